From an optimization exercise on the open Yosys and OpenROAD flow, aimed at small area, a short achievable clock period and few clock cycles per item; shortcuts taken in it are not production practice. Where RTL was checked, it was by simulation tests only, not by an equivalence proof against the original. Runs are listed by start time; runs that overlapped did not see each other's results, and the first one shown may already differ from the original design. Some runs may be left out. An edit can pass the tests and still lose a function that they never use. The RTL of runs 1 to 14, 20, 21, 24, 25, 27 to 30, 32 to 34, 37, 41 to 44 and 50 to 62 was laid out without a check of its function.

<file path="flow/design.v">
module unpipelined_divider #
(
    parameter N = 32
)
(
    input wire [N-1:0] dividend,
    input wire [N-1:0] divisor,
    input wire start,
    input wire rst,
    input wire clk,
    output reg [N-1:0] quotient,
    output reg [N-1:0] remainder,
    output reg done
);
    reg [N-1:0] quot_reg;         
    reg [N:0] rem_reg;            
    reg [N-1:0] div_reg;          
    reg [N-1:0] dividend_reg;     
    reg [5:0] bit_counter;        
    localparam IDLE = 2'b00;
    localparam INIT = 2'b01;
    localparam CALC = 2'b10;
    localparam FINISH = 2'b11;
    reg [1:0] state;
    always @(posedge clk or posedge rst) begin
        if (rst) begin
            quot_reg <= 0;
            rem_reg <= 0;
            div_reg <= 0;
            dividend_reg <= 0;
            bit_counter <= 0;
            done <= 0;
            quotient <= 0;
            remainder <= 0;
            state <= IDLE;
        end
        else begin
            case (state)
                IDLE: begin
                    done <= 0;
                    if (start) begin
                        state <= INIT;
                    end
                end
                INIT: begin
                    quot_reg <= 0;
                    rem_reg <= 0;
                    div_reg <= divisor;
                    dividend_reg <= dividend;
                    bit_counter <= N;   
                    state <= CALC;
                end
                CALC: begin
                    if (bit_counter > 0) begin
                        rem_reg <= {rem_reg[N-1:0], dividend_reg[N-1]};
                        dividend_reg <= {dividend_reg[N-2:0], 1'b0};   
                        if ({rem_reg[N-1:0], dividend_reg[N-1]} >= {1'b0, div_reg}) begin
                            rem_reg <= {rem_reg[N-1:0], dividend_reg[N-1]} - {1'b0, div_reg};
                            quot_reg <= {quot_reg[N-2:0], 1'b1};   
                        end else begin
                            quot_reg <= {quot_reg[N-2:0], 1'b0};   
                        end
                        bit_counter <= bit_counter - 1;
                    end else begin
                        state <= FINISH;
                    end
                end
                FINISH: begin
                    quotient <= quot_reg;
                    remainder <= rem_reg[N-1:0];
                    done <= 1;
                    state <= IDLE;
                end
            endcase
        end
    end
endmodule
</file>
<file path="flow/run.sh">
#!/bin/bash
# synth_recipe.tcl (not shown) runs the flow's synth.tcl, then flattens the netlist and writes it again
# the make line also repeats each setting of config.mk as NAME=value (left out here)
make -C /OpenROAD-flow-scripts/flow DESIGN_CONFIG=/design/flow/config.mk WORK_HOME=/design/flow/orfs CLKGATE_MAP_FILE= SYNTH_SCRIPT=/design/flow/synth_recipe.tcl finish
</file>
<file path="flow/config.mk">
export PLATFORM = sky130hd
export DESIGN_NAME = unpipelined_divider
export DESIGN_NICKNAME = unpipelined_divider
export VERILOG_FILES = /design/flow/design.v
export SDC_FILE = /design/flow/constraint.sdc
export NUM_CORES = 4
export LEC_CHECK = 0
export CAP_MARGIN = 20
export CORE_MARGIN = 2
export CORE_UTILIZATION = 40
export SLEW_MARGIN = 20
</file>
<file path="flow/constraint.sdc">
create_clock -name core_clock -period 4.0 [get_ports {clk}]
set_input_delay 0.8000 -clock core_clock [delete_from_list [all_inputs] [get_ports {clk}]]
set_output_delay 0.8000 -clock core_clock [all_outputs]
set_load 0.01 [all_outputs]
</file>
==> results.txt, run 1 <==
- The flow ran to the end and the layout has no timing, DRC or antenna violations.
- The max-slew violation count is 0.
- By area the synthesized netlist is led by sky130_fd_sc_hd__dfrtp_1 50%, sky130_fd_sc_hd__mux2_2 7.4%, sky130_fd_sc_hd__nand2_1 6.6%.
- The global routing usage summed across all routing layers is 17.6%.
- Summed over all failing endpoints, the final setup total negative slack is 0 ns.
- The slowest cell on the critical path is sky130_fd_sc_hd__a211oi_2.
- The floorplan step defined a die boundary enclosing 26300 um2.
- Once layout is complete, the utilization of the core stands at 51.3%.
- The required arrival time at the worst endpoint is 4.39 ns.
- Post-CTS timing repair inserted 0 buffers for setup.
- The number of cells on the worst hold path is 2.
- After detailed routing, the total wire length is 22.9 mm.
- The reg-to-reg setup timing slack is ~0.74 ns.
- The endpoint of the worst hold path is dividend_reg[9].
- The number of clock buffers added by TritonCTS is 24.
- The level count of the clock H-tree is 1.
- The clock reaches the later pin of the worst-skew pair after between 0.5 and 0.6 ns.
- The post-synthesis instance area is about 10000 um2.
- TritonCTS built the clock tree.
- The worst pin sits at a relative slew slack of 40.7%.
- The share of the synthesized area in the top cell type is about half.
- Walking the worst path, the cells encountered are ha_1 -> a21o_1 -> a211oi_1 -> o21ai_1 -> a211oi_2 -> o41ai_2 -> a211oi_4 -> buf_4 -> mux2i_1 -> o21ai_0.
- The fraction of layout cells with a size suffix above 1 is 12.6%.
- The number of enable-type register cells in the synthesized netlist is 0.
- Counting distinct cell types in the post-synthesis netlist gives a little under 60.
- Entering global routing, the biggest net connects 67 pins.
- 0 antenna diodes ended up in the layout.
- The final number of hold-violating endpoints is 0.
- The final period utilization is 81.5%.
- Summing over every cut layer, the via total after detailed routing is 7565.
- The post-route clock skew is 0.0130 ns.
- The number of vias per cell is ~5.2.
- Counting instances in the post-synthesis netlist gives the leading cell types as 201 x sky130_fd_sc_hd__dfrtp_1, 175 x sky130_fd_sc_hd__nand2_1, 77 x sky130_fd_sc_hd__nand3_1, 75 x sky130_fd_sc_hd__o21ai_0, 66 x sky130_fd_sc_hd__mux2_2.
- The maximum single-stage delay on the critical path is 0.48 ns.
- Setup violations remaining at the end of the flow were counted as 0.
- The area of the multi-input gates is 4600 um2.
- Summing the sequential cell areas from Yosys gives 50.4% of the chip area.
- The die outline width is around 160 um.
- Setup repair after global routing left no endpoint under its margin.
- Counting flops and latches in the post-synthesis netlist gives ~200.
- After filler insertion, the fill cell instance count of the layout stands at between 2000 and 2500.
- The data arrival time of the critical path is around 3.7 ns.
- The worst hold path begins at dividend_reg[9].
- The antenna violation net count after detailed routing is 0.
- The biggest fanout along the worst timing path is 52.
- The count of maximum capacitance violations is 0.
- The floorplan has 57 rows.
- The detailed router finished its first iteration with 343 violations.
- In this run the vertical extent of the chip is 162 um.
- The biggest area contributor in the post-synthesis netlist is sky130_fd_sc_hd__dfrtp_1.
- The total global routing overflow is 0.
- The worst min-delay path category is register to register.
- The first global-routing pass estimated roughly 38 mm of wire.
- The leading cell type by number of instances after synthesis is sky130_fd_sc_hd__dfrtp_1.
- The gate count of the mapped netlist is 991.
- For this configuration, the core starts out at a cell density of 41.0%.
- The routability congestion estimate from global placement is approximately 0.87.
- The synthesis warning total is 1.
- A synthesized cell averages a little over 10 um2.
- The number of global-route vias before repair is roughly 7300.
- The source of the worst register-to-register timing path is rem_reg[13].
- The slew of the pin with the lowest slew margin is 0.888 ns.
- STA classifies the critical path startpoint as a register.
- The initial antenna violation count is 1.
- The net count of the finished layout is 1212.
- The dominant synthesized flop cell is sky130_fd_sc_hd__dfrtp_1.
- The worst reg-to-reg path cell count is 10.
- Clock-pin slew was measured on the worst setup and hold paths at 0.06 ns.
- From synthesis to final layout, the design area changed by 25.4%.
- The clock drives 201 sinks.
- The deepest clock path buffer count is 3.
- After legalization and detailed placement, the total HPWL measured 15.5 mm.
- The number of hold-repair buffers added at the cts stage is 0.
- The mean routed wirelength per cell is approximately 16 um.
- In this run, post-CTS repair resized a total of 0 instances.
- The post-synthesis async set-or-reset flop share is 100%.
- The highest clock rate is a little over 0.3 GHz.
- The worst register-to-register path ends at rem_reg[28].
- The root buffer cell is sky130_fd_sc_hd__clkbuf_16.
- The total iterations of the first detailed-routing run is 4.
- The setup path with the least slack is of type register to register.
- Pin placement for this block handled 132 I/O pins.
- The number of port buffers is ~130.
- After floorplanning, the core was sized to cover roughly 24000 um2.
- Registers take 5030 um2.
- The clock period could shrink to 3.26 ns.
- STA classifies the critical path endpoint as a register.
- The residual DRC count is 0.
==> cell type report <==
class                      instances  share of cell area [%]
tap                              324                    3.24
clock buffer                      30                    5.38
clock inverter                    14                    1.38
timing repair buffer             148                    11.8
inverter                          42                    1.29
multi-input combinational        689                    36.8
sequential                       201                    40.2
==> worst max-delay path, delay by kind of cell, from the launching register on <==
| kind | cells | cell delay, ns |
|---|---|---|
| compound gates | 7 | 1.60 |
| buf+inv | 1 | 0.48 |
| flops | 1 | 0.41 |
| fa+ha+maj | 1 | 0.40 |
| mux | 1 | 0.25 |
==> layer usage <==
metal	part of all wire (%)	track usage (%)	up-vias
li1	-	-	3713
met1	48	24.8	3679
met2	46	28.4	141
met3	4.8	3.70	30
met4	1.6	3.66	2
met5	0.057	0	-
==> stage by stage <==
stage,hold slack (ns),worst slack (ns),instance area [um2],instances
2_1_floorplan,0.446,0.598,9990,991
3_3_place_gp,0.461,0.876,11700,1404
3_5_place_dp,0.468,0.750,11700,1404
4_1_cts,0.484,0.745,12500,1448
5_1_grt,0.500,0.495,12500,1448
6_report,0.478,0.739,12500,1448
==> placed cells by master, fill, tap and decap left out, types with 5 or more instances in the layout <==
cell,netlist,routed
sky130_fd_sc_hd__o21ai_1,8,8
sky130_fd_sc_hd__a22oi_1,10,10
sky130_fd_sc_hd__and2_1,5,5
sky130_fd_sc_hd__mux2i_1,25,25
sky130_fd_sc_hd__ha_1,38,36
sky130_fd_sc_hd__xnor2_1,11,11
sky130_fd_sc_hd__clkbuf_16,0,24
sky130_fd_sc_hd__o21ai_0,75,74
sky130_fd_sc_hd__nand3_1,77,77
sky130_fd_sc_hd__nor2b_1,6,6
sky130_fd_sc_hd__inv_1,42,41
sky130_fd_sc_hd__clkinv_2,0,5
sky130_fd_sc_hd__a21oi_1,23,23
sky130_fd_sc_hd__o311ai_0,18,18
sky130_fd_sc_hd__clkbuf_8,0,5
sky130_fd_sc_hd__xor2_1,19,19
sky130_fd_sc_hd__clkdlybuf4s50_1,0,131
sky130_fd_sc_hd__dfrtp_1,201,201
sky130_fd_sc_hd__nand2b_1,8,7
sky130_fd_sc_hd__mux2_2,66,66
sky130_fd_sc_hd__buf_4,1,14
sky130_fd_sc_hd__nand2_1,175,175
sky130_fd_sc_hd__a21o_1,16,16
sky130_fd_sc_hd__nor2_1,18,17
sky130_fd_sc_hd__a211oi_1,6,6
sky130_fd_sc_hd__a32oi_1,5,5
sky130_fd_sc_hd__and3_1,9,9
sky130_fd_sc_hd__a31oi_1,6,6
sky130_fd_sc_hd__o211ai_1,10,10
==> worst max path at each step <==
stage	cells past startpoint	startpoint	endpoint	slack, ns
floorplan	1	rst	bit_counter[0]	0.60
global placement	10	rem_reg[13]	rem_reg[28]	0.88
detailed placement	10	rem_reg[13]	rem_reg[28]	0.75
CTS	10	rem_reg[13]	rem_reg[28]	0.75
global route	10	rem_reg[9]	rem_reg[4]	0.50
finish	10	rem_reg[13]	rem_reg[28]	0.74
==> logic make-up (layout without fill, tap and decap cells) <==
logic type	count (synthesis)	after routing	share of synthesized area, %
AOI/OAI and AO/OA	210	210	13.9
and+or+nand+nor	319	319	14.3
DFF	201	201	50.4
muxes	91	91	9.94
buffers and inverters	101	234	3.93
adders and majority gates	39	39	4.96
xor gates and xnor gates	30	30	2.63
Power of run 1 is not shown: the default activity estimate is doubtful for this run.
==> run 2: changes to the inputs <==
==> flow/design.v (replaced) <==
module unpipelined_divider #
(
    parameter N = 32
)
(
    input wire [N-1:0] dividend,
    input wire [N-1:0] divisor,
    input wire start,
    input wire rst,
    input wire clk,
    output wire [N-1:0] quotient,
    output wire [N-1:0] remainder,
    output reg done
);
    reg [N-1:0] rem_reg;    
    reg [N-1:0] dq_reg;     
    reg [4:0]   cnt;        
    reg         busy;
    wire [N-1:0] r_in = start ? {N{1'b0}} : rem_reg;
    wire [N-1:0] q_in = start ? dividend : dq_reg;
    wire [N:0]   shifted = {r_in, q_in[N-1]};
    wire [N+1:0] diff    = {1'b0, shifted} - {2'b0, divisor};
    wire         ge      = ~diff[N+1];
    always @(posedge clk) begin
        rem_reg <= ge ? diff[N-1:0] : shifted[N-1:0];
        dq_reg  <= {q_in[N-2:0], ge};
    end
    always @(posedge clk or posedge rst) begin
        if (rst) begin
            busy <= 1'b0;
            done <= 1'b0;
            cnt  <= 5'd0;
        end else begin
            done <= busy && (cnt == 5'd31);
            if (start) begin
                busy <= 1'b1;
                cnt  <= 5'd1;
            end else if (busy) begin
                cnt <= cnt + 5'd1;
                if (cnt == 5'd31) busy <= 1'b0;
            end
        end
    end
    assign quotient  = dq_reg;
    assign remainder = rem_reg;
endmodule
==> results.txt, run 2 <==
- The clock drives 71 sinks.
- The synthesis warning total is 1.
- In this run, CTS created clock tree buffers numbering 9.
- Setup violations remaining at the end of the flow were counted as 0.
- Leaving out fill and tap cells, the most frequent cell in the layout is sky130_fd_sc_hd__clkdlybuf4s50_1.
- In this run the count of I/O pins placed on the die edge is about 130.
- The worst pin sits at a relative slew slack of 50.0%.
- The final number of hold-violating endpoints came to 0.
- The initial antenna violation count is 0.
- The routed layout has 3733 vias.
- Before antenna repair, the detailed router went through 4 iterations.
- CTS placed an instance of sky130_fd_sc_hd__clkbuf_8 at the clock tree root.
- In this run the critical register-to-register path is launched from rem_reg[0].
- The diode insertion count for antenna repair is 0.
- The run finished with no timing, DRC or antenna violations.
- The slowest cell on the critical path is sky130_fd_sc_hd__nor2_8.
- The total half-perimeter wirelength after legalization and detailed placement is 8.58 mm.
- The floorplan step defined a die boundary enclosing 12100 um2.
- The reg-to-reg setup timing slack is 1.01 ns.
- The post-synthesis async set-or-reset flop share is 9.86%.
- Summing the sequential cell areas from Yosys gives 32.4% of the chip area.
- At the worst endpoint, the arrival time is 3.78 ns.
- Counting flops and latches in the post-synthesis netlist gives between 70 and 80.
- The filler cell count in the final layout is between 1000 and 1500.
- The pre-CTS setup slack is between 0.07 and 0.08 ns.
- Measured in cells, the most critical reg-to-reg path has a length of 10.
- The die is 110 um tall.
- Once the clock tree was built, the resizer swapped 0 gates to a different size.
- The initial utilization of the core area, before any placement, comes to 41.3%.
- The layout contains a multi-input combinational cell count of between 300 and 400.
- The tap cell count is 140.
- The flip-flop and latch count is 71.
- For this run, the slowest stage of the critical path takes 0.62 ns.
- The clock edge transition at the registers on the reported setup and hold paths is 0.08 ns.
- Non-clock buffering takes up between 20% and 30% of total cell area after layout.
- The biggest fanout along the worst timing path is 35.
- The most critical setup path has its endpoint at rem_reg[6].
- The maximum number of pins on one net before global-route repair is 36.
- From left edge to right edge, the die measures between 100 and 150 um.
- The clock period minus worst slack is 3.53 ns.
- The antenna violation net count after detailed routing is 0.
- The met3 track demand over resource in global routing is 2.94%.
- The dominant synthesized flop cell is sky130_fd_sc_hd__dfxtp_1.
- Wires add up to 11.0 mm.
- The critical path launch point is divisor[1].
- The number of core rows is 38.
- Timing would allow up to 0.283 GHz.
- The register fraction of the total cell area is 23.3%.
- The number of buffers outside the clock class in the layout is 147.
- The number of clock buffer instances in the layout is 11.
- The number of setup buffers added after CTS is 0.
- The area overhead of the layout relative to synthesis is 38.9%.
- The required arrival time at the worst endpoint is 4.25 ns.
- The final-layout setup total negative slack is 0 ns.
- The critical path in this run is classified as input port to register.
- The net count of the finished layout is 708.
- The biggest area consumer among synthesized cells is sky130_fd_sc_hd__dfxtp_1.
- The number of stages on the worst setup path is 11.
- The register area is 1460 um2.
- The leading cell type by number of instances after synthesis is sky130_fd_sc_hd__dfxtp_1.
- Among all cell classes, the greatest summed area belongs to multi-input combinational cells.
- The count of cell types in the netlist is 50.
- In the final layout, the multi-input gates occupy 2800 um2.
- Of the total standard cell area in the layout, the multi-input combinational portion is 44.9%.
- The fraction of layout cells with a size suffix above 1 is 17.0%.
- Setup repair after global routing left no endpoint under its margin.
- Ranked by instance count, the synthesized netlist is headed by 64 x sky130_fd_sc_hd__dfxtp_1, 38 x sky130_fd_sc_hd__nor2b_1, 36 x sky130_fd_sc_hd__inv_1, 36 x sky130_fd_sc_hd__mux2_2, 34 x sky130_fd_sc_hd__ha_1.
- Traced cell by cell, the critical path runs through clkdlybuf4s50_1 -> inv_1 -> ha_1 -> nor2b_1 -> o2111ai_1 -> a21oi_2 -> a311oi_2 -> o21ai_4 -> a31oi_4 -> nor2_8 -> mux2_2.
- After layout, the inverter instance count without clock inverters stands at 36.
- The post-route clock skew is 0.00507 ns.
- In this run the tool buffered the top-level ports with 131 buffer cells.
[run 2: cell families after synthesis]
kind of cell               count (synthesis)  synth area share, %
xor gates and xnor gates                  32                 6.23
DFF                                       71                 32.4
AOI/OAI and AO/OA                        102                 15.9
muxes                                     63                 17.5
and+or+nand+nor                          109                 12.9
adders and majority gates                 35                 9.91
buffers and inverters                     52                 5.23
[run 2: layer usage]
layer  up-vias  part of all wire, %
met5         -                    0
met1      1761                   46
met4         0                  1.0
li1       1897                    -
met2        64                   50
met3        11                  3.4
[run 2: worst min-delay path by stage]
stage,end,slack (ns),cells past startpoint
global placement,dq_reg[24],0.46,1
global route,dq_reg[21],0.51,1
floorplan,cnt[4],0.49,2
CTS,dq_reg[11],0.49,1
detailed placement,dq_reg[30],0.47,1
finish,dq_reg[2],0.49,1
[run 2: worst reg2reg max path, cell delays in order (launching register included)]
cell and delay [ns]:
sky130_fd_sc_hd__dfxtp_1 0.31, sky130_fd_sc_hd__nor2b_1 0.14, sky130_fd_sc_hd__ha_1 0.27, sky130_fd_sc_hd__nor2b_1 0.17
sky130_fd_sc_hd__o2111ai_1 0.17, sky130_fd_sc_hd__a21oi_2 0.24, sky130_fd_sc_hd__a311oi_2 0.16, sky130_fd_sc_hd__o21ai_4 0.22
sky130_fd_sc_hd__a31oi_4 0.14, sky130_fd_sc_hd__nor2_8 0.63, sky130_fd_sc_hd__mux2_2 0.43
[run 2: stage by stage]
stage | util (%) | hold slack [ns] | area, um2 | cells
floorplan | - | 0.493 | 4500 | 464
global placement | 55.3 | 0.464 | 6020 | 735
detailed placement | 55.3 | 0.472 | 6020 | 735
CTS | 57.4 | 0.492 | 6240 | 751
global route | 57.4 | 0.506 | 6240 | 751
finish | 57.4 | 0.485 | 6240 | 751
Power of run 2 is not shown: the default activity estimate is doubtful for this run.
==> run 3: changes to the inputs <==
--- a/flow/design.v
+++ b/flow/design.v
@@ -17,12 +17,21 @@
     reg [4:0]   cnt;        
     reg         busy;
-    wire [N-1:0] r_in = start ? {N{1'b0}} : rem_reg;
-    wire [N-1:0] q_in = start ? dividend : dq_reg;
-    wire [N:0]   shifted = {r_in, q_in[N-1]};
+    wire d_nz = |divisor;
+    wire sk3 = (|divisor[31:24]) | (d_nz & ~(|dividend[31:8]));
+    wire sk2 = (|divisor[31:16]) | (d_nz & ~(|dividend[31:16]));
+    wire sk1 = (|divisor[31:8])  | (d_nz & ~(|dividend[31:24]));
+    wire [1:0] sh = sk3 ? 2'd3 : sk2 ? 2'd2 : sk1 ? 2'd1 : 2'd0;
+    wire [2*N-1:0] load = {{N{1'b0}}, dividend} << {sh, 3'b000};
+    wire [N:0]   shifted = {rem_reg, dq_reg[N-1]};
     wire [N+1:0] diff    = {1'b0, shifted} - {2'b0, divisor};
     wire         ge      = ~diff[N+1];
     always @(posedge clk) begin
-        rem_reg <= ge ? diff[N-1:0] : shifted[N-1:0];
-        dq_reg  <= {q_in[N-2:0], ge};
+        if (start) begin
+            rem_reg <= load[2*N-1:N];
+            dq_reg  <= load[N-1:0];
+        end else begin
+            rem_reg <= ge ? diff[N-1:0] : shifted[N-1:0];
+            dq_reg  <= {dq_reg[N-2:0], ge};
+        end
     end
     always @(posedge clk or posedge rst) begin
@@ -35,5 +44,5 @@
             if (start) begin
                 busy <= 1'b1;
-                cnt  <= 5'd1;
+                cnt  <= {sh, 3'b000};
             end else if (busy) begin
                 cnt <= cnt + 5'd1;
==> results.txt, run 3 <==
- Entering global routing, the biggest net connects 60 pins.
- The top cell types in the final layout, fill and taps aside, are 130 x sky130_fd_sc_hd__clkdlybuf4s50_1, 64 x sky130_fd_sc_hd__dfxtp_1, 58 x sky130_fd_sc_hd__mux2i_1.
- The floorplan has 40 rows.
- The max-slew violation count was 0.
- From synthesis to final layout, the design area changed by 41.5%.
- The synthesized-area fraction occupied by xor and xnor cells is 5.63%.
- The instance count after placement with tap cells included is ~900.
- In the synthesized netlist the dominant register cell turns out to be sky130_fd_sc_hd__dfxtp_1.
- The number of clock buffers inserted by TritonCTS is 9.
- The setup violation total in the final timing report is 0.
- For this design, the sink count on the clock tree is 71.
- The biggest fanout along the worst timing path is 6.
- Wires add up to 16.3 mm.
- Dividing the final minimum period by the clock period gives between 90% and 100%.
- The root buffer cell chosen for the clock tree is sky130_fd_sc_hd__clkbuf_16.
- For this run, the slowest stage of the critical path takes 0.48 ns.
- Clock skew on the completed layout was measured at about 0.0075 ns.
- Static timing analysis puts the maximum clock frequency at 0.268 GHz.
- The number of vias per cell is 5.38.
- The critical path goes through clkdlybuf4s50_1 -> inv_1 -> ha_1 -> o21ai_0 -> a2111oi_4 -> nor4_2 -> buf_4 -> a211oi_2 -> nor2_2 -> o211a_4 -> o21ba_1 -> buf_4 -> a32oi_1 -> o31ai_1.
- The share of the synthesized area in the top cell type is roughly 26%.
- The number of global-route vias before repair is a little under 5000.
- STA classifies the critical path startpoint as an input port.
- The source of the worst register-to-register timing path is rem_reg[1].
- The total iterations of the first detailed-routing run is 5.
- The path type of the worst setup path is input port to register.
- After clock tree synthesis, the clock-pin slew on the worst setup and hold paths is 0.06 ns.
- After synthesis, the most frequently instantiated cells are 64 x sky130_fd_sc_hd__dfxtp_1, 58 x sky130_fd_sc_hd__mux2i_1, 49 x sky130_fd_sc_hd__a21oi_1, 48 x sky130_fd_sc_hd__nor2_1.
- In this run the post-CTS setup repair buffer count came out at 0.
- The residual DRC count is 0.
- The deepest clock path buffer count is 2.
- The DRC violation total after the first TritonRoute iteration is 245.
- The setup slack after layout is 0.273 ns.
- The routability congestion estimate from global placement is approximately 0.9.
- The count of cell types in the netlist is 62.
- Following the worst setup path forward leads to its endpoint at rem_reg[18].
- Once layout is done, the placed cells without fillers occupy a little over 7000 um2.
- Detailed placement finished with a half-perimeter wire length of 13.1 mm.
- The placement-stage cell area is 6700 um2.
- The floorplan step set the die height to 116 um.
- The latest clock arrival within the worst-skew pair is 0.34 ns.
- The reg-to-reg critical path endpoint is rem_reg[18].
- Of the cells placed in the final design, the portion with a size suffix greater than 1 is between 10% and 20%.
- The level count of the clock H-tree is 3.
- sky130_fd_sc_hd__dfxtp_1 takes more of the synthesized area than any other cell.
- The worst pin sits at a relative slew slack of 36.4%.
- The final number of hold-violating endpoints is 0.
- The run finished with no timing, DRC or antenna violations.
- In the final routed layout, each cell accounts on average for between 15 and 20 um.
- The final layout contains around 850 nets.
- Max-cap violations in this run came to 0.
- The pre-CTS setup slack is -0.0572 ns.
- The slowest stage of the critical path is the sky130_fd_sc_hd__clkdlybuf4s50_1 cell.
- The critical path launch point is divisor[3].
- The antenna violation net count after detailed routing is 0.
- The number of ports placed on the die boundary is 132.
- The initial antenna violation count was 0.
- The mean post-synth cell area is about 8.5 um2.
- The routed layout has approximately 5000 vias.
- The share of synthesized cell area in full adder, half adder and majority cells is 8.94%.
- The first-pass GRT wire length is 25.7 mm.
- The leading cell type by number of instances after synthesis is sky130_fd_sc_hd__dfxtp_1.
- Summing all multi-input logic gate instances after layout gives 3240 um2.
- The post-synthesis sequential area ratio is 29.2%.
- Yosys mapped a number of flops with a built-in enable equal to 0.
- The worst hold slack is around 0.47 ns.
- The area inside the core boundary is 12100 um2.
- The TritonCTS clock tree is yes.
- The diode insertion count for antenna repair is 0.
- Adding up every negative setup slack in the final design gives 0 ns.
- The slew of the pin with the lowest slew margin is ~0.95 ns.
run 3: cell types whose count changed after synthesis, sizes merged, moves of 13 or more:
cell / previous run / this run
nand2: 21 / 42
o21ai: 20 / 33
nor4: 0 / 15
mux2: 58 / 8
nor2b: 38 / 3
a21oi: 36 / 49
mux2i: 5 / 58
nor2: 24 / 50
run 3: metal layers:
| layer | GRT usage [%] | vias up | part of all wire, % |
|---|---|---|---|
| li1 | - | 2453 | - |
| met1 | 34.0 | 2310 | 47 |
| met2 | 39.8 | 148 | 46 |
| met3 | 4.13 | 23 | 5.2 |
| met4 | 8.76 | 0 | 2.0 |
| met5 | 0 | - | 0 |
run 3: cell type report:
type / instances / share of cell area (%)
multi-input combinational: 449 / 46.0
timing repair buffer: 171 / 23.2
sequential: 71 / 20.7
clock buffer: 9 / 3.20
tap: 168 / 2.98
inverter: 42 / 2.24
clock inverter: 7 / 1.71
run 3: critical path: cells and delay by family:
kind,cells,cell delay [ns]
compound gates,7,1.76
buf+inv,4,0.86
fa+ha+maj,1,0.35
simple gates,2,0.14
run 3: worst min-delay path by stage:
stage	start	depth (start not counted)	slack [ns]	to
floorplan	dq_reg[9]	1	0.49	dq_reg[10]
global placement	dq_reg[10]	1	0.45	dq_reg[11]
detailed placement	dq_reg[7]	1	0.45	dq_reg[8]
CTS	dq_reg[13]	1	0.47	dq_reg[14]
global route	dq_reg[8]	1	0.49	dq_reg[9]
finish	dq_reg[8]	1	0.47	dq_reg[9]
run 3: kinds of logic after synthesis:
logic type,count (synthesis)
AO/OA/AOI/OAI,168
AND/OR/NAND/NOR,148
flip-flops,71
buffers and inverters,69
multiplexers,66
adder cells (fa/ha/maj),35
XOR/XNOR,32
Power of run 3 is not shown: the default activity estimate is doubtful for this run.
==> run 4: changes to the inputs <==
--- a/flow/config.mk
+++ b/flow/config.mk
@@ -9,3 +9,4 @@
 export CORE_MARGIN = 2
 export CORE_UTILIZATION = 40
+export SETUP_SLACK_MARGIN = 2.0
 export SLEW_MARGIN = 20
==> results.txt, run 4 <==
- Relative to the synthesized area, the layout overhead comes to 72.2%.
- In this run the biggest area consumer among cell types represents 25.7% of the synthesized area.
- The critical path buffer and inverter count is 5.
- The routed via count is 5457.
- The count of maximum capacitance violations is 0.
- The final-layout setup total negative slack is 0 ns.
- The setup violation total in the final timing report is 0.
- The final number of hold-violating endpoints is 0.
- The critical path is of the input port to register type.
- The run finished with no timing, DRC or antenna violations.
- The number of global-route vias before repair came to 5491.
- Traced cell by cell, the critical path runs through buf_8 -> inv_8 -> ha_4 -> nand4_4 -> a2111oi_4 -> nor4_4 -> a211oi_4 -> nor2_2 -> o211a_4 -> o21bai_4 -> buf_6 -> buf_12 -> buf_16 -> mux2i_2 -> o22ai_1.
- The library cell used most frequently in the layout, excluding fill and tap cells, is sky130_fd_sc_hd__buf_4.
- CTS built an H-tree with a depth of 3.
- The root buffer cell is sky130_fd_sc_hd__clkbuf_16.
- Once detail routing completed, the nets flagged for antenna violations numbered 0.
- The total half-perimeter wirelength after legalization and detailed placement is between 10 and 15 mm.
- The category of the worst setup path launch point is an input port.
- The required arrival time at the worst endpoint is 4.19 ns.
- The worst slew margin relative to its limit is 46.3%.
- The mean routed wirelength per cell is about 20 um.
- Setup repair after global routing could not meet its margin everywhere.
- After synthesis, the most frequently instantiated cells are 64 x sky130_fd_sc_hd__dfxtp_1, 58 x sky130_fd_sc_hd__mux2i_1, 49 x sky130_fd_sc_hd__a21oi_1, 48 x sky130_fd_sc_hd__nor2_1.
- After detailed routing, the total wire length is around 19 mm.
- The post-synthesis async set-or-reset flop share is roughly a tenth.
- The initial antenna violation count came to 0.
- The final layout contains a little over 900 nets.
- Yosys mapped a number of flops with a built-in enable equal to 0.
- The slew of the pin with the lowest slew margin is 0.805 ns.
- The post-synthesis instance area is about 5000 um2.
- For this configuration, the core starts out at a cell density of about two fifths.
- The slowest cell on the critical path is sky130_fd_sc_hd__a2111oi_4.
- The final non-filler cell total is 978.
- After synthesis, the cell types taking the most area are sky130_fd_sc_hd__dfxtp_1 26%, sky130_fd_sc_hd__mux2i_1 12%, sky130_fd_sc_hd__ha_1 8.5%.
- The instance count after placement with tap cells included is 884.
- The latest clock arrival within the worst-skew pair is 0.35 ns.
- After clock tree synthesis, the clock-pin slew on the worst setup and hold paths is 0.06 ns.
- The number of clock buffers inserted by TritonCTS is 9.
- Cells with a size suffix above 1 make up between 30% and 40% of the layout.
- The final period utilization is 76.1%.
- The largest single stage delay on the critical path is 0.40 ns.
- For this run, the leading register cell type out of synthesis is sky130_fd_sc_hd__dfxtp_1.
- In this run the worst path has a maximum fanout of 5.
- The flop and latch count out of synthesis is 71.
- The number of hold-repair buffers added at the cts stage is 0.
- The global routing usage summed across all routing layers is 29.3%.
- The residual DRC count is 0.
- The number of port buffers is around 130.
- 0 antenna diodes ended up in the layout.
- In this design, the largest share of critical-path delay is due to compound AO/OA/AOI/OAI gates.
- For this run, the top clock speed supported by timing is 0.328 GHz.
- The smallest clock period supported by the final layout is computed as 3.05 ns.
- In this run the post-CTS setup repair buffer count came out at 64.
- The pre-CTS setup slack is 0.0995 ns.
- In this run, the number of DRC markers left after iteration 0 of detailed routing was 308.
- For this run, the number of Yosys warnings is 1.
- The count of cell types in the netlist is 62.
- The leading cell type by number of instances after synthesis is sky130_fd_sc_hd__dfxtp_1.
- The setup slack after layout is 0.955 ns.
- The maximum number of pins on one net before global-route repair is 64.
- The core region is around 12000 um2.
- The first global-routing pass estimated between 20 and 30 mm of wire.
- Post-CTS repair changed the size of 389 cells.
- The clock sink count is between 70 and 80.
- The total iterations of the first detailed-routing run is 4.
- The worst min-delay path category is register to register.
- The deepest clock path buffer count is 2.
- Summed over all layers, the global routing overflow is 0.
- The biggest area contributor in the post-synthesis netlist is sky130_fd_sc_hd__dfxtp_1.
- At the worst endpoint, the arrival time is 3.24 ns.
- The routability congestion estimate from global placement is slightly above 0.9.
==> run 4: cell counts after synthesis <==
Identical to the previous run, type by type.
==> run 4: path summary, 6_finish.rpt <==
path	from	end	slack [ns]	cells after the start
worst max-delay path	divisor[6]	rem_reg[8]	0.95	15
worst min-delay path	dq_reg[11]	dq_reg[12]	0.47	1
worst max register to register	rem_reg[6]	rem_reg[8]	1.15	13
worst min register to register	dq_reg[11]	dq_reg[12]	0.47	1
max in group asynchronous	rst	cnt[4]	3.11	2
min in group asynchronous	rst	cnt[2]	0.68	2
==> run 4: kinds of logic (layout without fill, tap and decap cells) <==
kind of cell,after synthesis,count (layout),synth area share [%]
xor+xnor,32,32,5.63
flops,71,71,29.2
mux,66,66,13.5
compound gates,168,169,22.9
fa+ha+maj,35,35,8.94
buf+inv,69,289,5.63
simple gates,148,148,14.2
==> run 4: area by class of cell <==
cell class | count | area [um2]
Clock buffer | 9 | 225
Clock inverter | 7 | 103
Fill cell | 942 | 3480
Inverter | 42 | 180
Multi-Input combinational cell | 450 | 4270
Sequential cell | 71 | 1480
Tap cell | 168 | 210
Timing Repair Buffer | 231 | 2110
==> run 4: metrics by stage <==
step	hold slack [ns]	cell area (um2)
after floorplan	0.490	5270
after global routing	0.484	8580
final	0.471	8580
after detailed placement	0.448	6830
after CTS	0.466	8410
after global placement	0.454	6830
==> run 4: routing by layer <==
| layer | vias up | share of wire, % | wire, um | track usage (%) |
|---|---|---|---|---|
| li1 | 2588 | - | - | - |
| met1 | 2606 | 44 | 8620 | 37.6 |
| met2 | 223 | 47 | 9090 | 48.3 |
| met3 | 40 | 6.0 | 1180 | 5.75 |
| met4 | 0 | 3.0 | 587 | 12.0 |
| met5 | - | 0 | 0 | 0 |
Power of run 4 is not shown: the default activity estimate is doubtful for this run.
==> run 5: changes to the inputs <==
--- a/flow/config.mk
+++ b/flow/config.mk
@@ -9,4 +9,4 @@
 export CORE_MARGIN = 2
 export CORE_UTILIZATION = 40
-export SETUP_SLACK_MARGIN = 2.0
+export SETUP_SLACK_MARGIN = 1.0
 export SLEW_MARGIN = 20
==> results.txt, run 5 <==
- The count of cell types in the netlist is 62.
- The met2 layer usage reported by global route is 44.8%.
- The diode insertion count for antenna repair is 0.
- The endpoint identified for the worst register-to-register timing path is rem_reg[10].
- The setup check on the worst reg-to-reg path leaves a slack of 1.10 ns.
- STA classifies the critical path startpoint as an input port.
- The clock sink count is slightly above 70.
- The mean routed wirelength per cell is 19.2 um.
- The run finished with no timing, DRC or antenna violations.
- The leading cell type by number of instances after synthesis is sky130_fd_sc_hd__dfxtp_1.
- The number of vias per cell is roughly 5.6.
- Hold timing on the final database bottoms out at a slack of between 0.4 and 0.5 ns.
- Detailed routing inserted a total of 5406 vias.
- Clock-pin slew was measured on the worst setup and hold paths at 0.06 ns.
- The number of enable-type register cells in the synthesized netlist is 0.
- After routing, the total negative slack on setup checks comes to 0 ns.
- The number of hold-repair buffers added at the cts stage is 0.
- The leading cell type in the layout, fill and taps excluded is sky130_fd_sc_hd__clkdlybuf4s50_1.
- In this run, placement finished with an instance count of roughly 890.
- The area of the multi-input gates is 3980 um2.
- The number of port buffers is 131.
- The level count of the clock H-tree is 3.
- The pre-CTS setup slack is 0.112 ns.
- The deepest clock path buffer count is 2.
- The source of the worst register-to-register timing path is rem_reg[6].
- The latest clock arrival within the worst-skew pair is 0.34 ns.
- The DRC violation total after the first TritonRoute iteration is 303.
- Summing the areas of all compound-gate instances in the mapped netlist gives ~23% of the synthesized area.
- The share of synthesized cell area in full adder, half adder and majority cells is 8.94%.
- Setup violations remaining at the end of the flow were counted as 0.
- The final number of hold-violating endpoints is 0.
- The dominant combinational cell family by area after synthesis is compound AO/OA/AOI/OAI gates.
- TritonCTS built the clock tree.
- The filler cell count in the final layout is 947.
- The met3 track demand over resource in global routing is 5.44%.
- For the worst setup path, the data arrival time is 3.27 ns.
- Summing every instance area after synthesis gives 4980 um2.
- The first global-routing pass estimated about 29 mm of wire.
- The max-slew violation count was 0.
- The synthesis warning total is 1.
- Of all nets on the critical path, the largest fanout is 5.
- The global routing usage summed across all routing layers is about 28%.
- The min-delay analysis places its worst path in the category register to register.
- Setup repair after global routing could not meet its margin everywhere.
- The placement-stage cell area is 6750 um2.
- The critical path is of the input port to register type.
- Synthesis produced 589 cells.
- The total global routing overflow is 0.
- The biggest area consumer among synthesized cells is sky130_fd_sc_hd__dfxtp_1.
[run 5: cell counts after synthesis]
No cell type changed its count.
[run 5: worst min-delay path by stage]
stage	startpoint	endpoint	slack [ns]	cells past startpoint
after detailed placement	dq_reg[10]	dq_reg[11]	0.44	1
after floorplan	dq_reg[9]	dq_reg[10]	0.49	1
after global placement	dq_reg[10]	dq_reg[11]	0.45	1
after CTS	dq_reg[10]	dq_reg[11]	0.47	1
after global routing	dq_reg[10]	dq_reg[11]	0.49	1
final	dq_reg[8]	dq_reg[9]	0.47	1
[run 5: timing repair]
item                                   4_1_cts  5_1_grt
pin swaps                                   50       29
buffers inserted                            45       11
cloned                                       4        0
setup endpoints to repair                   58       55
endpoints found under the hold margin        0        0
gates resized for setup                    160       63
[run 5: critical path: stages]
cell	delay, ns
sky130_fd_sc_hd__buf_8	0.08
sky130_fd_sc_hd__inv_6	0.03
sky130_fd_sc_hd__ha_4	0.27
sky130_fd_sc_hd__nand4_4	0.11
sky130_fd_sc_hd__a2111oi_4	0.41
sky130_fd_sc_hd__nor4_4	0.11
sky130_fd_sc_hd__a211oi_4	0.29
sky130_fd_sc_hd__nor2_2	0.10
sky130_fd_sc_hd__o211a_4	0.27
sky130_fd_sc_hd__o21bai_4	0.16
sky130_fd_sc_hd__buf_6	0.12
sky130_fd_sc_hd__buf_12	0.11
sky130_fd_sc_hd__buf_16	0.12
sky130_fd_sc_hd__mux2i_1	0.18
sky130_fd_sc_hd__o22ai_1	0.08
[run 5: cell type report]
type / count / share of cell area [%]
Timing Repair Buffer: 219 / 25.4
Sequential cell: 71 / 17.6
Tap cell: 168 / 2.54
Inverter: 42 / 2.09
Clock buffer: 11 / 2.94
Clock inverter: 5 / 1.29
Multi-Input combinational cell: 449 / 48.1
[run 5: layer usage]
metal,vias to the layer above,share of wire [%]
met5,-,0
met4,0,3.5
met3,49,6.3
met2,236,47
met1,2565,43
li1,2556,-
Power of run 5 is not shown: the default activity estimate is doubtful for this run.
==> run 6: changes to the inputs <==
==> flow/flow/run.sh (new file) <==
#!/bin/bash
# The standard layout, except that the port buffers are the library's
# smallest plain buffer instead of the delay cell buffer_ports picks.
set -euo pipefail
export BUFFER_PORTS_ARGS="-buffer_cell sky130_fd_sc_hd__buf_1"
bash standard.sh > standard.log 2>&1
==> flow/standard.sh (new file) <==
#!/bin/bash
# synth_recipe.tcl (not shown) runs the flow's synth.tcl, then flattens the netlist and writes it again
# the make line also repeats each setting of config.mk as NAME=value (left out here)
make -C /OpenROAD-flow-scripts/flow DESIGN_CONFIG=/design/flow/config.mk WORK_HOME=/design/flow/orfs CLKGATE_MAP_FILE= SYNTH_SCRIPT=/design/flow/synth_recipe.tcl "${@:-finish}"
--- a/flow/config.mk
+++ b/flow/config.mk
@@ -9,4 +9,3 @@
 export CORE_MARGIN = 2
 export CORE_UTILIZATION = 40
-export SETUP_SLACK_MARGIN = 1.0
 export SLEW_MARGIN = 20
removed: flow/run.sh
==> results.txt, run 6 <==
- The synthesized-area fraction occupied by and/or/nand/nor cells is 14.2%.
- Averaged over all synthesized cells, the footprint is 8.45 um2.
- The clock edge transition at the registers on the reported setup and hold paths is approximately 0.060 ns.
- The first-pass GRT wire length is 24.4 mm.
- The max-slew violation count is 0.
- For this run, the slowest stage of the critical path takes approximately 0.53 ns.
- After clock tree synthesis, the setup repair step added 0 buffers.
- The run finished with no timing, DRC or antenna violations.
- The path type of the worst setup path is input port to register.
- The final number of hold-violating endpoints is 0.
- The number of enable-type register cells in the synthesized netlist is 0.
- The worst register-to-register path has a setup slack of 0.72 ns.
- Using the TritonRoute via totals, the vias-per-cell ratio works out to 5.48.
- Walking the worst path, the cells encountered are buf_1 -> inv_1 -> ha_1 -> a21oi_1 -> a21boi_0 -> nor4_2 -> a211oi_2 -> nor2_2 -> o211a_4 -> o21ba_1 -> buf_4 -> a32oi_1 -> o31ai_1.
- The area fraction in compound gates after synthesis is 22.9%.
- The root buffer cell is sky130_fd_sc_hd__clkbuf_16.
- The clock net in this run drives a total of 71 sinks.
- Setup violations remaining at the end of the flow were counted as 0.
- The core region is 12100 um2.
- For this run, the number of Yosys warnings is 1.
- For this block, the routed nets add up to 15.3 mm of wire.
- At the pin with the least slew margin, the transition time is just over 0.8 ns.
- The latest clock arrival within the worst-skew pair is 0.34 ns.
- The number of clock buffers inserted by TritonCTS is 9.
- The worst slew margin relative to its limit is 45.9%.
- Relative to the synthesized area, the layout overhead comes to 22.7%.
- The final standard cell area without fillers is 6110 um2.
- The die outline width is 116 um.
- The commonest cells after synthesis are 64 x sky130_fd_sc_hd__dfxtp_1, 58 x sky130_fd_sc_hd__mux2i_1, 49 x sky130_fd_sc_hd__a21oi_1, 48 x sky130_fd_sc_hd__nor2_1.
- Once the floorplan was initialized, standard cells occupied 41.3% of the core.
- The critical path launch point is divisor[7].
- The count of cell types in the netlist is 62.
- The number of ports placed on the die boundary is approximately 130.
- The worst min-delay path category is input port to asynchronous set/reset pin.
- Input and output buffers added on the ports amount to 131.
- Setup slack on the critical path of the routed design comes to 0.459 ns.
- The library cell used most frequently in the layout, excluding fill and tap cells, is sky130_fd_sc_hd__buf_1.
- The post-route netlist has 8.67% of its cells at a drive strength greater than 1.
- In this run the critical register-to-register path is captured at rem_reg[30].
- The global routing usage summed across all routing layers is 23.3%.
- Of the total synthesized cell area, the portion taken by XOR and XNOR cells is 5.63%.
- The gate count of the mapped netlist is roughly 590.
- The total global routing overflow is 0.
- The post-synthesis instance area is 4980 um2.
- The total half-perimeter wirelength after legalization and detailed placement is 12.3 mm.
- The source of the worst register-to-register timing path is dq_reg[31].
- The placement-stage cell area is 5790 um2.
- The die is 116 um tall.
- Hold is met by 0.359 ns.
- The pre-CTS setup slack is 0.130 ns.
- The number of core rows is 40.
- The TritonCTS clock tree is yes.
- The routed via count is 4963.
- The post-synthesis async set-or-reset flop share is 9.86%.
- The routability congestion estimate from global placement is 0.974.
- For this run, the detailed router's first-pass iteration total came to 5.
- Across the run, the number of max-cap violations was 0.
- The level count of the clock H-tree is 3.
- For this block, the initial DRC count from the detailed router was approximately 400.
- The floorplan step defined a die boundary enclosing 13400 um2.
- STA classifies the critical path endpoint as a register.
- The deepest clock path buffer count is 2.
- The worst path uses around nine tenths of the clock period.
- Setup repair after global routing left no endpoint under its margin.
- After detailed routing, the number of remaining DRC violations is 0.
- The share of synthesized cell area in full adder, half adder and majority cells is 8.94%.
- The post-route clock skew is 0.0122 ns.
- Sequential cells were found to cover 29.2% of the synthesized design area.
- The dominant combinational cell family by area after synthesis is compound AO/OA/AOI/OAI gates.
- In the final timing run, aggregate negative setup slack is 0 ns.
- The data arrival time of the critical path is ~3.8 ns.
run 6: metal layers:
layer  vias up  share of wire, %  global-route usage [%]
met5         -                 0                       0
met4         0               1.0                    5.06
met3        13               7.9                    5.13
met2       195                45                    36.7
met1      2316                46                    32.7
li1       2439                 -                       -
run 6: how the worst max path moves through the flow:
stage / end / slack, ns
final: rem_reg[22] / 0.46
after global routing: rem_reg[22] / 0.23
after CTS: rem_reg[22] / 0.47
after detailed placement: rem_reg[22] / 0.13
after global placement: rem_reg[30] / 0.20
after floorplan: rem_reg[24] / 0.74
run 6: critical path: cells and delay by family:
family / cells / cell delay (ns)
AO/OA/AOI/OAI: 7 / 1.57
AND/OR/NAND/NOR: 2 / 0.62
buffers and inverters: 3 / 0.41
adder cells (fa/ha/maj): 1 / 0.38
run 6: final cells by class:
class,instances,area [um2],area share [%]
Clock inverter,4,70.1,1.15
Timing Repair Buffer,160,723,11.8
Sequential cell,71,1460,23.8
Multi-Input combinational cell,449,3250,53.1
Inverter,42,158,2.58
Tap cell,168,210,3.44
Clock buffer,12,246,4.03
run 6: cell families (layout without fill, tap and decap cells):
family	Yosys count	count (layout)
compound gates	168	168
simple gates	148	148
flops	71	71
buf+inv	69	218
mux	66	66
fa+ha+maj	35	35
xor+xnor	32	32
run 6: metrics by stage:
step	util, %	std cells
floorplan	-	589
global placement	48.0	890
detailed placement	48.0	890
CTS	50.6	906
global route	50.7	906
finish	50.7	906
Power of run 6 is not shown: the default activity estimate is doubtful for this run.
==> run 7: changes to the inputs <==
--- a/flow/design.v
+++ b/flow/design.v
@@ -23,7 +23,29 @@
     wire [1:0] sh = sk3 ? 2'd3 : sk2 ? 2'd2 : sk1 ? 2'd1 : 2'd0;
     wire [2*N-1:0] load = {{N{1'b0}}, dividend} << {sh, 3'b000};
-    wire [N:0]   shifted = {rem_reg, dq_reg[N-1]};
-    wire [N+1:0] diff    = {1'b0, shifted} - {2'b0, divisor};
-    wire         ge      = ~diff[N+1];
+    wire [N:0] t = {rem_reg, dq_reg[N-1]};
+    wire [N-1:0] p = ~(t[N-1:0] ^ divisor);
+    wire [N-1:0] g0 = t[N-1:0] & ~divisor;
+    wire [N-1:0] gi = {g0[N-1:1], g0[0] | p[0]};
+    wire [N-1:0] G [0:5];
+    wire [N-1:0] P [0:5];
+    assign G[0] = gi;
+    assign P[0] = p;
+    genvar l, i;
+    generate
+        for (l = 0; l < 5; l = l + 1) begin : lvl
+            for (i = 0; i < N; i = i + 1) begin : bitp
+                if ((i >> l) & 1) begin : comb
+                    assign G[l+1][i] = G[l][i] | (P[l][i] & G[l][((i >> l) << l) - 1]);
+                    assign P[l+1][i] = P[l][i] & P[l][((i >> l) << l) - 1];
+                end else begin : pass
+                    assign G[l+1][i] = G[l][i];
+                    assign P[l+1][i] = P[l][i];
+                end
+            end
+        end
+    endgenerate
+    wire [N-1:0] cin  = {G[5][N-2:0], 1'b1};
+    wire [N-1:0] diff = p ^ cin;
+    wire         ge   = t[N] | G[5][N-1];
     always @(posedge clk) begin
         if (start) begin
@@ -31,5 +53,5 @@
             dq_reg  <= load[N-1:0];
         end else begin
-            rem_reg <= ge ? diff[N-1:0] : shifted[N-1:0];
+            rem_reg <= ge ? diff : t[N-1:0];
             dq_reg  <= {dq_reg[N-2:0], ge};
         end
==> results.txt, run 7 <==
- The flow ran to the end and the layout has no timing, DRC or antenna violations.
- The final period utilization is 86.0%.
- 132 I/O pins were placed.
- After floorplanning, the core was divided into 39 placement rows.
- The deepest clock path buffer count is 2.
- The DRC violation total after the first TritonRoute iteration is ~220.
- By area the synthesized netlist is led by sky130_fd_sc_hd__dfxtp_1 27%, sky130_fd_sc_hd__mux2i_1 10%, sky130_fd_sc_hd__ha_1 8.7%.
- STA classifies the critical path endpoint as a register.
- Tracing the worst setup path back leads to its startpoint at divisor[20].
- After the last flow step, the layout net total stands at roughly 770.
- From left edge to right edge, the die measures between 100 and 150 um.
- A synthesized cell averages a little under 9 um2.
- The detailed router placed 4554 vias in this run.
- The number of global-route vias before repair is 4520.
- The total half-perimeter wirelength after legalization and detailed placement is 11.3 mm.
- The routability congestion estimate from global placement is 0.951.
- Across the run, the number of max-cap violations was 0.
- For the pin with the worst max-slew slack, the measured transition is 0.930 ns.
- The library cell used most frequently in the layout, excluding fill and tap cells, is sky130_fd_sc_hd__buf_1.
- Buffers added to address setup during post-CTS repair amount to 0.
- In the synthesized netlist the dominant register cell turns out to be sky130_fd_sc_hd__dfxtp_1.
- After technology mapping, the gate count stands at 532.
- The die covers 12700 um2.
- In the layout the commonest cells are 130 x sky130_fd_sc_hd__buf_1, 64 x sky130_fd_sc_hd__dfxtp_1, 56 x sky130_fd_sc_hd__nor2_1.
- The antenna violation net count after detailed routing is 0.
- The number of port buffers is roughly 130.
- 0 antenna diodes ended up in the layout.
- The root buffer cell chosen for the clock tree is sky130_fd_sc_hd__clkbuf_16.
- The worst min-delay path category is input port to asynchronous set/reset pin.
- Summing all non-filler instances in the final layout gives an area of roughly 5700 um2.
- The commonest cells after synthesis are 64 x sky130_fd_sc_hd__dfxtp_1, 57 x sky130_fd_sc_hd__nor2_1, 49 x sky130_fd_sc_hd__mux2i_1, 42 x sky130_fd_sc_hd__inv_1, 36 x sky130_fd_sc_hd__a21oi_1.
- The final-layout setup total negative slack is 0 ns.
- The filler cells instantiated in the layout total 1119.
- Clock latency on the worst-skew pair, taken at its later pin, is 0.34 ns.
- The path type of the worst setup path is input port to register.
- The number of hold-repair buffers added at the cts stage is 0.
- In this design, the stage delay of the slowest critical-path cell is 0.55 ns.
- Buffers inserted during clock tree synthesis total 9.
- The total global routing overflow is 0.
- For this run, the number of Yosys warnings is 1.
- Clock-pin slew was measured on the worst setup and hold paths at 0.06 ns.
- Dividing the detail-routed wire length by the instance count gives 17.5 um.
- The area inside the core boundary is about 11000 um2.
- The share of the synthesized area in the top cell type is 27.1%.
- In the synthesized netlist the async set-or-reset flop fraction comes to 9.86%.
- The largest total area in the synthesized netlist belongs to sky130_fd_sc_hd__dfxtp_1.
- The area overhead of the layout relative to synthesis is 19.7%.
- The biggest fanout along the worst timing path is 17.
- Summing the sequential cell areas from Yosys gives 30.8% of the chip area.
- For the final database, setup skew stands at about 0.0085 ns.
- The level count of the clock H-tree is 3.
- The worst setup path is launched from an input port.
- The number of enable-type register cells in the synthesized netlist is 0.
- Before CTS, the worst setup slack after placement is 0.241 ns.
- The placement-stage cell area is 5390 um2.
- Counting I/O delays and the setup requirement, the final critical path takes ~3.4 ns.
- The leading cell type by number of instances after synthesis is sky130_fd_sc_hd__dfxtp_1.
- Post-CTS repair changed the size of 0 cells.
- Setup repair after global routing left no endpoint under its margin.
- The fraction of layout cells with a size suffix above 1 is 8.38%.
- The setup check on the worst reg-to-reg path leaves a slack of 0.78 ns.
- The reg-to-reg critical path endpoint is rem_reg[15].
- The startpoint identified for the worst register-to-register timing path is dq_reg[31].
- The max-slew violation count came to 0.
- The fraction of the core area covered by cells at the end of the flow is 49.4%.
- The worst reg-to-reg path cell count is 12.
- Headroom to the max-slew limit came out at 37.4%.
- The first TritonRoute pass finished after 4 iterations.
- The initial antenna violation count is 0.
- The initial utilization of the core area, before any placement, comes to roughly 41%.
- The first-pass GRT wire length is approximately 22 mm.
## run 7: how the worst min path moves through the flow
stage                 endpoint  slack, ns  cells past startpoint
CTS                       done       0.35                      2
floorplan           dq_reg[10]       0.49                      1
detailed placement  dq_reg[12]       0.46                      1
global placement    dq_reg[13]       0.44                      1
global route              busy       0.37                      2
finish                  cnt[3]       0.34                      2
## run 7: area by class of cell
| cell class | count | area [um2] | share of cell area, % |
|---|---|---|---|
| clock inverters | 6 | 46.3 | 0.817 |
| well taps | 143 | 179 | 3.16 |
| multi-input cells | 397 | 3010 | 53.1 |
| repair buffers | 142 | 588 | 10.4 |
| inverters | 42 | 158 | 2.78 |
| flip-flops and latches | 71 | 1460 | 25.7 |
| clock buffers | 10 | 229 | 4.04 |
## run 7: cells by family after synthesis
logic type | Yosys count | synth area share, %
buf+inv | 64 | 5.87
mux | 67 | 14.6
xor+xnor | 21 | 3.88
fa+ha+maj | 38 | 10.8
compound gates | 138 | 20.3
flops | 71 | 30.8
simple gates | 133 | 13.7
## run 7: critical path: cells and delay by family
family                   cells  cell delay, ns
AO/OA/AOI/OAI                4            1.27
adder cells (fa/ha/maj)      1            0.37
buffers and inverters        2            0.19
multiplexers                 1            0.40
AND/OR/NAND/NOR              3            0.66
## run 7: through the flow
step                instances  hold slack, ns
floorplan                 532           0.488
CTS                       811           0.349
detailed placement        795           0.455
global route              811           0.367
global placement          795           0.442
finish                    811           0.345
## run 7: per-layer routing
layer	share of wire (%)	GRT usage, %	up-vias
li1	-	-	2209
met1	43	28.3	2164
met2	48	36.6	168
met3	7.9	6.11	13
met4	0.90	5.77	0
met5	0	0	-
Power of run 7 is not shown: the default activity estimate is doubtful for this run.
==> run 8: changes to the inputs <==
--- a/flow/config.mk
+++ b/flow/config.mk
@@ -9,3 +9,4 @@
 export CORE_MARGIN = 2
 export CORE_UTILIZATION = 40
+export SETUP_SLACK_MARGIN = 1.0
 export SLEW_MARGIN = 20
==> results.txt, run 8 <==
- The total iterations of the first detailed-routing run is 5.
- The detail route stage leaves a number of antenna-violating nets equal to 0.
- The reg-to-reg setup timing slack is 1.18 ns.
- The TritonCTS clock tree is yes.
- The category of the worst setup path launch point is an input port.
- The leading cell type by number of instances after synthesis is sky130_fd_sc_hd__dfxtp_1.
- The dominant synthesized flop cell is sky130_fd_sc_hd__dfxtp_1.
- STA classifies the critical path endpoint as a register.
- From bottom edge to top edge, the die measures 113 um.
- The congestion estimate from routability-driven global placement came to 0.868.
- The clock edge transition at the registers on the reported setup and hold paths is around 0.07 ns.
- After the first detailed-routing iteration, the DRC count stood at 262.
- The final-layout setup total negative slack is 0 ns.
- The number of enable-type register cells in the synthesized netlist is 0.
- The die covers 12700 um2.
- Port buffering added 131 buffers.
- The die outline width is 113 um.
- The tool flagged a number of max-cap violations equal to 0.
- Clock latency on the worst-skew pair, taken at its later pin, is between 0.3 and 0.4 ns.
- The required arrival time at the worst endpoint is 4.27 ns.
- The critical path launch point is divisor[0].
- The worst path in the final design needs a cycle of 2.96 ns, including I/O delays and setup.
- Summing all multi-input logic gate instances after layout gives 3290 um2.
- Of all nets on the critical path, the largest fanout is 7.
- The final standard cell area without fillers is roughly 6000 um2.
- Of the synthesized area, sequential elements account for 30.8%.
- Synthesis produced a netlist whose cell count is 532.
- The filler cell count in the final layout is between 1000 and 1500.
- Counting instances in the post-synthesis netlist gives the leading cell types as 64 x sky130_fd_sc_hd__dfxtp_1, 57 x sky130_fd_sc_hd__nor2_1, 49 x sky130_fd_sc_hd__mux2i_1, 42 x sky130_fd_sc_hd__inv_1, 36 x sky130_fd_sc_hd__a21oi_1.
- The area overhead of the layout relative to synthesis is 29.4%.
- The reg-to-reg critical path endpoint is rem_reg[26].
- The number of placed instances, taps included, is slightly below 800.
- Between clock sinks in the finished design, the worst skew comes to 0.0106 ns.
- The flow ran to the end and the layout has no timing, DRC or antenna violations.
- In the final layout, flip-flops and latches occupy 1460 um2.
- The number of vias per cell is 5.64.
- Entering global routing, the biggest net connects 42 pins.
- The data arrival time of the critical path is 3.23 ns.
- The final layout contains 783 nets.
- The mean routed wirelength per cell is between 15 and 20 um.
- For this run, the number of Yosys warnings is 1.
- The startpoint identified for the worst register-to-register timing path is dq_reg[31].
- The synthesized design devotes to its leading area cell type 27.1% of total area.
- The mean post-synth cell area is 8.90 um2.
- Leaving out fill and tap cells, the most frequent cell in the layout is sky130_fd_sc_hd__buf_1.
- The floorplan has 39 rows.
- The cell sitting at the root of the clock tree is a sky130_fd_sc_hd__clkbuf_16.
- Yosys mapped the design onto 65 distinct sky130hd cell types.
- The worst slew margin relative to its limit is 63.9%.
- The flop and latch count out of synthesis is slightly above 70.
- The slew of the pin with the lowest slew margin is 0.539 ns.
- Hold is met by 0.356 ns.
- The final number of hold-violating endpoints came to 0.
- The placement-stage cell area is 5580 um2.
- The synthesized netlist occupies a cell area of 4740 um2.
- The final critical path takes up 74.1% of the cycle.
- Of the cells placed in the final design, the portion with a size suffix greater than 1 is 18.4%.
- Summed over all instances, the cell type with the most area after synthesis is sky130_fd_sc_hd__dfxtp_1.
- Measured in cells, the most critical reg-to-reg path has a length of 12.
- CTS built an H-tree with a depth of 3.
- The total global routing overflow is 0.
- The max-slew violation count is 0.
- The worst min-delay path category is input port to asynchronous set/reset pin.
- The highest clock rate is 0.338 GHz.
- The number of ports placed on the die boundary is 132.
- The initial antenna violation count is 0.
- In the synthesized netlist the async set-or-reset flop fraction comes to 9.86%.
- The total half-perimeter wirelength after legalization and detailed placement is 11.7 mm.
- The starting density of the core is 41.3%.
- The first-pass GRT wire length is 23.5 mm.
- For this run, design rule violations remaining after detail routing come to 0.
## run 8: cell count changes in the layout (fill, tap and decap cells not counted), sizes merged
cell      previous run  this run
clkinv               3         1
clkbuf              11        17
buf                141       149
clkinvlp             2         1
inv                 43        47
## run 8: timing repair
| action | CTS | global route |
|---|---|---|
| gates resized for setup | 15 | 30 |
| hold buffers | 0 | 0 |
| pin swaps | 7 | 8 |
| buffers inserted | 5 | 9 |
| setup endpoints to repair | 59 | 35 |
## run 8: cell type report
cell class	instances	share of cell area, %
multi-input combinational	397	53.6
sequential	71	23.8
timing repair buffer	157	12.2
clock buffer	9	3.68
tap	143	2.92
inverter	42	2.68
clock inverter	7	1.12
## run 8: metal layers
metal	up-vias	GRT usage [%]	wire [um]	share of wire (%)
li1	2242	-	-	-
met1	2218	30.6	6670	44
met2	174	38.6	7080	47
met3	22	4.50	1030	6.9
met4	0	6.18	284	1.9
met5	-	0	0	0
## run 8: kinds of logic (layout without fill, tap and decap cells)
logic type,count (synthesis),count (layout),share of synthesized area [%]
AND/OR/NAND/NOR,133,133,13.7
XOR/XNOR,21,21,3.88
flip-flops,71,71,30.8
AO/OA/AOI/OAI,138,138,20.3
buffers and inverters,64,215,5.87
adder cells (fa/ha/maj),38,38,10.8
multiplexers,67,67,14.6
## run 8: worst max-delay path, cell delays in order
cell                       delay [ns]
sky130_fd_sc_hd__buf_4           0.13
sky130_fd_sc_hd__ha_4            0.15
sky130_fd_sc_hd__fa_2            0.38
sky130_fd_sc_hd__nor2b_4         0.13
sky130_fd_sc_hd__o31a_1          0.20
sky130_fd_sc_hd__o211ai_1        0.14
sky130_fd_sc_hd__a211oi_2        0.31
sky130_fd_sc_hd__o21a_4          0.20
sky130_fd_sc_hd__a31oi_4         0.10
sky130_fd_sc_hd__buf_8           0.17
sky130_fd_sc_hd__or3b_1          0.37
sky130_fd_sc_hd__a21oi_1         0.15
Power of run 8 is not shown: the default activity estimate is doubtful for this run.
==> run 9: changes to the inputs <==
--- a/flow/config.mk
+++ b/flow/config.mk
@@ -9,4 +9,4 @@
 export CORE_MARGIN = 2
 export CORE_UTILIZATION = 40
-export SETUP_SLACK_MARGIN = 1.0
+export SETUP_SLACK_MARGIN = 1.5
 export SLEW_MARGIN = 20
==> results.txt, run 9 <==
- The post-synthesis async set-or-reset flop share is 9.86%.
- The share of the synthesized area in the top cell type is 27.1%.
- The global routing usage summed across all routing layers is 25.1%.
- The slew of the pin with the lowest slew margin is approximately 0.97 ns.
- The number of clock buffers added by TritonCTS is 9.
- The run finished with no timing, DRC or antenna violations.
- The finished cells cover slightly above 7000 um2.
- Across the routed clock network, the largest skew measured is approximately 0.0094 ns.
- For this run, global-route usage on met2 was measured as 42.0%.
- The top cell types in the final layout, fill and taps aside, are 107 x sky130_fd_sc_hd__buf_1, 64 x sky130_fd_sc_hd__dfxtp_1, 49 x sky130_fd_sc_hd__nor2_1.
- The total half-perimeter wirelength after legalization and detailed placement is 11.5 mm.
- The number of global-route vias before repair is between 4000 and 5000.
- The area-dominant cell class after layout is multi-input combinational cells.
- The clock edge transition at the registers on the reported setup and hold paths is 0.07 ns.
- In the post-synthesis netlist, the cell with the most instances is sky130_fd_sc_hd__dfxtp_1.
- The placement-stage cell area is 5670 um2.
- The pre-CTS setup slack is 0.372 ns.
- In the final routed layout, each cell accounts on average for roughly 19 um.
- The final non-filler cell total is between 800 and 900.
- 397 cells are multi-input combinational gates.
- Leaving out fill and tap cells, the most frequent cell in the layout is sky130_fd_sc_hd__buf_1.
- Counting along the longest clock path gives a buffer depth of 2.
- After clock tree synthesis, the repair step resized 100 gates.
- In the synthesized netlist, the cells that appear most often are 64 x sky130_fd_sc_hd__dfxtp_1, 57 x sky130_fd_sc_hd__nor2_1, 49 x sky130_fd_sc_hd__mux2i_1, 42 x sky130_fd_sc_hd__inv_1, 36 x sky130_fd_sc_hd__a21oi_1.
- The total overflow left after global routing is 0.
- The worst hold slack is 0.352 ns.
- In this run the tool buffered the top-level ports with 131 buffer cells.
- The biggest area consumer among synthesized cells is sky130_fd_sc_hd__dfxtp_1.
- The clock sink count is 71.
- In the finished design, the share of the clock period the worst path needs comes to 75.1%.
- The critical path in this run is classified as input port to register.
- The area of the multi-input gates is around 3700 um2.
- The antenna violation net count after detailed routing is 0.
- STA classifies the critical path endpoint as a register.
- The tap cell count is around 140.
- After detailed routing, the number of vias per cell comes to 5.78.
- In this run, placement finished with an instance count of between 700 and 800.
- The buffer count from post-CTS setup fixing is 35.
- The residual DRC count is 0.
- The latest clock arrival within the worst-skew pair is 0.34 ns.
- The setup violation total in the final timing report is 0.
- The worst min-delay path category is input port to asynchronous set/reset pin.
- The die area is ~13000 um2.
- By area the synthesized netlist is led by sky130_fd_sc_hd__dfxtp_1 27%, sky130_fd_sc_hd__mux2i_1 10%, sky130_fd_sc_hd__ha_1 8.7%.
- The initial antenna violation count came to 0.
- The routed via count is 4997.
- Of all nets on the critical path, the largest fanout is 7.
- The most used flip-flop cell after synthesis is sky130_fd_sc_hd__dfxtp_1.
- The number of core rows is 39.
- Clock buffers in the final layout number 9.
- The fraction of the core area covered by cells at the end of the flow is about three fifths.
- The highest clock rate is approximately 0.33 GHz.
- Buffers inserted to repair hold after CTS numbered 0.
- The number of ports placed on the die boundary is 132.
- The worst path needs 3.00 ns of the cycle, external delays included.
- The filler cell count in the final layout is 937.
- The area overhead of the layout relative to synthesis is 49.0%.
- The maximum number of pins on one net before global-route repair is 42.
- After synthesis the cells add up to between 4000 and 5000 um2.
- The busiest metal layer after global routing is met2.
- The starting density of the core is 41.3%.
- The die outline width is 113 um.
- At the worst endpoint, the required time is 4.27 ns.
- The fraction of layout cells with a size suffix above 1 is 29.8%.
- The DRC violation total after the first TritonRoute iteration is about 270.
- The number of buffers outside the clock class in the layout is 195.
- The register fraction of the total cell area is roughly a fifth.
- Measured on the final layout, buffering overhead outside the clock network stands at 18.6%.
- The routability congestion estimate from global placement is 0.884.
- The number of enable-type register cells in the synthesized netlist is 0.
- The synthesis warning total is 1.
## run 9: cell counts after synthesis
No cell type changed its count.
## run 9: path summary, 6_finish.rpt
kind | start | end | slack (ns) | depth (start not counted)
min reg2reg | dq_reg[12] | dq_reg[13] | 0.48 | 1
max in group asynchronous | rst | busy | 3.43 | 2
min | rst | done | 0.35 | 2
max reg2reg | dq_reg[31] | rem_reg[1] | 1.12 | 12
min in group core_clock | dq_reg[12] | dq_reg[13] | 0.48 | 1
max | divisor[17] | rem_reg[1] | 1.0 | 12
## run 9: metal layers
| layer | vias up | share of wire, % | wire length, um |
|---|---|---|---|
| li1 | 2332 | - | - |
| met3 | 49 | 8.1 | 1330 |
| met5 | - | 0 | 0 |
| met1 | 2387 | 41 | 6710 |
| met2 | 229 | 48 | 7990 |
| met4 | 0 | 3.0 | 493 |
## run 9: cells by family (layout without fill, tap and decap cells)
kind of cell	Yosys count	count (layout)	share of synthesized area, %
AO/OA/AOI/OAI	138	138	20.3
XOR/XNOR	21	21	3.88
adder cells (fa/ha/maj)	38	38	10.8
buffers and inverters	64	253	5.87
flip-flops	71	71	30.8
multiplexers	67	67	14.6
AND/OR/NAND/NOR	133	133	13.7
## run 9: critical path, stage by stage
cell and delay, ns:
sky130_fd_sc_hd__buf_1 0.13, sky130_fd_sc_hd__inv_1 0.09, sky130_fd_sc_hd__ha_4 0.25, sky130_fd_sc_hd__and3_4 0.17, sky130_fd_sc_hd__and3_4 0.18, sky130_fd_sc_hd__a221o_1 0.32
sky130_fd_sc_hd__or2_4 0.24, sky130_fd_sc_hd__o21a_4 0.24, sky130_fd_sc_hd__a31oi_4 0.23, sky130_fd_sc_hd__buf_12 0.18, sky130_fd_sc_hd__mux2_4 0.30, sky130_fd_sc_hd__a21oi_2 0.12
Power of run 9 is not shown: the default activity estimate is doubtful for this run.
==> run 10: changes to the inputs <==
==> flow/flow/run.sh (replaced) <==
#!/bin/bash
# The standard layout, with the port buffers set to the library's smallest
# plain buffer (buffer_ports otherwise picks a delay cell) and the settings
# below passed to the ORFS make.
set -euo pipefail
export BUFFER_PORTS_ARGS="-buffer_cell sky130_fd_sc_hd__buf_1"
export ADDER_MAP_FILE=
bash standard.sh > standard.log 2>&1
--- a/flow/config.mk
+++ b/flow/config.mk
@@ -9,4 +9,3 @@
 export CORE_MARGIN = 2
 export CORE_UTILIZATION = 40
-export SETUP_SLACK_MARGIN = 1.5
 export SLEW_MARGIN = 20
==> results.txt, run 10 <==
- Setup repair after global routing left no endpoint under its margin.
- For flop-to-flop paths, the worst setup slack is between 0.7 and 0.8 ns.
- The count of cells in the finished layout, fillers not included, comes to 888.
- Clock skew on the completed layout was measured at 0.00675 ns.
- The biggest area consumer among synthesized cells is sky130_fd_sc_hd__dfxtp_1.
- Sequential cells were found to cover 29.6% of the synthesized design area.
- The number of stages on the worst setup path is 13.
- Global routing consumed, on the met2 layer, a little over a third of the routing resources.
- For this run, the share of the core covered by cells in the final layout is 49.5%.
- TritonCTS built the clock tree.
- In this run, the number of DRC markers left after iteration 0 of detailed routing was ~220.
- The setup slack after layout is 0.453 ns.
- The area growth from synthesis to layout is 20.9%.
- The worst setup path is of the input port to register kind.
- The die is 115 um wide.
- The mean post-synth cell area is between 8 and 9 um2.
- Following the worst setup path forward leads to its endpoint at rem_reg[14].
- The number of enable-type register cells in the synthesized netlist is 0.
- The met1 global-route usage is 28.9%.
- The net count of the finished layout is 803.
- The gate count of the mapped netlist is 603.
- The slowest cell on the critical path is sky130_fd_sc_hd__maj3_1.
- The number of ports placed on the die boundary is 132.
- The root buffer cell is sky130_fd_sc_hd__clkbuf_16.
- The starting density of the core is approximately two fifths.
- The clock net in this run drives a total of 71 sinks.
- The count of instances resized after the clock tree is built is 0.
- The number of global-route vias before repair is 4643.
- The latest clock arrival within the worst-skew pair is about 0.34 ns.
- After clock tree synthesis, the clock-pin slew on the worst setup and hold paths is roughly 0.06 ns.
- The buffer count from post-CTS setup fixing is 0.
- The cell family contributing the most delay on the critical path is compound AO/OA/AOI/OAI gates.
- Buffers inserted to repair hold after CTS numbered 0.
- Counting flops with an async set or reset pin after synthesis yields a share of 9.86%.
- The setup violation total in the final timing report is 0.
- Counting instances in the post-synthesis netlist gives the leading cell types as 64 x sky130_fd_sc_hd__dfxtp_1, 53 x sky130_fd_sc_hd__nor2_1, 50 x sky130_fd_sc_hd__xnor2_1, 47 x sky130_fd_sc_hd__mux2i_1, 44 x sky130_fd_sc_hd__a21oi_1.
- The first detailed-routing pass took 4 iterations.
- The flow ran to the end and the layout has no timing, DRC or antenna violations.
- After synthesis, the netlist uses 63 different library cells.
- Global routing used 6.01% of the available met3 tracks.
- The nature of the critical path endpoint is a register.
- The library cell used most frequently in the layout, excluding fill and tap cells, is sky130_fd_sc_hd__buf_1.
- The signal on the critical path passes through buf_1 -> nor2b_1 -> nand2b_1 -> o311ai_2 -> a21o_1 -> maj3_1 -> o2111ai_1 -> and4_1 -> o221a_2 -> buf_12 -> nor3b_1 -> xor2_1 -> o21a_1.
- The area inside the core boundary is between 10000 and 15000 um2.
- The max-slew violation count came to 0.
- The biggest fanout along the worst timing path is 28.
- After routing the design area is 5940 um2.
- The worst path in the final design needs a cycle of ~3.5 ns, including I/O delays and setup.
- The synthesis warning total is 1.
- The pre-CTS setup slack is 0.115 ns.
- The source of the worst register-to-register timing path is rem_reg[1].
- In the post-synthesis netlist, the biggest area contributors are sky130_fd_sc_hd__dfxtp_1 26%, sky130_fd_sc_hd__mux2i_1 9.6%, sky130_fd_sc_hd__xnor2_1 8.9%.
- Based on the critical path, the design can be clocked at up to 0.282 GHz.
- The die area is 13200 um2.
- The worst hold slack is 0.344 ns.
- The die is between 100 and 150 um tall.
- In this run the tightest slew margin relative to its limit is between 50% and 60%.
- Counting cells, the worst reg-to-reg path comes to 12.
- The count of maximum capacitance violations is 0.
- The routability congestion estimate from global placement is 0.905.
- In this run the remaining antenna-violating nets after routing total 0.
- The critical path launch point is divisor[11].
- For the worst setup path, the data required time is 4.23 ns.
- Using the TritonRoute via totals, the vias-per-cell ratio works out to 5.37.
- The worst register-to-register path ends at rem_reg[14].
- The data arrival time of the critical path is 3.78 ns.
- The fraction of layout cells with a size suffix above 1 is 8.37%.
- Entering global routing, the biggest net connects 42 pins.
- The total global routing overflow is 0.
- The level count of the clock H-tree is 3.
- The post-detailed-routing wire length is 14.3 mm.
[run 10: cell types whose count changed after synthesis, moves of 11 or more]
cell	delta
sky130_fd_sc_hd__ha_1	-33
sky130_fd_sc_hd__xnor2_1	+37
sky130_fd_sc_hd__nor2b_1	+21
sky130_fd_sc_hd__nand2_1	+18
sky130_fd_sc_hd__o21ai_0	+11
sky130_fd_sc_hd__nand2b_1	+13
[run 10: routing by layer]
layer / vias to the layer above / share of wire, %
met5: - / 0
met4: 0 / 1.2
met3: 15 / 6.0
met2: 120 / 47
met1: 2254 / 46
li1: 2380 / -
[run 10: kinds of logic after synthesis]
family / Yosys count / synth area share, %
AOI/OAI and AO/OA: 128 / 16.5
and+or+nand+nor: 204 / 22.3
adders and majority gates: 15 / 3.21
buffers and inverters: 64 / 5.22
xor gates and xnor gates: 66 / 11.8
muxes: 55 / 11.4
DFF: 71 / 29.6
[run 10: how the worst min path moves through the flow]
stage               from         to  slack (ns)  cells after the start
2_1_floorplan  dq_reg[0]  dq_reg[1]        0.47                      2
3_3_place_gp   dq_reg[4]  dq_reg[5]        0.44                      2
3_5_place_dp   dq_reg[5]  dq_reg[6]        0.45                      2
4_1_cts              rst       busy        0.34                      2
5_1_grt              rst     cnt[1]        0.36                      2
6_report             rst       busy        0.34                      2
[run 10: layout make-up]
cell class	instances	area [um2]
Tap cell	147	184
Multi-Input combinational cell	468	3210
Clock inverter	6	73.8
Clock buffer	10	239
Inverter	40	150
Fill cell	1226	6070
Sequential cell	71	1460
Timing Repair Buffer	146	631
Power of run 10 is not shown: the default activity estimate is doubtful for this run.
==> run 11: changes to the inputs <==
--- a/flow/config.mk
+++ b/flow/config.mk
@@ -9,3 +9,4 @@
 export CORE_MARGIN = 2
 export CORE_UTILIZATION = 40
+export SETUP_SLACK_MARGIN = 1.0
 export SLEW_MARGIN = 20
==> results.txt, run 11 <==
- Data on the critical path arrives at its endpoint at 3.54 ns.
- The routed via count is 5093.
- For this run, the total global-route usage over all layers was measured as 24.1%.
- The diode insertion count for antenna repair is 0.
- In this run the number of cells on the critical path is 13.
- Clock latency on the worst-skew pair, taken at its later pin, is ~0.34 ns.
- Timing would allow up to around 0.31 GHz.
- The number of enable-type register cells in the synthesized netlist is 0.
- The count of buffers added on input and output ports is 131.
- For this run the aggregate overflow at the end of global routing stands at 0.
- In this run, distinct cell masters in the synthesized netlist total 63.
- The floorplan step defined a die boundary enclosing 13200 um2.
- The run finished with no timing, DRC or antenna violations.
- The number of core rows is 40.
- In the layout the commonest cells are 111 x sky130_fd_sc_hd__buf_1, 63 x sky130_fd_sc_hd__dfxtp_1, 47 x sky130_fd_sc_hd__mux2i_1.
- The antenna violation net count after detailed routing is 0.
- The die is 115 um wide.
- The DRC violation total after the first TritonRoute iteration is roughly 320.
- The TritonCTS clock tree is yes.
- The total half-perimeter wirelength after legalization and detailed placement is 11.4 mm.
- The root buffer cell is sky130_fd_sc_hd__clkbuf_16.
- The worst min-delay path category is input port to asynchronous set/reset pin.
- The deepest clock path buffer count is 2.
- The slowest cell on the critical path is sky130_fd_sc_hd__or4_4.
- The final number of hold-violating endpoints is 0.
- The commonest cells after synthesis are 64 x sky130_fd_sc_hd__dfxtp_1, 53 x sky130_fd_sc_hd__nor2_1, 50 x sky130_fd_sc_hd__xnor2_1, 47 x sky130_fd_sc_hd__mux2i_1, 44 x sky130_fd_sc_hd__a21oi_1.
- After clock tree synthesis, the clock-pin slew on the worst setup and hold paths is 0.06 ns.
- The maximum number of pins on one net before global-route repair is 43.
- The final critical path takes up between 80% and 90% of the cycle.
- The gate count of the mapped netlist is 603.
- Hold timing on the final database bottoms out at a slack of approximately 0.36 ns.
- The most common cell in the synthesized netlist is sky130_fd_sc_hd__dfxtp_1.
- The post-route clock skew is 0.0123 ns.
- The max-slew violation count is 0.
- The flop and latch count out of synthesis is 71.
- After routing the design area is roughly 6900 um2.
- STA classifies the critical path startpoint as an input port.
- The nature of the critical path endpoint is a register.
- In this run the worst path has a maximum fanout of 5.
- The critical path buffer and inverter count is 2.
- Setup total negative slack on the finished layout was measured at 0 ns.
- The mean post-synth cell area is between 8 and 9 um2.
- sky130_fd_sc_hd__dfxtp_1 takes more of the synthesized area than any other cell.
- The count of maximum capacitance violations is 0.
- The number of global-route vias before repair came to 5161.
- The mean routed wirelength per cell is 17.4 um.
- In this run the count of I/O pins placed on the die edge is 132.
- The share of the Yosys chip area taken by registers is 29.6%.
- In this run the tightest slew margin relative to its limit is a little over two fifths.
- Of the cells placed in the final design, the portion with a size suffix greater than 1 is roughly 25%.
- The post-synthesis async set-or-reset flop share is 9.86%.
- The level count of the clock H-tree is 3.
- The number of hold-repair buffers added at the cts stage is 0.
- The net count of the finished layout is 836.
- Traced cell by cell, the critical path runs through buf_8 -> nand2b_4 -> maj3_2 -> o311ai_2 -> a21o_1 -> maj3_2 -> o2111ai_2 -> and4_4 -> buf_6 -> a2111o_1 -> and3_4 -> or4_4 -> a21oi_2.
- The residual DRC count is 0.
- By instance count, the cell type seen most on the critical path is sky130_fd_sc_hd__maj3_2.
- The first detailed-routing pass ran for 4 iterations.
- For this configuration, the core starts out at a cell density of 40.9%.
- For the pin with the worst max-slew slack, the measured transition is 0.848 ns.
- The clock sink count is 71.
- The post-synthesis instance area is 4920 um2.
- The critical path is of the input port to register type.
- The smallest clock period supported by the final layout is computed as 3.27 ns.
- Routability-driven placement finished with a final weighted congestion of roughly 0.9.
- The share of the synthesized area in the top cell type is 26.1%.
- The setup violation total in the final timing report is 0.
- Once layout is complete, the utilization of the core stands at 57.7%.
- Ranked by total cell area, the synthesized netlist is headed by sky130_fd_sc_hd__dfxtp_1 26%, sky130_fd_sc_hd__mux2i_1 9.6%, sky130_fd_sc_hd__xnor2_1 8.9%.
- For this run, the number of Yosys warnings is 1.
- Buffers inserted during clock tree synthesis total 9.
## run 11: worst paths after layout
path                          endpoint        from  slack (ns)
hold / removal                    done         rst        0.36
max in group asynchronous       cnt[2]         rst        3.41
setup / recovery           rem_reg[29]  divisor[8]        0.73
min in group core_clock     dq_reg[31]  dq_reg[30]        0.46
setup reg to reg           rem_reg[29]  rem_reg[3]        0.81
hold reg to reg             dq_reg[31]  dq_reg[30]        0.46
## run 11: layout make-up
type	count	area [um2]
Inverter	40	150
Fill cell	1065	5080
Tap cell	147	184
Multi-Input combinational cell	469	3780
Sequential cell	71	1460
Clock inverter	6	86.3
Clock buffer	10	229
Timing Repair Buffer	178	1040
## run 11: routing by layer
layer  share of wire [%]  up-vias  track usage, %
met3                 5.8       39            4.69
met5                   0        -               0
li1                    -     2461               -
met2                  48      166            39.1
met1                  43     2427            30.5
met4                 3.1        0            12.4
## run 11: cell families (layout without fill, tap and decap cells)
family / after synthesis / count (layout) / synth area share, %
fa+ha+maj: 15 / 15 / 3.21
compound gates: 128 / 129 / 16.5
simple gates: 204 / 204 / 22.3
mux: 55 / 55 / 11.4
buf+inv: 64 / 234 / 5.22
xor+xnor: 66 / 66 / 11.8
flops: 71 / 71 / 29.6
## run 11: metrics by stage
step                      instances  setup WS (ns)
after global routing            921          0.643
final                           921          0.732
after CTS                       915          0.733
after detailed placement        870          0.125
after global placement          870          0.279
after floorplan                 603          0.670
## run 11: timing repair
action / 4_1_cts / 5_1_grt
gates resized for setup: 106 / 46
setup buffers: 26 / 6
pin swaps: 63 / 35
setup endpoints to repair: 44 / 34
gates cloned: 3 / 0
Power of run 11 is not shown: the default activity estimate is doubtful for this run.
==> run 12: changes to the inputs <==
--- a/flow/flow/run.sh
+++ b/flow/flow/run.sh
@@ -5,4 +5,4 @@
 set -euo pipefail
 export BUFFER_PORTS_ARGS="-buffer_cell sky130_fd_sc_hd__buf_1"
-export ADDER_MAP_FILE=
+
 bash standard.sh > standard.log 2>&1
--- a/flow/config.mk
+++ b/flow/config.mk
@@ -9,4 +9,5 @@
 export CORE_MARGIN = 2
 export CORE_UTILIZATION = 40
+export CTS_BUF_LIST = sky130_fd_sc_hd__clkbuf_4 sky130_fd_sc_hd__clkbuf_8
 export SETUP_SLACK_MARGIN = 1.0
 export SLEW_MARGIN = 20
==> results.txt, run 12 <==
- The flow ran to the end and the layout has no timing, DRC or antenna violations.
- The antenna violation net count after detailed routing is 0.
- After clock tree synthesis, the setup repair step added 4 buffers.
- The number of ports placed on the die boundary is about 130.
- The floorplan has 39 rows.
- The number of vias per cell is 5.65.
- From left edge to right edge, the die measures 113 um.
- The layout has 42 inverters outside the clock class.
- The average instance in the mapped netlist occupies 8.90 um2.
- Prior to clock tree synthesis, the placed netlist has a worst setup slack of 0.148 ns.
- The number of global-route vias before repair is ~4600.
- The number of clock buffer instances in the layout is 9.
- The design received a total of 143 well taps at floorplan.
- Once layout is complete, the utilization of the core stands at 52.6%.
- The pre-antenna-repair detailed-routing pass consisted of 4 iterations.
- The final layout contains 779 nets.
- The detailed-routed wire length on met3 is 979 um.
- The slowest cell on the critical path is sky130_fd_sc_hd__fa_2.
- Across all setup checks in the final design, the least slack found is between 1 and 1.5 ns.
- The count of cell types in the netlist is 65.
- The first-pass GRT wire length is between 20 and 25 mm.
- The signal on the critical path passes through buf_1 -> inv_1 -> ha_4 -> o211a_1 -> o31a_1 -> o211ai_1 -> buf_4 -> a21oi_4 -> or2_4 -> fa_2 -> xor2_1 -> mux2i_1 -> o21ai_1.
- The count of maximum capacitance violations is 0.
- The highest clock rate is ~0.34 GHz.
- The uppermost layer routed is met4.
- The worst pin sits at a relative slew slack of 63.4%.
- The flip-flop and latch count is 71.
- The clock passes through at most 2 buffers.
- After detailed routing, the number of remaining DRC violations is 0.
- The clock edge transition at the registers on the reported setup and hold paths is 0.09 ns.
- After layout, the minimum clock period comes to 2.96 ns.
- The instance count after placement with tap cells included is 796.
- The final period utilization is 73.9%.
- The leading cell type by number of instances after synthesis is sky130_fd_sc_hd__dfxtp_1.
- STA puts the critical path data required time at 4.23 ns.
- TritonCTS built the clock tree.
- The count of buffers added on input and output ports is 131.
- The worst hold slack is 0.334 ns.
- After synthesis the cells add up to 4740 um2.
- Summed over all layers, the routed wires come to 15.1 mm.
- The number of enable-type register cells in the synthesized netlist is 0.
- The die covers 12700 um2.
- Across all layers, the routed design uses 4644 vias.
- Of all the cell area in the finished design, the clock network holds 3.20%.
- The first routing iteration left 263 violations.
- The routability congestion estimate from global placement is approximately 0.87.
- The biggest area contributor in the post-synthesis netlist is sky130_fd_sc_hd__dfxtp_1.
- The repair_antennas step left the layout with diodes totalling 0.
- The total global routing overflow is 0.
## run 12: cell types whose count changed in the layout (fill, tap and decap cells not counted), moves of 13 or more
cell / delta
sky130_fd_sc_hd__nor2_1: +25
sky130_fd_sc_hd__xnor2_1: -21
sky130_fd_sc_hd__ha_1: +20
sky130_fd_sc_hd__buf_4: -19
sky130_fd_sc_hd__nand2_1: -19
sky130_fd_sc_hd__nor2_4: -17
sky130_fd_sc_hd__xnor2_2: -16
sky130_fd_sc_hd__o21ai_1: -15
sky130_fd_sc_hd__ha_4: +13
sky130_fd_sc_hd__nor2b_1: -13
## run 12: kinds of logic after synthesis
group / Yosys count / share of synthesized area (%)
AOI/OAI and AO/OA: 138 / 20.3
and+or+nand+nor: 133 / 13.7
DFF: 71 / 30.8
muxes: 67 / 14.6
buffers and inverters: 64 / 5.87
adders and majority gates: 38 / 10.8
xor gates and xnor gates: 21 / 3.88
## run 12: worst paths after layout
check / startpoint / slack (ns) / to
worst max-delay path: divisor[3] / 1.05 / rem_reg[17]
worst min-delay path: rst / 0.33 / cnt[0]
worst max register to register: dq_reg[31] / 1.12 / rem_reg[17]
worst min register to register: dq_reg[12] / 0.46 / dq_reg[13]
max in group asynchronous: rst / 3.44 / cnt[3]
min in group core_clock: dq_reg[12] / 0.46 / dq_reg[13]
## run 12: worst max-delay path, delay by kind of cell
| family | cells | cell delay (ns) |
|---|---|---|
| buffers and inverters | 3 | 0.39 |
| adders and majority gates | 2 | 0.63 |
| AOI/OAI and AO/OA | 5 | 0.78 |
| and+or+nand+nor | 1 | 0.26 |
| xor gates and xnor gates | 1 | 0.14 |
| muxes | 1 | 0.16 |
## run 12: routing by layer
metal  global-route usage (%)  vias up
met5                        0        -
met4                     5.93        0
met3                     4.66       19
met2                     38.4      158
met1                     30.3     2228
li1                         -     2239
Power of run 12 is not shown: the default activity estimate is doubtful for this run.
==> run 13: changes to the inputs <==
--- a/flow/config.mk
+++ b/flow/config.mk
@@ -8,6 +8,5 @@
 export CAP_MARGIN = 20
 export CORE_MARGIN = 2
-export CORE_UTILIZATION = 40
-export CTS_BUF_LIST = sky130_fd_sc_hd__clkbuf_4 sky130_fd_sc_hd__clkbuf_8
+export CORE_UTILIZATION = 65
 export SETUP_SLACK_MARGIN = 1.0
 export SLEW_MARGIN = 20
==> results.txt, run 13 <==
- The share of synthesized cell area in full adder, half adder and majority cells is 10.8%.
- The gate count of the mapped netlist is ~530.
- The final number of hold-violating endpoints is 0.
- In this run the clock root is driven by a sky130_fd_sc_hd__clkbuf_8.
- The number of global-route vias before repair is ~4600.
- The total global routing overflow is 0.
- The reg-to-reg setup timing slack is 1.02 ns.
- The biggest fanout along the worst timing path is 5.
- The die area is 7980 um2.
- The post-synthesis async set-or-reset flop share is under 10%.
- After Yosys synthesis, and, or, nand and nor cells account for 13.7% of the synthesized area.
- The setup slack after layout is 0.824 ns.
- The synthesized netlist devotes 20.3% of its cell area to compound gates.
- The clock sink count is 71.
- The level count of the clock H-tree is 3.
- The number of enable-type register cells in the synthesized netlist is 0.
- Setup total negative slack on the finished layout was measured at 0 ns.
- The dominant combinational cell family by area after synthesis is compound AO/OA/AOI/OAI gates.
- The highest clock rate is 0.315 GHz.
- The detail route stage leaves a number of antenna-violating nets equal to 0.
- The count of cell types in the netlist is 65.
- The required arrival time at the worst endpoint is 4.22 ns.
- The post-route clock skew is 0.0103 ns.
- The area inside the core boundary is 7140 um2.
- The detailed-routed wire length on met3 is 1.65 mm.
- For this block, the initial DRC count from the detailed router was approximately 550.
- The portion of netlist area occupied by mux cells is 14.6%.
- The category of the worst setup path launch point is an input port.
- The data arrival time of the critical path is 3.40 ns.
- The run finished with no timing, DRC or antenna violations.
- The final period utilization is 79.4%.
- The routability congestion estimate from global placement is 0.953.
- After detailed routing, the average wire length per cell comes to 20.1 um.
- Walking the worst path, the cells encountered are buf_1 -> inv_1 -> ha_1 -> a21o_1 -> a31oi_1 -> o21a_1 -> a211oi_4 -> o21a_4 -> a31oi_4 -> buf_4 -> mux2i_1 -> o21ai_1.
- By count the netlist is led by 64 x sky130_fd_sc_hd__dfxtp_1, 57 x sky130_fd_sc_hd__nor2_1, 49 x sky130_fd_sc_hd__mux2i_1, 42 x sky130_fd_sc_hd__inv_1, 36 x sky130_fd_sc_hd__a21oi_1.
- The worst slew margin relative to its limit is 39.7%.
- In the layout the commonest cells are 127 x sky130_fd_sc_hd__buf_1, 64 x sky130_fd_sc_hd__dfxtp_1, 56 x sky130_fd_sc_hd__nor2_1.
- The number of stages on the worst setup path is 12.
- The residual DRC count is 0.
- In this run, synthesis produced a sequential element count of 71.
- A synthesized cell averages 8.90 um2.
- In the post-synthesis netlist, the biggest area contributors are sky130_fd_sc_hd__dfxtp_1 27%, sky130_fd_sc_hd__mux2i_1 10%, sky130_fd_sc_hd__ha_1 8.7%.
- Buffers placed on the I/O ports in this run total about 130.
- The synthesized design spends more area on one cell type than any other, namely sky130_fd_sc_hd__dfxtp_1.
- The worst setup path is captured at a register.
- The clock edge transition at the registers on the reported setup and hold paths is ~0.09 ns.
- For this run, the number of Yosys warnings is 1.
- Wire segments on met2 add up to 7.38 mm in the final route.
- The kind of cell adding the most delay to the critical path is compound AO/OA/AOI/OAI gates.
- Entering global routing, the biggest net connects 43 pins.
- The diode insertion count for antenna repair is 0.
- The number of ports placed on the die boundary is 132.
- The critical path buffer and inverter count is 3.
- The max-slew violation count came to 0.
- Of the post-synthesis cell area, the dominant cell type holds a little over a quarter.
- The final layout contains routed wiring with a total length of about 16 mm.
- The die outline width is 89.4 um.
- The floorplan has 31 rows.
- The filler cells instantiated in the layout total 457.
- The area overhead of the layout relative to synthesis is 26.2%.
- The total half-perimeter wirelength after legalization and detailed placement is 10.9 mm.
- Leaving out fill and tap cells, the most frequent cell in the layout is sky130_fd_sc_hd__buf_1.
- The post-synthesis instance area is 4740 um2.
- The reg-to-reg critical path endpoint is rem_reg[16].
- Counting I/O delays and the setup requirement, the final critical path takes ~3.2 ns.
- The initial antenna violation count came to 0.
- The initial utilization of the core area, before any placement, comes to 66.4%.
- The slew of the pin with the lowest slew margin is 0.903 ns.
- For this run, the register share of the synthesized area comes to 30.8%.
- The met1 layer wirelength in the final routing is slightly above 6 mm.
- The routed via count is approximately 5000.
==> run 13: changes by cell type in the layout (fill, tap and decap cells not counted), sizes merged <==
cell and change:
buf +5, bufinv +1, inv -2, clkbuf -4, a31oi +1
==> run 13: stage by stage <==
step | hold slack (ns) | util [%] | instances | cell area (um2)
final | 0.321 | 83.8 | 779 | 5980
after global routing | 0.353 | 83.8 | 779 | 5980
after CTS | 0.322 | 81.3 | 772 | 5800
after detailed placement | 0.449 | 77.0 | 749 | 5490
after global placement | 0.445 | 77.0 | 749 | 5490
after floorplan | 0.488 | - | 532 | 4910
==> run 13: final cells by class <==
cell class / count / area (um2) / area share (%)
Sequential cell: 71 / 1460 / 24.4
Tap cell: 99 / 124 / 2.07
Clock inverter: 6 / 73.8 / 1.23
Timing Repair Buffer: 153 / 726 / 12.1
Clock buffer: 10 / 138 / 2.30
Multi-Input combinational cell: 398 / 3300 / 55.2
Inverter: 42 / 161 / 2.70
==> run 13: how the worst max path moves through the flow <==
stage,to,slack (ns),startpoint
after floorplan,rem_reg[15],0.93,divisor[0]
after global placement,rem_reg[4],0.50,divisor[16]
after detailed placement,rem_reg[4],0.40,divisor[16]
after CTS,rem_reg[26],1.02,divisor[0]
after global routing,rem_reg[16],0.81,divisor[9]
final,rem_reg[16],0.82,divisor[9]
==> run 13: layer usage <==
metal / GRT usage, % / vias up
met5: 0 / -
met4: 14.5 / 0
met3: 7.94 / 89
met2: 59.1 / 373
met1: 44.3 / 2364
li1: - / 2237
==> run 13: what timing repair did <==
action,in CTS,in global routing
endpoints found under the hold margin,0,0
setup endpoints to repair,35,43
cloned,1,1
setup buffers,6,6
hold buffers,0,0
pin swaps,3,17
gates resized for setup,8,30
Power of run 13 is not shown: the default activity estimate is doubtful for this run.
==> run 14: changes to the inputs <==
--- a/flow/design.v
+++ b/flow/design.v
@@ -24,28 +24,7 @@
     wire [2*N-1:0] load = {{N{1'b0}}, dividend} << {sh, 3'b000};
     wire [N:0] t = {rem_reg, dq_reg[N-1]};
-    wire [N-1:0] p = ~(t[N-1:0] ^ divisor);
-    wire [N-1:0] g0 = t[N-1:0] & ~divisor;
-    wire [N-1:0] gi = {g0[N-1:1], g0[0] | p[0]};
-    wire [N-1:0] G [0:5];
-    wire [N-1:0] P [0:5];
-    assign G[0] = gi;
-    assign P[0] = p;
-    genvar l, i;
-    generate
-        for (l = 0; l < 5; l = l + 1) begin : lvl
-            for (i = 0; i < N; i = i + 1) begin : bitp
-                if ((i >> l) & 1) begin : comb
-                    assign G[l+1][i] = G[l][i] | (P[l][i] & G[l][((i >> l) << l) - 1]);
-                    assign P[l+1][i] = P[l][i] & P[l][((i >> l) << l) - 1];
-                end else begin : pass
-                    assign G[l+1][i] = G[l][i];
-                    assign P[l+1][i] = P[l][i];
-                end
-            end
-        end
-    endgenerate
-    wire [N-1:0] cin  = {G[5][N-2:0], 1'b1};
-    wire [N-1:0] diff = p ^ cin;
-    wire         ge   = t[N] | G[5][N-1];
+    wire [N-1:0] r_step;
+    wire ge;
+    div_step #(.N(N)) step (.t(t), .divisor(divisor), .r(r_step), .ge(ge));
     always @(posedge clk) begin
         if (start) begin
@@ -53,5 +32,5 @@
             dq_reg  <= load[N-1:0];
         end else begin
-            rem_reg <= ge ? diff : t[N-1:0];
+            rem_reg <= r_step;
             dq_reg  <= {dq_reg[N-2:0], ge};
         end
@@ -76,2 +55,12 @@
     assign remainder = rem_reg;
 endmodule
+module div_step #(parameter N = 32) (
+    input  wire [N:0]   t,
+    input  wire [N-1:0] divisor,
+    output wire [N-1:0] r,
+    output wire         ge
+);
+    wire [N+1:0] diff = {1'b0, t} - {2'b0, divisor};
+    assign ge = ~diff[N+1];
+    assign r  = ge ? diff[N-1:0] : t[N-1:0];
+endmodule
--- a/flow/config.mk
+++ b/flow/config.mk
@@ -8,5 +8,6 @@
 export CAP_MARGIN = 20
 export CORE_MARGIN = 2
-export CORE_UTILIZATION = 65
+export CORE_UTILIZATION = 40
+export CTS_BUF_LIST = sky130_fd_sc_hd__clkbuf_4 sky130_fd_sc_hd__clkbuf_8
 export SETUP_SLACK_MARGIN = 1.0
 export SLEW_MARGIN = 20
==> results.txt, run 14 <==
- The flow ran to the end and the layout has no timing, DRC or antenna violations.
- By area the synthesized netlist is led by sky130_fd_sc_hd__dfxtp_1 25%, sky130_fd_sc_hd__ha_1 8.2%, sky130_fd_sc_hd__mux2i_1 7.9%.
- After routing, the total negative slack on setup checks comes to 0 ns.
- The pre-CTS setup slack is 0.552 ns.
- The number of global-route vias before repair came to 5098.
- Summing all non-filler instances in the final layout gives an area of slightly above 6000 um2.
- The maximum number of pins on one net before global-route repair is 50.
- The total iterations of the first detailed-routing run is 5.
- The mean post-synth cell area is 8.24 um2.
- The setup slack after layout is 0.995 ns.
- The synthesized-area fraction occupied by and/or/nand/nor cells is 18.2%.
- For met3 alone, demand over resource in global routing was 5.36%.
- The category of the worst setup path launch point is an input port.
- The area overhead of the layout relative to synthesis is 17.5%.
- The die is 118 um wide.
- The post-synthesis instance area is 5220 um2.
- The area inside the core boundary is 12700 um2.
- The sum of met2 wire segment lengths after detailed routing is around 7.3 mm.
- Cells with a size suffix above 1 make up between 9 and 10% of the layout.
- STA classifies the critical path endpoint as a register.
- The met2 layer usage reported by global route is 35.3%.
- The share of the synthesized area in the top cell type is 24.6%.
- The slowest cell on the critical path is sky130_fd_sc_hd__ha_1.
- Derived from the worst setup path, the maximum achievable clock frequency is 0.333 GHz.
- The detail route stage leaves a number of antenna-violating nets equal to 0.
- The clock edge transition at the registers on the reported setup and hold paths is 0.08 ns.
- The critical path buffer and inverter count is 3.
- The setup violation total in the final timing report is 0.
- The library cell used most frequently in the layout, excluding fill and tap cells, is sky130_fd_sc_hd__buf_1.
- The path type of the worst setup path is input port to register.
- The residual DRC count is 0.
- The floorplan has 41 rows.
- Clock tree synthesis selected as its root buffer the cell sky130_fd_sc_hd__clkbuf_8.
- Leaving out fill and tap cells, the most frequent cells in the layout are 130 x sky130_fd_sc_hd__buf_1, 64 x sky130_fd_sc_hd__dfxtp_1, 61 x sky130_fd_sc_hd__nand2_1.
- The final number of hold-violating endpoints is 0.
- TritonCTS built the clock tree.
- The count of cell types in the netlist is 74.
- Sequential cells were found to cover approximately 28% of the synthesized design area.
- For this run, the number of Yosys warnings is 1.
- For this run, the leading register cell type out of synthesis is sky130_fd_sc_hd__dfxtp_1.
- The biggest area consumer among synthesized cells is sky130_fd_sc_hd__dfxtp_1.
- Along the worst path, the maximum fanout reaches 9.
- The share of synthesized cell area in full adder, half adder and majority cells is 8.54%.
- The fraction of the core area covered by cells at the end of the flow is about 48%.
- The final period utilization is 75.1%.
- Setup repair after global routing could not meet its margin everywhere.
- For this run, global-route usage on met1 was measured as 31.6%.
- The detailed router used layers up to and including met4.
- Counting I/O delays and the setup requirement, the final critical path takes about 3 ns.
- The synthesized-area fraction occupied by xor and xnor cells is 4.53%.
- The slew of the pin with the lowest slew margin is 0.999 ns.
- The required arrival time at the worst endpoint is about 4.2 ns.
- For this block, wires on met1 add up to about 7.7 mm.
- Dividing the detail-routed wire length by the instance count gives 17.7 um.
- The latest clock arrival within the worst-skew pair is approximately 0.35 ns.
- In this run, the number of DRC markers left after iteration 0 of detailed routing was ~340.
- After global routing, the most crowded layer is met2.
- In the global route stage, overall resource usage came out at 22.9%.
- The routed via count is around 5300.
- The placement-stage cell area is 5800 um2.
- The final non-filler cell total is 932.
- The repair_antennas step left the layout with diodes totalling 0.
- Measured against its own limit, the worst slew margin works out to 33.3%.
- The instance count after placement with tap cells included is 914.
- The signal on the critical path passes through buf_1 -> inv_1 -> ha_1 -> a21oi_2 -> o21ai_1 -> o2111ai_1 -> a21oi_2 -> o31a_1 -> buf_4 -> nand2_4 -> a31oi_1 -> or3_1.
- The count of maximum capacitance violations is 0.
- The post-synthesis async set-or-reset flop share is 9.86%.
- The die boundary height is 118 um.
- The portion of netlist area occupied by mux cells is a little under a tenth.
- The number of enable-type register cells in the synthesized netlist is 0.
- The number of vias per cell is 5.69.
[run 14: cell count changes after synthesis, moves of 6 or more]
cell / change
sky130_fd_sc_hd__mux2i_1: -8
sky130_fd_sc_hd__nand2_1: +41
sky130_fd_sc_hd__a21oi_1: +13
sky130_fd_sc_hd__xor2_1: +6
sky130_fd_sc_hd__mux2_2: -10
sky130_fd_sc_hd__o21ai_0: +7
sky130_fd_sc_hd__nor2_1: -10
sky130_fd_sc_hd__o21ai_1: +23
[run 14: cells by family (layout without fill, tap and decap cells)]
logic type / count (synthesis) / after routing
xor+xnor: 27 / 27
flops: 71 / 71
fa+ha+maj: 35 / 35
mux: 49 / 49
buf+inv: 73 / 199
compound gates: 195 / 195
simple gates: 183 / 184
[run 14: final cells by class]
type | instances | area [um2]
multi-input cells | 490 | 3480
fillers | 1300 | 6540
inverters | 43 | 161
flip-flops and latches | 71 | 1460
well taps | 172 | 215
clock buffers | 11 | 145
repair buffers | 140 | 564
clock inverters | 5 | 105
[run 14: worst paths after layout]
check                            start     endpoint  slack (ns)  depth (start not counted)
setup / recovery            divisor[4]  rem_reg[23]         1.0                         12
max in group asynchronous          rst       cnt[1]        3.44                          2
hold reg to reg             dq_reg[11]   dq_reg[12]        0.47                          1
hold / removal                     rst       cnt[2]        0.34                          2
setup reg to reg           rem_reg[20]  rem_reg[23]        1.20                         10
min in group core_clock     dq_reg[11]   dq_reg[12]        0.47                          1
[run 14: timing repair]
| action | 4_1_cts | 5_1_grt |
|---|---|---|
| resized for setup | 6 | 12 |
| hold buffers | 0 | 0 |
| pin swaps | 1 | 6 |
| gates cloned | 0 | 1 |
| buffers inserted | 1 | 0 |
| setup endpoints to repair | 7 | 51 |
| hold endpoints to repair | 0 | 0 |
Power of run 14 is not shown: the default activity estimate is doubtful for this run.
==> run 15: changes to the inputs <==
--- a/flow/design.v
+++ b/flow/design.v
@@ -61,6 +61,28 @@
     output wire         ge
 );
-    wire [N+1:0] diff = {1'b0, t} - {2'b0, divisor};
-    assign ge = ~diff[N+1];
-    assign r  = ge ? diff[N-1:0] : t[N-1:0];
+    wire [N-1:0] p = ~(t[N-1:0] ^ divisor);
+    wire [N-1:0] g0 = t[N-1:0] & ~divisor;
+    wire [N-1:0] gi = {g0[N-1:1], g0[0] | p[0]};
+    wire [N-1:0] G [0:5];
+    wire [N-1:0] P [0:5];
+    assign G[0] = gi;
+    assign P[0] = p;
+    genvar l, i;
+    generate
+        for (l = 0; l < 5; l = l + 1) begin : lvl
+            for (i = 0; i < N; i = i + 1) begin : bitp
+                if ((i >> l) & 1) begin : comb
+                    assign G[l+1][i] = G[l][i] | (P[l][i] & G[l][((i >> l) << l) - 1]);
+                    assign P[l+1][i] = P[l][i] & P[l][((i >> l) << l) - 1];
+                end else begin : pass
+                    assign G[l+1][i] = G[l][i];
+                    assign P[l+1][i] = P[l][i];
+                end
+            end
+        end
+    endgenerate
+    wire [N-1:0] cin  = {G[5][N-2:0], 1'b1};
+    wire [N-1:0] diff = p ^ cin;
+    assign       ge   = t[N] | G[5][N-1];
+    assign r = ge ? diff : t[N-1:0];
 endmodule
--- a/flow/config.mk
+++ b/flow/config.mk
@@ -10,4 +10,4 @@
 export CORE_UTILIZATION = 40
 export CTS_BUF_LIST = sky130_fd_sc_hd__clkbuf_4 sky130_fd_sc_hd__clkbuf_8
-export SETUP_SLACK_MARGIN = 1.0
+export SETUP_SLACK_MARGIN = 1.25
 export SLEW_MARGIN = 20
==> results.txt, run 15 <==
- The flow ran to the end and the layout has no timing, DRC or antenna violations.
- For this design, the sink count on the clock tree is 71.
- After global routing the overflow that remains totals 0.
- In this run the worst setup path begins at divisor[0].
- In this run, synthesis produced a sequential element count of 71.
- For this run, the slowest stage of the critical path takes ~0.37 ns.
- The required arrival time at the worst endpoint is 4.30 ns.
- The slowest cell on the critical path is sky130_fd_sc_hd__a211o_4.
- STA classifies the critical path endpoint as a register.
- The commonest cells after synthesis are 64 x sky130_fd_sc_hd__dfxtp_1, 52 x sky130_fd_sc_hd__inv_1, 48 x sky130_fd_sc_hd__mux2i_1, 46 x sky130_fd_sc_hd__a21oi_1, 43 x sky130_fd_sc_hd__nor2_1.
- By area the synthesized netlist is led by sky130_fd_sc_hd__dfxtp_1 27%, sky130_fd_sc_hd__mux2i_1 10%, sky130_fd_sc_hd__ha_1 8.6%.
- The number of port buffers is 131.
- A synthesized cell averages 8.68 um2.
- The root buffer cell is sky130_fd_sc_hd__clkbuf_8.
- For this run, the register share of the synthesized area comes to 30.3%.
- The share of the synthesized area in the top cell type is 26.7%.
- The die outline width is 114 um.
- The dominant synthesized flop cell is sky130_fd_sc_hd__dfxtp_1.
- The library cells used most frequently in the layout, excluding fill and tap cells, are 125 x sky130_fd_sc_hd__buf_1, 63 x sky130_fd_sc_hd__dfxtp_1, 48 x sky130_fd_sc_hd__inv_1.
- The die boundary height is 114 um.
- The highest clock rate is roughly 0.35 GHz.
- For the final routed database, the setup TNS stands at 0 ns.
- The max-slew violation count is 0.
- For this configuration, the core starts out at a cell density of 40.5%.
- Synthesis produced 553 cells.
- The final number of hold-violating endpoints is 0.
- The clock edge transition at the registers on the reported setup and hold paths is 0.08 ns.
- The reg-to-reg critical path endpoint is rem_reg[29].
- The filler cell count in the final layout is 1139.
- The antenna violation net count after detailed routing is 0.
- The number of stages on the worst setup path is 12.
- Across every metal layer, demand over resource in global routing totals between 20% and 30%.
- Cells with a size suffix above 1 make up 21.2% of the layout.
- For the worst setup path, the data arrival time is 3.16 ns.
- For this block, the via count after detailed routing is 4877.
- The number of global-route vias before repair is 4459.
- The reg-to-reg setup timing slack is 1.22 ns.
- The smallest clock period supported by the final layout is computed as 2.86 ns.
- The worst hold slack is 0.342 ns.
- Buffers inserted to repair hold after CTS numbered 0.
- The worst min-delay path category is input port to asynchronous set/reset pin.
- The critical path buffer and inverter count is 2.
- The placed instances occupy a cell area of 5570 um2.
- The routability congestion estimate from global placement is 0.892.
- The pre-CTS setup slack is about 0.42 ns.
- The slew of the pin with the lowest slew margin is 0.618 ns.
- The worst register-to-register path has a depth of 12.
- The diode insertion count for antenna repair is 0.
- The mean routed wirelength per cell is 18.6 um.
- The source of the worst register-to-register timing path is dq_reg[31].
- The area of the multi-input gates is 3450 um2.
- The final critical path takes up between 70% and 80% of the cycle.
- The clock passes through at most 2 buffers.
- Pin placement for this block handled 132 I/O pins.
- The level count of the clock H-tree is 3.
- The TritonCTS clock tree is yes.
- The kind of cell with the highest combined delay along the critical path is compound AO/OA/AOI/OAI gates.
- The endpoint of the worst setup timing path is rem_reg[29].
- The synthesis warning total is 2.
- The die area is roughly 13000 um2.
- The clock arrives with 0.00924 ns of skew.
- The final standard cell area without fillers is 6580 um2.
- After the last flow step, the layout net total stands at between 800 and 900.
- After synthesis the cells add up to slightly below 5000 um2.
- The count of maximum capacitance violations is 0.
- Along the worst path, the maximum fanout reaches 5.
- The post-synthesis async set-or-reset flop share is approximately 9.9%.
- The number of vias per cell is 5.62.
- The setup slack after layout is 1.14 ns.
- The number of enable-type register cells in the synthesized netlist is 0.
- The detailed router finished its first iteration with between 300 and 400 violations.
==> run 15: changes by cell type in the layout (fill, tap and decap cells not counted), moves of 8 or more <==
cell                      previous run  this run
sky130_fd_sc_hd__ha_4                0         9
sky130_fd_sc_hd__o21ai_1            24        10
sky130_fd_sc_hd__ha_1               30        21
sky130_fd_sc_hd__buf_4               8        28
sky130_fd_sc_hd__nand2_1            61        24
sky130_fd_sc_hd__o21ai_0            25         7
sky130_fd_sc_hd__nor2_1             47        39
==> run 15: final cells by class <==
class	count	area share (%)
flip-flops and latches	71	22.2
clock buffers	11	2.30
inverters	52	3.08
clock inverters	5	1.94
repair buffers	175	15.2
multi-input cells	407	52.5
well taps	147	2.80
==> run 15: logic make-up after synthesis <==
| kind of cell | synth area share (%) |
|---|---|
| AOI/OAI and AO/OA | 22.0 |
| xor gates and xnor gates | 3.83 |
| DFF | 30.3 |
| and+or+nand+nor | 13.8 |
| adders and majority gates | 10.7 |
| buffers and inverters | 6.83 |
| muxes | 12.6 |
==> run 15: through the flow <==
| step | utilization (%) | instances |
|---|---|---|
| floorplan | - | 553 |
| global placement | 46.9 | 818 |
| detailed placement | 46.9 | 818 |
| CTS | 50.9 | 846 |
| global route | 55.4 | 868 |
| finish | 55.4 | 868 |
==> run 15: repair_timing <==
item                                    CTS  global route
gates cloned                              2             5
setup buffers                            10            17
gates resized for setup                  29            58
endpoints found under the setup margin   61            44
pin swaps                                 9            30
==> run 15: layer usage <==
layer  vias to the layer above  wire length, um  track usage (%)
li1                       2340                -                -
met1                      2339             7180             32.1
met2                       175             7610             36.7
met3                        23             1020             3.88
met4                         0              292             5.85
met5                         -                0                0
Testbench counts for the RTL of run 15, summed over its fixed seeds: cycles 10,456, items 512.
Power of run 15 is not shown: the default activity estimate is doubtful for this run.
==> run 16: changes to the inputs <==
--- a/flow/config.mk
+++ b/flow/config.mk
@@ -10,4 +10,4 @@
 export CORE_UTILIZATION = 40
 export CTS_BUF_LIST = sky130_fd_sc_hd__clkbuf_4 sky130_fd_sc_hd__clkbuf_8
-export SETUP_SLACK_MARGIN = 1.25
+export SETUP_SLACK_MARGIN = 1.5
 export SLEW_MARGIN = 20
==> results.txt, run 16 <==
- The total half-perimeter wirelength after legalization and detailed placement is 11.6 mm.
- The total iterations of the first detailed-routing run is 5.
- The area inside the core boundary is approximately 12000 um2.
- Among all stages on the critical path, the largest delay is contributed by sky130_fd_sc_hd__a311o_1.
- Routability-driven placement finished with a final weighted congestion of roughly 0.89.
- In the layout the commonest cells are 114 x sky130_fd_sc_hd__buf_1, 63 x sky130_fd_sc_hd__dfxtp_1, 48 x sky130_fd_sc_hd__inv_1.
- The initial antenna violation count is 0.
- The met1 global-route usage is 32.7%.
- STA puts the critical path data required time at 4.25 ns.
- The fraction of layout cells with a size suffix above 1 is 25.7%.
- In the routed design, unresolved DRC markers number 0.
- The first-pass GRT wire length is between 20 and 25 mm.
- The maximum single-stage delay on the critical path is 0.41 ns.
- The leading cell type by number of instances after synthesis is sky130_fd_sc_hd__dfxtp_1.
- Global routing used between 20% and 30% of the available tracks.
- The critical path buffer and inverter count is 1.
- The post-synthesis async set-or-reset flop share is 9.86%.
- The die covers 12900 um2.
- The synthesis warning total is 2.
- Each instance of the synthesized netlist takes up on average 8.68 um2.
- Along the worst path, the maximum fanout reaches 4.
- The post-synthesis sequential area ratio is 30.3%.
- In this run the core area contains 40 standard-cell rows.
- The number of ports placed on the die boundary is 132.
- After detailed routing, the total wire length is 16.2 mm.
- The biggest area consumer among synthesized cells is sky130_fd_sc_hd__dfxtp_1.
- The maximum number of pins on one net before global-route repair is 49.
- During placement, the flow inserted port buffers numbering 131.
- The gate count of the mapped netlist is 553.
- After global routing, the most crowded layer is met2.
- The number of global-route vias before repair came to 4822.
- The worst slew margin relative to its limit is 57.5%.
- The initial utilization of the core area, before any placement, comes to about two fifths.
- The flow ran to the end and the layout has no timing, DRC or antenna violations.
- Buffers inserted to repair hold after CTS numbered 0.
- The die boundary height is 114 um.
- The worst setup path is captured at a register.
- On the critical path the largest part of the delay comes from compound AO/OA/AOI/OAI gates.
- For this run, the leading register cell type out of synthesis is sky130_fd_sc_hd__dfxtp_1.
- The worst min-delay path category is input port to asynchronous set/reset pin.
- Leaving out fill and tap cells, the most frequent cell in the layout is sky130_fd_sc_hd__buf_1.
- The reg-to-reg setup timing slack is 1.18 ns.
- The net count of the finished layout is 821.
- The deepest clock path buffer count is 2.
- Traced cell by cell, the critical path runs through buf_8 -> ha_4 -> fa_2 -> nand2b_4 -> a21o_1 -> a211o_4 -> a311o_1 -> a21oi_2 -> xnor2_1 -> a21oi_1 -> a22o_1.
- The flop and latch count out of synthesis is 71.
- The worst hold slack is 0.330 ns.
- The number of different library cells used by synthesis comes to 63.
- Setup repair after global routing could not meet its margin everywhere.
==> run 16: kinds of logic (layout without fill, tap and decap cells) <==
| family | after synthesis | after routing | synth area share [%] |
|---|---|---|---|
| AOI/OAI and AO/OA | 153 | 153 | 22.0 |
| and+or+nand+nor | 136 | 136 | 13.8 |
| buffers and inverters | 75 | 243 | 6.83 |
| DFF | 71 | 71 | 30.3 |
| muxes | 59 | 59 | 12.6 |
| adders and majority gates | 38 | 38 | 10.7 |
| xor gates and xnor gates | 21 | 21 | 3.83 |
==> run 16: per-stage QoR <==
stage	instance area (um2)	cells	setup WS (ns)
after global placement	5580	818	0.555
after detailed placement	5580	818	0.481
final	6760	868	1.10
after CTS	6370	861	1.09
after global routing	6760	868	1.05
after floorplan	4960	553	1.11
==> run 16: layer usage <==
metal / part of all wire, % / wire length [um]
met5: 0 / 0
met4: 3.0 / 490
met3: 5.4 / 871
met2: 47 / 7620
met1: 44 / 7170
==> run 16: repair_timing <==
action,CTS,global route
endpoints found under the setup margin,64,63
hold endpoints to repair,0,0
buffers inserted,24,5
gates resized for setup,70,76
pin swaps,29,41
gates cloned,3,2
==> run 16: area by class of cell <==
cell class | count | area, um2
Fill cell | 1088 | 5100
Multi-Input combinational cell | 407 | 3600
Sequential cell | 71 | 1460
Timing Repair Buffer | 175 | 1100
Inverter | 52 | 203
Tap cell | 147 | 184
Clock buffer | 11 | 151
Clock inverter | 5 | 56.3
==> run 16: worst paths after layout <==
kind,from,endpoint,cells after the start
max in group asynchronous,rst,cnt[2],2
worst min-delay path,rst,done,2
min in group core_clock,dq_reg[10],dq_reg[11],1
worst min register to register,dq_reg[10],dq_reg[11],1
worst max-delay path,divisor[0],rem_reg[23],11
worst max register to register,dq_reg[31],rem_reg[23],11
Power of run 16 is not shown: the default activity estimate is doubtful for this run.
==> run 17: changes to the inputs <==
--- a/flow/config.mk
+++ b/flow/config.mk
@@ -10,4 +10,4 @@
 export CORE_UTILIZATION = 40
 export CTS_BUF_LIST = sky130_fd_sc_hd__clkbuf_4 sky130_fd_sc_hd__clkbuf_8
-export SETUP_SLACK_MARGIN = 1.5
+export SETUP_SLACK_MARGIN = 1.0
 export SLEW_MARGIN = 20
==> results.txt, run 17 <==
- Counting every instance in the synthesized netlist gives 553.
- Detailed routing inserted a total of roughly 4600 vias.
- The met2 layer usage reported by global route is 37.1%.
- In the final timing run, aggregate negative setup slack is 0 ns.
- The die boundary height is ~110 um.
- The critical path's most frequent cell is sky130_fd_sc_hd__a21o_1.
- The deepest clock path buffer count is 2.
- The finished layout holds roughly 840 standard cells, fillers aside.
- At the worst endpoint, the arrival time is 3.18 ns.
- With fillers left out, the area of the finished cells amounts to 5730 um2.
- The level count of the clock H-tree is 3.
- The met1 layer wirelength in the final routing is 6.38 mm.
- The net count of the finished layout is between 700 and 800.
- For the pin with the worst max-slew slack, the measured transition is 0.662 ns.
- For this design the top-level I/O count stands at about 130.
- For the final database, setup skew stands at 0.0105 ns.
- The synthesized netlist devotes ~3.8% of its cell area to XOR and XNOR gates.
- By area, the combinational part of the netlist is dominated by compound AO/OA/AOI/OAI gates.
- In this run the standard cell core region covers between 10000 and 15000 um2.
- The worst register-to-register path has a depth of 11.
- The flow ran to the end and the layout has no timing, DRC or antenna violations.
- The root buffer cell is sky130_fd_sc_hd__clkbuf_8.
- During placement, the flow inserted port buffers numbering 131.
- The worst path meets setup with 1.05 ns of slack.
- The nature of the critical path endpoint is a register.
- After synthesis, the mean cell area works out to 8.68 um2.
- In this run the top signal layer used is met4.
- The leading cell type in the layout, fill and taps excluded is sky130_fd_sc_hd__buf_1.
- Global routing consumed, on the met1 layer, 28.3% of the routing resources.
- At the placement stage, the worst setup path has a slack of 0.566 ns.
- The category of the worst setup path launch point is an input port.
- The final number of hold-violating endpoints is 0.
- Once the floorplan was initialized, standard cells occupied 40.5% of the core.
- The initial antenna violation count came to 0.
- The final period utilization is 73.8%.
- The maximum number of pins on one net before global-route repair is 49.
- The kind of cell with the highest combined delay along the critical path is compound AO/OA/AOI/OAI gates.
- The first routing iteration left 286 violations.
- Setup repair after global routing could not meet its margin everywhere.
- Measured along the x axis, the die boundary spans 114 um.
- In the routed layout, each cell is associated on average with a via count of 5.52.
- The antenna violation net count after detailed routing is 0.
- The maximum single-stage delay on the critical path is between 0.3 and 0.4 ns.
- The required arrival time at the worst endpoint is 4.23 ns.
- The signal on the critical path passes through buf_1 -> ha_1 -> fa_2 -> nand2b_4 -> a21o_1 -> a211o_4 -> a31oi_4 -> a21o_1 -> buf_6 -> mux2i_2 -> o22ai_1.
- The synthesis warning total is 2.
- In the global route stage, met3 resource usage came out at 3.83%.
- Of the total synthesized cell area, the portion taken by AND, OR, NAND and NOR gates is 13.8%.
- The residual DRC count is 0.
run 17: cell counts after synthesis:
No cell type changed its count.
run 17: path summary, 6_finish.rpt:
path                            start           to  slack (ns)
setup / recovery           divisor[0]  rem_reg[10]        1.05
hold / removal                    rst         busy        0.32
setup reg to reg           dq_reg[31]  rem_reg[10]        1.15
hold reg to reg             dq_reg[9]   dq_reg[10]        0.46
max in group asynchronous         rst       cnt[3]        3.47
min in group core_clock     dq_reg[9]   dq_reg[10]        0.46
run 17: logic make-up (layout without fill, tap and decap cells):
group | after synthesis | count (layout)
buffers and inverters | 75 | 212
AO/OA/AOI/OAI | 153 | 153
AND/OR/NAND/NOR | 136 | 136
flip-flops | 71 | 71
adder cells (fa/ha/maj) | 38 | 38
multiplexers | 59 | 59
XOR/XNOR | 21 | 21
run 17: worst register-to-register path, stage by stage, from the launching register on:
cell and delay [ns]:
sky130_fd_sc_hd__dfxtp_1 0.38, sky130_fd_sc_hd__inv_1 0.06, sky130_fd_sc_hd__ha_1 0.19, sky130_fd_sc_hd__fa_2 0.35, sky130_fd_sc_hd__nand2b_4 0.16, sky130_fd_sc_hd__a21o_1 0.19, sky130_fd_sc_hd__a211o_4 0.37, sky130_fd_sc_hd__a31oi_4 0.26
sky130_fd_sc_hd__a21o_1 0.21, sky130_fd_sc_hd__buf_6 0.20, sky130_fd_sc_hd__mux2i_2 0.25, sky130_fd_sc_hd__o22ai_1 0.10
run 17: final cells by class:
class                      instances  area, um2  share of cell area, %
clock buffer                      10        131                   2.29
timing repair buffer             144        618                   10.8
sequential                        71       1460                   25.4
inverter                          52        195                   3.41
tap                              147        184                   3.21
multi-input combinational        407       3070                   53.6
clock inverter                     6       70.1                   1.22
run 17: what timing repair did:
item / in CTS / in global routing
endpoints found under the setup margin: 3 / 31
pin swaps: 0 / 4
hold buffers: 0 / 0
buffers inserted: 0 / 4
resized for setup: 2 / 11
Power of run 17 is not shown: the default activity estimate is doubtful for this run.
==> run 18: changes to the inputs <==
--- a/flow/config.mk
+++ b/flow/config.mk
@@ -10,4 +10,4 @@
 export CORE_UTILIZATION = 40
 export CTS_BUF_LIST = sky130_fd_sc_hd__clkbuf_4 sky130_fd_sc_hd__clkbuf_8
-export SETUP_SLACK_MARGIN = 1.0
+export SETUP_SLACK_MARGIN = 0.5
 export SLEW_MARGIN = 20
==> results.txt, run 18 <==
- By area, the class that comes first in the final layout consists of multi-input combinational cells.
- The source of the worst register-to-register timing path is dq_reg[31].
- For the pin with the worst max-slew slack, the measured transition is 0.781 ns.
- The path type of the worst setup path is input port to register.
- Summed over its instances, the top area cell type makes up about a quarter of the synthesized netlist area.
- The commonest cells after synthesis are 64 x sky130_fd_sc_hd__dfxtp_1, 52 x sky130_fd_sc_hd__inv_1, 48 x sky130_fd_sc_hd__mux2i_1, 46 x sky130_fd_sc_hd__a21oi_1, 43 x sky130_fd_sc_hd__nor2_1.
- The number of global-route vias before repair came to 4345.
- The initial antenna violation count was 0.
- The antenna violation net count after detailed routing is 0.
- For this design, the sink count on the clock tree is 71.
- For the worst-skew pair, the clock arrives at the later sink with an insertion delay of 0.36 ns.
- The dominant synthesized flop cell is sky130_fd_sc_hd__dfxtp_1.
- The cell count after synthesis came out at about 550.
- TritonCTS built the clock tree.
- Detailed routing inserted a total of 4659 vias.
- The first global-routing pass estimated 22.8 mm of wire.
- Cells fill 48.0% of the core in the end.
- The initial utilization of the core area, before any placement, comes to between 40% and 50%.
- The number of ports placed on the die boundary is 132.
- The setup slack after layout is slightly below 0.8 ns.
- The post-detailed-routing wire length is roughly 14 mm.
- The required arrival time at the worst endpoint is 4.23 ns.
- The max-slew violation count came to 0.
- After detailed routing, the average wire length per cell comes to 17.4 um.
- After synthesis the cells add up to 4800 um2.
- The DRC violation total after the first TritonRoute iteration is 295.
- The die boundary height is ~110 um.
- The run finished with no timing, DRC or antenna violations.
- The fraction of layout cells with a size suffix above 1 is 7.43%.
- The worst reg-to-reg path cell count is 11.
- The slowest cell on the critical path is sky130_fd_sc_hd__a21o_1.
- The area of the multi-input gates is 3020 um2.
- In the final layout, multi-input gates take up a little over half of the cell area.
- In the routed layout, each cell is associated on average with a via count of 5.59.
- The area inside the core boundary is 11900 um2.
- The number of clock buffers added by TritonCTS is 9.
- After global routing the overflow that remains totals 0.
- The die outline width is 114 um.
- Data on the critical path arrives at its endpoint at between 3 and 4 ns.
- The nature of the critical path endpoint is a register.
- The post-synthesis async set-or-reset flop share is 9.86%.
- In this run the tightest slew margin relative to its limit is between 40% and 50%.
- Traced cell by cell, the critical path runs through buf_1 -> ha_1 -> fa_1 -> nand2b_1 -> a21o_1 -> a211o_1 -> a31oi_4 -> a21o_1 -> buf_4 -> mux2i_1 -> o21ai_0.
- The critical path's most frequent cell is sky130_fd_sc_hd__a21o_1.
- Max-cap violations in this run came to 0.
- The leading cell type in the layout, fill and taps excluded is sky130_fd_sc_hd__buf_1.
- For this run, the slowest stage of the critical path takes 0.43 ns.
- In this run, synthesis inferred 0 flip-flops with an integrated enable.
- At the end of the flow, the number of nets in the layout was 786.
- In this run the cell area measured after placement is between 5000 and 6000 um2.
- The top cell types in the final layout, fill and taps aside, are 130 x sky130_fd_sc_hd__buf_1, 64 x sky130_fd_sc_hd__dfxtp_1, 52 x sky130_fd_sc_hd__inv_1.
- The fraction of area in clock buffers and inverters is approximately 4.3%.
- Ranked by total cell area, the synthesized netlist is headed by sky130_fd_sc_hd__dfxtp_1 27%, sky130_fd_sc_hd__mux2i_1 10%, sky130_fd_sc_hd__ha_1 8.6%.
- Setup repair after global routing left no endpoint under its margin.
- Along the worst path, the maximum fanout reaches 9.
- The residual DRC count is 0.
- The number of hold-repair buffers added at the cts stage is 0.
- The clock passes through at most 2 buffers.
- Global routing consumed, over all layers together, ~22% of the routing resources.
- For the final routed database, the setup TNS stands at 0 ns.
- The most common cell in the synthesized netlist is sky130_fd_sc_hd__dfxtp_1.
- The routability congestion estimate from global placement is 0.896.
- The layout has 140 buffers outside the clock class.
- The reg-to-reg setup timing slack is 0.89 ns.
- In the finished design, the share of the clock period the worst path needs comes to 80.6%.
- The root buffer cell is sky130_fd_sc_hd__clkbuf_8.
- The number of clock buffer instances in the layout is 9.
- The total half-perimeter wirelength after legalization and detailed placement is 11.5 mm.
- The number of port buffers is 131.
- The buffer count from post-CTS setup fixing is 0.
- Leaving out the clock tree, the finished layout contains an inverter count of 52.
[run 18: through the flow]
step                      hold slack (ns)  cells
final                               0.330    833
after global routing                0.346    833
after floorplan                     0.488    553
after global placement              0.440    817
after detailed placement            0.449    817
after CTS                           0.334    833
[run 18: how the worst max path moves through the flow]
stage               startpoint          end  slack, ns  cells past startpoint
floorplan           divisor[0]  rem_reg[18]       0.95                     10
global placement    divisor[0]  rem_reg[22]       0.48                     11
detailed placement  divisor[0]  rem_reg[19]       0.41                     11
CTS                 divisor[0]  rem_reg[19]       0.78                     11
global route        divisor[0]  rem_reg[19]       0.61                     11
finish              divisor[0]  rem_reg[19]       0.78                     11
[run 18: logic make-up (layout without fill, tap and decap cells)]
logic type                 count (synthesis)  count (layout)  share of synthesized area, %
and+or+nand+nor                          136             136                          13.8
muxes                                     59              59                          12.6
buffers and inverters                     75             208                          6.83
adders and majority gates                 38              38                          10.7
xor gates and xnor gates                  21              21                          3.83
AOI/OAI and AO/OA                        153             153                          22.0
DFF                                       71              71                          30.3
[run 18: metal layers]
| metal | up-vias | wire (um) | global-route usage (%) |
|---|---|---|---|
| met1 | 2192 | 6450 | 30.0 |
| met4 | 0 | 218 | 5.12 |
| li1 | 2267 | - | - |
| met3 | 20 | 1080 | 4.57 |
| met5 | - | 0 | 0 |
| met2 | 180 | 6750 | 36.9 |
[run 18: critical path, delay by kind of cell]
| family | cells | cell delay, ns |
|---|---|---|
| compound gates | 5 | 1.31 |
| fa+ha+maj | 2 | 0.58 |
| buf+inv | 2 | 0.34 |
| mux | 1 | 0.20 |
| simple gates | 1 | 0.20 |
Power of run 18 is not shown: the default activity estimate is doubtful for this run.
==> run 19: changes to the inputs <==
--- a/flow/config.mk
+++ b/flow/config.mk
@@ -10,4 +10,4 @@
 export CORE_UTILIZATION = 40
 export CTS_BUF_LIST = sky130_fd_sc_hd__clkbuf_4 sky130_fd_sc_hd__clkbuf_8
-export SETUP_SLACK_MARGIN = 0.5
+export SETUP_SLACK_MARGIN = 0.75
 export SLEW_MARGIN = 20
==> results.txt, run 19 <==
- The flow ran to the end and the layout has no timing, DRC or antenna violations.
- After clock tree synthesis, the flow added hold-fix buffers numbering 0.
- The net count of the finished layout is 786.
- The endpoint of the worst setup timing path is dq_reg[16].
- The clock sink count is 71.
- The die boundary height is 114 um.
- The number of port buffers is 131.
- The number of enable-type register cells in the synthesized netlist is 0.
- Summing the sequential cell areas from Yosys gives between 30% and 40% of the chip area.
- Ranked by instance count, the synthesized netlist is headed by 64 x sky130_fd_sc_hd__dfxtp_1, 52 x sky130_fd_sc_hd__inv_1, 48 x sky130_fd_sc_hd__mux2i_1, 46 x sky130_fd_sc_hd__a21oi_1, 43 x sky130_fd_sc_hd__nor2_1.
- The routability congestion estimate from global placement is 0.896.
- TritonCTS built the clock tree.
- For this block, the via count after detailed routing is 4637.
- The min-delay analysis places its worst path in the category input port to asynchronous set/reset pin.
- The diode insertion count for antenna repair is 0.
- In the final layout, the share of cells above drive strength 1 is 7.58%.
- Global routing consumed, over all layers together, 22.3% of the routing resources.
- After filler insertion, the fill cell instance count of the layout stands at 1201.
- Among all flip-flop cells after synthesis, the most frequent one is sky130_fd_sc_hd__dfxtp_1.
- The first global-routing pass estimated 22.8 mm of wire.
- Summing all flip-flop and latch instances after layout gives 1460 um2.
- For the final database, setup skew stands at 0.00792 ns.
- The clock edge transition at the registers on the reported setup and hold paths is around 0.080 ns.
- In the finished design, the share of the clock period the worst path needs comes to 77.5%.
- The critical path launch point is divisor[30].
- The worst path needs around 3.1 ns of the cycle, external delays included.
- For the worst setup path, the data required time is 4.28 ns.
- The final number of hold-violating endpoints is 0.
- The biggest fanout along the worst timing path is 16.
- The latest clock arrival within the worst-skew pair is about 0.36 ns.
- The post-synthesis instance area is 4800 um2.
- The count of maximum capacitance violations is 0.
- The nature of the critical path endpoint is a register.
- Leaving out fill and tap cells, the most frequent cell in the layout is sky130_fd_sc_hd__buf_1.
- Setup repair after global routing left no endpoint under its margin.
- In the layout the commonest cells are 130 x sky130_fd_sc_hd__buf_1, 64 x sky130_fd_sc_hd__dfxtp_1, 52 x sky130_fd_sc_hd__inv_1.
- The number of clock buffers inserted by TritonCTS is 9.
- STA classifies the critical path startpoint as an input port.
- The residual DRC count is 0.
- Using the TritonRoute via totals, the vias-per-cell ratio works out to about 5.6.
- The path type of the worst setup path is input port to register.
- The highest clock rate is 0.322 GHz.
- The total iterations of the first detailed-routing run is 4.
- The worst register-to-register path ends at rem_reg[15].
- The maximum number of pins on one net before global-route repair is 49.
- The max-slew violation count is 0.
- The initial antenna violation count is 0.
- The startpoint identified for the worst register-to-register timing path is dq_reg[31].
- The gate count of the mapped netlist is around 550.
[run 19: cell counts after synthesis]
No cell type changed its count.
[run 19: logic make-up after synthesis]
group	count (synthesis)	share of synthesized area, %
buffers and inverters	75	6.83
flip-flops	71	30.3
adder cells (fa/ha/maj)	38	10.7
multiplexers	59	12.6
AO/OA/AOI/OAI	153	22.0
XOR/XNOR	21	3.83
AND/OR/NAND/NOR	136	13.8
[run 19: metrics by stage]
step                      std cells  worst slack [ns]  util, %  instance area (um2)
final                           833             0.899     48.0                 5690
after global routing            833             0.751     48.0                 5690
after global placement          817             0.484     45.9                 5450
after CTS                       833             0.779     48.0                 5690
after detailed placement        817             0.406     45.9                 5450
after floorplan                 553             0.950        -                 4800
[run 19: area by class of cell]
type | count | area share [%]
inverter | 52 | 3.43
sequential | 71 | 25.6
clock buffer | 9 | 2.18
clock inverter | 7 | 2.11
timing repair buffer | 140 | 10.3
tap | 147 | 3.23
multi-input combinational | 407 | 53.2
[run 19: critical path, cell delays in order]
cell and delay (ns):
sky130_fd_sc_hd__buf_1 0.08, sky130_fd_sc_hd__nor4_1 0.41, sky130_fd_sc_hd__nand4_1 0.33, sky130_fd_sc_hd__a31oi_1 0.25
sky130_fd_sc_hd__a21oi_1 0.13, sky130_fd_sc_hd__o21ai_4 0.46, sky130_fd_sc_hd__buf_4 0.30, sky130_fd_sc_hd__and2_1 0.30
sky130_fd_sc_hd__a21oi_1 0.11, sky130_fd_sc_hd__a21oi_1 0.19
[run 19: repair_timing]
action,CTS,global route
gates resized for setup,0,1
setup endpoints to repair,0,14
buffers inserted,0,0
[run 19: layer usage]
| metal | wire (um) | GRT usage (%) | up-vias |
|---|---|---|---|
| met4 | 222 | 5.12 | 0 |
| met5 | 0 | 0 | - |
| met1 | 6520 | 30.0 | 2186 |
| li1 | - | - | 2269 |
| met2 | 6750 | 36.9 | 165 |
| met3 | 999 | 4.57 | 17 |
Power of run 19 is not shown: the default activity estimate is doubtful for this run.
==> run 20: changes to the inputs <==
--- a/flow/design.v
+++ b/flow/design.v
@@ -18,9 +18,13 @@
     reg         busy;
     wire d_nz = |divisor;
-    wire sk3 = (|divisor[31:24]) | (d_nz & ~(|dividend[31:8]));
-    wire sk2 = (|divisor[31:16]) | (d_nz & ~(|dividend[31:16]));
-    wire sk1 = (|divisor[31:8])  | (d_nz & ~(|dividend[31:24]));
-    wire [1:0] sh = sk3 ? 2'd3 : sk2 ? 2'd2 : sk1 ? 2'd1 : 2'd0;
-    wire [2*N-1:0] load = {{N{1'b0}}, dividend} << {sh, 3'b000};
+    wire sk7 = (|divisor[31:28]) | (d_nz & ~(|dividend[31:4]));
+    wire sk6 = (|divisor[31:24]) | (d_nz & ~(|dividend[31:8]));
+    wire sk5 = (|divisor[31:20]) | (d_nz & ~(|dividend[31:12]));
+    wire sk4 = (|divisor[31:16]) | (d_nz & ~(|dividend[31:16]));
+    wire sk3 = (|divisor[31:12]) | (d_nz & ~(|dividend[31:20]));
+    wire sk2 = (|divisor[31:8]) | (d_nz & ~(|dividend[31:24]));
+    wire sk1 = (|divisor[31:4]) | (d_nz & ~(|dividend[31:28]));
+    wire [2:0] sh = sk7 ? 3'd7 : sk6 ? 3'd6 : sk5 ? 3'd5 : sk4 ? 3'd4 : sk3 ? 3'd3 : sk2 ? 3'd2 : sk1 ? 3'd1 : 3'd0;
+    wire [2*N-1:0] load = {{N{1'b0}}, dividend} << {sh, 2'b00};
     wire [N:0] t = {rem_reg, dq_reg[N-1]};
     wire [N-1:0] r_step;
@@ -45,5 +49,5 @@
             if (start) begin
                 busy <= 1'b1;
-                cnt  <= {sh, 3'b000};
+                cnt  <= {sh, 2'b00};
             end else if (busy) begin
                 cnt <= cnt + 5'd1;
--- a/flow/config.mk
+++ b/flow/config.mk
@@ -10,4 +10,4 @@
 export CORE_UTILIZATION = 40
 export CTS_BUF_LIST = sky130_fd_sc_hd__clkbuf_4 sky130_fd_sc_hd__clkbuf_8
-export SETUP_SLACK_MARGIN = 0.75
+export SETUP_SLACK_MARGIN = 1.0
 export SLEW_MARGIN = 20
==> results.txt, run 20 <==
- The number of vias per cell is 5.77.
- The biggest fanout along the worst timing path is 7.
- Once layout is complete, the utilization of the core stands at 59.4%.
- The Yosys step of the flow raised 2 warnings.
- The post-route clock skew is roughly 0.0073 ns.
- The die boundary height is 118 um.
- The commonest cells after synthesis are 74 x sky130_fd_sc_hd__mux2i_1, 64 x sky130_fd_sc_hd__dfxtp_1, 44 x sky130_fd_sc_hd__inv_1, 34 x sky130_fd_sc_hd__nor2_1, 33 x sky130_fd_sc_hd__ha_1.
- The top cell type by area accounts for 24.7% of the synthesized area.
- The net count of the finished layout is 857.
- Entering global routing, the biggest net connects 44 pins.
- The clock edge transition at the registers on the reported setup and hold paths is 0.08 ns.
- At the pin with the least slew margin, the transition time is 0.713 ns.
- Derived from the worst setup path, the maximum achievable clock frequency is 0.309 GHz.
- The starting density of the core is 41.1%.
- Once detailed placement completed, the half-perimeter wirelength came to 13.2 mm.
- At the worst endpoint, the arrival time is 3.47 ns.
- The routed design uses approximately 8.5 mm of met2 wire.
- Including well taps, the total number of placed cells is between 800 and 900.
- The mean routed wirelength per cell is between 20 and 25 um.
- The library cell used most frequently in the layout, excluding fill and tap cells, is sky130_fd_sc_hd__buf_1.
- The placement-stage cell area is 5960 um2.
- The area inside the core boundary is between 10000 and 15000 um2.
- The first global-routing pass estimated 28.2 mm of wire.
- For this run, asynchronously set or reset flops after synthesis account for under 10%.
- The max-slew violation count is 0.
- STA puts the critical path data required time at around 4.2 ns.
- The gate count of the mapped netlist is 575.
- The floorplan step defined a die boundary enclosing 13900 um2.
- Setup violations remaining at the end of the flow were counted as 0.
- The die outline width is 118 um.
- The library cells used most frequently in the layout, excluding fill and tap cells, are 119 x sky130_fd_sc_hd__buf_1, 64 x sky130_fd_sc_hd__dfxtp_1, 44 x sky130_fd_sc_hd__buf_4.
- The smallest clock period supported by the final layout is computed as 3.24 ns.
- The root buffer cell is sky130_fd_sc_hd__clkbuf_8.
- For this design, the sink count on the clock tree is 71.
- The final-layout setup total negative slack is 0 ns.
- The initial antenna violation count is 0.
- The diode insertion count for antenna repair is 0.
- The reg-to-reg setup timing slack is ~0.94 ns.
- The register area is 1460 um2.
- Of the cells placed in the final design, the portion with a size suffix greater than 1 is between 20 and 30%.
- The finished cells cover 7500 um2.
- The final period utilization is between 80% and 90%.
- Counting the buffers created by CTS gives 9.
- Global routing used 25.5% of the available tracks across all layers.
- After detailed routing, no signal wire sits above met4.
- The clock passes through at most 2 buffers.
- The number of core rows is 41.
- The leading cell type by number of instances after synthesis is sky130_fd_sc_hd__mux2i_1.
- The run finished with no timing, DRC or antenna violations.
- The synthesized design contains 0 enable-type register cells.
- The detail route stage leaves a number of antenna-violating nets equal to 0.
- The nature of the critical path endpoint is a register.
- The dominant synthesized flop cell is sky130_fd_sc_hd__dfxtp_1.
- The maximum single-stage delay on the critical path is 0.60 ns.
- The category of the worst setup path launch point is an input port.
- Max-cap violations in this run came to 0.
- The worst min-delay path category is input port to asynchronous set/reset pin.
- The average instance in the mapped netlist occupies 9.02 um2.
- After synthesis, the netlist uses 68 different library cells.
- In this run the cell area of the synthesized design comes to approximately 5200 um2.
- Input and output buffers added on the ports amount to 131.
- For this run, design rule violations remaining after detail routing come to 0.
- The number of cells on the worst reg-to-reg path is 14.
- The final non-filler cell total is 929.
- The H-tree was split into 3 levels.
- The area overhead of the layout relative to synthesis is 44.6%.
- The TritonCTS clock tree is yes.
- After the first detailed-routing iteration, the DRC count stood at between 400 and 500.
- The slowest cell on the critical path is sky130_fd_sc_hd__or4_4.
- The endpoint identified for the worst register-to-register timing path is rem_reg[20].
- Setup repair after global routing could not meet its margin everywhere.
## run 20: area by class of cell
cell class	instances	share of cell area [%]
timing repair buffer	196	16.7
clock inverter	5	0.751
tap	172	2.87
inverter	45	2.25
multi-input combinational	429	56.0
clock buffer	11	2.02
sequential	71	19.4
## run 20: logic make-up (layout without fill, tap and decap cells)
family	after synthesis	after routing	synth area share [%]
buffers and inverters	75	257	6.78
multiplexers	84	84	16.6
adder cells (fa/ha/maj)	38	38	9.90
AO/OA/AOI/OAI	155	155	21.1
flip-flops	71	71	28.1
XOR/XNOR	25	25	4.22
AND/OR/NAND/NOR	127	127	13.3
## run 20: how the worst max path moves through the flow
stage                  endpoint  slack, ns  depth (start not counted)
floorplan           rem_reg[26]       0.68                         14
global placement     rem_reg[5]       0.03                         11
detailed placement   rem_reg[5]       0.08                         11
CTS                  rem_reg[6]       0.82                         12
global route        rem_reg[14]       0.67                         13
finish              rem_reg[14]       0.76                         13
## run 20: timing repair
action | in CTS | in global routing
endpoints found under the hold margin | 0 | 0
hold buffers | 0 | 0
cloned | 7 | 0
endpoints found under the setup margin | 62 | 60
gates resized for setup | 93 | 93
setup buffers | 27 | 12
pin swaps | 20 | 40
## run 20: metal layers
metal  track usage [%]  vias to the layer above
li1                  -                     2484
met1              35.6                     2604
met2              39.8                      233
met3              4.02                       42
met4              9.11                        0
met5                 0                        -
## run 20: through the flow
stage	hold slack, ns	setup slack (ns)
after global routing	0.354	0.669
after CTS	0.342	0.816
after detailed placement	0.442	0.0839
after floorplan	0.466	0.679
after global placement	0.435	0.0298
final	0.330	0.761
## run 20: worst register-to-register path: cells and delay by family, from the launching register on
family,cells,cell delay [ns]
compound gates,7,1.36
fa+ha+maj,2,0.50
buf+inv,3,0.37
flops,1,0.35
mux,1,0.18
simple gates,1,0.15
Power of run 20 is not shown: the default activity estimate is doubtful for this run.
==> run 21: changes to the inputs <==
--- a/flow/design.v
+++ b/flow/design.v
@@ -18,13 +18,9 @@
     reg         busy;
     wire d_nz = |divisor;
-    wire sk7 = (|divisor[31:28]) | (d_nz & ~(|dividend[31:4]));
-    wire sk6 = (|divisor[31:24]) | (d_nz & ~(|dividend[31:8]));
-    wire sk5 = (|divisor[31:20]) | (d_nz & ~(|dividend[31:12]));
-    wire sk4 = (|divisor[31:16]) | (d_nz & ~(|dividend[31:16]));
-    wire sk3 = (|divisor[31:12]) | (d_nz & ~(|dividend[31:20]));
-    wire sk2 = (|divisor[31:8]) | (d_nz & ~(|dividend[31:24]));
-    wire sk1 = (|divisor[31:4]) | (d_nz & ~(|dividend[31:28]));
-    wire [2:0] sh = sk7 ? 3'd7 : sk6 ? 3'd6 : sk5 ? 3'd5 : sk4 ? 3'd4 : sk3 ? 3'd3 : sk2 ? 3'd2 : sk1 ? 3'd1 : 3'd0;
-    wire [2*N-1:0] load = {{N{1'b0}}, dividend} << {sh, 2'b00};
+    wire sk3 = (|divisor[31:24]) | (d_nz & ~(|dividend[31:8]));
+    wire sk2 = (|divisor[31:16]) | (d_nz & ~(|dividend[31:16]));
+    wire sk1 = (|divisor[31:8])  | (d_nz & ~(|dividend[31:24]));
+    wire [1:0] sh = sk3 ? 2'd3 : sk2 ? 2'd2 : sk1 ? 2'd1 : 2'd0;
+    wire [2*N-1:0] load = {{N{1'b0}}, dividend} << {sh, 3'b000};
     wire [N:0] t = {rem_reg, dq_reg[N-1]};
     wire [N-1:0] r_step;
@@ -49,5 +45,5 @@
             if (start) begin
                 busy <= 1'b1;
-                cnt  <= {sh, 2'b00};
+                cnt  <= {sh, 3'b000};
             end else if (busy) begin
                 cnt <= cnt + 5'd1;
@@ -76,7 +72,7 @@
         for (l = 0; l < 5; l = l + 1) begin : lvl
             for (i = 0; i < N; i = i + 1) begin : bitp
-                if ((i >> l) & 1) begin : comb
-                    assign G[l+1][i] = G[l][i] | (P[l][i] & G[l][((i >> l) << l) - 1]);
-                    assign P[l+1][i] = P[l][i] & P[l][((i >> l) << l) - 1];
+                if (i >= (1 << l)) begin : comb
+                    assign G[l+1][i] = G[l][i] | (P[l][i] & G[l][i - (1 << l)]);
+                    assign P[l+1][i] = P[l][i] & P[l][i - (1 << l)];
                 end else begin : pass
                     assign G[l+1][i] = G[l][i];
@@ -88,5 +84,5 @@
     wire [N-1:0] cin  = {G[5][N-2:0], 1'b1};
     wire [N-1:0] diff = p ^ cin;
-    assign       ge   = t[N] | G[5][N-1];
-    assign r = ge ? diff : t[N-1:0];
+    assign ge = t[N] | G[5][N-1];
+    assign r  = ge ? diff : t[N-1:0];
 endmodule
==> results.txt, run 21 <==
- The initial antenna violation count is 0.
- The area overhead of the layout relative to synthesis is 27.8%.
- The share of the synthesized area in the top cell type is 25.5%.
- The pre-CTS setup slack is 0.328 ns.
- The die covers 13500 um2.
- For this run, design rule violations remaining after detail routing come to 0.
- The met3 track demand over resource in global routing is between 3 and 4%.
- The count of cells in the finished layout, fillers not included, comes to 903.
- The critical path contains buffers and inverters numbering 4 combined.
- The run finished with no timing, DRC or antenna violations.
- The instance count after placement with tap cells included is 872.
- The category of the worst setup path launch point is an input port.
- The post-synthesis instance area is approximately 5000 um2.
- The clock sink count is approximately 70.
- The routed layout has between 4000 and 5000 vias.
- The number of clock buffers inserted by TritonCTS is 9.
- At the pin with the least slew margin, the transition time is 0.836 ns.
- The count of maximum capacitance violations is 0.
- TritonCTS built the clock tree.
- The post-route clock skew is 0.00958 ns.
- STA puts the critical path data required time at 4.28 ns.
- The reg-to-reg critical path endpoint is rem_reg[1].
- The floorplan step set the die width to 116 um.
- Hold is met by 0.323 ns.
- The fraction of the core area covered by cells at the end of the flow is 53.0%.
- The largest individual stage delay along the critical path comes from the cell sky130_fd_sc_hd__a2111o_1.
- The congestion estimate from routability-driven global placement came to 0.927.
- The library cell used most frequently in the layout, excluding fill and tap cells, is sky130_fd_sc_hd__buf_1.
- The met1 global-route usage is 31.4%.
- The biggest area consumer among synthesized cells is sky130_fd_sc_hd__dfxtp_1.
- STA classifies the critical path endpoint as a register.
- The DRC violation total after the first TritonRoute iteration is 443.
- The diode insertion count for antenna repair is 0.
- The synthesized design contains 0 enable-type register cells.
- The filler cells instantiated in the layout total ~1200.
- The die is 116 um tall.
- The routed design uses 707 um of met3 wire.
- The post-synthesis sequential area ratio is 29.0%.
- For this run, asynchronously set or reset flops after synthesis account for 9.86%.
- After synthesis the netlist holds a flip-flop and latch count of 71.
- The met2 layer usage reported by global route is 37.2%.
- The worst path needs 2.91 ns of the cycle, external delays included.
- After the last flow step, the layout net total stands at around 830.
- Summing all placed instances gives a cell area of 5790 um2.
- met2 is the most crowded layer.
- The cell count after synthesis came out at 588.
- The mean routed wirelength per cell is 17.5 um.
- After synthesis, the mean cell area works out to 8.54 um2.
- Timing would allow up to between 0.3 and 0.4 GHz.
- Row generation in the floorplan step produced 40 rows.
- Counting stages on the worst path, the most repeated cell is sky130_fd_sc_hd__buf_12.
- The worst reg-to-reg path cell count is 14.
- The worst min-delay path category is input port to asynchronous set/reset pin.
- The worst pin sits at a relative slew slack of a little over two fifths.
- Summed over all layers, the routed wires come to 15.8 mm.
- The total iterations of the first detailed-routing run is 5.
- For this run, the total global-route usage over all layers was measured as 23.0%.
- The area inside the core boundary is 12100 um2.
- The detail route stage leaves a number of antenna-violating nets equal to 0.
- The final-layout setup total negative slack is 0 ns.
- Broken down by cell family, the worst path's largest delay share belongs to compound AO/OA/AOI/OAI gates.
- The commonest cells after synthesis are 64 x sky130_fd_sc_hd__dfxtp_1, 52 x sky130_fd_sc_hd__a21oi_1, 47 x sky130_fd_sc_hd__mux2i_1, 46 x sky130_fd_sc_hd__nor2_1, 38 x sky130_fd_sc_hd__inv_1.
- The path type of the worst setup path is input port to register.
- Setup violations remaining at the end of the flow were counted as 0.
- The clock reaches the later pin of the worst-skew pair after roughly 0.36 ns.
- sky130_fd_sc_hd__dfxtp_1 is the most common cell in the netlist.
- The most critical setup path has its startpoint at divisor[5].
- Setup repair after global routing could not meet its margin everywhere.
- Once layout is done, the placed cells without fillers occupy between 6000 and 7000 um2.
- The deepest clock path buffer count is 2.
- The final number of hold-violating endpoints is 0.
==> run 21: cell count changes after synthesis, moves of 6 or more <==
cell                      before  now
sky130_fd_sc_hd__and2_1        4   11
sky130_fd_sc_hd__mux2i_1      74   47
sky130_fd_sc_hd__inv_1        44   38
sky130_fd_sc_hd__o31ai_1       4   10
sky130_fd_sc_hd__o21ai_0      30   17
sky130_fd_sc_hd__nor2_1       34   46
sky130_fd_sc_hd__or4_1        10    1
sky130_fd_sc_hd__a22oi_1      10    0
sky130_fd_sc_hd__a21oi_1      26   52
sky130_fd_sc_hd__a221o_1       8    2
sky130_fd_sc_hd__nor4_1        5   15
sky130_fd_sc_hd__xor2_1        9   15
==> run 21: logic make-up after synthesis <==
kind of cell	share of synthesized area, %
XOR/XNOR	5.06
flip-flops	29.0
AND/OR/NAND/NOR	14.5
AO/OA/AOI/OAI	25.0
adder cells (fa/ha/maj)	8.87
multiplexers	11.6
buffers and inverters	5.93
==> run 21: how the worst max path moves through the flow <==
stage	cells past startpoint	slack, ns	to
final	12	1.09	rem_reg[1]
after global routing	12	0.95	rem_reg[17]
after CTS	12	0.99	rem_reg[1]
after detailed placement	12	0.33	rem_reg[1]
after global placement	11	0.42	rem_reg[1]
after floorplan	11	0.89	rem_reg[28]
==> run 21: timing repair <==
action / 4_1_cts / 5_1_grt
pin swaps: 13 / 17
gates resized for setup: 21 / 44
setup endpoints to repair: 37 / 34
gates cloned: 1 / 0
setup buffers: 9 / 5
==> run 21: cell type report <==
type,count,area share (%)
clock buffers,11,2.26
clock inverters,5,0.897
flip-flops and latches,71,22.7
multi-input cells,448,55.9
well taps,168,3.28
inverters,39,2.44
repair buffers,161,12.5
==> run 21: worst register-to-register path, delay by kind of cell, from the launching register on <==
kind            cells  cell delay, ns
compound gates      6            1.17
mux                 2            0.44
buf+inv             3            0.41
fa+ha+maj           2            0.39
flops               1            0.31
simple gates        1            0.05
Power of run 21 is not shown: the default activity estimate is doubtful for this run.
==> run 22: changes to the inputs <==
--- a/flow/design.v
+++ b/flow/design.v
@@ -72,7 +72,7 @@
         for (l = 0; l < 5; l = l + 1) begin : lvl
             for (i = 0; i < N; i = i + 1) begin : bitp
-                if (i >= (1 << l)) begin : comb
-                    assign G[l+1][i] = G[l][i] | (P[l][i] & G[l][i - (1 << l)]);
-                    assign P[l+1][i] = P[l][i] & P[l][i - (1 << l)];
+                if ((i >> l) & 1) begin : comb
+                    assign G[l+1][i] = G[l][i] | (P[l][i] & G[l][((i >> l) << l) - 1]);
+                    assign P[l+1][i] = P[l][i] & P[l][((i >> l) << l) - 1];
                 end else begin : pass
                     assign G[l+1][i] = G[l][i];
@@ -84,5 +84,5 @@
     wire [N-1:0] cin  = {G[5][N-2:0], 1'b1};
     wire [N-1:0] diff = p ^ cin;
-    assign ge = t[N] | G[5][N-1];
-    assign r  = ge ? diff : t[N-1:0];
+    assign       ge   = t[N] | G[5][N-1];
+    assign r = ge ? diff : t[N-1:0];
 endmodule
--- a/flow/config.mk
+++ b/flow/config.mk
@@ -6,4 +6,5 @@
 export NUM_CORES = 4
 export LEC_CHECK = 0
+export ABC_AREA = 1
 export CAP_MARGIN = 20
 export CORE_MARGIN = 2
==> results.txt, run 22 <==
- For the worst-skew pair, the clock arrives at the later sink with an insertion delay of between 0.3 and 0.4 ns.
- Summing the sequential cell areas from Yosys gives 26.4% of the chip area.
- The max-slew violation count is 0.
- The worst setup path is captured at a register.
- The met2 layer usage reported by global route is 38.4%.
- The met3 track demand over resource in global routing is 4.09%.
- At the end of routability-driven placement, the weighted congestion stood at 0.887.
- For the pin with the worst max-slew slack, the measured transition is 0.633 ns.
- The fraction of cell area in non-clock buffers is under 10%.
- The level count of the clock H-tree is 3.
- The worst hold slack is 0.316 ns.
- For this run, the number of Yosys warnings is 2.
- The number of ports placed on the die boundary is 132.
- The region available for standard cell placement spans 13300 um2.
- The die is roughly 120 um tall.
- The synthesized design devotes to its leading area cell type roughly a quarter of total area.
- The total global routing overflow is 0.
- The flow ran to the end and the layout has no timing, DRC or antenna violations.
- The filler cell count in the final layout is between 1500 and 2000.
- The TritonCTS clock tree is yes.
- The biggest fanout along the worst timing path is 34.
- The synthesized design spends more area on one cell type than any other, namely sky130_fd_sc_hd__dfxtp_1.
- Ranked by total area, the top cell class in this layout is multi-input combinational cells.
- After routing, the total negative slack on setup checks comes to 0 ns.
- After layout, the worst setup slack is 1.19 ns.
- Clock skew on the completed layout was measured at 0.0101 ns.
- The placement-stage cell area is 6100 um2.
- For met1 alone, demand over resource in global routing was 32.4%.
- The busiest metal layer after global routing is met2.
- The fraction of area in clock buffers and inverters is 3.35%.
- Averaged over all synthesized cells, the footprint is 6.25 um2.
- The final non-filler cell total is between 1000 and 1500.
- The critical path is of the input port to register type.
- In this run the core area contains 42 standard-cell rows.
- The data arrival time of the critical path is around 3.1 ns.
- The library cells used most frequently in the layout, excluding fill and tap cells, are 253 x sky130_fd_sc_hd__nand2_1, 158 x sky130_fd_sc_hd__nand3_1, 142 x sky130_fd_sc_hd__inv_1.
- The detailed-routed wire length on met3 is about 960 um.
- Of the total standard cell area in the layout, the sequential portion is 22.8%.
- The post-synthesis async set-or-reset flop share is 9.86%.
- After routing the design area is 6380 um2.
- Leaving out the clock tree, the finished layout contains a buffer count of 141.
- The die area is 14700 um2.
- The clock edge transition at the registers on the reported setup and hold paths is 0.09 ns.
- The flip-flop and latch count is 71.
- The initial antenna violation count came to 0.
- The leading cell type in the layout, fill and taps excluded is sky130_fd_sc_hd__nand2_1.
- The cell area that synthesis handed to floorplanning was 5510 um2.
- The routed design could run at a clock period as short as around 2.8 ns.
- From synthesis to final layout, the design area changed by 15.8%.
- Summed over all nets, the half-perimeter wirelength after detailed placement is between 10 and 15 mm.
- The multi-input combinational area share is between 50% and 60%.
- By area the synthesized netlist is led by sky130_fd_sc_hd__dfxtp_1 23%, sky130_fd_sc_hd__nand2_1 17%, sky130_fd_sc_hd__nand3_1 14%.
- Summing all multi-input logic gate instances after layout gives 3360 um2.
- The tree is rooted in a sky130_fd_sc_hd__clkbuf_8.
- Entering global routing, the biggest net connects 38 pins.
- Leaving out the clock tree, the finished layout contains an inverter count of around 150.
- Detailed routing placed a total of 7.63 mm of wire on met2.
- The number of global-route vias before repair is 5462.
- The clock sink count is 71.
- From left edge to right edge, the die measures roughly 120 um.
- Summed over all layers, the routed wires come to ~17 mm.
- The starting density of the core is 41.3%.
- Counting the clock-network buffers in the layout gives 10.
- In the final layout, the share of cells above drive strength 1 is roughly 5.0%.
- In the global route stage, overall resource usage came out at about a quarter.
- After detailed placement, the design holds a cell count of between 1000 and 1500.
- The mean routed wirelength per cell is 14.2 um.
- The worst min-delay path category is input port to asynchronous set/reset pin.
- TritonCTS created 9 clock buffers.
- Signal routing reaches up to met4.
- The first global-routing pass estimated ~27 mm of wire.
run 22: cell types whose count changed after synthesis, sizes merged, moves of 15 or more:
cell,previous run,this run
nand4,6,34
nand2,35,263
mux2i,47,0
inv,38,145
nor2,47,66
nand3,4,161
nor4,15,0
a21oi,53,31
run 22: repair_timing:
item | in CTS | in global routing
pin swaps | 1 | 1
cloned | 1 | 0
resized for setup | 0 | 2
buffers inserted | 0 | 5
setup endpoints to repair | 3 | 33
run 22: worst max-delay path, cell delays in order:
cell	delay, ns
sky130_fd_sc_hd__buf_1	0.12
sky130_fd_sc_hd__nor2_1	0.13
sky130_fd_sc_hd__nand2_1	0.08
sky130_fd_sc_hd__nor2_1	0.28
sky130_fd_sc_hd__nand2_1	0.21
sky130_fd_sc_hd__inv_1	0.10
sky130_fd_sc_hd__nand2_1	0.06
sky130_fd_sc_hd__nand2_2	0.31
sky130_fd_sc_hd__nand3_2	0.26
sky130_fd_sc_hd__buf_4	0.32
sky130_fd_sc_hd__nand2_1	0.12
sky130_fd_sc_hd__nand3_1	0.17
sky130_fd_sc_hd__nand2_1	0.13
run 22: worst paths after layout:
kind                                  from  cells past startpoint  slack [ns]     endpoint
worst max-delay path            divisor[8]                     13        1.19  rem_reg[10]
worst min-delay path                   rst                      2        0.32         done
worst max register to register  dq_reg[31]                     16        1.34  rem_reg[19]
worst min register to register   dq_reg[9]                      2        0.46   dq_reg[10]
max in group asynchronous              rst                      2        3.46       cnt[0]
min in group core_clock          dq_reg[9]                      2        0.46   dq_reg[10]
run 22: kinds of logic after synthesis:
kind of cell,share of synthesized area [%]
xor+xnor,1.27
buf+inv,12.9
fa+ha+maj,9.31
compound gates,6.00
flops,26.4
simple gates,44.1
Testbench counts for the RTL of run 22, summed over its fixed seeds: cycles 10,456, items 512.
Power of run 22 is not shown: the default activity estimate is doubtful for this run.
==> run 23: changes to the inputs <==
--- a/flow/config.mk
+++ b/flow/config.mk
@@ -6,8 +6,7 @@
 export NUM_CORES = 4
 export LEC_CHECK = 0
-export ABC_AREA = 1
 export CAP_MARGIN = 20
 export CORE_MARGIN = 2
-export CORE_UTILIZATION = 40
+export CORE_UTILIZATION = 55
 export CTS_BUF_LIST = sky130_fd_sc_hd__clkbuf_4 sky130_fd_sc_hd__clkbuf_8
 export SETUP_SLACK_MARGIN = 1.0
==> results.txt, run 23 <==
- Synthesis produced a netlist whose cell count is 553.
- After detailed routing, the total wire length is approximately 14 mm.
- The fraction of cell area in non-clock buffers is 10.4%.
- The area overhead of the layout relative to synthesis is 18.1%.
- The register fraction of the total cell area is around 26%.
- The net count of the finished layout is 789.
- The die area is 9490 um2.
- The run finished with no timing, DRC or antenna violations.
- The layout has 9 clock buffers.
- In this run the biggest area consumer among cell types represents 26.7% of the synthesized area.
- Synthesis inferred 71 register bits.
- The post-route clock skew is 0.0198 ns.
- The area-dominant cell class after layout is multi-input combinational cells.
- The residual DRC count is 0.
- The initial antenna violation count is 0.
- The total iterations of the first detailed-routing run is 5.
- For met3 alone, demand over resource in global routing was 4.10%.
- The root buffer cell is sky130_fd_sc_hd__clkbuf_8.
- The biggest area consumer among synthesized cells is sky130_fd_sc_hd__dfxtp_1.
- The starting density of the core is 55.9%.
- The nature of the critical path endpoint is a register.
- The number of global-route vias before repair is 4552.
- The number of ports placed on the die boundary is 132.
- The first-pass GRT wire length is 22.3 mm.
- In this run the worst hold path is classified as input port to asynchronous set/reset pin.
- The sum of met2 wire segment lengths after detailed routing is about 7 mm.
- The detailed router used layers up to and including met4.
- The library cell used most frequently in the layout, excluding fill and tap cells, is sky130_fd_sc_hd__buf_1.
- The final number of hold-violating endpoints is 0.
- The clock edge transition at the registers on the reported setup and hold paths is 0.10 ns.
- In the finished design the tool counted flip-flops and latches totalling 71.
- The maximum single-stage delay on the critical path is 0.40 ns.
- Ranked by instance count, the synthesized netlist is headed by 64 x sky130_fd_sc_hd__dfxtp_1, 52 x sky130_fd_sc_hd__inv_1, 48 x sky130_fd_sc_hd__mux2i_1, 46 x sky130_fd_sc_hd__a21oi_1, 43 x sky130_fd_sc_hd__nor2_1.
- Setup repair after global routing could not meet its margin everywhere.
- The synthesis warning total is 2.
- At the pin with the least slew margin, the transition time is approximately 0.76 ns.
- In the final layout, flip-flops and latches occupy 1460 um2.
- The total global routing overflow is 0.
- The highest clock rate is 0.345 GHz.
- about 400 cells are multi-input combinational gates.
- The busiest metal layer after global routing is met2.
- The met2 layer usage reported by global route is 49.9%.
- The tap cell count is 108.
- The final period utilization is 72.4%.
- The maximum number of pins on one net before global-route repair is 49.
- The synthesized-area fraction occupied by and/or/nand/nor cells is 13.8%.
- Of the post-synthesis cell area, the part taken by muxes is between 10% and 20%.
- STA classifies the critical path startpoint as an input port.
- Of the total synthesized cell area, the portion taken by XOR and XNOR cells is 3.83%.
==> run 23: changes by cell type in the layout (fill, tap and decap cells not counted), moves of 16 or more <==
| cell | before | now |
|---|---|---|
| sky130_fd_sc_hd__nand4_1 | 33 | 7 |
| sky130_fd_sc_hd__mux2i_1 | 0 | 48 |
| sky130_fd_sc_hd__a21oi_1 | 30 | 46 |
| sky130_fd_sc_hd__nand2_1 | 253 | 32 |
| sky130_fd_sc_hd__nor2_1 | 63 | 43 |
| sky130_fd_sc_hd__nand3_1 | 158 | 9 |
| sky130_fd_sc_hd__inv_1 | 142 | 52 |
==> run 23: worst max-delay path, delay by kind of cell <==
kind | cells | cell delay, ns
adder cells (fa/ha/maj) | 1 | 0.34
AND/OR/NAND/NOR | 1 | 0.16
AO/OA/AOI/OAI | 6 | 1.42
buffers and inverters | 3 | 0.30
multiplexers | 1 | 0.21
==> run 23: timing repair <==
action                     CTS  global route
hold buffers                 0             0
buffers inserted             2             1
pin swaps                    2             3
hold endpoints to repair     0             0
setup endpoints to repair   24            35
resized for setup            3            11
==> run 23: path summary, 6_finish.rpt <==
path,start,endpoint,slack (ns),cells after the start
setup / recovery,divisor[13],rem_reg[31],1.10,12
hold / removal,rst,cnt[2],0.31,2
setup reg to reg,dq_reg[31],rem_reg[23],1.24,12
hold reg to reg,dq_reg[13],dq_reg[14],0.46,1
max in group asynchronous,rst,busy,3.48,2
min in group core_clock,dq_reg[13],dq_reg[14],0.46,1
==> run 23: stage by stage <==
stage | hold WS (ns) | setup WS [ns] | cells | area [um2] | util, %
finish | 0.310 | 1.10 | 797 | 5670 | 66.0
global route | 0.351 | 0.996 | 797 | 5670 | 66.0
CTS | 0.322 | 1.04 | 796 | 5600 | 65.1
detailed placement | 0.446 | 0.508 | 778 | 5370 | 62.5
global placement | 0.441 | 0.584 | 778 | 5370 | 62.5
floorplan | 0.488 | 0.960 | 553 | 4800 | -
Power of run 23 is not shown: the default activity estimate is doubtful for this run.
==> run 24: changes to the inputs <==
--- a/flow/design.v
+++ b/flow/design.v
@@ -24,15 +24,12 @@
     wire [2*N-1:0] load = {{N{1'b0}}, dividend} << {sh, 3'b000};
     wire [N:0] t = {rem_reg, dq_reg[N-1]};
-    wire [N-1:0] r_step;
+    wire [N-1:0] r_diff;
     wire ge;
-    div_step #(.N(N)) step (.t(t), .divisor(divisor), .r(r_step), .ge(ge));
+    div_step #(.N(N)) step (.t(t), .divisor(divisor), .diff(r_diff), .ge(ge));
+    wire take = ge & ~start;
+    wire [N-1:0] rem_hold = start ? load[2*N-1:N] : t[N-1:0];
     always @(posedge clk) begin
-        if (start) begin
-            rem_reg <= load[2*N-1:N];
-            dq_reg  <= load[N-1:0];
-        end else begin
-            rem_reg <= r_step;
-            dq_reg  <= {dq_reg[N-2:0], ge};
-        end
+        rem_reg <= take ? r_diff : rem_hold;
+        dq_reg  <= start ? load[N-1:0] : {dq_reg[N-2:0], ge};
     end
     always @(posedge clk or posedge rst) begin
@@ -58,5 +55,5 @@
     input  wire [N:0]   t,
     input  wire [N-1:0] divisor,
-    output wire [N-1:0] r,
+    output wire [N-1:0] diff,
     output wire         ge
 );
@@ -83,6 +80,5 @@
     endgenerate
     wire [N-1:0] cin  = {G[5][N-2:0], 1'b1};
-    wire [N-1:0] diff = p ^ cin;
+    assign diff = p ^ cin;
     assign       ge   = t[N] | G[5][N-1];
-    assign r = ge ? diff : t[N-1:0];
 endmodule
==> results.txt, run 24 <==
- The met2 layer usage reported by global route is about half.
- Of the total synthesized cell area, the portion taken by AND, OR, NAND and NOR gates is 9.10%.
- After synthesis the netlist holds a flip-flop and latch count of 71.
- The busiest metal layer after global routing is met2.
- The synthesized design spends more area on one cell type than any other, namely sky130_fd_sc_hd__dfxtp_1.
- The latest clock arrival within the worst-skew pair is 0.36 ns.
- The residual DRC count is 0.
- Across all register-to-register paths, the minimum setup slack is 0.96 ns.
- The initial antenna violation count is 0.
- The number of global-route vias before repair is 4078.
- The net count of the finished layout is 724.
- The area inside the core boundary is 7810 um2.
- The routed design uses around 1.1 mm of met3 wire.
- The number of vias per cell is 6.01.
- The netlist uses 58 different library cells.
- The slew of the pin with the lowest slew margin is 1.01 ns.
- The share of synthesized cell area in full adder, half adder and majority cells is 11.4%.
- In the layout the commonest cells are 122 x sky130_fd_sc_hd__buf_1, 64 x sky130_fd_sc_hd__dfxtp_1, 38 x sky130_fd_sc_hd__inv_1.
- The run finished with no timing, DRC or antenna violations.
- By count the netlist is led by 64 x sky130_fd_sc_hd__dfxtp_1, 43 x sky130_fd_sc_hd__inv_1, 37 x sky130_fd_sc_hd__mux2i_1, 33 x sky130_fd_sc_hd__ha_1, 19 x sky130_fd_sc_hd__nor2_1.
- The Yosys step of the flow raised 2 warnings.
- Measured in cells, the most critical reg-to-reg path has a length of 13.
- Of all nets on the critical path, the largest fanout is 5.
- The first global-routing pass estimated a little over 20 mm of wire.
- In this run the core area contains 32 standard-cell rows.
- The cell count after synthesis came out at 463.
- The mean routed wirelength per cell is 19.2 um.
- Summed over all layers, the global routing overflow is 0.
- Yosys instantiated no cell more often than sky130_fd_sc_hd__dfxtp_1.
- The maximum single-stage delay on the critical path is 0.37 ns.
- The setup violation total in the final timing report is 0.
- The nature of the critical path endpoint is a register.
- Leaving out fill and tap cells, the most frequent cell in the layout is sky130_fd_sc_hd__buf_1.
- The number of clock buffers inserted by TritonCTS is 9.
- The average instance in the mapped netlist occupies 9.68 um2.
- The number of antenna diodes in the final layout is 0.
- Measured against its own limit, the worst slew margin works out to between 30% and 40%.
- The filler cell count in the final layout is between 500 and 600.
- The post-synthesis instance area is ~4500 um2.
- The clock edge transition at the registers on the reported setup and hold paths is 0.08 ns.
- Across every metal layer, demand over resource in global routing totals 30.2%.
- After synthesis, the cell types taking the most area are sky130_fd_sc_hd__dfxtp_1 29%, sky130_fd_sc_hd__ha_1 9.2%, sky130_fd_sc_hd__mux2i_1 8.3%.
- For this configuration, the core starts out at a cell density of 57.4%.
- Setup repair after global routing could not meet its margin everywhere.
- The post-detailed-routing wire length is 13.9 mm.
- The slowest cell on the critical path is sky130_fd_sc_hd__fa_2.
- Based on the critical path, the design can be clocked at up to 0.321 GHz.
- Across the routed clock network, the largest skew measured is 0.0149 ns.
- Measured against the total synthesized area, the mux share comes to roughly 12%.
run 24: cell types whose count changed after synthesis, moves of 8 or more:
cell	delta
sky130_fd_sc_hd__mux2_2	-11
sky130_fd_sc_hd__nand2_1	-18
sky130_fd_sc_hd__mux2i_1	-11
sky130_fd_sc_hd__a21oi_1	-30
sky130_fd_sc_hd__o21ai_0	-8
sky130_fd_sc_hd__nor2_1	-24
sky130_fd_sc_hd__nor4_1	-8
sky130_fd_sc_hd__inv_1	-9
run 24: area by class of cell:
cell class	instances	area (um2)	area share [%]
multi-input cells	328	3120	52.0
flip-flops and latches	71	1460	24.3
repair buffers	166	922	15.4
inverters	43	164	2.73
clock buffers	12	159	2.65
well taps	102	128	2.13
clock inverters	4	52.6	0.876
run 24: metrics by stage:
step | setup slack [ns] | hold WS [ns] | instances | util, %
finish | 0.881 | 0.343 | 726 | 76.9
global route | 0.762 | 0.371 | 726 | 76.9
CTS | 0.821 | 0.346 | 716 | 73.1
detailed placement | 0.190 | 0.445 | 685 | 65.6
global placement | 0.299 | 0.445 | 685 | 65.6
floorplan | 0.554 | 0.490 | 463 | -
run 24: timing repair:
item                                    4_1_cts  5_1_grt
pin swaps                                    19       25
gates resized for setup                      33       55
cloned                                        3        1
endpoints found under the hold margin         0        0
endpoints found under the setup margin       38       61
setup buffers                                12        9
run 24: kinds of logic (layout without fill, tap and decap cells):
group / after synthesis / in the layout
simple gates: 78 / 78
flops: 71 / 71
buf+inv: 64 / 225
compound gates: 136 / 136
mux: 50 / 50
xor+xnor: 26 / 26
fa+ha+maj: 38 / 38
run 24: worst min-delay path by stage:
stage / end / slack [ns] / cells past startpoint
detailed placement: dq_reg[8] / 0.45 / 1
floorplan: dq_reg[10] / 0.49 / 1
global route: cnt[0] / 0.37 / 2
global placement: dq_reg[12] / 0.44 / 1
finish: done / 0.34 / 2
CTS: busy / 0.35 / 2
Power of run 24 is not shown: the default activity estimate is doubtful for this run.
==> run 25: changes to the inputs <==
--- a/flow/design.v
+++ b/flow/design.v
@@ -58,27 +58,6 @@
     output wire         ge
 );
-    wire [N-1:0] p = ~(t[N-1:0] ^ divisor);
-    wire [N-1:0] g0 = t[N-1:0] & ~divisor;
-    wire [N-1:0] gi = {g0[N-1:1], g0[0] | p[0]};
-    wire [N-1:0] G [0:5];
-    wire [N-1:0] P [0:5];
-    assign G[0] = gi;
-    assign P[0] = p;
-    genvar l, i;
-    generate
-        for (l = 0; l < 5; l = l + 1) begin : lvl
-            for (i = 0; i < N; i = i + 1) begin : bitp
-                if ((i >> l) & 1) begin : comb
-                    assign G[l+1][i] = G[l][i] | (P[l][i] & G[l][((i >> l) << l) - 1]);
-                    assign P[l+1][i] = P[l][i] & P[l][((i >> l) << l) - 1];
-                end else begin : pass
-                    assign G[l+1][i] = G[l][i];
-                    assign P[l+1][i] = P[l][i];
-                end
-            end
-        end
-    endgenerate
-    wire [N-1:0] cin  = {G[5][N-2:0], 1'b1};
-    assign diff = p ^ cin;
-    assign       ge   = t[N] | G[5][N-1];
+    wire [N+1:0] d = {1'b0, t} - {2'b0, divisor};
+    assign diff = d[N-1:0];
+    assign ge   = ~d[N+1];
 endmodule
==> results.txt, run 25 <==
- The residual DRC count is 0.
- Counting the fill cells in the layout gives 785.
- The latest clock arrival within the worst-skew pair is 0.37 ns.
- By area, the class that comes first in the final layout consists of multi-input combinational cells.
- The mean routed wirelength per cell is approximately 19 um.
- The maximum single-stage delay on the critical path is roughly 0.55 ns.
- Of all cell types, the one taking the most synthesized area is sky130_fd_sc_hd__dfxtp_1.
- Counting the inverters off the clock network in the layout gives 40.
- Summed over all failing endpoints, the final setup total negative slack is 0 ns.
- Once the floorplan was initialized, standard cells occupied 57.2% of the core.
- The tightest min-delay check is of the input port to asynchronous set/reset pin type.
- The initial antenna violation count was 0.
- The area inside the core boundary is 8810 um2.
- In the final layout, flip-flops and latches occupy 1460 um2.
- The DRC violation total after the first TritonRoute iteration is 292.
- The highest clock rate is 0.334 GHz.
- On the critical path the largest part of the delay comes from simple AND/OR/NAND/NOR gates.
- Data on the critical path arrives at its endpoint at about 3.2 ns.
- The library cell used most frequently in the layout, excluding fill and tap cells, is sky130_fd_sc_hd__buf_1.
- The number of hold-repair buffers added at the cts stage is 0.
- The smallest clock period supported by the final layout is computed as 2.99 ns.
- The level count of the clock H-tree is 3.
- The detailed-routed wire length on met3 is 1.29 mm.
- The multi-input combinational gate total is approximately 450.
- Summing every instance area after synthesis gives 5030 um2.
- After layout, the buffer instance count without clock buffers stands at 152.
- The first global-routing pass estimated 24.2 mm of wire.
- The max-slew violation count came to 0.
- The critical path buffer and inverter count is 2.
- The mean post-synth cell area is 8.49 um2.
- Walking the worst path, the cells encountered are buf_1 -> or4_4 -> nor4_4 -> o21a_1 -> o22ai_2 -> nand2b_4 -> clkbuf_16 -> mux2i_2 -> a2bb2oi_1 -> a21oi_1.
- The repair_antennas step left the layout with diodes totalling 0.
- The multi-input combinational area share is 57.3%.
- In the synthesized netlist the async set-or-reset flop fraction comes to 9.86%.
- The antenna violation net count after detailed routing is 0.
- After detailed routing, the number of vias per cell comes to between 6 and 7.
- The final period utilization is 74.9%.
- The top cell type by area accounts for 25.4% of the synthesized area.
- The post-detailed-routing wire length is 15.8 mm.
- By startpoint and endpoint, the worst setup path is classified as input port to register.
- The number of port buffers is 131.
- The synthesized netlist contains 65 unique library cells.
- The die outline width is 99.7 um.
- The die area is between 9000 and 10000 um2.
- The number of gates resized after CTS was 18.
- The category of the worst setup path launch point is an input port.
- Entering global routing, the biggest net connects 38 pins.
- The area overhead of the layout relative to synthesis is 22.5%.
- The die boundary height is 99.7 um.
- The global routing usage summed across all routing layers is between 30% and 40%.
- Row generation in the floorplan step produced 34 rows.
- The fraction of area in clock buffers and inverters is about 3.1%.
- The clock passes through at most 2 buffers.
- The root buffer cell is sky130_fd_sc_hd__clkbuf_8.
- The tap cell count is 108.
- The clock drives 71 sinks.
- Setup repair after global routing could not meet its margin everywhere.
- The synthesis warning total is 1.
- The fraction of layout cells with a size suffix above 1 is 13.2%.
- The buffer count from post-CTS setup fixing is 2.
- The fraction of cell area in non-clock buffers is approximately 11%.
- The run finished with no timing, DRC or antenna violations.
- The routability congestion estimate from global placement is 0.894.
- The worst setup path is captured at a register.
- By area the synthesized netlist is led by sky130_fd_sc_hd__dfxtp_1 25%, sky130_fd_sc_hd__mux2i_1 9.3%, sky130_fd_sc_hd__ha_1 8.4%.
- The number of clock buffers inserted by TritonCTS is 9.
- The count of maximum capacitance violations is 0.
- Counting flops with a built-in enable in the synthesized netlist gives 0.
- The required arrival time at the worst endpoint is 4.24 ns.
- Along the worst path, the maximum fanout reaches 7.
- The most used flip-flop cell after synthesis is sky130_fd_sc_hd__dfxtp_1.
run 25: changes by cell type in the layout (fill, tap and decap cells not counted), moves of 8 or more:
cell / delta
sky130_fd_sc_hd__buf_4: -9
sky130_fd_sc_hd__nor2_1: +25
sky130_fd_sc_hd__o21ai_0: +13
sky130_fd_sc_hd__mux2_2: +8
sky130_fd_sc_hd__a221o_1: -8
sky130_fd_sc_hd__buf_1: +8
sky130_fd_sc_hd__ha_1: +12
sky130_fd_sc_hd__a2bb2oi_1: +12
sky130_fd_sc_hd__ha_4: -10
sky130_fd_sc_hd__nand3_1: +12
sky130_fd_sc_hd__a21oi_1: +40
sky130_fd_sc_hd__nand2_1: +32
run 25: final timing paths:
kind,cells past startpoint,endpoint,slack [ns]
max in group asynchronous,2,cnt[3],3.47
hold reg to reg,1,dq_reg[13],0.47
min in group core_clock,1,dq_reg[13],0.47
setup reg to reg,11,rem_reg[30],1.17
setup / recovery,10,dq_reg[22],1.01
hold / removal,2,busy,0.32
run 25: kinds of logic after synthesis:
logic type / after synthesis / share of synthesized area, %
compound gates: 179 / 24.3
simple gates: 158 / 16.3
fa+ha+maj: 35 / 8.85
buf+inv: 68 / 5.67
mux: 56 / 11.4
flops: 71 / 28.9
xor+xnor: 26 / 4.52
run 25: routing by layer:
layer / up-vias / GRT usage, %
met5: - / 0
met4: 0 / 8.32
met3: 34 / 6.82
met2: 254 / 50.9
met1: 2423 / 41.0
li1: 2452 / -
run 25: metrics by stage:
step / hold slack (ns) / cell area (um2) / utilization, % / worst slack (ns) / cells
global placement: 0.436 / 5610 / 63.7 / 0.472 / 812
detailed placement: 0.444 / 5610 / 63.7 / 0.356 / 812
CTS: 0.322 / 5910 / 67.1 / 0.997 / 830
floorplan: 0.490 / 5040 / - / 1.01 / 593
global route: 0.312 / 6170 / 70.0 / 0.909 / 841
finish: 0.315 / 6170 / 70.0 / 1.01 / 841
Power of run 25 is not shown: the default activity estimate is doubtful for this run.
==> run 26: changes to the inputs <==
--- a/flow/design.v
+++ b/flow/design.v
@@ -24,12 +24,15 @@
     wire [2*N-1:0] load = {{N{1'b0}}, dividend} << {sh, 3'b000};
     wire [N:0] t = {rem_reg, dq_reg[N-1]};
-    wire [N-1:0] r_diff;
+    wire [N-1:0] r_step;
     wire ge;
-    div_step #(.N(N)) step (.t(t), .divisor(divisor), .diff(r_diff), .ge(ge));
-    wire take = ge & ~start;
-    wire [N-1:0] rem_hold = start ? load[2*N-1:N] : t[N-1:0];
+    div_step #(.N(N)) step (.t(t), .divisor(divisor), .r(r_step), .ge(ge));
     always @(posedge clk) begin
-        rem_reg <= take ? r_diff : rem_hold;
-        dq_reg  <= start ? load[N-1:0] : {dq_reg[N-2:0], ge};
+        if (start) begin
+            rem_reg <= load[2*N-1:N];
+            dq_reg  <= load[N-1:0];
+        end else begin
+            rem_reg <= r_step;
+            dq_reg  <= {dq_reg[N-2:0], ge};
+        end
     end
     always @(posedge clk or posedge rst) begin
@@ -55,9 +58,31 @@
     input  wire [N:0]   t,
     input  wire [N-1:0] divisor,
-    output wire [N-1:0] diff,
+    output wire [N-1:0] r,
     output wire         ge
 );
-    wire [N+1:0] d = {1'b0, t} - {2'b0, divisor};
-    assign diff = d[N-1:0];
-    assign ge   = ~d[N+1];
+    wire [N-1:0] p = ~(t[N-1:0] ^ divisor);
+    wire [N-1:0] g0 = t[N-1:0] & ~divisor;
+    wire [N-1:0] gi = {g0[N-1:1], g0[0] | p[0]};
+    wire [N-1:0] G [0:5];
+    wire [N-1:0] P [0:5];
+    assign G[0] = gi;
+    assign P[0] = p;
+    genvar l, i;
+    generate
+        for (l = 0; l < 5; l = l + 1) begin : lvl
+            for (i = 0; i < N; i = i + 1) begin : bitp
+                if ((i >> l) & 1) begin : comb
+                    assign G[l+1][i] = G[l][i] | (P[l][i] & G[l][((i >> l) << l) - 1]);
+                    assign P[l+1][i] = P[l][i] & P[l][((i >> l) << l) - 1];
+                end else begin : pass
+                    assign G[l+1][i] = G[l][i];
+                    assign P[l+1][i] = P[l][i];
+                end
+            end
+        end
+    endgenerate
+    wire [N-1:0] cin  = {G[5][N-2:0], 1'b1};
+    wire [N-1:0] diff = p ^ cin;
+    assign       ge   = t[N] | G[5][N-1];
+    assign r = ge ? diff : t[N-1:0];
 endmodule
--- a/flow/config.mk
+++ b/flow/config.mk
@@ -10,4 +10,6 @@
 export CORE_UTILIZATION = 55
 export CTS_BUF_LIST = sky130_fd_sc_hd__clkbuf_4 sky130_fd_sc_hd__clkbuf_8
+export CTS_CLUSTER_DIAMETER = 200
+export CTS_CLUSTER_SIZE = 40
 export SETUP_SLACK_MARGIN = 1.0
 export SLEW_MARGIN = 20
==> results.txt, run 26 <==
- The flow ran to the end and the layout has no timing, DRC or antenna violations.
- The critical path buffer and inverter count is 3.
- The total global routing overflow is 0.
- The dominant synthesized flop cell is sky130_fd_sc_hd__dfxtp_1.
- The cell sitting at the root of the clock tree is a sky130_fd_sc_hd__clkbuf_8.
- The biggest fanout along the worst timing path is 5.
- The die boundary height is 97.4 um.
- On the worst path, the slowest cell contributes a delay of roughly 0.40 ns.
- The final period utilization is 72.4%.
- Leaving out fill and tap cells, the most frequent cell in the layout is sky130_fd_sc_hd__buf_1.
- The number of ports placed on the die boundary is about 130.
- In this run the tool buffered the top-level ports with 131 buffer cells.
- In the layout the commonest cells are 130 x sky130_fd_sc_hd__buf_1, 64 x sky130_fd_sc_hd__dfxtp_1, 52 x sky130_fd_sc_hd__inv_1.
- The critical path goes through buf_1 -> inv_1 -> ha_1 -> a21o_1 -> a221o_1 -> o21ai_4 -> a31oi_4 -> buf_4 -> nand2b_4 -> a211oi_2 -> mux2i_1 -> o311a_1.
- Ranked by total cell area, the synthesized netlist is headed by sky130_fd_sc_hd__dfxtp_1 27%, sky130_fd_sc_hd__mux2i_1 10%, sky130_fd_sc_hd__ha_1 8.6%.
- The final number of hold-violating endpoints is 0.
- Averaged over all synthesized cells, the footprint is 8.68 um2.
- The number of clock buffers inserted by TritonCTS is 9.
- Setup violations remaining at the end of the flow were counted as 0.
- The die is 97.4 um wide.
- The count of cell types in the netlist is 63.
- The first-pass GRT wire length is about 22 mm.
- In this run, the number of DRC markers left after iteration 0 of detailed routing was 262.
- Counting every sink on the clock net gives 71.
- Headroom to the max-slew limit came out at 49.0%.
- Adding up every negative setup slack in the final design gives 0 ns.
- The final layout contains routed wiring with a total length of 14.3 mm.
- The post-route clock skew is 0.0198 ns.
- The post-synthesis async set-or-reset flop share is 9.86%.
- After synthesis, the most frequently instantiated cells are 64 x sky130_fd_sc_hd__dfxtp_1, 52 x sky130_fd_sc_hd__inv_1, 48 x sky130_fd_sc_hd__mux2i_1, 46 x sky130_fd_sc_hd__a21oi_1, 43 x sky130_fd_sc_hd__nor2_1.
- The synthesized design contains 0 enable-type register cells.
- Setup repair after global routing could not meet its margin everywhere.
- The mean routed wirelength per cell is roughly 18 um.
- No sink is reached through more buffers than the 2 on the longest clock path.
- The region available for standard cell placement spans 8590 um2.
- The tool flagged a number of max-cap violations equal to 0.
- The worst hold slack is approximately 0.31 ns.
- The gate count of the mapped netlist is 553.
- The share of the synthesized area in the top cell type is a little over a quarter.
- The die area is 9490 um2.
- Global routing consumed, over all layers together, 29.3% of the routing resources.
- The slew of the pin with the lowest slew margin is approximately 0.76 ns.
- From synthesis to final layout, the design area changed by 18.1%.
- The most common cell in the synthesized netlist is sky130_fd_sc_hd__dfxtp_1.
- The TritonCTS clock tree is yes.
- The data arrival time of the critical path is 3.21 ns.
- The maximum number of pins on one net before global-route repair is 49.
- The net count of the finished layout is 789.
- For the worst setup path, the data required time is 4.32 ns.
[run 26: cell type report]
cell class | count | area [um2] | share of cell area (%)
inverter | 52 | 195 | 3.44
sequential | 71 | 1460 | 25.7
multi-input combinational | 407 | 3090 | 54.6
clock inverter | 7 | 73.8 | 1.30
tap | 108 | 135 | 2.38
timing repair buffer | 143 | 591 | 10.4
clock buffer | 9 | 124 | 2.19
[run 26: worst max path at each step]
stage	endpoint	cells after the start	slack, ns
after floorplan	rem_reg[18]	10	0.96
after global placement	rem_reg[29]	12	0.58
after detailed placement	rem_reg[19]	11	0.51
after CTS	rem_reg[29]	12	1.04
after global routing	rem_reg[2]	9	1.0
final	rem_reg[31]	12	1.10
[run 26: metal layers]
metal	global-route usage (%)	part of all wire, %
met5	0	0
met4	12.3	2.8
met3	4.10	5.3
met2	49.9	49
met1	37.3	43
[run 26: cell families after synthesis]
logic type               share of synthesized area, %
multiplexers                                     12.6
buffers and inverters                            6.83
AND/OR/NAND/NOR                                  13.8
flip-flops                                       30.3
adder cells (fa/ha/maj)                          10.7
XOR/XNOR                                         3.83
AO/OA/AOI/OAI                                    22.0
[run 26: through the flow]
step / cell area, um2 / cells / utilization, %
after global placement: 5370 / 778 / 62.5
final: 5670 / 797 / 66.0
after floorplan: 4800 / 553 / -
after global routing: 5670 / 797 / 66.0
after CTS: 5600 / 796 / 65.1
after detailed placement: 5370 / 778 / 62.5
[run 26: what timing repair did]
item,in CTS,in global routing
cloned,0,0
pin swaps,2,3
endpoints found under the setup margin,24,35
hold buffers,0,0
resized for setup,3,11
setup buffers,2,1
Testbench counts for the RTL of run 26, summed over its fixed seeds: cycles 10,456, items 512.
Power of run 26 is not shown: the default activity estimate is doubtful for this run.
==> run 27: changes to the inputs <==
==> flow/design.v (replaced) <==
module unpipelined_divider #
(
    parameter N = 32
)
(
    input wire [N-1:0] dividend,
    input wire [N-1:0] divisor,
    input wire start,
    input wire rst,
    input wire clk,
    output wire [N-1:0] quotient,
    output wire [N-1:0] remainder,
    output reg done
);
    reg [N-1:0] rem_reg;    
    reg [N-1:0] dq_reg;     
    reg [4:0]   cnt;        
    reg         busy;
    wire d_nz = |divisor;
    wire sk3 = (|divisor[31:24]) | (d_nz & ~(|dividend[31:8]));
    wire sk2 = (|divisor[31:16]) | (d_nz & ~(|dividend[31:16]));
    wire sk1 = (|divisor[31:8])  | (d_nz & ~(|dividend[31:24]));
    wire [1:0] sh = sk3 ? 2'd3 : sk2 ? 2'd2 : sk1 ? 2'd1 : 2'd0;
    wire [2*N-1:0] load = {{N{1'b0}}, dividend} << {sh, 3'b000};
    wire [N:0] t = {rem_reg, dq_reg[N-1]};
    wire [N-1:0] diff;
    wire ge;
    div_step step (.a(t[N-1:0]), .b(divisor), .top(t[N]), .diff(diff), .ge(ge));
    always @(posedge clk) begin
        if (start) begin
            rem_reg <= load[2*N-1:N];
            dq_reg  <= load[N-1:0];
        end else begin
            rem_reg <= ge ? diff : t[N-1:0];
            dq_reg  <= {dq_reg[N-2:0], ge};
        end
    end
    always @(posedge clk or posedge rst) begin
        if (rst) begin
            busy <= 1'b0;
            done <= 1'b0;
            cnt  <= 5'd0;
        end else begin
            done <= busy && (cnt == 5'd31);
            if (start) begin
                busy <= 1'b1;
                cnt  <= {sh, 3'b000};
            end else if (busy) begin
                cnt <= cnt + 5'd1;
                if (cnt == 5'd31) busy <= 1'b0;
            end
        end
    end
    assign quotient  = dq_reg;
    assign remainder = rem_reg;
endmodule
module div_step (
    input  wire [31:0] a,
    input  wire [31:0] b,
    input  wire        top,
    output wire [31:0] diff,
    output wire        ge
);
    wire x = top;
    wire g0_0;
    bk_gen0 l0 (.a(a[0]), .b(b[0]), .g(g0_0));
    wire g0_1, p0_1;
    bk_gen  lg1 (.a(a[1]), .b(b[1]), .g(g0_1));
    bk_prop lp1 (.a(a[1]), .b(b[1]), .p(p0_1));
    wire g0_2, p0_2;
    bk_gen  lg2 (.a(a[2]), .b(b[2]), .g(g0_2));
    bk_prop lp2 (.a(a[2]), .b(b[2]), .p(p0_2));
    wire g0_3, p0_3;
    bk_gen  lg3 (.a(a[3]), .b(b[3]), .g(g0_3));
    bk_prop lp3 (.a(a[3]), .b(b[3]), .p(p0_3));
    wire g0_4, p0_4;
    bk_gen  lg4 (.a(a[4]), .b(b[4]), .g(g0_4));
    bk_prop lp4 (.a(a[4]), .b(b[4]), .p(p0_4));
    wire g0_5, p0_5;
    bk_gen  lg5 (.a(a[5]), .b(b[5]), .g(g0_5));
    bk_prop lp5 (.a(a[5]), .b(b[5]), .p(p0_5));
    wire g0_6, p0_6;
    bk_gen  lg6 (.a(a[6]), .b(b[6]), .g(g0_6));
    bk_prop lp6 (.a(a[6]), .b(b[6]), .p(p0_6));
    wire g0_7, p0_7;
    bk_gen  lg7 (.a(a[7]), .b(b[7]), .g(g0_7));
    bk_prop lp7 (.a(a[7]), .b(b[7]), .p(p0_7));
    wire g0_8, p0_8;
    bk_gen  lg8 (.a(a[8]), .b(b[8]), .g(g0_8));
    bk_prop lp8 (.a(a[8]), .b(b[8]), .p(p0_8));
    wire g0_9, p0_9;
    bk_gen  lg9 (.a(a[9]), .b(b[9]), .g(g0_9));
    bk_prop lp9 (.a(a[9]), .b(b[9]), .p(p0_9));
    wire g0_10, p0_10;
    bk_gen  lg10 (.a(a[10]), .b(b[10]), .g(g0_10));
    bk_prop lp10 (.a(a[10]), .b(b[10]), .p(p0_10));
    wire g0_11, p0_11;
    bk_gen  lg11 (.a(a[11]), .b(b[11]), .g(g0_11));
    bk_prop lp11 (.a(a[11]), .b(b[11]), .p(p0_11));
    wire g0_12, p0_12;
    bk_gen  lg12 (.a(a[12]), .b(b[12]), .g(g0_12));
    bk_prop lp12 (.a(a[12]), .b(b[12]), .p(p0_12));
    wire g0_13, p0_13;
    bk_gen  lg13 (.a(a[13]), .b(b[13]), .g(g0_13));
    bk_prop lp13 (.a(a[13]), .b(b[13]), .p(p0_13));
    wire g0_14, p0_14;
    bk_gen  lg14 (.a(a[14]), .b(b[14]), .g(g0_14));
    bk_prop lp14 (.a(a[14]), .b(b[14]), .p(p0_14));
    wire g0_15, p0_15;
    bk_gen  lg15 (.a(a[15]), .b(b[15]), .g(g0_15));
    bk_prop lp15 (.a(a[15]), .b(b[15]), .p(p0_15));
    wire g0_16, p0_16;
    bk_gen  lg16 (.a(a[16]), .b(b[16]), .g(g0_16));
    bk_prop lp16 (.a(a[16]), .b(b[16]), .p(p0_16));
    wire g0_17, p0_17;
    bk_gen  lg17 (.a(a[17]), .b(b[17]), .g(g0_17));
    bk_prop lp17 (.a(a[17]), .b(b[17]), .p(p0_17));
    wire g0_18, p0_18;
    bk_gen  lg18 (.a(a[18]), .b(b[18]), .g(g0_18));
    bk_prop lp18 (.a(a[18]), .b(b[18]), .p(p0_18));
    wire g0_19, p0_19;
    bk_gen  lg19 (.a(a[19]), .b(b[19]), .g(g0_19));
    bk_prop lp19 (.a(a[19]), .b(b[19]), .p(p0_19));
    wire g0_20, p0_20;
    bk_gen  lg20 (.a(a[20]), .b(b[20]), .g(g0_20));
    bk_prop lp20 (.a(a[20]), .b(b[20]), .p(p0_20));
    wire g0_21, p0_21;
    bk_gen  lg21 (.a(a[21]), .b(b[21]), .g(g0_21));
    bk_prop lp21 (.a(a[21]), .b(b[21]), .p(p0_21));
    wire g0_22, p0_22;
    bk_gen  lg22 (.a(a[22]), .b(b[22]), .g(g0_22));
    bk_prop lp22 (.a(a[22]), .b(b[22]), .p(p0_22));
    wire g0_23, p0_23;
    bk_gen  lg23 (.a(a[23]), .b(b[23]), .g(g0_23));
    bk_prop lp23 (.a(a[23]), .b(b[23]), .p(p0_23));
    wire g0_24, p0_24;
    bk_gen  lg24 (.a(a[24]), .b(b[24]), .g(g0_24));
    bk_prop lp24 (.a(a[24]), .b(b[24]), .p(p0_24));
    wire g0_25, p0_25;
    bk_gen  lg25 (.a(a[25]), .b(b[25]), .g(g0_25));
    bk_prop lp25 (.a(a[25]), .b(b[25]), .p(p0_25));
    wire g0_26, p0_26;
    bk_gen  lg26 (.a(a[26]), .b(b[26]), .g(g0_26));
    bk_prop lp26 (.a(a[26]), .b(b[26]), .p(p0_26));
    wire g0_27, p0_27;
    bk_gen  lg27 (.a(a[27]), .b(b[27]), .g(g0_27));
    bk_prop lp27 (.a(a[27]), .b(b[27]), .p(p0_27));
    wire g0_28, p0_28;
    bk_gen  lg28 (.a(a[28]), .b(b[28]), .g(g0_28));
    bk_prop lp28 (.a(a[28]), .b(b[28]), .p(p0_28));
    wire g0_29, p0_29;
    bk_gen  lg29 (.a(a[29]), .b(b[29]), .g(g0_29));
    bk_prop lp29 (.a(a[29]), .b(b[29]), .p(p0_29));
    wire g0_30, p0_30;
    bk_gen  lg30 (.a(a[30]), .b(b[30]), .g(g0_30));
    bk_prop lp30 (.a(a[30]), .b(b[30]), .p(p0_30));
    wire g0_31, p0_31;
    bk_gen  lg31 (.a(a[31]), .b(b[31]), .g(g0_31));
    bk_prop lp31 (.a(a[31]), .b(b[31]), .p(p0_31));
    wire g_1_0;
    bk_dot_g n0 (.gh(g0_1), .ph(p0_1), .gl(g0_0), .g(g_1_0));
    wire g_3_2, p_3_2;
    bk_dot n1 (.gh(g0_3), .ph(p0_3), .gl(g0_2), .pl(p0_2), .g(g_3_2), .p(p_3_2));
    wire g_5_4, p_5_4;
    bk_dot n2 (.gh(g0_5), .ph(p0_5), .gl(g0_4), .pl(p0_4), .g(g_5_4), .p(p_5_4));
    wire g_7_6, p_7_6;
    bk_dot n3 (.gh(g0_7), .ph(p0_7), .gl(g0_6), .pl(p0_6), .g(g_7_6), .p(p_7_6));
    wire g_9_8, p_9_8;
    bk_dot n4 (.gh(g0_9), .ph(p0_9), .gl(g0_8), .pl(p0_8), .g(g_9_8), .p(p_9_8));
    wire g_11_10, p_11_10;
    bk_dot n5 (.gh(g0_11), .ph(p0_11), .gl(g0_10), .pl(p0_10), .g(g_11_10), .p(p_11_10));
    wire g_13_12, p_13_12;
    bk_dot n6 (.gh(g0_13), .ph(p0_13), .gl(g0_12), .pl(p0_12), .g(g_13_12), .p(p_13_12));
    wire g_15_14, p_15_14;
    bk_dot n7 (.gh(g0_15), .ph(p0_15), .gl(g0_14), .pl(p0_14), .g(g_15_14), .p(p_15_14));
    wire g_17_16, p_17_16;
    bk_dot n8 (.gh(g0_17), .ph(p0_17), .gl(g0_16), .pl(p0_16), .g(g_17_16), .p(p_17_16));
    wire g_19_18, p_19_18;
    bk_dot n9 (.gh(g0_19), .ph(p0_19), .gl(g0_18), .pl(p0_18), .g(g_19_18), .p(p_19_18));
    wire g_21_20, p_21_20;
    bk_dot n10 (.gh(g0_21), .ph(p0_21), .gl(g0_20), .pl(p0_20), .g(g_21_20), .p(p_21_20));
    wire g_23_22, p_23_22;
    bk_dot n11 (.gh(g0_23), .ph(p0_23), .gl(g0_22), .pl(p0_22), .g(g_23_22), .p(p_23_22));
    wire g_25_24, p_25_24;
    bk_dot n12 (.gh(g0_25), .ph(p0_25), .gl(g0_24), .pl(p0_24), .g(g_25_24), .p(p_25_24));
    wire g_27_26, p_27_26;
    bk_dot n13 (.gh(g0_27), .ph(p0_27), .gl(g0_26), .pl(p0_26), .g(g_27_26), .p(p_27_26));
    wire g_29_28, p_29_28;
    bk_dot n14 (.gh(g0_29), .ph(p0_29), .gl(g0_28), .pl(p0_28), .g(g_29_28), .p(p_29_28));
    wire g_31_30, p_31_30;
    bk_dot n15 (.gh(g0_31), .ph(p0_31), .gl(g0_30), .pl(p0_30), .g(g_31_30), .p(p_31_30));
    wire g_3_0;
    bk_dot_g n16 (.gh(g_3_2), .ph(p_3_2), .gl(g_1_0), .g(g_3_0));
    wire g_7_4, p_7_4;
    bk_dot n17 (.gh(g_7_6), .ph(p_7_6), .gl(g_5_4), .pl(p_5_4), .g(g_7_4), .p(p_7_4));
    wire g_11_8, p_11_8;
    bk_dot n18 (.gh(g_11_10), .ph(p_11_10), .gl(g_9_8), .pl(p_9_8), .g(g_11_8), .p(p_11_8));
    wire g_15_12, p_15_12;
    bk_dot n19 (.gh(g_15_14), .ph(p_15_14), .gl(g_13_12), .pl(p_13_12), .g(g_15_12), .p(p_15_12));
    wire g_19_16, p_19_16;
    bk_dot n20 (.gh(g_19_18), .ph(p_19_18), .gl(g_17_16), .pl(p_17_16), .g(g_19_16), .p(p_19_16));
    wire g_23_20, p_23_20;
    bk_dot n21 (.gh(g_23_22), .ph(p_23_22), .gl(g_21_20), .pl(p_21_20), .g(g_23_20), .p(p_23_20));
    wire g_27_24, p_27_24;
    bk_dot n22 (.gh(g_27_26), .ph(p_27_26), .gl(g_25_24), .pl(p_25_24), .g(g_27_24), .p(p_27_24));
    wire g_31_28, p_31_28;
    bk_dot n23 (.gh(g_31_30), .ph(p_31_30), .gl(g_29_28), .pl(p_29_28), .g(g_31_28), .p(p_31_28));
    wire g_7_0;
    bk_dot_g n24 (.gh(g_7_4), .ph(p_7_4), .gl(g_3_0), .g(g_7_0));
    wire g_15_8, p_15_8;
    bk_dot n25 (.gh(g_15_12), .ph(p_15_12), .gl(g_11_8), .pl(p_11_8), .g(g_15_8), .p(p_15_8));
    wire g_23_16, p_23_16;
    bk_dot n26 (.gh(g_23_20), .ph(p_23_20), .gl(g_19_16), .pl(p_19_16), .g(g_23_16), .p(p_23_16));
    wire g_31_24, p_31_24;
    bk_dot n27 (.gh(g_31_28), .ph(p_31_28), .gl(g_27_24), .pl(p_27_24), .g(g_31_24), .p(p_31_24));
    wire g_15_0;
    bk_dot_g n28 (.gh(g_15_8), .ph(p_15_8), .gl(g_7_0), .g(g_15_0));
    wire g_31_16, p_31_16;
    bk_dot n29 (.gh(g_31_24), .ph(p_31_24), .gl(g_23_16), .pl(p_23_16), .g(g_31_16), .p(p_31_16));
    wire g_31_0;
    bk_dot_g_or n30 (.gh(g_31_16), .ph(p_31_16), .gl(g_15_0), .x(x), .g(g_31_0));
    wire g_23_0;
    bk_dot_g n31 (.gh(g_23_16), .ph(p_23_16), .gl(g_15_0), .g(g_23_0));
    wire g_11_0;
    bk_dot_g n32 (.gh(g_11_8), .ph(p_11_8), .gl(g_7_0), .g(g_11_0));
    wire g_19_0;
    bk_dot_g n33 (.gh(g_19_16), .ph(p_19_16), .gl(g_15_0), .g(g_19_0));
    wire g_27_0;
    bk_dot_g n34 (.gh(g_27_24), .ph(p_27_24), .gl(g_23_0), .g(g_27_0));
    wire g_5_0;
    bk_dot_g n35 (.gh(g_5_4), .ph(p_5_4), .gl(g_3_0), .g(g_5_0));
    wire g_9_0;
    bk_dot_g n36 (.gh(g_9_8), .ph(p_9_8), .gl(g_7_0), .g(g_9_0));
    wire g_13_0;
    bk_dot_g n37 (.gh(g_13_12), .ph(p_13_12), .gl(g_11_0), .g(g_13_0));
    wire g_17_0;
    bk_dot_g n38 (.gh(g_17_16), .ph(p_17_16), .gl(g_15_0), .g(g_17_0));
    wire g_21_0;
    bk_dot_g n39 (.gh(g_21_20), .ph(p_21_20), .gl(g_19_0), .g(g_21_0));
    wire g_25_0;
    bk_dot_g n40 (.gh(g_25_24), .ph(p_25_24), .gl(g_23_0), .g(g_25_0));
    wire g_29_0;
    bk_dot_g n41 (.gh(g_29_28), .ph(p_29_28), .gl(g_27_0), .g(g_29_0));
    wire g_2_0;
    bk_dot_g n42 (.gh(g0_2), .ph(p0_2), .gl(g_1_0), .g(g_2_0));
    wire g_4_0;
    bk_dot_g n43 (.gh(g0_4), .ph(p0_4), .gl(g_3_0), .g(g_4_0));
    wire g_6_0;
    bk_dot_g n44 (.gh(g0_6), .ph(p0_6), .gl(g_5_0), .g(g_6_0));
    wire g_8_0;
    bk_dot_g n45 (.gh(g0_8), .ph(p0_8), .gl(g_7_0), .g(g_8_0));
    wire g_10_0;
    bk_dot_g n46 (.gh(g0_10), .ph(p0_10), .gl(g_9_0), .g(g_10_0));
    wire g_12_0;
    bk_dot_g n47 (.gh(g0_12), .ph(p0_12), .gl(g_11_0), .g(g_12_0));
    wire g_14_0;
    bk_dot_g n48 (.gh(g0_14), .ph(p0_14), .gl(g_13_0), .g(g_14_0));
    wire g_16_0;
    bk_dot_g n49 (.gh(g0_16), .ph(p0_16), .gl(g_15_0), .g(g_16_0));
    wire g_18_0;
    bk_dot_g n50 (.gh(g0_18), .ph(p0_18), .gl(g_17_0), .g(g_18_0));
    wire g_20_0;
    bk_dot_g n51 (.gh(g0_20), .ph(p0_20), .gl(g_19_0), .g(g_20_0));
    wire g_22_0;
    bk_dot_g n52 (.gh(g0_22), .ph(p0_22), .gl(g_21_0), .g(g_22_0));
    wire g_24_0;
    bk_dot_g n53 (.gh(g0_24), .ph(p0_24), .gl(g_23_0), .g(g_24_0));
    wire g_26_0;
    bk_dot_g n54 (.gh(g0_26), .ph(p0_26), .gl(g_25_0), .g(g_26_0));
    wire g_28_0;
    bk_dot_g n55 (.gh(g0_28), .ph(p0_28), .gl(g_27_0), .g(g_28_0));
    wire g_30_0;
    bk_dot_g n56 (.gh(g0_30), .ph(p0_30), .gl(g_29_0), .g(g_30_0));
    assign ge = g_31_0;
    bk_diff0 s0 (.a(a[0]), .b(b[0]), .s(diff[0]));
    bk_sum s1 (.p(p0_1), .c(g0_0), .s(diff[1]));
    bk_sum s2 (.p(p0_2), .c(g_1_0), .s(diff[2]));
    bk_sum s3 (.p(p0_3), .c(g_2_0), .s(diff[3]));
    bk_sum s4 (.p(p0_4), .c(g_3_0), .s(diff[4]));
    bk_sum s5 (.p(p0_5), .c(g_4_0), .s(diff[5]));
    bk_sum s6 (.p(p0_6), .c(g_5_0), .s(diff[6]));
    bk_sum s7 (.p(p0_7), .c(g_6_0), .s(diff[7]));
    bk_sum s8 (.p(p0_8), .c(g_7_0), .s(diff[8]));
    bk_sum s9 (.p(p0_9), .c(g_8_0), .s(diff[9]));
    bk_sum s10 (.p(p0_10), .c(g_9_0), .s(diff[10]));
    bk_sum s11 (.p(p0_11), .c(g_10_0), .s(diff[11]));
    bk_sum s12 (.p(p0_12), .c(g_11_0), .s(diff[12]));
    bk_sum s13 (.p(p0_13), .c(g_12_0), .s(diff[13]));
    bk_sum s14 (.p(p0_14), .c(g_13_0), .s(diff[14]));
    bk_sum s15 (.p(p0_15), .c(g_14_0), .s(diff[15]));
    bk_sum s16 (.p(p0_16), .c(g_15_0), .s(diff[16]));
    bk_sum s17 (.p(p0_17), .c(g_16_0), .s(diff[17]));
    bk_sum s18 (.p(p0_18), .c(g_17_0), .s(diff[18]));
    bk_sum s19 (.p(p0_19), .c(g_18_0), .s(diff[19]));
    bk_sum s20 (.p(p0_20), .c(g_19_0), .s(diff[20]));
    bk_sum s21 (.p(p0_21), .c(g_20_0), .s(diff[21]));
    bk_sum s22 (.p(p0_22), .c(g_21_0), .s(diff[22]));
    bk_sum s23 (.p(p0_23), .c(g_22_0), .s(diff[23]));
    bk_sum s24 (.p(p0_24), .c(g_23_0), .s(diff[24]));
    bk_sum s25 (.p(p0_25), .c(g_24_0), .s(diff[25]));
    bk_sum s26 (.p(p0_26), .c(g_25_0), .s(diff[26]));
    bk_sum s27 (.p(p0_27), .c(g_26_0), .s(diff[27]));
    bk_sum s28 (.p(p0_28), .c(g_27_0), .s(diff[28]));
    bk_sum s29 (.p(p0_29), .c(g_28_0), .s(diff[29]));
    bk_sum s30 (.p(p0_30), .c(g_29_0), .s(diff[30]));
    bk_sum s31 (.p(p0_31), .c(g_30_0), .s(diff[31]));
endmodule
module bk_gen0 (input wire a, input wire b, output wire g);
    assign g = a | ~b;
endmodule
module bk_gen (input wire a, input wire b, output wire g);
    assign g = a & ~b;
endmodule
module bk_prop (input wire a, input wire b, output wire p);
    assign p = ~(a ^ b);
endmodule
module bk_dot (input wire gh, input wire ph, input wire gl, input wire pl,
               output wire g, output wire p);
    assign g = gh | (ph & gl);
    assign p = ph & pl;
endmodule
module bk_dot_g (input wire gh, input wire ph, input wire gl, output wire g);
    assign g = gh | (ph & gl);
endmodule
module bk_dot_g_or (input wire gh, input wire ph, input wire gl, input wire x,
                    output wire g);
    assign g = x | gh | (ph & gl);
endmodule
module bk_sum (input wire p, input wire c, output wire s);
    assign s = p ^ c;
endmodule
module bk_diff0 (input wire a, input wire b, output wire s);
    assign s = a ^ b;
endmodule
--- a/flow/config.mk
+++ b/flow/config.mk
@@ -10,6 +10,6 @@
 export CORE_UTILIZATION = 55
 export CTS_BUF_LIST = sky130_fd_sc_hd__clkbuf_4 sky130_fd_sc_hd__clkbuf_8
-export CTS_CLUSTER_DIAMETER = 200
-export CTS_CLUSTER_SIZE = 40
 export SETUP_SLACK_MARGIN = 1.0
 export SLEW_MARGIN = 20
+export SYNTH_HIERARCHICAL = 1
+export SYNTH_MINIMUM_KEEP_SIZE = 0
==> results.txt, run 27 <==
- The die boundary height is ~100 um.
- The synthesized netlist devotes 21.8% of its cell area to compound gates.
- Clock-pin slew was measured on the worst setup and hold paths at 0.08 ns.
- The post-synthesis async set-or-reset flop share is 9.86%.
- At the pin with the least slew margin, the transition time is between 0.5 and 0.6 ns.
- The biggest area consumer among synthesized cells is sky130_fd_sc_hd__dfxtp_1.
- In the final design database the tool counted roughly 730 nets.
- Sorting the synthesized cells by area gives the leading types as sky130_fd_sc_hd__dfxtp_1 25%, sky130_fd_sc_hd__mux2i_1 13%, sky130_fd_sc_hd__a21o_1 8.5%.
- OpenSTA, run right after detailed placement, puts the worst setup slack at slightly below 0.5 ns.
- The signal on the critical path passes through buf_1 -> or4_4 -> or4_4 -> a21o_4 -> a211oi_1 -> buf_4 -> buf_12 -> mux2i_1 -> o21bai_1.
- The max-slew violation count was 0.
- The number of ports placed on the die boundary is between 100 and 150.
- During placement, the flow inserted port buffers numbering approximately 130.
- By count the netlist is led by 67 x sky130_fd_sc_hd__mux2i_1, 64 x sky130_fd_sc_hd__dfxtp_1, 57 x sky130_fd_sc_hd__a21o_1, 34 x sky130_fd_sc_hd__xor2_1, 32 x sky130_fd_sc_hd__xnor2_1.
- The placement-stage cell area is about 5600 um2.
- At the worst endpoint, the required time is 4.24 ns.
- The maximum single-stage delay on the critical path is ~0.61 ns.
- In this run, post-CTS hold repair placed 0 buffers.
- In this run the number of cells on the critical path is 9.
- The share of synthesized cell area in full adder, half adder and majority cells is 0.496%.
- The most critical setup path has its endpoint at dq_reg[29].
- The library cells used most frequently in the layout, excluding fill and tap cells, are 126 x sky130_fd_sc_hd__buf_1, 64 x sky130_fd_sc_hd__mux2i_1, 64 x sky130_fd_sc_hd__dfxtp_1.
- The post-detailed-routing wire length is 14.3 mm.
- The share of the synthesized area in the top cell type is ~25%.
- The synthesized netlist devotes 21.2% of its cell area to simple gates.
- The area of the multi-input gates is 3530 um2.
- The routability congestion estimate from global placement is 0.901.
- The mean routed wirelength per cell is 18.4 um.
- The synthesis warning total is 7.
- The area inside the core boundary is about 9000 um2.
- The portion of netlist area occupied by mux cells is 13.3%.
- The root buffer cell is sky130_fd_sc_hd__clkbuf_8.
- The final route contains about 4700 vias.
- STA classifies the critical path startpoint as an input port.
- The most critical setup path has its startpoint at divisor[5].
- Among all cell types in the netlist, the one instantiated most often is sky130_fd_sc_hd__mux2i_1.
- The final number of hold-violating endpoints is 0.
- The flow ran to the end and the layout has no timing, DRC or antenna violations.
- The filler cell count in the final layout is 764.
- The initial antenna violation count is 0.
- Counting tap cells, the placed design contains a total of about 750 instances.
- The final non-filler cell total is 776.
- TritonCTS built the clock tree.
- The final period utilization is 75.6%.
- The final standard cell area without fillers is around 6000 um2.
- The reg-to-reg setup timing slack is 1.24 ns.
- The dominant synthesized flop cell is sky130_fd_sc_hd__dfxtp_1.
- The clock sink count is 71.
- The number of core rows is 34.
run 27: cell count changes in the layout (fill, tap and decap cells not counted), moves of 24 or more:
cell	change
sky130_fd_sc_hd__a21oi_1	-37
sky130_fd_sc_hd__ha_1	-29
sky130_fd_sc_hd__inv_1	-49
sky130_fd_sc_hd__a21o_1	+45
sky130_fd_sc_hd__nor2b_4	+31
sky130_fd_sc_hd__and2_1	+24
run 27: cell type report:
| class | instances | area share, % |
|---|---|---|
| sequential | 71 | 24.3 |
| clock inverter | 7 | 1.30 |
| clock buffer | 9 | 2.07 |
| multi-input combinational | 433 | 58.9 |
| timing repair buffer | 145 | 10.9 |
| inverter | 3 | 0.188 |
| tap | 108 | 2.26 |
run 27: cell families after synthesis:
logic type      Yosys count
compound gates          147
mux                      67
fa+ha+maj                 2
xor+xnor                 66
flops                    71
buf+inv                  31
simple gates            151
run 27: layer usage:
metal | share of wire (%) | track usage (%) | vias to the layer above | wire length, um
li1 | - | - | 2223 | -
met1 | 44 | 38.7 | 2250 | 6320
met2 | 48 | 47.8 | 188 | 6810
met3 | 6.5 | 5.64 | 20 | 925
met4 | 1.8 | 8.11 | 0 | 251
met5 | 0 | 0 | - | 0
run 27: Yosys stat by module (local to each module, per instance), excerpt:
module / flip-flops and latches / copies in the design / cells
bk_diff0: 0 / 1 / 1
bk_dot: 0 / 26 / 2
bk_dot_g_or: 0 / 1 / 1
bk_gen: 0 / 31 / 1
bk_gen0: 0 / 1 / 1
bk_prop: 0 / 31 / 1
unpipelined_divider: 71 / 1 / 357
run 27: repair_timing:
item | in CTS | in global routing
pin swaps | 0 | 6
buffers inserted | 0 | 7
resized for setup | 7 | 16
hold endpoints to repair | 0 | 0
setup endpoints to repair | 24 | 32
Power of run 27 is not shown: the default activity estimate is doubtful for this run.
==> run 28: changes to the inputs <==
--- a/flow/config.mk
+++ b/flow/config.mk
@@ -10,5 +10,5 @@
 export CORE_UTILIZATION = 55
 export CTS_BUF_LIST = sky130_fd_sc_hd__clkbuf_4 sky130_fd_sc_hd__clkbuf_8
-export SETUP_SLACK_MARGIN = 1.0
+export SETUP_SLACK_MARGIN = 1.5
 export SLEW_MARGIN = 20
 export SYNTH_HIERARCHICAL = 1
==> results.txt, run 28 <==
- The routability congestion estimate from global placement is around 0.92.
- The mean post-synth cell area is 9.44 um2.
- The clock period minus worst slack is just under 3 ns.
- The die area is 9960 um2.
- The synthesized netlist contains 43 unique library cells.
- Pin placement for this block handled about 130 I/O pins.
- Of the available clock period, the critical path in the final layout requires 73.0%.
- The residual DRC count is 0.
- The die is 99.8 um wide.
- The root buffer cell is sky130_fd_sc_hd__clkbuf_8.
- The category of the worst setup path launch point is an input port.
- STA classifies the critical path endpoint as a register.
- The clock sink count is between 70 and 80.
- The number of port buffers is 131.
- During synthesis, Yosys emitted a total of 7 warnings.
- In the synthesized netlist the dominant register cell turns out to be sky130_fd_sc_hd__dfxtp_1.
- In the global route stage, met1 resource usage came out at ~41%.
- In this run the critical register-to-register path is launched from rem_reg[0].
- The TritonCTS clock tree is yes.
- The deepest clock path buffer count is 2.
- The post-route clock skew is 0.0175 ns.
- The detailed router finished its first iteration with 401 violations.
- The max-slew violation count is 0.
- The post-synthesis async set-or-reset flop share is 9.86%.
- The number of hold-repair buffers added at the cts stage is 0.
- The number of clock buffers inserted by TritonCTS is 9.
- For the pin with the worst max-slew slack, the measured transition is between 0.5 and 0.6 ns.
- The first global-routing pass estimated 24.3 mm of wire.
- Setup violations remaining at the end of the flow were counted as 0.
- The biggest fanout along the worst timing path is 8.
- The later pin in the worst-skew pair is clocked with a latency of 0.35 ns.
- The gate count of the mapped netlist is 535.
- The post-synthesis sequential area ratio is 28.8%.
- In the final layout, the share of cells above drive strength 1 is 24.2%.
- After global routing the overflow that remains totals 0.
- The global routing stage identified its most utilized layer as met2.
- The global routing usage summed across all routing layers is between 30 and 40%.
- The final number of hold-violating endpoints is 0.
- In the final routed layout, each cell accounts on average for between 20 and 25 um.
- The leading cell type by number of instances after synthesis is sky130_fd_sc_hd__mux2i_1.
- In this run the remaining antenna-violating nets after routing total 0.
- By area the synthesized netlist is led by sky130_fd_sc_hd__dfxtp_1 25%, sky130_fd_sc_hd__mux2i_1 13%, sky130_fd_sc_hd__a21o_1 8.5%.
- The biggest area consumer among synthesized cells is sky130_fd_sc_hd__dfxtp_1.
- The share of the synthesized area in the top cell type is 25.4%.
- The worst min-delay path category is input port to asynchronous set/reset pin.
- The leading cell type in the layout, fill and taps excluded is sky130_fd_sc_hd__buf_1.
- The diode insertion count for antenna repair is 0.
- The setup path with the least slack is of type input port to register.
- The area overhead of the layout relative to synthesis is 36.0%.
- The area inside the core boundary is 8810 um2.
- The critical path launch point is divisor[6].
- Prior to clock tree synthesis, the placed netlist has a worst setup slack of around 0.45 ns.
- The final-layout setup total negative slack is 0 ns.
- The die boundary height is between 90 and 100 um.
- The instance count after placement with tap cells included is ~760.
- The highest clock rate is 0.343 GHz.
- Data on the critical path is required at its endpoint by 4.23 ns.
- The flow ran to the end and the layout has no timing, DRC or antenna violations.
- The level count of the clock H-tree is 3.
- In this run the tightest slew margin relative to its limit is 61.7%.
- Global routing consumed, on the met2 layer, between 40% and 50% of the routing resources.
- The post-detailed-routing wire length is around 16 mm.
- Setup slack closes at 1.08 ns.
- The worst hold slack is 0.333 ns.
- The number of enable-type register cells in the synthesized netlist is 0.
- The final standard cell area without fillers is between 6000 and 7000 um2.
- Once placement finished, the instance area stood at approximately 5700 um2.
- After the last flow step, the layout net total stands at 775.
- The initial antenna violation count was 0.
- The number of global-route vias before repair came to approximately 4700.
- The endpoint identified for the worst register-to-register timing path is rem_reg[14].
## run 28: cell counts after synthesis
Identical to the previous run, type by type.
## run 28: per-layer routing
layer	up-vias	wire length, um
li1	2314	-
met3	38	1570
met4	0	301
met2	291	7740
met1	2353	6790
met5	-	0
## run 28: area by class of cell
cell class	instances	area [um2]
fill	644	1940
inverter	3	11.3
tap	108	135
multi-input combinational	435	3810
clock inverter	5	82.6
sequential	71	1460
clock buffer	11	145
timing repair buffer	186	1230
## run 28: how the worst max path moves through the flow
stage | end | slack, ns
floorplan | dq_reg[28] | 0.76
global placement | rem_reg[7] | 0.54
detailed placement | rem_reg[7] | 0.45
CTS | rem_reg[7] | 1.12
global route | dq_reg[29] | 1.04
finish | dq_reg[31] | 1.08
## run 28: what timing repair did
action,CTS,global route
buffers inserted,25,15
pin swaps,20,38
resized for setup,75,56
setup endpoints to repair,66,66
cloned,6,1
## run 28: cell families after synthesis
group                    after synthesis  synth area share [%]
buffers and inverters                 31                  2.92
AND/OR/NAND/NOR                      151                  21.2
AO/OA/AOI/OAI                        147                  21.8
multiplexers                          67                  13.3
XOR/XNOR                              66                  11.4
flip-flops                            71                  28.8
adder cells (fa/ha/maj)                2                 0.496
## run 28: Yosys stat by module (local to each module, per instance), excerpt
module | cell area (um2) | copies in the design
bk_diff0 | 8.76 | 1
bk_dot_g | 7.51 | 30
bk_gen0 | 6.26 | 1
bk_prop | 8.76 | 31
bk_sum | 8.76 | 31
unpipelined_divider | 3470 | 1
## run 28: worst max-delay path, stage by stage
cell and delay [ns]:
sky130_fd_sc_hd__buf_8 0.10, sky130_fd_sc_hd__or4_4 0.53, sky130_fd_sc_hd__or4_4 0.62, sky130_fd_sc_hd__a21o_4 0.27, sky130_fd_sc_hd__a211oi_4 0.32, sky130_fd_sc_hd__mux2i_1 0.34, sky130_fd_sc_hd__o221ai_1 0.15
Power of run 28 is not shown: the default activity estimate is doubtful for this run.
--- run 29: outline of the changes from run 28 ---
flow/design.v: 334 -> 419 lines; modules unchanged: 1
  div_step: edited, 251 -> 297 lines, shown in part
  sk_gen0: new, 3 lines
  sk_gen: new, 3 lines
  sk_prop: new, 3 lines
  sk_dot_p: new, 5 lines
  sk_dot_pi: new, 5 lines
  sk_dot_n: new, 5 lines
  sk_dot_ni: new, 5 lines
  sk_dotg_p: new, 3 lines
  sk_dotg_pi: new, 3 lines
  sk_dotg_n: new, 3 lines
  sk_dotg_ni: new, 3 lines
  sk_dotg_p_x: new, 4 lines
  sk_dotg_pi_x: new, 4 lines
  sk_dotg_n_x: new, 4 lines
  sk_dotg_ni_x: new, 4 lines
  sk_sum: new, 3 lines
  sk_sumn: new, 3 lines
  sk_diff0: new, 3 lines
  removed: bk_gen0, bk_gen, bk_prop, bk_dot, bk_dot_g, bk_dot_g_or, bk_sum, bk_diff0
==> module div_step, changes in run 29, first 43 of 501 lines <==
@@ -8,244 +8,290 @@
     wire x = top;
     wire g0_0;
-    bk_gen0 l0 (.a(a[0]), .b(b[0]), .g(g0_0));
+    sk_gen0 l0 (.a(a[0]), .b(b[0]), .g(g0_0));
     wire g0_1, p0_1;
-    bk_gen  lg1 (.a(a[1]), .b(b[1]), .g(g0_1));
-    bk_prop lp1 (.a(a[1]), .b(b[1]), .p(p0_1));
+    sk_gen  lg1 (.a(a[1]), .b(b[1]), .g(g0_1));
+    sk_prop lp1 (.a(a[1]), .b(b[1]), .p(p0_1));
     wire g0_2, p0_2;
-    bk_gen  lg2 (.a(a[2]), .b(b[2]), .g(g0_2));
-    bk_prop lp2 (.a(a[2]), .b(b[2]), .p(p0_2));
+    sk_gen  lg2 (.a(a[2]), .b(b[2]), .g(g0_2));
+    sk_prop lp2 (.a(a[2]), .b(b[2]), .p(p0_2));
     wire g0_3, p0_3;
-    bk_gen  lg3 (.a(a[3]), .b(b[3]), .g(g0_3));
-    bk_prop lp3 (.a(a[3]), .b(b[3]), .p(p0_3));
+    sk_gen  lg3 (.a(a[3]), .b(b[3]), .g(g0_3));
+    sk_prop lp3 (.a(a[3]), .b(b[3]), .p(p0_3));
     wire g0_4, p0_4;
-    bk_gen  lg4 (.a(a[4]), .b(b[4]), .g(g0_4));
-    bk_prop lp4 (.a(a[4]), .b(b[4]), .p(p0_4));
+    sk_gen  lg4 (.a(a[4]), .b(b[4]), .g(g0_4));
+    sk_prop lp4 (.a(a[4]), .b(b[4]), .p(p0_4));
     wire g0_5, p0_5;
-    bk_gen  lg5 (.a(a[5]), .b(b[5]), .g(g0_5));
-    bk_prop lp5 (.a(a[5]), .b(b[5]), .p(p0_5));
+    sk_gen  lg5 (.a(a[5]), .b(b[5]), .g(g0_5));
+    sk_prop lp5 (.a(a[5]), .b(b[5]), .p(p0_5));
     wire g0_6, p0_6;
-    bk_gen  lg6 (.a(a[6]), .b(b[6]), .g(g0_6));
-    bk_prop lp6 (.a(a[6]), .b(b[6]), .p(p0_6));
+    sk_gen  lg6 (.a(a[6]), .b(b[6]), .g(g0_6));
+    sk_prop lp6 (.a(a[6]), .b(b[6]), .p(p0_6));
     wire g0_7, p0_7;
-    bk_gen  lg7 (.a(a[7]), .b(b[7]), .g(g0_7));
-    bk_prop lp7 (.a(a[7]), .b(b[7]), .p(p0_7));
+    sk_gen  lg7 (.a(a[7]), .b(b[7]), .g(g0_7));
+    sk_prop lp7 (.a(a[7]), .b(b[7]), .p(p0_7));
     wire g0_8, p0_8;
-    bk_gen  lg8 (.a(a[8]), .b(b[8]), .g(g0_8));
-    bk_prop lp8 (.a(a[8]), .b(b[8]), .p(p0_8));
==> module sk_gen0 as of run 29 <==
module sk_gen0 (input wire a, input wire b, output wire g);
    assign g = a | ~b;
endmodule
==> module sk_gen as of run 29 <==
module sk_gen (input wire a, input wire b, output wire g);
    assign g = a & ~b;
endmodule
==> module sk_prop as of run 29 <==
module sk_prop (input wire a, input wire b, output wire p);
    assign p = ~(a ^ b);
endmodule
==> module sk_dot_p as of run 29 <==
module sk_dot_p (input wire gh, input wire ph, input wire gl, input wire pl,
                 output wire g, output wire p);
    assign g = ~(gh | (ph & gl));
    assign p = ~(ph & pl);
endmodule
==> module sk_dot_pi as of run 29 <==
module sk_dot_pi (input wire gh, input wire ph, input wire gl, input wire pl,
                  output wire g, output wire p);
    assign g = ~(gh | (ph & ~gl));
    assign p = ~(ph & ~pl);
endmodule
==> module sk_dot_n as of run 29 <==
module sk_dot_n (input wire gh, input wire ph, input wire gl, input wire pl,
                 output wire g, output wire p);
    assign g = ~(gh & (ph | gl));
    assign p = ~(ph | pl);
endmodule
==> module sk_dot_ni as of run 29 <==
module sk_dot_ni (input wire gh, input wire ph, input wire gl, input wire pl,
                  output wire g, output wire p);
    assign g = ~(gh & (ph | ~gl));
    assign p = ~(ph | ~pl);
endmodule
==> module sk_dotg_p as of run 29 <==
module sk_dotg_p (input wire gh, input wire ph, input wire gl, output wire g);
    assign g = ~(gh | (ph & gl));
endmodule
==> module sk_dotg_pi as of run 29 <==
module sk_dotg_pi (input wire gh, input wire ph, input wire gl, output wire g);
    assign g = ~(gh | (ph & ~gl));
endmodule
==> module sk_dotg_n as of run 29 <==
module sk_dotg_n (input wire gh, input wire ph, input wire gl, output wire g);
    assign g = ~(gh & (ph | gl));
endmodule
==> module sk_dotg_ni as of run 29 <==
module sk_dotg_ni (input wire gh, input wire ph, input wire gl, output wire g);
    assign g = ~(gh & (ph | ~gl));
endmodule
==> module sk_dotg_p_x as of run 29 <==
module sk_dotg_p_x (input wire gh, input wire ph, input wire gl, input wire x,
                    output wire g);
    assign g = ~(x | gh | (ph & gl));
endmodule
==> module sk_dotg_pi_x as of run 29 <==
module sk_dotg_pi_x (input wire gh, input wire ph, input wire gl, input wire x,
                     output wire g);
    assign g = ~(x | gh | (ph & ~gl));
endmodule
==> module sk_dotg_n_x as of run 29 <==
module sk_dotg_n_x (input wire gh, input wire ph, input wire gl, input wire x,
                    output wire g);
    assign g = x | ~(gh & (ph | gl));
endmodule
==> module sk_dotg_ni_x as of run 29 <==
module sk_dotg_ni_x (input wire gh, input wire ph, input wire gl, input wire x,
                     output wire g);
    assign g = x | ~(gh & (ph | ~gl));
endmodule
==> module sk_sum as of run 29 <==
module sk_sum (input wire p, input wire c, output wire s);
    assign s = p ^ c;
endmodule
==> module sk_sumn as of run 29 <==
module sk_sumn (input wire p, input wire c, output wire s);
    assign s = ~(p ^ c);
endmodule
==> module sk_diff0 as of run 29 <==
module sk_diff0 (input wire a, input wire b, output wire s);
    assign s = a ^ b;
endmodule
--- a/flow/config.mk
+++ b/flow/config.mk
@@ -10,5 +10,5 @@
 export CORE_UTILIZATION = 55
 export CTS_BUF_LIST = sky130_fd_sc_hd__clkbuf_4 sky130_fd_sc_hd__clkbuf_8
-export SETUP_SLACK_MARGIN = 1.5
+export SETUP_SLACK_MARGIN = 1.0
 export SLEW_MARGIN = 20
 export SYNTH_HIERARCHICAL = 1
==> results.txt, run 29 <==
- The synthesis warning total is 7.
- In this run the remaining antenna-violating nets after routing total 0.
- The final-layout setup total negative slack is 0 ns.
- Dividing the final minimum period by the clock period gives 74.7%.
- Hold repair after CTS inserted 0 buffers.
- Synthesis produced a netlist whose cell count is roughly 610.
- By count the netlist is led by 67 x sky130_fd_sc_hd__mux2i_1, 64 x sky130_fd_sc_hd__dfxtp_1, 50 x sky130_fd_sc_hd__nand2_1, 47 x sky130_fd_sc_hd__a21oi_2, 47 x sky130_fd_sc_hd__xnor2_1.
- By area the synthesized netlist is led by sky130_fd_sc_hd__dfxtp_1 23%, sky130_fd_sc_hd__mux2i_1 12%, sky130_fd_sc_hd__nor2b_4 7.8%.
- In the routed design, unresolved DRC markers number 0.
- The synthesized-area fraction occupied by and/or/nand/nor cells is 20.8%.
- On the final layout, the worst clock skew is ~0.01 ns.
- The synthesized netlist contains 47 unique library cells.
- The leading cell type in the layout, fill and taps excluded is sky130_fd_sc_hd__buf_1.
- Clock latency on the worst-skew pair, taken at its later pin, is 0.36 ns.
- At the placement stage, the worst setup path has a slack of 0.541 ns.
- At the worst endpoint, the arrival time is 3.23 ns.
- The region available for standard cell placement spans 9730 um2.
- The first-pass GRT wire length is 24.6 mm.
- The die outline width is around 100 um.
- In the final routed layout, each cell accounts on average for 17.3 um.
- Detailed placement ended at an HPWL of roughly 12 mm.
- Of all cell types, the one taking the most synthesized area is sky130_fd_sc_hd__dfxtp_1.
- For this run the aggregate overflow at the end of global routing stands at 0.
- In this run the mean area of a mapped cell was 8.91 um2.
- The critical path goes through buf_1 -> or4_4 -> or4_4 -> a21o_1 -> a211oi_2 -> buf_4 -> mux2i_2 -> o21bai_1.
- Setup violations remaining at the end of the flow were counted as 0.
- For the pin with the worst max-slew slack, the measured transition is 0.592 ns.
- The number of enable-type register cells in the synthesized netlist is 0.
- The post-synthesis sequential area ratio is 26.6%.
- Summed over its instances, the top area cell type makes up between 20% and 30% of the synthesized netlist area.
- Timing would allow up to 0.335 GHz.
- The run finished with no timing, DRC or antenna violations.
- The synthesized-area fraction occupied by xor and xnor cells is 10.6%.
- After synthesis the cells add up to 5470 um2.
- The clock period could shrink to 2.99 ns.
- The first TritonRoute pass finished after 4 iterations.
- The post-detailed-routing wire length is between 15 and 20 mm.
- Measured in cells, the most critical reg-to-reg path has a length of 12.
- By instance count, the leading cell after synthesis is sky130_fd_sc_hd__mux2i_1.
- The final non-filler cell total is 880.
- The routed via count is 5029.
- The deepest clock path buffer count is 2.
- The final number of hold-violating endpoints is 0.
- The starting density of the core is 56.2%.
- The setup slack after layout is 1.01 ns.
- The area overhead of the layout relative to synthesis is 20.0%.
- For this run, the leading register cell type out of synthesis is sky130_fd_sc_hd__dfxtp_1.
- The fraction of layout cells with a size suffix above 1 is 22.6%.
- The share of synthesized cell area in full adder, half adder and majority cells is less than 1%.
run 29: final cells by class:
| cell class | instances | area share (%) |
|---|---|---|
| flip-flops and latches | 71 | 22.2 |
| well taps | 133 | 2.54 |
| multi-input cells | 479 | 60.3 |
| clock inverters | 7 | 1.58 |
| clock buffers | 9 | 1.89 |
| inverters | 36 | 2.06 |
| repair buffers | 145 | 9.46 |
run 29: final timing paths:
kind | startpoint | endpoint
setup / recovery | divisor[12] | dq_reg[24]
hold / removal | rst | done
setup reg to reg | rem_reg[0] | rem_reg[3]
hold reg to reg | dq_reg[10] | dq_reg[11]
max in group asynchronous | rst | cnt[0]
min in group core_clock | dq_reg[10] | dq_reg[11]
run 29: kinds of logic (layout without fill, tap and decap cells):
group | Yosys count | after routing
AND/OR/NAND/NOR | 174 | 174
AO/OA/AOI/OAI | 170 | 170
flip-flops | 71 | 71
multiplexers | 67 | 67
XOR/XNOR | 66 | 66
buffers and inverters | 64 | 197
adder cells (fa/ha/maj) | 2 | 2
run 29: per-stage QoR:
step	area, um2	hold slack [ns]	util, %
after global routing	6560	0.352	67.5
final	6560	0.327	67.5
after floorplan	5560	0.488	-
after CTS	6400	0.323	65.8
after global placement	6160	0.442	63.3
after detailed placement	6160	0.446	63.3
run 29: per-layer routing:
metal | track usage (%) | vias up | part of all wire [%]
met5 | 0 | - | 0
met4 | 9.27 | 0 | 2.0
met3 | 4.59 | 27 | 5.1
met2 | 46.5 | 137 | 48
met1 | 37.1 | 2413 | 45
li1 | - | 2452 | -
run 29: what timing repair did:
action                     in CTS  in global routing
pin swaps                       0                  2
resized for setup               3                 27
hold endpoints to repair        0                  0
setup endpoints to repair      23                 33
setup buffers                   0                  1
run 29: worst max-delay path: cells and delay by family:
kind,cells,cell delay [ns]
multiplexers,1,0.26
buffers and inverters,2,0.38
AND/OR/NAND/NOR,2,1.15
AO/OA/AOI/OAI,3,0.62
Power of run 29 is not shown: the default activity estimate is doubtful for this run.
==> run 30: changes to the inputs <==
--- a/flow/config.mk
+++ b/flow/config.mk
@@ -10,5 +10,5 @@
 export CORE_UTILIZATION = 55
 export CTS_BUF_LIST = sky130_fd_sc_hd__clkbuf_4 sky130_fd_sc_hd__clkbuf_8
-export SETUP_SLACK_MARGIN = 1.0
+export SETUP_SLACK_MARGIN = 1.5
 export SLEW_MARGIN = 20
 export SYNTH_HIERARCHICAL = 1
==> results.txt, run 30 <==
- The TritonCTS clock tree is yes.
- The synthesized design devotes to its leading area cell type 23.4% of total area.
- Port buffering added 131 buffers.
- The number of buffers outside the clock class in the layout is between 150 and 200.
- Once the clock tree was built, the setup fixing pass inserted 13 buffers.
- The cell area that synthesis handed to floorplanning was about 5500 um2.
- The routed via count is 5598.
- The synthesis warning total is 7.
- STA classifies the critical path endpoint as a register.
- The final number of hold-violating endpoints came to 0.
- The number of clock buffers inserted by TritonCTS is 9.
- The pre-CTS setup slack is roughly 0.45 ns.
- In this run the worst path has a maximum fanout of 5.
- The flip-flop and latch count is 71.
- In the layout the commonest cells are 105 x sky130_fd_sc_hd__buf_1, 64 x sky130_fd_sc_hd__dfxtp_1, 63 x sky130_fd_sc_hd__mux2i_1.
- Dividing the detail-routed via count by the number of cells gives 6.06.
- At the pin with the least slew margin, the transition time is 0.619 ns.
- The count of instances resized after the clock tree is built is 85.
- The register fraction of the total cell area is between 10% and 20%.
- After clock tree synthesis, the clock-pin slew on the worst setup and hold paths is 0.09 ns.
- The post-route clock skew is 0.0138 ns.
- In this run the core area contains 36 standard-cell rows.
- The clock tree synthesis step divided the H-tree into 3 levels.
- The filler cell count in the final layout is approximately 700.
- After detailed placement, the total cell area comes to 6360 um2.
- The clock network takes up 2.53% of total cell area after layout.
- The setup violation total in the final timing report is 0.
- The deepest clock path buffer count is 2.
- The mean routed wirelength per cell is 19.8 um.
- The largest total area in the synthesized netlist belongs to sky130_fd_sc_hd__dfxtp_1.
- In this run, synthesis produced a sequential element count of 71.
- The diode insertion count for antenna repair is 0.
- The number of ports placed on the die boundary is approximately 130.
- The detail route stage leaves a number of antenna-violating nets equal to 0.
- The die covers 10800 um2.
- The starting density of the core is 56.2%.
- In the post-synthesis netlist, the biggest area contributors are sky130_fd_sc_hd__dfxtp_1 23%, sky130_fd_sc_hd__mux2i_1 12%, sky130_fd_sc_hd__nor2b_4 7.8%.
- The area overhead of the layout relative to synthesis is 39.2%.
- The worst path in the final design needs a cycle of between 2 and 3 ns, including I/O delays and setup.
- STA puts the critical path data required time at around 4.3 ns.
- Leaving out fill and tap cells, the most frequent cell in the layout is sky130_fd_sc_hd__buf_1.
- The tap cell count is between 100 and 150.
- The final standard cell area without fillers is 7610 um2.
- The multi-input combinational area share is approximately 59%.
- The dominant synthesized flop cell is sky130_fd_sc_hd__dfxtp_1.
- The leading cell type by number of instances after synthesis is sky130_fd_sc_hd__mux2i_1.
- The final-layout setup total negative slack is 0 ns.
- The die boundary height is 104 um.
- After the last flow step, the layout net total stands at roughly 860.
- The number of global-route vias before repair was roughly 5000.
- Sorting the synthesized cells by how often they occur yields 67 x sky130_fd_sc_hd__mux2i_1, 64 x sky130_fd_sc_hd__dfxtp_1, 50 x sky130_fd_sc_hd__nand2_1, 47 x sky130_fd_sc_hd__a21oi_2, 47 x sky130_fd_sc_hd__xnor2_1.
- After synthesis, the share of flip-flops with an asynchronous set or reset is 9.86%.
- In the layout the tool counted multi-input logic cells amounting to about 480.
- The setup slack after layout is 1.12 ns.
- For met2 alone, demand over resource in global routing was 50.9%.
- Detailed placement ended at an HPWL of 11.6 mm.
- The data arrival time of the critical path is 3.13 ns.
- The global routing usage summed across all routing layers is 30.3%.
- The post-synthesis sequential area ratio is between 20% and 30%.
- The routed design has roughly 18 mm of wire.
- The highest clock rate is between 0.3 and 0.4 GHz.
- The maximum number of pins on one net before global-route repair is 38.
- The total global routing overflow is 0.
- The count of cell types in the netlist is 47.
- The initial antenna violation count is 0.
- The max-slew violation count is 0.
- The count of maximum capacitance violations is 0.
- The flow ran to the end and the layout has no timing, DRC or antenna violations.
- The register area is 1460 um2.
- The die is 104 um wide.
- The number of hold-repair buffers added at the cts stage is 0.
run 30: cells by family (layout without fill, tap and decap cells):
kind of cell	after synthesis	after routing	share of synthesized area (%)
muxes	67	67	12.3
adders and majority gates	2	2	0.457
buffers and inverters	64	238	4.96
xor gates and xnor gates	66	66	10.6
DFF	71	71	26.6
and+or+nand+nor	174	175	20.8
AOI/OAI and AO/OA	170	172	24.4
run 30: through the flow:
stage | util, % | hold WS [ns] | std cells
6_report | 78.3 | 0.322 | 924
4_1_cts | 72.7 | 0.321 | 895
3_5_place_dp | 65.3 | 0.451 | 861
5_1_grt | 78.3 | 0.335 | 924
3_3_place_gp | 65.3 | 0.443 | 861
2_1_floorplan | - | 0.488 | 614
run 30: path summary, 6_finish.rpt:
| path | slack (ns) | cells past startpoint | from | to |
|---|---|---|---|---|
| worst max register to register | 1.58 | 12 | rem_reg[19] | rem_reg[2] |
| worst min-delay path | 0.32 | 2 | rst | cnt[4] |
| worst max-delay path | 1.12 | 9 | divisor[2] | dq_reg[29] |
| min in group core_clock | 0.48 | 1 | dq_reg[14] | dq_reg[15] |
| max in group asynchronous | 3.46 | 2 | rst | cnt[0] |
| worst min register to register | 0.48 | 1 | dq_reg[14] | dq_reg[15] |
run 30: worst max-delay path, cell delays in order:
cell	delay [ns]
sky130_fd_sc_hd__buf_12	0.10
sky130_fd_sc_hd__or4_4	0.55
sky130_fd_sc_hd__or4_4	0.62
sky130_fd_sc_hd__a21o_4	0.26
sky130_fd_sc_hd__a211oi_4	0.23
sky130_fd_sc_hd__buf_4	0.16
sky130_fd_sc_hd__buf_6	0.11
sky130_fd_sc_hd__mux2i_1	0.21
sky130_fd_sc_hd__o21bai_1	0.08
run 30: per-layer routing:
metal	up-vias	wire length [um]
li1	2554	-
met1	2675	7090
met2	315	9010
met3	54	1640
met4	0	547
met5	-	0
Power of run 30 is not shown: the default activity estimate is doubtful for this run.
==> run 31: changes to the inputs <==
==> flow/design.v: back to that of run 15 <==
==> flow/flow/run.sh (replaced) <==
#!/bin/bash
# The standard layout (standard.sh) with two changes:
#  - the final ABC mapping of the standard synthesis uses flow/abc_map.script
#    (ORFS's speed script without its blanket upsizing);
#  - the port buffers are the library's smallest plain buffer (buffer_ports
#    otherwise picks a delay cell).
set -euo pipefail
here=$(pwd)
export FLOW_SYNTH_TCL=$here/synth_recipe.tcl
export MY_ABC_SCRIPT=$here/flow/abc_map.script
export BUFFER_PORTS_ARGS="-buffer_cell sky130_fd_sc_hd__buf_1"
sed "s#SYNTH_SCRIPT=[^ ]*#SYNTH_SCRIPT=$here/flow/my_synth.tcl#" standard.sh > my_standard.sh
grep -q "SYNTH_SCRIPT=$here/flow/my_synth.tcl" my_standard.sh
bash my_standard.sh > standard.log 2>&1
==> flow/flow/abc_map.script (new file) <==
&get -n
&st
&dch
&nf
&st
&syn2
&if -g -K 6
&synch2
&nf
&st
&syn2
&if -g -K 6
&synch2
&nf
&st
&syn2
&if -g -K 6
&synch2
&nf
&st
&syn2
&if -g -K 6
&synch2
&nf
&st
&syn2
&if -g -K 6
&synch2
&nf
&put
buffer -c
topo
stime -c

dnsize -c
==> flow/flow/my_synth.tcl (new file) <==
# The standard flow's synthesis (synth_recipe.tcl, unchanged), except that the final ABC
# technology mapping runs flow/abc_map.script instead of ORFS's speed script
proc abc {args} {
  set i [lsearch -exact $args -script]
  if {$i >= 0} {
    lset args [expr {$i + 1}] $::env(MY_ABC_SCRIPT)
  }
  yosys abc {*}$args
}
source $::env(FLOW_SYNTH_TCL)
--- a/flow/config.mk
+++ b/flow/config.mk
@@ -10,6 +10,4 @@
 export CORE_UTILIZATION = 55
 export CTS_BUF_LIST = sky130_fd_sc_hd__clkbuf_4 sky130_fd_sc_hd__clkbuf_8
-export SETUP_SLACK_MARGIN = 1.5
+export SETUP_SLACK_MARGIN = 1.0
 export SLEW_MARGIN = 20
-export SYNTH_HIERARCHICAL = 1
-export SYNTH_MINIMUM_KEEP_SIZE = 0
==> results.txt, run 31 <==
- The filler cell count in the final layout is 716.
- The worst slew margin relative to its limit is 57.2%.
- The die boundary height is 96.5 um.
- Setup repair after global routing could not meet its margin everywhere.
- The max-slew violation count is 0.
- The count of cell types in the netlist is between 50 and 60.
- The post-synthesis async set-or-reset flop share is 9.86%.
- In this run the mean area of a mapped cell was roughly 8.5 um2.
- The number of global-route vias before repair is 4257.
- The number of port buffers is ~130.
- Once layout is complete, the utilization of the core stands at 70.4%.
- The worst setup path is captured at a register.
- The area of the multi-input gates is 3130 um2.
- After clock tree synthesis, the clock-pin slew on the worst setup and hold paths is 0.08 ns.
- The residual DRC count is 0.
- The initial antenna violation count came to 0.
- Along the worst path, the maximum fanout reaches 8.
- The min-delay analysis places its worst path in the category input port to asynchronous set/reset pin.
- During I/O placement, the number of pins put on the boundary was 132.
- The dominant synthesized flop cell is sky130_fd_sc_hd__dfxtp_1.
- Global routing used 29.3% of the available tracks.
- The run finished with no timing, DRC or antenna violations.
- For this run, the top clock speed supported by timing is 0.335 GHz.
- The root buffer cell is sky130_fd_sc_hd__clkbuf_8.
- The first global-routing pass estimated 20.9 mm of wire.
- The number of vias per cell is 5.86.
- The routed design could run at a clock period as short as around 3.0 ns.
- The net count of the finished layout is 804.
- Counting cells, the worst reg-to-reg path comes to 11.
- In the layout the commonest cells are 130 x sky130_fd_sc_hd__buf_1, 64 x sky130_fd_sc_hd__dfxtp_1, 52 x sky130_fd_sc_hd__inv_1.
- The latest clock arrival within the worst-skew pair is 0.35 ns.
- The region available for standard cell placement spans 8260 um2.
- The data arrival time of the critical path is 3.26 ns.
- Data on the critical path is required at its endpoint by 4.28 ns.
- The number of antenna diodes in the final layout is 0.
- The synthesized design contains 71 register bits.
- The post-synthesis instance area is around 4700 um2.
- Summing over every cut layer, the via total after detailed routing is approximately 4700.
- Setup violations remaining at the end of the flow were counted as 0.
- The worst path uses 74.7% of the clock period.
- The number of clock buffers inserted by TritonCTS is 9.
- Detailed placement ended at an HPWL of 10.4 mm.
- The mean routed wirelength per cell is 17.5 um.
- The DRC violation total after the first TritonRoute iteration is between 200 and 250.
- Yosys attributes the largest share of cell area to sky130_fd_sc_hd__dfxtp_1 27%, sky130_fd_sc_hd__mux2i_1 10%, sky130_fd_sc_hd__ha_1 8.8%.
- The fraction of layout cells with a size suffix above 1 is 11.9%.
- The area overhead of the layout relative to synthesis is 23.5%.
- The total global routing overflow is 0.
- The placement-stage cell area is ~5300 um2.
- Across the run, the number of max-cap violations was 0.
- The initial utilization of the core area, before any placement, comes to about 57%.
- The number of core rows is 33.
- From left edge to right edge, the die measures 96.5 um.
- The final-layout setup total negative slack is 0 ns.
- The number of hold-repair buffers added at the cts stage is 0.
- TritonCTS built the clock tree.
- The biggest area consumer among synthesized cells is sky130_fd_sc_hd__dfxtp_1.
- The uppermost layer routed is met4.
- For this run, the detailed router's first-pass iteration total came to 5.
- The worst hold slack is ~0.35 ns.
- The synthesis warning total is 2.
- For this block, wires on met1 add up to 6.27 mm.
- The number of placed instances, taps included, is around 780.
- The gate count of the mapped netlist is 553.
- The deepest clock path buffer count is 2.
- The sum of met2 wire segment lengths after detailed routing is 6.64 mm.
- The clock sink count is just over 70.
- The congestion estimate from routability-driven global placement came to between 0.9 and 1.
- Between clock sinks in the finished design, the worst skew comes to 0.0103 ns.
- The setup slack after layout is between 1 and 1.5 ns.
- The leading cell type by number of instances after synthesis is sky130_fd_sc_hd__dfxtp_1.
run 31: final cells by class:
type	instances	area share [%]
inverter	52	3.36
timing repair buffer	158	12.2
multi-input combinational	407	53.8
tap	105	2.26
sequential	71	25.1
clock inverter	5	1.01
clock buffer	10	2.26
run 31: path summary, 6_finish.rpt:
kind / start / endpoint / slack [ns]
worst max-delay path: divisor[0] / rem_reg[6] / 1.01
worst min-delay path: rst / busy / 0.35
worst max register to register: dq_reg[31] / rem_reg[6] / 1.14
worst min register to register: dq_reg[11] / dq_reg[12] / 0.47
max in group asynchronous: rst / done / 3.43
min in group core_clock: dq_reg[11] / dq_reg[12] / 0.47
run 31: logic make-up (layout without fill, tap and decap cells):
family	after synthesis	in the layout	synth area share (%)
xor gates and xnor gates	21	21	3.91
AOI/OAI and AO/OA	153	153	21.4
adders and majority gates	38	38	10.9
buffers and inverters	75	225	6.33
muxes	59	59	12.8
DFF	71	71	31.0
and+or+nand+nor	136	136	13.7
run 31: layer usage:
layer | vias up | GRT usage [%]
li1 | 2302 | -
met1 | 2187 | 40.5
met2 | 227 | 46.6
met3 | 17 | 6.13
met4 | 0 | 7.63
met5 | - | 0
run 31: timing repair:
action,in CTS,in global routing
setup buffers,5,12
pin swaps,1,11
cloned,0,1
setup endpoints to repair,40,48
resized for setup,3,27
endpoints found under the hold margin,0,0
run 31: worst max-delay path, stage by stage:
cell and delay [ns]:
sky130_fd_sc_hd__buf_1 0.10, sky130_fd_sc_hd__ha_2 0.19, sky130_fd_sc_hd__fa_2 0.33, sky130_fd_sc_hd__nand2b_4 0.15, sky130_fd_sc_hd__a21o_1 0.20, sky130_fd_sc_hd__a211o_4 0.38, sky130_fd_sc_hd__a31oi_4 0.28, sky130_fd_sc_hd__a21oi_4 0.11
sky130_fd_sc_hd__buf_6 0.15, sky130_fd_sc_hd__or3_4 0.37, sky130_fd_sc_hd__a31oi_2 0.18
Testbench counts for the RTL of run 31, summed over its fixed seeds: cycles 10,456, items 512.
Power of run 31 is not shown: the default activity estimate is doubtful for this run.
==> run 32: too many edits to list; what changed since run 31 <==
flow/design.v: 88 -> 441 lines; modules unchanged: 0
  unpipelined_divider: edited, 56 -> 65 lines, not shown
  div_step: edited, 32 -> 297 lines, shown in part
  mux2: new, 3 lines
  or8: new, 3 lines
  skip_dec: new, 7 lines, not shown
  sk_gen0: new, 3 lines
  sk_gen: new, 3 lines
  sk_prop: new, 3 lines
  sk_dot_p: new, 5 lines
  sk_dot_pi: new, 5 lines
  sk_dot_n: new, 5 lines
  sk_dot_ni: new, 5 lines
  sk_dotg_p: new, 3 lines
  sk_dotg_pi: new, 3 lines
  sk_dotg_n: new, 3 lines
  sk_dotg_ni: new, 3 lines
  sk_dotg_p_x: new, 4 lines
  sk_dotg_pi_x: new, 4 lines
  sk_dotg_n_x: new, 4 lines
  sk_dotg_ni_x: new, 4 lines
  sk_sum: new, 3 lines
  sk_sumn: new, 3 lines
  sk_diff0: new, 3 lines
==> module div_step, changes in run 32, first 51 of 328 lines <==
@@ -1,32 +1,297 @@
-module div_step #(parameter N = 32) (
-    input  wire [N:0]   t,
-    input  wire [N-1:0] divisor,
-    output wire [N-1:0] r,
-    output wire         ge
+module div_step (
+    input  wire [31:0] a,
+    input  wire [31:0] b,
+    input  wire        top,
+    output wire [31:0] diff,
+    output wire        ge
 );
-    wire [N-1:0] p = ~(t[N-1:0] ^ divisor);
-    wire [N-1:0] g0 = t[N-1:0] & ~divisor;
-    wire [N-1:0] gi = {g0[N-1:1], g0[0] | p[0]};
-    wire [N-1:0] G [0:5];
-    wire [N-1:0] P [0:5];
-    assign G[0] = gi;
-    assign P[0] = p;
-    genvar l, i;
-    generate
-        for (l = 0; l < 5; l = l + 1) begin : lvl
-            for (i = 0; i < N; i = i + 1) begin : bitp
-                if ((i >> l) & 1) begin : comb
-                    assign G[l+1][i] = G[l][i] | (P[l][i] & G[l][((i >> l) << l) - 1]);
-                    assign P[l+1][i] = P[l][i] & P[l][((i >> l) << l) - 1];
-                end else begin : pass
-                    assign G[l+1][i] = G[l][i];
-                    assign P[l+1][i] = P[l][i];
-                end
-            end
-        end
-    endgenerate
-    wire [N-1:0] cin  = {G[5][N-2:0], 1'b1};
-    wire [N-1:0] diff = p ^ cin;
-    assign       ge   = t[N] | G[5][N-1];
-    assign r = ge ? diff : t[N-1:0];
+    wire x = top;
+    wire g0_0;
+    sk_gen0 l0 (.a(a[0]), .b(b[0]), .g(g0_0));
+    wire g0_1, p0_1;
+    sk_gen  lg1 (.a(a[1]), .b(b[1]), .g(g0_1));
+    sk_prop lp1 (.a(a[1]), .b(b[1]), .p(p0_1));
+    wire g0_2, p0_2;
+    sk_gen  lg2 (.a(a[2]), .b(b[2]), .g(g0_2));
+    sk_prop lp2 (.a(a[2]), .b(b[2]), .p(p0_2));
+    wire g0_3, p0_3;
+    sk_gen  lg3 (.a(a[3]), .b(b[3]), .g(g0_3));
+    sk_prop lp3 (.a(a[3]), .b(b[3]), .p(p0_3));
+    wire g0_4, p0_4;
==> module mux2 as of run 32 <==
module mux2 (input wire s, input wire a, input wire b, output wire y);
    assign y = s ? b : a;
endmodule
==> module or8 as of run 32 <==
module or8 (input wire [7:0] a, output wire y);
    assign y = |a;
endmodule
==> module sk_gen0 as of run 32 <==
module sk_gen0 (input wire a, input wire b, output wire g);
    assign g = a | ~b;
endmodule
==> module sk_gen as of run 32 <==
module sk_gen (input wire a, input wire b, output wire g);
    assign g = a & ~b;
endmodule
==> module sk_prop as of run 32 <==
module sk_prop (input wire a, input wire b, output wire p);
    assign p = ~(a ^ b);
endmodule
==> module sk_dot_p as of run 32 <==
module sk_dot_p (input wire gh, input wire ph, input wire gl, input wire pl,
                 output wire g, output wire p);
    assign g = ~(gh | (ph & gl));
    assign p = ~(ph & pl);
endmodule
==> module sk_dot_pi as of run 32 <==
module sk_dot_pi (input wire gh, input wire ph, input wire gl, input wire pl,
                  output wire g, output wire p);
    assign g = ~(gh | (ph & ~gl));
    assign p = ~(ph & ~pl);
endmodule
==> module sk_dot_n as of run 32 <==
module sk_dot_n (input wire gh, input wire ph, input wire gl, input wire pl,
                 output wire g, output wire p);
    assign g = ~(gh & (ph | gl));
    assign p = ~(ph | pl);
endmodule
==> module sk_dot_ni as of run 32 <==
module sk_dot_ni (input wire gh, input wire ph, input wire gl, input wire pl,
                  output wire g, output wire p);
    assign g = ~(gh & (ph | ~gl));
    assign p = ~(ph | ~pl);
endmodule
==> module sk_dotg_p as of run 32 <==
module sk_dotg_p (input wire gh, input wire ph, input wire gl, output wire g);
    assign g = ~(gh | (ph & gl));
endmodule
==> module sk_dotg_pi as of run 32 <==
module sk_dotg_pi (input wire gh, input wire ph, input wire gl, output wire g);
    assign g = ~(gh | (ph & ~gl));
endmodule
==> module sk_dotg_n as of run 32 <==
module sk_dotg_n (input wire gh, input wire ph, input wire gl, output wire g);
    assign g = ~(gh & (ph | gl));
endmodule
==> module sk_dotg_ni as of run 32 <==
module sk_dotg_ni (input wire gh, input wire ph, input wire gl, output wire g);
    assign g = ~(gh & (ph | ~gl));
endmodule
==> module sk_dotg_p_x as of run 32 <==
module sk_dotg_p_x (input wire gh, input wire ph, input wire gl, input wire x,
                    output wire g);
    assign g = ~(x | gh | (ph & gl));
endmodule
==> module sk_dotg_pi_x as of run 32 <==
module sk_dotg_pi_x (input wire gh, input wire ph, input wire gl, input wire x,
                     output wire g);
    assign g = ~(x | gh | (ph & ~gl));
endmodule
==> module sk_dotg_n_x as of run 32 <==
module sk_dotg_n_x (input wire gh, input wire ph, input wire gl, input wire x,
                    output wire g);
    assign g = x | ~(gh & (ph | gl));
endmodule
==> module sk_dotg_ni_x as of run 32 <==
module sk_dotg_ni_x (input wire gh, input wire ph, input wire gl, input wire x,
                     output wire g);
    assign g = x | ~(gh & (ph | ~gl));
endmodule
==> module sk_sum as of run 32 <==
module sk_sum (input wire p, input wire c, output wire s);
    assign s = p ^ c;
endmodule
==> module sk_sumn as of run 32 <==
module sk_sumn (input wire p, input wire c, output wire s);
    assign s = ~(p ^ c);
endmodule
==> module sk_diff0 as of run 32 <==
module sk_diff0 (input wire a, input wire b, output wire s);
    assign s = a ^ b;
endmodule
--- a/flow/config.mk
+++ b/flow/config.mk
@@ -12,2 +12,4 @@
 export SETUP_SLACK_MARGIN = 1.0
 export SLEW_MARGIN = 20
+export SYNTH_HIERARCHICAL = 1
+export SYNTH_MINIMUM_KEEP_SIZE = 0
==> results.txt, run 32 <==
- From left edge to right edge, the die measures 104 um.
- For this design, the sink count on the clock tree is 71.
- The met3 track demand over resource in global routing is 5.14%.
- In this run the cell area measured after placement is roughly 6300 um2.
- Together, buffers and inverters on the worst path number 2.
- The antenna violation net count after detailed routing is 0.
- The net count of the finished layout is 869.
- The run finished with no timing, DRC or antenna violations.
- The pre-CTS setup slack is around 0.34 ns.
- The post-route clock skew is 0.0127 ns.
- The path type of the worst setup path is input port to register.
- The number of hold-repair buffers added at the cts stage is 0.
- Summed over all failing endpoints, the final setup total negative slack is 0 ns.
- The starting density of the core is 56.6%.
- The final period utilization is about three quarters.
- The instance count after placement with tap cells included is 910.
- The number of core rows is 36.
- The highest clock rate is 0.339 GHz.
- The clock period minus worst slack is around 3.0 ns.
- For this run, design rule violations remaining after detail routing come to 0.
- The area inside the core boundary is 9730 um2.
- In the final routed layout, each cell accounts on average for 16.4 um.
- The final standard cell area without fillers is 6680 um2.
- The diode insertion count for antenna repair is 0.
- Clock-pin slew was measured on the worst setup and hold paths at ~0.090 ns.
- Traced cell by cell, the critical path runs through buf_1 -> nor4_1 -> nand2_1 -> o41ai_4 -> clkbuf_8 -> mux2i_1 -> nor2_1 -> a31o_2 -> mux2_2 -> mux2_2.
- Pin placement for this block handled between 100 and 150 I/O pins.
- The slowest stage of the critical path is the sky130_fd_sc_hd__o41ai_4 cell.
- On the worst path, the slowest cell contributes a delay of 0.47 ns.
- The later pin in the worst-skew pair is clocked with a latency of ~0.35 ns.
- The global routing usage summed across all routing layers is 26.8%.
- For the pin with the worst max-slew slack, the measured transition is 0.758 ns.
- The first global-routing pass estimated about 24 mm of wire.
- Setup repair after global routing could not meet its margin everywhere.
- The met2 layer usage reported by global route is 44.6%.
- Detailed routing inserted a total of 5281 vias.
- The biggest fanout along the worst timing path is 7.
- The library cell used most frequently in the layout, excluding fill and tap cells, is sky130_fd_sc_hd__buf_1.
- The DRC violation total after the first TritonRoute iteration is roughly 260.
- The mapped netlist covers 5510 um2.
- The maximum number of pins on one net before global-route repair is 61.
- The nature of the critical path endpoint is a register.
- The die boundary height is 104 um.
- The setup violation total in the final timing report is 0.
- In the final layout, the share of cells above drive strength 1 is between 20 and 25%.
- The layout has 847 filler cells.
- The critical path's most frequent cell is sky130_fd_sc_hd__mux2_2.
- The TritonCTS clock tree is yes.
- The category of the worst setup path launch point is an input port.
- met2 is the most crowded layer.
- The initial antenna violation count was 0.
- The root buffer cell is sky130_fd_sc_hd__clkbuf_8.
- Counting along the longest clock path gives a buffer depth of 2.
- The count of maximum capacitance violations is 0.
- The number of vias per cell is between 5 and 6.
- The routability congestion estimate from global placement is approximately 0.9.
- Data arrives at the worst endpoint at around 3.2 ns.
- After technology mapping, the gate count stands at about 640.
- The final number of hold-violating endpoints is 0.
- The library cells used most frequently in the layout, excluding fill and tap cells, are 130 x sky130_fd_sc_hd__buf_1, 96 x sky130_fd_sc_hd__mux2_2, 64 x sky130_fd_sc_hd__dfxtp_1.
- The min-delay analysis places its worst path in the category input port to asynchronous set/reset pin.
- In this run the number of H-tree levels came out at 3.
- Detailed placement finished with a half-perimeter wire length of 11.4 mm.
- The synthesis warning total is 7.
- The mean post-synth cell area is approximately 8.6 um2.
- The die area is 10800 um2.
- The kind of cell adding the most delay to the critical path is multiplexers.
- The total iterations of the first detailed-routing run is 5.
- STA puts the critical path data required time at 4.25 ns.
- The number of clock buffers inserted by TritonCTS is 9.
- Summed over all layers, the global routing overflow is 0.
- The finished layout holds 938 standard cells, fillers aside.
- The number of global-route vias before repair is a little under 5000.
- The max-slew violation count was 0.
- The post-detailed-routing wire length is 15.3 mm.
- The area overhead of the layout relative to synthesis is 21.2%.
- The worst slew margin relative to its limit is 49.4%.
- In the post-route analysis, the smallest setup slack over all paths is 1.05 ns.
- In the global route stage, met1 resource usage came out at between 30% and 40%.
- The number of port buffers is 131.
==> run 32: routing by layer <==
metal	part of all wire (%)	wire, um
met1	45	6930
met2	47	7240
met3	6.5	1010
met4	1.1	171
met5	0	0
==> run 32: repair_timing <==
action	CTS	global route
resized for setup	3	24
pin swaps	0	3
setup buffers	0	9
endpoints found under the setup margin	33	46
gates cloned	0	3
==> run 32: worst paths after layout <==
path,startpoint,endpoint,slack (ns),cells past startpoint
worst min register to register,dq_reg[12],dq_reg[13],0.47,1
min in group core_clock,dq_reg[12],dq_reg[13],0.47,1
worst min-delay path,rst,busy,0.33,2
max in group asynchronous,rst,cnt[4],3.46,2
worst max register to register,rem_reg[19],rem_reg[15],1.39,9
worst max-delay path,dividend[30],rem_reg[3],1.05,10
==> run 32: cell type report <==
cell class | instances | area (um2) | area share, %
Sequential cell | 71 | 1460 | 21.8
Timing Repair inverter | 1 | 5.00 | 0.0749
Clock buffer | 9 | 124 | 1.85
Inverter | 39 | 150 | 2.25
Tap cell | 133 | 166 | 2.49
Timing Repair Buffer | 153 | 677 | 10.1
Multi-Input combinational cell | 525 | 4040 | 60.5
Clock inverter | 7 | 61.3 | 0.918
==> run 32: stage by stage <==
step | hold WS, ns | utilization (%)
CTS | 0.325 | 66.4
finish | 0.330 | 68.7
global route | 0.353 | 68.7
detailed placement | 0.449 | 64.4
global placement | 0.439 | 64.4
floorplan | 0.488 | -
Power of run 32 is not shown: the default activity estimate is doubtful for this run.
==> run 33: changes to the inputs <==
--- a/flow/design.v
+++ b/flow/design.v
@@ -33,10 +33,11 @@
     wire ge;
     div_step step (.a(t[N-1:0]), .b(divisor), .top(t[N]), .diff(diff), .ge(ge));
-    wire [N-1:0] rem_a, rem_b, rem_next;
+    wire take;
+    and2b tk (.a(ge), .b_n(start), .y(take));
+    wire [N-1:0] rem_hold = start ? load[2*N-1:N] : t[N-1:0];
+    wire [N-1:0] rem_next;
     generate
         for (k = 0; k < N; k = k + 1) begin : rnext
-            mux2 ma (.s(start), .a(diff[k]), .b(load[N+k]), .y(rem_a[k]));
-            mux2 mb (.s(start), .a(t[k]), .b(load[N+k]), .y(rem_b[k]));
-            mux2 mg (.s(ge), .a(rem_b[k]), .b(rem_a[k]), .y(rem_next[k]));
+            mux2 mg (.s(take), .a(rem_hold[k]), .b(diff[k]), .y(rem_next[k]));
         end
     endgenerate
@@ -361,4 +362,7 @@
     sk_sum s31 (.p(p0_31), .c(g5_30), .s(diff[31]));
 endmodule
+module and2b (input wire a, input wire b_n, output wire y);
+    assign y = a & ~b_n;
+endmodule
 module mux2 (input wire s, input wire a, input wire b, output wire y);
     assign y = s ? b : a;
--- a/flow/config.mk
+++ b/flow/config.mk
@@ -10,5 +10,5 @@
 export CORE_UTILIZATION = 55
 export CTS_BUF_LIST = sky130_fd_sc_hd__clkbuf_4 sky130_fd_sc_hd__clkbuf_8
-export SETUP_SLACK_MARGIN = 1.0
+export SETUP_SLACK_MARGIN = 1.5
 export SLEW_MARGIN = 20
 export SYNTH_HIERARCHICAL = 1
==> results.txt, run 33 <==
- The flow ran to the end and the layout has no timing, DRC or antenna violations.
- The setup violation total in the final timing report is 0.
- The clock period could shrink to 2.60 ns.
- The leading cell type in the layout, fill and taps excluded is sky130_fd_sc_hd__buf_1.
- The nature of the critical path endpoint is a register.
- The synthesis warning total is 7.
- The clock drives just over 70 sinks.
- The total half-perimeter wirelength after legalization and detailed placement is 10.8 mm.
- TritonCTS built the clock tree.
- The highest clock rate is 0.384 GHz.
- The final number of hold-violating endpoints is 0.
- The placement-stage cell area is 5820 um2.
- For this run the aggregate overflow at the end of global routing stands at 0.
- The die area is 9880 um2.
- The slew of the pin with the lowest slew margin is 0.429 ns.
- The number of clock buffers inserted by TritonCTS is 9.
- Across the run, the number of max-cap violations was 0.
- STA classifies the critical path startpoint as an input port.
- In this run the critical register-to-register path is launched from rem_reg[0].
- The initial antenna violation count is 0.
- The worst reg-to-reg path cell count is 10.
- The number of hold-repair buffers added at the cts stage is 0.
- The total iterations of the first detailed-routing run is 6.
- For this configuration, the core starts out at a cell density of 57.1%.
- The biggest fanout along the worst timing path is 6.
- CTS built an H-tree with a depth of 3.
- For this run, the post-layout net count is 839.
- In the layout the commonest cells are 82 x sky130_fd_sc_hd__buf_1, 64 x sky130_fd_sc_hd__dfxtp_1, 43 x sky130_fd_sc_hd__a21oi_1.
- The worst path uses 65.0% of the clock period.
- 132 I/O pins were placed.
- In the final routed layout, each cell accounts on average for between 15 and 20 um.
- The first-pass GRT wire length is 24.3 mm.
- The residual DRC count is 0.
- Synthesis produced 611 cells.
- With fillers left out, the area of the finished cells amounts to 7080 um2.
- The reg-to-reg critical path endpoint is rem_reg[21].
- The die outline width is around 99 um.
- After clock tree synthesis, the clock-pin slew on the worst setup and hold paths is 0.09 ns.
- Adding up every negative setup slack in the final design gives 0 ns.
- Routability-driven placement finished with a final weighted congestion of around 0.93.
- Once detail routing completed, the nets flagged for antenna violations numbered 0.
- Headroom to the max-slew limit came out at 71.3%.
- Counting along the longest clock path gives a buffer depth of 2.
- The global routing usage summed across all routing layers is 30.5%.
- The diode insertion count for antenna repair is 0.
- The region available for standard cell placement spans 8760 um2.
- The root buffer cell chosen for the clock tree is sky130_fd_sc_hd__clkbuf_8.
- The average instance in the mapped netlist occupies 8.19 um2.
- The number of vias per cell is 6.07.
- The fraction of layout cells with a size suffix above 1 is 32.0%.
- The tightest min-delay check is of the input port to asynchronous set/reset pin type.
- Setup repair after global routing could not meet its margin everywhere.
- The data arrival time of the critical path is about 2.9 ns.
- The worst setup path is of the input port to register kind.
- The maximum number of pins on one net before global-route repair is 37.
- The routed via count is between 5000 and 6000.
- The reg-to-reg setup timing slack is 1.61 ns.
- The DRC violation total after the first TritonRoute iteration is 384.
- Wires add up to approximately 17 mm.
- The number of port buffers is between 100 and 150.
- Clock latency on the worst-skew pair, taken at its later pin, is between 0.3 and 0.4 ns.
- For the final database, setup skew stands at 0.00739 ns.
- After floorplanning, the core was divided into 34 placement rows.
- The max-slew violation count came to 0.
- The required arrival time at the worst endpoint is 4.26 ns.
- The synthesized netlist occupies a cell area of 5010 um2.
- Compared with the post-synthesis result, the final layout area differs by 41.4%.
- The number of global-route vias before repair is 4935.
- Measured along the y axis, the die boundary spans between 90 and 100 um.
[run 33: worst max path at each step]
stage,startpoint,to,slack (ns),depth (start not counted)
detailed placement,divisor[17],rem_reg[15],0.41,10
finish,dividend[18],rem_reg[0],1.40,9
global placement,divisor[17],rem_reg[1],0.53,10
CTS,dividend[14],rem_reg[6],1.50,9
global route,dividend[30],rem_reg[0],1.37,9
floorplan,divisor[3],rem_reg[0],1.03,9
[run 33: worst max-delay path, stage by stage]
cell                      delay [ns]
sky130_fd_sc_hd__buf_6          0.12
sky130_fd_sc_hd__nor4_4         0.29
sky130_fd_sc_hd__nand2_2        0.11
sky130_fd_sc_hd__o41ai_4        0.49
sky130_fd_sc_hd__buf_6          0.21
sky130_fd_sc_hd__mux2_2         0.34
sky130_fd_sc_hd__nand2_1        0.11
sky130_fd_sc_hd__a31oi_1        0.10
sky130_fd_sc_hd__mux2_2         0.28
[run 33: through the flow]
stage / cells / hold slack (ns) / setup slack [ns] / utilization [%]
2_1_floorplan: 611 / 0.488 / 1.03 / -
3_3_place_gp: 836 / 0.443 / 0.534 / 66.5
3_5_place_dp: 836 / 0.448 / 0.407 / 66.5
4_1_cts: 869 / 0.318 / 1.50 / 73.2
5_1_grt: 883 / 0.327 / 1.37 / 80.8
6_report: 883 / 0.313 / 1.40 / 80.8
[run 33: final cells by class]
cell class                 count  area [um2]
clock buffer                   9         124
clock inverter                 7        63.8
multi-input combinational    481        4160
fill                         605        1690
tap                          108         135
inverter                      39         146
timing repair buffer         168         990
sequential                    71        1460
[run 33: repair_timing]
item	4_1_cts	5_1_grt
gates cloned	4	1
pin swaps	16	34
setup endpoints to repair	63	61
gates resized for setup	82	139
setup buffers	13	13
[run 33: metal layers]
metal / global-route usage, % / share of wire [%]
met1: 41.1 / 42
met2: 49.5 / 48
met3: 4.85 / 8.2
met4: 11.5 / 2.8
met5: 0 / 0
Power of run 33 is not shown: the default activity estimate is doubtful for this run.
==> run 34: changes to the inputs <==
--- a/flow/config.mk
+++ b/flow/config.mk
@@ -10,5 +10,5 @@
 export CORE_UTILIZATION = 55
 export CTS_BUF_LIST = sky130_fd_sc_hd__clkbuf_4 sky130_fd_sc_hd__clkbuf_8
-export SETUP_SLACK_MARGIN = 1.5
+export SETUP_SLACK_MARGIN = 2.0
 export SLEW_MARGIN = 20
 export SYNTH_HIERARCHICAL = 1
==> results.txt, run 34 <==
- The run finished with no timing, DRC or antenna violations.
- The clock period minus worst slack is 2.85 ns.
- The largest single stage delay on the critical path is approximately 0.4 ns.
- The reg-to-reg critical path endpoint is rem_reg[9].
- Setup repair after global routing could not meet its margin everywhere.
- The net count of the finished layout is about 880.
- The critical path in this run is classified as input port to register.
- STA classifies the critical path endpoint as a register.
- The worst hold slack is 0.319 ns.
- The first global-routing pass estimated 29.5 mm of wire.
- Counting cells, the worst reg-to-reg path comes to 11.
- The category of the worst setup path launch point is an input port.
- For this run, design rule violations remaining after detail routing come to 0.
- Based on the critical path, the design can be clocked at up to 0.351 GHz.
- The clock passes through at most 2 buffers.
- For this design, the slowest cell found on the critical path is sky130_fd_sc_hd__nor4_2.
- The diode insertion count for antenna repair is 0.
- The placement-stage cell area is between 5000 and 6000 um2.
- The critical path goes through buf_2 -> nor4_2 -> nand2_2 -> nor3_4 -> o41ai_4 -> buf_6 -> buf_16 -> buf_8 -> mux2i_2 -> o2bb2ai_1 -> mux2_2.
- After legalization and detailed placement, the total HPWL measured 11.2 mm.
- The number of stages on the worst setup path is 11.
- The mean post-synth cell area is 8.19 um2.
- The initial antenna violation count is 0.
- The leading cell type in the layout, fill and taps excluded is sky130_fd_sc_hd__buf_1.
- The number of ports placed on the die boundary is 132.
- The critical path starts at divisor[4].
- The antenna violation net count after detailed routing is 0.
- The cell family contributing the most delay on the critical path is simple AND/OR/NAND/NOR gates.
- The final number of hold-violating endpoints was 0.
- The floorplan step defined a core boundary enclosing 8760 um2.
- The mean routed wirelength per cell is 26.0 um.
- The final standard cell area without fillers is 8050 um2.
- Along the worst path, the maximum fanout reaches 5.
- In this run the register-to-register setup slack is 1.32 ns.
- The number of vias per cell is 6.89.
- Before CTS, the worst setup slack after placement is about 0.65 ns.
- The total global routing overflow is 0.
- The data arrival time of the critical path is 3.10 ns.
- The max-slew violation count is 0.
- The post-route clock skew is ~0.0055 ns.
- The number of port buffers is about 130.
- The gate count of the mapped netlist is 611.
- For this run, the detailed router's first-pass iteration total came to 6.
- The latest clock arrival within the worst-skew pair is 0.36 ns.
- The die area is around 10000 um2.
- Clock tree synthesis selected as its root buffer the cell sky130_fd_sc_hd__clkbuf_8.
- The number of global-route vias before repair is 5591.
- The setup slack after layout is between 1 and 1.5 ns.
- For this configuration, the core starts out at a cell density of 57.1%.
- At the pin with the least slew margin, the transition time is ~0.64 ns.
- The die is 99.4 um tall.
- The count of maximum capacitance violations is 0.
- Relative to the synthesized area, the layout overhead comes to 60.8%.
- Leaving out fill and tap cells, the most frequent cells in the layout are 78 x sky130_fd_sc_hd__buf_1, 64 x sky130_fd_sc_hd__dfxtp_1, 52 x sky130_fd_sc_hd__buf_4.
- Global routing consumed, over all layers together, 38.1% of the routing resources.
- Clock tree synthesis found a total of 71 sinks.
- The filler cell count in the final layout is 306.
- The number of clock buffers inserted by TritonCTS is 9.
- Yosys printed 7 warnings.
- Cells with a size suffix above 1 make up 39.8% of the layout.
- TritonCTS built the clock tree.
- After clock tree synthesis, the clock-pin slew on the worst setup and hold paths is approximately 0.09 ns.
- In this run the horizontal extent of the chip is 99.4 um.
- The endpoint of the worst setup timing path is rem_reg[14].
- The worst slew margin relative to its limit is about 57%.
- The DRC violation total after the first TritonRoute iteration is 743.
- Data on the critical path is required at its endpoint by 4.25 ns.
- The critical path buffer and inverter count is 4.
- The post-synthesis instance area is ~5000 um2.
- In this run the worst hold path is classified as input port to asynchronous set/reset pin.
- The routed via count is 6338.
run 34: repair_timing:
item	in CTS	in global routing
setup endpoints to repair	66	66
gates resized for setup	254	57
cloned	8	0
pin swaps	74	32
buffers inserted	41	19
run 34: routing by layer:
layer | global-route usage (%) | routed length [um] | vias to the layer above
li1 | - | - | 2560
met1 | 47.4 | 8330 | 2928
met2 | 63.1 | 10900 | 643
met3 | 8.36 | 2710 | 207
met4 | 17.4 | 1980 | 0
met5 | 0 | 0 | -
run 34: worst min-delay path by stage:
stage            endpoint  slack (ns)  depth (start not counted)
2_1_floorplan  dq_reg[12]        0.49                          1
3_3_place_gp    dq_reg[9]        0.45                          1
3_5_place_dp    dq_reg[9]        0.46                          1
4_1_cts              done        0.32                          2
5_1_grt            cnt[4]        0.35                          2
6_report           cnt[4]        0.32                          2
run 34: worst register-to-register path, cell delays in order, from the launching register on:
cell	delay (ns)
sky130_fd_sc_hd__dfxtp_1	0.55
sky130_fd_sc_hd__nor2b_1	0.31
sky130_fd_sc_hd__a21oi_4	0.08
sky130_fd_sc_hd__o21ai_4	0.22
sky130_fd_sc_hd__a21oi_4	0.10
sky130_fd_sc_hd__o21ai_4	0.23
sky130_fd_sc_hd__a211oi_2	0.12
sky130_fd_sc_hd__inv_1	0.10
sky130_fd_sc_hd__nor2b_4	0.17
sky130_fd_sc_hd__buf_12	0.16
sky130_fd_sc_hd__buf_12	0.15
sky130_fd_sc_hd__mux2_2	0.37
run 34: cell type report:
class	count	area, um2	area share, %
clock inverter	7	61.3	0.762
sequential	71	1460	18.1
tap	108	135	1.68
inverter	39	151	1.88
multi-input combinational	480	4520	56.2
clock buffer	9	124	1.54
timing repair buffer	206	1600	19.9
run 34: metrics by stage:
stage                     std cells  utilization (%)
after floorplan                 611                -
after global placement          836             68.2
after detailed placement        836             68.2
after CTS                       901             87.6
after global routing            920             91.8
final                           920             91.8
Power of run 34 is not shown: the default activity estimate is doubtful for this run.
==> run 35: changes to the inputs <==
==> flow/design.v: back to that of run 15 <==
==> flow/flow/run.sh (replaced) <==
#!/bin/bash
# The standard layout, with the port buffers set to the library's smallest
# plain buffer (buffer_ports otherwise picks a delay cell) and the settings
# below passed to the ORFS make.
set -euo pipefail
export BUFFER_PORTS_ARGS="-buffer_cell sky130_fd_sc_hd__buf_1"
export RECOVER_POWER=50
bash standard.sh > standard.log 2>&1
--- a/flow/config.mk
+++ b/flow/config.mk
@@ -10,6 +10,4 @@
 export CORE_UTILIZATION = 55
 export CTS_BUF_LIST = sky130_fd_sc_hd__clkbuf_4 sky130_fd_sc_hd__clkbuf_8
-export SETUP_SLACK_MARGIN = 2.0
+export SETUP_SLACK_MARGIN = 1.0
 export SLEW_MARGIN = 20
-export SYNTH_HIERARCHICAL = 1
-export SYNTH_MINIMUM_KEEP_SIZE = 0
removed: flow/flow/abc_map.script
removed: flow/flow/my_synth.tcl
==> results.txt, run 35 <==
- The count of maximum capacitance violations is 1.
- The final standard cell area without fillers is 5660 um2.
- Measured along the y axis, the die boundary spans 97.4 um.
- On the worst path, the slowest cell contributes a delay of 0.36 ns.
- The required arrival time at the worst endpoint is 4.18 ns.
- The latest clock arrival within the worst-skew pair is between 0.3 and 0.4 ns.
- The fraction of layout cells with a size suffix above 1 is 9.00%.
- The antenna violation net count after detailed routing is 0.
- The leading cell type in the layout, fill and taps excluded is sky130_fd_sc_hd__buf_1.
- Across the routed clock network, the largest skew measured is 0.0202 ns.
- The clock passes through at most 2 buffers.
- The total iterations of the first detailed-routing run is 5.
- The kind of cell adding the most delay to the critical path is compound AO/OA/AOI/OAI gates.
- The category of the worst setup path launch point is an input port.
- The initial antenna violation count is 0.
- The dominant synthesized flop cell is sky130_fd_sc_hd__dfxtp_1.
- The synthesized netlist contains 63 unique library cells.
- In the final layout, flip-flops and latches occupy 1460 um2.
- The die covers between 9000 and 10000 um2.
- The maximum number of pins on one net before global-route repair is 49.
- After the first detailed-routing iteration, the DRC count stood at 209.
- The starting density of the core is 55.9%.
- In the final design database the tool counted 789 nets.
- The clock period minus worst slack is 2.95 ns.
- Buffers inserted during clock tree synthesis total 9.
- The area growth from synthesis to layout is 18.0%.
- The layout checks failed on max-capacitance violations, max-slew violations.
- After synthesis, the cell types taking the most area are sky130_fd_sc_hd__dfxtp_1 27%, sky130_fd_sc_hd__mux2i_1 10%, sky130_fd_sc_hd__ha_1 8.6%.
- In the post-synthesis netlist, the cell with the most instances is sky130_fd_sc_hd__dfxtp_1.
- The setup violation total in the final timing report is 0.
- The final period utilization is 73.7%.
- After detailed routing, the number of remaining DRC violations is 0.
- Dividing the detail-routed wire length by the instance count gives about 18 um.
- The commonest cells after synthesis are 64 x sky130_fd_sc_hd__dfxtp_1, 52 x sky130_fd_sc_hd__inv_1, 48 x sky130_fd_sc_hd__mux2i_1, 46 x sky130_fd_sc_hd__a21oi_1, 43 x sky130_fd_sc_hd__nor2_1.
- The root buffer cell is sky130_fd_sc_hd__clkbuf_8.
- The global routing usage summed across all routing layers is 29.3%.
- After synthesis the cells add up to 4800 um2.
- For this design, the slowest cell found on the critical path is sky130_fd_sc_hd__ha_1.
- The routability congestion estimate from global placement is 0.929.
- The number of stages on the worst setup path is 11.
- Headroom to the max-slew limit came out at -37.8%.
- For the worst flop-to-flop path, the logic depth is 11.
- The diode insertion count for antenna repair is 0.
- The clock edge transition at the registers on the reported setup and hold paths is 0.10 ns.
- The flow ran to the end, but the layout failed its checks.
- The mean post-synth cell area is 8.68 um2.
- The max-slew violation count came to 48.
- The reg-to-reg setup timing slack is 1.22 ns.
- The cell that appears most often on the critical path is sky130_fd_sc_hd__a21oi_1.
-- run 35: worst max-delay path by stage --
stage / start / end / slack, ns
after global routing: divisor[15] / rem_reg[2] / 0.91
final: divisor[25] / rem_reg[4] / 1.05
after CTS: divisor[0] / rem_reg[29] / 1.04
after floorplan: divisor[0] / rem_reg[18] / 0.96
after global placement: divisor[0] / rem_reg[29] / 0.58
after detailed placement: divisor[0] / rem_reg[19] / 0.51
-- run 35: logic make-up after synthesis --
kind of cell | after synthesis | synth area share, %
adder cells (fa/ha/maj) | 38 | 10.7
buffers and inverters | 75 | 6.83
multiplexers | 59 | 12.6
AND/OR/NAND/NOR | 136 | 13.8
XOR/XNOR | 21 | 3.83
flip-flops | 71 | 30.3
AO/OA/AOI/OAI | 153 | 22.0
-- run 35: layout make-up --
type                            count  area share, %
Inverter                           52           3.45
Tap cell                          108           2.39
Clock inverter                      7           1.30
Clock buffer                        9           2.19
Multi-Input combinational cell    407           54.6
Timing Repair Buffer              143           10.3
Sequential cell                    71           25.7
-- run 35: stage by stage --
stage          setup WS [ns]  hold slack (ns)  std cells  utilization (%)
2_1_floorplan          0.960            0.488        553                -
3_3_place_gp           0.584            0.441        778             62.5
3_5_place_dp           0.508            0.446        778             62.5
4_1_cts                 1.04            0.322        796             65.1
5_1_grt                0.908            0.351        797             65.9
6_report                1.05            0.309        797             65.9
-- run 35: what timing repair did --
| action | 4_1_cts | 5_1_grt |
|---|---|---|
| pin swaps | 2 | 3 |
| cloned | 0 | 0 |
| endpoints found under the setup margin | 24 | 35 |
| hold buffers | 0 | 0 |
| gates resized for setup | 3 | 11 |
| buffers inserted | 2 | 1 |
-- run 35: per-layer routing --
layer	wire length, um	share of wire (%)	vias to the layer above	track usage, %
li1	-	-	2275	-
met2	7010	49	159	49.9
met5	0	0	-	0
met4	399	2.8	0	12.3
met3	777	5.4	30	4.10
met1	6160	43	2260	37.3
Testbench counts for the RTL of run 35, summed over its fixed seeds: cycles 10,456, items 512.
Power of run 35 is not shown: the default activity estimate is doubtful for this run.
==> run 36: changes to the inputs <==
--- a/flow/flow/run.sh
+++ b/flow/flow/run.sh
@@ -5,4 +5,4 @@
 set -euo pipefail
 export BUFFER_PORTS_ARGS="-buffer_cell sky130_fd_sc_hd__buf_1"
-export RECOVER_POWER=50
+
 bash standard.sh > standard.log 2>&1
--- a/flow/config.mk
+++ b/flow/config.mk
@@ -12,2 +12,3 @@
 export SETUP_SLACK_MARGIN = 1.0
 export SLEW_MARGIN = 20
+export TNS_END_PERCENT = 20
==> results.txt, run 36 <==
- The flow ran to the end and the layout has no timing, DRC or antenna violations.
- The tree built by TritonCTS fans out to between 70 and 80 sinks.
- The area overhead of the layout relative to synthesis is 17.9%.
- The first global-routing pass estimated 21.4 mm of wire.
- During I/O placement, the number of pins put on the boundary was 132.
- The area inside the core boundary is about 8600 um2.
- The library cell used most frequently in the layout, excluding fill and tap cells, is sky130_fd_sc_hd__buf_1.
- The mean post-synth cell area is slightly below 9 um2.
- The later pin in the worst-skew pair is clocked with a latency of approximately 0.36 ns.
- The mean routed wirelength per cell is between 15 and 20 um.
- The max-slew violation count came to 0.
- After clock tree synthesis, the flow added hold-fix buffers numbering 0.
- For met1 alone, demand over resource in global routing was 36.5%.
- The DRC violation total after the first TritonRoute iteration is 148.
- The residual DRC count is 0.
- The initial antenna violation count is 0.
- For this run, the total global-route usage over all layers was measured as 28.1%.
- Synthesis handed over a netlist of 553 instances.
- Across all register-to-register paths, the minimum setup slack is 1.21 ns.
- After synthesis the cells add up to roughly 4800 um2.
- The source of the worst register-to-register timing path is dq_reg[31].
- In this run the critical register-to-register path is captured at rem_reg[15].
- The category of the worst setup path launch point is an input port.
- The deepest clock path buffer count is 2.
- The level count of the clock H-tree is 3.
- The flop and latch count out of synthesis is 71.
- Setup violations remaining at the end of the flow were counted as 0.
- Entering global routing, the biggest net connects 41 pins.
- The final period utilization is 74.2%.
- The routed layout has 4656 vias.
- The post-route clock skew is 0.0142 ns.
- For this run, the register share of the synthesized area comes to a little under a third.
- Setup repair after global routing could not meet its margin everywhere.
- Clock-pin slew was measured on the worst setup and hold paths at 0.09 ns.
- Global routing consumed, on the met2 layer, between 40% and 50% of the routing resources.
- Cells with a size suffix above 1 make up 9.41% of the layout.
- The share of the synthesized area in the top cell type is 26.7%.
- The count of maximum capacitance violations is 0.
- The path type of the worst setup path is input port to register.
- Registers take 1460 um2.
- Yosys mapped a number of flops with a built-in enable equal to 0.
- The synthesized design spends more area on one cell type than any other, namely sky130_fd_sc_hd__dfxtp_1.
- The count of cell types in the netlist is 63.
- After synthesis, the share of cell area in mux cells is about 13%.
- Sorting the synthesized cells by how often they occur yields 64 x sky130_fd_sc_hd__dfxtp_1, 52 x sky130_fd_sc_hd__inv_1, 48 x sky130_fd_sc_hd__mux2i_1, 46 x sky130_fd_sc_hd__a21oi_1, 43 x sky130_fd_sc_hd__nor2_1.
- The final-layout setup total negative slack is 0 ns.
- The worst register-to-register path has a depth of 12.
- Summed over all layers, the routed wires come to 13.8 mm.
- The final number of hold-violating endpoints is 0.
[run 36: cell counts after synthesis]
No cell type changed its count.
[run 36: final cells by class]
class                   instances  area share [%]
multi-input cells             407            54.6
well taps                     108            2.39
clock buffers                   9            2.19
flip-flops and latches         71            25.7
inverters                      52            3.45
clock inverters                 7            1.08
repair buffers                145            10.6
[run 36: logic make-up (layout without fill, tap and decap cells)]
| group | Yosys count | count (layout) |
|---|---|---|
| multiplexers | 59 | 59 |
| adder cells (fa/ha/maj) | 38 | 38 |
| buffers and inverters | 75 | 213 |
| XOR/XNOR | 21 | 21 |
| flip-flops | 71 | 71 |
| AND/OR/NAND/NOR | 136 | 136 |
| AO/OA/AOI/OAI | 153 | 153 |
[run 36: worst max-delay path: stages]
cell and delay, ns:
sky130_fd_sc_hd__buf_1 0.08, sky130_fd_sc_hd__nor4_1 0.65, sky130_fd_sc_hd__nand4_1 0.28, sky130_fd_sc_hd__a21oi_2 0.20
sky130_fd_sc_hd__buf_4 0.34, sky130_fd_sc_hd__mux2i_1 0.27, sky130_fd_sc_hd__inv_1 0.06, sky130_fd_sc_hd__a221oi_1 0.44
sky130_fd_sc_hd__a21oi_1 0.07
[run 36: what timing repair did]
item | in CTS | in global routing
resized for setup | 1 | 11
pin swaps | 0 | 2
endpoints found under the setup margin | 12 | 31
gates cloned | 0 | 1
setup buffers | 0 | 3
[run 36: metrics by stage]
step / utilization, % / hold slack (ns) / cell area (um2) / cells / setup WS [ns]
2_1_floorplan: - / 0.488 / 4800 / 553 / 0.960
3_3_place_gp: 62.6 / 0.440 / 5380 / 779 / 0.632
3_5_place_dp: 62.6 / 0.444 / 5380 / 779 / 0.564
4_1_cts: 64.8 / 0.328 / 5570 / 795 / 0.966
5_1_grt: 65.9 / 0.357 / 5660 / 799 / 0.918
6_report: 65.9 / 0.325 / 5660 / 799 / 1.03
Power of run 36 is not shown: the default activity estimate is doubtful for this run.
==> run 37: changes to the inputs <==
--- a/flow/design.v
+++ b/flow/design.v
@@ -36,18 +36,18 @@
         end
     end
+    always @(posedge clk) begin
+        if (start) cnt <= {sh, 3'b000};
+        else       cnt <= cnt + 5'd1;
+    end
     always @(posedge clk or posedge rst) begin
         if (rst) begin
             busy <= 1'b0;
             done <= 1'b0;
-            cnt  <= 5'd0;
         end else begin
             done <= busy && (cnt == 5'd31);
-            if (start) begin
+            if (start)
                 busy <= 1'b1;
-                cnt  <= {sh, 3'b000};
-            end else if (busy) begin
-                cnt <= cnt + 5'd1;
-                if (cnt == 5'd31) busy <= 1'b0;
-            end
+            else if (cnt == 5'd31)
+                busy <= 1'b0;
         end
     end
--- a/flow/config.mk
+++ b/flow/config.mk
@@ -12,3 +12,2 @@
 export SETUP_SLACK_MARGIN = 1.0
 export SLEW_MARGIN = 20
-export TNS_END_PERCENT = 20
==> results.txt, run 37 <==
- The kind of cell adding the most delay to the critical path is multiplexers.
- Setup total negative slack on the finished layout was measured at 0 ns.
- Summed over all layers, the global routing overflow is 0.
- The number of port buffers is between 100 and 150.
- In this run, the number of DRC markers left after iteration 0 of detailed routing was 211.
- Sorting the synthesized cells by area gives the leading types as sky130_fd_sc_hd__dfxtp_1 30%, sky130_fd_sc_hd__mux2i_1 11%, sky130_fd_sc_hd__ha_1 8.9%.
- The filler cell count in the final layout is approximately 700.
- The number of core rows is 33.
- The portion of netlist area occupied by mux cells is 14.3%.
- In this design, the stage delay of the slowest critical-path cell is 0.55 ns.
- The synthesis warning total is 2.
- After Yosys synthesis, and, or, nand and nor cells account for 14.2% of the synthesized area.
- The share of synthesized cell area in full adder, half adder and majority cells is between 10% and 20%.
- The number of global-route vias before repair was between 4000 and 5000.
- The path class of the tightest hold or removal check is input port to asynchronous set/reset pin.
- The worst setup path is of the input port to register kind.
- The gate count of the mapped netlist is 519.
- After synthesis, the most frequently instantiated cells are 69 x sky130_fd_sc_hd__dfxtp_1, 52 x sky130_fd_sc_hd__mux2i_1, 48 x sky130_fd_sc_hd__inv_1, 36 x sky130_fd_sc_hd__nor2_1, 33 x sky130_fd_sc_hd__ha_1.
- The critical path goes through buf_1 -> or4_1 -> nor2_2 -> a41oi_1 -> a21oi_4 -> buf_12 -> mux2i_1 -> mux2i_1 -> mux2_2.
- The die is around 96 um tall.
- Routability-driven placement finished with a final weighted congestion of 0.908.
- The critical path buffer and inverter count is 2.
- The biggest area consumer among synthesized cells is sky130_fd_sc_hd__dfxtp_1.
- The post-route clock skew is between 0.015 and 0.02 ns.
- The dominant synthesized flop cell is sky130_fd_sc_hd__dfxtp_1.
- The TritonCTS clock tree is yes.
- The initial antenna violation count is 0.
- In the routed layout, each cell is associated on average with a via count of 5.89.
- The worst path in the final design needs a cycle of between 2 and 3 ns, including I/O delays and setup.
- The share of the synthesized area in the top cell type is 29.6%.
- The initial utilization of the core area, before any placement, comes to between 50% and 60%.
- The required arrival time at the worst endpoint is 4.24 ns.
- The flow ran to the end and the layout has no timing, DRC or antenna violations.
- The most common cell in the synthesized netlist is sky130_fd_sc_hd__dfxtp_1.
- The area fraction in compound gates after synthesis is just over 20%.
- The core region is approximately 8200 um2.
- The dominant combinational cell family by area after synthesis is compound AO/OA/AOI/OAI gates.
- For this run, design rule violations remaining after detail routing come to 0.
- Clock latency on the worst-skew pair, taken at its later pin, is around 0.35 ns.
- The flop and latch count out of synthesis is between 70 and 80.
- 0 antenna diodes ended up in the layout.
- In the global route stage, overall resource usage came out at 29.6%.
- The slowest stage of the critical path belongs to the cell sky130_fd_sc_hd__or4_1.
- The total iterations of the first detailed-routing run is 5.
- Clock tree synthesis found a total of 71 sinks.
- From synthesis to final layout, the design area changed by 25.2%.
- The cell area that synthesis handed to floorplanning was 4660 um2.
- The data arrival time of the critical path is around 3.2 ns.
- Counting flops with an async set or reset pin after synthesis yields a share of under 10%.
## run 37: cell count changes in the layout (fill, tap and decap cells not counted), sizes merged, moves of 6 or more
cell | before | now
a31oi | 8 | 2
nand3 | 10 | 16
nand2 | 33 | 27
a221oi | 8 | 2
a21o | 10 | 3
inv | 57 | 51
nor2 | 44 | 37
a21oi | 49 | 19
## run 37: cell families (layout without fill, tap and decap cells)
logic type | after synthesis | in the layout
fa+ha+maj | 38 | 38
compound gates | 127 | 127
buf+inv | 70 | 213
mux | 65 | 65
flops | 71 | 71
simple gates | 132 | 132
xor+xnor | 16 | 16
## run 37: stage by stage
stage	setup slack, ns	instances	area (um2)
after floorplan	0.868	519	4760
after global placement	0.473	739	5320
after detailed placement	0.376	739	5320
after CTS	1.00	759	5650
after global routing	0.977	767	5830
final	1.05	767	5830
## run 37: cell type report
cell class | instances | area [um2] | area share, %
Clock buffer | 9 | 124 | 2.12
Timing Repair Buffer | 149 | 671 | 11.5
Sequential cell | 71 | 1430 | 24.5
Clock inverter | 7 | 103 | 1.76
Multi-Input combinational cell | 378 | 3190 | 54.8
Tap cell | 105 | 131 | 2.25
Inverter | 48 | 180 | 3.09
## run 37: final timing paths
path	from	end	cells past startpoint
min	rst	busy	2
max	dividend[29]	dq_reg[25]	9
min reg2reg	cnt[0]	cnt[0]	1
max reg2reg	dq_reg[31]	rem_reg[4]	12
min in group core_clock	cnt[0]	cnt[0]	1
max in group asynchronous	rst	done	2
## run 37: timing repair
| action | 4_1_cts | 5_1_grt |
|---|---|---|
| endpoints found under the setup margin | 30 | 27 |
| buffers inserted | 4 | 8 |
| gates resized for setup | 12 | 31 |
| pin swaps | 5 | 9 |
## run 37: metal layers
layer	share of wire, %	vias to the layer above	global-route usage [%]
met5	0	-	0
met4	1.6	0	9.40
met3	5.9	18	4.62
met2	49	155	50.0
met1	43	2155	38.5
li1	-	2192	-
Power of run 37 is not shown: the default activity estimate is doubtful for this run.
==> run 38: changes to the inputs <==
--- a/flow/design.v
+++ b/flow/design.v
@@ -36,18 +36,18 @@
         end
     end
-    always @(posedge clk) begin
-        if (start) cnt <= {sh, 3'b000};
-        else       cnt <= cnt + 5'd1;
-    end
     always @(posedge clk or posedge rst) begin
         if (rst) begin
             busy <= 1'b0;
             done <= 1'b0;
+            cnt  <= 5'd0;
         end else begin
             done <= busy && (cnt == 5'd31);
-            if (start)
+            if (start) begin
                 busy <= 1'b1;
-            else if (cnt == 5'd31)
-                busy <= 1'b0;
+                cnt  <= {sh, 3'b000};
+            end else if (busy) begin
+                cnt <= cnt + 5'd1;
+                if (cnt == 5'd31) busy <= 1'b0;
+            end
         end
     end
--- a/flow/config.mk
+++ b/flow/config.mk
@@ -10,4 +10,4 @@
 export CORE_UTILIZATION = 55
 export CTS_BUF_LIST = sky130_fd_sc_hd__clkbuf_4 sky130_fd_sc_hd__clkbuf_8
-export SETUP_SLACK_MARGIN = 1.0
+export SETUP_SLACK_MARGIN = 1.1
 export SLEW_MARGIN = 20
==> results.txt, run 38 <==
- Global routing used 5.54% of the available met3 tracks.
- Sorting the synthesized cells by how often they occur yields 64 x sky130_fd_sc_hd__dfxtp_1, 52 x sky130_fd_sc_hd__inv_1, 48 x sky130_fd_sc_hd__mux2i_1, 46 x sky130_fd_sc_hd__a21oi_1, 43 x sky130_fd_sc_hd__nor2_1.
- During I/O placement, the number of pins put on the boundary was 132.
- The busiest metal layer after global routing is met2.
- Hold is met by 0.326 ns.
- Cells fill 70.1% of the core in the end.
- The latest clock arrival within the worst-skew pair is 0.36 ns.
- The final period utilization is 72.2%.
- The leading cell type by number of instances after synthesis is sky130_fd_sc_hd__dfxtp_1.
- The routability congestion estimate from global placement is 0.925.
- The final standard cell area without fillers is 6020 um2.
- The flow ran to the end and the layout has no timing, DRC or antenna violations.
- The count of maximum capacitance violations is 0.
- The uppermost layer routed is met4.
- Setup repair after global routing could not meet its margin everywhere.
- The biggest fanout along the worst timing path is 7.
- The data arrival time of the critical path is about 3.1 ns.
- Each instance of the synthesized netlist takes up on average a little under 9 um2.
- The total overflow left after global routing is 0.
- Summed over all instances, the cell type with the most area after synthesis is sky130_fd_sc_hd__dfxtp_1.
- In the synthesized netlist the async set-or-reset flop fraction comes to 9.86%.
- The initial antenna violation count came to 0.
- The nature of the critical path endpoint is a register.
- The cell count after synthesis came out at 553.
- The critical path's most frequent cell is sky130_fd_sc_hd__buf_6.
- Timing analysis after detailed placement gives a worst setup slack of 0.273 ns.
- The number of global-route vias before repair was 4535.
- The met2 layer usage reported by global route is between 40% and 50%.
- The critical path contains buffers and inverters numbering 2 combined.
- In this run, post-CTS hold repair placed 0 buffers.
- The clock sink count is just over 70.
- The share of the synthesized area in the top cell type is about a quarter.
- The post-synthesis instance area is 4800 um2.
- Detailed routing placed a total of 6.68 mm of wire on met2.
- The final number of hold-violating endpoints is 0.
- Global routing used between 20% and 30% of the available tracks.
- The number of antenna diodes in the final layout is 0.
- The filler cell count in the final layout is 737.
- After detailed routing, the wire length on met1 is 6.58 mm.
- The count of cell types in the netlist is 63.
- The final non-filler cell total is 814.
- After floorplanning, the core was divided into 34 placement rows.
- The synthesized design contains 0 enable-type register cells.
- The DRC violation total after the first TritonRoute iteration is around 230.
- The post-detailed-routing wire length is 14.3 mm.
- During synthesis, Yosys emitted a total of 2 warnings.
- In this run the deepest clock path goes through 2 buffers.
- The path type of the worst setup path is input port to register.
- At the pin with the least slew margin, the transition time is 0.662 ns.
-- run 38: cell types whose count changed after synthesis, sizes merged, moves of 5 or more --
| cell | before | now |
|---|---|---|
| nand3 | 16 | 10 |
| a221oi | 2 | 8 |
| a21oi | 19 | 49 |
| nor2 | 37 | 44 |
| buf | 10 | 15 |
| nand2 | 27 | 33 |
| nor4 | 11 | 16 |
| xor2 | 6 | 11 |
| dfxtp | 69 | 64 |
| o22ai | 4 | 9 |
| a21o | 3 | 10 |
| a31oi | 2 | 8 |
| dfrtp | 2 | 7 |
-- run 38: cell type report --
cell class	instances	area, um2	area share, %
Clock buffer	9	124	2.06
Clock inverter	7	103	1.70
Inverter	52	195	3.24
Multi-Input combinational cell	408	3250	54.1
Sequential cell	71	1460	24.2
Tap cell	108	135	2.24
Timing Repair Buffer	159	753	12.5
-- run 38: final timing paths --
check / to / cells after the start
max: rem_reg[18] / 11
min: cnt[4] / 2
max reg2reg: rem_reg[18] / 11
min reg2reg: dq_reg[21] / 2
max in group asynchronous: cnt[3] / 2
min in group core_clock: dq_reg[21] / 2
-- run 38: kinds of logic after synthesis --
logic type               Yosys count  synth area share, %
XOR/XNOR                          21                 3.83
flip-flops                        71                 30.3
AO/OA/AOI/OAI                    153                 22.0
adder cells (fa/ha/maj)           38                 10.7
AND/OR/NAND/NOR                  136                 13.8
multiplexers                      59                 12.6
buffers and inverters             75                 6.83
-- run 38: timing repair --
action	CTS	global route
endpoints found under the setup margin	55	52
gates cloned	1	0
resized for setup	17	25
pin swaps	15	13
setup buffers	16	3
-- run 38: worst reg2reg max path: cells and delay by family, from the launching register on --
family          cells  cell delay [ns]
compound gates      6             1.46
fa+ha+maj           2             0.49
flops               1             0.37
buf+inv             2             0.23
simple gates        1             0.15
Testbench counts for the RTL of run 38, summed over its fixed seeds: cycles 10,456, items 512.
Power of run 38 is not shown: the default activity estimate is doubtful for this run.
==> run 39: changes to the inputs <==
--- a/flow/config.mk
+++ b/flow/config.mk
@@ -8,6 +8,6 @@
 export CAP_MARGIN = 20
 export CORE_MARGIN = 2
-export CORE_UTILIZATION = 55
+export CORE_UTILIZATION = 70
 export CTS_BUF_LIST = sky130_fd_sc_hd__clkbuf_4 sky130_fd_sc_hd__clkbuf_8
-export SETUP_SLACK_MARGIN = 1.1
+export SETUP_SLACK_MARGIN = 1.0
 export SLEW_MARGIN = 20
==> results.txt, run 39 <==
- The met1 layer wirelength in the final routing is 5.70 mm.
- The share of the synthesized area in the top cell type is 26.7%.
- For this block, the via count after detailed routing is 5137.
- Detailed routing placed a total of 1.22 mm of wire on met3.
- Setup violations remaining at the end of the flow were counted as 0.
- The number of core rows is 30.
- The filler cell count in the final layout is 389.
- In this run the number of H-tree levels came out at 3.
- The run finished with no timing, DRC or antenna violations.
- The worst setup path is launched from an input port.
- The count of maximum capacitance violations is 0.
- The total half-perimeter wirelength after legalization and detailed placement is 10.8 mm.
- The max-slew violation count is 0.
- Dividing the detail-routed via count by the number of cells gives 6.62.
- The clock edge transition at the registers on the reported setup and hold paths is 0.08 ns.
- The number of port buffers is 131.
- The path class of the tightest hold or removal check is input port to asynchronous set/reset pin.
- By area the synthesized netlist is led by sky130_fd_sc_hd__dfxtp_1 27%, sky130_fd_sc_hd__mux2i_1 10%, sky130_fd_sc_hd__ha_1 8.6%.
- The path type of the worst setup path is input port to register.
- The gate count of the mapped netlist is 553.
- The global routing usage summed across all routing layers is 39.4%.
- Counting instances in the post-synthesis netlist gives the leading cell types as 64 x sky130_fd_sc_hd__dfxtp_1, 52 x sky130_fd_sc_hd__inv_1, 48 x sky130_fd_sc_hd__mux2i_1, 46 x sky130_fd_sc_hd__a21oi_1, 43 x sky130_fd_sc_hd__nor2_1.
- The number of ports placed on the die boundary is 132.
- The DRC violation total after the first TritonRoute iteration is 461.
- The data arrival time of the critical path is about 3.2 ns.
- The required arrival time at the worst endpoint is ~4.2 ns.
- The post-detailed-routing wire length is approximately 15 mm.
- The total iterations of the first detailed-routing run is 5.
- At the pin with the least slew margin, the transition time is just over 0.7 ns.
- The maximum number of pins on one net before global-route repair is 49.
- The number of global-route vias before repair is around 4700.
- Summing the sequential cell areas from Yosys gives a little under a third of the chip area.
- In the final timing run, aggregate negative setup slack is 0 ns.
- The area of the multi-input gates is 3110 um2.
- The clock period minus worst slack is 2.97 ns.
- The flop and latch count out of synthesis is 71.
- The synthesized netlist contains 63 unique library cells.
- Setup repair after global routing could not meet its margin everywhere.
- The area growth from synthesis to layout is 20.8%.
- The latest clock arrival within the worst-skew pair is 0.35 ns.
- After the last flow step, the layout net total stands at ~800.
- The congestion estimate from routability-driven global placement came to 1.01.
- The number of clock buffers inserted by TritonCTS is 9.
- In the final routed layout, each cell accounts on average for 19.6 um.
- The post-synthesis instance area is 4800 um2.
- The biggest fanout along the worst timing path is 6.
- The floorplan step set the die height to 86.8 um.
- After detailed routing, the number of remaining DRC violations is 0.
- The leading cell type by number of instances after synthesis is sky130_fd_sc_hd__dfxtp_1.
==> run 39: cell counts after synthesis <==
No cell type changed its count.
==> run 39: worst paths after layout <==
path | endpoint | cells after the start
worst max-delay path | rem_reg[26] | 12
worst min-delay path | cnt[3] | 2
worst max register to register | rem_reg[21] | 12
worst min register to register | dq_reg[21] | 2
max in group asynchronous | done | 2
min in group core_clock | dq_reg[21] | 2
==> run 39: worst max-delay path, delay by kind of cell <==
kind	cells	cell delay (ns)
buffers and inverters	3	0.31
and+or+nand+nor	3	0.49
adders and majority gates	1	0.33
AOI/OAI and AO/OA	5	1.23
==> run 39: timing repair <==
action                                  in CTS  in global routing
endpoints found under the setup margin      34                 44
gates cloned                                 0                  1
pin swaps                                    4                 10
gates resized for setup                      5                 15
buffers inserted                             4                  6
hold buffers                                 0                  0
==> run 39: logic make-up after synthesis <==
group,count (synthesis),synth area share [%]
compound gates,153,22.0
xor+xnor,21,3.83
fa+ha+maj,38,10.7
buf+inv,75,6.83
flops,71,30.3
mux,59,12.6
simple gates,136,13.8
==> run 39: cell type report <==
cell class              count  share of cell area [%]
repair buffers            150                    11.8
inverters                  52                    3.36
clock buffers              11                    2.50
flip-flops and latches     71                    25.1
clock inverters             5                    1.83
well taps                  80                    1.73
multi-input cells         407                    53.6
==> run 39: metrics by stage <==
step                cell area [um2]  instances  utilization (%)  hold slack, ns  worst slack [ns]
floorplan                      4800        553                -           0.488             0.960
global placement               5340        749             79.5           0.445             0.575
detailed placement             5340        749             79.5           0.455             0.507
CTS                            5660        769             84.2           0.336              1.00
global route                   5800        776             86.3           0.367             0.898
finish                         5800        776             86.3           0.331              1.03
==> run 39: per-layer routing <==
metal	track usage [%]	vias to the layer above
met3	5.33	99
met1	47.2	2385
met2	66.5	365
met4	24.1	0
li1	-	2288
met5	0	-
Power of run 39 is not shown: the default activity estimate is doubtful for this run.
==> run 40: changes to the inputs <==
--- a/flow/config.mk
+++ b/flow/config.mk
@@ -8,6 +8,7 @@
 export CAP_MARGIN = 20
 export CORE_MARGIN = 2
-export CORE_UTILIZATION = 70
+export CORE_UTILIZATION = 55
 export CTS_BUF_LIST = sky130_fd_sc_hd__clkbuf_4 sky130_fd_sc_hd__clkbuf_8
+export PLACE_DENSITY = 0.8
 export SETUP_SLACK_MARGIN = 1.0
 export SLEW_MARGIN = 20
==> results.txt, run 40 <==
- Sequential elements use between 30% and 40% of the synthesized area.
- The synthesized netlist devotes 22.0% of its cell area to compound gates.
- Dividing the detail-routed wire length by the instance count gives 18.2 um.
- The reg-to-reg critical path endpoint is rem_reg[26].
- The routed via count is 4902.
- The synthesis warning total is 2.
- The number of enable-type register cells in the synthesized netlist is 0.
- The worst slew margin relative to its limit is 41.4%.
- After synthesis, the largest family of logic cells by area is compound AO/OA/AOI/OAI gates.
- The worst reg-to-reg path cell count is 12.
- In this run the critical register-to-register path is launched from dq_reg[31].
- The first global-routing pass estimated 22.8 mm of wire.
- Multiplexer cells account for 12.6% of the synthesized area.
- The count of maximum capacitance violations is 0.
- The run finished with no timing, DRC or antenna violations.
- The top cell type by area accounts for 26.7% of the synthesized area.
- The region available for standard cell placement spans 8590 um2.
- The final-layout setup total negative slack is 0 ns.
- At the end of the flow, the number of nets in the layout was 797.
- The leading cell type in the layout, fill and taps excluded is sky130_fd_sc_hd__buf_1.
- STA puts the critical path data required time at 4.28 ns.
- For flop-to-flop paths, the worst setup slack is 1.17 ns.
- In this run the worst path has a maximum fanout of 5.
- In the final layout, flip-flops and latches occupy ~1500 um2.
- CTS built an H-tree with a depth of 3.
- The number of port buffers is 131.
- The final period utilization is 74.2%.
- TritonCTS built the clock tree.
- The number of ports placed on the die boundary is 132.
- The die outline width is 97.4 um.
- The clock passes through at most 2 buffers.
- The initial antenna violation count is 0.
- The area of the multi-input gates is 3140 um2.
- The post-route clock skew is ~0.017 ns.
- Data on the critical path arrives at its endpoint at 3.24 ns.
- The maximum number of pins on one net before global-route repair is 49.
- The worst setup path is captured at a register.
- The clock period minus worst slack is around 3 ns.
- The number of clock buffers inserted by TritonCTS is 9.
- The path type of the worst setup path is input port to register.
- The synthesized netlist devotes 13.8% of its cell area to simple gates.
- The max-slew violation count was 0.
- Clock-pin slew was measured on the worst setup and hold paths at roughly 0.09 ns.
- The die area is ~9500 um2.
- The die boundary height is around 97 um.
- The total half-perimeter wirelength after legalization and detailed placement is 11.2 mm.
- Among all flip-flop cells after synthesis, the most frequent one is sky130_fd_sc_hd__dfxtp_1.
- At the pin with the least slew margin, the transition time is ~0.88 ns.
- The buffer count from post-CTS setup fixing is 5.
[run 40: area by class of cell]
cell class	instances	share of cell area, %
Multi-Input combinational cell	407	54.2
Clock buffer	9	2.14
Timing Repair Buffer	151	11.5
Tap cell	108	2.33
Inverter	52	3.37
Clock inverter	7	1.25
Sequential cell	71	25.2
[run 40: routing by layer]
layer | global-route usage [%] | up-vias | part of all wire [%]
met4 | 10.8 | 0 | 2.8
met1 | 36.3 | 2334 | 40
li1 | - | 2293 | -
met2 | 51.6 | 229 | 49
met5 | 0 | - | 0
met3 | 6.33 | 46 | 7.7
[run 40: critical path, cell delays in order]
cell and delay (ns):
sky130_fd_sc_hd__buf_1 0.10, sky130_fd_sc_hd__ha_1 0.21, sky130_fd_sc_hd__fa_2 0.34, sky130_fd_sc_hd__nand2b_4 0.16, sky130_fd_sc_hd__a21o_1 0.19, sky130_fd_sc_hd__a211o_4 0.38, sky130_fd_sc_hd__a31oi_4 0.26, sky130_fd_sc_hd__buf_4 0.15
sky130_fd_sc_hd__nand2b_4 0.15, sky130_fd_sc_hd__a31oi_2 0.12, sky130_fd_sc_hd__nor3b_2 0.18, sky130_fd_sc_hd__nor4_1 0.20
[run 40: per-stage QoR]
| stage | cells | util, % | setup slack (ns) | cell area [um2] | hold slack (ns) |
|---|---|---|---|---|---|
| 2_1_floorplan | 553 | - | 0.960 | 4800 | 0.488 |
| 3_3_place_gp | 776 | 62.5 | 0.614 | 5370 | 0.444 |
| 3_5_place_dp | 776 | 62.5 | 0.509 | 5370 | 0.459 |
| 4_1_cts | 797 | 65.3 | 1.02 | 5610 | 0.323 |
| 5_1_grt | 805 | 67.4 | 0.943 | 5790 | 0.362 |
| 6_report | 805 | 67.4 | 1.03 | 5790 | 0.327 |
Power of run 40 is not shown: the default activity estimate is doubtful for this run.
==> run 41: changes to the inputs <==
==> flow/design.v: back to that of run 33 <==
==> flow/flow/run.sh (replaced) <==
#!/bin/bash
# The standard layout (standard.sh) with two changes:
#  - the final ABC mapping of the standard synthesis uses flow/abc_map.script
#    (ORFS's speed script without its blanket upsizing);
#  - the port buffers are the library's smallest plain buffer (buffer_ports
#    otherwise picks a delay cell).
set -euo pipefail
here=$(pwd)
export FLOW_SYNTH_TCL=$here/synth_recipe.tcl
export MY_ABC_SCRIPT=$here/flow/abc_map.script
export BUFFER_PORTS_ARGS="-buffer_cell sky130_fd_sc_hd__buf_1"
sed "s#SYNTH_SCRIPT=[^ ]*#SYNTH_SCRIPT=$here/flow/my_synth.tcl#" standard.sh > my_standard.sh
grep -q "SYNTH_SCRIPT=$here/flow/my_synth.tcl" my_standard.sh
bash my_standard.sh > standard.log 2>&1
==> flow/flow/abc_map.script (new file) <==
&get -n
&st
&dch
&nf
&st
&syn2
&if -g -K 6
&synch2
&nf
&st
&syn2
&if -g -K 6
&synch2
&nf
&st
&syn2
&if -g -K 6
&synch2
&nf
&st
&syn2
&if -g -K 6
&synch2
&nf
&st
&syn2
&if -g -K 6
&synch2
&nf
&put
buffer -c
topo
stime -c

dnsize -c
==> flow/flow/my_synth.tcl (new file) <==
# The standard flow's synthesis (synth_recipe.tcl, unchanged), except that the final ABC
# technology mapping runs flow/abc_map.script instead of ORFS's speed script
proc abc {args} {
  set i [lsearch -exact $args -script]
  if {$i >= 0} {
    lset args [expr {$i + 1}] $::env(MY_ABC_SCRIPT)
  }
  yosys abc {*}$args
}
source $::env(FLOW_SYNTH_TCL)
--- a/flow/config.mk
+++ b/flow/config.mk
@@ -10,5 +10,6 @@
 export CORE_UTILIZATION = 55
 export CTS_BUF_LIST = sky130_fd_sc_hd__clkbuf_4 sky130_fd_sc_hd__clkbuf_8
-export PLACE_DENSITY = 0.8
 export SETUP_SLACK_MARGIN = 1.0
 export SLEW_MARGIN = 20
+export SYNTH_HIERARCHICAL = 1
+export SYNTH_MINIMUM_KEEP_SIZE = 0
==> results.txt, run 41 <==
- The die outline width is 99.4 um.
- Counting I/O delays and the setup requirement, the final critical path takes 2.83 ns.
- In this run the standard cell core region covers between 8000 and 9000 um2.
- The deepest clock path buffer count is 2.
- TritonCTS built the clock tree.
- The slowest cell on the critical path is sky130_fd_sc_hd__o41ai_2.
- The post-synthesis instance area is 5010 um2.
- Setup repair after global routing left no endpoint under its margin.
- The setup violation total in the final timing report is 0.
- Clock-pin slew was measured on the worst setup and hold paths at 0.09 ns.
- Measured along the y axis, the die boundary spans 99.4 um.
- Summed over all nets, the half-perimeter wirelength after detailed placement is 10.9 mm.
- The mean post-synth cell area is 8.19 um2.
- The biggest fanout along the worst timing path is 19.
- The run finished with no timing, DRC or antenna violations.
- The critical path goes through buf_1 -> nor4_1 -> nand2_1 -> o41ai_2 -> buf_4 -> mux2_2 -> nand2_1 -> a31oi_1 -> mux2_2.
- The worst min-delay path category is input port to asynchronous set/reset pin.
- The sum of met2 wire segment lengths after detailed routing is 6.68 mm.
- The routability congestion estimate from global placement is 0.880.
- The count of instances resized after the clock tree is built is 1.
- The net count of the finished layout is a little over 800.
- The path type of the worst setup path is input port to register.
- The slew of the pin with the lowest slew margin is 0.742 ns.
- The nature of the critical path endpoint is a register.
- The detailed-routed wire length on met3 is 1.14 mm.
- The initial antenna violation count is 0.
- The number of clock buffers inserted by TritonCTS is 9.
- The met1 global-route usage is slightly above 40%.
- Setup total negative slack on the finished layout was measured at 0 ns.
- The highest clock rate is 0.353 GHz.
- The clock sink count is 71.
- The leading cell type in the layout, fill and taps excluded is sky130_fd_sc_hd__buf_1.
- The number of buffers and inverters on the critical path is 2.
- In this run the post-CTS setup repair buffer count came out at 0.
- The kind of cell adding the most delay to the critical path is multiplexers.
- The synthesis warning total is 7.
- The met2 layer usage reported by global route is 47.5%.
- CTS placed an instance of sky130_fd_sc_hd__clkbuf_8 at the clock tree root.
- The busiest metal layer after global routing is met2.
- The total iterations of the first detailed-routing run is 5.
- The mean routed wirelength per cell is 17.1 um.
- The latest clock arrival within the worst-skew pair is 0.36 ns.
- Across every metal layer, demand over resource in global routing totals 29.6%.
- The critical path crosses 9 cells after its start point.
- The clock tree synthesis step divided the H-tree into 3 levels.
- The DRC violation total after the first TritonRoute iteration is 288.
- For this run, the slowest stage of the critical path takes 0.43 ns.
- Hold repair after CTS inserted 0 buffers.
- The number of ports placed on the die boundary is 132.
- Entering global routing, the biggest net connects 53 pins.
- The data arrival time of the critical path is 3.07 ns.
- The worst reg-to-reg path cell count is 10.
- Global routing consumed, on the met3 layer, 4.85% of the routing resources.
- In this run the core area contains 34 standard-cell rows.
- For this block, the routed nets add up to roughly 15 mm of wire.
- Synthesis produced a netlist whose cell count is around 610.
- The total global routing overflow is 0.
- The number of global-route vias before repair is 4671.
- The final number of hold-violating endpoints is 0.
- The max-slew violation count was 0.
- The fraction of layout cells with a size suffix above 1 is roughly an eighth.
- The starting density of the core is 57.1%.
- The number of antenna diodes in the final layout is 0.
- The number of port buffers is 131.
- The first global-routing pass estimated 23.6 mm of wire.
- The post-route clock skew is roughly 0.01 ns.
- The antenna violation net count after detailed routing is 0.
- At the worst endpoint, the required time is 4.24 ns.
- The worst slew margin relative to its limit is approximately half.
- The die area is 9880 um2.
- Across all layers, the routed design uses between 5000 and 6000 vias.
- The area growth from synthesis to layout is 20.2%.
- The category of the worst setup path launch point is an input port.
- The final period utilization is 70.8%.
- In the routed layout, each cell is associated on average with a via count of between 5 and 6.
- The detailed router used layers up to and including met4.
- The count of maximum capacitance violations is 0.
- The met1 layer wirelength in the final routing is 6.65 mm.
- The top cell types in the final layout, fill and taps aside, are 130 x sky130_fd_sc_hd__buf_1, 64 x sky130_fd_sc_hd__dfxtp_1, 55 x sky130_fd_sc_hd__nand2_1.
- The residual DRC count is 0.
-- run 41: cell count changes in the layout (fill, tap and decap cells not counted), moves of 8 or more --
cell,before,now
sky130_fd_sc_hd__xnor2_1,10,41
sky130_fd_sc_hd__mux2_2,11,40
sky130_fd_sc_hd__o21ai_0,16,29
sky130_fd_sc_hd__inv_1,52,37
sky130_fd_sc_hd__o2bb2ai_1,8,24
sky130_fd_sc_hd__xor2_1,11,19
sky130_fd_sc_hd__nor2b_1,2,40
sky130_fd_sc_hd__nand2_1,32,55
sky130_fd_sc_hd__nor2_1,43,31
sky130_fd_sc_hd__nand2b_1,3,13
sky130_fd_sc_hd__ha_1,29,2
sky130_fd_sc_hd__a21oi_1,46,54
sky130_fd_sc_hd__a21o_1,10,0
-- run 41: cell type report --
| cell class | instances | area (um2) |
|---|---|---|
| clock buffer | 9 | 124 |
| clock inverter | 7 | 104 |
| timing repair buffer | 145 | 623 |
| fill | 793 | 2750 |
| sequential | 71 | 1460 |
| inverter | 39 | 146 |
| multi-input combinational | 479 | 3430 |
| tap | 108 | 135 |
-- run 41: stage by stage --
stage          area, um2  util, %  instances  hold WS (ns)  setup slack (ns)
2_1_floorplan       5110        -        611         0.488             0.981
3_3_place_gp        5730     65.3        838         0.450             0.641
3_5_place_dp        5730     65.3        838         0.449             0.474
4_1_cts             5970     68.1        855         0.339              1.07
5_1_grt             6020     68.6        858         0.343              1.06
6_report            6020     68.6        858         0.328              1.17
-- run 41: worst paths after layout --
check,slack [ns],to,from
setup / recovery,1.17,rem_reg[7],dividend[17]
hold / removal,0.33,busy,rst
setup reg to reg,1.46,rem_reg[8],rem_reg[17]
hold reg to reg,0.46,dq_reg[14],dq_reg[13]
max in group asynchronous,3.46,cnt[3],rst
min in group core_clock,0.46,dq_reg[14],dq_reg[13]
Power of run 41 is not shown: the default activity estimate is doubtful for this run.
==> run 42: changes to the inputs <==
--- a/flow/config.mk
+++ b/flow/config.mk
@@ -10,5 +10,5 @@
 export CORE_UTILIZATION = 55
 export CTS_BUF_LIST = sky130_fd_sc_hd__clkbuf_4 sky130_fd_sc_hd__clkbuf_8
-export SETUP_SLACK_MARGIN = 1.0
+export SETUP_SLACK_MARGIN = 1.25
 export SLEW_MARGIN = 20
 export SYNTH_HIERARCHICAL = 1
==> results.txt, run 42 <==
- The level count of the clock H-tree is 3.
- The die boundary height is 99.4 um.
- The final number of hold-violating endpoints is 0.
- The tool flagged a number of max-cap violations equal to 0.
- The clock net in this run drives a total of 71 sinks.
- The total global routing overflow is 0.
- For this run, global-route usage on met2 was measured as 44.9%.
- The number of buffers and inverters on the critical path is 2.
- The post-route clock skew is 0.0117 ns.
- The fraction of layout cells with a size suffix above 1 is 19.2%.
- The library cell used most frequently in the layout, excluding fill and tap cells, is sky130_fd_sc_hd__buf_1.
- Along the worst path, the maximum fanout reaches 5.
- At the worst endpoint, the arrival time is 3.13 ns.
- The setup violation total in the final timing report is 0.
- The latest clock arrival within the worst-skew pair is 0.35 ns.
- After detailed routing, the number of remaining DRC violations is 0.
- The area overhead of the layout relative to synthesis is 26.6%.
- The max-slew violation count was 0.
- After technology mapping, the gate count stands at 611.
- TritonCTS built the clock tree.
- The deepest clock path buffer count is 2.
- The worst slew margin relative to its limit is 63.6%.
- The clock edge transition at the registers on the reported setup and hold paths is 0.09 ns.
- The net count of the finished layout is 821.
- The routability congestion estimate from global placement is about 0.9.
- The antenna violation net count after detailed routing is 0.
- Counting buffers and inverters, the worst setup path is 9 cells deep.
- Global routing consumed, over all layers together, 28.3% of the routing resources.
- The worst path in the final design needs a cycle of 2.89 ns, including I/O delays and setup.
- STA classifies the critical path endpoint as a register.
- Entering global routing, the biggest net connects 37 pins.
- Among all stages on the critical path, the largest delay is contributed by sky130_fd_sc_hd__o41ai_4.
- The root buffer cell is sky130_fd_sc_hd__clkbuf_8.
- about 130 I/O pins were placed.
- Yosys printed 7 warnings.
- The number of global-route vias before repair is 4631.
- The met3 track demand over resource in global routing is 5.13%.
- Leaving out fill and tap cells, the most frequent cells in the layout are 121 x sky130_fd_sc_hd__buf_1, 64 x sky130_fd_sc_hd__dfxtp_1, 51 x sky130_fd_sc_hd__a21oi_1.
- The final period utilization is between 70 and 80%.
- After floorplanning, the core was sized to cover 8760 um2.
- In the routed layout, each cell is associated on average with a via count of 5.88.
- Row generation in the floorplan step produced 34 rows.
- The post-synthesis instance area is about 5000 um2.
- The min-delay analysis places its worst path in the category input port to asynchronous set/reset pin.
- For the final routed database, the setup TNS stands at 0 ns.
- The worst register-to-register path begins at rem_reg[2].
- Once the floorplan was initialized, standard cells occupied between 50% and 60% of the core.
- The mean routed wirelength per cell is 16.8 um.
- The routed layout has just over 5000 vias.
- The routed design has 14.5 mm of wire.
- The slew of the pin with the lowest slew margin is 0.544 ns.
- The reg-to-reg critical path endpoint is rem_reg[20].
- The worst reg-to-reg path cell count is 10.
- The largest single stage delay on the critical path is 0.62 ns.
- The die covers 9880 um2.
- The busiest metal layer after global routing is met2.
- The setup path with the least slack is of type input port to register.
- The run finished with no timing, DRC or antenna violations.
- After synthesis, the mean cell area works out to slightly above 8 um2.
- The met1 global-route usage is 39.7%.
- The number of port buffers is 131.
- The first routing iteration left 398 violations.
- The total iterations of the first detailed-routing run is 6.
- 0 antenna diodes ended up in the layout.
- The first global-routing pass estimated 22.6 mm of wire.
- The required arrival time at the worst endpoint is around 4.2 ns.
- The signal on the critical path passes through buf_2 -> nor4_1 -> nand2_1 -> o41ai_4 -> clkbuf_16 -> mux2_2 -> nand2_1 -> a31oi_1 -> mux2_2.
- The endpoint of the worst setup timing path is rem_reg[0].
- The die outline width is roughly 100 um.
- Setup repair after global routing could not meet its margin everywhere.
- The kind of cell adding the most delay to the critical path is compound AO/OA/AOI/OAI gates.
- The highest clock rate is between 0.3 and 0.4 GHz.
- The initial antenna violation count came to 0.
- The number of clock buffers inserted by TritonCTS is 9.
- STA classifies the critical path startpoint as an input port.
- The critical path starts at dividend[17].
- The total half-perimeter wirelength after legalization and detailed placement is 10.8 mm.
- The number of hold-repair buffers added at the cts stage is 0.
- The reg-to-reg setup timing slack is 1.61 ns.
## run 42: worst min-delay path by stage
stage,end,slack (ns),from,cells after the start
5_1_grt,done,0.33,rst,2
6_report,done,0.32,rst,2
2_1_floorplan,dq_reg[14],0.49,dq_reg[13],1
3_5_place_dp,dq_reg[13],0.45,dq_reg[12],1
4_1_cts,busy,0.32,rst,2
3_3_place_gp,dq_reg[14],0.44,dq_reg[13],1
## run 42: repair_timing
action,CTS,global route
setup endpoints to repair,41,52
pin swaps,0,10
resized for setup,6,41
buffers inserted,3,7
gates cloned,1,3
## run 42: layout make-up
class | count | area (um2)
inverter | 39 | 146
clock inverter | 7 | 60.1
timing repair buffer | 151 | 717
tap | 108 | 135
multi-input combinational | 480 | 3700
clock buffer | 9 | 124
fill | 718 | 2420
sequential | 71 | 1460
## run 42: routing by layer
layer,share of wire [%],vias up
met4,1.9,0
met2,46,231
met5,0,-
met3,8.1,37
li1,-,2443
met1,44,2372
## run 42: metrics by stage
| stage | cells | hold WS (ns) | utilization [%] | instance area, um2 | setup slack (ns) |
|---|---|---|---|---|---|
| 6_report | 865 | 0.323 | 72.3 | 6340 | 1.11 |
| 4_1_cts | 855 | 0.325 | 69.5 | 6090 | 1.25 |
| 5_1_grt | 865 | 0.329 | 72.3 | 6340 | 1.13 |
| 3_5_place_dp | 835 | 0.452 | 66.4 | 5820 | 0.336 |
| 3_3_place_gp | 835 | 0.441 | 66.4 | 5820 | 0.532 |
| 2_1_floorplan | 611 | 0.488 | - | 5220 | 1.03 |
Power of run 42 is not shown: the default activity estimate is doubtful for this run.
==> run 43: changes to the inputs <==
==> flow/design.v (replaced) <==
module unpipelined_divider #
(
    parameter N = 32
)
(
    input wire [N-1:0] dividend,
    input wire [N-1:0] divisor,
    input wire start,
    input wire rst,
    input wire clk,
    output wire [N-1:0] quotient,
    output wire [N-1:0] remainder,
    output reg done
);
    reg [N-1:0] rem_reg;    
    reg [N-1:0] quot_reg;   
    reg [4:0]   cnt;        
    reg         busy;
    wire d_nz = |divisor;
    wire sk3 = (|divisor[31:24]) | (d_nz & ~(|dividend[31:8]));
    wire sk2 = (|divisor[31:16]) | (d_nz & ~(|dividend[31:16]));
    wire sk1 = (|divisor[31:8])  | (d_nz & ~(|dividend[31:24]));
    wire [1:0] sh = sk3 ? 2'd3 : sk2 ? 2'd2 : sk1 ? 2'd1 : 2'd0;
    wire [N-1:0] rem_load = sh == 2'd3 ? {8'd0, dividend[N-1:8]} :
                            sh == 2'd2 ? {16'd0, dividend[N-1:16]} :
                            sh == 2'd1 ? {24'd0, dividend[N-1:24]} : {N{1'b0}};
    reg x_reg;
    wire [N-1:0] x_by_cnt;
    genvar k;
    generate
        for (k = 0; k < N - 1; k = k + 1) begin : xb
            assign x_by_cnt[k] = dividend[N-2-k];
        end
    endgenerate
    assign x_by_cnt[N-1] = 1'b0;
    wire x_first = dividend[{~sh, 3'b111}];
    wire [N:0] t = {rem_reg, x_reg};
    wire [N-1:0] r_step;
    wire ge;
    div_step #(.N(N)) step (.t(t), .divisor(divisor), .r(r_step), .ge(ge));
    always @(posedge clk) begin
        if (start) begin
            rem_reg  <= rem_load;
            quot_reg <= {N{1'b0}};
            x_reg    <= x_first;
        end else begin
            rem_reg  <= r_step;
            quot_reg <= {quot_reg[N-2:0], ge};
            x_reg    <= x_by_cnt[cnt];
        end
    end
    always @(posedge clk or posedge rst) begin
        if (rst) begin
            busy <= 1'b0;
            done <= 1'b0;
            cnt  <= 5'd0;
        end else begin
            done <= busy && (cnt == 5'd31);
            if (start) begin
                busy <= 1'b1;
                cnt  <= {sh, 3'b000};
            end else if (busy) begin
                cnt <= cnt + 5'd1;
                if (cnt == 5'd31) busy <= 1'b0;
            end
        end
    end
    assign quotient  = quot_reg;
    assign remainder = rem_reg;
endmodule
module div_step #(parameter N = 32) (
    input  wire [N:0]   t,
    input  wire [N-1:0] divisor,
    output wire [N-1:0] r,
    output wire         ge
);
    wire [N-1:0] p = ~(t[N-1:0] ^ divisor);
    wire [N-1:0] g0 = t[N-1:0] & ~divisor;
    wire [N-1:0] gi = {g0[N-1:1], g0[0] | p[0]};
    wire [N-1:0] G [0:5];
    wire [N-1:0] P [0:5];
    assign G[0] = gi;
    assign P[0] = p;
    genvar l, i;
    generate
        for (l = 0; l < 5; l = l + 1) begin : lvl
            for (i = 0; i < N; i = i + 1) begin : bitp
                if ((i >> l) & 1) begin : comb
                    assign G[l+1][i] = G[l][i] | (P[l][i] & G[l][((i >> l) << l) - 1]);
                    assign P[l+1][i] = P[l][i] & P[l][((i >> l) << l) - 1];
                end else begin : pass
                    assign G[l+1][i] = G[l][i];
                    assign P[l+1][i] = P[l][i];
                end
            end
        end
    endgenerate
    wire [N-1:0] cin  = {G[5][N-2:0], 1'b1};
    wire [N-1:0] diff = p ^ cin;
    assign       ge   = t[N] | G[5][N-1];
    assign r = ge ? diff : t[N-1:0];
endmodule
==> flow/flow/run.sh (replaced) <==
#!/bin/bash
# The standard layout, with the port buffers set to the library's smallest
# plain buffer (buffer_ports otherwise picks a delay cell) and the settings
# below passed to the ORFS make.
set -euo pipefail
export BUFFER_PORTS_ARGS="-buffer_cell sky130_fd_sc_hd__buf_1"

bash standard.sh > standard.log 2>&1
--- a/flow/config.mk
+++ b/flow/config.mk
@@ -10,6 +10,4 @@
 export CORE_UTILIZATION = 55
 export CTS_BUF_LIST = sky130_fd_sc_hd__clkbuf_4 sky130_fd_sc_hd__clkbuf_8
-export SETUP_SLACK_MARGIN = 1.25
+export SETUP_SLACK_MARGIN = 1.0
 export SLEW_MARGIN = 20
-export SYNTH_HIERARCHICAL = 1
-export SYNTH_MINIMUM_KEEP_SIZE = 0
removed: flow/flow/abc_map.script
removed: flow/flow/my_synth.tcl
==> results.txt, run 43 <==
- The nature of the critical path endpoint is a register.
- The flop and latch count out of synthesis is about 70.
- Summed over all failing endpoints, the final setup total negative slack is 0 ns.
- In this run the cell area measured after placement is 5240 um2.
- For this run, the top clock speed supported by timing is 0.333 GHz.
- The setup slack after layout is 0.999 ns.
- On the critical path, the stage with the largest delay is an instance of sky130_fd_sc_hd__fa_2.
- Synthesis produced a netlist whose cell count is 531.
- The worst setup path is of the input port to register kind.
- Cells with a size suffix above 1 make up 14.2% of the layout.
- The final number of hold-violating endpoints is 0.
- Detailed routing inserted a total of 4581 vias.
- The root buffer cell is sky130_fd_sc_hd__clkbuf_8.
- The clock period minus worst slack is 3.00 ns.
- The die boundary height is approximately 96 um.
- The residual DRC count is 0.
- The dominant combinational cell family by area after synthesis is simple AND/OR/NAND/NOR gates.
- The H-tree was split into 3 levels.
- Along the worst path, the maximum fanout reaches 7.
- The area inside the core boundary is roughly 8200 um2.
- The count of maximum capacitance violations is 0.
- The most used flip-flop cell after synthesis is sky130_fd_sc_hd__dfxtp_1.
- For this run, the detailed router's first-pass iteration total came to 5.
- For this run, the number of Yosys warnings is 2.
- The total half-perimeter wirelength after legalization and detailed placement is about 9.4 mm.
- The post-detailed-routing wire length is 13.1 mm.
- The fraction of the core area covered by cells at the end of the flow is 70.6%.
- The number of different library cells used by synthesis comes to 60.
- The data arrival time of the critical path is approximately 3.3 ns.
- The required arrival time at the worst endpoint is roughly 4.3 ns.
- CTS saw between 70 and 80 sinks.
- The initial antenna violation count is 0.
- The instance count after placement with tap cells included is 751.
- Summing the areas of all fa, ha and maj instances in the mapped netlist gives ~11% of the synthesized area.
- TritonCTS built the clock tree.
- After Yosys synthesis, XOR and XNOR cells account for between 4 and 5% of the synthesized area.
- The area fraction in compound gates after synthesis is a little under a fifth.
- Entering global routing, the biggest net connects 64 pins.
- Walking the worst path, the cells encountered are buf_8 -> ha_4 -> fa_2 -> nand2b_4 -> a21o_4 -> a211o_1 -> a21oi_4 -> a21oi_4 -> o21ai_4 -> buf_6 -> buf_6 -> nor3_4 -> a311oi_2.
- The run finished with no timing, DRC or antenna violations.
- Measured against the total synthesized area, the mux share comes to slightly above 8%.
- The post-synthesis async set-or-reset flop share is 9.72%.
- For the pin with the worst max-slew slack, the measured transition is between 0.8 and 0.9 ns.
- After Yosys synthesis, and, or, nand and nor cells account for 19.8% of the synthesized area.
- The die is 96.0 um wide.
- Setup repair after global routing could not meet its margin everywhere.
- The deepest clock path buffer count is 2.
- The share of synthesized area in the top cell type comes to approximately 28%.
- In this run the mean area of a mapped cell was 8.77 um2.
-- run 43: kinds of logic (layout without fill, tap and decap cells) --
family,count (synthesis),in the layout
AND/OR/NAND/NOR,179,179
AO/OA/AOI/OAI,125,125
flip-flops,72,72
buffers and inverters,67,217
adder cells (fa/ha/maj),38,38
multiplexers,27,27
XOR/XNOR,23,23
-- run 43: path summary, 6_finish.rpt --
| path | start | to | slack, ns | cells after the start |
|---|---|---|---|---|
| setup / recovery | divisor[0] | rem_reg[1] | 1.0 | 13 |
| setup reg to reg | x_reg | rem_reg[1] | 1.13 | 13 |
| min in group core_clock | quot_reg[19] | quot_reg[20] | 0.46 | 1 |
| hold / removal | rst | cnt[0] | 0.34 | 2 |
| hold reg to reg | quot_reg[19] | quot_reg[20] | 0.46 | 1 |
| max in group asynchronous | rst | cnt[4] | 3.44 | 2 |
-- run 43: what timing repair did --
action                                  CTS  global route
hold buffers                              0             0
pin swaps                                 3            15
setup buffers                             8            11
endpoints found under the setup margin   31            28
resized for setup                         8            39
-- run 43: routing by layer --
layer | wire, um | share of wire (%) | up-vias | track usage, %
met5 | 0 | 0 | - | 0
met4 | 166 | 1.3 | 0 | 7.14
met3 | 1050 | 8.0 | 16 | 5.25
met2 | 6240 | 48 | 214 | 45.0
met1 | 5620 | 43 | 2148 | 37.2
li1 | - | - | 2203 | -
-- run 43: final cells by class --
cell class                 instances  area, um2
multi-input combinational        392       3110
fill                             704       2420
sequential                        72       1480
timing repair buffer             157        734
inverter                          44        165
tap                              105        131
clock buffer                       9        124
clock inverter                     7       61.3
-- run 43: worst max-delay path: cells and delay by family --
family / cells / cell delay, ns
adders and majority gates: 2 / 0.50
buffers and inverters: 3 / 0.42
AOI/OAI and AO/OA: 6 / 1.34
and+or+nand+nor: 2 / 0.19
Power of run 43 is not shown: the default activity estimate is doubtful for this run.
==> run 44: changes to the inputs <==
--- a/flow/config.mk
+++ b/flow/config.mk
@@ -8,5 +8,5 @@
 export CAP_MARGIN = 20
 export CORE_MARGIN = 2
-export CORE_UTILIZATION = 55
+export CORE_UTILIZATION = 40
 export CTS_BUF_LIST = sky130_fd_sc_hd__clkbuf_4 sky130_fd_sc_hd__clkbuf_8
 export SETUP_SLACK_MARGIN = 1.0
==> results.txt, run 44 <==
- The core region is between 10000 and 15000 um2.
- The run finished with no timing, DRC or antenna violations.
- The path class of the tightest hold or removal check is input port to asynchronous set/reset pin.
- The area of the multi-input gates is around 3000 um2.
- Hold repair after CTS inserted 0 buffers.
- The worst setup path is captured at a register.
- Counting distinct cell types in the post-synthesis netlist gives 60.
- The die area is 12500 um2.
- The number of clock buffers inserted by TritonCTS is 9.
- Among all cell types in the netlist, the one instantiated most often is sky130_fd_sc_hd__dfxtp_1.
- The setup violation total in the final timing report is 0.
- The number of vias per cell is ~5.5.
- The top cell type by area accounts for 27.9% of the synthesized area.
- At the end of routability-driven placement, the weighted congestion stood at between 0.9 and 1.
- The biggest fanout along the worst timing path is 8.
- The clock period minus worst slack is between 3 and 4 ns.
- From bottom edge to top edge, the die measures 112 um.
- The reg-to-reg setup timing slack is between 1 and 1.5 ns.
- By startpoint and endpoint, the worst setup path is classified as input port to register.
- The initial antenna violation count is 0.
- The root buffer cell chosen for the clock tree is sky130_fd_sc_hd__clkbuf_8.
- The max-slew violation count was 0.
- The post-route clock skew is 0.00820 ns.
- The final number of hold-violating endpoints is 0.
- For the worst setup path, the data required time is 4.21 ns.
- The number of enable-type register cells in the synthesized netlist is 0.
- Global routing consumed, over all layers together, around 22% of the routing resources.
- The fraction of layout cells with a size suffix above 1 is 12.9%.
- The area overhead of the layout relative to synthesis is 26.4%.
- After synthesis the cells add up to roughly 4700 um2.
- The highest clock rate is roughly 0.33 GHz.
- The count of maximum capacitance violations is 0.
- The total half-perimeter wirelength after legalization and detailed placement is between 10 and 15 mm.
- After synthesis, the cell types taking the most area are sky130_fd_sc_hd__dfxtp_1 28%, sky130_fd_sc_hd__ha_1 8.9%, sky130_fd_sc_hd__mux4_2 4.4%.
- The worst slew margin relative to its limit is 52.2%.
- The gate count of the mapped netlist is 531.
- The critical path's most frequent cell is sky130_fd_sc_hd__buf_6.
- The floorplan has 39 rows.
- The synthesis warning total is 2.
- Before antenna repair, the detailed router went through 4 iterations.
- The library cells used most frequently in the layout, excluding fill and tap cells, are 129 x sky130_fd_sc_hd__buf_1, 65 x sky130_fd_sc_hd__dfxtp_1, 43 x sky130_fd_sc_hd__inv_1.
- The data arrival time of the critical path is 3.29 ns.
- The residual DRC count is 0.
- The mean post-synth cell area is 8.77 um2.
- Measured on the finished design, the core utilization comes to 51.7%.
- The deepest clock path buffer count is 2.
- Measured along the x axis, the die boundary spans 112 um.
- The number of global-route vias before repair was 4339.
- Entering global routing, the biggest net connects 38 pins.
- Once layout is done, the placed cells without fillers occupy approximately 6000 um2.
- Grouping stages by cell kind, the critical path spends the most delay in compound AO/OA/AOI/OAI gates.
- In the finished design, the share of the clock period the worst path needs comes to 76.8%.
- The TritonCTS clock tree is yes.
- The DRC violation total after the first TritonRoute iteration is 285.
- Counting flops with an async set or reset pin after synthesis yields a share of around a tenth.
- For the pin with the worst max-slew slack, the measured transition is 0.717 ns.
- The source of the worst register-to-register timing path is x_reg.
- The post-synthesis sequential area ratio is 31.7%.
- The commonest cells after synthesis are 65 x sky130_fd_sc_hd__dfxtp_1, 43 x sky130_fd_sc_hd__inv_1, 39 x sky130_fd_sc_hd__nand2_1, 33 x sky130_fd_sc_hd__ha_1.
- The number of port buffers is 131.
- Counting both buffers and inverters, the worst setup path holds a total of 4.
- Setup slack closes at 0.928 ns.
- The filler cell count in the final layout is 1118.
- The number of stages on the worst setup path is 14.
- The worst register-to-register path has a depth of 14.
- The antenna violation net count after detailed routing is 0.
- Summed over all layers, the global routing overflow is 0.
- Setup repair after global routing could not meet its margin everywhere.
- The first-pass GRT wire length is 22.3 mm.
- The category of the worst setup path launch point is an input port.
- The number of ports placed on the die boundary is 132.
[run 44: cell counts after synthesis]
No cell type changed its count.
[run 44: worst min path at each step]
stage,from,to,slack (ns),cells after the start
floorplan,rem_reg[23],rem_reg[24],0.49,2
global placement,quot_reg[13],quot_reg[14],0.45,1
detailed placement,quot_reg[7],quot_reg[8],0.45,1
CTS,rst,cnt[3],0.34,2
global route,rst,done,0.36,2
finish,rst,cnt[3],0.35,2
[run 44: metrics by stage]
step | hold WS [ns] | std cells
floorplan | 0.491 | 531
global placement | 0.449 | 789
CTS | 0.342 | 820
detailed placement | 0.447 | 789
finish | 0.347 | 826
global route | 0.357 | 826
[run 44: what timing repair did]
item / 4_1_cts / 5_1_grt
resized for setup: 9 / 25
pin swaps: 5 / 12
setup buffers: 12 / 6
cloned: 3 / 0
setup endpoints to repair: 27 / 31
[run 44: kinds of logic after synthesis]
family,Yosys count,share of synthesized area (%)
AND/OR/NAND/NOR,179,19.8
AO/OA/AOI/OAI,125,18.8
flip-flops,72,31.7
buffers and inverters,67,6.05
adder cells (fa/ha/maj),38,11.0
multiplexers,27,8.22
XOR/XNOR,23,4.33
[run 44: layout make-up]
cell class	count	area share, %
clock buffers	10	2.23
well taps	143	3.04
clock inverters	6	1.57
inverters	44	2.81
repair buffers	158	13.2
multi-input cells	393	52.0
flip-flops and latches	72	25.1
[run 44: routing by layer]
metal  wire, um  vias to the layer above  track usage, %  part of all wire [%]
met5          0                        -               0                     0
met1       6280                     2153            29.4                    44
met4        291                        0            7.08                   2.0
met2       6730                      162            37.0                    47
met3        897                       22            4.08                   6.3
li1           -                     2205               -                     -
Power of run 44 is not shown: the default activity estimate is doubtful for this run.
## Run 45: large edit since run 44, in outline
flow/design.v: 102 -> 457 lines; modules unchanged: 0
  unpipelined_divider: edited, 70 -> 78 lines, not shown
  div_step: edited, 32 -> 297 lines, shown in part
  and2b: new, 3 lines
  mux2: new, 3 lines
  or8: new, 3 lines
  skip_dec: new, 7 lines, not shown
  sk_gen0: new, 3 lines
  sk_gen: new, 3 lines
  sk_prop: new, 3 lines
  sk_dot_p: new, 5 lines, not shown
  sk_dot_pi: new, 5 lines, not shown
  sk_dot_n: new, 5 lines, not shown
  sk_dot_ni: new, 5 lines, not shown
  sk_dotg_p: new, 3 lines
  sk_dotg_pi: new, 3 lines
  sk_dotg_n: new, 3 lines
  sk_dotg_ni: new, 3 lines
  sk_dotg_p_x: new, 4 lines
  sk_dotg_pi_x: new, 4 lines, not shown
  sk_dotg_n_x: new, 4 lines, not shown
  sk_dotg_ni_x: new, 4 lines, not shown
  sk_sum: new, 3 lines
  sk_sumn: new, 3 lines
  sk_diff0: new, 3 lines
==> module div_step, changes in run 45, first 47 of 328 lines <==
@@ -1,32 +1,297 @@
-module div_step #(parameter N = 32) (
-    input  wire [N:0]   t,
-    input  wire [N-1:0] divisor,
-    output wire [N-1:0] r,
-    output wire         ge
+module div_step (
+    input  wire [31:0] a,
+    input  wire [31:0] b,
+    input  wire        top,
+    output wire [31:0] diff,
+    output wire        ge
 );
-    wire [N-1:0] p = ~(t[N-1:0] ^ divisor);
-    wire [N-1:0] g0 = t[N-1:0] & ~divisor;
-    wire [N-1:0] gi = {g0[N-1:1], g0[0] | p[0]};
-    wire [N-1:0] G [0:5];
-    wire [N-1:0] P [0:5];
-    assign G[0] = gi;
-    assign P[0] = p;
-    genvar l, i;
-    generate
-        for (l = 0; l < 5; l = l + 1) begin : lvl
-            for (i = 0; i < N; i = i + 1) begin : bitp
-                if ((i >> l) & 1) begin : comb
-                    assign G[l+1][i] = G[l][i] | (P[l][i] & G[l][((i >> l) << l) - 1]);
-                    assign P[l+1][i] = P[l][i] & P[l][((i >> l) << l) - 1];
-                end else begin : pass
-                    assign G[l+1][i] = G[l][i];
-                    assign P[l+1][i] = P[l][i];
-                end
-            end
-        end
-    endgenerate
-    wire [N-1:0] cin  = {G[5][N-2:0], 1'b1};
-    wire [N-1:0] diff = p ^ cin;
-    assign       ge   = t[N] | G[5][N-1];
-    assign r = ge ? diff : t[N-1:0];
+    wire x = top;
+    wire g0_0;
+    sk_gen0 l0 (.a(a[0]), .b(b[0]), .g(g0_0));
+    wire g0_1, p0_1;
+    sk_gen  lg1 (.a(a[1]), .b(b[1]), .g(g0_1));
+    sk_prop lp1 (.a(a[1]), .b(b[1]), .p(p0_1));
+    wire g0_2, p0_2;
+    sk_gen  lg2 (.a(a[2]), .b(b[2]), .g(g0_2));
+    sk_prop lp2 (.a(a[2]), .b(b[2]), .p(p0_2));
==> module and2b as of run 45 <==
module and2b (input wire a, input wire b_n, output wire y);
    assign y = a & ~b_n;
endmodule
==> module mux2 as of run 45 <==
module mux2 (input wire s, input wire a, input wire b, output wire y);
    assign y = s ? b : a;
endmodule
==> module or8 as of run 45 <==
module or8 (input wire [7:0] a, output wire y);
    assign y = |a;
endmodule
==> module sk_gen0 as of run 45 <==
module sk_gen0 (input wire a, input wire b, output wire g);
    assign g = a | ~b;
endmodule
==> module sk_gen as of run 45 <==
module sk_gen (input wire a, input wire b, output wire g);
    assign g = a & ~b;
endmodule
==> module sk_prop as of run 45 <==
module sk_prop (input wire a, input wire b, output wire p);
    assign p = ~(a ^ b);
endmodule
==> module sk_dotg_p as of run 45 <==
module sk_dotg_p (input wire gh, input wire ph, input wire gl, output wire g);
    assign g = ~(gh | (ph & gl));
endmodule
==> module sk_dotg_pi as of run 45 <==
module sk_dotg_pi (input wire gh, input wire ph, input wire gl, output wire g);
    assign g = ~(gh | (ph & ~gl));
endmodule
==> module sk_dotg_n as of run 45 <==
module sk_dotg_n (input wire gh, input wire ph, input wire gl, output wire g);
    assign g = ~(gh & (ph | gl));
endmodule
==> module sk_dotg_ni as of run 45 <==
module sk_dotg_ni (input wire gh, input wire ph, input wire gl, output wire g);
    assign g = ~(gh & (ph | ~gl));
endmodule
==> module sk_dotg_p_x as of run 45 <==
module sk_dotg_p_x (input wire gh, input wire ph, input wire gl, input wire x,
                    output wire g);
    assign g = ~(x | gh | (ph & gl));
endmodule
==> module sk_sum as of run 45 <==
module sk_sum (input wire p, input wire c, output wire s);
    assign s = p ^ c;
endmodule
==> module sk_sumn as of run 45 <==
module sk_sumn (input wire p, input wire c, output wire s);
    assign s = ~(p ^ c);
endmodule
==> module sk_diff0 as of run 45 <==
module sk_diff0 (input wire a, input wire b, output wire s);
    assign s = a ^ b;
endmodule
==> flow/flow/run.sh (replaced) <==
#!/bin/bash
# The standard layout (standard.sh) with two changes:
#  - the final ABC mapping of the standard synthesis uses flow/abc_map.script
#    (ORFS's speed script without its blanket upsizing);
#  - the port buffers are the library's smallest plain buffer (buffer_ports
#    otherwise picks a delay cell).
set -euo pipefail
here=$(pwd)
export FLOW_SYNTH_TCL=$here/synth_recipe.tcl
export MY_ABC_SCRIPT=$here/flow/abc_map.script
export BUFFER_PORTS_ARGS="-buffer_cell sky130_fd_sc_hd__buf_1"
sed "s#SYNTH_SCRIPT=[^ ]*#SYNTH_SCRIPT=$here/flow/my_synth.tcl#" standard.sh > my_standard.sh
grep -q "SYNTH_SCRIPT=$here/flow/my_synth.tcl" my_standard.sh
bash my_standard.sh > standard.log 2>&1
==> flow/flow/abc_map.script (new file) <==
&get -n
&st
&dch
&nf
&st
&syn2
&if -g -K 6
&synch2
&nf
&st
&syn2
&if -g -K 6
&synch2
&nf
&st
&syn2
&if -g -K 6
&synch2
&nf
&st
&syn2
&if -g -K 6
&synch2
&nf
&st
&syn2
&if -g -K 6
&synch2
&nf
&put
buffer -c
topo
stime -c

dnsize -c
==> flow/flow/my_synth.tcl (new file) <==
# The standard flow's synthesis (synth_recipe.tcl, unchanged), except that the final ABC
# technology mapping runs flow/abc_map.script instead of ORFS's speed script
proc abc {args} {
  set i [lsearch -exact $args -script]
  if {$i >= 0} {
    lset args [expr {$i + 1}] $::env(MY_ABC_SCRIPT)
  }
  yosys abc {*}$args
}
source $::env(FLOW_SYNTH_TCL)
--- a/flow/config.mk
+++ b/flow/config.mk
@@ -8,6 +8,8 @@
 export CAP_MARGIN = 20
 export CORE_MARGIN = 2
-export CORE_UTILIZATION = 40
+export CORE_UTILIZATION = 55
 export CTS_BUF_LIST = sky130_fd_sc_hd__clkbuf_4 sky130_fd_sc_hd__clkbuf_8
 export SETUP_SLACK_MARGIN = 1.0
 export SLEW_MARGIN = 20
+export SYNTH_HIERARCHICAL = 1
+export SYNTH_MINIMUM_KEEP_SIZE = 0
==> results.txt, run 45 <==
- The run finished with no timing, DRC or antenna violations.
- The wire-length estimate of the detail-placed layout is 9.18 mm.
- The endpoint of the worst setup timing path is rem_reg[6].
- The worst reg-to-reg path cell count is 10.
- The category of the worst setup path launch point is an input port.
- Once placement finished, the instance area stood at 5560 um2.
- The DRC violation total after the first TritonRoute iteration is 167.
- The worst hold path belongs to the class input port to asynchronous set/reset pin.
- The total overflow left after global routing is 0.
- The residual DRC count is 0.
- The largest single stage delay on the critical path is roughly 0.3 ns.
- Measured against its own limit, the worst slew margin works out to 42.7%.
- After detailed routing, the average wire length per cell comes to 14.5 um.
- The synthesis warning total is 7.
- Of the cells placed in the final design, the portion with a size suffix greater than 1 is 12.7%.
- The tree is rooted in a sky130_fd_sc_hd__clkbuf_8.
- In the final timing run, aggregate negative setup slack is 0 ns.
- TritonCTS built the clock tree.
- The total iterations of the first detailed-routing run is 4.
- TritonCTS created 9 clock buffers.
- Setup repair after global routing left no endpoint under its margin.
- Traced cell by cell, the critical path runs through buf_1 -> nor4_1 -> nand2_1 -> o31ai_2 -> buf_4 -> nand2_2 -> o22a_1 -> o211ai_1 -> o21ai_0 -> mux2_2.
- The final period utilization is 68.5%.
- The setup violation total in the final timing report is 0.
- The number of core rows is 34.
- CTS saw 72 sinks.
- The final standard cell area without fillers is 5830 um2.
- The clock edge transition at the registers on the reported setup and hold paths is 0.09 ns.
- The required arrival time at the worst endpoint is 4.25 ns.
- The routed via count is 4497.
- The gate count of the mapped netlist is 599.
- The diode insertion count for antenna repair is 0.
- The number of stages on the worst setup path is 10.
- Across the run, the number of max-cap violations was 0.
- Entering global routing, the biggest net connects 92 pins.
- STA classifies the critical path endpoint as a register.
- The setup check on the worst reg-to-reg path leaves a slack of 1.46 ns.
- The area inside the core boundary is 8640 um2.
- Leaving out fill and tap cells, the most frequent cells in the layout are 130 x sky130_fd_sc_hd__buf_1, 72 x sky130_fd_sc_hd__nor2b_1, 71 x sky130_fd_sc_hd__inv_1.
- The post-detailed-routing wire length is 12.3 mm.
- Global routing used 26.0% of the available tracks.
- Subtracting the final worst setup slack from the clock period gives around 2.7 ns.
- The path type of the worst setup path is input port to register.
- The biggest fanout along the worst timing path is 22.
- For this design, the slowest cell found on the critical path is sky130_fd_sc_hd__nor4_1.
- In this run the deepest clock path goes through 2 buffers.
- The max-slew violation count is 0.
- The data arrival time of the critical path is 2.98 ns.
- The starting density of the core is around 56%.
- The leading cell type in the layout, fill and taps excluded is sky130_fd_sc_hd__buf_1.
- The pre-CTS setup slack is 0.424 ns.
- In this run the critical register-to-register path is captured at rem_reg[6].
- The startpoint identified for the worst register-to-register timing path is rem_reg[16].
- 132 I/O pins were placed.
- The die is 97.9 um wide.
- The post-route clock skew is 0.0136 ns.
- In the routed layout, each cell is associated on average with a via count of 5.33.
- The antenna violation net count after detailed routing is 0.
- The number of global-route vias before repair is 4146.
- In the final design database the tool counted between 700 and 800 nets.
- The mean post-synth cell area is just over 8 um2.
- The slew of the pin with the lowest slew margin is 0.859 ns.
- The area overhead of the layout relative to synthesis is 20.2%.
- The final number of hold-violating endpoints is 0.
- After layout, the worst setup slack is around 1.3 ns.
- At the end of routability-driven placement, the weighted congestion stood at around 0.90.
- The H-tree generated during clock tree synthesis spans 3 levels.
- The critical path buffer and inverter count is 2.
- The highest clock rate is 0.365 GHz.
- The initial antenna violation count was 0.
- The floorplan step set the die height to between 90 and 100 um.
- Broken down by cell family, the worst path's largest delay share belongs to compound AO/OA/AOI/OAI gates.
- The floorplan step defined a die boundary enclosing roughly 9600 um2.
- The critical path launch point is dividend[24].
- The first-pass GRT wire length is 20.3 mm.
- In this run the tool buffered the top-level ports with 131 buffer cells.
- The latest clock arrival within the worst-skew pair is between 0.3 and 0.4 ns.
- Summing every instance area after synthesis gives 4850 um2.
-- run 45: cell type report --
| cell class | count | area [um2] |
|---|---|---|
| sequential | 72 | 1480 |
| tap | 108 | 135 |
| clock buffer | 9 | 124 |
| clock inverter | 7 | 83.8 |
| inverter | 71 | 267 |
| timing repair buffer | 139 | 578 |
| multi-input combinational | 437 | 3170 |
| fill | 806 | 2810 |
-- run 45: routing by layer --
metal | up-vias | part of all wire, % | global-route usage [%]
li1 | 2286 | - | -
met4 | 0 | 1.5 | 6.73
met2 | 121 | 47 | 41.6
met1 | 2074 | 47 | 35.8
met5 | - | 0 | 0
met3 | 16 | 4.9 | 5.58
-- run 45: worst min path at each step --
stage	startpoint	end	slack (ns)	cells past startpoint
5_1_grt	rst	cnt[2]	0.33	2
6_report	rst	cnt[2]	0.32	2
2_1_floorplan	quot_reg[9]	quot_reg[10]	0.49	1
3_5_place_dp	quot_reg[8]	quot_reg[9]	0.46	1
3_3_place_gp	quot_reg[21]	quot_reg[22]	0.44	1
4_1_cts	rst	cnt[2]	0.32	2
-- run 45: repair_timing --
action / 4_1_cts / 5_1_grt
resized for setup: 1 / 3
buffers inserted: 0 / 2
hold buffers: 0 / 0
setup endpoints to repair: 32 / 32
cloned: 1 / 0
-- run 45: metrics by stage --
| stage | instances | util, % | hold WS (ns) |
|---|---|---|---|
| after floorplan | 599 | - | 0.492 |
| after global placement | 824 | 64.4 | 0.444 |
| after detailed placement | 824 | 64.4 | 0.457 |
| after CTS | 841 | 67.0 | 0.316 |
| after global routing | 843 | 67.5 | 0.328 |
| final | 843 | 67.5 | 0.323 |
Testbench counts for the RTL of run 45, summed over its fixed seeds: cycles 10,456, items 512.
Power of run 45 is not shown: the default activity estimate is doubtful for this run.
==> run 46: changes to the inputs <==
--- a/flow/config.mk
+++ b/flow/config.mk
@@ -10,5 +10,5 @@
 export CORE_UTILIZATION = 55
 export CTS_BUF_LIST = sky130_fd_sc_hd__clkbuf_4 sky130_fd_sc_hd__clkbuf_8
-export SETUP_SLACK_MARGIN = 1.0
+export SETUP_SLACK_MARGIN = 1.5
 export SLEW_MARGIN = 20
 export SYNTH_HIERARCHICAL = 1
==> results.txt, run 46 <==
- In this run the deepest clock path goes through 2 buffers.
- In this run the mean area of a mapped cell was roughly 8.1 um2.
- The latest clock arrival within the worst-skew pair is between 0.3 and 0.4 ns.
- The final-layout setup total negative slack is 0 ns.
- The clock period minus worst slack is between 2 and 3 ns.
- The maximum number of pins on one net before global-route repair is 42.
- The flow ran to the end and the layout has no timing, DRC or antenna violations.
- The root buffer cell chosen for the clock tree is sky130_fd_sc_hd__clkbuf_8.
- Together, buffers and inverters on the worst path number 3.
- In this run the worst path has a maximum fanout of 9.
- The worst setup path is of the input port to register kind.
- The total overflow left after global routing is 0.
- The total half-perimeter wirelength after legalization and detailed placement is ~9.6 mm.
- Of the available clock period, the critical path in the final layout requires 62.7%.
- The max-slew violation count is 0.
- The die boundary height is 97.9 um.
- The congestion estimate from routability-driven global placement came to 0.909.
- The starting density of the core is between 50% and 60%.
- The required arrival time at the worst endpoint is ~4.3 ns.
- The post-synthesis instance area is 4850 um2.
- The worst setup path is captured at a register.
- The worst min-delay path category is input port to asynchronous set/reset pin.
- The region available for standard cell placement spans 8640 um2.
- The routed via count is 5026.
- The final number of hold-violating endpoints is 0.
- The gate count of the mapped netlist is 599.
- The slew of the pin with the lowest slew margin is 0.876 ns.
- Before antenna repair, the detailed router went through 5 iterations.
- After detailed routing, the total wire length is between 15 and 20 mm.
- The detail route stage leaves a number of antenna-violating nets equal to 0.
- The net count of the finished layout is 836.
- The number of clock buffers inserted by TritonCTS is 9.
- The die area is 9590 um2.
- The slowest cell on the critical path is sky130_fd_sc_hd__nor4_2.
- The synthesis warning total is 7.
- The cell that appears most often on the critical path is sky130_fd_sc_hd__nand2_1.
- For this design, the CTS-stage hold fixing added 0 buffers.
- The die outline width is 97.9 um.
- In this run, the number of DRC markers left after iteration 0 of detailed routing was 263.
- The global routing usage summed across all routing layers is 27.3%.
- The data arrival time of the critical path is 2.80 ns.
- The count of maximum capacitance violations is 0.
- The number of antenna diodes in the final layout is 0.
- The kind of cell adding the most delay to the critical path is simple AND/OR/NAND/NOR gates.
- TritonCTS built the clock tree.
- The number of port buffers is 131.
- The number of vias per cell is between 5 and 6.
- The initial antenna violation count is 0.
- The highest clock rate is 0.398 GHz.
- Buffers added to address setup during post-CTS repair amount to 12.
- The maximum single-stage delay on the critical path is about 0.29 ns.
- The clock sink count is 72.
- The worst slew margin relative to its limit is 41.6%.
- The number of global-route vias before repair is approximately 4400.
- The count of instances resized after the clock tree is built is 40.
- Setup repair after global routing left no endpoint under its margin.
- The first-pass GRT wire length is 21.4 mm.
- After clock tree synthesis, the clock-pin slew on the worst setup and hold paths is 0.09 ns.
- CTS built an H-tree with a depth of 3.
- The fraction of layout cells with a size suffix above 1 is about 34%.
- The reg-to-reg setup timing slack is 1.63 ns.
- Walking the worst path, the cells encountered are buf_1 -> nor4_2 -> nand2_1 -> o31ai_4 -> buf_6 -> buf_4 -> nand2_1 -> o22ai_1 -> mux2_2.
- The setup violation total in the final timing report is 0.
- After detailed routing, the number of remaining DRC violations is 0.
- The mean routed wirelength per cell is 17.1 um.
- The category of the worst setup path launch point is an input port.
- The number of ports placed on the die boundary is 132.
- The floorplan has 34 rows.
- From synthesis to final layout, the design area changed by 48.0%.
- The leading cell type in the layout, fill and taps excluded is sky130_fd_sc_hd__buf_1.
- Across the routed clock network, the largest skew measured is 0.0123 ns.
- In the layout the commonest cells are 88 x sky130_fd_sc_hd__buf_1, 71 x sky130_fd_sc_hd__inv_1, 71 x sky130_fd_sc_hd__nor2b_1.
run 46: final timing paths:
check | start | endpoint | depth (start not counted)
max | dividend[16] | rem_reg[13] | 9
min | rst | cnt[3] | 2
max reg2reg | rem_reg[10] | rem_reg[13] | 11
min reg2reg | quot_reg[24] | quot_reg[25] | 1
max in group asynchronous | rst | cnt[1] | 2
min in group core_clock | quot_reg[24] | quot_reg[25] | 1
run 46: per-stage QoR:
step	hold WS [ns]	instance area (um2)	setup slack, ns	util, %	std cells
2_1_floorplan	0.492	5080	1.04	-	599
3_3_place_gp	0.443	5710	0.729	66.1	827
3_5_place_dp	0.449	5710	0.663	66.1	827
4_1_cts	0.330	6160	1.49	71.4	855
5_1_grt	0.347	7180	1.38	83.1	880
6_report	0.328	7180	1.49	83.1	880
run 46: worst register-to-register path, cell delays in order, from the launching register on:
cell                       delay [ns]
sky130_fd_sc_hd__dfxtp_1         0.51
sky130_fd_sc_hd__xnor2_4         0.18
sky130_fd_sc_hd__nand2_2         0.13
sky130_fd_sc_hd__nor2_4          0.17
sky130_fd_sc_hd__nand2_1         0.11
sky130_fd_sc_hd__o21ai_4         0.20
sky130_fd_sc_hd__a211oi_2        0.09
sky130_fd_sc_hd__inv_1           0.07
sky130_fd_sc_hd__nor2b_4         0.15
sky130_fd_sc_hd__buf_12          0.16
sky130_fd_sc_hd__buf_8           0.13
sky130_fd_sc_hd__mux2_2          0.34
run 46: final cells by class:
cell class	count	area, um2
clock inverters	7	61.3
clock buffers	9	124
inverters	71	267
multi-input cells	437	4030
well taps	108	135
flip-flops and latches	72	1480
fillers	548	1460
repair buffers	176	1090
run 46: per-layer routing:
layer,global-route usage [%],part of all wire (%),vias up
met2,45.9,50,227
met3,4.37,6.9,48
met5,0,0,-
met1,37.1,41,2381
met4,6.30,2.2,0
li1,-,-,2370
Power of run 46 is not shown: the default activity estimate is doubtful for this run.
==> run 47: changes to the inputs <==
--- a/flow/design.v
+++ b/flow/design.v
@@ -29,7 +29,10 @@
     skip_dec sd (.d_any(d_any), .x_any(x_any), .sk3(sk3), .sk2(sk2), .sk1(sk1));
     wire [1:0] sh = {sk2, sk3 | (sk1 & ~sk2)};
-    wire [N-1:0] rem_load = sh == 2'd3 ? {8'd0, dividend[N-1:8]} :
-                            sh == 2'd2 ? {16'd0, dividend[N-1:16]} :
-                            sh == 2'd1 ? {24'd0, dividend[N-1:24]} : {N{1'b0}};
+    wire ld3 = start & sk3;
+    wire ld2 = start & sk2 & ~sk3;
+    wire ld1 = start & sk1 & ~sk2;
+    wire [N-1:0] rem_load = ({N{ld3}} & {8'd0, dividend[N-1:8]}) |
+                            ({N{ld2}} & {16'd0, dividend[N-1:16]}) |
+                            ({N{ld1}} & {24'd0, dividend[N-1:24]});
     wire [N-1:0] x_by_cnt;
     generate
@@ -46,5 +49,5 @@
     wire take;
     and2b tk (.a(ge), .b_n(start), .y(take));
-    wire [N-1:0] rem_hold = start ? rem_load : t[N-1:0];
+    wire [N-1:0] rem_hold = rem_load | ({N{~start}} & t[N-1:0]);
     wire [N-1:0] rem_next;
     generate
@@ -212,70 +215,116 @@
     wire g1_31, p1_31;
     sk_dot_p n15 (.gh(g0_31), .ph(p0_31), .gl(g0_30), .pl(p0_30), .g(g1_31), .p(p1_31));
+    wire g1_1_c;
+    sk_inv i_g1_1 (.a(g1_1), .y(g1_1_c));
     wire g2_2;
-    sk_dotg_pi n16 (.gh(g0_2), .ph(p0_2), .gl(g1_1), .g(g2_2));
+    sk_dotg_p n16 (.gh(g0_2), .ph(p0_2), .gl(g1_1_c), .g(g2_2));
     wire g2_3;
     sk_dotg_n n17 (.gh(g1_3), .ph(p1_3), .gl(g1_1), .g(g2_3));
+    wire g1_5_c;
+    sk_inv i_g1_5 (.a(g1_5), .y(g1_5_c));
+    wire p1_5_c;
+    sk_inv i_p1_5 (.a(p1_5), .y(p1_5_c));
     wire g2_6, p2_6;
-    sk_dot_pi n18 (.gh(g0_6), .ph(p0_6), .gl(g1_5), .pl(p1_5), .g(g2_6), .p(p2_6));
+    sk_dot_p n18 (.gh(g0_6), .ph(p0_6), .gl(g1_5_c), .pl(p1_5_c), .g(g2_6), .p(p2_6));
     wire g2_7, p2_7;
     sk_dot_n n19 (.gh(g1_7), .ph(p1_7), .gl(g1_5), .pl(p1_5), .g(g2_7), .p(p2_7));
+    wire g1_9_c;
+    sk_inv i_g1_9 (.a(g1_9), .y(g1_9_c));
+    wire p1_9_c;
+    sk_inv i_p1_9 (.a(p1_9), .y(p1_9_c));
     wire g2_10, p2_10;
-    sk_dot_pi n20 (.gh(g0_10), .ph(p0_10), .gl(g1_9), .pl(p1_9), .g(g2_10), .p(p2_10));
+    sk_dot_p n20 (.gh(g0_10), .ph(p0_10), .gl(g1_9_c), .pl(p1_9_c), .g(g2_10), .p(p2_10));
     wire g2_11, p2_11;
     sk_dot_n n21 (.gh(g1_11), .ph(p1_11), .gl(g1_9), .pl(p1_9), .g(g2_11), .p(p2_11));
+    wire g1_13_c;
+    sk_inv i_g1_13 (.a(g1_13), .y(g1_13_c));
+    wire p1_13_c;
+    sk_inv i_p1_13 (.a(p1_13), .y(p1_13_c));
     wire g2_14, p2_14;
-    sk_dot_pi n22 (.gh(g0_14), .ph(p0_14), .gl(g1_13), .pl(p1_13), .g(g2_14), .p(p2_14));
+    sk_dot_p n22 (.gh(g0_14), .ph(p0_14), .gl(g1_13_c), .pl(p1_13_c), .g(g2_14), .p(p2_14));
     wire g2_15, p2_15;
     sk_dot_n n23 (.gh(g1_15), .ph(p1_15), .gl(g1_13), .pl(p1_13), .g(g2_15), .p(p2_15));
+    wire g1_17_c;
+    sk_inv i_g1_17 (.a(g1_17), .y(g1_17_c));
+    wire p1_17_c;
+    sk_inv i_p1_17 (.a(p1_17), .y(p1_17_c));
     wire g2_18, p2_18;
-    sk_dot_pi n24 (.gh(g0_18), .ph(p0_18), .gl(g1_17), .pl(p1_17), .g(g2_18), .p(p2_18));
+    sk_dot_p n24 (.gh(g0_18), .ph(p0_18), .gl(g1_17_c), .pl(p1_17_c), .g(g2_18), .p(p2_18));
     wire g2_19, p2_19;
     sk_dot_n n25 (.gh(g1_19), .ph(p1_19), .gl(g1_17), .pl(p1_17), .g(g2_19), .p(p2_19));
+    wire g1_21_c;
+    sk_inv i_g1_21 (.a(g1_21), .y(g1_21_c));
+    wire p1_21_c;
+    sk_inv i_p1_21 (.a(p1_21), .y(p1_21_c));
     wire g2_22, p2_22;
-    sk_dot_pi n26 (.gh(g0_22), .ph(p0_22), .gl(g1_21), .pl(p1_21), .g(g2_22), .p(p2_22));
+    sk_dot_p n26 (.gh(g0_22), .ph(p0_22), .gl(g1_21_c), .pl(p1_21_c), .g(g2_22), .p(p2_22));
     wire g2_23, p2_23;
     sk_dot_n n27 (.gh(g1_23), .ph(p1_23), .gl(g1_21), .pl(p1_21), .g(g2_23), .p(p2_23));
+    wire g1_25_c;
+    sk_inv i_g1_25 (.a(g1_25), .y(g1_25_c));
+    wire p1_25_c;
+    sk_inv i_p1_25 (.a(p1_25), .y(p1_25_c));
     wire g2_26, p2_26;
-    sk_dot_pi n28 (.gh(g0_26), .ph(p0_26), .gl(g1_25), .pl(p1_25), .g(g2_26), .p(p2_26));
+    sk_dot_p n28 (.gh(g0_26), .ph(p0_26), .gl(g1_25_c), .pl(p1_25_c), .g(g2_26), .p(p2_26));
     wire g2_27, p2_27;
     sk_dot_n n29 (.gh(g1_27), .ph(p1_27), .gl(g1_25), .pl(p1_25), .g(g2_27), .p(p2_27));
+    wire g1_29_c;
+    sk_inv i_g1_29 (.a(g1_29), .y(g1_29_c));
+    wire p1_29_c;
+    sk_inv i_p1_29 (.a(p1_29), .y(p1_29_c));
     wire g2_30, p2_30;
-    sk_dot_pi n30 (.gh(g0_30), .ph(p0_30), .gl(g1_29), .pl(p1_29), .g(g2_30), .p(p2_30));
+    sk_dot_p n30 (.gh(g0_30), .ph(p0_30), .gl(g1_29_c), .pl(p1_29_c), .g(g2_30), .p(p2_30));
     wire g2_31, p2_31;
     sk_dot_n n31 (.gh(g1_31), .ph(p1_31), .gl(g1_29), .pl(p1_29), .g(g2_31), .p(p2_31));
     wire g3_4;
     sk_dotg_p n32 (.gh(g0_4), .ph(p0_4), .gl(g2_3), .g(g3_4));
+    wire g2_3_c;
+    sk_inv i_g2_3 (.a(g2_3), .y(g2_3_c));
     wire g3_5;
-    sk_dotg_ni n33 (.gh(g1_5), .ph(p1_5), .gl(g2_3), .g(g3_5));
+    sk_dotg_n n33 (.gh(g1_5), .ph(p1_5), .gl(g2_3_c), .g(g3_5));
     wire g3_6;
-    sk_dotg_ni n34 (.gh(g2_6), .ph(p2_6), .gl(g2_3), .g(g3_6));
+    sk_dotg_n n34 (.gh(g2_6), .ph(p2_6), .gl(g2_3_c), .g(g3_6));
     wire g3_7;
     sk_dotg_p n35 (.gh(g2_7), .ph(p2_7), .gl(g2_3), .g(g3_7));
     wire g3_12, p3_12;
     sk_dot_p n36 (.gh(g0_12), .ph(p0_12), .gl(g2_11), .pl(p2_11), .g(g3_12), .p(p3_12));
+    wire g2_11_c;
+    sk_inv i_g2_11 (.a(g2_11), .y(g2_11_c));
+    wire p2_11_c;
+    sk_inv i_p2_11 (.a(p2_11), .y(p2_11_c));
     wire g3_13, p3_13;
-    sk_dot_ni n37 (.gh(g1_13), .ph(p1_13), .gl(g2_11), .pl(p2_11), .g(g3_13), .p(p3_13));
+    sk_dot_n n37 (.gh(g1_13), .ph(p1_13), .gl(g2_11_c), .pl(p2_11_c), .g(g3_13), .p(p3_13));
     wire g3_14, p3_14;
-    sk_dot_ni n38 (.gh(g2_14), .ph(p2_14), .gl(g2_11), .pl(p2_11), .g(g3_14), .p(p3_14));
+    sk_dot_n n38 (.gh(g2_14), .ph(p2_14), .gl(g2_11_c), .pl(p2_11_c), .g(g3_14), .p(p3_14));
     wire g3_15, p3_15;
     sk_dot_p n39 (.gh(g2_15), .ph(p2_15), .gl(g2_11), .pl(p2_11), .g(g3_15), .p(p3_15));
     wire g3_20, p3_20;
     sk_dot_p n40 (.gh(g0_20), .ph(p0_20), .gl(g2_19), .pl(p2_19), .g(g3_20), .p(p3_20));
+    wire g2_19_c;
+    sk_inv i_g2_19 (.a(g2_19), .y(g2_19_c));
+    wire p2_19_c;
+    sk_inv i_p2_19 (.a(p2_19), .y(p2_19_c));
     wire g3_21, p3_21;
-    sk_dot_ni n41 (.gh(g1_21), .ph(p1_21), .gl(g2_19), .pl(p2_19), .g(g3_21), .p(p3_21));
+    sk_dot_n n41 (.gh(g1_21), .ph(p1_21), .gl(g2_19_c), .pl(p2_19_c), .g(g3_21), .p(p3_21));
     wire g3_22, p3_22;
-    sk_dot_ni n42 (.gh(g2_22), .ph(p2_22), .gl(g2_19), .pl(p2_19), .g(g3_22), .p(p3_22));
+    sk_dot_n n42 (.gh(g2_22), .ph(p2_22), .gl(g2_19_c), .pl(p2_19_c), .g(g3_22), .p(p3_22));
     wire g3_23, p3_23;
     sk_dot_p n43 (.gh(g2_23), .ph(p2_23), .gl(g2_19), .pl(p2_19), .g(g3_23), .p(p3_23));
     wire g3_28, p3_28;
     sk_dot_p n44 (.gh(g0_28), .ph(p0_28), .gl(g2_27), .pl(p2_27), .g(g3_28), .p(p3_28));
+    wire g2_27_c;
+    sk_inv i_g2_27 (.a(g2_27), .y(g2_27_c));
+    wire p2_27_c;
+    sk_inv i_p2_27 (.a(p2_27), .y(p2_27_c));
     wire g3_29, p3_29;
-    sk_dot_ni n45 (.gh(g1_29), .ph(p1_29), .gl(g2_27), .pl(p2_27), .g(g3_29), .p(p3_29));
+    sk_dot_n n45 (.gh(g1_29), .ph(p1_29), .gl(g2_27_c), .pl(p2_27_c), .g(g3_29), .p(p3_29));
     wire g3_30, p3_30;
-    sk_dot_ni n46 (.gh(g2_30), .ph(p2_30), .gl(g2_27), .pl(p2_27), .g(g3_30), .p(p3_30));
+    sk_dot_n n46 (.gh(g2_30), .ph(p2_30), .gl(g2_27_c), .pl(p2_27_c), .g(g3_30), .p(p3_30));
     wire g3_31, p3_31;
     sk_dot_p n47 (.gh(g2_31), .ph(p2_31), .gl(g2_27), .pl(p2_27), .g(g3_31), .p(p3_31));
+    wire g3_7_c;
+    sk_inv i_g3_7 (.a(g3_7), .y(g3_7_c));
     wire g4_8;
-    sk_dotg_pi n48 (.gh(g0_8), .ph(p0_8), .gl(g3_7), .g(g4_8));
+    sk_dotg_p n48 (.gh(g0_8), .ph(p0_8), .gl(g3_7_c), .g(g4_8));
     wire g4_9;
     sk_dotg_n n49 (.gh(g1_9), .ph(p1_9), .gl(g3_7), .g(g4_9));
@@ -283,15 +332,19 @@
     sk_dotg_n n50 (.gh(g2_10), .ph(p2_10), .gl(g3_7), .g(g4_10));
     wire g4_11;
-    sk_dotg_pi n51 (.gh(g2_11), .ph(p2_11), .gl(g3_7), .g(g4_11));
+    sk_dotg_p n51 (.gh(g2_11), .ph(p2_11), .gl(g3_7_c), .g(g4_11));
     wire g4_12;
     sk_dotg_n n52 (.gh(g3_12), .ph(p3_12), .gl(g3_7), .g(g4_12));
     wire g4_13;
-    sk_dotg_pi n53 (.gh(g3_13), .ph(p3_13), .gl(g3_7), .g(g4_13));
+    sk_dotg_p n53 (.gh(g3_13), .ph(p3_13), .gl(g3_7_c), .g(g4_13));
     wire g4_14;
-    sk_dotg_pi n54 (.gh(g3_14), .ph(p3_14), .gl(g3_7), .g(g4_14));
+    sk_dotg_p n54 (.gh(g3_14), .ph(p3_14), .gl(g3_7_c), .g(g4_14));
     wire g4_15;
     sk_dotg_n n55 (.gh(g3_15), .ph(p3_15), .gl(g3_7), .g(g4_15));
+    wire g3_23_c;
+    sk_inv i_g3_23 (.a(g3_23), .y(g3_23_c));
+    wire p3_23_c;
+    sk_inv i_p3_23 (.a(p3_23), .y(p3_23_c));
     wire g4_24, p4_24;
-    sk_dot_pi n56 (.gh(g0_24), .ph(p0_24), .gl(g3_23), .pl(p3_23), .g(g4_24), .p(p4_24));
+    sk_dot_p n56 (.gh(g0_24), .ph(p0_24), .gl(g3_23_c), .pl(p3_23_c), .g(g4_24), .p(p4_24));
     wire g4_25, p4_25;
     sk_dot_n n57 (.gh(g1_25), .ph(p1_25), .gl(g3_23), .pl(p3_23), .g(g4_25), .p(p4_25));
@@ -299,23 +352,25 @@
     sk_dot_n n58 (.gh(g2_26), .ph(p2_26), .gl(g3_23), .pl(p3_23), .g(g4_26), .p(p4_26));
     wire g4_27, p4_27;
-    sk_dot_pi n59 (.gh(g2_27), .ph(p2_27), .gl(g3_23), .pl(p3_23), .g(g4_27), .p(p4_27));
+    sk_dot_p n59 (.gh(g2_27), .ph(p2_27), .gl(g3_23_c), .pl(p3_23_c), .g(g4_27), .p(p4_27));
     wire g4_28, p4_28;
     sk_dot_n n60 (.gh(g3_28), .ph(p3_28), .gl(g3_23), .pl(p3_23), .g(g4_28), .p(p4_28));
     wire g4_29, p4_29;
-    sk_dot_pi n61 (.gh(g3_29), .ph(p3_29), .gl(g3_23), .pl(p3_23), .g(g4_29), .p(p4_29));
+    sk_dot_p n61 (.gh(g3_29), .ph(p3_29), .gl(g3_23_c), .pl(p3_23_c), .g(g4_29), .p(p4_29));
     wire g4_30, p4_30;
-    sk_dot_pi n62 (.gh(g3_30), .ph(p3_30), .gl(g3_23), .pl(p3_23), .g(g4_30), .p(p4_30));
+    sk_dot_p n62 (.gh(g3_30), .ph(p3_30), .gl(g3_23_c), .pl(p3_23_c), .g(g4_30), .p(p4_30));
     wire g4_31, p4_31;
     sk_dot_n n63 (.gh(g3_31), .ph(p3_31), .gl(g3_23), .pl(p3_23), .g(g4_31), .p(p4_31));
     wire g5_16;
     sk_dotg_p n64 (.gh(g0_16), .ph(p0_16), .gl(g4_15), .g(g5_16));
+    wire g4_15_c;
+    sk_inv i_g4_15 (.a(g4_15), .y(g4_15_c));
     wire g5_17;
-    sk_dotg_ni n65 (.gh(g1_17), .ph(p1_17), .gl(g4_15), .g(g5_17));
+    sk_dotg_n n65 (.gh(g1_17), .ph(p1_17), .gl(g4_15_c), .g(g5_17));
     wire g5_18;
-    sk_dotg_ni n66 (.gh(g2_18), .ph(p2_18), .gl(g4_15), .g(g5_18));
+    sk_dotg_n n66 (.gh(g2_18), .ph(p2_18), .gl(g4_15_c), .g(g5_18));
     wire g5_19;
     sk_dotg_p n67 (.gh(g2_19), .ph(p2_19), .gl(g4_15), .g(g5_19));
     wire g5_20;
-    sk_dotg_ni n68 (.gh(g3_20), .ph(p3_20), .gl(g4_15), .g(g5_20));
+    sk_dotg_n n68 (.gh(g3_20), .ph(p3_20), .gl(g4_15_c), .g(g5_20));
     wire g5_21;
     sk_dotg_p n69 (.gh(g3_21), .ph(p3_21), .gl(g4_15), .g(g5_21));
@@ -323,7 +378,7 @@
     sk_dotg_p n70 (.gh(g3_22), .ph(p3_22), .gl(g4_15), .g(g5_22));
     wire g5_23;
-    sk_dotg_ni n71 (.gh(g3_23), .ph(p3_23), .gl(g4_15), .g(g5_23));
+    sk_dotg_n n71 (.gh(g3_23), .ph(p3_23), .gl(g4_15_c), .g(g5_23));
     wire g5_24;
-    sk_dotg_ni n72 (.gh(g4_24), .ph(p4_24), .gl(g4_15), .g(g5_24));
+    sk_dotg_n n72 (.gh(g4_24), .ph(p4_24), .gl(g4_15_c), .g(g5_24));
     wire g5_25;
     sk_dotg_p n73 (.gh(g4_25), .ph(p4_25), .gl(g4_15), .g(g5_25));
@@ -331,11 +386,11 @@
     sk_dotg_p n74 (.gh(g4_26), .ph(p4_26), .gl(g4_15), .g(g5_26));
     wire g5_27;
-    sk_dotg_ni n75 (.gh(g4_27), .ph(p4_27), .gl(g4_15), .g(g5_27));
+    sk_dotg_n n75 (.gh(g4_27), .ph(p4_27), .gl(g4_15_c), .g(g5_27));
     wire g5_28;
     sk_dotg_p n76 (.gh(g4_28), .ph(p4_28), .gl(g4_15), .g(g5_28));
     wire g5_29;
-    sk_dotg_ni n77 (.gh(g4_29), .ph(p4_29), .gl(g4_15), .g(g5_29));
+    sk_dotg_n n77 (.gh(g4_29), .ph(p4_29), .gl(g4_15_c), .g(g5_29));
     wire g5_30;
-    sk_dotg_ni n78 (.gh(g4_30), .ph(p4_30), .gl(g4_15), .g(g5_30));
+    sk_dotg_n n78 (.gh(g4_30), .ph(p4_30), .gl(g4_15_c), .g(g5_30));
     wire g5_31;
     sk_dotg_p_x n79 (.gh(g4_31), .ph(p4_31), .gl(g4_15), .x(x), .g(g5_31));
@@ -447,4 +502,7 @@
     assign g = x | ~(gh & (ph | ~gl));
 endmodule
+module sk_inv (input wire a, output wire y);
+    assign y = ~a;
+endmodule
 module sk_sum (input wire p, input wire c, output wire s);
     assign s = p ^ c;
--- a/flow/config.mk
+++ b/flow/config.mk
@@ -10,5 +10,5 @@
 export CORE_UTILIZATION = 55
 export CTS_BUF_LIST = sky130_fd_sc_hd__clkbuf_4 sky130_fd_sc_hd__clkbuf_8
-export SETUP_SLACK_MARGIN = 1.5
+export SETUP_SLACK_MARGIN = 1.25
 export SLEW_MARGIN = 20
 export SYNTH_HIERARCHICAL = 1
==> results.txt, run 47 <==
- The flow ran to the end and the layout has no timing, DRC or antenna violations.
- For the finished layout, the period the worst path requires is 2.78 ns.
- The setup check on the worst reg-to-reg path leaves a slack of 1.58 ns.
- The worst path uses between 60% and 70% of the clock period.
- The synthesis warning total is 7.
- After synthesis, the mean cell area works out to 8.32 um2.
- In this run the critical register-to-register path is launched from rem_reg[0].
- The nature of the critical path endpoint is a register.
- Input and output buffers added on the ports amount to between 100 and 150.
- The slowest cell on the critical path is sky130_fd_sc_hd__o41ai_2.
- The clock sink count is 72.
- Global routing used 25.7% of the available tracks.
- The critical path goes through buf_1 -> nor4_1 -> nand2_1 -> o41ai_2 -> buf_4 -> buf_12 -> mux2_2 -> a21oi_1 -> o21ai_0 -> and4_1.
- The kind of cell adding the most delay to the critical path is compound AO/OA/AOI/OAI gates.
- The diode insertion count for antenna repair is 0.
- The final route contains 4391 vias.
- The worst register-to-register path ends at rem_reg[10].
- From bottom edge to top edge, the die measures 95.4 um.
- The first-pass GRT wire length is 18.2 mm.
- The worst min-delay path category is input port to asynchronous set/reset pin.
- The max-slew violation count came to 0.
- The mean routed wirelength per cell is 14.9 um.
- The die covers 9100 um2.
- In this design, the stage delay of the slowest critical-path cell is ~0.42 ns.
- The number of ports placed on the die boundary is 132.
- Buffers inserted to repair hold after CTS numbered 0.
- The die is 95.4 um wide.
- The worst reg-to-reg path cell count is 10.
- The setup slack after layout is 1.22 ns.
- Once detail routing completed, the nets flagged for antenna violations numbered 0.
- The critical path buffer and inverter count is 3.
- At the end of the flow the core is filled with cells to a little under three quarters.
- Setup violations remaining at the end of the flow were counted as 0.
- The gate count of the mapped netlist is 552.
- The pre-CTS setup slack is 0.686 ns.
- The data arrival time of the critical path is 3.02 ns.
- The final number of hold-violating endpoints was 0.
- The total global routing overflow is 0.
- The worst slew margin relative to its limit is 61.6%.
- Setup repair after global routing could not meet its margin everywhere.
- The number of global-route vias before repair is 3883.
- The latest clock arrival within the worst-skew pair is 0.34 ns.
- The number of core rows is 33.
- After the first detailed-routing iteration, the DRC count stood at 195.
- The root buffer cell is sky130_fd_sc_hd__clkbuf_8.
- For this run, design rule violations remaining after detail routing come to 0.
- The instance count after placement with tap cells included is about 780.
- The maximum number of pins on one net before global-route repair is just under 60.
- The first TritonRoute pass finished after 4 iterations.
- The post-synthesis instance area is 4590 um2.
- The leading cell type in the layout, fill and taps excluded is sky130_fd_sc_hd__buf_1.
- At the pin with the least slew margin, the transition time is 0.576 ns.
- After routing, the total negative slack on setup checks comes to 0 ns.
- The TritonCTS clock tree is yes.
- TritonCTS created 9 clock buffers.
- The category of the worst setup path launch point is an input port.
- Counting the fill cells in the layout gives 665.
- The highest clock rate is around 0.36 GHz.
- The count of maximum capacitance violations is 0.
- The area inside the core boundary is 8130 um2.
- The deepest clock path buffer count is 2.
- At the end of routability-driven placement, the weighted congestion stood at 0.899.
- Once detailed placement completed, the half-perimeter wirelength came to about 9.0 mm.
- The top cell types in the final layout, fill and taps aside, are 130 x sky130_fd_sc_hd__buf_1, 72 x sky130_fd_sc_hd__nor2b_1, 65 x sky130_fd_sc_hd__dfxtp_1.
- The level count of the clock H-tree is 3.
- The initial antenna violation count came to 0.
- After clock tree synthesis, the clock-pin slew on the worst setup and hold paths is around 0.090 ns.
- The final non-filler cell total is 799.
- The required arrival time at the worst endpoint is roughly 4.2 ns.
- On the final layout, the worst clock skew is between 0.008 and 0.009 ns.
- For this configuration, the core starts out at a cell density of 56.5%.
- The number of vias per cell is between 5 and 6.
- The worst setup path is of the input port to register kind.
- The biggest fanout along the worst timing path is 6.
- The fraction of layout cells with a size suffix above 1 is 16.7%.
- The post-detailed-routing wire length is 11.9 mm.
- In the final design database the tool counted 758 nets.
- From synthesis to final layout, the design area changed by 26.3%.
## run 47: what timing repair did
item	4_1_cts	5_1_grt
endpoints found under the setup margin	26	32
buffers inserted	4	3
pin swaps	1	2
gates resized for setup	0	16
## run 47: final cells by class
cell class | count | area [um2] | area share, %
timing repair buffer | 145 | 623 | 10.7
tap | 105 | 131 | 2.27
sequential | 72 | 1480 | 25.5
multi-input combinational | 429 | 3260 | 56.2
inverter | 32 | 120 | 2.07
clock inverter | 7 | 62.6 | 1.08
clock buffer | 9 | 124 | 2.14
## run 47: metal layers
| layer | part of all wire [%] | vias to the layer above | track usage [%] |
|---|---|---|---|
| met4 | 1.3 | 0 | 6.67 |
| met5 | 0 | - | 0 |
| met2 | 50 | 163 | 44.3 |
| met3 | 6.1 | 19 | 4.66 |
| li1 | - | 2196 | - |
| met1 | 43 | 2013 | 33.3 |
## run 47: stage by stage
step / area, um2 / hold WS [ns]
6_report: 5800 / 0.358
5_1_grt: 5800 / 0.359
3_5_place_dp: 5460 / 0.452
3_3_place_gp: 5460 / 0.442
4_1_cts: 5670 / 0.354
2_1_floorplan: 4830 / 0.492
## run 47: worst max path at each step
stage	from	endpoint	slack (ns)	depth (start not counted)
finish	dividend[23]	x_reg	1.22	10
global route	dividend[31]	x_reg	1.16	10
CTS	dividend[23]	rem_reg[15]	1.28	10
detailed placement	divisor[1]	rem_reg[15]	0.69	11
global placement	divisor[1]	rem_reg[1]	0.75	11
floorplan	divisor[2]	rem_reg[0]	1.14	9
Testbench counts for the RTL of run 47, summed over its fixed seeds: cycles 10,456, items 512.
Power of run 47 is not shown: the default activity estimate is doubtful for this run.
==> run 48: changes to the inputs <==
==> flow/design.v: back to that of run 45 <==
==> results.txt, run 48 <==
- Port buffering added approximately 130 buffers.
- TritonCTS built the clock tree.
- The post-route clock skew is 0.0111 ns.
- The final number of hold-violating endpoints is 0.
- The antenna violation net count after detailed routing is 0.
- The initial antenna violation count is 0.
- The final standard cell area without fillers is ~6100 um2.
- The maximum number of pins on one net before global-route repair is 62.
- In this run, post-CTS hold repair placed 0 buffers.
- The final non-filler cell total is 851.
- The floorplan step defined a die boundary enclosing roughly 9600 um2.
- The worst min-delay path category is input port to asynchronous set/reset pin.
- Setup repair after global routing could not meet its margin everywhere.
- The category of the worst setup path launch point is an input port.
- Fill cells in the final layout number 716.
- For the worst setup path, the data arrival time is 2.88 ns.
- The pre-CTS setup slack is between 0.7 and 0.8 ns.
- CTS placed an instance of sky130_fd_sc_hd__clkbuf_8 at the clock tree root.
- The die is 97.9 um wide.
- Counting along the longest clock path gives a buffer depth of 2.
- For this configuration, the core starts out at a cell density of 56.2%.
- After technology mapping, the gate count stands at 599.
- The first TritonRoute pass finished after 4 iterations.
- The net count of the finished layout is between 800 and 900.
- The detailed router finished its first iteration with 239 violations.
- For this block, the routed nets add up to 12.5 mm of wire.
- The clock period minus worst slack is roughly 2.6 ns.
- The number of ports placed on the die boundary is 132.
- The path type of the worst setup path is input port to register.
- In the layout the commonest cells are 127 x sky130_fd_sc_hd__buf_1, 72 x sky130_fd_sc_hd__nor2b_1, 71 x sky130_fd_sc_hd__inv_1.
- The number of global-route vias before repair is 4365.
- The post-synthesis instance area is 4850 um2.
- The mean routed wirelength per cell is 14.6 um.
- The total overflow left after global routing is 0.
- The required arrival time at the worst endpoint is 4.25 ns.
- In this run the number of H-tree levels came out at 3.
- The die is 97.9 um tall.
- The setup violation total in the final timing report is 0.
- For the worst-skew pair, the clock arrives at the later sink with an insertion delay of 0.35 ns.
- The clock edge transition at the registers on the reported setup and hold paths is 0.09 ns.
- Derived from the worst setup path, the maximum achievable clock frequency is 0.381 GHz.
- For this run, design rule violations remaining after detail routing come to 0.
- The setup slack after layout is 1.37 ns.
- The fraction of layout cells with a size suffix above 1 is 17.5%.
- After floorplanning, the core was divided into 34 placement rows.
- The first-pass GRT wire length is 20.5 mm.
- Global routing consumed, over all layers together, 26.0% of the routing resources.
- The placed instances occupy a cell area of 5700 um2.
- The final-layout setup total negative slack is 0 ns.
- Averaged over all synthesized cells, the footprint is 8.10 um2.
- The worst hold slack is about 0.34 ns.
- Leaving out fill and tap cells, the most frequent cell in the layout is sky130_fd_sc_hd__buf_1.
- For the pin with the worst max-slew slack, the measured transition is 0.668 ns.
- During synthesis, Yosys emitted a total of 7 warnings.
- The final critical path takes up 65.7% of the cycle.
- The flow ran to the end and the layout has no timing, DRC or antenna violations.
- The area overhead of the layout relative to synthesis is 25.6%.
- The detailed router placed roughly 4600 vias in this run.
- The instance count after placement with tap cells included is 827.
- The tool flagged a number of max-cap violations equal to 0.
- The worst slew margin relative to its limit is 55.5%.
- Along the worst path, the maximum fanout reaches 9.
- Clock tree synthesis inserted a total of 9 buffers.
- The fraction of the core area covered by cells at the end of the flow is 70.5%.
- CTS saw 72 sinks.
- 0 antenna diodes ended up in the layout.
- The max-slew violation count is 0.
- The routability congestion estimate from global placement is 0.903.
- After detailed routing, the number of vias per cell comes to roughly 5.4.
- STA classifies the critical path endpoint as a register.
- The area inside the core boundary is approximately 8600 um2.
- Summed over all nets, the half-perimeter wirelength after detailed placement is 9.53 mm.
[run 48: worst max-delay path: stages]
cell and delay, ns:
sky130_fd_sc_hd__buf_1 0.13, sky130_fd_sc_hd__xnor2_2 0.26, sky130_fd_sc_hd__nand2_1 0.14, sky130_fd_sc_hd__o21ai_2 0.20, sky130_fd_sc_hd__a21oi_4 0.05, sky130_fd_sc_hd__buf_12 0.14
sky130_fd_sc_hd__o21ai_4 0.15, sky130_fd_sc_hd__a211oi_2 0.09, sky130_fd_sc_hd__inv_1 0.09, sky130_fd_sc_hd__nor2b_4 0.23, sky130_fd_sc_hd__buf_4 0.22, sky130_fd_sc_hd__mux2_2 0.34
[run 48: per-layer routing]
metal / vias up / track usage, % / share of wire, %
met3: 18 / 5.37 / 5.3
met5: - / 0 / 0
li1: 2313 / - / -
met4: 0 / 8.12 / 1.3
met2: 140 / 41.2 / 46
met1: 2103 / 35.9 / 47
[run 48: cell type report]
| class | count | area (um2) | share of cell area [%] |
|---|---|---|---|
| Tap cell | 108 | 135 | 2.22 |
| Multi-Input combinational cell | 437 | 3400 | 55.8 |
| Inverter | 71 | 267 | 4.37 |
| Sequential cell | 72 | 1480 | 24.2 |
| Clock buffer | 9 | 124 | 2.03 |
| Clock inverter | 7 | 61.3 | 1.01 |
| Timing Repair Buffer | 147 | 629 | 10.3 |
[run 48: worst paths after layout]
check,start,cells after the start,end,slack [ns]
max in group asynchronous,rst,2,busy,3.45
max reg2reg,rem_reg[1],11,rem_reg[7],1.50
max,divisor[6],12,rem_reg[7],1.37
min reg2reg,quot_reg[21],1,quot_reg[22],0.46
min,rst,2,cnt[3],0.34
min in group core_clock,quot_reg[21],1,quot_reg[22],0.46
[run 48: repair_timing]
action | in CTS | in global routing
gates resized for setup | 5 | 23
setup endpoints to repair | 25 | 30
pin swaps | 0 | 2
cloned | 1 | 0
setup buffers | 3 | 4
Testbench counts for the RTL of run 48, summed over its fixed seeds: cycles 10,456, items 512.
Power of run 48 is not shown: the default activity estimate is doubtful for this run.
==> run 49: changes to the inputs <==
==> flow/design.v: back to that of run 47 <==
--- a/flow/config.mk
+++ b/flow/config.mk
@@ -10,5 +10,5 @@
 export CORE_UTILIZATION = 55
 export CTS_BUF_LIST = sky130_fd_sc_hd__clkbuf_4 sky130_fd_sc_hd__clkbuf_8
-export SETUP_SLACK_MARGIN = 1.25
+export SETUP_SLACK_MARGIN = 1.0
 export SLEW_MARGIN = 20
 export SYNTH_HIERARCHICAL = 1
==> results.txt, run 49 <==
- The post-synthesis instance area is 4590 um2.
- Setup repair after global routing left no endpoint under its margin.
- The highest clock rate is 0.361 GHz.
- For the pin with the worst max-slew slack, the measured transition is 0.675 ns.
- With fillers left out, the area of the finished cells amounts to ~5400 um2.
- The final number of hold-violating endpoints is 0.
- The number of global-route vias before repair was 3853.
- The routed via count is 4365.
- Leaving out fill and tap cells, the most frequent cells in the layout are 130 x sky130_fd_sc_hd__buf_1, 72 x sky130_fd_sc_hd__nor2b_1, 65 x sky130_fd_sc_hd__dfxtp_1.
- The final critical path takes up a little over two thirds of the cycle.
- The TritonCTS clock tree is yes.
- The diode insertion count for antenna repair is 0.
- The nature of the critical path endpoint is a register.
- After detailed routing, the total wire length is 11.8 mm.
- Compared with the post-synthesis result, the final layout area differs by 18.3%.
- The worst slew margin relative to its limit is 54.6%.
- The buffer count from post-CTS setup fixing is 0.
- The setup violation total in the final timing report is 0.
- Detailed placement ended at an HPWL of a little under 9 mm.
- The met1 layer wirelength in the final routing is 5.10 mm.
- In the global route stage, overall resource usage came out at 25.7%.
- At the worst endpoint, the arrival time is 3.01 ns.
- In this run the worst path has a maximum fanout of 23.
- The number of vias per cell is 5.51.
- The number of core rows is 33.
- The required arrival time at the worst endpoint is 4.24 ns.
- The max-slew violation count was 0.
- The synthesis warning total is 7.
- The final-layout setup total negative slack is 0 ns.
- The total iterations of the first detailed-routing run is 5.
- The clock sink count is 72.
- The path type of the worst setup path is input port to register.
- Entering global routing, the biggest net connects 39 pins.
- The clock arrives with 0.0110 ns of skew.
- Global routing finished with a remaining overflow of 0.
- The flow ran to the end and the layout has no timing, DRC or antenna violations.
- TritonCTS created 9 clock buffers.
- In this run the tool buffered the top-level ports with 131 buffer cells.
- The leading cell type in the layout, fill and taps excluded is sky130_fd_sc_hd__buf_1.
- Clock latency on the worst-skew pair, taken at its later pin, is around 0.35 ns.
- The count of maximum capacitance violations is 0.
- The deepest clock path buffer count is 2.
- After detailed placement, the total cell area comes to 5230 um2.
- Clock-pin slew was measured on the worst setup and hold paths at 0.09 ns.
- The fraction of layout cells with a size suffix above 1 is between 10% and 20%.
- The antenna violation net count after detailed routing is 0.
- The die outline width is 95.4 um.
- The net count of the finished layout is 751.
- The mean post-synth cell area is 8.32 um2.
- The initial utilization of the core area, before any placement, comes to 56.5%.
- The die is approximately 95 um tall.
- The initial antenna violation count is 0.
- The worst min-delay path category is input port to asynchronous set/reset pin.
- The worst setup path is launched from an input port.
- Summed over all nets, wire length on met2 after detailed routing comes to ~6 mm.
- The first-pass GRT wire length is 18.3 mm.
- Once the clock tree was built, the resizer swapped 0 gates to a different size.
- The mean routed wirelength per cell is 14.9 um.
- The clock period minus worst slack is 2.77 ns.
- The routability congestion estimate from global placement is 0.936.
- The DRC violation total after the first TritonRoute iteration is 209.
- The filler cell count in the final layout is 702.
- Wire segments on met3 add up to 780 um in the final route.
- The level count of the clock H-tree is 3.
- The die covers 9100 um2.
- The number of hold-repair buffers added at the cts stage is 0.
- The residual DRC count is 0.
- The uppermost layer routed is met4.
- The area inside the core boundary is 8130 um2.
- 132 I/O pins were placed.
- The gate count of the mapped netlist is 552.
- The tree is rooted in a sky130_fd_sc_hd__clkbuf_8.
-- run 49: layer usage --
| metal | up-vias | GRT usage, % |
|---|---|---|
| li1 | 2167 | - |
| met1 | 2032 | 33.2 |
| met2 | 161 | 44.7 |
| met3 | 5 | 4.11 |
| met4 | 0 | 6.90 |
| met5 | - | 0 |
-- run 49: metrics by stage --
stage	std cells	hold WS, ns	setup slack (ns)	utilization [%]
finish	792	0.335	1.23	66.8
global route	792	0.343	0.999	66.8
CTS	790	0.326	1.03	66.5
detailed placement	774	0.453	0.684	64.2
global placement	774	0.443	0.737	64.2
floorplan	552	0.492	1.02	-
-- run 49: worst paths after layout --
path                              start  cells past startpoint      endpoint  slack (ns)
hold / removal                      rst                      2        cnt[0]        0.34
setup / recovery             divisor[0]                     11   rem_reg[13]        1.23
max in group asynchronous           rst                      2        cnt[1]        3.44
hold reg to reg            quot_reg[14]                      1  quot_reg[15]        0.46
min in group core_clock    quot_reg[14]                      1  quot_reg[15]        0.46
setup reg to reg             rem_reg[9]                     10   rem_reg[13]        1.42
-- run 49: final cells by class --
type,instances,area [um2],area share (%)
Multi-Input combinational cell,429,2960,54.5
Inverter,32,120,2.21
Sequential cell,72,1480,27.2
Clock buffer,9,124,2.28
Timing Repair Buffer,138,558,10.3
Clock inverter,7,61.3,1.13
Tap cell,105,131,2.42
-- run 49: worst max-delay path: stages --
cell and delay, ns:
sky130_fd_sc_hd__buf_1 0.16, sky130_fd_sc_hd__nand2b_1 0.13, sky130_fd_sc_hd__a21oi_1 0.30, sky130_fd_sc_hd__o21ai_2 0.15
sky130_fd_sc_hd__a21oi_2 0.36, sky130_fd_sc_hd__o21ai_4 0.16, sky130_fd_sc_hd__a211oi_1 0.24, sky130_fd_sc_hd__inv_1 0.08
sky130_fd_sc_hd__nor2b_4 0.14, sky130_fd_sc_hd__buf_12 0.19, sky130_fd_sc_hd__mux2_2 0.27
Testbench counts for the RTL of run 49, summed over its fixed seeds: cycles 10,456, items 512.
Power of run 49 is not shown: the default activity estimate is doubtful for this run.
==> run 50: changes to the inputs <==
--- a/flow/design.v
+++ b/flow/design.v
@@ -45,8 +45,9 @@
     wire [N:0] t = {rem_reg, x_reg};
     wire [N-1:0] diff;
-    wire ge;
-    div_step step (.a(t[N-1:0]), .b(divisor), .top(t[N]), .diff(diff), .ge(ge));
+    wire ge, ge_n;
+    div_step step (.a(t[N-1:0]), .b(divisor), .top(t[N]), .diff(diff), .ge(ge),
+                   .ge_n(ge_n));
     wire take;
-    and2b tk (.a(ge), .b_n(start), .y(take));
+    nor2 tk (.a(ge_n), .b(start), .y(take));
     wire [N-1:0] rem_hold = rem_load | ({N{~start}} & t[N-1:0]);
     wire [N-1:0] rem_next;
@@ -85,5 +86,6 @@
     input  wire        top,
     output wire [31:0] diff,
-    output wire        ge
+    output wire        ge,
+    output wire        ge_n
 );
     wire x = top;
@@ -395,5 +397,6 @@
     wire g5_31;
     sk_dotg_p_x n79 (.gh(g4_31), .ph(p4_31), .gl(g4_15), .x(x), .g(g5_31));
-    assign ge = ~g5_31;
+    assign ge_n = g5_31;
+    sk_inv i_ge (.a(g5_31), .y(ge));
     sk_diff0 s0 (.a(a[0]), .b(b[0]), .s(diff[0]));
     sk_sum s1 (.p(p0_1), .c(g0_0), .s(diff[1]));
@@ -429,6 +432,6 @@
     sk_sum s31 (.p(p0_31), .c(g5_30), .s(diff[31]));
 endmodule
-module and2b (input wire a, input wire b_n, output wire y);
-    assign y = a & ~b_n;
+module nor2 (input wire a, input wire b, output wire y);
+    assign y = ~(a | b);
 endmodule
 module mux2 (input wire s, input wire a, input wire b, output wire y);
==> results.txt, run 50 <==
- Counting along the longest clock path gives a buffer depth of 2.
- The worst setup path is captured at a register.
- The DRC violation total after the first TritonRoute iteration is 207.
- In this run the count of I/O pins placed on the die edge is roughly 130.
- Input and output buffers added on the ports amount to 131.
- The path type of the worst setup path is input port to register.
- The number of global-route vias before repair is around 4000.
- In this run the standard cell core region covers 8130 um2.
- Dividing the synthesized area by the synthesized cell count gives between 8 and 9 um2.
- The maximum number of pins on one net before global-route repair is 58.
- The mapped netlist covers around 4600 um2.
- The worst reg-to-reg path cell count is 9.
- After clock tree synthesis, the clock-pin slew on the worst setup and hold paths is ~0.090 ns.
- The congestion estimate from routability-driven global placement came to 0.901.
- The level count of the clock H-tree is 3.
- The critical path ends at rem_reg[13].
- Summing all non-filler instances in the final layout gives an area of 5450 um2.
- The setup slack after layout is 1.19 ns.
- The residual DRC count is 0.
- The total overflow left after global routing is 0.
- TritonCTS built the clock tree.
- At the end of the flow, the number of nets in the layout was 753.
- The run finished with no timing, DRC or antenna violations.
- The final period utilization is 70.2%.
- The max-slew violation count was 0.
- The number of core rows is 33.
- In the layout the commonest cells are 130 x sky130_fd_sc_hd__buf_1, 72 x sky130_fd_sc_hd__nor2b_1, 65 x sky130_fd_sc_hd__dfxtp_1.
- On the critical path the largest part of the delay comes from compound AO/OA/AOI/OAI gates.
- Counting tap cells, the placed design contains a total of 776 instances.
- The die covers a little over 9000 um2.
- Summed over all layers, the routed wires come to 12.0 mm.
- STA classifies the critical path startpoint as an input port.
- The routed via count is 4407.
- The die boundary height is around 95 um.
- The latest clock arrival within the worst-skew pair is 0.35 ns.
- The mean routed wirelength per cell is 15.1 um.
- The reg-to-reg critical path endpoint is rem_reg[13].
- The worst register-to-register path has a setup slack of 1.38 ns.
- Adding up every negative setup slack in the final design gives 0 ns.
- Across every metal layer, demand over resource in global routing totals approximately a quarter.
- Based on the critical path, the design can be clocked at up to 0.356 GHz.
- Once layout is complete, the cells apart from fillers number 794.
- The clock period minus worst slack is 2.81 ns.
- Walking the worst path, the cells encountered are buf_1 -> xnor2_1 -> a21oi_1 -> o21ai_2 -> a21oi_2 -> o21ai_4 -> a211oi_2 -> nor2_4 -> buf_4 -> mux2_2.
- The worst min-delay path category is input port to asynchronous set/reset pin.
- The worst register-to-register path begins at rem_reg[0].
- The number of clock buffers inserted by TritonCTS is 9.
- The wire-length estimate of the detail-placed layout is slightly above 9 mm.
- Across all hold checks on the routed design, the worst slack comes to 0.332 ns.
- The antenna violation net count after detailed routing is 0.
- The root buffer cell is sky130_fd_sc_hd__clkbuf_8.
- STA puts the critical path data required time at 4.23 ns.
- The starting density of the core is 56.4%.
- The slew of the pin with the lowest slew margin is 0.582 ns.
- The first-pass GRT wire length is 18.7 mm.
- The final number of hold-violating endpoints is 0.
- The maximum single-stage delay on the critical path is roughly 0.36 ns.
- The repair_antennas step left the layout with diodes totalling 0.
- The gate count of the mapped netlist is 552.
- The critical path launch point is divisor[1].
- Along the worst path, the maximum fanout reaches 11.
- At the end of the flow the core is filled with cells to 67.0%.
- The clock sink count is 72.
- The largest individual stage delay along the critical path comes from the cell sky130_fd_sc_hd__mux2_2.
- The worst slew margin relative to its limit is 61.2%.
- The initial antenna violation count is 0.
- The tool flagged a number of max-cap violations equal to 0.
- For the worst setup path, the data arrival time is 3.04 ns.
- The floorplan step set the die width to 95.3 um.
- Leaving out fill and tap cells, the most frequent cell in the layout is sky130_fd_sc_hd__buf_1.
- The fraction of layout cells with a size suffix above 1 is 10.6%.
- The total iterations of the first detailed-routing run is 5.
- The Yosys step of the flow raised 7 warnings.
- The post-route clock skew is 0.0138 ns.
- Counting both buffers and inverters, the worst setup path holds a total of 2.
- Using the TritonRoute via totals, the vias-per-cell ratio works out to 5.55.
- Setup repair after global routing left no endpoint under its margin.
- The setup violation total in the final timing report is 0.
- The area overhead of the layout relative to synthesis is 18.8%.
- OpenSTA, run right after detailed placement, puts the worst setup slack at roughly 0.76 ns.
- The number of stages on the worst setup path is 10.
- Once placement finished, the instance area stood at around 5200 um2.
## run 50: worst min-delay path by stage
stage	from	endpoint	slack [ns]	depth (start not counted)
global placement	quot_reg[15]	quot_reg[16]	0.44	1
detailed placement	quot_reg[30]	quot_reg[31]	0.45	1
CTS	rst	done	0.34	2
finish	rst	done	0.33	2
floorplan	quot_reg[9]	quot_reg[10]	0.49	1
global route	rst	done	0.34	2
## run 50: layout make-up
class,instances,area [um2]
tap,105,131
sequential,72,1480
multi-input combinational,429,2960
clock inverter,7,61.3
timing repair buffer,140,573
fill,753,2680
clock buffer,9,124
inverter,32,120
## run 50: metal layers
layer / global-route usage [%] / wire length, um / up-vias / share of wire, %
met1: 33.6 / 5210 / 2055 / 44
li1: - / - / 2181 / -
met3: 4.03 / 733 / 18 / 6.1
met5: 0 / 0 / - / 0
met4: 10.5 / 209 / 0 / 1.7
met2: 44.7 / 5810 / 153 / 49
## run 50: worst register-to-register path: stages (launching register included)
cell and delay (ns):
sky130_fd_sc_hd__dfxtp_1 0.42, sky130_fd_sc_hd__xnor2_1 0.18, sky130_fd_sc_hd__a21oi_1 0.16, sky130_fd_sc_hd__o21ai_2 0.27, sky130_fd_sc_hd__a21oi_2 0.16, sky130_fd_sc_hd__o21ai_4 0.30
sky130_fd_sc_hd__a211oi_2 0.15, sky130_fd_sc_hd__nor2_4 0.23, sky130_fd_sc_hd__buf_4 0.26, sky130_fd_sc_hd__mux2_2 0.37
## run 50: timing repair
item / in CTS / in global routing
hold buffers: 0 / 0
setup buffers: 0 / 2
setup endpoints to repair: 0 / 11
resized for setup: 0 / 3
Power of run 50 is not shown: the default activity estimate is doubtful for this run.
==> run 51: changes to the inputs <==
--- a/flow/design.v
+++ b/flow/design.v
@@ -18,21 +18,24 @@
     reg [4:0]   cnt;        
     reg         busy;
-    wire [3:0] d_any, x_any;
+    wire [7:0] d_any, x_any;
     genvar k;
     generate
-        for (k = 0; k < 4; k = k + 1) begin : byte_or
-            or8 od (.a(divisor[8*k +: 8]), .y(d_any[k]));
-            or8 ox (.a(dividend[8*k +: 8]), .y(x_any[k]));
+        for (k = 0; k < 8; k = k + 1) begin : nib_or
+            or4 od (.a(divisor[4*k +: 4]), .y(d_any[k]));
+            or4 ox (.a(dividend[4*k +: 4]), .y(x_any[k]));
         end
     endgenerate
-    wire sk3, sk2, sk1;
-    skip_dec sd (.d_any(d_any), .x_any(x_any), .sk3(sk3), .sk2(sk2), .sk1(sk1));
-    wire [1:0] sh = {sk2, sk3 | (sk1 & ~sk2)};
-    wire ld3 = start & sk3;
-    wire ld2 = start & sk2 & ~sk3;
-    wire ld1 = start & sk1 & ~sk2;
-    wire [N-1:0] rem_load = ({N{ld3}} & {8'd0, dividend[N-1:8]}) |
-                            ({N{ld2}} & {16'd0, dividend[N-1:16]}) |
-                            ({N{ld1}} & {24'd0, dividend[N-1:24]});
+    wire [7:1] sk;
+    skip_dec sd (.d_any(d_any), .x_any(x_any), .sk(sk));
+    wire [2:0] sh = {sk[4], sk[6] | (sk[2] & ~sk[4]),
+                     sk[7] | (sk[5] & ~sk[6]) | (sk[3] & ~sk[4]) | (sk[1] & ~sk[2])};
+    wire [7:1] ld = {start & sk[7], {6{start}} & sk[6:1] & ~sk[7:2]};
+    reg [N-1:0] rem_load;
+    integer j;
+    always @(*) begin
+        rem_load = {N{1'b0}};
+        for (j = 1; j < 8; j = j + 1)
+            rem_load = rem_load | ({N{ld[j]}} & (dividend >> (N - 4 * j)));
+    end
     wire [N-1:0] x_by_cnt;
     generate
@@ -42,5 +45,5 @@
     endgenerate
     assign x_by_cnt[N-1] = 1'b0;
-    wire x_first = dividend[{~sh, 3'b111}];
+    wire x_first = dividend[{~sh, 2'b11}];
     wire [N:0] t = {rem_reg, x_reg};
     wire [N-1:0] diff;
@@ -71,5 +74,5 @@
             if (start) begin
                 busy <= 1'b1;
-                cnt  <= {sh, 3'b000};
+                cnt  <= {sh, 2'b00};
             end else if (busy) begin
                 cnt <= cnt + 5'd1;
@@ -438,13 +441,16 @@
     assign y = s ? b : a;
 endmodule
-module or8 (input wire [7:0] a, output wire y);
+module or4 (input wire [3:0] a, output wire y);
     assign y = |a;
 endmodule
-module skip_dec (input wire [3:0] d_any, input wire [3:0] x_any,
-                 output wire sk3, output wire sk2, output wire sk1);
+module skip_dec (input wire [7:0] d_any, input wire [7:0] x_any,
+                 output wire [7:1] sk);
     wire d_nz = |d_any;
-    assign sk3 = d_any[3] | (d_nz & ~(|x_any[3:1]));
-    assign sk2 = (|d_any[3:2]) | (d_nz & ~(|x_any[3:2]));
-    assign sk1 = (|d_any[3:1]) | (d_nz & ~x_any[3]);
+    genvar j;
+    generate
+        for (j = 1; j < 8; j = j + 1) begin : s
+            assign sk[j] = (|d_any[7:j]) | (d_nz & ~(|x_any[7:8-j]));
+        end
+    endgenerate
 endmodule
 module sk_gen0 (input wire a, input wire b, output wire g);
==> results.txt, run 51 <==
- Clock skew on the completed layout was measured at 0.0130 ns.
- Across all setup checks in the final design, the least slack found is ~0.46 ns.
- The number of vias per cell is 6.13.
- The slew of the pin with the lowest slew margin is slightly below 0.9 ns.
- In the finished design, the share of the clock period the worst path needs comes to roughly nine tenths.
- In this run the worst path has a maximum fanout of 8.
- In this design, the stage delay of the slowest critical-path cell is 0.56 ns.
- The run finished with no timing, DRC or antenna violations.
- The initial antenna violation count is 0.
- CTS placed an instance of sky130_fd_sc_hd__clkbuf_8 at the clock tree root.
- The max-slew violation count is 0.
- Setup repair after global routing could not meet its margin everywhere.
- The area inside the core boundary is roughly 9200 um2.
- Counting both buffers and inverters, the worst setup path holds a total of 1.
- For the worst setup path, the data arrival time is 3.79 ns.
- The DRC violation total after the first TritonRoute iteration is 631.
- The register area is approximately 1500 um2.
- The number of ports placed on the die boundary is 132.
- The die outline width is 101 um.
- Clock-pin slew was measured on the worst setup and hold paths at 0.10 ns.
- The critical path goes through buf_6 -> or4_4 -> or4_4 -> or3_4 -> o31ai_4 -> nor2b_2 -> and2_4 -> a22o_1 -> a221oi_2 -> nand3_1 -> mux2_4.
- The highest clock rate is 0.282 GHz.
- The H-tree generated during clock tree synthesis spans 3 levels.
- The antenna violation net count after detailed routing is 0.
- The maximum number of pins on one net before global-route repair is 53.
- The synthesis warning total is 7.
- On the critical path, the stage with the largest delay is an instance of sky130_fd_sc_hd__or4_4.
- The multi-input combinational cells in the finished layout cover a total of 3860 um2.
- The number of core rows is 35.
- The final number of hold-violating endpoints is 0.
- For this block, the routed nets add up to 17.9 mm of wire.
- The congestion estimate from routability-driven global placement came to ~0.94.
- The required arrival time at the worst endpoint is 4.25 ns.
- The global routing usage summed across all routing layers is between 30% and 40%.
- The die covers between 10000 and 15000 um2.
- The number of clock buffers inserted by TritonCTS is 9.
- The worst setup path is launched from an input port.
- The pre-CTS setup slack is -0.0629 ns.
- The total half-perimeter wirelength after legalization and detailed placement is 12.2 mm.
- Compared with the post-synthesis result, the final layout area differs by 36.8%.
- The first detailed-routing pass took 5 iterations.
- The count of maximum capacitance violations is 0.
- Once the floorplan was initialized, standard cells occupied 56.1% of the core.
- STA classifies the critical path endpoint as a register.
- Headroom to the max-slew limit came out at 40.4%.
- The die boundary height is 101 um.
- The number of global-route vias before repair is approximately 5400.
- The final-layout setup total negative slack is 0 ns.
- The setup violation total in the final timing report is 0.
- The worst hold slack is 0.312 ns.
- The first global-routing pass estimated 26.6 mm of wire.
- The diode insertion count for antenna repair is 0.
- In the layout the commonest cells are 128 x sky130_fd_sc_hd__buf_1, 70 x sky130_fd_sc_hd__nor2b_1, 66 x sky130_fd_sc_hd__buf_4.
- In the final layout, the share of cells above drive strength 1 is 22.8%.
- For the finished layout, the period the worst path requires is 3.54 ns.
- The clock sink count is between 70 and 80.
- The post-synthesis instance area is a little over 5000 um2.
- The path type of the worst setup path is input port to register.
- The TritonCTS clock tree is yes.
- After the last flow step, the layout net total stands at 902.
- The latest clock arrival within the worst-skew pair is approximately 0.36 ns.
- The total global routing overflow is 0.
- The library cell used most frequently in the layout, excluding fill and tap cells, is sky130_fd_sc_hd__buf_1.
- After detailed routing, the number of remaining DRC violations is 0.
- Synthesis produced a netlist whose cell count is between 600 and 700.
- The mean routed wirelength per cell is 18.8 um.
- The filler cell count in the final layout is approximately 700.
- Counting along the longest clock path gives a buffer depth of 2.
- Among the stages of the critical path, the cell type that occurs most often is sky130_fd_sc_hd__or4_4.
- The number of port buffers is 131.
- The worst hold path belongs to the class input port to asynchronous set/reset pin.
- The routed via count is 5822.
- The fraction of the core area covered by cells at the end of the flow is 76.7%.
- The kind of cell adding the most delay to the critical path is simple AND/OR/NAND/NOR gates.
- A synthesized cell averages 8.02 um2.
==> run 51: what timing repair did <==
item                       CTS  global route
cloned                       1             1
hold buffers                 0             0
setup endpoints to repair   30            31
gates resized for setup     50            37
buffers inserted            16            22
pin swaps                   20            20
==> run 51: stage by stage <==
stage / cells / instance area (um2)
3_3_place_gp: 893 / 6070
4_1_cts: 926 / 6660
3_5_place_dp: 893 / 6070
2_1_floorplan: 640 / 5260
6_report: 949 / 7020
5_1_grt: 949 / 7020
==> run 51: final timing paths <==
kind	depth (start not counted)	slack, ns	startpoint	to
max in group asynchronous	2	3.48	rst	cnt[3]
min in group core_clock	1	0.46	quot_reg[26]	quot_reg[27]
max reg2reg	9	1.28	rem_reg[0]	rem_reg[3]
min	2	0.31	rst	cnt[1]
max	11	0.46	dividend[26]	rem_reg[3]
min reg2reg	1	0.46	quot_reg[26]	quot_reg[27]
==> run 51: layer usage <==
metal,vias up,global-route usage [%],routed length [um]
met3,87,7.28,1310
met2,346,56.1,8550
li1,2673,-,-
met4,0,14.8,789
met1,2716,41.7,7200
met5,-,0,0
==> run 51: cell type report <==
| type | count | area share [%] |
|---|---|---|
| clock buffers | 9 | 1.76 |
| clock inverters | 7 | 1.53 |
| repair buffers | 211 | 17.0 |
| inverters | 33 | 1.76 |
| well taps | 111 | 1.98 |
| multi-input cells | 506 | 55.0 |
| flip-flops and latches | 72 | 21.0 |
==> run 51: worst reg2reg max path, delay by kind of cell (launching register included) <==
| kind | cells | cell delay (ns) |
|---|---|---|
| buffers and inverters | 1 | 0.21 |
| and+or+nand+nor | 1 | 0.10 |
| xor gates and xnor gates | 1 | 0.13 |
| DFF | 1 | 0.42 |
| muxes | 1 | 0.33 |
| AOI/OAI and AO/OA | 5 | 1.42 |
Power of run 51 is not shown: the default activity estimate is doubtful for this run.
==> run 52: changes to the inputs <==
==> flow/design.v: back to that of run 50 <==
--- a/flow/config.mk
+++ b/flow/config.mk
@@ -8,5 +8,5 @@
 export CAP_MARGIN = 20
 export CORE_MARGIN = 2
-export CORE_UTILIZATION = 55
+export CORE_UTILIZATION = 45
 export CTS_BUF_LIST = sky130_fd_sc_hd__clkbuf_4 sky130_fd_sc_hd__clkbuf_8
 export SETUP_SLACK_MARGIN = 1.0
==> results.txt, run 52 <==
- The critical path is of the input port to register type.
- The number of core rows is 36.
- In the routed layout, each cell is associated on average with a via count of 5.41.
- Entering global routing, the biggest net connects 58 pins.
- The die boundary height is around 100 um.
- The detail route stage leaves a number of antenna-violating nets equal to 0.
- Counting the fill cells in the layout gives 1010.
- For the pin with the worst max-slew slack, the measured transition is 0.888 ns.
- The worst setup path is captured at a register.
- The area overhead of the layout relative to synthesis is 19.2%.
- The H-tree was split into 3 levels.
- For this run, the slowest stage of the critical path takes 0.41 ns.
- The routability congestion estimate from global placement is 0.901.
- The initial antenna violation count is 0.
- The leading cell type in the layout, fill and taps excluded is sky130_fd_sc_hd__buf_1.
- The worst setup path is launched from an input port.
- In this run the mean area of a mapped cell was 8.31 um2.
- The diode insertion count for antenna repair is 0.
- The die area is 11000 um2.
- The total global routing overflow is 0.
- Clock tree synthesis inserted a total of 9 buffers.
- After the first detailed-routing iteration, the DRC count stood at 204.
- Leaving out fill and tap cells, the most frequent cells in the layout are 130 x sky130_fd_sc_hd__buf_1, 72 x sky130_fd_sc_hd__nor2b_1, 65 x sky130_fd_sc_hd__dfxtp_1.
- The gate count of the mapped netlist is 552.
- The total iterations of the first detailed-routing run is 5.
- The clock period minus worst slack is 2.81 ns.
- The data arrival time of the critical path is 3.05 ns.
- On the critical path, the stage with the largest delay is an instance of sky130_fd_sc_hd__o21ai_0.
- The residual DRC count is 0.
- The setup violation total in the final timing report is 0.
- Yosys printed 7 warnings.
- The worst pin sits at a relative slew slack of 40.8%.
- On the critical path the largest part of the delay comes from compound AO/OA/AOI/OAI gates.
- The post-synthesis instance area is 4590 um2.
- The final number of hold-violating endpoints is 0.
- Measured along the x axis, the die boundary spans 105 um.
- The biggest fanout along the worst timing path is 10.
- The number of global-route vias before repair is roughly 4200.
- The highest clock rate is approximately 0.36 GHz.
- The deepest clock path buffer count is 2.
- The tightest min-delay check is of the input port to asynchronous set/reset pin type.
- The number of ports placed on the die boundary is 132.
- The final-layout setup total negative slack is 0 ns.
- The routed via count is around 4400.
- Traced cell by cell, the critical path runs through buf_1 -> xnor2_1 -> a21oi_1 -> o21ai_0 -> a21oi_1 -> o21ai_4 -> inv_1 -> o21ai_0 -> xor2_1 -> mux2_2.
- The post-route clock skew is 0.00994 ns.
- The run finished with no timing, DRC or antenna violations.
- The total half-perimeter wirelength after legalization and detailed placement is between 9 and 10 mm.
- Clock tree synthesis selected as its root buffer the cell sky130_fd_sc_hd__clkbuf_8.
- Together, buffers and inverters on the worst path number 2.
- The max-slew violation count came to 0.
- The region available for standard cell placement spans 9820 um2.
- Setup repair after global routing left no endpoint under its margin.
- For this configuration, the core starts out at a cell density of 46.7%.
- The TritonCTS clock tree is yes.
- The number of port buffers is 131.
- In the final design database the tool counted 751 nets.
- The tree built by TritonCTS fans out to 72 sinks.
- The fraction of layout cells with a size suffix above 1 is 10.3%.
- After clock tree synthesis, the clock-pin slew on the worst setup and hold paths is 0.08 ns.
- The count of maximum capacitance violations is 0.
- Clock latency on the worst-skew pair, taken at its later pin, is 0.35 ns.
- The post-detailed-routing wire length is 12.6 mm.
- Global routing consumed, over all layers together, 22.2% of the routing resources.
- The first global-routing pass estimated 19.9 mm of wire.
- After detailed routing, the average wire length per cell comes to 15.3 um.
- Dividing the final minimum period by the clock period gives 70.4%.
- The required arrival time at the worst endpoint is about 4.2 ns.
run 52: metrics by stage:
step / utilization (%) / cells / area (um2) / hold slack [ns] / setup WS [ns]
6_report: 55.7 / 820 / 5470 / 0.337 / 1.19
5_1_grt: 55.7 / 820 / 5470 / 0.342 / 1.01
4_1_cts: 55.5 / 819 / 5450 / 0.328 / 1.01
3_5_place_dp: 53.7 / 803 / 5270 / 0.450 / 0.646
3_3_place_gp: 53.7 / 803 / 5270 / 0.443 / 0.729
2_1_floorplan: - / 552 / 4620 / 0.492 / 1.04
run 52: layout make-up:
cell class	count	area (um2)	share of cell area, %
clock buffer	9	124	2.26
clock inverter	7	60.1	1.10
sequential	72	1480	27.0
timing repair buffer	138	562	10.3
multi-input combinational	429	2960	54.2
inverter	32	120	2.19
tap	133	166	3.04
run 52: timing repair:
action / CTS / global route
hold buffers: 0 / 0
endpoints found under the setup margin: 0 / 24
buffers inserted: 0 / 1
resized for setup: 0 / 2
hold endpoints to repair: 0 / 0
run 52: path summary, 6_finish.rpt:
path                                    from           end  slack [ns]  cells after the start
worst max register to register    rem_reg[8]   rem_reg[31]        1.43                      9
worst min-delay path                     rst        cnt[0]        0.34                      2
worst max-delay path              divisor[9]   rem_reg[31]        1.19                     10
max in group asynchronous                rst        cnt[3]        3.46                      2
min in group core_clock         quot_reg[29]  quot_reg[30]        0.46                      1
worst min register to register  quot_reg[29]  quot_reg[30]        0.46                      1
run 52: layer usage:
metal	vias to the layer above	global-route usage, %	share of wire, %
li1	2167	-	-
met1	2090	27.2	43
met2	162	38.0	48
met3	15	5.68	6.8
met4	0	7.05	1.7
met5	-	0	0
Power of run 52 is not shown: the default activity estimate is doubtful for this run.
==> run 53: changes to the inputs <==
--- a/flow/config.mk
+++ b/flow/config.mk
@@ -8,7 +8,7 @@
 export CAP_MARGIN = 20
 export CORE_MARGIN = 2
-export CORE_UTILIZATION = 45
+export CORE_UTILIZATION = 55
 export CTS_BUF_LIST = sky130_fd_sc_hd__clkbuf_4 sky130_fd_sc_hd__clkbuf_8
-export SETUP_SLACK_MARGIN = 1.0
+export SETUP_SLACK_MARGIN = 0.8
 export SLEW_MARGIN = 20
 export SYNTH_HIERARCHICAL = 1
==> results.txt, run 53 <==
- STA puts the critical path data arrival time at ~3.2 ns.
- The net count of the finished layout is between 700 and 800.
- The fraction of layout cells with a size suffix above 1 is 10.4%.
- The first-pass GRT wire length is 18.5 mm.
- The post-route clock skew is 0.0122 ns.
- The filler cells instantiated in the layout total 734.
- The level count of the clock H-tree is 3.
- The worst reg-to-reg path cell count is 10.
- Static timing analysis puts the maximum clock frequency at 0.337 GHz.
- After detailed routing, the wire length on met1 is roughly 5.3 mm.
- The tap cell count is between 100 and 150.
- The deepest clock path buffer count is 2.
- The register fraction of the total cell area is 27.1%.
- At the pin with the least slew margin, the transition time is 0.697 ns.
- The latest clock arrival within the worst-skew pair is 0.36 ns.
- The floorplan step defined a die boundary enclosing 9090 um2.
- The initial antenna violation count is 0.
- The number of port buffers is 131.
- The flow ran to the end and the layout has no timing, DRC or antenna violations.
- After clock tree synthesis, the clock-pin slew on the worst setup and hold paths is roughly 0.090 ns.
- The area of the multi-input gates is 2960 um2.
- In the detailed route, the total length drawn on met3 is 710 um.
- For this design, the CTS-stage hold fixing added 0 buffers.
- The multi-input combinational area share is 54.2%.
- The required arrival time at the worst endpoint is 4.25 ns.
- The count of maximum capacitance violations is 0.
- The clock period minus worst slack is 2.97 ns.
- The worst min-delay path category is input port to asynchronous set/reset pin.
- For this block, the via count after detailed routing is roughly 4400.
- The mean post-synth cell area is just over 8 um2.
- The starting density of the core is 56.4%.
- The worst setup path is captured at a register.
- The gate count of the mapped netlist is 552.
- The number of global-route vias before repair was 3898.
- The pre-antenna-repair detailed-routing pass consisted of 5 iterations.
- The routability congestion estimate from global placement is 0.865.
- In the routed layout, each cell is associated on average with a via count of between 5 and 6.
- Detailed routing placed a total of 5.98 mm of wire on met2.
- The number of ports placed on the die boundary is 132.
- The reg-to-reg setup timing slack is around 1.2 ns.
- The number of antenna diodes in the final layout is 0.
- The worst path uses 74.2% of the clock period.
- After routing, the total negative slack on setup checks comes to 0 ns.
- The uppermost layer routed is met4.
- The number of buffers outside the clock class in the layout is 140.
- By area, multi-input combinational cells come first.
- The post-detailed-routing wire length is 12.2 mm.
- The TritonCTS clock tree is yes.
- In the finished design the tool counted flip-flops and latches totalling 72.
- From bottom edge to top edge, the die measures 95.3 um.
- Leaving out the clock tree, the finished layout contains an inverter count of 32.
- In this run, the number of DRC markers left after iteration 0 of detailed routing was between 200 and 250.
- The die is 95.3 um wide.
- In the layout the commonest cells are 130 x sky130_fd_sc_hd__buf_1, 72 x sky130_fd_sc_hd__nor2b_1, 65 x sky130_fd_sc_hd__dfxtp_1.
- The global routing usage summed across all routing layers is 26.3%.
- The biggest fanout along the worst timing path is 9.
- Registers take 1480 um2.
- Setup violations remaining at the end of the flow were counted as 0.
- The fraction of area in clock buffers and inverters is 3.42%.
- The leading cell type in the layout, fill and taps excluded is sky130_fd_sc_hd__buf_1.
- The max-slew violation count was 0.
- The worst hold slack is 0.327 ns.
- Once detailed placement completed, the half-perimeter wirelength came to 8.95 mm.
- The antenna violation net count after detailed routing is 0.
- In this run the standard cell core region covers 8130 um2.
- The multi-input combinational gate total is 430.
- The category of the worst setup path launch point is an input port.
- The root buffer cell is sky130_fd_sc_hd__clkbuf_8.
- The number of core rows is 33.
- After layout, the clock buffer instance count stands at 9.
- The mean routed wirelength per cell is 15.3 um.
run 53: per-stage QoR:
| step | std cells | cell area, um2 | setup slack [ns] | util [%] |
|---|---|---|---|---|
| final | 795 | 5450 | 1.03 | 67.1 |
| after global routing | 795 | 5450 | 0.882 | 67.1 |
| after CTS | 792 | 5400 | 0.857 | 66.4 |
| after detailed placement | 775 | 5200 | 0.337 | 64.0 |
| after global placement | 775 | 5200 | 0.391 | 64.0 |
| after floorplan | 552 | 4600 | 0.818 | - |
run 53: worst max path at each step:
stage	startpoint	end	slack [ns]	cells past startpoint
global route	divisor[1]	rem_reg[30]	0.88	11
global placement	divisor[1]	rem_reg[15]	0.39	9
finish	divisor[1]	rem_reg[30]	1.03	11
detailed placement	divisor[3]	rem_reg[29]	0.34	9
CTS	divisor[1]	rem_reg[0]	0.86	9
floorplan	divisor[1]	rem_reg[0]	0.82	8
run 53: critical path, cell delays in order:
cell	delay [ns]
sky130_fd_sc_hd__buf_1	0.11
sky130_fd_sc_hd__xnor2_1	0.16
sky130_fd_sc_hd__a21oi_1	0.29
sky130_fd_sc_hd__o21ai_1	0.22
sky130_fd_sc_hd__a21oi_2	0.43
sky130_fd_sc_hd__o21ai_2	0.15
sky130_fd_sc_hd__buf_4	0.20
sky130_fd_sc_hd__inv_1	0.21
sky130_fd_sc_hd__o21ai_0	0.18
sky130_fd_sc_hd__xor2_1	0.18
sky130_fd_sc_hd__mux2_2	0.28
run 53: layer usage:
layer	vias up	track usage, %
li1	2186	-
met2	162	46.1
met4	0	7.49
met1	2086	32.8
met5	-	0
met3	12	4.82
run 53: what timing repair did:
item                                    in CTS  in global routing
pin swaps                                    1                  2
resized for setup                            2                  1
setup buffers                                0                  2
endpoints found under the setup margin      32                 32
gates cloned                                 1                  0
Power of run 53 is not shown: the default activity estimate is doubtful for this run.
==> run 54: changes to the inputs <==
--- a/flow/design.v
+++ b/flow/design.v
@@ -62,18 +62,18 @@
         x_reg    <= start ? x_first : x_by_cnt[cnt];
     end
+    always @(posedge clk) begin
+        if (start) cnt <= {sh, 3'b000};
+        else       cnt <= cnt + 5'd1;
+    end
     always @(posedge clk or posedge rst) begin
         if (rst) begin
             busy <= 1'b0;
             done <= 1'b0;
-            cnt  <= 5'd0;
         end else begin
             done <= busy && (cnt == 5'd31);
-            if (start) begin
+            if (start)
                 busy <= 1'b1;
-                cnt  <= {sh, 3'b000};
-            end else if (busy) begin
-                cnt <= cnt + 5'd1;
-                if (cnt == 5'd31) busy <= 1'b0;
-            end
+            else if (cnt == 5'd31)
+                busy <= 1'b0;
         end
     end
--- a/flow/config.mk
+++ b/flow/config.mk
@@ -10,5 +10,5 @@
 export CORE_UTILIZATION = 55
 export CTS_BUF_LIST = sky130_fd_sc_hd__clkbuf_4 sky130_fd_sc_hd__clkbuf_8
-export SETUP_SLACK_MARGIN = 0.8
+export SETUP_SLACK_MARGIN = 1.0
 export SLEW_MARGIN = 20
 export SYNTH_HIERARCHICAL = 1
==> results.txt, run 54 <==
- The net count of the finished layout is 754.
- Clock-pin slew was measured on the worst setup and hold paths at roughly 0.09 ns.
- The category of the worst setup path launch point is an input port.
- The clock sink count is a little over 70.
- The final standard cell area without fillers is 5440 um2.
- Measured along the x axis, the die boundary spans 95.1 um.
- The biggest fanout along the worst timing path is 28.
- The flow ran to the end and the layout has no timing, DRC or antenna violations.
- The final-layout setup total negative slack is 0 ns.
- Buffers inserted during clock tree synthesis total 9.
- The routed layout has roughly 4400 vias.
- The met1 layer wirelength in the final routing is 5.73 mm.
- Wire segments on met3 add up to 752 um in the final route.
- The worst min-delay path category is input port to asynchronous set/reset pin.
- The post-route clock skew is about 0.016 ns.
- The deepest clock path buffer count is 2.
- For this run the aggregate overflow at the end of global routing stands at 0.
- The initial antenna violation count is 0.
- The number of antenna diodes in the final layout is 0.
- The die boundary height is 95.1 um.
- The final number of hold-violating endpoints is 0.
- Setup repair after global routing left no endpoint under its margin.
- Synthesis produced a netlist whose cell count is ~550.
- The met3 track demand over resource in global routing is 6.17%.
- The maximum number of pins on one net before global-route repair is 47.
- After legalization and detailed placement, the total HPWL measured 9.29 mm.
- Dividing the synthesized area by the synthesized cell count gives 8.27 um2.
- Summing all placed instances gives a cell area of 5210 um2.
- The post-synthesis instance area is approximately 4600 um2.
- For the pin with the worst max-slew slack, the measured transition is 0.614 ns.
- After detailed routing, the number of vias per cell comes to 5.55.
- In the global route stage, overall resource usage came out at between 20% and 30%.
- The met2 layer usage reported by global route is 43.6%.
- The residual DRC count is 0.
- The starting density of the core is 56.1%.
- In the layout the commonest cells are 130 x sky130_fd_sc_hd__buf_1, 73 x sky130_fd_sc_hd__nor2b_1, 70 x sky130_fd_sc_hd__dfxtp_1.
- In this run the tool buffered the top-level ports with 131 buffer cells.
- The area inside the core boundary is between 8000 and 9000 um2.
- STA classifies the critical path endpoint as a register.
- The setup path with the least slack is of type input port to register.
- The critical path launch point is divisor[1].
- After detailed routing, the total wire length is roughly 12 mm.
- The worst register-to-register path ends at rem_reg[24].
- The number of ports placed on the die boundary is roughly 130.
- The leading cell type in the layout, fill and taps excluded is sky130_fd_sc_hd__buf_1.
- Cells with a size suffix above 1 make up 10.0% of the layout.
- The number of core rows is 33.
- The met1 global-route usage is 36.8%.
- Across all register-to-register paths, the minimum setup slack is approximately 1.3 ns.
- The number of global-route vias before repair is slightly above 4000.
- The setup violation total in the final timing report is 0.
- The worst reg-to-reg path cell count is 9.
- The source of the worst register-to-register timing path is rem_reg[0].
- The filler cell count in the final layout is 732.
- The final period utilization is 71.2%.
- The endpoint of the worst setup timing path is rem_reg[24].
- In this run the number of H-tree levels came out at 3.
- The DRC violation total after the first TritonRoute iteration is 281.
- The max-slew violation count is 0.
- The clock period minus worst slack is 2.85 ns.
- The busiest metal layer after global routing is met2.
- After detailed routing, the met2 layer carries 5.59 mm of wire.
- The first detailed-routing pass took 5 iterations.
- The count of maximum capacitance violations is 0.
- The number of hold-repair buffers added at the cts stage is 0.
- Based on the critical path, the design can be clocked at up to 0.351 GHz.
- The area of the multi-input gates is 2950 um2.
- The register area is 1450 um2.
- For the worst-skew pair, the clock arrives at the later sink with an insertion delay of about 0.35 ns.
- Data on the critical path is required at its endpoint by 4.23 ns.
- The area overhead of the layout relative to synthesis is 19.3%.
- The antenna violation net count after detailed routing is 0.
- The synthesis warning total is 7.
- The worst slew margin relative to its limit is 59.0%.
- Routability-driven placement finished with a final weighted congestion of 0.989.
- STA puts the critical path data arrival time at between 3 and 4 ns.
- After detailed routing, no signal wire sits above met4.
- Clock tree synthesis selected as its root buffer the cell sky130_fd_sc_hd__clkbuf_8.
- The TritonCTS clock tree is yes.
- The first global-routing pass estimated roughly 19 mm of wire.
- The mean routed wirelength per cell is 15.5 um.
- The die covers about 9000 um2.
==> run 54: layout make-up <==
type	count	share of cell area, %
Timing Repair Buffer	139	10.4
Clock buffer	9	2.28
Inverter	35	2.41
Clock inverter	7	1.59
Sequential cell	72	26.7
Multi-Input combinational cell	428	54.2
Tap cell	105	2.41
==> run 54: per-stage QoR <==
| step | hold slack, ns | cells | setup slack (ns) | util, % |
|---|---|---|---|---|
| 2_1_floorplan | 0.454 | 551 | 1.04 | - |
| 3_3_place_gp | 0.439 | 777 | 0.796 | 64.1 |
| 3_5_place_dp | 0.449 | 777 | 0.734 | 64.1 |
| 4_1_cts | 0.246 | 793 | 1.12 | 66.7 |
| 5_1_grt | 0.264 | 795 | 1.00 | 66.9 |
| 6_report | 0.261 | 795 | 1.15 | 66.9 |
==> run 54: critical path, cell delays in order <==
cell,delay [ns]
sky130_fd_sc_hd__buf_1,0.11
sky130_fd_sc_hd__xnor2_1,0.16
sky130_fd_sc_hd__a21oi_1,0.31
sky130_fd_sc_hd__o21ai_2,0.16
sky130_fd_sc_hd__a21oi_2,0.45
sky130_fd_sc_hd__o21ai_4,0.18
sky130_fd_sc_hd__a211oi_2,0.31
sky130_fd_sc_hd__nor2_4,0.11
sky130_fd_sc_hd__buf_12,0.20
sky130_fd_sc_hd__mux2_2,0.28
==> run 54: how the worst min path moves through the flow <==
| stage | to | slack (ns) | depth (start not counted) |
|---|---|---|---|
| 2_1_floorplan | done | 0.45 | 1 |
| 3_3_place_gp | quot_reg[31] | 0.44 | 1 |
| 3_5_place_dp | quot_reg[27] | 0.45 | 1 |
| 4_1_cts | done | 0.25 | 2 |
| 5_1_grt | done | 0.26 | 2 |
| 6_report | done | 0.26 | 2 |
==> run 54: timing repair <==
item | CTS | global route
endpoints found under the setup margin | 0 | 31
buffers inserted | 0 | 2
resized for setup | 0 | 2
Power of run 54 is not shown: the default activity estimate is doubtful for this run.
==> run 55: changes to the inputs <==
--- a/flow/design.v
+++ b/flow/design.v
@@ -43,16 +43,14 @@
     assign x_by_cnt[N-1] = 1'b0;
     wire x_first = dividend[{~sh, 3'b111}];
-    wire [N:0] t = {rem_reg, x_reg};
+    wire [N:0] t = {rem_reg, x_reg} & {(N+1){~start}};
     wire [N-1:0] diff;
     wire ge, ge_n;
     div_step step (.a(t[N-1:0]), .b(divisor), .top(t[N]), .diff(diff), .ge(ge),
                    .ge_n(ge_n));
-    wire take;
-    nor2 tk (.a(ge_n), .b(start), .y(take));
-    wire [N-1:0] rem_hold = rem_load | ({N{~start}} & t[N-1:0]);
+    wire [N-1:0] rem_hold = rem_load | t[N-1:0];
     wire [N-1:0] rem_next;
     generate
         for (k = 0; k < N; k = k + 1) begin : rnext
-            mux2 mg (.s(take), .a(rem_hold[k]), .b(diff[k]), .y(rem_next[k]));
+            mux2 mg (.s(ge_n), .a(diff[k]), .b(rem_hold[k]), .y(rem_next[k]));
         end
     endgenerate
@@ -432,7 +430,4 @@
     sk_sum s31 (.p(p0_31), .c(g5_30), .s(diff[31]));
 endmodule
-module nor2 (input wire a, input wire b, output wire y);
-    assign y = ~(a | b);
-endmodule
 module mux2 (input wire s, input wire a, input wire b, output wire y);
     assign y = s ? b : a;
--- a/flow/config.mk
+++ b/flow/config.mk
@@ -10,5 +10,5 @@
 export CORE_UTILIZATION = 55
 export CTS_BUF_LIST = sky130_fd_sc_hd__clkbuf_4 sky130_fd_sc_hd__clkbuf_8
-export SETUP_SLACK_MARGIN = 1.0
+export SETUP_SLACK_MARGIN = 1.25
 export SLEW_MARGIN = 20
 export SYNTH_HIERARCHICAL = 1
==> results.txt, run 55 <==
- The flow ran to the end and the layout has no timing, DRC or antenna violations.
- The setup path with the least slack is of type input port to register.
- Entering global routing, the biggest net connects 23 pins.
- Setup repair after global routing could not meet its margin everywhere.
- The post-detailed-routing wire length is 14.0 mm.
- The clock sink count is 72.
- The mean routed wirelength per cell is 16.7 um.
- Clock tree synthesis selected as its root buffer the cell sky130_fd_sc_hd__clkbuf_8.
- The register area is between 1000 and 1500 um2.
- The fraction of layout cells with a size suffix above 1 is 25.8%.
- For the worst-skew pair, the clock arrives at the later sink with an insertion delay of 0.36 ns.
- The first TritonRoute pass finished after 5 iterations.
- The worst path needs 2.80 ns of the cycle, external delays included.
- The number of ports placed on the die boundary is 132.
- The max-slew violation count is 0.
- The top cell types in the final layout, fill and taps aside, are 123 x sky130_fd_sc_hd__buf_1, 70 x sky130_fd_sc_hd__dfxtp_1, 67 x sky130_fd_sc_hd__nor2b_1.
- The buffer count from post-CTS setup fixing is 8.
- In this run the top signal layer used is met4.
- The clock edge transition at the registers on the reported setup and hold paths is 0.09 ns.
- The DRC violation total after the first TritonRoute iteration is 283.
- The required arrival time at the worst endpoint is 4.25 ns.
- Detailed routing placed a total of 6.74 mm of wire on met2.
- The TritonCTS clock tree is yes.
- The worst reg-to-reg path cell count is 12.
- The highest clock rate is 0.357 GHz.
- The number of global-route vias before repair is 4164.
- The setup check on the worst reg-to-reg path leaves a slack of 1.51 ns.
- The first global-routing pass estimated 19.6 mm of wire.
- In the final routing, the length of wire on met1 measures 6.13 mm.
- The total half-perimeter wirelength after legalization and detailed placement is ~9.2 mm.
- After the last flow step, the layout net total stands at 794.
- The data arrival time of the critical path is 3.05 ns.
- In this run the worst hold path is classified as input port to asynchronous set/reset pin.
- The residual DRC count is 0.
- For this configuration, the core starts out at a cell density of 56.9%.
- The number of core rows is 33.
- In this run the vertical extent of the chip is 96.4 um.
- The antenna violation net count after detailed routing is 0.
- In this run, post-CTS repair resized a total of 37 instances.
- The core region is 8260 um2.
- At the pin with the least slew margin, the transition time is 0.738 ns.
- The category of the worst setup path launch point is an input port.
- The routed via count is 4762.
- Once layout is done, the placed cells without fillers occupy 6400 um2.
- The global routing usage summed across all routing layers is 27.4%.
- The mean post-synth cell area is 8.23 um2.
- The reg-to-reg critical path endpoint is rem_reg[9].
- The initial antenna violation count is 0.
- The leading cell type in the layout, fill and taps excluded is sky130_fd_sc_hd__buf_1.
- The routability congestion estimate from global placement is 0.924.
- Measured against its own limit, the worst slew margin works out to 50.8%.
- On the final layout, the worst clock skew is 0.0163 ns.
- The worst register-to-register path begins at rem_reg[1].
- The diode insertion count for antenna repair is 0.
- The number of clock buffers inserted by TritonCTS is 9.
- The area overhead of the layout relative to synthesis is 36.3%.
- STA classifies the critical path endpoint as a register.
- After detailed routing, the number of vias per cell comes to ~5.7.
- The final period utilization is a little over two thirds.
- Synthesis produced a netlist whose cell count is 571.
- Wire segments on met3 add up to 917 um in the final route.
- Buffers inserted to repair hold after CTS numbered 0.
- The count of maximum capacitance violations is 0.
- The die outline width is 96.4 um.
- The setup violation total in the final timing report is 0.
- For the final routed database, the setup TNS stands at 0 ns.
- After global routing the overflow that remains totals 0.
- The level count of the clock H-tree is 3.
- In this run the tool buffered the top-level ports with 131 buffer cells.
- Once placement finished, the instance area stood at 5420 um2.
- The final number of hold-violating endpoints is 0.
- The biggest fanout along the worst timing path is 8.
- The die covers 9300 um2.
- The post-synthesis instance area is around 4700 um2.
- The longest clock path from root to sink contains 2 buffers.
- The filler cell count in the final layout is 638.
- Summing all multi-input logic gate instances after layout gives 3580 um2.
- Yosys printed 7 warnings.
-- run 55: routing by layer --
| layer | global-route usage (%) | up-vias |
|---|---|---|
| li1 | - | 2270 |
| met1 | 35.9 | 2266 |
| met2 | 45.9 | 207 |
| met3 | 5.04 | 19 |
| met4 | 8.45 | 0 |
| met5 | 0 | - |
-- run 55: critical path, cell delays in order --
cell and delay [ns]:
sky130_fd_sc_hd__buf_1 0.13, sky130_fd_sc_hd__nor4_1 0.31, sky130_fd_sc_hd__nand2_1 0.23, sky130_fd_sc_hd__nor3_1 0.27, sky130_fd_sc_hd__o21ai_0 0.26, sky130_fd_sc_hd__nand2_1 0.20
sky130_fd_sc_hd__nor2_1 0.16, sky130_fd_sc_hd__a221o_1 0.41, sky130_fd_sc_hd__mux2_2 0.28
-- run 55: worst max-delay path by stage --
stage / cells after the start / from / endpoint / slack, ns
5_1_grt: 10 / dividend[28] / rem_reg[6] / 1.20
6_report: 9 / divisor[15] / rem_reg[1] / 1.20
4_1_cts: 11 / start / rem_reg[16] / 1.25
2_1_floorplan: 11 / start / rem_reg[0] / 0.43
3_5_place_dp: 11 / start / rem_reg[1] / 0.31
3_3_place_gp: 10 / start / rem_reg[2] / 0.41
-- run 55: per-stage QoR --
stage | hold slack [ns] | util [%] | instances | setup WS, ns
floorplan | 0.441 | - | 571 | 0.430
global route | 0.247 | 77.5 | 835 | 1.20
global placement | 0.445 | 65.7 | 795 | 0.409
detailed placement | 0.449 | 65.7 | 795 | 0.306
finish | 0.250 | 77.5 | 835 | 1.20
CTS | 0.237 | 71.6 | 822 | 1.25
-- run 55: layout make-up --
class                           instances  area share (%)
Inverter                               33            1.93
Tap cell                              105            2.05
Sequential cell                        72            22.7
Multi-Input combinational cell        446            56.0
Timing Repair Buffer                  163            14.1
Clock buffer                            9            1.93
Clock inverter                          7            1.31
Power of run 55 is not shown: the default activity estimate is doubtful for this run.
==> run 56: changes to the inputs <==
--- a/flow/config.mk
+++ b/flow/config.mk
@@ -10,5 +10,5 @@
 export CORE_UTILIZATION = 55
 export CTS_BUF_LIST = sky130_fd_sc_hd__clkbuf_4 sky130_fd_sc_hd__clkbuf_8
-export SETUP_SLACK_MARGIN = 1.25
+export SETUP_SLACK_MARGIN = 1.0
 export SLEW_MARGIN = 20
 export SYNTH_HIERARCHICAL = 1
==> results.txt, run 56 <==
- On the final layout, the worst clock skew is around 0.015 ns.
- Counting along the longest clock path gives a buffer depth of 2.
- Setup violations remaining at the end of the flow were counted as 0.
- The reg-to-reg critical path endpoint is rem_reg[1].
- The number of global-route vias before repair came to 4032.
- The clock sink count is 72.
- The max-slew violation count is 0.
- The critical path's most frequent cell is sky130_fd_sc_hd__o21ai_1.
- The placement-stage cell area is 5420 um2.
- Summing all non-filler instances in the final layout gives an area of 5760 um2.
- The run finished with no timing, DRC or antenna violations.
- For the final routed database, the setup TNS stands at 0 ns.
- The worst hold slack is 0.251 ns.
- The mean routed wirelength per cell is 15.0 um.
- The reg-to-reg setup timing slack is 1.44 ns.
- The critical path goes through clkbuf_8 -> buf_4 -> nor2b_2 -> xnor2_1 -> a21oi_1 -> o21ai_1 -> a21oi_2 -> o21ai_1 -> a211oi_4 -> buf_12 -> mux2_2.
- Across the run, the number of max-cap violations was 0.
- The TritonCTS clock tree is yes.
- The number of ports placed on the die boundary is 132.
- In this run the core area contains 33 standard-cell rows.
- The worst reg-to-reg path cell count is 9.
- The number of vias per cell is 5.59.
- Headroom to the max-slew limit came out at between 50% and 60%.
- The die outline width is 96.4 um.
- Clock-pin slew was measured on the worst setup and hold paths at 0.09 ns.
- The worst min-delay path category is input port to asynchronous set/reset pin.
- Averaged over all synthesized cells, the footprint is 8.23 um2.
- The initial utilization of the core area, before any placement, comes to 56.9%.
- Leaving out fill and tap cells, the most frequent cell in the layout is sky130_fd_sc_hd__buf_1.
- Leaving out fill and tap cells, the most frequent cells in the layout are 130 x sky130_fd_sc_hd__buf_1, 88 x sky130_fd_sc_hd__nor2b_1, 70 x sky130_fd_sc_hd__dfxtp_1.
- STA classifies the critical path startpoint as an input port.
- The slowest stage of the critical path belongs to the cell sky130_fd_sc_hd__mux2_2.
- The DRC violation total after the first TritonRoute iteration is between 300 and 400.
- Of the cells placed in the final design, the portion with a size suffix greater than 1 is 14.8%.
- In the finished design, the share of the clock period the worst path needs comes to between 70 and 80%.
- The root buffer cell is sky130_fd_sc_hd__clkbuf_8.
- The initial antenna violation count is 0.
- Yosys printed 7 warnings.
- The total half-perimeter wirelength after legalization and detailed placement is ~9.2 mm.
- After global routing the overflow that remains totals 0.
- The filler cell count in the final layout is ~750.
- The area inside the core boundary is 8260 um2.
- The repair_antennas step left the layout with diodes totalling 0.
- The die boundary height is 96.4 um.
- After the last flow step, the layout net total stands at about 770.
- Global routing used 26.0% of the available tracks.
- Setup repair after global routing left no endpoint under its margin.
- STA classifies the critical path endpoint as a register.
- The final route contains 4553 vias.
- After clock tree synthesis, the flow added hold-fix buffers numbering 0.
- The worst register-to-register path begins at rem_reg[0].
- Along the worst path, the maximum fanout reaches 24.
- The clock period minus worst slack is 2.86 ns.
- The largest single stage delay on the critical path is 0.36 ns.
- The detail route stage leaves a number of antenna-violating nets equal to 0.
- After detailed routing, the number of remaining DRC violations is 0.
- The number of clock buffers inserted by TritonCTS is 9.
- After technology mapping, the gate count stands at 571.
- Compared with the post-synthesis result, the final layout area differs by 22.6%.
- The number of port buffers is 131.
- Before antenna repair, the detailed router went through 4 iterations.
- The post-synthesis instance area is 4700 um2.
- The data arrival time of the critical path is 3.11 ns.
- At the pin with the least slew margin, the transition time is 0.730 ns.
- The maximum number of pins on one net before global-route repair is 35.
- STA puts the critical path data required time at 4.25 ns.
- Cells fill 69.8% of the core in the end.
- The final number of hold-violating endpoints is 0.
- The highest clock rate is 0.349 GHz.
- Clock latency on the worst-skew pair, taken at its later pin, is 0.36 ns.
- The path type of the worst setup path is input port to register.
- The first-pass GRT wire length is between 15 and 20 mm.
- The level count of the clock H-tree is 3.
- The die area is 9300 um2.
- The post-detailed-routing wire length is 12.2 mm.
- The congestion estimate from routability-driven global placement came to 0.924.
run 56: through the flow:
stage	setup WS (ns)	instances
after CTS	1.07	813
after floorplan	0.430	571
after global placement	0.409	795
final	1.14	814
after detailed placement	0.306	795
after global routing	0.983	814
run 56: worst max-delay path by stage:
stage                             end  startpoint  cells past startpoint  slack, ns
after CTS                 rem_reg[31]       start                     11       1.07
after global routing      rem_reg[25]       start                     12       0.98
after floorplan            rem_reg[0]       start                     11       0.43
after global placement     rem_reg[2]       start                     10       0.41
after detailed placement   rem_reg[1]       start                     11       0.31
final                      rem_reg[1]       start                     11       1.14
run 56: final cells by class:
cell class	instances	area [um2]	share of cell area, %
sequential	72	1450	25.2
clock inverter	7	83.8	1.46
inverter	33	124	2.15
tap	105	131	2.28
multi-input combinational	446	3230	56.1
clock buffer	9	124	2.15
timing repair buffer	142	617	10.7
run 56: timing repair:
| action | CTS | global route |
|---|---|---|
| endpoints found under the setup margin | 33 | 33 |
| setup buffers | 2 | 1 |
| gates resized for setup | 11 | 14 |
| pin swaps | 1 | 1 |
run 56: worst max-delay path, delay by kind of cell:
family | cells | cell delay [ns]
compound gates | 5 | 1.02
mux | 1 | 0.36
simple gates | 1 | 0.17
buf+inv | 3 | 0.61
xor+xnor | 1 | 0.13
run 56: metal layers:
layer  wire length [um]  global-route usage, %
met1               5600                   35.1
met2               5650                   42.4
met3                844                   5.04
met4                134                   7.86
met5                  0                      0
Power of run 56 is not shown: the default activity estimate is doubtful for this run.
==> run 57: changes to the inputs <==
--- a/flow/design.v
+++ b/flow/design.v
@@ -18,21 +18,23 @@
     reg [4:0]   cnt;        
     reg         busy;
-    wire [3:0] d_any, x_any;
+    wire [7:0] d_any, x_any;
     genvar k;
     generate
-        for (k = 0; k < 4; k = k + 1) begin : byte_or
-            or8 od (.a(divisor[8*k +: 8]), .y(d_any[k]));
-            or8 ox (.a(dividend[8*k +: 8]), .y(x_any[k]));
+        for (k = 0; k < 8; k = k + 1) begin : nib_or
+            or4 od (.a(divisor[4*k +: 4]), .y(d_any[k]));
+            or4 ox (.a(dividend[4*k +: 4]), .y(x_any[k]));
         end
     endgenerate
-    wire sk3, sk2, sk1;
-    skip_dec sd (.d_any(d_any), .x_any(x_any), .sk3(sk3), .sk2(sk2), .sk1(sk1));
-    wire [1:0] sh = {sk2, sk3 | (sk1 & ~sk2)};
-    wire ld3 = start & sk3;
-    wire ld2 = start & sk2 & ~sk3;
-    wire ld1 = start & sk1 & ~sk2;
-    wire [N-1:0] rem_load = ({N{ld3}} & {8'd0, dividend[N-1:8]}) |
-                            ({N{ld2}} & {16'd0, dividend[N-1:16]}) |
-                            ({N{ld1}} & {24'd0, dividend[N-1:24]});
+    wire l24, l16, l12, l8, l4;
+    skip_dec sd (.d_any(d_any), .x_any(x_any), .start(start),
+                 .l24(l24), .l16(l16), .l12(l12), .l8(l8), .l4(l4));
+    wire [N-1:0] rem_load = ({N{l24}} & {8'd0, dividend[N-1:8]}) |
+                            ({N{l16}} & {16'd0, dividend[N-1:16]}) |
+                            ({N{l12}} & {20'd0, dividend[N-1:20]}) |
+                            ({N{l8}} & {24'd0, dividend[N-1:24]}) |
+                            ({N{l4}} & {28'd0, dividend[N-1:28]});
+    wire [4:0] cnt_load = {l24 | l16, l24 | l12 | l8, l12 | l4, 2'b00};
+    wire x_first = l24 ? dividend[7] : l16 ? dividend[15] : l12 ? dividend[19] :
+                   l8 ? dividend[23] : l4 ? dividend[27] : dividend[31];
     wire [N-1:0] x_by_cnt;
     generate
@@ -42,15 +44,16 @@
     endgenerate
     assign x_by_cnt[N-1] = 1'b0;
-    wire x_first = dividend[{~sh, 3'b111}];
-    wire [N:0] t = {rem_reg, x_reg} & {(N+1){~start}};
+    wire [N:0] t = {rem_reg, x_reg};
     wire [N-1:0] diff;
     wire ge, ge_n;
     div_step step (.a(t[N-1:0]), .b(divisor), .top(t[N]), .diff(diff), .ge(ge),
                    .ge_n(ge_n));
-    wire [N-1:0] rem_hold = rem_load | t[N-1:0];
+    wire take;
+    nor2 tk (.a(ge_n), .b(start), .y(take));
+    wire [N-1:0] rem_hold = rem_load | ({N{~start}} & t[N-1:0]);
     wire [N-1:0] rem_next;
     generate
         for (k = 0; k < N; k = k + 1) begin : rnext
-            mux2 mg (.s(ge_n), .a(diff[k]), .b(rem_hold[k]), .y(rem_next[k]));
+            mux2 mg (.s(take), .a(rem_hold[k]), .b(diff[k]), .y(rem_next[k]));
         end
     endgenerate
@@ -61,5 +64,5 @@
     end
     always @(posedge clk) begin
-        if (start) cnt <= {sh, 3'b000};
+        if (start) cnt <= cnt_load;
         else       cnt <= cnt + 5'd1;
     end
@@ -430,16 +433,27 @@
     sk_sum s31 (.p(p0_31), .c(g5_30), .s(diff[31]));
 endmodule
+module nor2 (input wire a, input wire b, output wire y);
+    assign y = ~(a | b);
+endmodule
 module mux2 (input wire s, input wire a, input wire b, output wire y);
     assign y = s ? b : a;
 endmodule
-module or8 (input wire [7:0] a, output wire y);
+module or4 (input wire [3:0] a, output wire y);
     assign y = |a;
 endmodule
-module skip_dec (input wire [3:0] d_any, input wire [3:0] x_any,
-                 output wire sk3, output wire sk2, output wire sk1);
+module skip_dec (input wire [7:0] d_any, input wire [7:0] x_any, input wire start,
+                 output wire l24, output wire l16, output wire l12,
+                 output wire l8, output wire l4);
     wire d_nz = |d_any;
-    assign sk3 = d_any[3] | (d_nz & ~(|x_any[3:1]));
-    assign sk2 = (|d_any[3:2]) | (d_nz & ~(|x_any[3:2]));
-    assign sk1 = (|d_any[3:1]) | (d_nz & ~x_any[3]);
+    wire c24 = (|d_any[7:6]) | (d_nz & ~(|x_any[7:2]));
+    wire c16 = (|d_any[7:4]) | (d_nz & ~(|x_any[7:4]));
+    wire c12 = (|d_any[7:3]) | (d_nz & ~(|x_any[7:5]));
+    wire c8  = (|d_any[7:2]) | (d_nz & ~(|x_any[7:6]));
+    wire c4  = (|d_any[7:1]) | (d_nz & ~x_any[7]);
+    assign l24 = start & c24;
+    assign l16 = start & c16 & ~c24;
+    assign l12 = start & c12 & ~c16;
+    assign l8  = start & c8 & ~c12;
+    assign l4  = start & c4 & ~c8;
 endmodule
 module sk_gen0 (input wire a, input wire b, output wire g);
==> results.txt, run 57 <==
- The final number of hold-violating endpoints was 0.
- The run finished with no timing, DRC or antenna violations.
- The max-slew violation count came to 0.
- Counting the buffers created by CTS gives 9.
- The net count of the finished layout is 768.
- The signal on the critical path passes through buf_1 -> or4_4 -> or4_4 -> a21boi_1 -> and3b_4 -> a22o_1 -> a221o_1 -> mux2_2.
- TritonCTS built the clock tree.
- The register area is about 1500 um2.
- The final critical path takes up 74.9% of the cycle.
- The initial antenna violation count came to 0.
- The synthesis warning total is 7.
- The number of ports placed on the die boundary is 132.
- The gate count of the mapped netlist is 561.
- On the critical path, the stage with the largest delay is an instance of sky130_fd_sc_hd__or4_4.
- Clock skew on the completed layout was measured at about 0.008 ns.
- Routability-driven placement finished with a final weighted congestion of 0.902.
- The count of nets left with antenna violations once routing finished came out at 0.
- The worst setup path is of the input port to register kind.
- Setup violations remaining at the end of the flow were counted as 0.
- The residual DRC count is 0.
- Leaving out fill and tap cells, the most frequent cells in the layout are 130 x sky130_fd_sc_hd__buf_1, 75 x sky130_fd_sc_hd__nor2b_1, 70 x sky130_fd_sc_hd__dfxtp_1.
- The total global routing overflow is 0.
- Detailed routing placed a total of 830 um of wire on met3.
- The clock edge transition at the registers on the reported setup and hold paths is roughly 0.08 ns.
- After synthesis the cells add up to 4670 um2.
- The floorplan step defined a die boundary enclosing 9240 um2.
- STA classifies the critical path startpoint as an input port.
- The floorplan has 33 rows.
- In this run, post-CTS hold repair placed 0 buffers.
- The number of vias per cell is 5.66.
- The filler cell count in the final layout is approximately 720.
- The slew of the pin with the lowest slew margin is 0.744 ns.
- Setup repair after global routing could not meet its margin everywhere.
- STA puts the critical path data required time at approximately 4.3 ns.
- The maximum single-stage delay on the critical path is 0.59 ns.
- The diode insertion count for antenna repair is 0.
- For the final routed database, the setup TNS stands at 0 ns.
- The total iterations of the first detailed-routing run is 6.
- The count of maximum capacitance violations is 0.
- The first-pass GRT wire length is 19.7 mm.
- For this run, the top clock speed supported by timing is 0.334 GHz.
- The core region is 8220 um2.
- The area of the multi-input gates is 3110 um2.
- The maximum number of pins on one net before global-route repair is 43.
- The die outline width is 96.1 um.
- Once placement finished, the instance area stood at ~5400 um2.
- The worst hold path belongs to the class input port to asynchronous set/reset pin.
- Data arrives at the worst endpoint at 3.24 ns.
- The starting density of the core is 56.8%.
- The total half-perimeter wirelength after legalization and detailed placement is ~9.5 mm.
- For this block, the initial DRC count from the detailed router was 220.
- The routed via count is roughly 4600.
- In the final layout, the share of cells above drive strength 1 is 12.6%.
- The finished cells cover 5650 um2.
- The level count of the clock H-tree is 3.
- The nature of the critical path endpoint is a register.
- The area overhead of the layout relative to synthesis is 21.1%.
- The die boundary height is between 90 and 100 um.
- The clock passes through at most 2 buffers.
- The met1 layer wirelength in the final routing is 5.58 mm.
- The sum of met2 wire segment lengths after detailed routing is 6.00 mm.
- The number of global-route vias before repair is roughly 4200.
- Port buffering added ~130 buffers.
- The global routing usage summed across all routing layers is 27.5%.
- The post-detailed-routing wire length is 12.6 mm.
- After detailed routing, the average wire length per cell comes to 15.6 um.
- The root buffer cell is sky130_fd_sc_hd__clkbuf_8.
- The mean post-synth cell area is 8.32 um2.
- The cell that appears most often on the critical path is sky130_fd_sc_hd__or4_4.
- The library cell used most frequently in the layout, excluding fill and tap cells, is sky130_fd_sc_hd__buf_1.
- Along the worst path, the maximum fanout reaches 19.
- The worst slew margin relative to its limit is between 50 and 60%.
- Clock latency on the worst-skew pair, taken at its later pin, is 0.36 ns.
- The clock period minus worst slack is 3.00 ns.
- The worst hold slack is around 0.25 ns.
- Signal routing reaches up to met4.
- The clock sink count is around 70.
==> run 57: worst max-delay path: cells and delay by family <==
| kind | cells | cell delay [ns] |
|---|---|---|
| AND/OR/NAND/NOR | 3 | 1.44 |
| AO/OA/AOI/OAI | 3 | 0.63 |
| multiplexers | 1 | 0.26 |
| buffers and inverters | 1 | 0.11 |
==> run 57: repair_timing <==
| action | CTS | global route |
|---|---|---|
| gates cloned | 0 | 0 |
| endpoints found under the setup margin | 19 | 28 |
| pin swaps | 0 | 3 |
| resized for setup | 6 | 9 |
| buffers inserted | 0 | 4 |
==> run 57: cell type report <==
cell class                 instances  share of cell area, %
clock buffer                       9                   2.19
inverter                          37                   2.46
timing repair buffer             145                   10.9
multi-input combinational        434                   55.1
sequential                        72                   25.7
clock inverter                     7                   1.37
tap                              105                   2.33
==> run 57: path summary, 6_finish.rpt <==
check,start,slack (ns),cells after the start,to
setup / recovery,divisor[14],1.00,8,rem_reg[9]
hold / removal,rst,0.25,2,done
setup reg to reg,rem_reg[16],1.30,9,rem_reg[23]
hold reg to reg,quot_reg[21],0.46,1,quot_reg[22]
max in group asynchronous,rst,3.64,2,busy
min in group core_clock,quot_reg[21],0.46,1,quot_reg[22]
==> run 57: through the flow <==
stage	worst slack (ns)	util (%)	cells
2_1_floorplan	0.870	-	561
3_3_place_gp	0.346	65.2	789
3_5_place_dp	0.227	65.2	789
4_1_cts	1.02	68.0	805
5_1_grt	0.894	68.8	809
6_report	1.00	68.8	809
==> run 57: layer usage <==
metal | global-route usage (%) | vias up
li1 | - | 2245
met1 | 36.4 | 2142
met2 | 44.6 | 172
met3 | 5.56 | 19
met4 | 9.40 | 0
met5 | 0 | -
Power of run 57 is not shown: the default activity estimate is doubtful for this run.
==> run 58: changes to the inputs <==
--- a/flow/config.mk
+++ b/flow/config.mk
@@ -10,5 +10,5 @@
 export CORE_UTILIZATION = 55
 export CTS_BUF_LIST = sky130_fd_sc_hd__clkbuf_4 sky130_fd_sc_hd__clkbuf_8
-export SETUP_SLACK_MARGIN = 1.0
+export SETUP_SLACK_MARGIN = 1.1
 export SLEW_MARGIN = 20
 export SYNTH_HIERARCHICAL = 1
==> results.txt, run 58 <==
- The flow ran to the end and the layout has no timing, DRC or antenna violations.
- Once the floorplan was initialized, standard cells occupied 56.8% of the core.
- In this run, CTS created clock tree buffers numbering 9.
- Of the cells placed in the final design, the portion with a size suffix greater than 1 is 17.6%.
- Setup repair after global routing could not meet its margin everywhere.
- In this run the critical register-to-register path is launched from rem_reg[16].
- The maximum number of pins on one net before global-route repair is 43.
- The TritonCTS clock tree is yes.
- In the routed design, unresolved DRC markers number 0.
- The path type of the worst setup path is input port to register.
- The final number of hold-violating endpoints is 0.
- At the end of the flow the core is filled with cells to a little under three quarters.
- The number of placed instances, taps included, is 791.
- The die covers 9240 um2.
- Counting cells, the worst reg-to-reg path comes to 9.
- The final non-filler cell total is between 800 and 900.
- The setup violation total in the final timing report is 0.
- The congestion estimate from routability-driven global placement came to 0.915.
- The clock sink count is 72.
- The worst hold slack is 0.261 ns.
- Fill cells in the final layout number 721.
- In the final routed layout, each cell accounts on average for 16.1 um.
- The tightest min-delay check is of the input port to asynchronous set/reset pin type.
- For the worst setup path, the data arrival time is 3.22 ns.
- The area overhead of the layout relative to synthesis is 26.3%.
- The die is 96.1 um wide.
- The slew of the pin with the lowest slew margin is ~0.76 ns.
- The highest clock rate is approximately 0.33 GHz.
- The number of global-route vias before repair is 4290.
- The tree is rooted in a sky130_fd_sc_hd__clkbuf_8.
- In the final timing run, aggregate negative setup slack is 0 ns.
- The total area inside the core boundary comes to about 8000 um2.
- Hold repair after CTS inserted 0 buffers.
- The routed via count is 4665.
- The total half-perimeter wirelength after legalization and detailed placement is about 9.6 mm.
- The number of core rows is 33.
- 132 I/O pins were placed.
- The worst pin sits at a relative slew slack of 49.0%.
- The clock passes through at most 2 buffers.
- The synthesis warning total is 7.
- Global routing used 28.6% of the available tracks across all layers.
- The category of the worst setup path launch point is an input port.
- Clock-pin slew was measured on the worst setup and hold paths at roughly 0.080 ns.
- Buffers placed on the I/O ports in this run total 131.
- Across the routed clock network, the largest skew measured is roughly 0.0098 ns.
- The die boundary height is 96.1 um.
- The first global-routing pass estimated 20.6 mm of wire.
- The cell area that synthesis handed to floorplanning was 4670 um2.
- The antenna violation net count after detailed routing is 0.
- The H-tree was split into 3 levels.
- The setup check on the worst reg-to-reg path leaves a slack of 1.38 ns.
- After synthesis, the mean cell area works out to approximately 8.3 um2.
- STA puts the critical path data required time at roughly 4.2 ns.
- The total global routing overflow is 0.
- The final period utilization is between 70% and 80%.
- The nature of the critical path endpoint is a register.
- Max-cap violations in this run came to 0.
- The gate count of the mapped netlist is 561.
- Subtracting the final worst setup slack from the clock period gives 2.99 ns.
- Along the worst path, the maximum fanout reaches 5.
- The max-slew violation count is 0.
- The number of vias per cell is between 5 and 6.
- The net count of the finished layout is 778.
- The initial antenna violation count is 0.
- Leaving out fill and tap cells, the most frequent cell in the layout is sky130_fd_sc_hd__buf_1.
- The diode insertion count for antenna repair is 0.
- The first detailed-routing pass ran for 6 iterations.
- In this run, the number of DRC markers left after iteration 0 of detailed routing was 222.
- For this block, the routed nets add up to 13.2 mm of wire.
- The top cell types in the final layout, fill and taps aside, are 122 x sky130_fd_sc_hd__buf_1, 74 x sky130_fd_sc_hd__nor2b_1, 70 x sky130_fd_sc_hd__dfxtp_1.
- The reg-to-reg critical path endpoint is rem_reg[9].
- The latest clock arrival within the worst-skew pair is 0.35 ns.
[run 58: worst max-delay path by stage]
stage | from | end | cells past startpoint
finish | divisor[6] | rem_reg[9] | 8
global route | divisor[26] | x_reg | 10
CTS | divisor[6] | rem_reg[11] | 8
floorplan | divisor[14] | rem_reg[8] | 8
global placement | divisor[29] | x_reg | 8
detailed placement | dividend[21] | rem_reg[11] | 8
[run 58: through the flow]
stage	worst slack, ns	cell area (um2)
2_1_floorplan	0.870	4800
3_3_place_gp	0.312	5430
3_5_place_dp	0.420	5430
4_1_cts	1.06	5790
5_1_grt	0.976	5890
6_report	1.01	5890
[run 58: area by class of cell]
cell class,instances,area [um2],area share (%)
Multi-Input combinational cell,435,3250,55.1
Sequential cell,72,1450,24.6
Timing Repair Buffer,154,737,12.5
Inverter,37,139,2.36
Tap cell,105,131,2.23
Clock buffer,9,124,2.10
Clock inverter,7,61.3,1.04
[run 58: what timing repair did]
item                       CTS  global route
resized for setup           25            27
cloned                       1             0
pin swaps                    8            17
setup endpoints to repair   22            34
setup buffers                8             3
[run 58: critical path, cell delays in order]
cell and delay, ns:
sky130_fd_sc_hd__buf_6 0.10, sky130_fd_sc_hd__or4_4 0.56, sky130_fd_sc_hd__or4_4 0.59, sky130_fd_sc_hd__a21boi_2 0.18, sky130_fd_sc_hd__and3b_4 0.26, sky130_fd_sc_hd__a22o_1 0.21
sky130_fd_sc_hd__a221o_1 0.25, sky130_fd_sc_hd__mux2_4 0.27
[run 58: routing by layer]
layer / vias up / routed length (um) / global-route usage [%]
li1: 2268 / - / -
met1: 2159 / 5800 / 38.1
met2: 220 / 6180 / 46.5
met3: 18 / 1010 / 5.48
met4: 0 / 206 / 9.76
met5: - / 0 / 0
Power of run 58 is not shown: the default activity estimate is doubtful for this run.
==> run 59: changes to the inputs <==
--- a/flow/design.v
+++ b/flow/design.v
@@ -440,5 +440,11 @@
 endmodule
 module or4 (input wire [3:0] a, output wire y);
-    assign y = |a;
+    wire lo_n, hi_n;
+    nor2 n0 (.a(a[0]), .b(a[1]), .y(lo_n));
+    nor2 n1 (.a(a[2]), .b(a[3]), .y(hi_n));
+    nand2 n2 (.a(lo_n), .b(hi_n), .y(y));
+endmodule
+module nand2 (input wire a, input wire b, output wire y);
+    assign y = ~(a & b);
 endmodule
 module skip_dec (input wire [7:0] d_any, input wire [7:0] x_any, input wire start,
--- a/flow/config.mk
+++ b/flow/config.mk
@@ -10,5 +10,5 @@
 export CORE_UTILIZATION = 55
 export CTS_BUF_LIST = sky130_fd_sc_hd__clkbuf_4 sky130_fd_sc_hd__clkbuf_8
-export SETUP_SLACK_MARGIN = 1.1
+export SETUP_SLACK_MARGIN = 1.0
 export SLEW_MARGIN = 20
 export SYNTH_HIERARCHICAL = 1
==> results.txt, run 59 <==
- The post-route clock skew is 0.00940 ns.
- The filler cell count in the final layout is approximately 750.
- The max-slew violation count was 0.
- The final-layout setup total negative slack is 0 ns.
- The net count of the finished layout is ~800.
- The post-synthesis instance area is 4720 um2.
- The number of core rows is 33.
- The buffer count from post-CTS setup fixing is 0.
- The run finished with no timing, DRC or antenna violations.
- The number of clock buffers added by TritonCTS is 9.
- The synthesis warning total is 7.
- For flop-to-flop paths, the worst setup slack is 1.41 ns.
- The post-detailed-routing wire length is ~13 mm.
- The count of buffers added on input and output ports is ~130.
- Data on the critical path is required at its endpoint by 4.24 ns.
- After global routing the overflow that remains totals 0.
- The area overhead of the layout relative to synthesis is 18.8%.
- The number of vias per cell is 5.56.
- The met1 global-route usage is 35.7%.
- Once detail routing completed, the nets flagged for antenna violations numbered 0.
- The busiest metal layer after global routing is met2.
- Setup repair after global routing could not meet its margin everywhere.
- The initial antenna violation count came to 0.
- The clock sink count is 72.
- For the finished layout, the period the worst path requires is 2.85 ns.
- Setup violations remaining at the end of the flow were counted as 0.
- In this run the worst path has a maximum fanout of 19.
- The worst slew margin relative to its limit is between 50 and 60%.
- The number of global-route vias before repair came to 4328.
- The number of ports placed on the die boundary is 132.
- Measured in cells, the most critical reg-to-reg path has a length of 9.
- The gate count of the mapped netlist is 589.
- The highest clock rate is 0.351 GHz.
- The count of maximum capacitance violations is 0.
- Of the available clock period, the critical path in the final layout requires between 70% and 80%.
- The number of hold-repair buffers added at the cts stage is 0.
- The worst setup path is captured at a register.
- The HPWL after detailed placement is 9.40 mm.
- The level count of the clock H-tree is 3.
- The leading cell type in the layout, fill and taps excluded is sky130_fd_sc_hd__buf_1.
- The routability congestion estimate from global placement is 0.916.
- The met3 track demand over resource in global routing is under 10%.
- The mean routed wirelength per cell is 15.0 um.
- The slew of the pin with the lowest slew margin is 0.700 ns.
- The final number of hold-violating endpoints is 0.
- The region available for standard cell placement spans 8260 um2.
- The kind of cell with the highest combined delay along the critical path is simple AND/OR/NAND/NOR gates.
- After detailed routing, the number of remaining DRC violations is 0.
- The first detailed-routing pass ran for 7 iterations.
- The root buffer cell is sky130_fd_sc_hd__clkbuf_8.
- For the worst-skew pair, the clock arrives at the later sink with an insertion delay of 0.34 ns.
- TritonCTS built the clock tree.
- The diode insertion count for antenna repair is 0.
- The worst setup path is of the input port to register kind.
- The maximum number of pins on one net before global-route repair is 47.
- Counting both buffers and inverters, the worst setup path holds a total of 1.
- In the global route stage, overall resource usage came out at between 20% and 30%.
- In this run the critical register-to-register path is launched from rem_reg[0].
- The die is 96.6 um tall.
- The die area is between 9000 and 10000 um2.
- Global routing consumed, on the met2 layer, 43.1% of the routing resources.
- The DRC violation total after the first TritonRoute iteration is 268.
- The die outline width is ~97 um.
- The first global-routing pass estimated 20.5 mm of wire.
- The final route contains between 4000 and 5000 vias.
- Leaving out fill and tap cells, the most frequent cells in the layout are 130 x sky130_fd_sc_hd__buf_1, 75 x sky130_fd_sc_hd__nor2b_1, 70 x sky130_fd_sc_hd__dfxtp_1.
- The reg-to-reg critical path endpoint is rem_reg[0].
- The starting density of the core is 57.1%.
- The mean post-synth cell area is 8.01 um2.
- In this design, the stage delay of the slowest critical-path cell is 0.60 ns.
- The clock edge transition at the registers on the reported setup and hold paths is 0.09 ns.
- The worst min-delay path category is input port to asynchronous set/reset pin.
- The deepest clock path buffer count is 2.
- Walking the worst path, the cells encountered are buf_1 -> nor2_1 -> nand2_1 -> or4_1 -> a21boi_0 -> and3b_2 -> a22o_1 -> a221o_1 -> mux2_2.
- Among all stages on the critical path, the largest delay is contributed by sky130_fd_sc_hd__or4_1.
- The data arrival time of the critical path is 3.09 ns.
- STA classifies the critical path startpoint as an input port.
- The fraction of layout cells with a size suffix above 1 is 10.3%.
[run 59: worst max path at each step]
stage / from / to / slack (ns) / cells past startpoint
2_1_floorplan: divisor[9] / rem_reg[0] / 1.04 / 8
3_3_place_gp: divisor[13] / rem_reg[10] / 0.72 / 9
3_5_place_dp: divisor[13] / rem_reg[9] / 0.68 / 9
4_1_cts: divisor[13] / rem_reg[11] / 1.06 / 9
5_1_grt: divisor[17] / rem_reg[1] / 0.99 / 10
6_report: divisor[15] / rem_reg[9] / 1.15 / 9
[run 59: metrics by stage]
stage | hold WS [ns] | utilization [%] | setup slack [ns] | instances | cell area [um2]
floorplan | 0.454 | - | 1.04 | 589 | 4750
global placement | 0.442 | 65.2 | 0.715 | 817 | 5380
detailed placement | 0.455 | 65.2 | 0.683 | 817 | 5380
CTS | 0.260 | 67.7 | 1.06 | 833 | 5590
global route | 0.269 | 67.9 | 0.994 | 833 | 5600
finish | 0.268 | 67.9 | 1.15 | 833 | 5600
[run 59: area by class of cell]
cell class | count | area (um2) | area share, %
multi-input combinational | 462 | 3100 | 55.4
clock inverter | 7 | 83.8 | 1.50
tap | 105 | 131 | 2.34
inverter | 37 | 139 | 2.48
timing repair buffer | 141 | 572 | 10.2
sequential | 72 | 1450 | 25.9
clock buffer | 9 | 124 | 2.21
[run 59: metal layers]
| metal | vias up | share of wire, % | routed length, um |
|---|---|---|---|
| li1 | 2292 | - | - |
| met1 | 2147 | 46 | 5750 |
| met2 | 175 | 47 | 5850 |
| met3 | 17 | 6.3 | 790 |
| met4 | 0 | 1.1 | 140 |
| met5 | - | 0 | 0 |
[run 59: repair_timing]
action	4_1_cts	5_1_grt
setup endpoints to repair	0	33
resized for setup	0	5
hold endpoints to repair	0	0
Power of run 59 is not shown: the default activity estimate is doubtful for this run.
==> run 60: changes to the inputs <==
==> flow/design.v: back to that of run 54 <==
--- a/flow/config.mk
+++ b/flow/config.mk
@@ -10,5 +10,5 @@
 export CORE_UTILIZATION = 55
 export CTS_BUF_LIST = sky130_fd_sc_hd__clkbuf_4 sky130_fd_sc_hd__clkbuf_8
-export SETUP_SLACK_MARGIN = 1.0
+export SETUP_SLACK_MARGIN = 0.9
 export SLEW_MARGIN = 20
 export SYNTH_HIERARCHICAL = 1
==> results.txt, run 60 <==
- The flip-flop and latch count is just over 70.
- The starting density of the core is about 56%.
- The first-pass GRT wire length is 19.8 mm.
- The slowest cell on the critical path is sky130_fd_sc_hd__and2_1.
- The tap cell count is about 110.
- between 100 and 150 I/O pins were placed.
- The antenna violation net count after detailed routing is 0.
- Based on the critical path, the design can be clocked at up to between 0.3 and 0.4 GHz.
- Setup repair after global routing left no endpoint under its margin.
- After detailed routing, the total wire length is 12.7 mm.
- The fraction of layout cells with a size suffix above 1 is 9.86%.
- The initial antenna violation count is 0.
- The post-synthesis instance area is roughly 4600 um2.
- The register area is 1450 um2.
- The post-route clock skew is between 0.015 and 0.02 ns.
- The maximum number of pins on one net before global-route repair is 52.
- In the routed layout, each cell is associated on average with a via count of 5.57.
- From synthesis to final layout, the design area changed by 20.3%.
- The die area is 9030 um2.
- The floorplan step set the die height to around 95 um.
- The critical path goes through buf_1 -> nor4_1 -> nand2_1 -> nor3_1 -> o41ai_2 -> buf_4 -> and2_1 -> a22o_1 -> a221o_1 -> mux2_2.
- The net count of the finished layout is 754.
- The total half-perimeter wirelength after legalization and detailed placement is 9.16 mm.
- The nature of the critical path endpoint is a register.
- The count of maximum capacitance violations is 0.
- The critical path buffer and inverter count is 2.
- The multi-input combinational area share is about 54%.
- For this run, design rule violations remaining after detail routing come to 0.
- The max-slew violation count is 0.
- The congestion estimate from routability-driven global placement came to about 0.95.
- Setup violations remaining at the end of the flow were counted as 0.
- The gate count of the mapped netlist is 551.
- The die is 95.1 um wide.
- Measured against its own limit, the worst slew margin works out to 54.4%.
- The fraction of cell area in non-clock buffers is 10.4%.
- TritonCTS built the clock tree.
- The critical path is of the input port to register type.
- The area-dominant cell class after layout is multi-input combinational cells.
- The area inside the core boundary is 8130 um2.
- The category of the worst setup path launch point is an input port.
- TritonCTS created 9 clock buffers.
- For this run, combinational gates with multiple inputs come to between 400 and 500.
- In the layout the commonest cells are 130 x sky130_fd_sc_hd__buf_1, 73 x sky130_fd_sc_hd__nor2b_1, 70 x sky130_fd_sc_hd__dfxtp_1.
- Non-clock buffers in the final layout number 138.
- At the pin with the least slew margin, the transition time is 0.683 ns.
- The final critical path takes up 74.6% of the cycle.
- The mean routed wirelength per cell is 15.9 um.
- Sequential cells make up about a quarter of the cell area.
- The root buffer cell is sky130_fd_sc_hd__clkbuf_8.
- The kind of cell adding the most delay to the critical path is simple AND/OR/NAND/NOR gates.
- The level count of the clock H-tree is 3.
- The number of global-route vias before repair is 4078.
- Global routing finished with a remaining overflow of 0.
- The leading cell type in the layout, fill and taps excluded is sky130_fd_sc_hd__buf_1.
- The longest clock path from root to sink contains 2 buffers.
- The diode insertion count for antenna repair is 0.
- The latest clock arrival within the worst-skew pair is 0.36 ns.
- After clock tree synthesis, the clock-pin slew on the worst setup and hold paths is approximately 0.080 ns.
- The routed design could run at a clock period as short as 2.98 ns.
- Summing all multi-input logic gate instances after layout gives 2950 um2.
- In this design, the stage delay of the slowest critical-path cell is ~0.37 ns.
- The biggest fanout along the worst timing path is 17.
- The final-layout setup total negative slack is 0 ns.
- The clock network takes up roughly 4.5% of total cell area after layout.
- During synthesis, Yosys emitted a total of 7 warnings.
- The worst min-delay path category is input port to asynchronous set/reset pin.
- Data on the critical path is required at its endpoint by 4.25 ns.
- The number of port buffers is roughly 130.
- Across all layers, the routed design uses about 4400 vias.
- The run finished with no timing, DRC or antenna violations.
- Counting the fill cells in the layout gives just over 700.
- Clock tree synthesis found a total of 72 sinks.
- The global routing usage summed across all routing layers is 28.3%.
- The number of core rows is 33.
- The non-clock inverter count in the final layout is 35.
- The pre-antenna-repair detailed-routing pass consisted of 5 iterations.
- For the worst setup path, the data arrival time is 3.23 ns.
- After the first detailed-routing iteration, the DRC count stood at roughly 270.
- The final number of hold-violating endpoints was 0.
- The mean post-synth cell area is 8.27 um2.
- The number of clock buffer instances in the layout is 10.
==> run 60: cell types whose count changed in the layout (fill, tap and decap cells not counted), moves of 5 or more <==
cell and change:
sky130_fd_sc_hd__nor2_1 -9, sky130_fd_sc_hd__mux4_2 -5, sky130_fd_sc_hd__nand2_1 -9, sky130_fd_sc_hd__a22oi_1 -20, sky130_fd_sc_hd__a221oi_1 +6, sky130_fd_sc_hd__mux4_1 +5, sky130_fd_sc_hd__nor4_1 +14, sky130_fd_sc_hd__a21oi_1 -5
==> run 60: what timing repair did <==
action	CTS	global route
hold buffers	0	0
pin swaps	1	2
setup buffers	0	2
gates resized for setup	2	1
setup endpoints to repair	32	32
gates cloned	1	0
==> run 60: path summary, 6_finish.rpt <==
path / end / slack, ns / depth (start not counted) / startpoint
min in group core_clock: quot_reg[27] / 0.46 / 1 / quot_reg[26]
hold reg to reg: quot_reg[27] / 0.46 / 1 / quot_reg[26]
setup reg to reg: rem_reg[15] / 1.35 / 9 / rem_reg[16]
max in group asynchronous: busy / 3.62 / 2 / rst
hold / removal: done / 0.26 / 2 / rst
setup / recovery: rem_reg[7] / 1.02 / 10 / divisor[15]
==> run 60: routing by layer <==
metal | vias up | share of wire, % | global-route usage [%]
met5 | - | 0 | 0
met4 | 0 | 1.8 | 10.3
met3 | 23 | 7.2 | 5.93
met2 | 179 | 48 | 46.8
met1 | 2048 | 43 | 36.6
li1 | 2182 | - | -
==> run 60: per-stage QoR <==
stage	setup WS, ns	cells	util (%)	area, um2	hold slack [ns]
detailed placement	0.428	776	63.6	5180	0.451
floorplan	0.908	551	-	4570	0.454
global placement	0.508	776	63.6	5180	0.442
global route	0.901	795	67.4	5480	0.266
finish	1.02	795	67.4	5480	0.260
CTS	0.998	793	66.9	5440	0.258
Power of run 60 is not shown: the default activity estimate is doubtful for this run.
==> run 61: changes to the inputs <==
--- a/flow/design.v
+++ b/flow/design.v
@@ -18,21 +18,29 @@
     reg [4:0]   cnt;        
     reg         busy;
-    wire [3:0] d_any, x_any;
+    wire [3:0] d_byte, x_byte;
+    wire d_n1, d_n3, x_n7, x_n5;
     genvar k;
     generate
         for (k = 0; k < 4; k = k + 1) begin : byte_or
-            or8 od (.a(divisor[8*k +: 8]), .y(d_any[k]));
-            or8 ox (.a(dividend[8*k +: 8]), .y(x_any[k]));
+            or8 od (.a(divisor[8*k +: 8]), .y(d_byte[k]));
+            or8 ox (.a(dividend[8*k +: 8]), .y(x_byte[k]));
         end
     endgenerate
-    wire sk3, sk2, sk1;
-    skip_dec sd (.d_any(d_any), .x_any(x_any), .sk3(sk3), .sk2(sk2), .sk1(sk1));
-    wire [1:0] sh = {sk2, sk3 | (sk1 & ~sk2)};
-    wire ld3 = start & sk3;
-    wire ld2 = start & sk2 & ~sk3;
-    wire ld1 = start & sk1 & ~sk2;
-    wire [N-1:0] rem_load = ({N{ld3}} & {8'd0, dividend[N-1:8]}) |
-                            ({N{ld2}} & {16'd0, dividend[N-1:16]}) |
-                            ({N{ld1}} & {24'd0, dividend[N-1:24]});
+    or4 on1 (.a(divisor[7:4]), .y(d_n1));
+    or4 on3 (.a(divisor[15:12]), .y(d_n3));
+    or4 on7 (.a(dividend[31:28]), .y(x_n7));
+    or4 on5 (.a(dividend[23:20]), .y(x_n5));
+    wire l24, l16, l12, l8, l4;
+    skip_dec sd (.d_byte(d_byte), .x_byte(x_byte), .d_n1(d_n1), .d_n3(d_n3),
+                 .x_n7(x_n7), .x_n5(x_n5), .start(start),
+                 .l24(l24), .l16(l16), .l12(l12), .l8(l8), .l4(l4));
+    wire [N-1:0] rem_load = ({N{l24}} & {8'd0, dividend[N-1:8]}) |
+                            ({N{l16}} & {16'd0, dividend[N-1:16]}) |
+                            ({N{l12}} & {20'd0, dividend[N-1:20]}) |
+                            ({N{l8}} & {24'd0, dividend[N-1:24]}) |
+                            ({N{l4}} & {28'd0, dividend[N-1:28]});
+    wire [4:0] cnt_load = {l24 | l16, l24 | l12 | l8, l12 | l4, 2'b00};
+    wire x_first = l24 ? dividend[7] : l16 ? dividend[15] : l12 ? dividend[19] :
+                   l8 ? dividend[23] : l4 ? dividend[27] : dividend[31];
     wire [N-1:0] x_by_cnt;
     generate
@@ -42,5 +50,4 @@
     endgenerate
     assign x_by_cnt[N-1] = 1'b0;
-    wire x_first = dividend[{~sh, 3'b111}];
     wire [N:0] t = {rem_reg, x_reg};
     wire [N-1:0] diff;
@@ -63,5 +70,5 @@
     end
     always @(posedge clk) begin
-        if (start) cnt <= {sh, 3'b000};
+        if (start) cnt <= cnt_load;
         else       cnt <= cnt + 5'd1;
     end
@@ -438,13 +445,32 @@
     assign y = s ? b : a;
 endmodule
+module or4 (input wire [3:0] a, output wire y);
+    wire lo_n, hi_n;
+    nor2 n0 (.a(a[0]), .b(a[1]), .y(lo_n));
+    nor2 n1 (.a(a[2]), .b(a[3]), .y(hi_n));
+    nand2 n2 (.a(lo_n), .b(hi_n), .y(y));
+endmodule
+module nand2 (input wire a, input wire b, output wire y);
+    assign y = ~(a & b);
+endmodule
 module or8 (input wire [7:0] a, output wire y);
     assign y = |a;
 endmodule
-module skip_dec (input wire [3:0] d_any, input wire [3:0] x_any,
-                 output wire sk3, output wire sk2, output wire sk1);
-    wire d_nz = |d_any;
-    assign sk3 = d_any[3] | (d_nz & ~(|x_any[3:1]));
-    assign sk2 = (|d_any[3:2]) | (d_nz & ~(|x_any[3:2]));
-    assign sk1 = (|d_any[3:1]) | (d_nz & ~x_any[3]);
+module skip_dec (input wire [3:0] d_byte, input wire [3:0] x_byte,
+                 input wire d_n1, input wire d_n3, input wire x_n7, input wire x_n5,
+                 input wire start,
+                 output wire l24, output wire l16, output wire l12,
+                 output wire l8, output wire l4);
+    wire d_nz = |d_byte;
+    wire c24 = d_byte[3] | (d_nz & ~(|x_byte[3:1]));
+    wire c16 = (|d_byte[3:2]) | (d_nz & ~(|x_byte[3:2]));
+    wire c12 = (|d_byte[3:2]) | d_n3 | (d_nz & ~(x_byte[3] | x_n5));
+    wire c8  = (|d_byte[3:1]) | (d_nz & ~x_byte[3]);
+    wire c4  = (|d_byte[3:1]) | d_n1 | (d_nz & ~x_n7);
+    assign l24 = start & c24;
+    assign l16 = start & c16 & ~c24;
+    assign l12 = start & c12 & ~c16;
+    assign l8  = start & c8 & ~c12;
+    assign l4  = start & c4 & ~c8;
 endmodule
 module sk_gen0 (input wire a, input wire b, output wire g);
--- a/flow/config.mk
+++ b/flow/config.mk
@@ -10,5 +10,5 @@
 export CORE_UTILIZATION = 55
 export CTS_BUF_LIST = sky130_fd_sc_hd__clkbuf_4 sky130_fd_sc_hd__clkbuf_8
-export SETUP_SLACK_MARGIN = 0.9
+export SETUP_SLACK_MARGIN = 1.0
 export SLEW_MARGIN = 20
 export SYNTH_HIERARCHICAL = 1
==> results.txt, run 61 <==
- Dividing the detail-routed wire length by the instance count gives 15.8 um.
- Clock tree synthesis inserted a total of 9 buffers.
- Of the cells placed in the final design, the portion with a size suffix greater than 1 is 12.2%.
- The worst hold slack is 0.256 ns.
- The total global routing overflow is 0.
- The total iterations of the first detailed-routing run is 9.
- The tree is rooted in a sky130_fd_sc_hd__clkbuf_8.
- The setup slack after layout is ~1.1 ns.
- The clock period minus worst slack is 2.87 ns.
- The antenna violation net count after detailed routing is 0.
- For this run, the number of Yosys warnings is 7.
- The max-slew violation count is 0.
- The clock sink count is 72.
- The count of maximum capacitance violations is 0.
- The first global-routing pass estimated approximately 21 mm of wire.
- The number of global-route vias before repair is 4366.
- The global routing usage summed across all routing layers is around 29%.
- For the pin with the worst max-slew slack, the measured transition is 0.753 ns.
- Counting every instance in the synthesized netlist gives 578.
- The initial utilization of the core area, before any placement, comes to between 50% and 60%.
- The final number of hold-violating endpoints is 0.
- The net count of the finished layout is between 700 and 800.
- The sum of met2 wire segment lengths after detailed routing is 6.06 mm.
- The routability congestion estimate from global placement is 0.935.
- Global routing used 47.5% of the available met2 tracks.
- The global routing stage identified its most utilized layer as met2.
- The pre-CTS setup slack is 0.244 ns.
- The H-tree was split into 3 levels.
- Setup repair after global routing left no endpoint under its margin.
- The total half-perimeter wirelength after legalization and detailed placement is 9.59 mm.
- From bottom edge to top edge, the die measures between 90 and 100 um.
- In this run the tool buffered the top-level ports with 131 buffer cells.
- Timing would allow up to 0.349 GHz.
- The worst slew margin relative to its limit is roughly 50%.
- At the end of the flow the core is filled with cells to 69.1%.
- The clock edge transition at the registers on the reported setup and hold paths is 0.09 ns.
- The number of vias per cell is ~5.7.
- The latest clock arrival within the worst-skew pair is 0.36 ns.
- The area overhead of the layout relative to synthesis is 21.3%.
- The repair_antennas step left the layout with diodes totalling 0.
- STA classifies the critical path endpoint as a register.
- STA puts the critical path data required time at 4.26 ns.
- After routing, the total negative slack on setup checks comes to 0 ns.
- The cell area that synthesis handed to floorplanning was 4700 um2.
- Setup violations remaining at the end of the flow were counted as 0.
- The met3 track demand over resource in global routing is 4.81%.
- The flow ran to the end and the layout has no timing, DRC or antenna violations.
- The clock passes through at most 2 buffers.
- The critical path is of the input port to register type.
- The die area is 9310 um2.
- Data on the critical path arrives at its endpoint at 3.12 ns.
- The area inside the core boundary is 8260 um2.
- In the layout the commonest cells are 130 x sky130_fd_sc_hd__buf_1, 74 x sky130_fd_sc_hd__nor2b_1, 70 x sky130_fd_sc_hd__dfxtp_1.
- Summing over every cut layer, the via total after detailed routing is ~4700.
- around 130 I/O pins were placed.
- The biggest fanout along the worst timing path is 13.
- The worst setup path is launched from an input port.
- The worst hold path belongs to the class input port to asynchronous set/reset pin.
- The highest layer touched by signal routing is met4.
- The detailed-routed wire length on met3 is around 900 um.
- The post-route clock skew is 0.0119 ns.
- The TritonCTS clock tree is yes.
- The met1 global-route usage is slightly below 40%.
- The met1 layer wirelength in the final routing is 5.88 mm.
- Entering global routing, the biggest net connects 59 pins.
- The die outline width is 96.5 um.
- The leading cell type in the layout, fill and taps excluded is sky130_fd_sc_hd__buf_1.
- Wires add up to between 10 and 15 mm.
- Dividing the final minimum period by the clock period gives 71.7%.
- The DRC violation total after the first TritonRoute iteration is 272.
- The initial antenna violation count is 0.
- After floorplanning, the core was divided into 33 placement rows.
- Each instance of the synthesized netlist takes up on average 8.14 um2.
- The residual DRC count is 0.
-- run 61: critical path: stages --
cell and delay, ns:
sky130_fd_sc_hd__buf_1 0.13, sky130_fd_sc_hd__nor4_2 0.33, sky130_fd_sc_hd__nand2_1 0.23, sky130_fd_sc_hd__nor4_4 0.43, sky130_fd_sc_hd__or4b_2 0.19, sky130_fd_sc_hd__a21oi_1 0.07, sky130_fd_sc_hd__buf_4 0.19, sky130_fd_sc_hd__a22o_1 0.24
sky130_fd_sc_hd__a221o_1 0.25, sky130_fd_sc_hd__mux2_2 0.26
-- run 61: through the flow --
step                      std cells  area [um2]
after floorplan                 578        4730
after global placement          809        5400
after detailed placement        809        5400
after CTS                       825        5630
after global routing            827        5710
final                           827        5710
-- run 61: final timing paths --
| path | slack (ns) | cells past startpoint | start | endpoint |
|---|---|---|---|---|
| worst max-delay path | 1.13 | 10 | divisor[15] | rem_reg[8] |
| worst min-delay path | 0.26 | 2 | rst | done |
| worst max register to register | 1.37 | 9 | rem_reg[9] | rem_reg[21] |
| worst min register to register | 0.46 | 1 | quot_reg[18] | quot_reg[19] |
| max in group asynchronous | 3.64 | 2 | rst | busy |
| min in group core_clock | 0.46 | 1 | quot_reg[18] | quot_reg[19] |
-- run 61: cell type report --
| class | instances | area, um2 |
|---|---|---|
| Inverter | 37 | 139 |
| Sequential cell | 72 | 1450 |
| Clock inverter | 7 | 85.1 |
| Multi-Input combinational cell | 451 | 3160 |
| Tap cell | 105 | 131 |
| Clock buffer | 9 | 124 |
| Fill cell | 742 | 2550 |
| Timing Repair Buffer | 146 | 618 |
-- run 61: timing repair --
item / in CTS / in global routing
buffers inserted: 0 / 2
pin swaps: 0 / 1
setup endpoints to repair: 25 / 33
hold buffers: 0 / 0
resized for setup: 5 / 11
endpoints found under the hold margin: 0 / 0
Power of run 61 is not shown: the default activity estimate is doubtful for this run.
==> run 62: changes to the inputs <==
--- a/flow/config.mk
+++ b/flow/config.mk
@@ -10,5 +10,5 @@
 export CORE_UTILIZATION = 55
 export CTS_BUF_LIST = sky130_fd_sc_hd__clkbuf_4 sky130_fd_sc_hd__clkbuf_8
-export SETUP_SLACK_MARGIN = 1.0
+export SETUP_SLACK_MARGIN = 1.2
 export SLEW_MARGIN = 20
 export SYNTH_HIERARCHICAL = 1
==> results.txt, run 62 <==
- STA puts the critical path data arrival time at 3.06 ns.
- The number of global-route vias before repair was 4343.
- The TritonCTS clock tree is yes.
- The mean routed wirelength per cell is 16.2 um.
- The diode insertion count for antenna repair is 0.
- The maximum number of pins on one net before global-route repair is 44.
- The pre-CTS setup slack is 0.575 ns.
- The worst setup path is launched from an input port.
- The setup slack after layout is 1.19 ns.
- The core region is between 8000 and 9000 um2.
- The count of maximum capacitance violations is 0.
- Hold is met by ~0.26 ns.
- Subtracting the final worst setup slack from the clock period gives 2.81 ns.
- From synthesis to final layout, the design area changed by 30.1%.
- The number of vias per cell is 5.77.
- After layout, the worst path uses 70.3% of the clock period.
- Measured along the y axis, the die boundary spans 96.5 um.
- The floorplan has 33 rows.
- Measured on the finished design, the core utilization comes to 74.1%.
- The initial antenna violation count was 0.
- Counting the fill cells in the layout gives 654.
- The routed layout has 4855 vias.
- Cells with a size suffix above 1 make up 20.7% of the layout.
- TritonCTS created 9 clock buffers.
- The total overflow left after global routing is 0.
- Counting tap cells, the placed design contains a total of 808 instances.
- The worst min-delay path category is input port to asynchronous set/reset pin.
- Dividing the synthesized area by the synthesized cell count gives 8.14 um2.
- The pre-antenna-repair detailed-routing pass consisted of 5 iterations.
- The path type of the worst setup path is input port to register.
- The root buffer cell is sky130_fd_sc_hd__clkbuf_8.
- For this block, the initial DRC count from the detailed router was 540.
- In the routed design, unresolved DRC markers number 0.
- Global routing consumed, over all layers together, about 28% of the routing resources.
- The routability congestion estimate from global placement is between 0.8 and 0.9.
- The deepest clock path buffer count is 2.
- The post-route clock skew is 0.0124 ns.
- Synthesis produced a netlist whose cell count is around 580.
- The finished layout holds 841 standard cells, fillers aside.
- For the worst setup path, the data required time is 4.25 ns.
- The die outline width is a little under 100 um.
- After detailed placement, the total cell area comes to 5580 um2.
- Yosys printed 7 warnings.
- The clock edge transition at the registers on the reported setup and hold paths is around 0.090 ns.
- The leading cell type in the layout, fill and taps excluded is sky130_fd_sc_hd__buf_1.
- The final number of hold-violating endpoints came to 0.
- Setup repair after global routing could not meet its margin everywhere.
- Input and output buffers added on the ports amount to 131.
- In the layout the commonest cells are 122 x sky130_fd_sc_hd__buf_1, 74 x sky130_fd_sc_hd__nor2b_1, 70 x sky130_fd_sc_hd__dfxtp_1.
- Once detail routing completed, the nets flagged for antenna violations numbered 0.
- Based on the critical path, the design can be clocked at up to 0.355 GHz.
- The sequential cells in the finished layout cover a total of 1450 um2.
- After routing, the total negative slack on setup checks comes to 0 ns.
- The floorplan step defined a die boundary enclosing 9310 um2.
- The area of the multi-input gates is 3470 um2.
- The clock sink count is ~70.
- The latest clock arrival within the worst-skew pair is 0.35 ns.
- The max-slew violation count is 0.
- The starting density of the core is 57.0%.
- Hold repair after CTS inserted 0 buffers.
- The first global-routing pass estimated roughly 20 mm of wire.
- The number of ports placed on the die boundary is 132.
- The biggest fanout along the worst timing path is 9.
- The final standard cell area without fillers is 6120 um2.
- STA classifies the critical path endpoint as a register.
- The worst slew margin relative to its limit is about half.
- The total half-perimeter wirelength after legalization and detailed placement is around 9.8 mm.
- CTS built an H-tree with a depth of 3.
- The setup violation total in the final timing report is 0.
- The net count of the finished layout is 800.
- The post-synthesis instance area is roughly 4700 um2.
- At the pin with the least slew margin, the transition time is 0.730 ns.
- The post-detailed-routing wire length is 13.6 mm.
- The flow ran to the end and the layout has no timing, DRC or antenna violations.
run 62: worst max-delay path, cell delays in order:
cell	delay (ns)
sky130_fd_sc_hd__buf_1	0.16
sky130_fd_sc_hd__nor4_4	0.32
sky130_fd_sc_hd__nand2_2	0.13
sky130_fd_sc_hd__buf_4	0.17
sky130_fd_sc_hd__a2111oi_4	0.39
sky130_fd_sc_hd__nor3b_2	0.11
sky130_fd_sc_hd__buf_6	0.15
sky130_fd_sc_hd__buf_4	0.13
sky130_fd_sc_hd__a222oi_1	0.33
sky130_fd_sc_hd__nand2_1	0.10
sky130_fd_sc_hd__mux2_2	0.27
run 62: final cells by class:
type	count	share of cell area, %
Sequential cell	72	23.7
Timing Repair Buffer	160	12.0
Clock inverter	7	1.08
Clock buffer	9	2.02
Inverter	37	2.27
Multi-Input combinational cell	451	56.7
Tap cell	105	2.15
run 62: timing repair:
| item | in CTS | in global routing |
|---|---|---|
| resized for setup | 7 | 40 |
| endpoints found under the setup margin | 33 | 32 |
| pin swaps | 3 | 15 |
| hold endpoints to repair | 0 | 0 |
| gates cloned | 0 | 0 |
| buffers inserted | 4 | 13 |
run 62: path summary, 6_finish.rpt:
kind | end | cells past startpoint | slack (ns) | startpoint
max in group asynchronous | busy | 2 | 3.63 | rst
worst max-delay path | rem_reg[5] | 11 | 1.19 | divisor[10]
worst max register to register | rem_reg[25] | 10 | 1.44 | rem_reg[2]
min in group core_clock | quot_reg[21] | 1 | 0.46 | quot_reg[20]
worst min register to register | quot_reg[21] | 1 | 0.46 | quot_reg[20]
worst min-delay path | done | 2 | 0.26 | rst
run 62: per-layer routing:
layer,vias up,global-route usage (%),routed length [um]
li1,2318,-,-
met1,2278,38.3,5960
met2,227,46.2,6500
met3,32,4.03,918
met4,0,7.98,241
met5,-,0,0
Power of run 62 is not shown: the default activity estimate is doubtful for this run.
==> run 63: changes to the inputs <==
==> flow/design.v: back to that of run 47 <==
--- a/flow/config.mk
+++ b/flow/config.mk
@@ -8,7 +8,7 @@
 export CAP_MARGIN = 20
 export CORE_MARGIN = 2
-export CORE_UTILIZATION = 55
+export CORE_UTILIZATION = 50
 export CTS_BUF_LIST = sky130_fd_sc_hd__clkbuf_4 sky130_fd_sc_hd__clkbuf_8
-export SETUP_SLACK_MARGIN = 1.2
+export SETUP_SLACK_MARGIN = 1.0
 export SLEW_MARGIN = 20
 export SYNTH_HIERARCHICAL = 1
==> results.txt, run 63 <==
- The run finished with no timing, DRC or antenna violations.
- The latest clock arrival within the worst-skew pair is 0.35 ns.
- The final number of hold-violating endpoints is 0.
- The highest metal layer carrying signal wires in the routed design is met4.
- The TritonCTS clock tree is yes.
- In this run the tool buffered the top-level ports with 131 buffer cells.
- The count of maximum capacitance violations is 0.
- The post-synthesis instance area is 4590 um2.
- Walking the worst path, the cells encountered are buf_1 -> xnor2_1 -> a21oi_1 -> o21ai_2 -> a21oi_2 -> o21ai_4 -> a211oi_1 -> inv_1 -> nor2b_4 -> buf_12 -> mux2_2.
- The fraction of layout cells with a size suffix above 1 is between 10% and 20%.
- In the synthesized netlist, the number of instances is 552.
- The number of clock buffers inserted by TritonCTS is 9.
- STA classifies the critical path startpoint as an input port.
- The total global routing overflow is 0.
- The busiest metal layer after global routing is met2.
- The pre-CTS setup slack is 0.618 ns.
- The post-route clock skew is approximately 0.012 ns.
- The path type of the worst setup path is input port to register.
- The met1 global-route usage is 33.8%.
- After layout, the minimum clock period comes to ~2.8 ns.
- The setup slack after layout is around 1.2 ns.
- The highest clock rate is 0.355 GHz.
- The worst slew margin relative to its limit is 58.0%.
- The die area is 9970 um2.
- The biggest fanout along the worst timing path is 24.
- Setup repair after global routing left no endpoint under its margin.
- The max-slew violation count is 0.
- The number of vias per cell is 5.50.
- The setup violation total in the final timing report is 0.
- The DRC violation total after the first TritonRoute iteration is 134.
- For the pin with the worst max-slew slack, the measured transition is roughly 0.62 ns.
- In this run, placement finished with an instance count of 778.
- In this run the standard cell core region covers 8810 um2.
- After detailed routing, the number of remaining DRC violations is 0.
- Clock tree synthesis found a total of 72 sinks.
- Among all stages on the critical path, the largest delay is contributed by sky130_fd_sc_hd__mux2_2.
- After the last flow step, the layout net total stands at 752.
- The detailed-routed wire length on met3 is 856 um.
- The sum of met2 wire segment lengths after detailed routing is 5.58 mm.
- The total iterations of the first detailed-routing run is 5.
- In the finished design, the share of the clock period the worst path needs comes to about 70%.
- During synthesis, Yosys emitted a total of 7 warnings.
- The final standard cell area without fillers is about 5500 um2.
- The top cell types in the final layout, fill and taps aside, are 130 x sky130_fd_sc_hd__buf_1, 72 x sky130_fd_sc_hd__nor2b_1, 65 x sky130_fd_sc_hd__dfxtp_1.
- After clock tree synthesis, the clock-pin slew on the worst setup and hold paths is 0.09 ns.
- The worst min-delay path category is input port to asynchronous set/reset pin.
- Grouping stages by cell kind, the critical path spends the most delay in compound AO/OA/AOI/OAI gates.
- The routability congestion estimate from global placement is 0.952.
- The die boundary height is 99.8 um.
- In this run the deepest clock path goes through 2 buffers.
- The mean routed wirelength per cell is 15.3 um.
- The mean post-synth cell area is 8.32 um2.
- The maximum number of pins on one net before global-route repair is 58.
- The number of core rows is 34.
- The starting density of the core is 52.1%.
- The fraction of the core area covered by cells at the end of the flow is just over 60%.
- The level count of the clock H-tree is 3.
- The data arrival time of the critical path is about 3.1 ns.
- The number of ports placed on the die boundary is 132.
- The met3 track demand over resource in global routing is 4.67%.
- The post-detailed-routing wire length is 12.2 mm.
- The final non-filler cell total is approximately 800.
- Clock tree synthesis selected as its root buffer the cell sky130_fd_sc_hd__clkbuf_8.
- For this block, wires on met1 add up to ~5.5 mm.
- The leading cell type in the layout, fill and taps excluded is sky130_fd_sc_hd__buf_1.
- The met2 layer usage reported by global route is 39.3%.
- After filler insertion, the fill cell instance count of the layout stands at roughly 840.
- The initial antenna violation count came to 0.
- The worst hold slack is 0.327 ns.
- The die outline width is 99.8 um.
- In the final timing run, aggregate negative setup slack is 0 ns.
==> run 63: cell types whose count changed in the layout (fill, tap and decap cells not counted), moves of 5 or more <==
cell | previous run | this run
sky130_fd_sc_hd__nor2_1 | 31 | 42
sky130_fd_sc_hd__buf_4 | 27 | 7
sky130_fd_sc_hd__dfrtp_1 | 2 | 7
sky130_fd_sc_hd__xnor2_1 | 26 | 45
sky130_fd_sc_hd__nand2_1 | 45 | 40
sky130_fd_sc_hd__xnor2_2 | 18 | 3
sky130_fd_sc_hd__dfxtp_1 | 70 | 65
sky130_fd_sc_hd__nor4_1 | 6 | 14
sky130_fd_sc_hd__buf_1 | 122 | 130
sky130_fd_sc_hd__nor4_2 | 7 | 0
sky130_fd_sc_hd__inv_1 | 37 | 32
sky130_fd_sc_hd__clkbuf_2 | 9 | 1
sky130_fd_sc_hd__o21ai_0 | 32 | 38
sky130_fd_sc_hd__nand3_1 | 5 | 0
==> run 63: worst paths after layout <==
check	from	to	slack, ns	depth (start not counted)
max	divisor[1]	rem_reg[6]	1.18	11
min	rst	cnt[0]	0.33	2
max reg2reg	rem_reg[0]	rem_reg[6]	1.40	10
min reg2reg	quot_reg[17]	quot_reg[18]	0.46	1
max in group asynchronous	rst	cnt[3]	3.46	2
min in group core_clock	quot_reg[17]	quot_reg[18]	0.46	1
==> run 63: cell type report <==
cell class / instances / area share, %
Clock buffer: 9 / 2.27
Timing Repair Buffer: 139 / 10.4
Multi-Input combinational cell: 429 / 54.6
Clock inverter: 7 / 1.10
Tap cell: 108 / 2.47
Sequential cell: 72 / 27.0
Inverter: 32 / 2.20
==> run 63: repair_timing <==
| item | 4_1_cts | 5_1_grt |
|---|---|---|
| hold buffers | 0 | 0 |
| hold endpoints to repair | 0 | 0 |
| pin swaps | 0 | 0 |
| endpoints found under the setup margin | 21 | 27 |
| buffers inserted | 2 | 0 |
| gates resized for setup | 0 | 6 |
Testbench counts for the RTL of run 63, summed over its fixed seeds: cycles 10,456, items 512.
Power of run 63 is not shown: the default activity estimate is doubtful for this run.
==> run 64: changes to the inputs <==
--- a/flow/config.mk
+++ b/flow/config.mk
@@ -8,5 +8,5 @@
 export CAP_MARGIN = 20
 export CORE_MARGIN = 2
-export CORE_UTILIZATION = 50
+export CORE_UTILIZATION = 60
 export CTS_BUF_LIST = sky130_fd_sc_hd__clkbuf_4 sky130_fd_sc_hd__clkbuf_8
 export SETUP_SLACK_MARGIN = 1.0
==> results.txt, run 64 <==
- The flow ran to the end and the layout has no timing, DRC or antenna violations.
- The number of port buffers is 131.
- Dividing the detail-routed via count by the number of cells gives 5.54.
- Summed over all layers, the global routing overflow is 0.
- The total half-perimeter wirelength after legalization and detailed placement is 9.03 mm.
- The TritonCTS clock tree is yes.
- The latest clock arrival within the worst-skew pair is 0.34 ns.
- The post-synthesis instance area is 4590 um2.
- The path type of the worst setup path is input port to register.
- The slew of the pin with the lowest slew margin is 0.683 ns.
- The residual DRC count is 0.
- The worst min-delay path category is input port to asynchronous set/reset pin.
- The source of the worst register-to-register timing path is rem_reg[0].
- The mean post-synth cell area is 8.32 um2.
- For the final database, setup skew stands at 0.00885 ns.
- The required arrival time at the worst endpoint is 4.23 ns.
- After layout, the worst path uses 69.4% of the clock period.
- For met1 alone, demand over resource in global routing was between 30 and 40%.
- The category of the worst setup path launch point is an input port.
- The area of the multi-input gates is just under 3000 um2.
- In this design, the largest share of critical-path delay is due to compound AO/OA/AOI/OAI gates.
- The clock period minus worst slack is between 2 and 3 ns.
- The number of ports placed on the die boundary is 132.
- The worst register-to-register path ends at rem_reg[13].
- Setup repair after global routing left no endpoint under its margin.
- The highest clock rate is 0.360 GHz.
- The die is 91.5 um wide.
- In this design, the stage delay of the slowest critical-path cell is 0.36 ns.
- The slowest cell on the critical path is sky130_fd_sc_hd__mux2_2.
- The initial utilization of the core area, before any placement, comes to 62.6%.
- The initial antenna violation count came to 0.
- For flop-to-flop paths, the worst setup slack is ~1.4 ns.
- In the final layout, the share of cells above drive strength 1 is 10.2%.
- Measured against its own limit, the worst slew margin works out to 54.1%.
- After filler insertion, the fill cell instance count of the layout stands at 618.
- The clock passes through at most 2 buffers.
- The antenna violation net count after detailed routing is 0.
- Synthesis produced 552 cells.
- Measured along the y axis, the die boundary spans 91.5 um.
- Global routing used between 20% and 30% of the available tracks across all layers.
- From synthesis to final layout, the design area changed by 18.2%.
- The clock net in this run drives a total of 72 sinks.
- The maximum number of pins on one net before global-route repair is 40.
- The critical path goes through buf_1 -> xnor2_1 -> a21oi_1 -> o21ai_2 -> a21oi_2 -> o21ai_4 -> a211oi_1 -> inv_1 -> nor2b_4 -> buf_12 -> mux2_2.
- The post-detailed-routing wire length is 11.7 mm.
- In this run the standard cell core region covers around 7300 um2.
- The net count of the finished layout is 750.
- The routed via count is between 4000 and 5000.
- The max-slew violation count is 0.
- In the global route stage, met2 resource usage came out at 46.7%.
- The die covers about 8400 um2.
- The clock edge transition at the registers on the reported setup and hold paths is 0.09 ns.
- Row generation in the floorplan step produced 31 rows.
- The layer flagged by global routing as most heavily used is met2.
- The total iterations of the first detailed-routing run is 5.
- In this run, the number of DRC markers left after iteration 0 of detailed routing was 231.
- The met3 track demand over resource in global routing is 5.06%.
- Setup violations remaining at the end of the flow were counted as 0.
- Data arrives at the worst endpoint at 3.01 ns.
- The critical path crosses 11 cells after its start point.
- The diode insertion count for antenna repair is 0.
- The synthesis warning total is 7.
- The final number of hold-violating endpoints is 0.
- The routability congestion estimate from global placement is 0.902.
- Counting the buffers created by CTS gives 9.
- The root buffer cell is sky130_fd_sc_hd__clkbuf_8.
- The worst setup path is captured at a register.
- The mean routed wirelength per cell is 14.9 um.
- The first global-routing pass estimated 18.7 mm of wire.
- The top cell types in the final layout, fill and taps aside, are 130 x sky130_fd_sc_hd__buf_1, 72 x sky130_fd_sc_hd__nor2b_1, 65 x sky130_fd_sc_hd__dfxtp_1.
- The register area is 1480 um2.
- The number of global-route vias before repair is 4006.
- Counting both buffers and inverters, the worst setup path holds a total of 3.
- Max-cap violations in this run came to 0.
- The level count of the clock H-tree is 3.
- The final-layout setup total negative slack is 0 ns.
- In this run the worst path has a maximum fanout of 23.
- The worst reg-to-reg path cell count is 10.
- The library cell used most frequently in the layout, excluding fill and tap cells, is sky130_fd_sc_hd__buf_1.
==> run 64: repair_timing <==
action                     CTS  global route
hold buffers                 0             0
buffers inserted             0             1
setup endpoints to repair    0            23
resized for setup            0             2
==> run 64: per-layer routing <==
| layer | share of wire [%] | vias up |
|---|---|---|
| met5 | 0 | - |
| met3 | 6.9 | 8 |
| met2 | 50 | 161 |
| met1 | 42 | 2004 |
| met4 | 0.91 | 0 |
| li1 | - | 2172 |
==> run 64: worst register-to-register path: cells and delay by family (launching register included) <==
kind	cells	cell delay [ns]
AOI/OAI and AO/OA	5	1.22
xor gates and xnor gates	1	0.12
buffers and inverters	2	0.26
DFF	1	0.42
muxes	1	0.29
and+or+nand+nor	1	0.14
==> run 64: worst max path at each step <==
stage / start / endpoint / slack, ns
after floorplan: divisor[1] / rem_reg[0] / 1.02
after global placement: divisor[1] / rem_reg[12] / 0.74
after detailed placement: divisor[1] / rem_reg[13] / 0.66
after CTS: divisor[1] / rem_reg[13] / 1.03
after global routing: divisor[1] / rem_reg[26] / 1.06
final: divisor[1] / rem_reg[13] / 1.22
==> run 64: per-stage QoR <==
step	cell area (um2)	util, %	setup WS (ns)	std cells	hold slack (ns)
floorplan	4620	-	1.02	552	0.492
global placement	5220	71.2	0.740	768	0.441
detailed placement	5220	71.2	0.658	768	0.452
CTS	5410	73.7	1.03	784	0.349
global route	5430	74.0	1.06	785	0.359
finish	5430	74.0	1.22	785	0.363
==> run 64: area by class of cell <==
class	instances	area share, %
Tap cell	99	2.28
Sequential cell	72	27.2
Clock inverter	7	1.20
Multi-Input combinational cell	429	54.7
Inverter	32	2.21
Clock buffer	9	2.28
Timing Repair Buffer	137	10.1
Power of run 64 is not shown: the default activity estimate is doubtful for this run.
==> run 65: changes to the inputs <==
--- a/flow/config.mk
+++ b/flow/config.mk
@@ -8,5 +8,5 @@
 export CAP_MARGIN = 20
 export CORE_MARGIN = 2
-export CORE_UTILIZATION = 60
+export CORE_UTILIZATION = 65
 export CTS_BUF_LIST = sky130_fd_sc_hd__clkbuf_4 sky130_fd_sc_hd__clkbuf_8
 export SETUP_SLACK_MARGIN = 1.0
==> results.txt, run 65 <==
- The flow ran to the end and the layout has no timing, DRC or antenna violations.
- Port buffering added 131 buffers.
- The post-synthesis instance area is 4590 um2.
- The detailed-routed wire length on met3 is about 880 um.
- The slowest cell on the critical path is sky130_fd_sc_hd__a21oi_2.
- For this block, the initial DRC count from the detailed router was 285.
- The maximum number of pins on one net before global-route repair is 58.
- The root buffer cell is sky130_fd_sc_hd__clkbuf_8.
- The die boundary height is 88.1 um.
- The fraction of layout cells with a size suffix above 1 is 10.5%.
- In this run the number of cells on the critical path is 11.
- The area growth from synthesis to layout is 18.3%.
- The final number of hold-violating endpoints is 0.
- Data on the critical path is required at its endpoint by between 4 and 5 ns.
- The clock period minus worst slack is 2.79 ns.
- Along the worst path, the maximum fanout reaches 23.
- The final period utilization is a little over two thirds.
- Once the floorplan was initialized, standard cells occupied about two thirds of the core.
- The first detailed-routing pass ran for 5 iterations.
- The synthesis warning total is 7.
- The final-layout setup total negative slack is 0 ns.
- The number of vias per cell is 5.80.
- Timing would allow up to 0.358 GHz.
- The nature of the critical path endpoint is a register.
- TritonCTS built the clock tree.
- The uppermost layer routed is met4.
- The die outline width is 88.1 um.
- Measured against its own limit, the worst slew margin works out to 54.4%.
- Together, buffers and inverters on the worst path number 3.
- The total global routing overflow is 0.
- The reg-to-reg critical path endpoint is rem_reg[0].
- The count of nets left with antenna violations once routing finished came out at 0.
- The kind of cell adding the most delay to the critical path is compound AO/OA/AOI/OAI gates.
- The setup violation total in the final timing report is 0.
- Setup slack on the worst reg-to-reg path comes out at 1.40 ns.
- Clock skew on the completed layout was measured at 0.0123 ns.
- After clock tree synthesis, the clock-pin slew on the worst setup and hold paths is 0.09 ns.
- The die area is 7750 um2.
- Wires add up to 12.1 mm.
- For this run, the slowest stage of the critical path takes ~0.38 ns.
- The worst min-delay path category is input port to asynchronous set/reset pin.
- In this run, post-CTS hold repair placed 0 buffers.
- The category of the worst setup path launch point is an input port.
- After filler insertion, the fill cell instance count of the layout stands at 499.
- Summing over every cut layer, the via total after detailed routing is 4538.
- At the pin with the least slew margin, the transition time is approximately 0.68 ns.
- For this run, the post-layout net count is 750.
- Leaving out fill and tap cells, the most frequent cells in the layout are 130 x sky130_fd_sc_hd__buf_1, 72 x sky130_fd_sc_hd__nor2b_1, 65 x sky130_fd_sc_hd__dfxtp_1.
- In this run the number of H-tree levels came out at 3.
- The latest clock arrival within the worst-skew pair is approximately 0.34 ns.
- The clock sink count is 72.
- For the worst setup path, the data arrival time is 3.02 ns.
- The tool flagged a number of max-cap violations equal to 0.
- Tracing the worst setup path back leads to its startpoint at divisor[0].
- Leaving out fill and tap cells, the most frequent cell in the layout is sky130_fd_sc_hd__buf_1.
- The max-slew violation count was 0.
- The total half-perimeter wirelength after legalization and detailed placement is 8.93 mm.
- The first-pass GRT wire length is 19.1 mm.
- The number of clock buffers inserted by TritonCTS is 9.
- The sum of met2 wire segment lengths after detailed routing is 5.84 mm.
- The initial antenna violation count is 0.
- The number of core rows is 30.
- 0 antenna diodes ended up in the layout.
- The mean post-synth cell area is ~8.3 um2.
- Setup repair after global routing left no endpoint under its margin.
- Routability-driven placement finished with a final weighted congestion of 0.936.
- The signal on the critical path passes through buf_1 -> nand2b_1 -> a21oi_1 -> o21ai_2 -> a21oi_2 -> o21ai_4 -> a211oi_1 -> inv_1 -> nor2b_4 -> buf_12 -> mux2_2.
- After detailed routing, the number of remaining DRC violations is 0.
- The source of the worst register-to-register timing path is rem_reg[0].
- The deepest clock path buffer count is 2.
- After floorplanning, the core was sized to cover roughly 6800 um2.
- The number of ports placed on the die boundary is roughly 130.
- Synthesis handed over a netlist of 552 instances.
- The met1 layer wirelength in the final routing is ~5 mm.
- The worst reg-to-reg path cell count is 10.
- The path type of the worst setup path is input port to register.
- The endpoint of the worst setup timing path is rem_reg[0].
- Global routing used 31.1% of the available tracks across all layers.
- Dividing the detail-routed wire length by the instance count gives roughly 15 um.
- The number of global-route vias before repair is approximately 4100.
==> run 65: layout make-up <==
class | instances | area [um2] | area share (%)
clock buffers | 9 | 124 | 2.28
clock inverters | 7 | 61.3 | 1.13
inverters | 32 | 120 | 2.21
multi-input cells | 429 | 2980 | 54.8
flip-flops and latches | 72 | 1480 | 27.2
well taps | 96 | 120 | 2.21
repair buffers | 137 | 551 | 10.1
==> run 65: through the flow <==
step / hold slack [ns] / utilization [%] / setup WS [ns] / instances / instance area (um2)
after detailed placement: 0.450 / 76.3 / 0.669 / 765 / 5210
after global placement: 0.442 / 76.3 / 0.760 / 765 / 5210
after CTS: 0.342 / 79.0 / 1.02 / 781 / 5400
after global routing: 0.354 / 79.5 / 1.08 / 782 / 5430
final: 0.346 / 79.5 / 1.21 / 782 / 5430
after floorplan: 0.492 / - / 1.02 / 552 / 4620
==> run 65: layer usage <==
layer,GRT usage [%],up-vias
li1,-,2175
met1,39.2,2087
met2,52.8,235
met3,5.66,41
met4,12.1,0
met5,0,-
==> run 65: how the worst min path moves through the flow <==
| stage | start | end | slack, ns | cells after the start |
|---|---|---|---|---|
| floorplan | quot_reg[9] | quot_reg[10] | 0.49 | 1 |
| global placement | quot_reg[12] | quot_reg[13] | 0.44 | 1 |
| detailed placement | quot_reg[27] | quot_reg[28] | 0.45 | 1 |
| CTS | rst | done | 0.34 | 2 |
| global route | rst | busy | 0.35 | 2 |
| finish | rst | busy | 0.35 | 2 |
==> run 65: timing repair <==
item,CTS,global route
resized for setup,0,4
buffers inserted,0,1
endpoints found under the setup margin,0,32
Power of run 65 is not shown: the default activity estimate is doubtful for this run.

==> separate check: timing with driven ports <==
The flow's constraints put no driver on any port. The routed layouts listed below were extracted and timed again, unchanged, in two steps. Step 1, drivers: a clkbuf_16 drives clk and a buf_2 each remaining input, both assumed. Step 2 moves the port delays by t, midway between the first and last clock arrival at a register: inputs arrive t later, outputs are due t later. That takes back most of the time a late clock gives input paths. Three values: ideal, step 1, step 2; two values: the first two.
run | shift t [ns] | setup WS [ns] | worst hold slack (ns) | worst data-port slew with drivers (ns)
run 1 | 0.561 | 0.739 / 0.739 / 0.739 | 0.478 / 0.478 / 0.478 | 0.06
run 2 | 0.385 | 0.466 / 0.463 / 0.079 | 0.485 / 0.485 / 0.485 | 0.05
run 3 | 0.375 | 0.273 / 0.277 / -0.098 | 0.471 / 0.471 / 0.471 | 0.05
run 4 | 0.384 | 0.955 / 0.945 / 0.562 | 0.471 / 0.471 / 0.471 | 0.05
run 5 | 0.380 | 0.930 / 0.918 / 0.538 | 0.467 / 0.467 / 0.467 | 0.05
run 6 | 0.367 | 0.459 / 0.471 / 0.104 | 0.359 / 0.342 / 0.462 | 0.05
run 7 | 0.377 | 0.561 / 0.578 / 0.201 | 0.345 / 0.327 / 0.464 | 0.05
run 8 | 0.373 | 1.038 / 1.041 / 0.667 | 0.356 / 0.338 / 0.453 | 0.04
run 9 | 0.380 | 0.997 / 1.006 / 0.626 | 0.352 / 0.332 / 0.477 | 0.05
run 10 | 0.372 | 0.453 / 0.467 / 0.094 | 0.344 / 0.327 / 0.452 | 0.06
run 11 | 0.372 | 0.732 / 0.728 / 0.356 | 0.359 / 0.341 / 0.461 | 0.06
run 12 | 0.383 | 1.045 / 1.025 / 0.642 | 0.334 / 0.322 / 0.462 | 0.05
run 13 | 0.391 | 0.824 / 0.820 / 0.429 | 0.321 / 0.309 / 0.470 | 0.05
run 14 | 0.378 | 0.995 / 1.004 / 0.627 | 0.339 / 0.326 / 0.471 | 0.05
run 15 | 0.386 | 1.140 / 1.133 / 0.748 | 0.342 / 0.330 / 0.476 | 0.05
run 16 | 0.386 | 1.100 / 1.092 / 0.706 | 0.330 / 0.318 / 0.471 | 0.06
run 17 | 0.386 | 1.048 / 1.057 / 0.671 | 0.322 / 0.316 / 0.460 | 0.04
run 18 | 0.385 | 0.776 / 0.783 / 0.398 | 0.330 / 0.320 / 0.473 | 0.04
run 19 | 0.385 | 0.899 / 0.907 / 0.522 | 0.331 / 0.321 / 0.471 | 0.04
run 20 | 0.390 | 0.761 / 0.755 / 0.365 | 0.330 / 0.316 / 0.453 | 0.05
run 21 | 0.384 | 1.092 / 1.080 / 0.696 | 0.323 / 0.315 / 0.460 | 0.05
run 22 | 0.401 | 1.192 / 1.207 / 0.806 | 0.316 / 0.300 / 0.459 | 0.05
run 23 | 0.391 | 1.104 / 1.107 / 0.717 | 0.310 / 0.296 / 0.460 | 0.04
run 24 | 0.381 | 0.881 / 0.877 / 0.496 | 0.343 / 0.332 / 0.470 | 0.05
run 25 | 0.393 | 1.006 / 1.019 / 0.626 | 0.315 / 0.305 / 0.471 | 0.04
run 26 | 0.391 | 1.104 / 1.107 / 0.717 | 0.310 / 0.296 / 0.460 | 0.04
run 27 | 0.380 | 0.977 / 0.987 / 0.607 | 0.338 / 0.326 / 0.472 | 0.04
run 28 | 0.381 | 1.082 / 1.078 / 0.697 | 0.333 / 0.317 / 0.474 | 0.06
run 29 | 0.389 | 1.014 / 1.027 / 0.638 | 0.327 / 0.316 / 0.467 | 0.04
run 30 | 0.394 | 1.116 / 1.107 / 0.714 | 0.322 / 0.305 / 0.476 | 0.07
run 31 | 0.384 | 1.012 / 1.022 / 0.639 | 0.345 / 0.329 / 0.467 | 0.05
run 32 | 0.383 | 1.049 / 1.062 / 0.679 | 0.330 / 0.318 / 0.471 | 0.06
run 33 | 0.392 | 1.399 / 1.393 / 1.001 | 0.313 / 0.305 / 0.460 | 0.07
run 34 | 0.401 | 1.154 / 1.167 / 0.767 | 0.319 / 0.300 / 0.481 | 0.07
run 35 | 0.393 | 1.050 / 1.064 / 0.671 | 0.309 / 0.294 / 0.463 | 0.04
run 36 | 0.390 | 1.030 / 1.043 / 0.654 | 0.325 / 0.311 / 0.465 | 0.04
run 37 | 0.378 | 1.047 / 1.061 / 0.683 | 0.251 / 0.235 / 0.447 | 0.05
run 38 | 0.386 | 1.111 / 1.113 / 0.727 | 0.326 / 0.314 / 0.483 | 0.05
run 39 | 0.380 | 1.025 / 1.037 / 0.657 | 0.331 / 0.316 / 0.474 | 0.04
run 40 | 0.394 | 1.032 / 1.040 / 0.647 | 0.327 / 0.324 / 0.478 | 0.04
run 41 | 0.387 | 1.168 / 1.181 / 0.795 | 0.328 / 0.313 / 0.464 | 0.04
run 42 | 0.380 | 1.112 / 1.116 / 0.736 | 0.323 / 0.310 / 0.462 | 0.04
run 43 | 0.382 | 0.999 / 0.991 / 0.609 | 0.344 / 0.331 / 0.465 | 0.05
run 44 | 0.382 | 0.928 / 0.925 / 0.543 | 0.347 / 0.333 / 0.463 | 0.05
run 45 | 0.383 | 1.261 / 1.271 / 0.888 | 0.323 / 0.318 / 0.461 | 0.03
run 46 | 0.380 | 1.490 / 1.499 / 1.119 | 0.328 / 0.324 / 0.466 | 0.05
run 47 | 0.371 | 1.220 / 1.234 / 0.863 | 0.358 / 0.346 / 0.453 | 0.05
run 48 | 0.380 | 1.374 / 1.381 / 1.002 | 0.340 / 0.338 / 0.464 | 0.04
run 49 | 0.383 | 1.226 / 1.234 / 0.851 | 0.335 / 0.329 / 0.459 | 0.04
run 50 | 0.383 | 1.192 / 1.205 / 0.823 | 0.332 / 0.319 / 0.463 | 0.05
run 51 | 0.392 | 0.456 / 0.458 / 0.067 | 0.312 / 0.299 / 0.461 | 0.05
run 52 | 0.378 | 1.186 / 1.198 / 0.820 | 0.337 / 0.322 / 0.457 | 0.04
run 53 | 0.384 | 1.033 / 1.048 / 0.664 | 0.327 / 0.312 / 0.466 | 0.04
run 54 | 0.375 | 1.151 / 1.161 / 0.786 | 0.261 / 0.252 / 0.453 | 0.04
run 55 | 0.384 | 1.197 / 1.206 / 0.822 | 0.250 / 0.240 / 0.461 | 0.15
run 56 | 0.382 | 1.137 / 1.140 / 0.759 | 0.251 / 0.242 / 0.461 | 0.04
run 57 | 0.383 | 1.004 / 1.012 / 0.629 | 0.251 / 0.250 / 0.464 | 0.04
run 58 | 0.375 | 1.012 / 1.013 / 0.638 | 0.261 / 0.264 / 0.465 | 0.04
run 59 | 0.369 | 1.149 / 1.158 / 0.789 | 0.268 / 0.267 / 0.462 | 0.04
run 60 | 0.382 | 1.018 / 1.020 / 0.638 | 0.260 / 0.249 / 0.457 | 0.04
run 61 | 0.388 | 1.134 / 1.145 / 0.757 | 0.256 / 0.251 / 0.463 | 0.04
run 62 | 0.372 | 1.186 / 1.198 / 0.826 | 0.259 / 0.259 / 0.465 | 0.04
run 63 | 0.380 | 1.179 / 1.190 / 0.810 | 0.327 / 0.313 / 0.460 | 0.05
run 64 | 0.370 | 1.223 / 1.236 / 0.865 | 0.363 / 0.352 / 0.459 | 0.05
run 65 | 0.368 | 1.210 / 1.219 / 0.850 | 0.346 / 0.337 / 0.466 | 0.05
Met with ideal ports but missed after step 2: setup timing in run 3. For run 12, which loses most, drivers alone change the setup slack by -0.020 ns; drivers and shift together by -0.403 ns.
